Source: an optimization exercise on an open RTL-to-GDS flow (aim: small area). Production flows keep margins and buffers that such runs may drop.
At most, simulation tests tie the RTL to the original design; equivalence was not proved.
The runs stand in the order in which they began. Some may have run side by side, so a run need not build on the results above it, and the first need not be the original design.
The series may have gaps, and a smaller design here may also do less where the tests do not look.
Only the layout flow was run in runs 7 and 9; the RTL was not checked for function there.

==> flow/design.v <==
module reset_synch(RST_n,rst_n,clk);
input logic RST_n, clk;
output logic rst_n;
logic ff1;
always_ff @(negedge clk, negedge RST_n) begin
	if(!RST_n) begin
		ff1 <= 0;
		rst_n <= 0;
	end
	else begin
		ff1 <= 1'b1;
		rst_n <= ff1;
	end
end
endmodule
module UART_tx(clk , rst_n ,trmt , tx_data, tx_done, TX);
input clk, trmt, rst_n ;
input [7:0] tx_data;
output TX ;
output reg tx_done;
typedef enum logic {IDLE , TRANSMITTING} state_t;
logic init, shift ,transmitting;
logic [3:0] bit_cnt;
logic [3:0] nxt_bit_cnt;
logic [11:0] baud_cnt;
logic [11:0] nxt_baud_cnt;
logic [8:0] shift_reg;
logic [8:0] nxt_shift_reg;
always_comb begin
casez ({init,shift})
2'b1?: nxt_bit_cnt = '0;
2'b01: nxt_bit_cnt = bit_cnt + 1;
2'b00: nxt_bit_cnt = bit_cnt;
endcase
end
always_ff @(posedge clk) begin
bit_cnt <= nxt_bit_cnt;
end
always_comb begin
casez ({(init || shift),transmitting})
2'b1?: nxt_baud_cnt = '0;
2'b01: nxt_baud_cnt = baud_cnt + 1;
2'b00: nxt_baud_cnt = baud_cnt;
endcase
end
always_ff @(posedge clk) begin
baud_cnt <= nxt_baud_cnt;
end
assign shift = (baud_cnt === 12'hA2C)?1'b1:1'b0;
always_comb begin
casez ({init,shift})
2'b1?: nxt_shift_reg = {tx_data,1'b0};
2'b01: nxt_shift_reg = {1'b1,shift_reg[8:1]};
2'b00: nxt_shift_reg = shift_reg;
endcase
end
always_ff @(posedge clk , negedge rst_n) begin
if(!rst_n)
shift_reg <= '1;
else
shift_reg <= nxt_shift_reg;
end
assign TX = shift_reg[0];
state_t state, nxt_state;
logic setdone;
always_comb begin
nxt_state = state;
init = 0;
transmitting = 0;
setdone = 0;
unique case(state)
IDLE: if(trmt) begin
      init = 1;
	  nxt_state = TRANSMITTING;
	  end
TRANSMITTING: begin
               init = 0;
               transmitting = 1;
               if(bit_cnt === 4'b1010) begin
               setdone = 1;
			   nxt_state = IDLE;
			   end
			   end
endcase
end
always_ff @(posedge clk, negedge rst_n) begin
if(!rst_n)
state <= IDLE;
else
state <= nxt_state;
end     
always_ff @(posedge clk, negedge rst_n) begin
if(!rst_n)
tx_done <= 1'b0;
else begin
	if(init)
	tx_done <= 1'b0;
	else if(setdone)
	tx_done <= 1'b1;
end
end
endmodule
module UART_rcv(clk , rst_n ,clr_rdy , rx_data, rdy, RX);
input clk, RX, rst_n , clr_rdy;
output [7:0] rx_data;
output reg rdy;
typedef enum logic {IDLE , RCVNG} state_t;
logic start, shift ,receiving;
logic [3:0] bit_cnt;
logic [3:0] nxt_bit_cnt;
logic [11:0] baud_cnt;
logic [11:0] nxt_baud_cnt;
logic [8:0] shift_reg;
logic [8:0] nxt_shift_reg;
always_comb begin
casez ({start,shift})
2'b1?: nxt_bit_cnt = '0;
2'b01: nxt_bit_cnt = bit_cnt + 1;
2'b00: nxt_bit_cnt = bit_cnt;
endcase
end
always_ff @(posedge clk) begin
bit_cnt <= nxt_bit_cnt;
end
always_comb begin
casez ({(start || shift),receiving})
2'b1?: begin 
       if(start == 1)
	   nxt_baud_cnt = 12'h516;
	   else
	   nxt_baud_cnt = 12'hA2C;
	   end
2'b01: nxt_baud_cnt = baud_cnt - 1;
2'b00: nxt_baud_cnt = baud_cnt;
endcase
end
always_ff @(posedge clk) begin
baud_cnt <= nxt_baud_cnt;
end
assign shift = (baud_cnt === 12'h000)?1'b1:1'b0;
always_comb begin
casez (shift)
1'b1: nxt_shift_reg = {RX,shift_reg[8:1]};
1'b0: nxt_shift_reg = shift_reg;
endcase
end
always_ff @(posedge clk) begin
shift_reg <= nxt_shift_reg;
end
assign rx_data = shift_reg[7:0];
state_t state, nxt_state;
logic set_rdy ;
always_comb begin
nxt_state = state;
receiving= 0;
set_rdy = 0;
unique case(state)
IDLE: if(start) begin
	  nxt_state = RCVNG;
	  end
RCVNG: begin
               receiving = 1;
               if(bit_cnt === 4'b1010) begin
               set_rdy = 1;
			   nxt_state = IDLE;
			   end
			   end
endcase
end
assign start = (state == IDLE && RX == 0)?1'b1:1'b0;
always_ff @(posedge clk, negedge rst_n) begin
if(!rst_n)
state <= IDLE;
else
state <= nxt_state;
end     
always_ff @(posedge clk, negedge rst_n) begin
if(!rst_n)
rdy <= 1'b0;
else begin
	if(start | clr_rdy)
	rdy <= 1'b0;
	else if(set_rdy)
	rdy <= 1'b1;
end
end
endmodule
module UART(clk,rst_n,RX,TX,rx_rdy,clr_rx_rdy,rx_data,trmt,tx_data,tx_done);
input clk,rst_n;		 
input RX,trmt;		 
input clr_rx_rdy;		 
input [7:0] tx_data;		 
output TX,rx_rdy,tx_done;	 
output [7:0] rx_data;		 
UART_tx iTX(.clk(clk), .rst_n(rst_n), .TX(TX), .trmt(trmt),
        .tx_data(tx_data), .tx_done(tx_done));
UART_rcv iRX(.clk(clk), .rst_n(rst_n), .RX(RX), .rdy(rx_rdy),
            .clr_rdy(clr_rx_rdy), .rx_data(rx_data));
endmodule
module UART_wrapper(clk, rst_n, RX, trmt, resp, tx_done, TX, clr_cmd_rdy, cmd, cmd_rdy);
input logic clk, rst_n, RX, trmt, clr_cmd_rdy;
input logic [7:0] resp;
output logic cmd_rdy, tx_done, TX;
output logic [15:0] cmd;
logic rx_rdy, clr_rdy, byte_sel;
logic [7:0] rx_data;
logic [7:0] ff_in;
logic [7:0]upperbyte;
logic set_cmd_rdy;
UART uart(.clk(clk),.rst_n(rst_n),.RX(RX),.TX(TX),.rx_rdy(rx_rdy),.clr_rx_rdy(clr_rdy),.rx_data(rx_data),.trmt(trmt),.tx_data(resp),.tx_done(tx_done));
typedef enum logic {IDLE , RCVNG} state_t; 
state_t state, nxt_state;
always_ff @(posedge clk) begin
	upperbyte <= (byte_sel)?rx_data:upperbyte;
end
always_ff @(posedge clk, negedge rst_n) begin
	if(!rst_n)
		state <= IDLE;
	else
		state <= nxt_state;
end
always_comb begin
	nxt_state = state ;
	set_cmd_rdy = 0;
	clr_rdy = 0;
	byte_sel = 0;
	case (state)
	IDLE:   begin
					  if(rx_rdy) begin
							byte_sel = 1;
							clr_rdy = 1;
							nxt_state = RCVNG;
						end
				  end
	RCVNG:  begin
					 if(rx_rdy) begin
						set_cmd_rdy = 1;
						clr_rdy = 1;
						nxt_state = IDLE;
					 end
					end
	endcase
end
always_ff @(posedge clk, negedge rst_n) begin
	if(!rst_n)
		cmd_rdy <= 0;
	else if(set_cmd_rdy)
		cmd_rdy <= 1;
	else if(rx_rdy)
		cmd_rdy <= 0;
	else if(clr_cmd_rdy)
		cmd_rdy <= 0;
end
assign cmd = {upperbyte,rx_data};
endmodule
module cmd_proc(cmd, cmd_rdy, clk, rst_n, cal_done, sol_cmplt, mv_cmplt, dsrd_hdng, stp_lft, stp_rght,
								strt_mv,strt_hdng,cmd_md, strt_cal, clr_cmd_rdy, send_resp, in_cal);
	input logic [15:0] cmd;
	input logic cmd_rdy, clk, rst_n, cal_done, sol_cmplt, mv_cmplt;
	output logic [11:0] dsrd_hdng;
	output logic stp_lft, stp_rght, strt_mv, strt_hdng, cmd_md, strt_cal, clr_cmd_rdy, send_resp, in_cal;
	logic [11:0] new_hdng;
	logic new_stp_lft, new_stp_rght;
	logic change_dsrd_hdng, change_stp;
	typedef enum logic [1:0] {IDLE, WAIT_CAL, WAIT_MV, WAIT_SLV} state_t;
	state_t state , nxt_state;
	always_ff @(posedge clk, negedge rst_n) begin
		if(!rst_n)
			dsrd_hdng <= '0;
		else
			dsrd_hdng <= (change_dsrd_hdng)?new_hdng:dsrd_hdng;
	end
	always_ff @(posedge clk, negedge rst_n) begin
		if(!rst_n) begin
			stp_lft <= 0;
			stp_rght <= 0;
		end
		else begin
			stp_lft <= (change_stp)?new_stp_lft:stp_lft;
			stp_rght <= (change_stp)?new_stp_rght:stp_rght;
		end
	end
	always_ff @(posedge clk, negedge rst_n) begin
		if(!rst_n)
			state <= IDLE;
		else
			state <= nxt_state;
	end
	always_comb begin
		nxt_state = state;
		change_dsrd_hdng = 0;
		change_stp = 0;
		new_hdng = '0;
		new_stp_lft = 0;
		new_stp_rght = 0;
		strt_mv = 0;
		strt_hdng = 0;
		cmd_md = 1;
		strt_cal = 0;
		clr_cmd_rdy = 0;
		in_cal = 0;
		send_resp = 0;
		case (state)
			IDLE:	begin
							if(cmd_rdy) begin
								clr_cmd_rdy = 1;
								if(cmd[15:13] === 3'b000) begin
									strt_cal = 1;
									nxt_state = WAIT_CAL;
								end
								else if(cmd[15:13] === 3'b001) begin
									new_hdng = cmd[11:0];
									change_dsrd_hdng = 1;
									strt_hdng = 1;
									nxt_state = WAIT_MV;
								end
								else if(cmd[15:13] === 3'b010) begin
									strt_mv = 1;
									change_stp = 1;
									new_stp_lft = cmd[1];
									new_stp_rght = cmd[0];
									nxt_state = WAIT_MV;
								end
								else if(cmd[15:13] === 3'b011) begin
									cmd_md = 0;
									nxt_state = WAIT_SLV;
								end
								else 
									nxt_state = state;
							end
						end
			WAIT_CAL: begin
									in_cal = 1;
									if(cal_done) begin
										send_resp = 1;
										nxt_state = IDLE;
									end
								end
			WAIT_MV:	begin
									if(mv_cmplt) begin
										send_resp = 1;
										nxt_state = IDLE;
									end
								end
			WAIT_SLV: begin
									cmd_md = 0;
									if(sol_cmplt) begin
										send_resp = 1;
										nxt_state = IDLE;
									end
								end
		endcase
	end
endmodule
module maze_solve(cmd_md, cmd0, lft_opn, rght_opn, mv_cmplt,sol_cmplt, clk, rst_n,
									strt_hdng, dsrd_hdng, strt_mv, stp_lft, stp_rght);
	input logic cmd_md, cmd0, lft_opn, rght_opn, mv_cmplt, sol_cmplt, clk, rst_n;
	output logic strt_hdng, strt_mv, stp_lft, stp_rght;
	output logic [11:0] dsrd_hdng;
	logic change_hdng;
	logic [11:0] new_hdng;
	always_ff @(posedge clk, negedge rst_n) begin
		if(!rst_n)
			dsrd_hdng <= '0;
		else if (change_hdng)
			dsrd_hdng <= new_hdng;
	end
	assign stp_lft = (cmd0)?1'b1:1'b0;
	assign stp_rght = ~stp_lft;
	typedef enum logic [2:0] {IDLE, WAIT_FRWRD, STRT_HDNG, NEW_HDNG, WAIT_HDNG} state_t;
	state_t state, nxt_state;
	always_comb begin
	nxt_state = state;
	change_hdng = 0;
	strt_hdng = 0;
	strt_mv = 0;
	new_hdng = '0;
	case (state)
	IDLE: begin
			if(!cmd_md) begin
				strt_mv = 1;
				nxt_state = WAIT_FRWRD;
			end
			end
	WAIT_FRWRD: begin
					if(mv_cmplt) begin
						nxt_state = NEW_HDNG;
					end
				end
	NEW_HDNG: begin
				if(sol_cmplt)
					nxt_state = IDLE;
				else if(cmd0) begin
					if(lft_opn) begin
						change_hdng = 1;
						new_hdng = (dsrd_hdng === 12'h000)?12'h3FF:
											 (dsrd_hdng === 12'h3ff)?12'h7ff:
											 (dsrd_hdng === 12'h7ff)?12'hC00:12'h000;
						nxt_state = STRT_HDNG;
					end
					else if (rght_opn) begin
						change_hdng = 1;
						new_hdng = (dsrd_hdng === 12'h000)?12'hC00:
											 (dsrd_hdng === 12'hC00)?12'h7ff:
											 (dsrd_hdng === 12'h7ff)?12'h3ff:12'h000;
						nxt_state = STRT_HDNG;
					end
					else begin
						change_hdng = 1;
						new_hdng = 12'h7FF;
						nxt_state = STRT_HDNG;
					end
				end
				else begin
					if(rght_opn) begin
						change_hdng = 1;
						new_hdng = (dsrd_hdng === 12'h000)?12'hC00:
											 (dsrd_hdng === 12'hC00)?12'h7ff:
											 (dsrd_hdng === 12'h7ff)?12'h3ff:12'h000;
						nxt_state = STRT_HDNG;
					end
					else if (lft_opn) begin
						change_hdng = 1;
						new_hdng = (dsrd_hdng === 12'h000)?12'h3FF:
											 (dsrd_hdng === 12'h3ff)?12'h7ff:
											 (dsrd_hdng === 12'h7ff)?12'hC00:12'h000;
						nxt_state = STRT_HDNG;
					end
					else begin
						change_hdng = 1;
						new_hdng = 12'h7FF;
						nxt_state = STRT_HDNG;
					end
				end
				end
	STRT_HDNG: begin
							strt_hdng = 1;
							nxt_state = WAIT_HDNG;
						end
	WAIT_HDNG: begin
							if(mv_cmplt) begin
							 strt_mv = 1;
							 nxt_state = WAIT_FRWRD;
							end
						end
	endcase
	end
	always_ff @(posedge clk, negedge rst_n) begin
		if(!rst_n)
			state <= IDLE;
		else
			state <= nxt_state;
	end
endmodule
module navigate(clk,rst_n,strt_hdng,strt_mv,stp_lft,stp_rght,mv_cmplt,hdng_rdy,moving,
                en_fusion,at_hdng,lft_opn,rght_opn,frwrd_opn,frwrd_spd);
  parameter FAST_SIM = 1;		 
  input clk,rst_n;					 
  input strt_hdng;					 
  input strt_mv;					 
  input stp_lft;					 
  input stp_rght;					 
  input hdng_rdy;					 
  output logic mv_cmplt;			 
  output logic moving;				 
  output en_fusion;					 
  input at_hdng;					 
  input lft_opn,rght_opn,frwrd_opn;	 
  output reg [10:0] frwrd_spd;		 
  logic [5:0] frwrd_inc;
  logic lft_opn_rise , rght_opn_rise;
  logic q1,q2;  
  logic dec_frwrd, dec_frwrd_fast, inc_frwrd, init_frwrd;
  typedef enum logic [2:0] {IDLE ,HEADING, ACCELERATE, STOP, FASTSTOP} state_t;
  localparam MAX_FRWRD = 11'h2A0;		 
  localparam MIN_FRWRD = 11'h0D0;		 
  always_ff @(posedge clk, negedge rst_n)
    if (!rst_n)
	  frwrd_spd <= 11'h000;
	else if (init_frwrd)		 
	  frwrd_spd <= MIN_FRWRD;									 
	else if (hdng_rdy && inc_frwrd && (frwrd_spd<MAX_FRWRD))	 
	  frwrd_spd <= frwrd_spd + {5'h00,frwrd_inc};				 
	else if (hdng_rdy && (frwrd_spd>11'h000) && (dec_frwrd | dec_frwrd_fast))
	  frwrd_spd <= ((dec_frwrd_fast) && (frwrd_spd>{2'h0,frwrd_inc,3'b000})) ? frwrd_spd - {2'h0,frwrd_inc,3'b000} :  
                    (dec_frwrd_fast) ? 11'h000 :	   
	                (frwrd_spd>{4'h0,frwrd_inc,1'b0}) ? frwrd_spd - {4'h0,frwrd_inc,1'b0} :  
					11'h000;
 always_ff @(posedge clk) begin
  q1 <= lft_opn;
  q2 <= rght_opn;
  end
  assign lft_opn_rise = (!q1 & lft_opn);
  assign rght_opn_rise = (!q2 & rght_opn);
  assign en_fusion = (frwrd_spd > (MAX_FRWRD/2));
  generate if(FAST_SIM)begin
  assign frwrd_inc = 6'h18;
  end else begin
  assign frwrd_inc = 6'h02;
  end
  endgenerate
  state_t state, nxt_state;
  always_comb begin 
  mv_cmplt = 0;
  moving = 0;
  dec_frwrd = 0;
  dec_frwrd_fast = 0;
  inc_frwrd = 0;
  init_frwrd = 0;
  nxt_state = state;
  case(state) 
  IDLE:  begin
         if(strt_hdng) begin
         nxt_state = HEADING;
		 end
		 if(strt_mv) begin
		 init_frwrd = 1;
		 nxt_state = ACCELERATE;
		 end
		 end
  HEADING:  begin
            if(at_hdng) begin
            mv_cmplt = 1;
			nxt_state = IDLE;
			end 
			else begin
			moving = 1;
			end
			end
  ACCELERATE: begin
             inc_frwrd = 1;
             moving = 1;
             if(!frwrd_opn) begin
			 nxt_state = FASTSTOP;
			 end
			 else if((lft_opn_rise && stp_lft) || (rght_opn_rise && stp_rght)) begin 
			 nxt_state = STOP;
			 end
			 end
   STOP:   begin 
           if(frwrd_spd == 0)begin
			mv_cmplt = 1;
			nxt_state = IDLE;
			end
			else begin
			dec_frwrd = 1;
			moving = 1;
			end
			end
   FASTSTOP: begin 
            if(frwrd_spd == 0)begin
			mv_cmplt = 1;
			nxt_state = IDLE;
			end
			else begin
			dec_frwrd_fast = 1;
			moving = 1;
			end
			end
   default: nxt_state = FASTSTOP;  
   endcase
   end
   always_ff @(posedge clk,negedge rst_n) begin
   if(!rst_n)
   state <= IDLE;
   else
   state <= nxt_state;
   end
    endmodule
module SPI_mnrch(rst_n, clk,wrt, MISO, wt_data, MOSI, SCLK, SS_n, done, rd_data);
input logic wrt, MISO , clk , rst_n;
input [15:0] wt_data;
output logic MOSI, SCLK, SS_n, done;
output logic [15:0] rd_data;
typedef enum logic [1:0] {IDLE, FRONTPORCH ,TRANSACTION, BACKPORCH} state_t;
state_t state, nxt_state;
logic ld_SCLK;
logic [4:0] SCLK_div;
logic smpl, shft_imm, shft, init , set_done;
logic [3:0]bit_cnt;
logic MISO_smpl;
logic [15:0]shft_reg;
logic done15;
always_ff @(posedge clk) begin
	SCLK_div <= (ld_SCLK)?5'b10111:(SCLK_div+1);
end 
assign rd_data = shft_reg;
assign SCLK = SCLK_div[4];
assign smpl = (SCLK_div === 5'b01111)?1'b1:1'b0;
assign shft_imm = (SCLK_div === 5'b11111)?1'b1:1'b0;
assign done15 = (bit_cnt === 4'b1111);
always_ff @(posedge clk) begin
	if(init)
		bit_cnt <= 4'b0000;
	else if(shft) 
		bit_cnt <=bit_cnt+1;
end
always_ff @(posedge clk) begin
	MISO_smpl <= (smpl)?MISO:MISO_smpl;
end
always_ff @(posedge clk) begin
	shft_reg <= (init)?wt_data:
	            (shft)?{shft_reg[14:0],MISO_smpl}:shft_reg;
end
assign MOSI = shft_reg[15];
always_comb begin
init = 0;
ld_SCLK = 0;
set_done = 0;
shft = 0;
nxt_state = state;
case(state)
IDLE:				begin
              ld_SCLK = 1;
              if(wrt) begin
              init = 1;
              nxt_state = FRONTPORCH;
              end
            end
FRONTPORCH:	begin
              if(shft_imm)
              nxt_state = TRANSACTION;
            end
TRANSACTION: begin
              if(done15) begin
              nxt_state = BACKPORCH;
             end
             else if(shft_imm) begin
              shft = 1;
              end
             end
BACKPORCH:   begin
              if(shft_imm) begin
              ld_SCLK = 1;
              shft = 1;
              set_done = 1;
              nxt_state = IDLE;
              end
            end
endcase
end
always_ff @(posedge clk , negedge rst_n) begin
	if(!rst_n)
		state <= IDLE;
	else 
		state <= nxt_state;
end
always_ff @(posedge clk , negedge rst_n) begin
	if(!rst_n)
		SS_n <= 1;
	else if(init)
		SS_n <= 0;
	else if(set_done)
		SS_n <= 1;
end
always_ff @(posedge clk, negedge rst_n) begin
	if(!rst_n)
		done <= 0;
	else if(init)
		done <= 0;
	else if(set_done)
		done <= 1;
end
endmodule
module inertial_integrator(clk,rst_n,strt_cal,cal_done,vld,rdy,yaw_rt,
                           IR_Dtrm,heading,moving,en_fusion);
  parameter FAST_SIM = 1;		 
  input clk, rst_n;
  input strt_cal;						 
  input vld;							 
  input signed [15:0] yaw_rt;			 
  input [8:0] IR_Dtrm;					 
  input moving;							 
  input en_fusion;						 
  output logic cal_done;				 
  output reg rdy;
  output signed [11:0] heading;
  reg signed [18:0] yaw_comp;			 
  reg signed [18:0] yaw_scaled;			 
  reg vld_ff1,vld_ff2;				 
  logic clr_integrator;
  logic clr_smpl_cntr;
  logic en_smpl_cntr;
  logic compensate_offset;
  typedef enum reg[1:0] {IDLE,CALIBRATING,RUNNING} state_t;
  state_t state,nstate;
  reg signed [26:0] yaw_int;						 
  reg signed [18:0] yaw_off;						 
  reg [11:0] smpl_cntr;								 
  wire signed [24:0] prod_rate;		 
  wire enough_smpls;		 
  wire signed [18:0] yaw_fusion;
  always_ff @(posedge clk, negedge rst_n)
    if (!rst_n)
	   state <= IDLE;
	 else
	   state <= nstate;
  always_comb begin
	 cal_done = 0;
	 clr_integrator = 0;
	 clr_smpl_cntr = 0;
	 en_smpl_cntr = 0;
	 compensate_offset = 0;
	 nstate = IDLE;
	 case (state)
	   IDLE : begin
		  if (strt_cal) begin				 
		    clr_integrator = 1;			 
			clr_smpl_cntr = 1;				 
		    nstate = CALIBRATING;			 
		  end else
		    nstate = IDLE;
		end
		CALIBRATING : begin
		  en_smpl_cntr = vld_ff1;			 
		  if (enough_smpls) begin			 
		    cal_done = 1;
			clr_integrator = 1;
			nstate = RUNNING;
		  end else
			nstate = CALIBRATING;
		end
		default : begin		 
		  compensate_offset = 1;
		  if (strt_cal) begin				 
			 clr_smpl_cntr = 1;
			 clr_integrator = 1;
			 nstate = CALIBRATING;
		  end else
		    nstate = RUNNING;
		end
	 endcase
  end
  always_ff @(posedge clk) begin
    yaw_comp <= (compensate_offset) ? {yaw_rt,3'b000}-yaw_off : {{3{yaw_rt[15]}},yaw_rt};
  end
  always_ff @(posedge clk)
    if (vld_ff1)
      yaw_scaled <= yaw_comp;		 
  always @(posedge clk, negedge rst_n)
    if (!rst_n)
	  smpl_cntr <= 0;
	else if (clr_smpl_cntr)
	  smpl_cntr <= 0;
	else if (en_smpl_cntr)
	  smpl_cntr <= smpl_cntr + 1;
  generate if (FAST_SIM)
    assign enough_smpls = (smpl_cntr==12'h008) ? 1'b1 : 1'b0;
  else
    assign enough_smpls = (smpl_cntr==12'h800) ? 1'b1 : 1'b0;
  endgenerate	
  always_ff @(posedge clk, negedge rst_n)
    if (!rst_n) begin
	  vld_ff1 <= 1'b0;
	  vld_ff2 <= 1'b0;
	  rdy <= 1'b0;
	end else begin
      vld_ff1 <= vld;
      vld_ff2 <= vld_ff1;
	  rdy <= vld_ff2;
	end
	assign yaw_fusion = (en_fusion) ? -{{3{IR_Dtrm[8]}},IR_Dtrm,7'h00} + {{7{IR_Dtrm[8]}},IR_Dtrm,3'h0} :  
                                      19'h00000;
  always @(posedge clk, negedge rst_n)
    if (!rst_n) begin
	  yaw_int <= 0;
	end else if (clr_integrator) begin
	  yaw_int <= 0;
	end else if ((vld_ff2) && ((!compensate_offset) || (moving))) begin
	  if (FAST_SIM)	 
	    yaw_int  <= yaw_int + {{6{yaw_scaled[18]}},yaw_scaled,2'b00} +
	                          {{7{yaw_fusion[18]}},yaw_fusion,1'b0};
      else							
	    yaw_int  <= yaw_int + {{8{yaw_scaled[18]}},yaw_scaled} + 
	                          {{8{yaw_fusion[18]}},yaw_fusion};
	end
  always @(posedge clk, negedge rst_n)
    if (!rst_n) begin
	  yaw_off <= 19'h00000;
	end else if (cal_done) begin
	  if (FAST_SIM) begin
		yaw_off <= yaw_int[21:0];
      end else begin
		yaw_off <= yaw_int[26:8];
	  end
	end
	assign heading = yaw_int[26:15];
endmodule
module inert_intf(clk,rst_n,strt_cal,cal_done,heading,rdy,IR_Dtrm,
                  SS_n,SCLK,MOSI,MISO,INT,moving,en_fusion);
  parameter FAST_SIM = 0;	 
  input logic clk, rst_n;
  input logic MISO;							 
  input logic INT;							 
  input logic strt_cal;						 
  input logic moving;							 
  input logic en_fusion;						 
  input logic [8:0] IR_Dtrm;					 
  output logic cal_done;				 
  output logic signed [11:0] heading;	 
  output logic rdy;					 
  output logic SS_n,SCLK,MOSI;		 
  logic done;
  logic [15:0] inert_data;		 
  logic signed [15:0] yaw_rt;
  logic C_Y_H, C_Y_L, wrt, vld;
  logic  [15:0] wt_data;
  logic [15:0] timer;
  logic [7:0] yawL;
  logic [7:0] yawH;
  logic ff1_INT, ff2_INT;
  always_ff @(posedge clk, negedge rst_n) begin
    if(!rst_n)
      timer <= '0;
    else
      timer <= timer + 1;
  end
  always_ff @(posedge clk) begin
    if(C_Y_L)
      yawL <= inert_data[7:0];
  end
  always_ff @(posedge clk) begin
    if(C_Y_H)
      yawH <= inert_data[7:0];
  end
  always_ff @(posedge clk) begin
		ff1_INT <= INT;
		ff2_INT <= ff1_INT;
  end
	assign yaw_rt = {yawH,yawL};
  typedef enum logic [2:0] {INIT1, INIT2,INIT3, WAIT,READH, READL, DONE} state_t; 
  state_t state, nxt_state;
  SPI_mnrch iSPI(.clk(clk),.rst_n(rst_n),.SS_n(SS_n),.SCLK(SCLK),
                 .MISO(MISO),.MOSI(MOSI),.wrt(wrt),.done(done),
				 .rd_data(inert_data),.wt_data(wt_data));
  inertial_integrator #(FAST_SIM) iINT(.clk(clk), .rst_n(rst_n), .strt_cal(strt_cal),
                        .vld(vld),.rdy(rdy),.cal_done(cal_done), .yaw_rt(yaw_rt),.moving(moving),
						.en_fusion(en_fusion),.IR_Dtrm(IR_Dtrm),.heading(heading));
  always_comb begin
  nxt_state = state;
  C_Y_H = 0;
  C_Y_L = 0;
  wrt = 0;
  vld = 0;
  wt_data = 16'h0000;
  case (state)
  INIT1: begin
          wt_data = 16'h0D02;
          if(&timer) begin
            wrt = 1;
            nxt_state = INIT2;
          end
         end
  INIT2: begin
          wt_data = 16'h1160;
          if(done) begin 
						wrt = 1;
						nxt_state = INIT3;
          end
         end
  INIT3: begin
          wt_data = 16'h1440;
          if(done) begin 
						wrt = 1;
						nxt_state = WAIT;
          end
				 end
  WAIT:  begin
          if(ff2_INT) begin
            wt_data = 16'hA700;
            wrt = 1;
            nxt_state = READH;
          end
				 end
  READH: begin
          if(done) begin
						C_Y_H = 1;
						wt_data = 16'hA600;
						wrt = 1;
						nxt_state = READL;
          end
         end
	READL: begin
          if(done) begin
						C_Y_L = 1;
						nxt_state = DONE;
          end
         end
	DONE:  begin
          vld = 1;
          nxt_state = WAIT;
         end 
	default: nxt_state = INIT1;
  endcase
  end
  always_ff @(posedge clk, negedge rst_n) begin
	if(!rst_n)
		state <= INIT1;
	else
		state <= nxt_state;
  end
endmodule
module IR_math(lft_opn, rght_opn,lft_IR,rght_IR, IR_Dtrm,en_fusion,dsrd_hdng,dsrd_hdng_adj);
parameter NOM_IR = 12'h970;
input signed  lft_opn , rght_opn;
input   [11:0]lft_IR;
input   [11:0]rght_IR;
input signed  [8:0]IR_Dtrm;
input signed  en_fusion;
input signed  [11:0]dsrd_hdng;
output signed  [11:0]dsrd_hdng_adj;
logic signed [12:0] diff_lftright;
logic signed [12:0] diff_lftNOM;
logic signed [12:0] diff_NOMright;
logic signed [11:0]mux0;
logic signed [11:0]mux1;
logic signed [11:0]mux2;
assign diff_lftright = lft_IR - rght_IR;
assign diff_lftNOM = lft_IR - NOM_IR;
assign diff_NOMright = NOM_IR - rght_IR;
assign mux0 = (rght_opn)?diff_lftNOM[11:0]:diff_lftright[12:1];
assign mux1 = (lft_opn)?diff_NOMright[11:0]:mux0;
assign mux2 = (lft_opn&&rght_opn)?12'h000:mux1;
logic signed [12:0]extmux2;
assign extmux2 = {{6{mux2[11]}},mux2[11:5]};
logic signed [12:0]extIR_Dtrm;
assign extIR_Dtrm =  {{4{IR_Dtrm[8]}},IR_Dtrm[6:0],2'b00};
logic [12:0]sum_extmux2_extDterm;
assign sum_extmux2_extDterm = extIR_Dtrm + extmux2;
logic signed [12:0]div2sum_extmux2_extDterm;
assign div2sum_extmux2_extDterm = {sum_extmux2_extDterm[12],sum_extmux2_extDterm[12:1]};
logic signed [12:0]fin; 
assign fin = div2sum_extmux2_extDterm + dsrd_hdng;
assign dsrd_hdng_adj = (en_fusion)?fin[11:0]:dsrd_hdng;
endmodule
module I_term(err_sat,moverflowing,hdng_vld,clk,rst_n,I_term);
	input signed [9:0]err_sat;
	input moverflowing,hdng_vld , clk, rst_n;
	output signed [11:0]I_term;
	logic signed [15:0]integrator;
	logic signed [15:0]nxt_integrator;
	logic signed [15:0]err_ext;
	logic signed [15:0]sum;
	logic overflow;
	logic update;
	assign err_ext = {{6{err_sat[9]}},err_sat[9:0]};
	assign sum = err_ext + integrator;
	assign overflow = (integrator[15] === err_ext[15] && err_ext[15] !== sum[15] )?1'b1:1'b0;
	assign update = (~overflow && hdng_vld)?1'b1:1'b0;
	assign nxt_integrator = (~moverflowing)?16'h0000:
													(update)?sum:integrator;
	assign I_term = integrator[15:4];
	always_ff @(posedge clk, negedge rst_n) begin
	 if (!rst_n)
		integrator <= 16'h0000;
	 else
		integrator <= nxt_integrator;
	end
endmodule
module D_term(err_sat, hdng_vld, rst_n, clk ,D_term);
	input signed [9:0] err_sat;
	input hdng_vld, rst_n, clk;
	output signed [12:0] D_term;
	localparam signed [4:0]D_COEFF = 5'h0E;
	logic signed [9:0] d1;
	logic signed [9:0] d2;
	logic signed [9:0] q1;
	logic signed [9:0] q2;
	logic signed [10:0]diff;
	logic signed [7:0]diff_sat;
	assign d1 = (hdng_vld)?err_sat:q1;
	assign d2 = (hdng_vld)?q1:q2;
	always_ff @(posedge clk, negedge rst_n) begin
		if(!rst_n) begin
			q1 <= 0;
			q2 <= 0;
		end
		else begin
			q1 <= d1;
			q2 <= d2;
		end
	end
	assign diff = err_sat - q2;
	assign diff_sat = (diff[10] === 0 && |diff[9:7])?8'b01111111:
									  (diff[10] === 1 && !(&diff[9:7]))?8'b10000000:diff[7:0];
	assign D_term = diff_sat * D_COEFF;
endmodule
module P_term(error, P_term_out);
	input signed [11:0] error;
	output signed [13:0] P_term_out;
	localparam signed [3:0] P_COEFF = 4'h3;
	logic signed [9:0] err_sat;
	assign err_sat = (error[11] === 0 && |error[10:9])?10'b0111111111:
									 (error[11] === 1 && !(&error[10:9]))?10'b1000000000:
										error[9:0];
	assign P_term_out =  P_COEFF * err_sat;
endmodule
module PID(actl_hdng , dsrd_hdng , lft_spd , rght_spd , clk, rst_n ,moverflowing , hdng_vld, frwrd_spd , at_hdng);
	input signed [11:0] actl_hdng;
	input signed [11:0] dsrd_hdng;
	input signed [10:0] frwrd_spd;
	input clk, rst_n, moverflowing, hdng_vld;
	output signed [11:0] lft_spd;
	output signed [11:0] rght_spd;
	output at_hdng;
	localparam signed [9:0]low_err_pos = 10'b0000011110;
	localparam signed [9:0]low_err_neg = 10'b1111100010;
	logic signed [9:0] err_sat;
	logic signed [11:0] error;
	logic signed [13:0] P_term_out;
	logic signed [11:0] I_term_out;
	logic signed [12:0] D_term_out;
	logic signed [11:0] ext_frwrd_spd;
	logic signed [15:0] sum;
	logic signed [14:0] ext_P_term_out;
	logic signed [14:0] ext_D_term_out;
	logic signed [14:0] ext_I_term_out;
	assign error[11:0] = actl_hdng - dsrd_hdng;
	assign ext_frwrd_spd = {1'b0,frwrd_spd} ;
	assign err_sat = (error[11] === 0 && |error[10:9])?10'b0111111111:
									 (error[11] === 1 && !(&error[10:9]))?10'b1000000000:
										error[9:0];
	P_term P(.error(error) , .P_term_out(P_term_out));
	assign ext_P_term_out = {P_term_out[13],P_term_out} ;
	I_term I(.err_sat(err_sat),.moverflowing(moverflowing),.hdng_vld(hdng_vld),.clk(clk),.rst_n(rst_n),.I_term(I_term_out));
	assign ext_I_term_out = {{3{I_term_out[11]}},I_term_out} ;
	D_term D(.err_sat(err_sat), .hdng_vld(hdng_vld), .rst_n(rst_n), .clk(clk) ,.D_term(D_term_out));
	assign ext_D_term_out = {{2{D_term_out[12]}},D_term_out} ;
	assign sum = ext_D_term_out + ext_I_term_out + ext_P_term_out ;
	assign lft_spd =  (moverflowing)? sum[14:3] +  ext_frwrd_spd : 12'h000;
	assign rght_spd =  (moverflowing)?  ext_frwrd_spd - sum[14:3]: 12'h000;
	assign at_hdng = (err_sat < low_err_pos && err_sat > low_err_neg);
endmodule
module DutyScaleROM(clk,batt_level,scale);
  input clk;
  input [5:0] batt_level;
  output [12:0] scale;
  reg [11:0]scaleMem[0:63];
  reg [11:0] entry;
  assign scale = {1'b0,entry};	 
 always_ff @(posedge clk) begin
   case(batt_level)
     8'h00 : entry <= 12'h91B;
     8'h01 : entry <= 12'h90F;
     8'h02 : entry <= 12'h903;
     8'h03 : entry <= 12'h8F8;
     8'h04 : entry <= 12'h8EC;
     8'h05 : entry <= 12'h8E0;
     8'h06 : entry <= 12'h8D5;
     8'h07 : entry <= 12'h8C9;
     8'h08 : entry <= 12'h8BE;
     8'h09 : entry <= 12'h8B3;
     8'h0A : entry <= 12'h8A8;
     8'h0B : entry <= 12'h89D;
     8'h0C : entry <= 12'h892;
     8'h0D : entry <= 12'h888;
     8'h0E : entry <= 12'h87D;
     8'h0F : entry <= 12'h872;
     8'h10 : entry <= 12'h868;
     8'h11 : entry <= 12'h85E;
     8'h12 : entry <= 12'h854;
     8'h13 : entry <= 12'h849;
     8'h14 : entry <= 12'h83F;
     8'h15 : entry <= 12'h836;
     8'h16 : entry <= 12'h82C;
     8'h17 : entry <= 12'h822;
     8'h18 : entry <= 12'h818;
     8'h19 : entry <= 12'h80F;
     8'h1A : entry <= 12'h805;
     8'h1B : entry <= 12'h7FC;
     8'h1C : entry <= 12'h7F3;
     8'h1D : entry <= 12'h7E9;
     8'h1E : entry <= 12'h7E0;
     8'h1F : entry <= 12'h7D7;
     8'h20 : entry <= 12'h7CE;
     8'h21 : entry <= 12'h7C5;
     8'h22 : entry <= 12'h7BD;
     8'h23 : entry <= 12'h7B4;
     8'h24 : entry <= 12'h7AB;
     8'h25 : entry <= 12'h7A3;
     8'h26 : entry <= 12'h79A;
     8'h27 : entry <= 12'h792;
     8'h28 : entry <= 12'h789;
     8'h29 : entry <= 12'h781;
     8'h2A : entry <= 12'h779;
     8'h2B : entry <= 12'h771;
     8'h2C : entry <= 12'h769;
     8'h2D : entry <= 12'h761;
     8'h2E : entry <= 12'h759;
     8'h2F : entry <= 12'h751;
     8'h30 : entry <= 12'h749;
     8'h31 : entry <= 12'h741;
     8'h32 : entry <= 12'h73A;
     8'h33 : entry <= 12'h732;
     8'h34 : entry <= 12'h72B;
     8'h35 : entry <= 12'h723;
     8'h36 : entry <= 12'h71C;
     8'h37 : entry <= 12'h714;
     8'h38 : entry <= 12'h70D;
     8'h39 : entry <= 12'h706;
     8'h3A : entry <= 12'h6FF;
     8'h3B : entry <= 12'h6F7;
     8'h3C : entry <= 12'h6F0;
     8'h3D : entry <= 12'h6E9;
     8'h3E : entry <= 12'h6E2;
     8'h3F : entry <= 12'h6DB;
   endcase
 end
endmodule
module PWM12(clk,rst_n,duty,PWM1,PWM2);
input clk, rst_n;
input [11:0] duty;
output reg PWM1, PWM2;
reg [11:0] cnt;
localparam NONOVERLAP = 12'h02C;
logic S1,S2,R1,R2;
always_comb begin
S1 = 0;
R1 = 0;
S2 = 0;
R2 = 0;
if(cnt >= NONOVERLAP)
S1 = 1;
if(cnt >= (duty+NONOVERLAP))
S2 = 1;
if(cnt >= duty)
R1 = 1;
if(&cnt)
R2 = 1;
end
always_ff @(posedge clk, negedge rst_n) begin
if(!rst_n)
PWM1 <= 1'b0;
else begin
	if(R1)
	PWM1 <= 1'b0;
	else if(S1)
	PWM1 <= 1'b1;
    else
	PWM1 <= PWM1;
end
end
always_ff @(posedge clk, negedge rst_n) begin
if(!rst_n)
PWM2 <= 1'b0;
else begin
	if(R2)
	PWM2 <= 1'b0;
	else if(S2)
	PWM2 <= 1'b1;
    else
	PWM2 <= PWM2;
end
end
always_ff @(posedge clk , negedge rst_n) begin
if(!rst_n)
cnt <= '0;
else
cnt <= cnt + 1;
end
endmodule
module PWM8(clk,rst_n,duty,PWM_sig);
  input clk,rst_n;		 
  input [7:0] duty;	 
  output reg PWM_sig;
  wire set, reset;
  reg [7:0] cnt;
  always_ff @(posedge clk, negedge rst_n) 
    if (!rst_n)
	  cnt <= 8'h0;
	else
	  cnt <= cnt + 1;
  assign set = ~|cnt;		 
  assign reset = (cnt>=duty) ? 1'b1 : 1'b0;
  always_ff @(posedge clk, negedge rst_n)
    if (!rst_n)
	  PWM_sig <= 1'b0;
	else if (reset)
	  PWM_sig <= 1'b0;
	else if (set)
	  PWM_sig <= 1'b1;
endmodule
module MtrDrv(lft_spd, vbatt, rght_spd, clk, rst_n, lftPWM1, lftPWM2, rghtPWM1, rghtPWM2);
input logic [11:0] vbatt;
input logic signed [11:0] lft_spd, rght_spd;
input logic clk, rst_n;
output logic lftPWM1, lftPWM2, rghtPWM1, rghtPWM2;
logic signed [12:0] scale;
DutyScaleROM ROM(.clk(clk),.batt_level(vbatt[9:4]),.scale(scale));
logic signed [23:0] lft_prod , rght_prod;
logic [11:0] lft_duty , rght_duty;
assign lft_prod = scale * lft_spd;
assign rght_prod = scale * rght_spd;
logic signed [11:0] lft_scaled, rght_scaled;
logic signed [12:0]  lft_div, rght_div;
assign lft_div = lft_prod[23:11];
assign rght_div = rght_prod[23:11];
assign lft_scaled =  (lft_div[12] === 0 && lft_div[11])?12'b011111111111:
									 (lft_div[11] === 1 && (!lft_div[11]))?12'b100000000000:
										lft_div[11:0];
assign rght_scaled =  (rght_div[12] === 0 && rght_div[11])?12'b011111111111:
									 (rght_div[11] === 1 && (!rght_div[11]))?12'b100000000000:
										rght_div[11:0];										
assign lft_duty = lft_scaled + 12'h800;
assign rght_duty = 12'h800 - rght_scaled;
PWM12 lftPWM(.clk(clk),.rst_n(rst_n),.duty(lft_duty),.PWM1(lftPWM1),.PWM2(lftPWM2));
PWM12 rghtPWM(.clk(clk),.rst_n(rst_n),.duty(rght_duty),.PWM1(rghtPWM1),.PWM2(rghtPWM2));
endmodule
module A2D_intf(clk,rst_n,strt_cnv,cnv_cmplt,chnnl,res,SS_n,SCLK,MOSI,MISO);
  input clk,rst_n;			 
  input strt_cnv;			 
  input [2:0] chnnl;		 
  input MISO;				 
  output [11:0] res;		 
  output logic cnv_cmplt;	 
  output SS_n;				 
  output SCLK,MOSI;			 
  typedef enum reg[1:0] {IDLE,CMD,WAIT,RSP} state_t;
  state_t state, nxt_state;
  reg [7:0] wait_cnt;
  wire [15:0] rspns;		 
  wire [15:0] cmd;
  wire done;
  logic wrt,clr_cnt;
  assign cmd = {2'b00,chnnl,11'h000};		 
  always_ff @(posedge clk, negedge rst_n)
    if (!rst_n)
	  state <= IDLE;
	else
	  state <= nxt_state;
  always_ff @(posedge clk)
    if (clr_cnt)
	  wait_cnt <= 8'h00;
	else
	  wait_cnt <= wait_cnt + 1;
  always_comb begin
	wrt = 0;
	cnv_cmplt = 1'b0;
	clr_cnt = 0;
	nxt_state = IDLE;
	case (state)
	  IDLE:
	    if (strt_cnv) begin
		  nxt_state = CMD;
		  wrt = 1;
		end
	  CMD: begin
	    if (done) begin
		  clr_cnt = 1;
		  nxt_state = WAIT;
		end else
		  nxt_state = CMD;
	  end
	  WAIT: begin			 
		wrt = 1;
		nxt_state = RSP;
	  end
	  RSP: begin
	    if (done) begin
		  cnv_cmplt = 1;
		  nxt_state = IDLE;
		end else
		  nxt_state = RSP;
	  end
	endcase
  end
  SPI_mnrch iSPI(.clk(clk),.rst_n(rst_n),.SS_n(SS_n),.SCLK(SCLK),.MISO(MISO),.MOSI(MOSI),.wrt(wrt),
                  .done(done),.rd_data(rspns),.wt_data(cmd));
  assign res = rspns[11:0];		 
endmodule
module sensor_intf(clk,rst_n,IR_lft_en,IR_cntr_en,IR_rght_en,lft_IR,
                   rght_IR,IR_Dtrm,vbatt,lft_opn,rght_opn,strt_cal,
				   frwrd_opn,batt_low,A2D_SS_n,
				   A2D_SCLK,A2D_MOSI,A2D_MISO,LED);
  parameter FAST_SIM = 1'b1;
  parameter NOM_IR = 12'h900;		 
  input clk,rst_n;					 
  input A2D_MISO;
  input strt_cal;					 
  output IR_lft_en;					 
  output IR_cntr_en;
  output IR_rght_en;
  output reg [11:0] lft_IR;				 
  output reg [11:0] rght_IR;			 
  output reg [8:0] IR_Dtrm;					 
  output [11:0] vbatt;					 
  output lft_opn,frwrd_opn,rght_opn;	 
  output batt_low;						 
  output A2D_SS_n;						 
  output A2D_MOSI, A2D_SCLK;			 
  output [6:0] LED;
  typedef enum reg [2:0] {LFT_STTL,LFT_CPTR,CNTR_STTL,CNTR_CPTR,RGHT_STTL,
                          RGHT_CPTR,BATT_STTL,BATT_CPTR} state_t;
  typedef enum reg {IDLE,CAL} cal_state_t;
  state_t state,nxt_state;
  cal_state_t cal_state, nxt_cal_state;
  wire [11:0] res;
  wire cnv_cmplt;
  wire IR_duty;
  wire signed [8:0] lft_IR_Dtrm,rght_IR_Dtrm;
  wire signed [12:0] lft_IR_diff,rght_IR_diff;
  wire signed [9:0] IR_Dtrm_sum;
  wire sttl_ovr;				 
  wire [13:0] vbatt_accum;		 
  wire [11:0] IR_err;			 
  logic strt_cnv;
  logic capture_batt,capture_rght,capture_lft,capture_cntr;
  logic [2:0] chnnl;
  logic [1:0] IR_sel;
  logic clr_avg_accums;
  logic accum_lft,accum_rght;
  logic ld_offs;
  reg [11:0] cntr_IR;
  reg [15:0] tmr;			 
  reg [11:0] lft_IR_prev1,rght_IR_prev1;	 
  reg [11:0] lft_IR_prev2,rght_IR_prev2;	 
  reg [11:0] lft_IR_prev3,rght_IR_prev3;	 
  reg [11:0] vbatt1,vbatt2,vbatt3,vbatt4;	 
  reg [11:0] lft_off_reg,rght_off_reg;		 
  reg [14:0] lft_accum,rght_accum;			 
  reg [3:0] smpl_cnt;
  localparam OPEN_THRES = 12'hD30;
  localparam OPEN_THRES_FRNT = 12'hDC0;
  localparam HUG = 12'h0E0;			 
  generate if (FAST_SIM)
	assign sttl_ovr = &tmr[10:0];
  else
	assign sttl_ovr = &tmr;
  endgenerate
  always_ff @(posedge clk, negedge rst_n)
    if (!rst_n)
	  tmr <= 16'h0000;
	else
	  tmr <= tmr + 1;
  always_ff @(posedge clk, negedge rst_n)
    if (!rst_n) begin
      vbatt1 <= 12'hC00;
	  vbatt2 <= 12'hC00;
	  vbatt3 <= 12'hC00;
	  vbatt4 <= 12'hC00;
    end else if (capture_batt) begin
      vbatt1 <= res;
	  vbatt2 <= vbatt1;
	  vbatt3 <= vbatt2;
	  vbatt4 <= vbatt3;
	end
  assign vbatt_accum = vbatt1 + vbatt2 + vbatt3 + vbatt4;
  assign vbatt = vbatt_accum[13:2];				 
  assign LED = vbatt[11:5];
  assign batt_low = (vbatt[11:4]<8'hD9)? 1'b1 : 1'b0;	 
  always_ff @(posedge clk, negedge rst_n)
    if (!rst_n)
      cntr_IR <= 12'h0000;
    else if (capture_cntr)
      cntr_IR <= res;
  always_ff @(posedge clk, negedge rst_n)
    if (!rst_n) begin
      rght_IR <= 12'h000;
	  rght_IR_prev1 <= 12'h000;
	  rght_IR_prev2 <= 12'h000;
	  rght_IR_prev3 <= 12'h000;
    end else if (capture_rght) begin
      rght_IR <= res - rght_off_reg;
	  rght_IR_prev1 <= rght_IR;
	  rght_IR_prev2 <= rght_IR_prev1;
	  rght_IR_prev3 <= rght_IR_prev2;
    end
  always_ff @(posedge clk, negedge rst_n)
    if (!rst_n) begin
      lft_IR <= 12'h000;
	  lft_IR_prev1 <= 12'h000;
	  lft_IR_prev2 <= 12'h000;
	  lft_IR_prev3 <= 12'h000;
    end else if (capture_lft) begin
      lft_IR <= res - lft_off_reg;
	  lft_IR_prev1 <= lft_IR;
	  lft_IR_prev2 <= lft_IR_prev1;
	  lft_IR_prev3 <= lft_IR_prev2;
	end
  assign lft_IR_diff = {1'b0,lft_IR} - {1'b0,lft_IR_prev3};
  assign rght_IR_diff = {1'b0,rght_IR} - {1'b0,rght_IR_prev3};
  assign lft_IR_Dtrm = (lft_IR_diff[12] & ~&lft_IR_diff[11:8]) ? 9'h100 :
                       (~lft_IR_diff[12] & |lft_IR_diff[11:8]) ? 9'h0FF :
					   lft_IR_diff[8:0];
  assign rght_IR_Dtrm = (rght_IR_diff[12] & ~&rght_IR_diff[11:8]) ? 9'h100 :
                        (~rght_IR_diff[12] & |rght_IR_diff[11:8]) ? 9'h0FF :
						rght_IR_diff[8:0]; 
  assign IR_Dtrm_sum = {lft_IR_Dtrm[8],lft_IR_Dtrm} - {rght_IR_Dtrm[8],rght_IR_Dtrm};
  always_ff @(posedge clk)
    IR_Dtrm <= ((lft_opn) && (rght_opn)) ? 9'h000 :		 
              (lft_opn) ? ~{rght_IR_Dtrm[8],rght_IR_Dtrm[8:1]} :				 
	      (rght_opn) ? {lft_IR_Dtrm[8],lft_IR_Dtrm[8:1]} :				 
	      IR_Dtrm_sum[9:1];
  always_ff @(posedge clk, negedge rst_n)
    if (!rst_n)
      state <= LFT_STTL;
    else
      state <= nxt_state;
  always_comb begin
    strt_cnv = 0;
    capture_batt = 0;
    capture_rght = 0;
    capture_lft = 0;
    capture_cntr = 0;
    chnnl = 3'b000;
    IR_sel = 2'b00;		 
    nxt_state = state;
    case (state)
      LFT_STTL : begin
	    IR_sel = 2'b01;				 
	    if (sttl_ovr) begin
	      chnnl = 3'b101;			 
	      strt_cnv = 1;
	      nxt_state = LFT_CPTR;
		end
	  end
	  LFT_CPTR : begin
	    IR_sel = 2'b01;				 
		if (cnv_cmplt) begin
		  capture_lft = 1;
		  nxt_state = CNTR_STTL;
		end
	  end
      CNTR_STTL : begin
	    IR_sel = 2'b10;				 
	    if (sttl_ovr) begin
	      chnnl = 3'b111;			 
	      strt_cnv = 1;
	      nxt_state = CNTR_CPTR;
		end
	  end	    
	  CNTR_CPTR : begin
	    IR_sel = 2'b10;				 
		if (cnv_cmplt) begin
		  capture_cntr = 1;
		  nxt_state = RGHT_STTL;
		end
	  end
      RGHT_STTL : begin
	    IR_sel = 2'b11;				 
	    if (sttl_ovr) begin
	      chnnl = 3'b010;			 
	      strt_cnv = 1;
	      nxt_state = RGHT_CPTR;
		end
	  end
	  RGHT_CPTR : begin
	    IR_sel = 2'b11;				 
		if (cnv_cmplt) begin
		  capture_rght = 1;
		  nxt_state = BATT_STTL;
		end
	  end
	  BATT_STTL : begin
	    if (sttl_ovr) begin
	      chnnl = 3'b000;			 
	      strt_cnv = 1;
	      nxt_state = BATT_CPTR;
		end
	  end
	  BATT_CPTR : begin
	    if (cnv_cmplt) begin
	      capture_batt = 1;
		  nxt_state = LFT_STTL;
	    end
	  end
    endcase
  end
  assign IR_err = res - NOM_IR - HUG;	 
  always_ff @(posedge clk)
    if (clr_avg_accums)
	  lft_accum <= 15'h0000;
	else if (accum_lft)
	  lft_accum <= lft_accum + {{3{IR_err[11]}},IR_err};
  always_ff @(posedge clk)
    if (clr_avg_accums)
	  rght_accum <= 15'h0000;
	else if (accum_rght)
	  rght_accum <= rght_accum + {{3{IR_err[11]}},IR_err};
  always_ff @(posedge clk)
    if (clr_avg_accums)
	  smpl_cnt <= 4'h0;
	else if (accum_rght)	 
	  smpl_cnt <= smpl_cnt + 1;
  always_ff @(posedge clk, negedge rst_n)
    if (!rst_n) begin
	  lft_off_reg <= 12'h000;
	  rght_off_reg <= 12'h000;
	end else if (clr_avg_accums) begin
	  lft_off_reg <= 12'h000;
	  rght_off_reg <= 12'h000;
	end else if (ld_offs) begin
	  lft_off_reg <= lft_accum[14:3];
	  rght_off_reg <= rght_accum[14:3];
	end
  always_ff @(posedge clk, negedge rst_n)
    if (!rst_n)
      cal_state <= IDLE;
    else
      cal_state <= nxt_cal_state;
  always_comb begin
    clr_avg_accums = 0;
    accum_lft = 0;
	accum_rght = 0;
	ld_offs = 0;
    nxt_cal_state = cal_state;
	case (cal_state)
	  IDLE : begin
	    if (strt_cal) begin
		  clr_avg_accums = 1;
		  nxt_cal_state = CAL;
		end
	  end
	  CAL : begin
	    accum_lft = capture_lft;
		accum_rght = capture_rght;
		if (smpl_cnt == 4'h8) begin
		  ld_offs = 1;
		  nxt_cal_state = IDLE;
		end
	  end
	endcase
  end
  assign lft_opn = (lft_IR>OPEN_THRES) ? 1'b1 : 1'b0;
  assign frwrd_opn = (cntr_IR>OPEN_THRES_FRNT) ? 1'b1 : 1'b0;
  assign rght_opn = (rght_IR>OPEN_THRES) ? 1'b1 : 1'b0;
  A2D_intf iA2D(.clk(clk),.rst_n(rst_n),.strt_cnv(strt_cnv),.cnv_cmplt(cnv_cmplt),
                .chnnl(chnnl),.res(res),.SS_n(A2D_SS_n),.SCLK(A2D_SCLK),.MOSI(A2D_MOSI),
  			    .MISO(A2D_MISO));
  PWM8 iDRV(.clk(clk),.rst_n(rst_n),.duty(8'hC0),.PWM_sig(IR_duty));
  assign IR_lft_en = (IR_sel==2'b01) ? IR_duty : 1'b0;
  assign IR_cntr_en = (IR_sel==2'b10) ? IR_duty : 1'b0;
  assign IR_rght_en = (IR_sel==2'b11) ? IR_duty : 1'b0;
endmodule
module piezo_drv(clk, rst_n, batt_low, fanfare, piezo, piezo_n);
parameter FAST_SIM = 1;
input logic clk, rst_n, batt_low, fanfare;
output logic piezo, piezo_n;
logic [23:0] dur_cnt;
logic [14:0] freq_cnt;
logic rst_dur, rst_freq;
typedef enum logic[3:0] {IDLE, G6, G7,C7,E7, E7_LOWBAT, G6_LOWBAT, C7_LOWBAT, G7_2, E7_2} state_t;
always_ff @(posedge clk) begin
	if(rst_dur)
		dur_cnt <= '0;
	else
		dur_cnt <= (FAST_SIM)? dur_cnt + 16: dur_cnt + 1;
end
always_ff @(posedge clk) begin
	if(rst_freq)
		freq_cnt <= '0;
	else
		freq_cnt <= (FAST_SIM)? freq_cnt + 16: freq_cnt + 1;
end
state_t state, nxt_state;
always_comb begin
piezo = 0;
nxt_state = state;
rst_freq = 0;
rst_dur = 0;
case (state)
IDLE: begin
		  if(batt_low) begin
			nxt_state = G6_LOWBAT;
			rst_freq = 1;
			rst_dur = 1;
		end
		else if (fanfare) begin
			nxt_state = G6;
			rst_freq = 1;
			rst_dur = 1;
		end
	  end
G6_LOWBAT: begin
				if (dur_cnt >= 8388608) begin
					 rst_dur = 1;
					 rst_freq = 1;
					 nxt_state = C7_LOWBAT;
				end
				else if(freq_cnt < 16000)
					 piezo = 1;
				else if(freq_cnt > 31888) begin
					 rst_freq = 1;
				end 
			end	
C7_LOWBAT: begin
				if (dur_cnt >= 8388608) begin
					 rst_dur = 1;
					 rst_freq =1;
					 nxt_state = E7_LOWBAT;
				end
				else if(freq_cnt < 12000)
					 piezo = 1;
				else if(freq_cnt > 23890) begin
					 rst_freq = 1;
				end 
			end
E7_LOWBAT: begin
				if (dur_cnt >= 8388608) begin
					 rst_dur = 1;
					 rst_freq =1;
					 nxt_state = IDLE;
				end
				else if(freq_cnt < 9500)
					 piezo = 1;
				else if(freq_cnt > 18960) begin
					 rst_freq = 1;
				end 
			end
G6:	begin
			if(dur_cnt > 8388608) begin
				rst_dur = 1;
				rst_freq = 1;
				nxt_state = C7;
			end
			else if(freq_cnt < 16000)
					 piezo = 1;
			else if(freq_cnt > 31888) begin
					 rst_freq = 1;
		end 
		end
C7:	begin
		if (dur_cnt >= 8388608) begin
					 rst_dur = 1;
					 rst_freq =1;
					 nxt_state = E7;
				end
				else if(freq_cnt < 12000)
					 piezo = 1;
				else if(freq_cnt > 23890) begin
					 rst_freq = 1;
				end 
		end
E7: begin
				if (dur_cnt >= 8388608) begin
					 rst_dur = 1;
					 rst_freq =1;
					 nxt_state = G7;
				end
				else if(freq_cnt < 9500)
					 piezo = 1;
				else if(freq_cnt > 18960) begin
					 rst_freq = 1;
				end 
			end
G7: begin
			if(dur_cnt > 12582912) begin
				rst_dur = 1;
				rst_freq = 1;
				nxt_state = E7_2;
			end
			else if(freq_cnt < 7971)
					 piezo = 1;
			else if(freq_cnt > 15943) begin
					 rst_freq = 1;
			end 
		end
E7_2:	begin
			if (dur_cnt >= 8388608) begin
					 rst_dur = 1;
					 rst_freq =1;
					 nxt_state = G7_2;
				end
				else if(freq_cnt < 9500)
					 piezo = 1;
				else if(freq_cnt > 18960) begin
					 rst_freq = 1;
				end 
		end
G7_2:begin
			if(dur_cnt > 12582912) begin
				rst_dur = 1;
				rst_freq = 1;
				nxt_state = IDLE;
			end
			else if(freq_cnt < 7971)
					 piezo = 1;
			else if(freq_cnt > 15943) begin
					 rst_freq = 1;
			end 
		end
default: nxt_state = IDLE;
endcase
end
always_ff @(posedge clk, negedge rst_n) begin
	if(!rst_n)
		state <= IDLE;
	else
		state <= nxt_state;
end
assign piezo_n = ~piezo;
endmodule
module MazeRunner(
  input clk, RST_n,						 
  output INRT_SS_n,INRT_SCLK,INRT_MOSI,	 
  input INRT_MISO,						 
  input INRT_INT,						 
  output A2D_SS_n,A2D_SCLK,A2D_MOSI,	 
  input A2D_MISO,						 
  output lftPWM1,lftPWM2,				 
  output rghtPWM1,rghtPWM2,				 
  input RX,								 
  input hall_n,							 
  output TX,							 
  output piezo,piezo_n,					 
  output IR_lft_en,						 
  output IR_cntr_en,					 
  output IR_rght_en,					 
  output [7:0] LED
);
  localparam FAST_SIM = 1;
  localparam NOM_IR = 12'h900;			 
  wire rst_n;							 
  wire strt_cal;						 
  wire cal_done;						 
  wire signed [11:0] lft_spd, rght_spd;	 
  wire signed [11:0] actl_hdng;			 
  wire signed [11:0] dsrd_hdng_cmd;		 
  wire signed [11:0] dsrd_hdng_slv;		 
  wire signed [11:0] dsrd_hdng;			 
  wire signed [11:0] dsrd_hdng_adj;		 
  wire strt_hdng_cmd,strt_hdng_slv;		 
  wire strt_mv_cmd,strt_mv_slv;			 
  wire strt_mv,strt_hdng;				 
  wire stp_lft_cmd,stp_rght_cmd;		 
  wire stp_lft_slv,stp_rght_slv;		 
  wire stp_lft,stp_rght;				 
  wire [11:0] lft_IR,rght_IR;			 
  wire [8:0] IR_Dtrm; 					 
  wire [11:0] vbatt;					 
  wire lft_opn,rght_opn,frwrd_opn;		 
  wire hdng_rdy;						 
  wire moving;							 
  wire en_fusion;						 
  wire at_hdng;							 
  wire send_resp;						 
  wire mv_cmplt;						 
  wire sol_cmplt;						 
  wire resp_sent;
  wire [10:0] frwrd_spd;				 
  wire [15:0] cmd;						 
  wire cmd_rdy;							 
  wire clr_cmd_rdy;						 
  wire batt_low;
  wire cmd_md;							 
  assign sol_cmplt = ~hall_n;			 
  reset_synch iRST(.*);
  UART_wrapper iWRAP(.clk(clk), .rst_n(rst_n), .RX(RX), .TX(TX), .resp(8'hA5), 
               .trmt(send_resp), .tx_done(resp_sent),
			   .cmd_rdy(cmd_rdy), .cmd(cmd), .clr_cmd_rdy(clr_cmd_rdy));
  cmd_proc iCMD(.clk(clk),.rst_n(rst_n),.cmd(cmd),.cmd_rdy(cmd_rdy),
           .clr_cmd_rdy(clr_cmd_rdy),.send_resp(send_resp),.strt_cal(strt_cal),
		   .cal_done(cal_done),.cmd_md(cmd_md),.dsrd_hdng(dsrd_hdng_cmd),
		   .strt_hdng(strt_hdng_cmd),.strt_mv(strt_mv_cmd),.stp_lft(stp_lft_cmd),
		   .stp_rght(stp_rght_cmd),.mv_cmplt(mv_cmplt),.sol_cmplt(sol_cmplt),
		   .in_cal(LED[0]));
  maze_solve iSLV(.clk(clk),.rst_n(rst_n),.cmd0(cmd[0]),.cmd_md(cmd_md),
             .lft_opn(lft_opn),.rght_opn(rght_opn),.dsrd_hdng(dsrd_hdng_slv),
			 .strt_hdng(strt_hdng_slv),.strt_mv(strt_mv_slv),
			 .stp_lft(stp_lft_slv),.stp_rght(stp_rght_slv),.mv_cmplt(mv_cmplt)
			 ,.sol_cmplt(sol_cmplt));
  assign dsrd_hdng = (cmd_md) ? dsrd_hdng_cmd : dsrd_hdng_slv;
  assign strt_hdng = (cmd_md) ? strt_hdng_cmd : strt_hdng_slv;
  assign strt_mv = (cmd_md) ? strt_mv_cmd : strt_mv_slv;
  assign stp_lft = (cmd_md) ? stp_lft_cmd : stp_lft_slv;
  assign stp_rght = (cmd_md) ? stp_rght_cmd : stp_rght_slv;
  navigate #(FAST_SIM) iNAV(.clk(clk),.rst_n(rst_n),.strt_hdng(strt_hdng),.strt_mv(strt_mv),
                .stp_lft(stp_lft),.stp_rght(stp_rght),.mv_cmplt(mv_cmplt),.hdng_rdy(hdng_rdy),
				.moving(moving),.en_fusion(en_fusion),.at_hdng(at_hdng),.lft_opn(lft_opn),
				.rght_opn(rght_opn),.frwrd_opn(frwrd_opn),.frwrd_spd(frwrd_spd));
  assign LED[7:1] = 7'h00;	 
  inert_intf #(FAST_SIM) iNEMO(.clk(clk),.rst_n(rst_n),.strt_cal(strt_cal),
             .cal_done(cal_done),.heading(actl_hdng),.rdy(hdng_rdy),.IR_Dtrm(IR_Dtrm),   
			 .SS_n(INRT_SS_n),.SCLK(INRT_SCLK),.MOSI(INRT_MOSI),.MISO(INRT_MISO),
			 .INT(INRT_INT),.moving(moving),.en_fusion(en_fusion));
  IR_math #(NOM_IR) iIR_adj(.lft_opn(lft_opn),.rght_opn(rght_opn),.lft_IR(lft_IR),.rght_IR(rght_IR),
                            .IR_Dtrm(IR_Dtrm),.en_fusion(en_fusion),.dsrd_hdng(dsrd_hdng),
				            .dsrd_hdng_adj(dsrd_hdng_adj));
  PID iCNTRL(.clk(clk),.rst_n(rst_n),.moverflowing(moving),.dsrd_hdng(dsrd_hdng_adj),.actl_hdng(actl_hdng),
             .hdng_vld(hdng_rdy),.at_hdng(at_hdng),.frwrd_spd(frwrd_spd),.lft_spd(lft_spd),
			 .rght_spd(rght_spd));
  MtrDrv iMTR(.clk(clk),.rst_n(rst_n),.lft_spd(lft_spd),.rght_spd(rght_spd),
              .vbatt(vbatt),.lftPWM1(lftPWM1),.lftPWM2(lftPWM2),
				  .rghtPWM1(rghtPWM1),.rghtPWM2(rghtPWM2));
  sensor_intf #(FAST_SIM,NOM_IR) iIR(.clk(clk),.rst_n(rst_n),
                          .IR_lft_en(IR_lft_en),.strt_cal(strt_cal),
                          .IR_cntr_en(IR_cntr_en),.IR_rght_en(IR_rght_en),
						  .lft_IR(lft_IR),.rght_IR(rght_IR),.IR_Dtrm(IR_Dtrm),
						  .vbatt(vbatt),.lft_opn(lft_opn),.rght_opn(rght_opn),
						  .frwrd_opn(frwrd_opn),.batt_low(batt_low),
						  .A2D_SS_n(A2D_SS_n),.A2D_SCLK(A2D_SCLK),
						  .A2D_MOSI(A2D_MOSI),.A2D_MISO(A2D_MISO),.LED());
  piezo_drv #(FAST_SIM) ICHRG(.clk(clk),.rst_n(rst_n),.batt_low(batt_low),.fanfare(sol_cmplt),
                           .piezo(piezo),.piezo_n(piezo_n));
endmodule
==> flow/run.sh <==
#!/bin/bash
# synth_recipe.tcl (not shown) runs the flow's synth.tcl, then flattens the netlist and writes it again
# the make line also repeats each setting of config.mk as NAME=value (left out here)
make -C /OpenROAD-flow-scripts/flow DESIGN_CONFIG=/design/flow/config.mk WORK_HOME=/design/flow/orfs CLKGATE_MAP_FILE= SYNTH_SCRIPT=/design/flow/synth_recipe.tcl finish
==> flow/config.mk <==
export PLATFORM = sky130hd
export DESIGN_NAME = MazeRunner
export DESIGN_NICKNAME = MazeRunner
export VERILOG_FILES = /design/flow/design.v
export SDC_FILE = /design/flow/constraint.sdc
export NUM_CORES = 4
export LEC_CHECK = 0
export CAP_MARGIN = 20
export CORE_MARGIN = 2
export CORE_UTILIZATION = 40
export PLACE_DENSITY = 0.6
export SLEW_MARGIN = 20
==> flow/constraint.sdc <==
create_clock -name core_clock -period 27.0 [get_ports {clk}]
set_input_delay 5.4000 -clock core_clock [delete_from_list [all_inputs] [get_ports {clk}]]
set_output_delay 5.4000 -clock core_clock [all_outputs]
set_load 0.01 [all_outputs]
==> reports/results.tsv, run 1 <==
stage	metric	value	unit
global_routing	pin count of the biggest net entering global routing	159	
final_layout	Largest regs	iNEMO.iINT.yaw_int x25, ICHRG.dur_cnt x20	
final_layout	max FFs per register	25	
worst_setup_path	CP max-delay cell	xnor2_1	
worst_setup_path	R2R depth	104	
floorplan	Die W	362	um
logic_synthesis	async set-reset flop share out of synthesis	62.7	%
worst_setup_path	R2R Path End	iMTR.rghtPWM.PWM2$_DFFE_PN0P_	
logic_synthesis	Post-synth EDFFs	104	
logic_synthesis	Post-Synthesis Cell Area	51300	sq um
global_routing	GRT Overall Usage	17.5	%
outcome	outcome	no timing/DRC/antenna violations	
worst_setup_path	CP Data Required Time	27.55	ns
logic_synthesis	synthesized flop and latch total	651	
final_layout	Most flops, register	iNEMO.iINT.yaw_int	
logic_synthesis	Synth warnings	18	
logic_synthesis	syn avg cell area	9.05	sq um
placement	number of port buffers	23	
hold_path	hold wc startpoint	iRST.ff1$_DFF_NN0_	
worst_setup_path	slowest stage delay, CP	0.71	ns
detailed_routing	Routed WL	113000	um
floorplan	Boundary Pins	31	
clock_network	Worst-Skew Late Latency	0.69	ns
final_layout	Antenna Cells	0	
logic_synthesis	ys flop type	dfrtp_1	
worst_setup_path	CP Launch Point	iIR.rght_IR[1]$_DFFE_PN0P_	
sta	RSZ-0062 raised after global routing	false	
sta	# setup viols final	0	
sta	Fin Clk Skew	0.0528	ns
final_layout	share of cells above drive strength 1	5.95	%
global_routing	vias in the first global route	38039	
placement	GPL Wtd Cong	0.861	
sta	final hold violation count	0	
floorplan	Starting Density	40.3	%
logic_synthesis	Cell variety after synth	108	
detailed_routing	DR vias/cell	5.17	
global_routing	initial antenna violation count	0	
worst_setup_path	Critical Path Sink Type	flip-flop	
sta	f_max	0.0403	GHz
sta	setup total negative slack	0	ns
clock_network	buffers inserted during post-CTS setup optimization	0	
hold_path	WHS Path Cells	0	
sta	Slew headroom	28.9	%
final_layout	number of fillers in the final layout	12415	
worst_setup_path	crit-path max FO	15	
detailed_routing	DRC	0	
hold_path	Hold Path End	iRST.rst_n$_DFF_NN0_	
clock_network	Clock transition at path regs	0.07	ns
floorplan	die area	131000	sq um
final_layout	Post-layout nets	6464	
clock_network	root buf cell	clkbuf_16	
clock_network	CTS H-tree depth	3	
worst_setup_path	WS Path Type	reg2reg	
clock_network	CTS tree	yes	
detailed_routing	Wirelength per Cell	15.3	um
logic_synthesis	Syn Inst Count	5666	
detailed_routing	drt pass-1 iters	6	
final_layout	P&R area growth vs syn	9.37	%
logic_synthesis	post-synthesis sequential area ratio	31.5	%
floorplan	Core ar.	127000	sq um
hold_path	Min-Delay Path Class	reg2reg	
detailed_routing	via count	38097	
floorplan	die height	362	um
detailed_routing	drt initial violations	2362	
floorplan	Site Rows	131	
sta	Final Cycle Share	91.8	%
clock_network	number of clock sinks	651	
sta	max-slew violation count	0	
global_routing	GRT overflow	0	
worst_setup_path	CP most frequent cell	ha_1	
detailed_routing	Detail Route Antenna Nets	0	
worst_setup_path	crit path DAT	25.34	ns
sta	Worst Max-Slew Pin Slew	1.06	ns
worst_setup_path	startpoint types	flip-flop	
worst_setup_path	RR Startpoint	iIR.rght_IR[1]$_DFFE_PN0P_	
run	Max-Cap Viols	0	
clock_network	Inserted Clock Buffers	78	
global_routing	first-pass GRT wire length	191000	um
worst_setup_path	reg2reg setup slack	2.21	ns
placement	dpl hpwl	84200	um
sta	Tmin final	24.79	ns
clock_network	CTS Buffer Depth	3	
## how the worst max path moves through the flow
stage	depth (start not counted)	slack (ns)	end
floorplan	0	1.22	ICHRG.state[0]$_DFFE_PN0P_
global placement	105	2.75	iMTR.rghtPWM.PWM2$_DFFE_PN0P_
detailed placement	105	2.24	iMTR.rghtPWM.PWM2$_DFFE_PN0P_
CTS	105	2.10	iMTR.rghtPWM.PWM2$_DFFE_PN0P_
global route	107	0.06	iMTR.rghtPWM.PWM2$_DFFE_PN0P_
finish	104	2.21	iMTR.rghtPWM.PWM2$_DFFE_PN0P_
## repair_timing
| action | 4_1_cts | 5_1_grt |
|---|---|---|
| gates resized for setup | 0 | 2 |
| setup endpoints to repair | 0 | 2 |
| hold buffers | 0 | 0 |
## cell families (layout without fill, tap and decap cells)
family / after synthesis / after routing / synth area share [%]
AND/OR/NAND/NOR: 1740 / 1740 / 15.8
AO/OA/AOI/OAI: 1132 / 1132 / 13.9
buffers and inverters: 847 / 874 / 6.31
adder cells (fa/ha/maj): 823 / 823 / 24.0
flip-flops: 651 / 651 / 31.5
XOR/XNOR: 372 / 372 / 6.40
multiplexers: 99 / 99 / 2.10
other: 2 / 9 / 0.0146
## cell type report
class                   instances  area (sq um)  share of cell area (%)
well taps                    1662          2080                    3.71
repair buffers                 73           618                    1.10
inverters                     655          2460                    4.38
clock buffers                 103          2180                    3.88
multi-input cells            4175         32000                    57.1
clock inverters                43           606                    1.08
flip-flops and latches        651         16100                    28.8
## critical path, delay by kind of cell, from the launching register on
kind / cells / cell delay [ns]
and+or+nand+nor: 19 / 2.72
DFF: 1 / 0.41
adders and majority gates: 21 / 8.02
xor gates and xnor gates: 9 / 2.64
buffers and inverters: 7 / 0.52
AOI/OAI and AO/OA: 48 / 10.33
## layer usage
layer  global-route usage [%]  wire length [um]  up-vias
li1                         -                 -    19027
met1                     23.3             52800    18320
met2                     29.2             52400      585
met3                     2.59              4350      165
met4                     5.43              3190        0
met5                        0                 0        -
## through the flow
step                hold WS [ns]  util (%)  std cells  setup slack (ns)  area, sq um
floorplan                  0.292         -       5673              1.22        51300
global placement           0.296      41.9       7216              2.75        53300
detailed placement         0.299      41.9       7216              2.24        53300
CTS                        0.299      44.0       7362              2.10        56100
global route               0.300      44.1       7362            0.0603        56100
finish                     0.296      44.1       7362              2.21        56100
## placed cells by master (no fill, tap or decap), types with 24 or more instances in the layout
master	synthesis	layout
or2_2	25	25
nor4_1	25	24
o31ai_1	28	28
a21o_1	103	103
o21bai_1	45	45
a211oi_1	25	25
xor2_1	133	133
nor2b_1	77	77
xnor2_1	237	236
nor2_1	387	385
ha_1	554	554
and2_1	53	52
nor3_1	114	114
o21ai_0	338	338
inv_1	648	648
nand4_1	29	29
a31oi_1	31	30
fa_1	269	269
clkbuf_16	0	80
nand3_1	123	123
edfxtp_1	104	104
dfrtp_1	388	388
a21boi_0	30	30
mux2_2	71	71
a21oi_1	301	300
o21a_1	38	38
and3_1	99	99
buf_4	8	49
mux2i_1	28	28
dfxtp_1	139	139
nand2_1	650	650
nand2b_1	68	68
## Yosys cell counts (12+ instances only)
cell type | instances | share of area (%)
ha_1 | 554 | 14
and3_1 | 99 | 1.2
a21boi_0 | 30 | 0.44
o31ai_1 | 28 | 0.41
a21oi_1 | 301 | 2.9
nand2b_1 | 68 | 0.83
dfstp_2 | 18 | 0.92
nand2_1 | 650 | 4.8
a211oi_1 | 25 | 0.37
dfxtp_1 | 139 | 5.4
clkbuf_1 | 161 | 1.2
o21ai_1 | 12 | 0.12
o21ai_0 | 338 | 3.3
nor4_1 | 25 | 0.30
edfxtp_1 | 104 | 6.1
or3_1 | 23 | 0.28
and2_1 | 53 | 0.65
nor3_1 | 114 | 1.1
o21a_1 | 38 | 0.56
xnor2_1 | 237 | 4.0
a22o_1 | 23 | 0.39
mux2_2 | 71 | 1.6
a31oi_1 | 31 | 0.38
or2_2 | 25 | 0.30
a21o_1 | 103 | 1.5
nor2b_1 | 77 | 0.94
dfrtp_1 | 388 | 19
inv_1 | 648 | 4.7
o211ai_1 | 22 | 0.32
nor2_1 | 387 | 2.8
xor2_1 | 133 | 2.3
nand3b_1 | 16 | 0.23
fa_1 | 269 | 10
mux2i_1 | 28 | 0.55
nand3_1 | 123 | 1.2
o22ai_1 | 12 | 0.15
nand4_1 | 29 | 0.35
o21bai_1 | 45 | 0.66
Power of run 1 is left out: the tool's default activity adds up to more than one toggle a clock period on the data nets, which glitch-free logic cannot reach.
==> run 2, diff against run 1 <==
--- a/flow/design.v
+++ b/flow/design.v
@@ -24,8 +24,6 @@
 logic [3:0] nxt_bit_cnt;
 logic [11:0] baud_cnt;
 logic [11:0] nxt_baud_cnt;
-logic [8:0] shift_reg;
-logic [8:0] nxt_shift_reg;
 always_comb begin
 casez ({init,shift})
 2'b1?: nxt_bit_cnt = '0;
@@ -47,22 +45,11 @@
 baud_cnt <= nxt_baud_cnt;
 end
 assign shift = (baud_cnt === 12'hA2C)?1'b1:1'b0;
-always_comb begin
-casez ({init,shift})
-2'b1?: nxt_shift_reg = {tx_data,1'b0};
-2'b01: nxt_shift_reg = {1'b1,shift_reg[8:1]};
-2'b00: nxt_shift_reg = shift_reg;
-endcase
-end
-always_ff @(posedge clk , negedge rst_n) begin
-if(!rst_n)
-shift_reg <= '1;
-else
-shift_reg <= nxt_shift_reg;
-end
-assign TX = shift_reg[0];
 state_t state, nxt_state;
 logic setdone;
+logic [10:0] frame;
+assign frame = {2'b11,tx_data,1'b0};
+assign TX = (state == TRANSMITTING && bit_cnt <= 4'd10) ? frame[bit_cnt] : 1'b1;
 always_comb begin
 nxt_state = state;
 init = 0;
@@ -357,16 +344,23 @@
 	input logic cmd_md, cmd0, lft_opn, rght_opn, mv_cmplt, sol_cmplt, clk, rst_n;
 	output logic strt_hdng, strt_mv, stp_lft, stp_rght;
 	output logic [11:0] dsrd_hdng;
+	logic [1:0] quad, new_quad;
 	logic change_hdng;
-	logic [11:0] new_hdng;
 	always_ff @(posedge clk, negedge rst_n) begin
 		if(!rst_n)
-			dsrd_hdng <= '0;
+			quad <= 2'b00;
 		else if (change_hdng)
-			dsrd_hdng <= new_hdng;
+			quad <= new_quad;
 	end
-	assign stp_lft = (cmd0)?1'b1:1'b0;
-	assign stp_rght = ~stp_lft;
+	always_comb
+		case (quad)
+			2'b00: dsrd_hdng = 12'h000;
+			2'b01: dsrd_hdng = 12'h3FF;
+			2'b10: dsrd_hdng = 12'h7FF;
+			default: dsrd_hdng = 12'hC00;
+		endcase
+	assign stp_lft = cmd0;
+	assign stp_rght = ~cmd0;
 	typedef enum logic [2:0] {IDLE, WAIT_FRWRD, STRT_HDNG, NEW_HDNG, WAIT_HDNG} state_t;
 	state_t state, nxt_state;
 	always_comb begin
@@ -374,7 +368,7 @@
 	change_hdng = 0;
 	strt_hdng = 0;
 	strt_mv = 0;
-	new_hdng = '0;
+	new_quad = quad;
 	case (state)
 	IDLE: begin
 			if(!cmd_md) begin
@@ -390,47 +384,15 @@
 	NEW_HDNG: begin
 				if(sol_cmplt)
 					nxt_state = IDLE;
-				else if(cmd0) begin
-					if(lft_opn) begin
-						change_hdng = 1;
-						new_hdng = (dsrd_hdng === 12'h000)?12'h3FF:
-											 (dsrd_hdng === 12'h3ff)?12'h7ff:
-											 (dsrd_hdng === 12'h7ff)?12'hC00:12'h000;
-						nxt_state = STRT_HDNG;
-					end
-					else if (rght_opn) begin
-						change_hdng = 1;
-						new_hdng = (dsrd_hdng === 12'h000)?12'hC00:
-											 (dsrd_hdng === 12'hC00)?12'h7ff:
-											 (dsrd_hdng === 12'h7ff)?12'h3ff:12'h000;
-						nxt_state = STRT_HDNG;
-					end
-					else begin
-						change_hdng = 1;
-						new_hdng = 12'h7FF;
-						nxt_state = STRT_HDNG;
-					end
-				end
 				else begin
-					if(rght_opn) begin
-						change_hdng = 1;
-						new_hdng = (dsrd_hdng === 12'h000)?12'hC00:
-											 (dsrd_hdng === 12'hC00)?12'h7ff:
-											 (dsrd_hdng === 12'h7ff)?12'h3ff:12'h000;
-						nxt_state = STRT_HDNG;
-					end
-					else if (lft_opn) begin
-						change_hdng = 1;
-						new_hdng = (dsrd_hdng === 12'h000)?12'h3FF:
-											 (dsrd_hdng === 12'h3ff)?12'h7ff:
-											 (dsrd_hdng === 12'h7ff)?12'hC00:12'h000;
-						nxt_state = STRT_HDNG;
-					end
-					else begin
-						change_hdng = 1;
-						new_hdng = 12'h7FF;
-						nxt_state = STRT_HDNG;
-					end
+					change_hdng = 1;
+					nxt_state = STRT_HDNG;
+					if (cmd0 ? lft_opn : (!rght_opn && lft_opn))
+						new_quad = quad + 2'b01;		 
+					else if (rght_opn)
+						new_quad = quad - 2'b01;		 
+					else
+						new_quad = 2'b10;			 
 				end
 				end
 	STRT_HDNG: begin
@@ -466,39 +428,34 @@
   output en_fusion;					 
   input at_hdng;					 
   input lft_opn,rght_opn,frwrd_opn;	 
-  output reg [10:0] frwrd_spd;		 
-  logic [5:0] frwrd_inc;
+  output [10:0] frwrd_spd;		 
   logic lft_opn_rise , rght_opn_rise;
   logic q1,q2;  
   logic dec_frwrd, dec_frwrd_fast, inc_frwrd, init_frwrd;
   typedef enum logic [2:0] {IDLE ,HEADING, ACCELERATE, STOP, FASTSTOP} state_t;
   localparam MAX_FRWRD = 11'h2A0;		 
   localparam MIN_FRWRD = 11'h0D0;		 
+  logic [6:0] fs;
+  assign frwrd_spd = {1'b0,fs,3'b000};
   always_ff @(posedge clk, negedge rst_n)
     if (!rst_n)
-	  frwrd_spd <= 11'h000;
-	else if (init_frwrd)		 
-	  frwrd_spd <= MIN_FRWRD;									 
-	else if (hdng_rdy && inc_frwrd && (frwrd_spd<MAX_FRWRD))	 
-	  frwrd_spd <= frwrd_spd + {5'h00,frwrd_inc};				 
-	else if (hdng_rdy && (frwrd_spd>11'h000) && (dec_frwrd | dec_frwrd_fast))
-	  frwrd_spd <= ((dec_frwrd_fast) && (frwrd_spd>{2'h0,frwrd_inc,3'b000})) ? frwrd_spd - {2'h0,frwrd_inc,3'b000} :  
-                    (dec_frwrd_fast) ? 11'h000 :	   
-	                (frwrd_spd>{4'h0,frwrd_inc,1'b0}) ? frwrd_spd - {4'h0,frwrd_inc,1'b0} :  
-					11'h000;
+	  fs <= 7'd0;
+	else if (init_frwrd)
+	  fs <= 7'd26;										 
+	else if (hdng_rdy && inc_frwrd && (fs<7'd84))		 
+	  fs <= fs + 7'd3;									 
+	else if (hdng_rdy && (fs>7'd0) && (dec_frwrd | dec_frwrd_fast))
+	  fs <= ((dec_frwrd_fast) && (fs>7'd24)) ? fs - 7'd24 :
+                    (dec_frwrd_fast) ? 7'd0 :
+	                (fs>7'd6) ? fs - 7'd6 :
+					7'd0;
  always_ff @(posedge clk) begin
   q1 <= lft_opn;
   q2 <= rght_opn;
   end
   assign lft_opn_rise = (!q1 & lft_opn);
   assign rght_opn_rise = (!q2 & rght_opn);
-  assign en_fusion = (frwrd_spd > (MAX_FRWRD/2));
-  generate if(FAST_SIM)begin
-  assign frwrd_inc = 6'h18;
-  end else begin
-  assign frwrd_inc = 6'h02;
-  end
-  endgenerate
+  assign en_fusion = (fs > 7'd42);		 
   state_t state, nxt_state;
   always_comb begin 
   mv_cmplt = 0;
@@ -538,7 +495,7 @@
 			 end
 			 end
    STOP:   begin 
-           if(frwrd_spd == 0)begin
+           if(fs == 7'd0)begin
 			mv_cmplt = 1;
 			nxt_state = IDLE;
 			end
@@ -548,7 +505,7 @@
 			end
 			end
    FASTSTOP: begin 
-            if(frwrd_spd == 0)begin
+            if(fs == 7'd0)begin
 			mv_cmplt = 1;
 			nxt_state = IDLE;
 			end
@@ -675,8 +632,7 @@
   output logic cal_done;				 
   output reg rdy;
   output signed [11:0] heading;
-  reg signed [18:0] yaw_comp;			 
-  reg signed [18:0] yaw_scaled;			 
+  reg comp_smpl;						 
   reg vld_ff1,vld_ff2;				 
   logic clr_integrator;
   logic clr_smpl_cntr;
@@ -684,11 +640,11 @@
   logic compensate_offset;
   typedef enum reg[1:0] {IDLE,CALIBRATING,RUNNING} state_t;
   state_t state,nstate;
-  reg signed [26:0] yaw_int;						 
-  reg signed [18:0] yaw_off;						 
-  reg [11:0] smpl_cntr;								 
-  wire signed [24:0] prod_rate;		 
-  wire enough_smpls;		 
+  reg signed [26:1] yaw_int;						 
+  reg signed [18:1] yaw_off;						 
+  reg [3:0] smpl_cntr;								 
+  wire enough_smpls;
+  wire signed [18:0] yaw_comp;
   wire signed [18:0] yaw_fusion;
   always_ff @(posedge clk, negedge rst_n)
     if (!rst_n)
@@ -704,16 +660,16 @@
 	 nstate = IDLE;
 	 case (state)
 	   IDLE : begin
-		  if (strt_cal) begin				 
-		    clr_integrator = 1;			 
-			clr_smpl_cntr = 1;				 
-		    nstate = CALIBRATING;			 
+		  if (strt_cal) begin
+		    clr_integrator = 1;
+			clr_smpl_cntr = 1;
+		    nstate = CALIBRATING;
 		  end else
 		    nstate = IDLE;
 		end
 		CALIBRATING : begin
-		  en_smpl_cntr = vld_ff1;			 
-		  if (enough_smpls) begin			 
+		  en_smpl_cntr = vld_ff1;
+		  if (enough_smpls) begin
 		    cal_done = 1;
 			clr_integrator = 1;
 			nstate = RUNNING;
@@ -722,7 +678,7 @@
 		end
 		default : begin		 
 		  compensate_offset = 1;
-		  if (strt_cal) begin				 
+		  if (strt_cal) begin
 			 clr_smpl_cntr = 1;
 			 clr_integrator = 1;
 			 nstate = CALIBRATING;
@@ -731,12 +687,10 @@
 		end
 	 endcase
   end
-  always_ff @(posedge clk) begin
-    yaw_comp <= (compensate_offset) ? {yaw_rt,3'b000}-yaw_off : {{3{yaw_rt[15]}},yaw_rt};
-  end
   always_ff @(posedge clk)
-    if (vld_ff1)
-      yaw_scaled <= yaw_comp;		 
+    if (vld)
+      comp_smpl <= compensate_offset;
+  assign yaw_comp = (comp_smpl) ? {yaw_rt,3'b000}-{yaw_off,1'b0} : {{3{yaw_rt[15]}},yaw_rt};
   always @(posedge clk, negedge rst_n)
     if (!rst_n)
 	  smpl_cntr <= 0;
@@ -744,11 +698,7 @@
 	  smpl_cntr <= 0;
 	else if (en_smpl_cntr)
 	  smpl_cntr <= smpl_cntr + 1;
-  generate if (FAST_SIM)
-    assign enough_smpls = (smpl_cntr==12'h008) ? 1'b1 : 1'b0;
-  else
-    assign enough_smpls = (smpl_cntr==12'h800) ? 1'b1 : 1'b0;
-  endgenerate	
+  assign enough_smpls = (smpl_cntr==4'h8) ? 1'b1 : 1'b0;
   always_ff @(posedge clk, negedge rst_n)
     if (!rst_n) begin
 	  vld_ff1 <= 1'b0;
@@ -759,7 +709,7 @@
       vld_ff2 <= vld_ff1;
 	  rdy <= vld_ff2;
 	end
-	assign yaw_fusion = (en_fusion) ? -{{3{IR_Dtrm[8]}},IR_Dtrm,7'h00} + {{7{IR_Dtrm[8]}},IR_Dtrm,3'h0} :  
+  assign yaw_fusion = (en_fusion) ? -{{3{IR_Dtrm[8]}},IR_Dtrm,7'h00} + {{7{IR_Dtrm[8]}},IR_Dtrm,3'h0} :
                                       19'h00000;
   always @(posedge clk, negedge rst_n)
     if (!rst_n) begin
@@ -767,27 +717,18 @@
 	end else if (clr_integrator) begin
 	  yaw_int <= 0;
 	end else if ((vld_ff2) && ((!compensate_offset) || (moving))) begin
-	  if (FAST_SIM)	 
-	    yaw_int  <= yaw_int + {{6{yaw_scaled[18]}},yaw_scaled,2'b00} +
-	                          {{7{yaw_fusion[18]}},yaw_fusion,1'b0};
-      else							
-	    yaw_int  <= yaw_int + {{8{yaw_scaled[18]}},yaw_scaled} + 
-	                          {{8{yaw_fusion[18]}},yaw_fusion};
+	  yaw_int  <= yaw_int + {{6{yaw_comp[18]}},yaw_comp,1'b0} + {{7{yaw_fusion[18]}},yaw_fusion};
 	end
   always @(posedge clk, negedge rst_n)
     if (!rst_n) begin
-	  yaw_off <= 19'h00000;
+	  yaw_off <= 18'h00000;
 	end else if (cal_done) begin
-	  if (FAST_SIM) begin
-		yaw_off <= yaw_int[21:0];
-      end else begin
-		yaw_off <= yaw_int[26:8];
-	  end
+	  yaw_off <= yaw_int[18:1];		 
 	end
 	assign heading = yaw_int[26:15];
 endmodule
 module inert_intf(clk,rst_n,strt_cal,cal_done,heading,rdy,IR_Dtrm,
-                  SS_n,SCLK,MOSI,MISO,INT,moving,en_fusion);
+                  SS_n,SCLK,MOSI,MISO,INT,moving,en_fusion,tmr);
   parameter FAST_SIM = 0;	 
   input logic clk, rst_n;
   input logic MISO;							 
@@ -796,6 +737,7 @@
   input logic moving;							 
   input logic en_fusion;						 
   input logic [8:0] IR_Dtrm;					 
+  input logic [15:0] tmr;						 
   output logic cal_done;				 
   output logic signed [11:0] heading;	 
   output logic rdy;					 
@@ -805,16 +747,9 @@
   logic signed [15:0] yaw_rt;
   logic C_Y_H, C_Y_L, wrt, vld;
   logic  [15:0] wt_data;
-  logic [15:0] timer;
   logic [7:0] yawL;
   logic [7:0] yawH;
   logic ff1_INT, ff2_INT;
-  always_ff @(posedge clk, negedge rst_n) begin
-    if(!rst_n)
-      timer <= '0;
-    else
-      timer <= timer + 1;
-  end
   always_ff @(posedge clk) begin
     if(C_Y_L)
       yawL <= inert_data[7:0];
@@ -846,7 +781,7 @@
   case (state)
   INIT1: begin
           wt_data = 16'h0D02;
-          if(&timer) begin
+          if(&tmr) begin
             wrt = 1;
             nxt_state = INIT2;
           end
@@ -1031,180 +966,140 @@
 	assign rght_spd =  (moverflowing)?  ext_frwrd_spd - sum[14:3]: 12'h000;
 	assign at_hdng = (err_sat < low_err_pos && err_sat > low_err_neg);
 endmodule
-module DutyScaleROM(clk,batt_level,scale);
+module DutyScaleROM(clk,batt_level,dscale);
   input clk;
   input [5:0] batt_level;
-  output [12:0] scale;
-  reg [11:0]scaleMem[0:63];
-  reg [11:0] entry;
-  assign scale = {1'b0,entry};	 
- always_ff @(posedge clk) begin
-   case(batt_level)
-     8'h00 : entry <= 12'h91B;
-     8'h01 : entry <= 12'h90F;
-     8'h02 : entry <= 12'h903;
-     8'h03 : entry <= 12'h8F8;
-     8'h04 : entry <= 12'h8EC;
-     8'h05 : entry <= 12'h8E0;
-     8'h06 : entry <= 12'h8D5;
-     8'h07 : entry <= 12'h8C9;
-     8'h08 : entry <= 12'h8BE;
-     8'h09 : entry <= 12'h8B3;
-     8'h0A : entry <= 12'h8A8;
-     8'h0B : entry <= 12'h89D;
-     8'h0C : entry <= 12'h892;
-     8'h0D : entry <= 12'h888;
-     8'h0E : entry <= 12'h87D;
-     8'h0F : entry <= 12'h872;
-     8'h10 : entry <= 12'h868;
-     8'h11 : entry <= 12'h85E;
-     8'h12 : entry <= 12'h854;
-     8'h13 : entry <= 12'h849;
-     8'h14 : entry <= 12'h83F;
-     8'h15 : entry <= 12'h836;
-     8'h16 : entry <= 12'h82C;
-     8'h17 : entry <= 12'h822;
-     8'h18 : entry <= 12'h818;
-     8'h19 : entry <= 12'h80F;
-     8'h1A : entry <= 12'h805;
-     8'h1B : entry <= 12'h7FC;
-     8'h1C : entry <= 12'h7F3;
-     8'h1D : entry <= 12'h7E9;
-     8'h1E : entry <= 12'h7E0;
-     8'h1F : entry <= 12'h7D7;
-     8'h20 : entry <= 12'h7CE;
-     8'h21 : entry <= 12'h7C5;
-     8'h22 : entry <= 12'h7BD;
-     8'h23 : entry <= 12'h7B4;
-     8'h24 : entry <= 12'h7AB;
-     8'h25 : entry <= 12'h7A3;
-     8'h26 : entry <= 12'h79A;
-     8'h27 : entry <= 12'h792;
-     8'h28 : entry <= 12'h789;
-     8'h29 : entry <= 12'h781;
-     8'h2A : entry <= 12'h779;
-     8'h2B : entry <= 12'h771;
-     8'h2C : entry <= 12'h769;
-     8'h2D : entry <= 12'h761;
-     8'h2E : entry <= 12'h759;
-     8'h2F : entry <= 12'h751;
-     8'h30 : entry <= 12'h749;
-     8'h31 : entry <= 12'h741;
-     8'h32 : entry <= 12'h73A;
-     8'h33 : entry <= 12'h732;
-     8'h34 : entry <= 12'h72B;
-     8'h35 : entry <= 12'h723;
-     8'h36 : entry <= 12'h71C;
-     8'h37 : entry <= 12'h714;
-     8'h38 : entry <= 12'h70D;
-     8'h39 : entry <= 12'h706;
-     8'h3A : entry <= 12'h6FF;
-     8'h3B : entry <= 12'h6F7;
-     8'h3C : entry <= 12'h6F0;
-     8'h3D : entry <= 12'h6E9;
-     8'h3E : entry <= 12'h6E2;
-     8'h3F : entry <= 12'h6DB;
-   endcase
- end
+  output logic signed [9:0] dscale;		 
+  reg [5:0] addr;
+  always_ff @(posedge clk)
+    addr <= batt_level;
+  always_comb begin
+    case(addr)
+      6'h00 : dscale = 10'h11B;
+      6'h01 : dscale = 10'h10F;
+      6'h02 : dscale = 10'h103;
+      6'h03 : dscale = 10'h0F8;
+      6'h04 : dscale = 10'h0EC;
+      6'h05 : dscale = 10'h0E0;
+      6'h06 : dscale = 10'h0D5;
+      6'h07 : dscale = 10'h0C9;
+      6'h08 : dscale = 10'h0BE;
+      6'h09 : dscale = 10'h0B3;
+      6'h0A : dscale = 10'h0A8;
+      6'h0B : dscale = 10'h09D;
+      6'h0C : dscale = 10'h092;
+      6'h0D : dscale = 10'h088;
+      6'h0E : dscale = 10'h07D;
+      6'h0F : dscale = 10'h072;
+      6'h10 : dscale = 10'h068;
+      6'h11 : dscale = 10'h05E;
+      6'h12 : dscale = 10'h054;
+      6'h13 : dscale = 10'h049;
+      6'h14 : dscale = 10'h03F;
+      6'h15 : dscale = 10'h036;
+      6'h16 : dscale = 10'h02C;
+      6'h17 : dscale = 10'h022;
+      6'h18 : dscale = 10'h018;
+      6'h19 : dscale = 10'h00F;
+      6'h1A : dscale = 10'h005;
+      6'h1B : dscale = 10'h3FC;
+      6'h1C : dscale = 10'h3F3;
+      6'h1D : dscale = 10'h3E9;
+      6'h1E : dscale = 10'h3E0;
+      6'h1F : dscale = 10'h3D7;
+      6'h20 : dscale = 10'h3CE;
+      6'h21 : dscale = 10'h3C5;
+      6'h22 : dscale = 10'h3BD;
+      6'h23 : dscale = 10'h3B4;
+      6'h24 : dscale = 10'h3AB;
+      6'h25 : dscale = 10'h3A3;
+      6'h26 : dscale = 10'h39A;
+      6'h27 : dscale = 10'h392;
+      6'h28 : dscale = 10'h389;
+      6'h29 : dscale = 10'h381;
+      6'h2A : dscale = 10'h379;
+      6'h2B : dscale = 10'h371;
+      6'h2C : dscale = 10'h369;
+      6'h2D : dscale = 10'h361;
+      6'h2E : dscale = 10'h359;
+      6'h2F : dscale = 10'h351;
+      6'h30 : dscale = 10'h349;
+      6'h31 : dscale = 10'h341;
+      6'h32 : dscale = 10'h33A;
+      6'h33 : dscale = 10'h332;
+      6'h34 : dscale = 10'h32B;
+      6'h35 : dscale = 10'h323;
+      6'h36 : dscale = 10'h31C;
+      6'h37 : dscale = 10'h314;
+      6'h38 : dscale = 10'h30D;
+      6'h39 : dscale = 10'h306;
+      6'h3A : dscale = 10'h2FF;
+      6'h3B : dscale = 10'h2F7;
+      6'h3C : dscale = 10'h2F0;
+      6'h3D : dscale = 10'h2E9;
+      6'h3E : dscale = 10'h2E2;
+      6'h3F : dscale = 10'h2DB;
+    endcase
+  end
 endmodule
-module PWM12(clk,rst_n,duty,PWM1,PWM2);
+module PWM12(clk,rst_n,cnt,duty,PWM1,PWM2);
 input clk, rst_n;
+input [11:0] cnt;			 
 input [11:0] duty;
 output reg PWM1, PWM2;
-reg [11:0] cnt;
 localparam NONOVERLAP = 12'h02C;
 logic S1,S2,R1,R2;
-always_comb begin
-S1 = 0;
-R1 = 0;
-S2 = 0;
-R2 = 0;
-if(cnt >= NONOVERLAP)
-S1 = 1;
-if(cnt >= (duty+NONOVERLAP))
-S2 = 1;
-if(cnt >= duty)
-R1 = 1;
-if(&cnt)
-R2 = 1;
-end
+logic [11:0] duty_no;
+assign duty_no = duty + NONOVERLAP;		 
+assign S1 = (cnt >= NONOVERLAP);
+assign S2 = (cnt >= duty_no);
+assign R1 = (cnt >= duty);
+assign R2 = &cnt;
 always_ff @(posedge clk, negedge rst_n) begin
 if(!rst_n)
 PWM1 <= 1'b0;
-else begin
-	if(R1)
-	PWM1 <= 1'b0;
-	else if(S1)
-	PWM1 <= 1'b1;
-    else
-	PWM1 <= PWM1;
-end
+else if(R1)
+PWM1 <= 1'b0;
+else if(S1)
+PWM1 <= 1'b1;
 end
 always_ff @(posedge clk, negedge rst_n) begin
 if(!rst_n)
 PWM2 <= 1'b0;
-else begin
-	if(R2)
-	PWM2 <= 1'b0;
-	else if(S2)
-	PWM2 <= 1'b1;
-    else
-	PWM2 <= PWM2;
-end
-end
-always_ff @(posedge clk , negedge rst_n) begin
-if(!rst_n)
-cnt <= '0;
-else
-cnt <= cnt + 1;
+else if(R2)
+PWM2 <= 1'b0;
+else if(S2)
+PWM2 <= 1'b1;
 end
 endmodule
-module PWM8(clk,rst_n,duty,PWM_sig);
+module PWM8(clk,rst_n,cnt,PWM_sig);
   input clk,rst_n;		 
-  input [7:0] duty;	 
-  output reg PWM_sig;
-  wire set, reset;
-  reg [7:0] cnt;
-  always_ff @(posedge clk, negedge rst_n) 
-    if (!rst_n)
-	  cnt <= 8'h0;
-	else
-	  cnt <= cnt + 1;
-  assign set = ~|cnt;		 
-  assign reset = (cnt>=duty) ? 1'b1 : 1'b0;
-  always_ff @(posedge clk, negedge rst_n)
-    if (!rst_n)
-	  PWM_sig <= 1'b0;
-	else if (reset)
-	  PWM_sig <= 1'b0;
-	else if (set)
-	  PWM_sig <= 1'b1;
+  input [7:0] cnt;		 
+  output PWM_sig;
+  assign PWM_sig = (|cnt) && (cnt <= 8'hC0);
 endmodule
-module MtrDrv(lft_spd, vbatt, rght_spd, clk, rst_n, lftPWM1, lftPWM2, rghtPWM1, rghtPWM2);
+module MtrDrv(lft_spd, vbatt, rght_spd, clk, rst_n, cnt, lftPWM1, lftPWM2, rghtPWM1, rghtPWM2);
 input logic [11:0] vbatt;
 input logic signed [11:0] lft_spd, rght_spd;
 input logic clk, rst_n;
+input logic [11:0] cnt;				 
 output logic lftPWM1, lftPWM2, rghtPWM1, rghtPWM2;
-logic signed [12:0] scale;
-DutyScaleROM ROM(.clk(clk),.batt_level(vbatt[9:4]),.scale(scale));
-logic signed [23:0] lft_prod , rght_prod;
-logic [11:0] lft_duty , rght_duty;
-assign lft_prod = scale * lft_spd;
-assign rght_prod = scale * rght_spd;
-logic signed [11:0] lft_scaled, rght_scaled;
+logic signed [9:0] dscale;			 
+DutyScaleROM ROM(.clk(clk),.batt_level(vbatt[9:4]),.dscale(dscale));
+logic signed [21:0] lft_pd, rght_pd;
+assign lft_pd = lft_spd * dscale;
+assign rght_pd = rght_spd * dscale;
 logic signed [12:0]  lft_div, rght_div;
-assign lft_div = lft_prod[23:11];
-assign rght_div = rght_prod[23:11];
-assign lft_scaled =  (lft_div[12] === 0 && lft_div[11])?12'b011111111111:
-									 (lft_div[11] === 1 && (!lft_div[11]))?12'b100000000000:
-										lft_div[11:0];
-assign rght_scaled =  (rght_div[12] === 0 && rght_div[11])?12'b011111111111:
-									 (rght_div[11] === 1 && (!rght_div[11]))?12'b100000000000:
-										rght_div[11:0];										
+assign lft_div = {lft_spd[11],lft_spd} + {{2{lft_pd[21]}},lft_pd[21:11]};
+assign rght_div = {rght_spd[11],rght_spd} + {{2{rght_pd[21]}},rght_pd[21:11]};
+logic [11:0] lft_scaled, rght_scaled;
+logic [11:0] lft_duty , rght_duty;
+assign lft_scaled = (!lft_div[12] && lft_div[11]) ? 12'h7FF : lft_div[11:0];
+assign rght_scaled = (!rght_div[12] && rght_div[11]) ? 12'h7FF : rght_div[11:0];
 assign lft_duty = lft_scaled + 12'h800;
 assign rght_duty = 12'h800 - rght_scaled;
-PWM12 lftPWM(.clk(clk),.rst_n(rst_n),.duty(lft_duty),.PWM1(lftPWM1),.PWM2(lftPWM2));
-PWM12 rghtPWM(.clk(clk),.rst_n(rst_n),.duty(rght_duty),.PWM1(rghtPWM1),.PWM2(rghtPWM2));
+PWM12 lftPWM(.clk(clk),.rst_n(rst_n),.cnt(cnt),.duty(lft_duty),.PWM1(lftPWM1),.PWM2(lftPWM2));
+PWM12 rghtPWM(.clk(clk),.rst_n(rst_n),.cnt(cnt),.duty(rght_duty),.PWM1(rghtPWM1),.PWM2(rghtPWM2));
 endmodule
 module A2D_intf(clk,rst_n,strt_cnv,cnv_cmplt,chnnl,res,SS_n,SCLK,MOSI,MISO);
   input clk,rst_n;			 
@@ -1271,7 +1166,7 @@
 module sensor_intf(clk,rst_n,IR_lft_en,IR_cntr_en,IR_rght_en,lft_IR,
                    rght_IR,IR_Dtrm,vbatt,lft_opn,rght_opn,strt_cal,
 				   frwrd_opn,batt_low,A2D_SS_n,
-				   A2D_SCLK,A2D_MOSI,A2D_MISO,LED);
+				   A2D_SCLK,A2D_MOSI,A2D_MISO,tmr);
   parameter FAST_SIM = 1'b1;
   parameter NOM_IR = 12'h900;		 
   input clk,rst_n;					 
@@ -1288,7 +1183,7 @@
   output batt_low;						 
   output A2D_SS_n;						 
   output A2D_MOSI, A2D_SCLK;			 
-  output [6:0] LED;
+  input [10:0] tmr;						 
   typedef enum reg [2:0] {LFT_STTL,LFT_CPTR,CNTR_STTL,CNTR_CPTR,RGHT_STTL,
                           RGHT_CPTR,BATT_STTL,BATT_CPTR} state_t;
   typedef enum reg {IDLE,CAL} cal_state_t;
@@ -1310,28 +1205,18 @@
   logic clr_avg_accums;
   logic accum_lft,accum_rght;
   logic ld_offs;
-  reg [11:0] cntr_IR;
-  reg [15:0] tmr;			 
+  reg frwrd_opn_r;		 
   reg [11:0] lft_IR_prev1,rght_IR_prev1;	 
   reg [11:0] lft_IR_prev2,rght_IR_prev2;	 
   reg [11:0] lft_IR_prev3,rght_IR_prev3;	 
   reg [11:0] vbatt1,vbatt2,vbatt3,vbatt4;	 
-  reg [11:0] lft_off_reg,rght_off_reg;		 
   reg [14:0] lft_accum,rght_accum;			 
+  wire [11:0] lft_off_reg,rght_off_reg;		 
   reg [3:0] smpl_cnt;
   localparam OPEN_THRES = 12'hD30;
   localparam OPEN_THRES_FRNT = 12'hDC0;
   localparam HUG = 12'h0E0;			 
-  generate if (FAST_SIM)
-	assign sttl_ovr = &tmr[10:0];
-  else
-	assign sttl_ovr = &tmr;
-  endgenerate
-  always_ff @(posedge clk, negedge rst_n)
-    if (!rst_n)
-	  tmr <= 16'h0000;
-	else
-	  tmr <= tmr + 1;
+  assign sttl_ovr = &tmr[10:0];
   always_ff @(posedge clk, negedge rst_n)
     if (!rst_n) begin
       vbatt1 <= 12'hC00;
@@ -1346,13 +1231,12 @@
 	end
   assign vbatt_accum = vbatt1 + vbatt2 + vbatt3 + vbatt4;
   assign vbatt = vbatt_accum[13:2];				 
-  assign LED = vbatt[11:5];
   assign batt_low = (vbatt[11:4]<8'hD9)? 1'b1 : 1'b0;	 
   always_ff @(posedge clk, negedge rst_n)
     if (!rst_n)
-      cntr_IR <= 12'h0000;
+      frwrd_opn_r <= 1'b0;
     else if (capture_cntr)
-      cntr_IR <= res;
+      frwrd_opn_r <= (res>OPEN_THRES_FRNT) ? 1'b1 : 1'b0;
   always_ff @(posedge clk, negedge rst_n)
     if (!rst_n) begin
       rght_IR <= 12'h000;
@@ -1467,32 +1351,27 @@
     endcase
   end
   assign IR_err = res - NOM_IR - HUG;	 
-  always_ff @(posedge clk)
-    if (clr_avg_accums)
+  always_ff @(posedge clk, negedge rst_n)
+    if (!rst_n)
+	  lft_accum <= 15'h0000;
+    else if (clr_avg_accums)
 	  lft_accum <= 15'h0000;
-	else if (accum_lft)
+	else if (accum_lft && !ld_offs)
 	  lft_accum <= lft_accum + {{3{IR_err[11]}},IR_err};
-  always_ff @(posedge clk)
-    if (clr_avg_accums)
+  always_ff @(posedge clk, negedge rst_n)
+    if (!rst_n)
+	  rght_accum <= 15'h0000;
+    else if (clr_avg_accums)
 	  rght_accum <= 15'h0000;
-	else if (accum_rght)
+	else if (accum_rght && !ld_offs)
 	  rght_accum <= rght_accum + {{3{IR_err[11]}},IR_err};
   always_ff @(posedge clk)
     if (clr_avg_accums)
 	  smpl_cnt <= 4'h0;
 	else if (accum_rght)	 
 	  smpl_cnt <= smpl_cnt + 1;
-  always_ff @(posedge clk, negedge rst_n)
-    if (!rst_n) begin
-	  lft_off_reg <= 12'h000;
-	  rght_off_reg <= 12'h000;
-	end else if (clr_avg_accums) begin
-	  lft_off_reg <= 12'h000;
-	  rght_off_reg <= 12'h000;
-	end else if (ld_offs) begin
-	  lft_off_reg <= lft_accum[14:3];
-	  rght_off_reg <= rght_accum[14:3];
-	end
+  assign lft_off_reg = (cal_state==CAL) ? 12'h000 : lft_accum[14:3];
+  assign rght_off_reg = (cal_state==CAL) ? 12'h000 : rght_accum[14:3];
   always_ff @(posedge clk, negedge rst_n)
     if (!rst_n)
       cal_state <= IDLE;
@@ -1522,12 +1401,12 @@
 	endcase
   end
   assign lft_opn = (lft_IR>OPEN_THRES) ? 1'b1 : 1'b0;
-  assign frwrd_opn = (cntr_IR>OPEN_THRES_FRNT) ? 1'b1 : 1'b0;
+  assign frwrd_opn = frwrd_opn_r;
   assign rght_opn = (rght_IR>OPEN_THRES) ? 1'b1 : 1'b0;
   A2D_intf iA2D(.clk(clk),.rst_n(rst_n),.strt_cnv(strt_cnv),.cnv_cmplt(cnv_cmplt),
                 .chnnl(chnnl),.res(res),.SS_n(A2D_SS_n),.SCLK(A2D_SCLK),.MOSI(A2D_MOSI),
   			    .MISO(A2D_MISO));
-  PWM8 iDRV(.clk(clk),.rst_n(rst_n),.duty(8'hC0),.PWM_sig(IR_duty));
+  PWM8 iDRV(.clk(clk),.rst_n(rst_n),.cnt(tmr[7:0]),.PWM_sig(IR_duty));
   assign IR_lft_en = (IR_sel==2'b01) ? IR_duty : 1'b0;
   assign IR_cntr_en = (IR_sel==2'b10) ? IR_duty : 1'b0;
   assign IR_rght_en = (IR_sel==2'b11) ? IR_duty : 1'b0;
@@ -1536,21 +1415,25 @@
 parameter FAST_SIM = 1;
 input logic clk, rst_n, batt_low, fanfare;
 output logic piezo, piezo_n;
+logic [19:0] dur_hi;
+logic [10:0] freq_hi;
 logic [23:0] dur_cnt;
 logic [14:0] freq_cnt;
+assign dur_cnt = {dur_hi,4'b0000};
+assign freq_cnt = {freq_hi,4'b0000};
 logic rst_dur, rst_freq;
 typedef enum logic[3:0] {IDLE, G6, G7,C7,E7, E7_LOWBAT, G6_LOWBAT, C7_LOWBAT, G7_2, E7_2} state_t;
 always_ff @(posedge clk) begin
 	if(rst_dur)
-		dur_cnt <= '0;
+		dur_hi <= '0;
 	else
-		dur_cnt <= (FAST_SIM)? dur_cnt + 16: dur_cnt + 1;
+		dur_hi <= dur_hi + 1;
 end
 always_ff @(posedge clk) begin
 	if(rst_freq)
-		freq_cnt <= '0;
+		freq_hi <= '0;
 	else
-		freq_cnt <= (FAST_SIM)? freq_cnt + 16: freq_cnt + 1;
+		freq_hi <= freq_hi + 1;
 end
 state_t state, nxt_state;
 always_comb begin
@@ -1745,6 +1628,12 @@
   wire cmd_md;							 
   assign sol_cmplt = ~hall_n;			 
   reset_synch iRST(.*);
+  logic [15:0] tmr;
+  always_ff @(posedge clk, negedge rst_n)
+    if (!rst_n)
+      tmr <= 16'h0000;
+    else
+      tmr <= tmr + 16'h0001;
   UART_wrapper iWRAP(.clk(clk), .rst_n(rst_n), .RX(RX), .TX(TX), .resp(8'hA5), 
                .trmt(send_resp), .tx_done(resp_sent),
 			   .cmd_rdy(cmd_rdy), .cmd(cmd), .clr_cmd_rdy(clr_cmd_rdy));
@@ -1772,7 +1661,7 @@
   inert_intf #(FAST_SIM) iNEMO(.clk(clk),.rst_n(rst_n),.strt_cal(strt_cal),
              .cal_done(cal_done),.heading(actl_hdng),.rdy(hdng_rdy),.IR_Dtrm(IR_Dtrm),   
 			 .SS_n(INRT_SS_n),.SCLK(INRT_SCLK),.MOSI(INRT_MOSI),.MISO(INRT_MISO),
-			 .INT(INRT_INT),.moving(moving),.en_fusion(en_fusion));
+			 .INT(INRT_INT),.moving(moving),.en_fusion(en_fusion),.tmr(tmr));
   IR_math #(NOM_IR) iIR_adj(.lft_opn(lft_opn),.rght_opn(rght_opn),.lft_IR(lft_IR),.rght_IR(rght_IR),
                             .IR_Dtrm(IR_Dtrm),.en_fusion(en_fusion),.dsrd_hdng(dsrd_hdng),
 				            .dsrd_hdng_adj(dsrd_hdng_adj));
@@ -1780,7 +1669,7 @@
              .hdng_vld(hdng_rdy),.at_hdng(at_hdng),.frwrd_spd(frwrd_spd),.lft_spd(lft_spd),
 			 .rght_spd(rght_spd));
   MtrDrv iMTR(.clk(clk),.rst_n(rst_n),.lft_spd(lft_spd),.rght_spd(rght_spd),
-              .vbatt(vbatt),.lftPWM1(lftPWM1),.lftPWM2(lftPWM2),
+              .vbatt(vbatt),.cnt(tmr[11:0]),.lftPWM1(lftPWM1),.lftPWM2(lftPWM2),
 				  .rghtPWM1(rghtPWM1),.rghtPWM2(rghtPWM2));
   sensor_intf #(FAST_SIM,NOM_IR) iIR(.clk(clk),.rst_n(rst_n),
                           .IR_lft_en(IR_lft_en),.strt_cal(strt_cal),
@@ -1789,7 +1678,7 @@
 						  .vbatt(vbatt),.lft_opn(lft_opn),.rght_opn(rght_opn),
 						  .frwrd_opn(frwrd_opn),.batt_low(batt_low),
 						  .A2D_SS_n(A2D_SS_n),.A2D_SCLK(A2D_SCLK),
-						  .A2D_MOSI(A2D_MOSI),.A2D_MISO(A2D_MISO),.LED());
+						  .A2D_MOSI(A2D_MOSI),.A2D_MISO(A2D_MISO),.tmr(tmr[10:0]));
   piezo_drv #(FAST_SIM) ICHRG(.clk(clk),.rst_n(rst_n),.batt_low(batt_low),.fanfare(sol_cmplt),
                            .piezo(piezo),.piezo_n(piezo_n));
 endmodule
==> run 2 against run 1 <==
Compared with the run above: still clean on timing, DRC and antenna; final cell count is 5.8% lower; core utilization is 0.48 points lower; flip-flop and latch count is 135 lower.
==> reports/results.tsv, run 2 <==
stage	metric	value	unit	change
detailed_routing	DRC	0		unchanged
worst_setup_path	WS Path Type	reg2reg		unchanged
placement	number of port buffers	23		unchanged
worst_setup_path	CP most frequent cell	o21ai_0		was ha_1
floorplan	Core ar.	118000	sq um	was 127000 sq um
final_layout	Antenna Cells	0		unchanged
final_layout	P&R area growth vs syn	8.31	%	was 9.37%
logic_synthesis	count leader, synth	inv_1		was nand2_1
clock_network	Inserted Clock Buffers	58		was 78
global_routing	GRT overflow	0		unchanged
detailed_routing	Routed WL	108000	um	was 113000 um
clock_network	CTS tree	yes		unchanged
placement	worst slack, placed	1.25	ns	was 2.24 ns
worst_setup_path	Critical Path Sink Type	flip-flop		unchanged
outcome	outcome	no timing/DRC/antenna violations		unchanged
sta	f_max	0.0403	GHz	about the same
sta	worst-case hold slack	0.297	ns	was 0.296 ns
sta	# setup viols final	0		unchanged
logic_synthesis	ys flop type	dfrtp_1		unchanged
placement	GPL Wtd Cong	0.856		was 0.861
final_layout	Final Cell Area	51300	sq um	was 56100 sq um
worst_setup_path	critical path buffer and inverter count	10		was 7
placement	dpl cell area	49300	sq um	was 53300 sq um
worst_setup_path	CP max-delay cell	fa_1		was xnor2_1
sta	Tmin final	24.80	ns	was 24.79 ns
logic_synthesis	largest area contributor in the netlist	dfrtp_1		unchanged
detailed_routing	met3 WL	3730	um	was 4350 um
floorplan	die area	121000	sq um	was 131000 sq um
clock_network	Hold Buf Count CTS	0		unchanged
floorplan	Site Rows	126		was 131
logic_synthesis	Post-synth top cells	676 x inv_1, 633 x nand2_1, 539 x ha_1, 355 x nor2_1, 353 x o21ai_0		was 650 x nand2_1, 648 x inv_1, 554 x ha_1, 388 x dfrtp_1, 387 x nor2_1
logic_synthesis	Synth warnings	18		unchanged
worst_setup_path	startpoint types	flip-flop		unchanged
floorplan	die height	348	um	was 362 um
final_layout	Post-layout nets	6182		was 6464
hold_path	Min-Delay Path Class	reg2reg		unchanged
clock_network	CTS Buffer Depth	3		unchanged
placement	dpl hpwl	81600	um	was 84200 um
sta	Final Cycle Share	91.8	%	about the same
clock_network	root buf cell	clkbuf_16		unchanged
logic_synthesis	async set-reset flop share out of synthesis	66.1	%	was 62.7%
detailed_routing	drt pass-1 iters	5		was 6
clock_network	CTS H-tree depth	2		was 3
logic_synthesis	Syn Inst Count	5394		was 5666
sta	Fin Clk Skew	0.0538	ns	was 0.0528 ns
sta	RSZ-0062 raised after global routing	false		unchanged
logic_synthesis	Cell variety after synth	100		was 108
sta	Worst Max-Slew Pin Slew	1.07	ns	was 1.06 ns
run	Max-Cap Viols	0		unchanged
logic_synthesis	top area cells in the synthesized netlist	dfrtp_1 17%, ha_1 14%, fa_1 12%		was dfrtp_1 19%, ha_1 14%, fa_1 10%
detailed_routing	Detail Route Antenna Nets	0		unchanged
global_routing	first-pass GRT wire length	183000	um	was 191000 um
worst_setup_path	slowest stage delay, CP	0.55	ns	was 0.71 ns
detailed_routing	via count	35819		was 38097
detailed_routing	met2 wire len	49700	um	was 52400 um
logic_synthesis	Post-synth EDFFs	86		was 104
floorplan	Boundary Pins	31		unchanged
sta	setup total negative slack	0	ns	unchanged
global_routing	pin count of the biggest net entering global routing	142		was 159
global_routing	GRT Overall Usage	18.0	%	was 17.5%
detailed_routing	wire length on met1	51900	um	was 52800 um
global_routing	initial antenna violation count	1		was 0
logic_synthesis	Post-Synthesis Cell Area	47400	sq um	was 51300 sq um
worst_setup_path	cell family with most CP delay	compound AO/OA/AOI/OAI gates		unchanged
global_routing	vias in the first global route	35877		was 38039
worst_setup_path	crit path DAT	25.32	ns	was 25.34 ns
logic_synthesis	post-synthesis sequential area ratio	27.2	%	was 31.5%
sta	final worst setup slack	2.20	ns	was 2.21 ns
sta	final hold violation count	0		unchanged
final_layout	commonest cells after routing, fill and taps aside	675 x inv_1, 633 x nand2_1, 539 x ha_1		was 650 x nand2_1, 648 x inv_1, 554 x ha_1
sta	Slew headroom	28.3	%	was 28.9%
worst_setup_path	crit-path max FO	12		was 15
final_layout	commonest non-fill, non-tap cell in the layout	inv_1		was nand2_1
detailed_routing	drt initial violations	1975		was 2362
clock_network	number of clock sinks	516		was 651
clock_network	Clock transition at path regs	0.06	ns	was 0.07 ns
final_layout	Most flops, register	iNEMO.iINT.yaw_int		unchanged
worst_setup_path	CP Data Required Time	27.53	ns	was 27.55 ns
logic_synthesis	syn avg cell area	8.78	sq um	was 9.05 sq um
floorplan	Starting Density	40.2	%	was 40.3%
clock_network	Worst-Skew Late Latency	0.66	ns	was 0.69 ns
logic_synthesis	synthesized flop and latch total	516		was 651
sta	max-slew violation count	0		unchanged
final_layout	max FFs per register	25		unchanged
final_layout	share of cells above drive strength 1	5.13	%	was 5.95%
final_layout	Largest regs	iNEMO.iINT.yaw_int x25, ICHRG.dur_hi x20, iNEMO.iINT.yaw_off x17		was iNEMO.iINT.yaw_int x25, ICHRG.dur_cnt x20
detailed_routing	top layer in use	met4		unchanged
floorplan	Die W	348	um	was 362 um
detailed_routing	DR vias/cell	5.16		was 5.17
detailed_routing	Wirelength per Cell	15.6	um	was 15.3 um
logic_synthesis	Yosys top cell area share	17.4	%	was 18.9%
## run 2: logic make-up (layout without fill, tap and decap cells)
family	Yosys count	count (layout)	share of synthesized area, %
AO/OA/AOI/OAI	1145	1145	15.1
XOR/XNOR	362	362	6.72
adder cells (fa/ha/maj)	823	823	26.2
buffers and inverters	851	853	6.83
flip-flops	516	516	27.2
multiplexers	86	86	2.03
other	2	8	0.0159
AND/OR/NAND/NOR	1609	1609	15.8
## run 2: layer usage
layer,track usage (%),up-vias
met2,30.0,493
met1,24.9,17216
met5,0,-
li1,-,17984
met4,4.86,0
met3,1.87,126
## run 2: path summary, 6_finish.rpt
kind | depth (start not counted) | from | to | slack (ns)
max | 113 | iIR.rght_IR[1]$_DFFE_PN0P_ | iMTR.rghtPWM.PWM2$_DFFE_PN0P_ | 2.20
min | 0 | iRST.ff1$_DFF_NN0_ | iRST.rst_n$_DFF_NN0_ | 0.30
max reg2reg | 113 | iIR.rght_IR[1]$_DFFE_PN0P_ | iMTR.rghtPWM.PWM2$_DFFE_PN0P_ | 2.20
min reg2reg | 0 | iRST.ff1$_DFF_NN0_ | iRST.rst_n$_DFF_NN0_ | 0.30
max in group asynchronous | 1 | RST_n | iRST.rst_n$_DFF_NN0_ | 8.51
min in group asynchronous | 1 | iRST.rst_n$_DFF_NN0_ | ICHRG.state[1]$_DFFE_PN0P_ | 13.96
## run 2: cell type report
cell class	count	area (sq um)
clock buffer	75	1600
clock inverter	35	372
fill	11508	66500
inverter	677	2540
multi-input combinational	4033	31400
sequential	516	12900
tap	1536	1920
timing repair buffer	66	586
## run 2: worst register-to-register path, delay by kind of cell (launching register included)
kind,cells,cell delay [ns]
buffers and inverters,10,0.77
AO/OA/AOI/OAI,43,8.50
adder cells (fa/ha/maj),22,8.17
XOR/XNOR,9,1.94
AND/OR/NAND/NOR,29,4.87
flip-flops,1,0.42
## run 2: repair_timing
action / 4_1_cts / 5_1_grt
setup buffers: 0 / 1
resized for setup: 0 / 11
setup endpoints to repair: 0 / 4
## run 2: metrics by stage
stage	util [%]	instances
final	43.6	6938
after global routing	43.6	6938
after CTS	43.5	6936
after detailed placement	41.8	6826
after global placement	41.8	6826
after floorplan	-	5400
Power of run 2 is left out for the same reason.
==> run 3, diff against run 2 <==
--- a/flow/design.v
+++ b/flow/design.v
@@ -24,10 +24,14 @@
 logic [3:0] nxt_bit_cnt;
 logic [11:0] baud_cnt;
 logic [11:0] nxt_baud_cnt;
+logic [3:0] bit_cnt_inc;
+logic [11:0] baud_cnt_inc;
+rc_inc #(4) iBITINC(.a(bit_cnt), .s(bit_cnt_inc));
+rc_inc #(12) iBAUDINC(.a(baud_cnt), .s(baud_cnt_inc));
 always_comb begin
 casez ({init,shift})
 2'b1?: nxt_bit_cnt = '0;
-2'b01: nxt_bit_cnt = bit_cnt + 1;
+2'b01: nxt_bit_cnt = bit_cnt_inc;
 2'b00: nxt_bit_cnt = bit_cnt;
 endcase
 end
@@ -37,7 +41,7 @@
 always_comb begin
 casez ({(init || shift),transmitting})
 2'b1?: nxt_baud_cnt = '0;
-2'b01: nxt_baud_cnt = baud_cnt + 1;
+2'b01: nxt_baud_cnt = baud_cnt_inc;
 2'b00: nxt_baud_cnt = baud_cnt;
 endcase
 end
@@ -93,16 +97,18 @@
 output reg rdy;
 typedef enum logic {IDLE , RCVNG} state_t;
 logic start, shift ,receiving;
-logic [3:0] bit_cnt;
+logic [3:0] bit_cnt, bit_cnt_inc;
 logic [3:0] nxt_bit_cnt;
-logic [11:0] baud_cnt;
+logic [11:0] baud_cnt, baud_cnt_dec;
 logic [11:0] nxt_baud_cnt;
 logic [8:0] shift_reg;
 logic [8:0] nxt_shift_reg;
+rc_inc #(4) iBITINC(.a(bit_cnt), .s(bit_cnt_inc));
+rc_add #(12) iBAUDDEC(.a(baud_cnt), .b(12'hFFF), .ci(1'b0), .s(baud_cnt_dec), .co());
 always_comb begin
 casez ({start,shift})
 2'b1?: nxt_bit_cnt = '0;
-2'b01: nxt_bit_cnt = bit_cnt + 1;
+2'b01: nxt_bit_cnt = bit_cnt_inc;
 2'b00: nxt_bit_cnt = bit_cnt;
 endcase
 end
@@ -111,13 +117,13 @@
 end
 always_comb begin
 casez ({(start || shift),receiving})
-2'b1?: begin 
+2'b1?: begin
        if(start == 1)
 	   nxt_baud_cnt = 12'h516;
 	   else
 	   nxt_baud_cnt = 12'hA2C;
 	   end
-2'b01: nxt_baud_cnt = baud_cnt - 1;
+2'b01: nxt_baud_cnt = baud_cnt_dec;
 2'b00: nxt_baud_cnt = baud_cnt;
 endcase
 end
@@ -160,7 +166,7 @@
 state <= IDLE;
 else
 state <= nxt_state;
-end     
+end
 always_ff @(posedge clk, negedge rst_n) begin
 if(!rst_n)
 rdy <= 1'b0;
@@ -538,8 +544,12 @@
 logic MISO_smpl;
 logic [15:0]shft_reg;
 logic done15;
+logic [4:0] SCLK_div_inc;
+logic [3:0] bit_cnt_inc;
+rc_inc #(5) iDIVINC(.a(SCLK_div), .s(SCLK_div_inc));
+rc_inc #(4) iBITINC(.a(bit_cnt), .s(bit_cnt_inc));
 always_ff @(posedge clk) begin
-	SCLK_div <= (ld_SCLK)?5'b10111:(SCLK_div+1);
+	SCLK_div <= (ld_SCLK)?5'b10111:SCLK_div_inc;
 end 
 assign rd_data = shft_reg;
 assign SCLK = SCLK_div[4];
@@ -550,7 +560,7 @@
 	if(init)
 		bit_cnt <= 4'b0000;
 	else if(shft) 
-		bit_cnt <=bit_cnt+1;
+		bit_cnt <= bit_cnt_inc;
 end
 always_ff @(posedge clk) begin
 	MISO_smpl <= (smpl)?MISO:MISO_smpl;
@@ -644,6 +654,8 @@
   reg signed [18:1] yaw_off;						 
   reg [3:0] smpl_cntr;								 
   wire enough_smpls;
+  wire [3:0] smpl_cntr_inc;
+  rc_inc #(4) iSMPLINC(.a(smpl_cntr), .s(smpl_cntr_inc));
   wire signed [18:0] yaw_comp;
   wire signed [18:0] yaw_fusion;
   always_ff @(posedge clk, negedge rst_n)
@@ -690,14 +702,16 @@
   always_ff @(posedge clk)
     if (vld)
       comp_smpl <= compensate_offset;
-  assign yaw_comp = (comp_smpl) ? {yaw_rt,3'b000}-{yaw_off,1'b0} : {{3{yaw_rt[15]}},yaw_rt};
+  wire [18:1] yaw_diff;
+  rc_add #(18) iCOMP(.a({yaw_rt,2'b00}), .b(~yaw_off), .ci(1'b1), .s(yaw_diff), .co());
+  assign yaw_comp = (comp_smpl) ? {yaw_diff,1'b0} : {{3{yaw_rt[15]}},yaw_rt};
   always @(posedge clk, negedge rst_n)
     if (!rst_n)
 	  smpl_cntr <= 0;
 	else if (clr_smpl_cntr)
 	  smpl_cntr <= 0;
 	else if (en_smpl_cntr)
-	  smpl_cntr <= smpl_cntr + 1;
+	  smpl_cntr <= smpl_cntr_inc;
   assign enough_smpls = (smpl_cntr==4'h8) ? 1'b1 : 1'b0;
   always_ff @(posedge clk, negedge rst_n)
     if (!rst_n) begin
@@ -709,15 +723,21 @@
       vld_ff2 <= vld_ff1;
 	  rdy <= vld_ff2;
 	end
-  assign yaw_fusion = (en_fusion) ? -{{3{IR_Dtrm[8]}},IR_Dtrm,7'h00} + {{7{IR_Dtrm[8]}},IR_Dtrm,3'h0} :
-                                      19'h00000;
+  wire [15:3] fus_raw;
+  rc_add #(13) iFUS(.a({{4{IR_Dtrm[8]}},IR_Dtrm}), .b(~{IR_Dtrm,4'h0}), .ci(1'b1), .s(fus_raw), .co());
+  assign yaw_fusion = (en_fusion) ? {{3{fus_raw[15]}},fus_raw,3'b000} : 19'h00000;
+  wire [20:0] yaw_inc;
+  rc_add #(18) iINC(.a({yaw_comp[18],yaw_comp[18:2]}), .b({{2{yaw_fusion[18]}},yaw_fusion[18:3]}), .ci(1'b0), .s(yaw_inc[20:3]), .co());
+  assign yaw_inc[2:0] = {yaw_comp[1:0],1'b0};
+  wire [26:1] yaw_int_nxt;
+  rc_add #(26) iINT(.a(yaw_int), .b({{5{yaw_inc[20]}},yaw_inc}), .ci(1'b0), .s(yaw_int_nxt), .co());
   always @(posedge clk, negedge rst_n)
     if (!rst_n) begin
 	  yaw_int <= 0;
 	end else if (clr_integrator) begin
 	  yaw_int <= 0;
 	end else if ((vld_ff2) && ((!compensate_offset) || (moving))) begin
-	  yaw_int  <= yaw_int + {{6{yaw_comp[18]}},yaw_comp,1'b0} + {{7{yaw_fusion[18]}},yaw_fusion};
+	  yaw_int  <= yaw_int_nxt;
 	end
   always @(posedge clk, negedge rst_n)
     if (!rst_n) begin
@@ -879,7 +899,7 @@
 	logic overflow;
 	logic update;
 	assign err_ext = {{6{err_sat[9]}},err_sat[9:0]};
-	assign sum = err_ext + integrator;
+	rc_add #(16) iISUM(.a(integrator), .b(err_ext), .ci(1'b0), .s(sum), .co());
 	assign overflow = (integrator[15] === err_ext[15] && err_ext[15] !== sum[15] )?1'b1:1'b0;
 	assign update = (~overflow && hdng_vld)?1'b1:1'b0;
 	assign nxt_integrator = (~moverflowing)?16'h0000:
@@ -1213,6 +1233,8 @@
   reg [14:0] lft_accum,rght_accum;			 
   wire [11:0] lft_off_reg,rght_off_reg;		 
   reg [3:0] smpl_cnt;
+  wire [3:0] smpl_cnt_inc;
+  rc_inc #(4) iSMPLINC(.a(smpl_cnt), .s(smpl_cnt_inc));
   localparam OPEN_THRES = 12'hD30;
   localparam OPEN_THRES_FRNT = 12'hDC0;
   localparam HUG = 12'h0E0;			 
@@ -1229,7 +1251,10 @@
 	  vbatt3 <= vbatt2;
 	  vbatt4 <= vbatt3;
 	end
-  assign vbatt_accum = vbatt1 + vbatt2 + vbatt3 + vbatt4;
+  wire [12:0] vb12, vb34;
+  rc_add #(13) iVB12(.a({1'b0,vbatt1}), .b({1'b0,vbatt2}), .ci(1'b0), .s(vb12), .co());
+  rc_add #(13) iVB34(.a({1'b0,vbatt3}), .b({1'b0,vbatt4}), .ci(1'b0), .s(vb34), .co());
+  rc_add #(14) iVBSUM(.a({1'b0,vb12}), .b({1'b0,vb34}), .ci(1'b0), .s(vbatt_accum), .co());
   assign vbatt = vbatt_accum[13:2];				 
   assign batt_low = (vbatt[11:4]<8'hD9)? 1'b1 : 1'b0;	 
   always_ff @(posedge clk, negedge rst_n)
@@ -1237,6 +1262,10 @@
       frwrd_opn_r <= 1'b0;
     else if (capture_cntr)
       frwrd_opn_r <= (res>OPEN_THRES_FRNT) ? 1'b1 : 1'b0;
+  wire [11:0] IR_new;
+  wire [11:0] off_sel;
+  assign off_sel = (state==LFT_CPTR) ? lft_off_reg : rght_off_reg;
+  rc_add #(12) iIRSUB(.a(res), .b(~off_sel), .ci(1'b1), .s(IR_new), .co());
   always_ff @(posedge clk, negedge rst_n)
     if (!rst_n) begin
       rght_IR <= 12'h000;
@@ -1244,7 +1273,7 @@
 	  rght_IR_prev2 <= 12'h000;
 	  rght_IR_prev3 <= 12'h000;
     end else if (capture_rght) begin
-      rght_IR <= res - rght_off_reg;
+      rght_IR <= IR_new;
 	  rght_IR_prev1 <= rght_IR;
 	  rght_IR_prev2 <= rght_IR_prev1;
 	  rght_IR_prev3 <= rght_IR_prev2;
@@ -1256,20 +1285,20 @@
 	  lft_IR_prev2 <= 12'h000;
 	  lft_IR_prev3 <= 12'h000;
     end else if (capture_lft) begin
-      lft_IR <= res - lft_off_reg;
+      lft_IR <= IR_new;
 	  lft_IR_prev1 <= lft_IR;
 	  lft_IR_prev2 <= lft_IR_prev1;
 	  lft_IR_prev3 <= lft_IR_prev2;
 	end
-  assign lft_IR_diff = {1'b0,lft_IR} - {1'b0,lft_IR_prev3};
-  assign rght_IR_diff = {1'b0,rght_IR} - {1'b0,rght_IR_prev3};
+  rc_add #(13) iLDIFF(.a({1'b0,lft_IR}), .b({1'b1,~lft_IR_prev3}), .ci(1'b1), .s(lft_IR_diff), .co());
+  rc_add #(13) iRDIFF(.a({1'b0,rght_IR}), .b({1'b1,~rght_IR_prev3}), .ci(1'b1), .s(rght_IR_diff), .co());
   assign lft_IR_Dtrm = (lft_IR_diff[12] & ~&lft_IR_diff[11:8]) ? 9'h100 :
                        (~lft_IR_diff[12] & |lft_IR_diff[11:8]) ? 9'h0FF :
 					   lft_IR_diff[8:0];
   assign rght_IR_Dtrm = (rght_IR_diff[12] & ~&rght_IR_diff[11:8]) ? 9'h100 :
                         (~rght_IR_diff[12] & |rght_IR_diff[11:8]) ? 9'h0FF :
 						rght_IR_diff[8:0]; 
-  assign IR_Dtrm_sum = {lft_IR_Dtrm[8],lft_IR_Dtrm} - {rght_IR_Dtrm[8],rght_IR_Dtrm};
+  rc_add #(10) iDSUM(.a({lft_IR_Dtrm[8],lft_IR_Dtrm}), .b(~{rght_IR_Dtrm[8],rght_IR_Dtrm}), .ci(1'b1), .s(IR_Dtrm_sum), .co());
   always_ff @(posedge clk)
     IR_Dtrm <= ((lft_opn) && (rght_opn)) ? 9'h000 :		 
               (lft_opn) ? ~{rght_IR_Dtrm[8],rght_IR_Dtrm[8:1]} :				 
@@ -1350,26 +1379,28 @@
 	  end
     endcase
   end
-  assign IR_err = res - NOM_IR - HUG;	 
+  rc_add #(12) iIRERR(.a(res), .b(12'h000 - NOM_IR - HUG), .ci(1'b0), .s(IR_err), .co());
+  wire [14:0] accum_new;
+  rc_add #(15) iACC(.a((state==LFT_CPTR) ? lft_accum : rght_accum), .b({{3{IR_err[11]}},IR_err}), .ci(1'b0), .s(accum_new), .co());
   always_ff @(posedge clk, negedge rst_n)
     if (!rst_n)
 	  lft_accum <= 15'h0000;
     else if (clr_avg_accums)
 	  lft_accum <= 15'h0000;
 	else if (accum_lft && !ld_offs)
-	  lft_accum <= lft_accum + {{3{IR_err[11]}},IR_err};
+	  lft_accum <= accum_new;
   always_ff @(posedge clk, negedge rst_n)
     if (!rst_n)
 	  rght_accum <= 15'h0000;
     else if (clr_avg_accums)
 	  rght_accum <= 15'h0000;
 	else if (accum_rght && !ld_offs)
-	  rght_accum <= rght_accum + {{3{IR_err[11]}},IR_err};
+	  rght_accum <= accum_new;
   always_ff @(posedge clk)
     if (clr_avg_accums)
 	  smpl_cnt <= 4'h0;
 	else if (accum_rght)	 
-	  smpl_cnt <= smpl_cnt + 1;
+	  smpl_cnt <= smpl_cnt_inc;
   assign lft_off_reg = (cal_state==CAL) ? 12'h000 : lft_accum[14:3];
   assign rght_off_reg = (cal_state==CAL) ? 12'h000 : rght_accum[14:3];
   always_ff @(posedge clk, negedge rst_n)
@@ -1421,19 +1452,23 @@
 logic [14:0] freq_cnt;
 assign dur_cnt = {dur_hi,4'b0000};
 assign freq_cnt = {freq_hi,4'b0000};
+logic [19:0] dur_hi_inc;
+logic [10:0] freq_hi_inc;
+rc_inc #(20) iDURINC(.a(dur_hi), .s(dur_hi_inc));
+rc_inc #(11) iFRQINC(.a(freq_hi), .s(freq_hi_inc));
 logic rst_dur, rst_freq;
 typedef enum logic[3:0] {IDLE, G6, G7,C7,E7, E7_LOWBAT, G6_LOWBAT, C7_LOWBAT, G7_2, E7_2} state_t;
 always_ff @(posedge clk) begin
 	if(rst_dur)
 		dur_hi <= '0;
 	else
-		dur_hi <= dur_hi + 1;
+		dur_hi <= dur_hi_inc;
 end
 always_ff @(posedge clk) begin
 	if(rst_freq)
 		freq_hi <= '0;
 	else
-		freq_hi <= freq_hi + 1;
+		freq_hi <= freq_hi_inc;
 end
 state_t state, nxt_state;
 always_comb begin
@@ -1628,12 +1663,13 @@
   wire cmd_md;							 
   assign sol_cmplt = ~hall_n;			 
   reset_synch iRST(.*);
-  logic [15:0] tmr;
+  logic [15:0] tmr, tmr_inc;
+  rc_inc #(16) iTMRINC(.a(tmr), .s(tmr_inc));
   always_ff @(posedge clk, negedge rst_n)
     if (!rst_n)
       tmr <= 16'h0000;
     else
-      tmr <= tmr + 16'h0001;
+      tmr <= tmr_inc;
   UART_wrapper iWRAP(.clk(clk), .rst_n(rst_n), .RX(RX), .TX(TX), .resp(8'hA5), 
                .trmt(send_resp), .tx_done(resp_sent),
 			   .cmd_rdy(cmd_rdy), .cmd(cmd), .clr_cmd_rdy(clr_cmd_rdy));
@@ -1682,3 +1718,42 @@
   piezo_drv #(FAST_SIM) ICHRG(.clk(clk),.rst_n(rst_n),.batt_low(batt_low),.fanfare(sol_cmplt),
                            .piezo(piezo),.piezo_n(piezo_n));
 endmodule
+module rc_add #(parameter W = 8) (
+  input  [W-1:0] a, b,
+  input          ci,
+  output [W-1:0] s,
+  output         co
+);
+  wire [W:0] c;
+  assign c[0] = ci;
+  genvar i;
+  generate for (i = 0; i < W; i = i + 1) begin : g_bit
+    assign s[i] = a[i] ^ b[i] ^ c[i];
+    assign c[i+1] = (a[i] & b[i]) | (c[i] & (a[i] ^ b[i]));
+  end endgenerate
+  assign co = c[W];
+endmodule
+module rc_inc #(parameter W = 8) (
+  input  [W-1:0] a,
+  output [W-1:0] s
+);
+  wire [W:0] c;
+  assign c[0] = 1'b1;
+  genvar i;
+  generate for (i = 0; i < W; i = i + 1) begin : g_bit
+    assign s[i] = a[i] ^ c[i];
+    assign c[i+1] = a[i] & c[i];
+  end endgenerate
+endmodule
+module rc_ge #(parameter W = 8) (
+  input  [W-1:0] a, b,
+  output         ge
+);
+  wire [W:0] c;
+  assign c[0] = 1'b1;
+  genvar i;
+  generate for (i = 0; i < W; i = i + 1) begin : g_bit
+    assign c[i+1] = (a[i] & ~b[i]) | (c[i] & (a[i] | ~b[i]));
+  end endgenerate
+  assign ge = c[W];
+endmodule
==> run 3 against run 2 <==
Compared with the run above: synthesized cell count shrank 15%; non-clock buffer count grew 2; hold slack lost 0.0012 ns; critical path type unchanged; critical endpoint unchanged; largest cell class unchanged.
==> reports/results.tsv, run 3 <==
stage	metric	value	unit	change
outcome	outcome	no timing/DRC/antenna violations		unchanged
clock_network	Hold Buf Count CTS	0		unchanged
sta	worst-case hold slack	0.295	ns	was 0.297 ns
worst_setup_path	RR Startpoint	iIR.rght_IR[1]$_DFFE_PN0P_		unchanged
clock_network	CTS tree	yes		unchanged
global_routing	GRT Overall Usage	17.5	%	was 18.0%
clock_network	root buf cell	clkbuf_16		unchanged
floorplan	die area	113000	sq um	was 121000 sq um
sta	Final Cycle Share	92.3	%	was 91.8%
logic_synthesis	largest family of logic cells by synthesized area	adder cells		unchanged
logic_synthesis	largest area contributor in the netlist	dfrtp_1		unchanged
run	Max-Cap Viols	0		unchanged
logic_synthesis	Post-synth top cells	594 x inv_1, 497 x nand2_1, 448 x ha_1, 397 x fa_1, 329 x dfrtp_1		was 676 x inv_1, 633 x nand2_1, 539 x ha_1, 355 x nor2_1, 353 x o21ai_0
final_layout	Antenna Cells	0		unchanged
floorplan	Starting Density	40.2	%	about the same
worst_setup_path	WS Path Type	reg2reg		unchanged
worst_setup_path	crit-path max FO	13		was 12
hold_path	WHS Path Cells	0		unchanged
sta	setup total negative slack	0	ns	unchanged
worst_setup_path	Critical Path Sink Type	flip-flop		unchanged
hold_path	Hold Path End	iRST.rst_n$_DFF_NN0_		unchanged
sta	f_max	0.0401	GHz	was 0.0403 GHz
floorplan	die height	337	um	was 348 um
global_routing	GRT overflow	0		unchanged
sta	# setup viols final	0		unchanged
logic_synthesis	post-synthesis mux area share	4.60	%	was 2.03%
logic_synthesis	Post-synth EDFFs	86		unchanged
hold_path	Min-Delay Path Class	reg2reg		unchanged
logic_synthesis	Synth Area in Adders	30.6	%	was 26.2%
logic_synthesis	Yosys top cell area share	18.6	%	was 17.4%
detailed_routing	Wirelength per Cell	15.9	um	was 15.6 um
detailed_routing	drt pass-1 iters	7		was 5
worst_setup_path	R2R Path End	iMTR.rghtPWM.PWM2$_DFFE_PN0P_		unchanged
global_routing	pin count of the biggest net entering global routing	163		was 142
clock_network	CTS H-tree depth	2		unchanged
logic_synthesis	top area cells in the synthesized netlist	dfrtp_1 19%, fa_1 18%, ha_1 13%		was dfrtp_1 17%, ha_1 14%, fa_1 12%
final_layout	share of cells above drive strength 1	7.67	%	was 5.13%
clock_network	Gates resized, CTS repair	0		unchanged
logic_synthesis	Synth Area in Compound Gates	11.7	%	was 15.1%
detailed_routing	Routed WL	97500	um	was 108000 um
logic_synthesis	async set-reset flop share out of synthesis	66.1	%	unchanged
worst_setup_path	slowest stage delay, CP	0.53	ns	was 0.55 ns
clock_network	Inserted Clock Buffers	53		was 58
logic_synthesis	count leader, synth	inv_1		unchanged
floorplan	Core ar.	110000	sq um	was 118000 sq um
sta	Worst Max-Slew Pin Slew	1.07	ns	about the same
worst_setup_path	crit path DAT	25.44	ns	was 25.32 ns
floorplan	Boundary Pins	31		unchanged
logic_synthesis	Post-Synthesis Cell Area	44300	sq um	was 47400 sq um
clock_network	Clock transition at path regs	0.07	ns	was 0.06 ns
logic_synthesis	syn avg cell area	9.60	sq um	was 8.78 sq um
worst_setup_path	CP Data Required Time	27.52	ns	was 27.53 ns
placement	GPL Wtd Cong	0.849		was 0.856
floorplan	Die W	337	um	was 348 um
floorplan	Site Rows	122		was 126
logic_synthesis	Synth warnings	18		unchanged
sta	final hold violation count	0		unchanged
final_layout	commonest cells after routing, fill and taps aside	594 x inv_1, 497 x nand2_1, 448 x ha_1		was 675 x inv_1, 633 x nand2_1, 539 x ha_1
worst_setup_path	CP Launch Point	iIR.rght_IR[1]$_DFFE_PN0P_		unchanged
final_layout	commonest non-fill, non-tap cell in the layout	inv_1		unchanged
logic_synthesis	synthesized flop and latch total	516		unchanged
clock_network	buffers inserted during post-CTS setup optimization	0		unchanged
logic_synthesis	post-synthesis sequential area ratio	29.2	%	was 27.2%
logic_synthesis	Synth Area in Simple Gates	13.8	%	was 15.8%
logic_synthesis	Cell variety after synth	103		was 100
global_routing	vias in the first global route	31075		was 35877
worst_setup_path	CP most frequent cell	ha_1		was o21ai_0
clock_network	number of clock sinks	516		unchanged
worst_setup_path	CP max-delay cell	fa_1		unchanged
logic_synthesis	ys flop type	dfrtp_1		unchanged
detailed_routing	DR vias/cell	5.08		was 5.16
final_layout	P&R area growth vs syn	8.43	%	was 8.31%
detailed_routing	via count	31050		was 35819
worst_setup_path	reg2reg setup slack	2.08	ns	was 2.20 ns
sta	Fin Clk Skew	0.0493	ns	was 0.0538 ns
logic_synthesis	Post-Synth XOR/XNOR Area	3.62	%	was 6.72%
clock_network	Worst-Skew Late Latency	0.64	ns	was 0.66 ns
sta	Slew headroom	28.4	%	was 28.3%
clock_network	CTS Buffer Depth	3		unchanged
sta	RSZ-0062 raised after global routing	false		unchanged
global_routing	first-pass GRT wire length	162000	um	was 183000 um
final_layout	Largest regs	iNEMO.iINT.yaw_int x25, ICHRG.dur_hi x20, iNEMO.iINT.yaw_off x17		unchanged
logic_synthesis	Syn Inst Count	4611		was 5394
detailed_routing	Detail Route Antenna Nets	0		unchanged
placement	dpl hpwl	74500	um	was 81600 um
detailed_routing	DRC	0		unchanged
hold_path	hold wc startpoint	iRST.ff1$_DFF_NN0_		unchanged
detailed_routing	drt initial violations	1798		was 1975
sta	max-slew violation count	0		unchanged
final_layout	Most flops, register	iNEMO.iINT.yaw_int		unchanged
global_routing	initial antenna violation count	0		was 1
worst_setup_path	R2R depth	104		was 113
final_layout	max FFs per register	25		unchanged
final_layout	Post-layout nets	5433		was 6182
worst_setup_path	cell family with most CP delay	compound AO/OA/AOI/OAI gates		unchanged
worst_setup_path	startpoint types	flip-flop		unchanged
placement	number of port buffers	23		unchanged
worst_setup_path	critical path buffer and inverter count	13		was 10
sta	Tmin final	24.92	ns	was 24.80 ns
-- run 3: kinds of logic after synthesis --
group,count (synthesis)
and+or+nand+nor,1296
adders and majority gates,845
AOI/OAI and AO/OA,829
buffers and inverters,755
DFF,516
muxes,186
xor gates and xnor gates,182
other,2
-- run 3: per-stage QoR --
step	worst slack, ns	cells	util (%)	instance area [sq um]
2_1_floorplan	3.16	4617	-	44300
3_3_place_gp	1.53	6014	41.9	46100
3_5_place_dp	0.982	6014	41.9	46100
4_1_cts	0.862	6114	43.5	48000
5_1_grt	0.0626	6114	43.6	48000
6_report	2.08	6114	43.6	48000
-- run 3: per-layer routing --
metal  global-route usage (%)  vias to the layer above  part of all wire (%)
met5                        0                        -                     0
met4                     4.14                        0                   2.1
met2                     29.5                      414                    48
met3                     1.46                      111                   2.8
met1                     24.4                    15242                    48
li1                         -                    15283                     -
-- run 3: area by class of cell --
cell class                 instances  area, sq um
clock buffer                      60         1460
fill                           10761        62200
sequential                       516        12900
tap                             1488         1860
multi-input combinational       3346        28600
timing repair buffer              68          581
clock inverter                    40          383
inverter                         596         2240
-- run 3: how the worst max path moves through the flow --
stage | to | slack [ns] | cells after the start
6_report | iMTR.rghtPWM.PWM2$_DFFE_PN0P_ | 2.08 | 104
5_1_grt | iMTR.rghtPWM.PWM2$_DFFE_PN0P_ | 0.06 | 115
4_1_cts | iMTR.rghtPWM.PWM2$_DFFE_PN0P_ | 0.86 | 104
3_5_place_dp | iMTR.rghtPWM.PWM2$_DFFE_PN0P_ | 0.98 | 104
3_3_place_gp | iMTR.rghtPWM.PWM2$_DFFE_PN0P_ | 1.53 | 108
2_1_floorplan | iMTR.rghtPWM.PWM2$_DFFE_PN0P_ | 3.16 | 110
Power of run 3 is left out for the same reason.
==> run 4, diff against run 3 <==
--- a/flow/design.v
+++ b/flow/design.v
@@ -1062,18 +1062,14 @@
     endcase
   end
 endmodule
-module PWM12(clk,rst_n,cnt,duty,PWM1,PWM2);
+module PWM12(clk,rst_n,cnt,S1,R1,S2,PWM1,PWM2);
 input clk, rst_n;
 input [11:0] cnt;			 
-input [11:0] duty;
+input S1;					 
+input R1;					 
+input S2;					 
 output reg PWM1, PWM2;
-localparam NONOVERLAP = 12'h02C;
-logic S1,S2,R1,R2;
-logic [11:0] duty_no;
-assign duty_no = duty + NONOVERLAP;		 
-assign S1 = (cnt >= NONOVERLAP);
-assign S2 = (cnt >= duty_no);
-assign R1 = (cnt >= duty);
+logic R2;
 assign R2 = &cnt;
 always_ff @(posedge clk, negedge rst_n) begin
 if(!rst_n)
@@ -1106,20 +1102,189 @@
 output logic lftPWM1, lftPWM2, rghtPWM1, rghtPWM2;
 logic signed [9:0] dscale;			 
 DutyScaleROM ROM(.clk(clk),.batt_level(vbatt[9:4]),.dscale(dscale));
-logic signed [21:0] lft_pd, rght_pd;
-assign lft_pd = lft_spd * dscale;
-assign rght_pd = rght_spd * dscale;
-logic signed [12:0]  lft_div, rght_div;
-assign lft_div = {lft_spd[11],lft_spd} + {{2{lft_pd[21]}},lft_pd[21:11]};
-assign rght_div = {rght_spd[11],rght_spd} + {{2{rght_pd[21]}},rght_pd[21:11]};
-logic [11:0] lft_scaled, rght_scaled;
-logic [11:0] lft_duty , rght_duty;
-assign lft_scaled = (!lft_div[12] && lft_div[11]) ? 12'h7FF : lft_div[11:0];
-assign rght_scaled = (!rght_div[12] && rght_div[11]) ? 12'h7FF : rght_div[11:0];
-assign lft_duty = lft_scaled + 12'h800;
-assign rght_duty = 12'h800 - rght_scaled;
-PWM12 lftPWM(.clk(clk),.rst_n(rst_n),.cnt(cnt),.duty(lft_duty),.PWM1(lftPWM1),.PWM2(lftPWM2));
-PWM12 rghtPWM(.clk(clk),.rst_n(rst_n),.cnt(cnt),.duty(rght_duty),.PWM1(rghtPWM1),.PWM2(rghtPWM2));
+logic [12:0]  lft_div, rght_div;
+spd_scale iLMUL(.spd(lft_spd), .d(dscale), .div(lft_div));
+spd_scale iRMUL(.spd(rght_spd), .d(dscale), .div(rght_div));
+logic [11:0] lft_x, rght_x;
+assign lft_x = (!lft_div[12] && lft_div[11]) ? 12'hFFF : {~lft_div[11],lft_div[10:0]};
+assign rght_x = (!rght_div[12] && rght_div[11]) ? 12'hFFF : {~rght_div[11],rght_div[10:0]};
+logic [11:0] cm;
+rc_add #(12) iCM(.a(cnt), .b(12'hFD4), .ci(1'b0), .s(cm), .co());
+logic S1;
+assign S1 = (cnt >= 12'h02C);
+logic lR1, lG, lW, lS2;
+rc_ge #(12) iLR1(.a(cnt), .b(lft_x), .ge(lR1));
+rc_ge #(12) iLG(.a(cm), .b(lft_x), .ge(lG));
+assign lW = (lft_x >= 12'hFD4);
+assign lS2 = lW ? (S1 | lG) : (S1 & lG);
+logic rz, rR1c, rGc, rR1, rG, rW, rS2;
+assign rz = ~|rght_x;
+rc_add #(12) iRR1(.a(cnt), .b(rght_x), .ci(1'b0), .s(), .co(rR1c));
+rc_add #(12) iRG(.a(cm), .b(rght_x), .ci(1'b0), .s(), .co(rGc));
+assign rR1 = rz | rR1c;
+assign rG = rz | rGc;
+assign rW = ~rz & (rght_x <= 12'd44);
+assign rS2 = rW ? (S1 | rG) : (S1 & rG);
+PWM12 lftPWM(.clk(clk),.rst_n(rst_n),.cnt(cnt),.S1(S1),.R1(lR1),.S2(lS2),.PWM1(lftPWM1),.PWM2(lftPWM2));
+PWM12 rghtPWM(.clk(clk),.rst_n(rst_n),.cnt(cnt),.S1(S1),.R1(rR1),.S2(rS2),.PWM1(rghtPWM1),.PWM2(rghtPWM2));
+endmodule
+module spd_scale(input [11:0] spd, input [9:0] d, output [12:0] div);
+  wire [10:0] dd = {d, 1'b0};
+  wire one0 = dd[1] ^ dd[0];
+  wire two0 = (dd[2] & ~dd[1] & ~dd[0]) | (~dd[2] & dd[1] & dd[0]);
+  wire neg0 = dd[2];
+  wire [12:0] m0 = one0 ? {spd[11],spd} : two0 ? {spd,1'b0} : 13'd0;
+  wire [12:0] pp0 = m0 ^ {13{neg0}};
+  wire one1 = dd[3] ^ dd[2];
+  wire two1 = (dd[4] & ~dd[3] & ~dd[2]) | (~dd[4] & dd[3] & dd[2]);
+  wire neg1 = dd[4];
+  wire [12:0] m1 = one1 ? {spd[11],spd} : two1 ? {spd,1'b0} : 13'd0;
+  wire [12:0] pp1 = m1 ^ {13{neg1}};
+  wire one2 = dd[5] ^ dd[4];
+  wire two2 = (dd[6] & ~dd[5] & ~dd[4]) | (~dd[6] & dd[5] & dd[4]);
+  wire neg2 = dd[6];
+  wire [12:0] m2 = one2 ? {spd[11],spd} : two2 ? {spd,1'b0} : 13'd0;
+  wire [12:0] pp2 = m2 ^ {13{neg2}};
+  wire one3 = dd[7] ^ dd[6];
+  wire two3 = (dd[8] & ~dd[7] & ~dd[6]) | (~dd[8] & dd[7] & dd[6]);
+  wire neg3 = dd[8];
+  wire [12:0] m3 = one3 ? {spd[11],spd} : two3 ? {spd,1'b0} : 13'd0;
+  wire [12:0] pp3 = m3 ^ {13{neg3}};
+  wire one4 = dd[9] ^ dd[8];
+  wire two4 = (dd[10] & ~dd[9] & ~dd[8]) | (~dd[10] & dd[9] & dd[8]);
+  wire neg4 = dd[10];
+  wire [12:0] m4 = one4 ? {spd[11],spd} : two4 ? {spd,1'b0} : 13'd0;
+  wire [12:0] pp4 = m4 ^ {13{neg4}};
+  wire hs0 = ~pp0[12] ^ pp1[10];
+  wire hc0 = ~pp0[12] & pp1[10];
+  wire hs1 = pp1[11] ^ pp2[9];
+  wire hc1 = pp1[11] & pp2[9];
+  wire hs2 = pp0[6] ^ pp1[4];
+  wire hc2 = pp0[6] & pp1[4];
+  wire hs3 = pp0[7] ^ pp1[5];
+  wire hc3 = pp0[7] & pp1[5];
+  wire fs4 = pp0[8] ^ pp1[6] ^ pp2[4];
+  wire fc4 = (pp0[8] & pp1[6]) | (pp0[8] & pp2[4]) | (pp1[6] & pp2[4]);
+  wire hs5 = pp3[2] ^ pp4[0];
+  wire hc5 = pp3[2] & pp4[0];
+  wire fs6 = pp0[9] ^ pp1[7] ^ pp2[5];
+  wire fc6 = (pp0[9] & pp1[7]) | (pp0[9] & pp2[5]) | (pp1[7] & pp2[5]);
+  wire hs7 = pp3[3] ^ pp4[1];
+  wire hc7 = pp3[3] & pp4[1];
+  wire fs8 = pp0[10] ^ pp1[8] ^ pp2[6];
+  wire fc8 = (pp0[10] & pp1[8]) | (pp0[10] & pp2[6]) | (pp1[8] & pp2[6]);
+  wire hs9 = pp3[4] ^ pp4[2];
+  wire hc9 = pp3[4] & pp4[2];
+  wire fs10 = pp0[11] ^ pp1[9] ^ pp2[7];
+  wire fc10 = (pp0[11] & pp1[9]) | (pp0[11] & pp2[7]) | (pp1[9] & pp2[7]);
+  wire fs11 = pp3[5] ^ pp4[3] ^ spd[0];
+  wire fc11 = (pp3[5] & pp4[3]) | (pp3[5] & spd[0]) | (pp4[3] & spd[0]);
+  wire fs12 = pp2[8] ^ pp3[6] ^ pp4[4];
+  wire fc12 = (pp2[8] & pp3[6]) | (pp2[8] & pp4[4]) | (pp3[6] & pp4[4]);
+  wire fs13 = spd[1] ^ 1'b1 ^ hs0;
+  wire fc13 = (spd[1] & 1'b1) | (spd[1] & hs0) | (1'b1 & hs0);
+  wire fs14 = pp3[7] ^ pp4[5] ^ spd[2];
+  wire fc14 = (pp3[7] & pp4[5]) | (pp3[7] & spd[2]) | (pp4[5] & spd[2]);
+  wire fs15 = 1'b1 ^ hs1 ^ hc0;
+  wire fc15 = (1'b1 & hs1) | (1'b1 & hc0) | (hs1 & hc0);
+  wire fs16 = ~pp1[12] ^ pp2[10] ^ pp3[8];
+  wire fc16 = (~pp1[12] & pp2[10]) | (~pp1[12] & pp3[8]) | (pp2[10] & pp3[8]);
+  wire fs17 = pp4[6] ^ spd[3] ^ hc1;
+  wire fc17 = (pp4[6] & spd[3]) | (pp4[6] & hc1) | (spd[3] & hc1);
+  wire fs18 = pp2[11] ^ pp3[9] ^ pp4[7];
+  wire fc18 = (pp2[11] & pp3[9]) | (pp2[11] & pp4[7]) | (pp3[9] & pp4[7]);
+  wire hs19 = spd[4] ^ 1'b1;
+  wire hc19 = spd[4] & 1'b1;
+  wire fs20 = ~pp2[12] ^ pp3[10] ^ pp4[8];
+  wire fc20 = (~pp2[12] & pp3[10]) | (~pp2[12] & pp4[8]) | (pp3[10] & pp4[8]);
+  wire hs21 = pp3[11] ^ pp4[9];
+  wire hc21 = pp3[11] & pp4[9];
+  wire hs22 = pp0[4] ^ pp1[2];
+  wire hc22 = pp0[4] & pp1[2];
+  wire hs23 = pp0[5] ^ pp1[3];
+  wire hc23 = pp0[5] & pp1[3];
+  wire fs24 = pp2[2] ^ pp3[0] ^ neg3;
+  wire fc24 = (pp2[2] & pp3[0]) | (pp2[2] & neg3) | (pp3[0] & neg3);
+  wire fs25 = pp2[3] ^ pp3[1] ^ hs3;
+  wire fc25 = (pp2[3] & pp3[1]) | (pp2[3] & hs3) | (pp3[1] & hs3);
+  wire fs26 = neg4 ^ fs4 ^ hs5;
+  wire fc26 = (neg4 & fs4) | (neg4 & hs5) | (fs4 & hs5);
+  wire fs27 = fs6 ^ hs7 ^ fc4;
+  wire fc27 = (fs6 & hs7) | (fs6 & fc4) | (hs7 & fc4);
+  wire fs28 = fs8 ^ hs9 ^ fc6;
+  wire fc28 = (fs8 & hs9) | (fs8 & fc6) | (hs9 & fc6);
+  wire fs29 = fs10 ^ fs11 ^ fc8;
+  wire fc29 = (fs10 & fs11) | (fs10 & fc8) | (fs11 & fc8);
+  wire fs30 = fs12 ^ fs13 ^ fc10;
+  wire fc30 = (fs12 & fs13) | (fs12 & fc10) | (fs13 & fc10);
+  wire fs31 = fs14 ^ fs15 ^ fc12;
+  wire fc31 = (fs14 & fs15) | (fs14 & fc12) | (fs15 & fc12);
+  wire fs32 = fs16 ^ fs17 ^ fc14;
+  wire fc32 = (fs16 & fs17) | (fs16 & fc14) | (fs17 & fc14);
+  wire fs33 = fs18 ^ hs19 ^ fc16;
+  wire fc33 = (fs18 & hs19) | (fs18 & fc16) | (hs19 & fc16);
+  wire fs34 = spd[5] ^ fs20 ^ fc18;
+  wire fc34 = (spd[5] & fs20) | (spd[5] & fc18) | (fs20 & fc18);
+  wire fs35 = spd[6] ^ 1'b1 ^ hs21;
+  wire fc35 = (spd[6] & 1'b1) | (spd[6] & hs21) | (1'b1 & hs21);
+  wire fs36 = ~pp3[12] ^ pp4[10] ^ spd[7];
+  wire fc36 = (~pp3[12] & pp4[10]) | (~pp3[12] & spd[7]) | (pp4[10] & spd[7]);
+  wire hs37 = pp4[11] ^ spd[8];
+  wire hc37 = pp4[11] & spd[8];
+  wire hs38 = pp0[2] ^ pp1[0];
+  wire hc38 = pp0[2] & pp1[0];
+  wire hs39 = pp0[3] ^ pp1[1];
+  wire hc39 = pp0[3] & pp1[1];
+  wire fs40 = pp2[0] ^ neg2 ^ hs22;
+  wire fc40 = (pp2[0] & neg2) | (pp2[0] & hs22) | (neg2 & hs22);
+  wire fs41 = pp2[1] ^ hs23 ^ hc22;
+  wire fc41 = (pp2[1] & hs23) | (pp2[1] & hc22) | (hs23 & hc22);
+  wire fs42 = hs2 ^ fs24 ^ hc23;
+  wire fc42 = (hs2 & fs24) | (hs2 & hc23) | (fs24 & hc23);
+  wire fs43 = hc2 ^ fs25 ^ fc24;
+  wire fc43 = (hc2 & fs25) | (hc2 & fc24) | (fs25 & fc24);
+  wire fs44 = hc3 ^ fs26 ^ fc25;
+  wire fc44 = (hc3 & fs26) | (hc3 & fc25) | (fs26 & fc25);
+  wire fs45 = hc5 ^ fs27 ^ fc26;
+  wire fc45 = (hc5 & fs27) | (hc5 & fc26) | (fs27 & fc26);
+  wire fs46 = hc7 ^ fs28 ^ fc27;
+  wire fc46 = (hc7 & fs28) | (hc7 & fc27) | (fs28 & fc27);
+  wire fs47 = hc9 ^ fs29 ^ fc28;
+  wire fc47 = (hc9 & fs29) | (hc9 & fc28) | (fs29 & fc28);
+  wire fs48 = fc11 ^ fs30 ^ fc29;
+  wire fc48 = (fc11 & fs30) | (fc11 & fc29) | (fs30 & fc29);
+  wire fs49 = fc13 ^ fs31 ^ fc30;
+  wire fc49 = (fc13 & fs31) | (fc13 & fc30) | (fs31 & fc30);
+  wire fs50 = fc15 ^ fs32 ^ fc31;
+  wire fc50 = (fc15 & fs32) | (fc15 & fc31) | (fs32 & fc31);
+  wire fs51 = fc17 ^ fs33 ^ fc32;
+  wire fc51 = (fc17 & fs33) | (fc17 & fc32) | (fs33 & fc32);
+  wire fs52 = hc19 ^ fs34 ^ fc33;
+  wire fc52 = (hc19 & fs34) | (hc19 & fc33) | (fs34 & fc33);
+  wire fs53 = fc20 ^ fs35 ^ fc34;
+  wire fc53 = (fc20 & fs35) | (fc20 & fc34) | (fs35 & fc34);
+  wire fs54 = hc21 ^ fs36 ^ fc35;
+  wire fc54 = (hc21 & fs36) | (hc21 & fc35) | (fs36 & fc35);
+  wire fs55 = 1'b1 ^ hs37 ^ fc36;
+  wire fc55 = (1'b1 & hs37) | (1'b1 & fc36) | (hs37 & fc36);
+  wire fs56 = ~pp4[12] ^ spd[9] ^ hc37;
+  wire fc56 = (~pp4[12] & spd[9]) | (~pp4[12] & hc37) | (spd[9] & hc37);
+  wire hs57 = spd[10] ^ 1'b1;
+  wire hc57 = spd[10] & 1'b1;
+  wire [11:0] lc;
+  assign lc[0] = 1'b0;
+  assign lc[1] = (pp0[0] & neg0) | (lc[0] & (pp0[0] | neg0));
+  assign lc[2] = (pp0[1] & 1'b0) | (lc[1] & (pp0[1] | 1'b0));
+  assign lc[3] = (neg1 & hs38) | (lc[2] & (neg1 | hs38));
+  assign lc[4] = (hs39 & hc38) | (lc[3] & (hs39 | hc38));
+  assign lc[5] = (fs40 & hc39) | (lc[4] & (fs40 | hc39));
+  assign lc[6] = (fs41 & fc40) | (lc[5] & (fs41 | fc40));
+  assign lc[7] = (fs42 & fc41) | (lc[6] & (fs42 | fc41));
+  assign lc[8] = (fs43 & fc42) | (lc[7] & (fs43 | fc42));
+  assign lc[9] = (fs44 & fc43) | (lc[8] & (fs44 | fc43));
+  assign lc[10] = (fs45 & fc44) | (lc[9] & (fs45 | fc44));
+  assign lc[11] = (fs46 & fc45) | (lc[10] & (fs46 | fc45));
+  assign div = {1'b1, ~spd[11], hs57, fs56, fs55, fs54, fs53, fs52, fs51, fs50, fs49, fs48, fs47} + {1'b0, hc57, fc56, fc55, fc54, fc53, fc52, fc51, fc50, fc49, fc48, fc47, fc46} + {12'd0, lc[11]};
 endmodule
 module A2D_intf(clk,rst_n,strt_cnv,cnv_cmplt,chnnl,res,SS_n,SCLK,MOSI,MISO);
   input clk,rst_n;			 
==> run 4 against run 3 <==
Compared with the run above: core utilization grew 0.31 points; via count is 3.7% higher; die area shrank 5.0%; register-to-register slack improved by 0.77 ns; global-route usage increased by 1.8 points; design area fell by 5.0%; critical endpoint is now iMTR.lftPWM.PWM1$_DFFE_PN0P_; highest routed layer unchanged.
==> reports/results.tsv, run 4 <==
stage	metric	value	unit	change
outcome	outcome	no timing/DRC/antenna violations		unchanged
logic_synthesis	async set-reset flop share out of synthesis	66.1	%	unchanged
floorplan	die height	328	um	was 337 um
sta	Worst Max-Slew Pin Slew	1.01	ns	was 1.07 ns
logic_synthesis	post-synthesis sequential area ratio	30.7	%	was 29.2%
floorplan	Site Rows	118		was 122
clock_network	Hold Buf Count CTS	0		unchanged
run	Max-Cap Viols	0		unchanged
logic_synthesis	count leader, synth	inv_1		unchanged
sta	max-slew violation count	0		unchanged
detailed_routing	Detail Route Antenna Nets	0		unchanged
clock_network	buffers inserted during post-CTS setup optimization	0		unchanged
hold_path	Min-Delay Path Class	reg2reg		unchanged
final_layout	share of cells above drive strength 1	8.66	%	was 7.67%
worst_setup_path	slowest stage delay, CP	0.69	ns	was 0.53 ns
clock_network	Clock transition at path regs	0.06	ns	was 0.07 ns
worst_setup_path	crit-path max FO	28		was 13
clock_network	root buf cell	clkbuf_16		unchanged
clock_network	number of clock sinks	516		unchanged
final_layout	Post-Route Utilization	43.9	%	was 43.6%
clock_network	Worst-Skew Late Latency	0.68	ns	was 0.64 ns
global_routing	GRT Overall Usage	19.3	%	was 17.5%
final_layout	commonest cells after routing, fill and taps aside	497 x inv_1, 398 x nand2_1, 359 x ha_1		was 594 x inv_1, 497 x nand2_1, 448 x ha_1
floorplan	Starting Density	40.5	%	was 40.2%
final_layout	Antenna Cells	0		unchanged
detailed_routing	drt pass-1 iters	7		unchanged
logic_synthesis	Post-Synthesis Cell Area	42100	sq um	was 44300 sq um
clock_network	CTS H-tree depth	2		unchanged
sta	f_max	0.0414	GHz	was 0.0401 GHz
detailed_routing	Routed WL	103000	um	was 97500 um
final_layout	number of fillers in the final layout	10193		was 10761
clock_network	CTS tree	yes		unchanged
final_layout	commonest non-fill, non-tap cell in the layout	inv_1		unchanged
logic_synthesis	Post-synth EDFFs	86		unchanged
worst_setup_path	Critical Path Sink Type	flip-flop		unchanged
clock_network	Inserted Clock Buffers	61		was 53
floorplan	Die W	328	um	was 337 um
floorplan	Core ar.	104000	sq um	was 110000 sq um
clock_network	Gates resized, CTS repair	0		unchanged
global_routing	first-pass GRT wire length	170000	um	was 162000 um
logic_synthesis	top area cells in the synthesized netlist	dfrtp_1 20%, fa_1 13%, ha_1 11%		was dfrtp_1 19%, fa_1 18%, ha_1 13%
logic_synthesis	Post-synth top cells	497 x inv_1, 398 x nand2_1, 359 x ha_1, 329 x dfrtp_1, 320 x nor2_1		was 594 x inv_1, 497 x nand2_1, 448 x ha_1, 397 x fa_1, 329 x dfrtp_1
final_layout	Most flops, register	iNEMO.iINT.yaw_int		unchanged
logic_synthesis	Syn Inst Count	4566		was 4611
sta	final hold violation count	0		unchanged
global_routing	pin count of the biggest net entering global routing	154		was 163
worst_setup_path	CP Data Required Time	27.59	ns	was 27.52 ns
worst_setup_path	WS Path Type	reg2reg		unchanged
final_layout	Largest regs	iNEMO.iINT.yaw_int x25, ICHRG.dur_hi x20, iNEMO.iINT.yaw_off x17		unchanged
logic_synthesis	largest area contributor in the netlist	dfrtp_1		unchanged
detailed_routing	drt initial violations	2555		was 1798
sta	Slew headroom	32.7	%	was 28.4%
final_layout	max FFs per register	25		unchanged
sta	# setup viols final	0		unchanged
logic_synthesis	syn avg cell area	9.21	sq um	was 9.60 sq um
final_layout	Post-layout nets	5095		was 5433
sta	RSZ-0062 raised after global routing	false		unchanged
logic_synthesis	Yosys top cell area share	19.6	%	was 18.6%
sta	Tmin final	24.15	ns	was 24.92 ns
clock_network	CTS Buffer Depth	3		unchanged
logic_synthesis	Synth warnings	18		unchanged
detailed_routing	DRC	0		unchanged
logic_synthesis	ys flop type	dfrtp_1		unchanged
floorplan	Boundary Pins	31		unchanged
global_routing	vias in the first global route	31710		was 31075
logic_synthesis	synthesized flop and latch total	516		unchanged
worst_setup_path	crit path DAT	24.74	ns	was 25.44 ns
worst_setup_path	CP max-delay cell	a2111oi_0		was fa_1
sta	Fin Clk Skew	0.0553	ns	was 0.0493 ns
detailed_routing	Wirelength per Cell	17.5	um	was 15.9 um
placement	GPL Wtd Cong	0.904		was 0.849
global_routing	initial antenna violation count	0		unchanged
sta	setup total negative slack	0	ns	unchanged
placement	dpl hpwl	74600	um	was 74500 um
floorplan	die area	108000	sq um	was 113000 sq um
placement	number of port buffers	23		unchanged
detailed_routing	DR vias/cell	5.46		was 5.08
logic_synthesis	Cell variety after synth	106		was 103
global_routing	GRT overflow	0		unchanged
final_layout	P&R area growth vs syn	8.43	%	about the same
detailed_routing	via count	32192		was 31050
sta	Final Cycle Share	89.5	%	was 92.3%
worst_setup_path	startpoint types	flip-flop		unchanged
run 4: per-stage QoR:
step / instance area, sq um / setup WS [ns] / std cells / hold WS, ns
global route: 45600 / 0.565 / 5896 / 0.314
CTS: 45600 / 3.02 / 5895 / 0.307
finish: 45600 / 2.85 / 5896 / 0.305
floorplan: 42100 / 3.22 / 4572 / 0.292
detailed placement: 43500 / 3.11 / 5780 / 0.307
global placement: 43500 / 3.68 / 5780 / 0.294
run 4: final timing paths:
| check | start | endpoint | slack, ns | cells past startpoint |
|---|---|---|---|---|
| worst max-delay path | iIR.lft_IR[9]$_DFFE_PN0P_ | iMTR.lftPWM.PWM1$_DFFE_PN0P_ | 2.85 | 95 |
| worst min-delay path | iRST.ff1$_DFF_NN0_ | iRST.rst_n$_DFF_NN0_ | 0.30 | 0 |
| worst max register to register | iIR.lft_IR[9]$_DFFE_PN0P_ | iMTR.lftPWM.PWM1$_DFFE_PN0P_ | 2.85 | 95 |
| worst min register to register | iRST.ff1$_DFF_NN0_ | iRST.rst_n$_DFF_NN0_ | 0.30 | 0 |
| max in group asynchronous | RST_n | iRST.ff1$_DFF_NN0_ | 8.53 | 1 |
| min in group asynchronous | iRST.rst_n$_DFF_NN0_ | iIR.lft_IR_prev1[1]$_DFFE_PN0P_ | 13.88 | 1 |
run 4: per-layer routing:
metal,up-vias,global-route usage [%],wire [um]
li1,15627,-,-
met1,15511,27.1,47800
met2,836,30.8,46800
met3,218,2.72,5510
met4,0,5.60,2970
met5,-,0,0
run 4: kinds of logic after synthesis:
logic type	Yosys count	share of synthesized area, %
AO/OA/AOI/OAI	1159	17.9
buffers and inverters	758	6.96
adder cells (fa/ha/maj)	643	23.7
other	2	0.0179
XOR/XNOR	118	2.47
multiplexers	191	4.99
AND/OR/NAND/NOR	1179	13.2
flip-flops	516	30.7
run 4: cell type report:
cell class / count / area [sq um] / share of cell area [%]
timing repair buffer: 76 / 661 / 1.45
tap: 1380 / 1730 / 3.79
sequential: 516 / 12900 / 28.3
clock buffer: 88 / 1750 / 3.84
inverter: 511 / 1920 / 4.21
multi-input combinational: 3298 / 26300 / 57.7
clock inverter: 27 / 317 / 0.694
run 4: worst max-delay path: cells and delay by family (launching register included):
| kind | cells | cell delay, ns |
|---|---|---|
| compound gates | 32 | 8.09 |
| buf+inv | 8 | 1.18 |
| xor+xnor | 5 | 1.38 |
| flops | 1 | 0.47 |
| mux | 1 | 0.26 |
| simple gates | 28 | 4.97 |
| fa+ha+maj | 21 | 7.70 |
Power of run 4 is left out for the same reason.
==> run 5, diff against run 4 <==
--- a/flow/design.v
+++ b/flow/design.v
@@ -91,9 +91,10 @@
 end
 end
 endmodule
-module UART_rcv(clk , rst_n ,clr_rdy , rx_data, rdy, RX);
+module UART_rcv(clk , rst_n ,clr_rdy , rx_data, rx_data_n, rdy, RX);
 input clk, RX, rst_n , clr_rdy;
 output [7:0] rx_data;
+output [7:0] rx_data_n;		 
 output reg rdy;
 typedef enum logic {IDLE , RCVNG} state_t;
 logic start, shift ,receiving;
@@ -141,6 +142,7 @@
 shift_reg <= nxt_shift_reg;
 end
 assign rx_data = shift_reg[7:0];
+assign rx_data_n = nxt_shift_reg[7:0];
 state_t state, nxt_state;
 logic set_rdy ;
 always_comb begin
@@ -178,33 +180,38 @@
 end
 end
 endmodule
-module UART(clk,rst_n,RX,TX,rx_rdy,clr_rx_rdy,rx_data,trmt,tx_data,tx_done);
+module UART(clk,rst_n,RX,TX,rx_rdy,clr_rx_rdy,rx_data,rx_data_n,trmt,tx_data,tx_done);
 input clk,rst_n;		 
 input RX,trmt;		 
 input clr_rx_rdy;		 
 input [7:0] tx_data;		 
 output TX,rx_rdy,tx_done;	 
-output [7:0] rx_data;		 
+output [7:0] rx_data;
+output [7:0] rx_data_n;		 
 UART_tx iTX(.clk(clk), .rst_n(rst_n), .TX(TX), .trmt(trmt),
         .tx_data(tx_data), .tx_done(tx_done));
 UART_rcv iRX(.clk(clk), .rst_n(rst_n), .RX(RX), .rdy(rx_rdy),
-            .clr_rdy(clr_rx_rdy), .rx_data(rx_data));
+            .clr_rdy(clr_rx_rdy), .rx_data(rx_data), .rx_data_n(rx_data_n));
 endmodule
-module UART_wrapper(clk, rst_n, RX, trmt, resp, tx_done, TX, clr_cmd_rdy, cmd, cmd_rdy);
+module UART_wrapper(clk, rst_n, RX, trmt, resp, tx_done, TX, clr_cmd_rdy, cmd, cmd_rdy, cmd_n, cmd_rdy_n);
 input logic clk, rst_n, RX, trmt, clr_cmd_rdy;
 input logic [7:0] resp;
 output logic cmd_rdy, tx_done, TX;
 output logic [15:0] cmd;
+output logic [15:0] cmd_n;		 
+output logic cmd_rdy_n;
 logic rx_rdy, clr_rdy, byte_sel;
-logic [7:0] rx_data;
+logic [7:0] rx_data, rx_data_n;
+logic [7:0] upperbyte_n;
 logic [7:0] ff_in;
 logic [7:0]upperbyte;
 logic set_cmd_rdy;
-UART uart(.clk(clk),.rst_n(rst_n),.RX(RX),.TX(TX),.rx_rdy(rx_rdy),.clr_rx_rdy(clr_rdy),.rx_data(rx_data),.trmt(trmt),.tx_data(resp),.tx_done(tx_done));
+UART uart(.clk(clk),.rst_n(rst_n),.RX(RX),.TX(TX),.rx_rdy(rx_rdy),.clr_rx_rdy(clr_rdy),.rx_data(rx_data),.rx_data_n(rx_data_n),.trmt(trmt),.tx_data(resp),.tx_done(tx_done));
 typedef enum logic {IDLE , RCVNG} state_t; 
 state_t state, nxt_state;
+assign upperbyte_n = (byte_sel)?rx_data:upperbyte;
 always_ff @(posedge clk) begin
-	upperbyte <= (byte_sel)?rx_data:upperbyte;
+	upperbyte <= upperbyte_n;
 end
 always_ff @(posedge clk, negedge rst_n) begin
 	if(!rst_n)
@@ -234,21 +241,24 @@
 					end
 	endcase
 end
+assign cmd_rdy_n = set_cmd_rdy | (cmd_rdy & ~rx_rdy & ~clr_cmd_rdy);
 always_ff @(posedge clk, negedge rst_n) begin
 	if(!rst_n)
 		cmd_rdy <= 0;
-	else if(set_cmd_rdy)
-		cmd_rdy <= 1;
-	else if(rx_rdy)
-		cmd_rdy <= 0;
-	else if(clr_cmd_rdy)
-		cmd_rdy <= 0;
+	else
+		cmd_rdy <= cmd_rdy_n;
 end
 assign cmd = {upperbyte,rx_data};
+assign cmd_n = {upperbyte_n,rx_data_n};
 endmodule
 module cmd_proc(cmd, cmd_rdy, clk, rst_n, cal_done, sol_cmplt, mv_cmplt, dsrd_hdng, stp_lft, stp_rght,
-								strt_mv,strt_hdng,cmd_md, strt_cal, clr_cmd_rdy, send_resp, in_cal);
+								strt_mv,strt_hdng,cmd_md, strt_cal, clr_cmd_rdy, send_resp, in_cal,
+								cmd_n, cmd_rdy_n, cmd_md_n, dsrd_hdng_n);
 	input logic [15:0] cmd;
+	input logic [15:0] cmd_n;			 
+	input logic cmd_rdy_n;
+	output logic cmd_md_n;				 
+	output logic [11:0] dsrd_hdng_n;
 	input logic cmd_rdy, clk, rst_n, cal_done, sol_cmplt, mv_cmplt;
 	output logic [11:0] dsrd_hdng;
 	output logic stp_lft, stp_rght, strt_mv, strt_hdng, cmd_md, strt_cal, clr_cmd_rdy, send_resp, in_cal;
@@ -257,12 +267,15 @@
 	logic change_dsrd_hdng, change_stp;
 	typedef enum logic [1:0] {IDLE, WAIT_CAL, WAIT_MV, WAIT_SLV} state_t;
 	state_t state , nxt_state;
+	assign dsrd_hdng_n = (change_dsrd_hdng)?new_hdng:dsrd_hdng;
 	always_ff @(posedge clk, negedge rst_n) begin
 		if(!rst_n)
 			dsrd_hdng <= '0;
 		else
-			dsrd_hdng <= (change_dsrd_hdng)?new_hdng:dsrd_hdng;
+			dsrd_hdng <= dsrd_hdng_n;
 	end
+	assign cmd_md_n = !((nxt_state == WAIT_SLV) ||
+	                    ((nxt_state == IDLE) && cmd_rdy_n && (cmd_n[15:13] == 3'b011)));
 	always_ff @(posedge clk, negedge rst_n) begin
 		if(!rst_n) begin
 			stp_lft <= 0;
@@ -346,25 +359,31 @@
 	end
 endmodule
 module maze_solve(cmd_md, cmd0, lft_opn, rght_opn, mv_cmplt,sol_cmplt, clk, rst_n,
-									strt_hdng, dsrd_hdng, strt_mv, stp_lft, stp_rght);
+									strt_hdng, dsrd_hdng, strt_mv, stp_lft, stp_rght, dsrd_hdng_n);
 	input logic cmd_md, cmd0, lft_opn, rght_opn, mv_cmplt, sol_cmplt, clk, rst_n;
 	output logic strt_hdng, strt_mv, stp_lft, stp_rght;
 	output logic [11:0] dsrd_hdng;
+	output logic [11:0] dsrd_hdng_n;		 
 	logic [1:0] quad, new_quad;
 	logic change_hdng;
+	logic [1:0] quad_n;
+	assign quad_n = (change_hdng) ? new_quad : quad;
 	always_ff @(posedge clk, negedge rst_n) begin
 		if(!rst_n)
 			quad <= 2'b00;
-		else if (change_hdng)
-			quad <= new_quad;
+		else
+			quad <= quad_n;
 	end
-	always_comb
-		case (quad)
-			2'b00: dsrd_hdng = 12'h000;
-			2'b01: dsrd_hdng = 12'h3FF;
-			2'b10: dsrd_hdng = 12'h7FF;
-			default: dsrd_hdng = 12'hC00;
+	function automatic [11:0] quad_hdng(input [1:0] q);
+		case (q)
+			2'b00: quad_hdng = 12'h000;
+			2'b01: quad_hdng = 12'h3FF;
+			2'b10: quad_hdng = 12'h7FF;
+			default: quad_hdng = 12'hC00;
 		endcase
+	endfunction
+	assign dsrd_hdng = quad_hdng(quad);
+	assign dsrd_hdng_n = quad_hdng(quad_n);
 	assign stp_lft = cmd0;
 	assign stp_rght = ~cmd0;
 	typedef enum logic [2:0] {IDLE, WAIT_FRWRD, STRT_HDNG, NEW_HDNG, WAIT_HDNG} state_t;
@@ -421,7 +440,7 @@
 	end
 endmodule
 module navigate(clk,rst_n,strt_hdng,strt_mv,stp_lft,stp_rght,mv_cmplt,hdng_rdy,moving,
-                en_fusion,at_hdng,lft_opn,rght_opn,frwrd_opn,frwrd_spd);
+                en_fusion,at_hdng,lft_opn,rght_opn,frwrd_opn,frwrd_spd,en_fusion_n);
   parameter FAST_SIM = 1;		 
   input clk,rst_n;					 
   input strt_hdng;					 
@@ -431,7 +450,8 @@
   input hdng_rdy;					 
   output logic mv_cmplt;			 
   output logic moving;				 
-  output en_fusion;					 
+  output en_fusion;
+  output en_fusion_n;				 
   input at_hdng;					 
   input lft_opn,rght_opn,frwrd_opn;	 
   output [10:0] frwrd_spd;		 
@@ -443,18 +463,25 @@
   localparam MIN_FRWRD = 11'h0D0;		 
   logic [6:0] fs;
   assign frwrd_spd = {1'b0,fs,3'b000};
-  always_ff @(posedge clk, negedge rst_n)
-    if (!rst_n)
-	  fs <= 7'd0;
-	else if (init_frwrd)
-	  fs <= 7'd26;										 
+  logic [6:0] fs_n;
+  always_comb
+	if (init_frwrd)
+	  fs_n = 7'd26;										 
 	else if (hdng_rdy && inc_frwrd && (fs<7'd84))		 
-	  fs <= fs + 7'd3;									 
+	  fs_n = fs + 7'd3;									 
 	else if (hdng_rdy && (fs>7'd0) && (dec_frwrd | dec_frwrd_fast))
-	  fs <= ((dec_frwrd_fast) && (fs>7'd24)) ? fs - 7'd24 :
+	  fs_n = ((dec_frwrd_fast) && (fs>7'd24)) ? fs - 7'd24 :
                     (dec_frwrd_fast) ? 7'd0 :
 	                (fs>7'd6) ? fs - 7'd6 :
 					7'd0;
+	else
+	  fs_n = fs;
+  always_ff @(posedge clk, negedge rst_n)
+    if (!rst_n)
+	  fs <= 7'd0;
+	else
+	  fs <= fs_n;
+  assign en_fusion_n = (fs_n > 7'd42);
  always_ff @(posedge clk) begin
   q1 <= lft_opn;
   q2 <= rght_opn;
@@ -630,7 +657,7 @@
 end
 endmodule
 module inertial_integrator(clk,rst_n,strt_cal,cal_done,vld,rdy,yaw_rt,
-                           IR_Dtrm,heading,moving,en_fusion);
+                           IR_Dtrm,heading,moving,en_fusion,heading_n);
   parameter FAST_SIM = 1;		 
   input clk, rst_n;
   input strt_cal;						 
@@ -642,6 +669,7 @@
   output logic cal_done;				 
   output reg rdy;
   output signed [11:0] heading;
+  output [11:0] heading_n;				 
   reg comp_smpl;						 
   reg vld_ff1,vld_ff2;				 
   logic clr_integrator;
@@ -734,11 +762,13 @@
   always @(posedge clk, negedge rst_n)
     if (!rst_n) begin
 	  yaw_int <= 0;
-	end else if (clr_integrator) begin
-	  yaw_int <= 0;
-	end else if ((vld_ff2) && ((!compensate_offset) || (moving))) begin
-	  yaw_int  <= yaw_int_nxt;
+	end else begin
+	  yaw_int <= yaw_int_n;
 	end
+  wire [26:1] yaw_int_n;
+  assign yaw_int_n = (clr_integrator) ? 26'h0 :
+                     ((vld_ff2) && ((!compensate_offset) || (moving))) ? yaw_int_nxt : yaw_int;
+  assign heading_n = yaw_int_n[26:15];
   always @(posedge clk, negedge rst_n)
     if (!rst_n) begin
 	  yaw_off <= 18'h00000;
@@ -748,7 +778,7 @@
 	assign heading = yaw_int[26:15];
 endmodule
 module inert_intf(clk,rst_n,strt_cal,cal_done,heading,rdy,IR_Dtrm,
-                  SS_n,SCLK,MOSI,MISO,INT,moving,en_fusion,tmr);
+                  SS_n,SCLK,MOSI,MISO,INT,moving,en_fusion,tmr,heading_n);
   parameter FAST_SIM = 0;	 
   input logic clk, rst_n;
   input logic MISO;							 
@@ -759,6 +789,7 @@
   input logic [8:0] IR_Dtrm;					 
   input logic [15:0] tmr;						 
   output logic cal_done;				 
+  output logic [11:0] heading_n;		 
   output logic signed [11:0] heading;	 
   output logic rdy;					 
   output logic SS_n,SCLK,MOSI;		 
@@ -790,7 +821,7 @@
 				 .rd_data(inert_data),.wt_data(wt_data));
   inertial_integrator #(FAST_SIM) iINT(.clk(clk), .rst_n(rst_n), .strt_cal(strt_cal),
                         .vld(vld),.rdy(rdy),.cal_done(cal_done), .yaw_rt(yaw_rt),.moving(moving),
-						.en_fusion(en_fusion),.IR_Dtrm(IR_Dtrm),.heading(heading));
+						.en_fusion(en_fusion),.IR_Dtrm(IR_Dtrm),.heading(heading),.heading_n(heading_n));
   always_comb begin
   nxt_state = state;
   C_Y_H = 0;
@@ -855,38 +886,36 @@
 		state <= nxt_state;
   end
 endmodule
-module IR_math(lft_opn, rght_opn,lft_IR,rght_IR, IR_Dtrm,en_fusion,dsrd_hdng,dsrd_hdng_adj);
+module IR_math(en_fusion,dsrd_hdng,IR_corr,dsrd_hdng_adj);
+input en_fusion;
+input [11:0] dsrd_hdng;
+input [11:0] IR_corr;			 
+output [11:0] dsrd_hdng_adj;
+wire [11:0] sum;
+rc_add #(12) iADJ(.a(dsrd_hdng), .b(IR_corr), .ci(1'b0), .s(sum), .co());
+assign dsrd_hdng_adj = (en_fusion) ? sum : dsrd_hdng;
+endmodule
+module IR_corr(lft_IR,rght_IR,IR_Dtrm,corr);
 parameter NOM_IR = 12'h970;
-input signed  lft_opn , rght_opn;
 input   [11:0]lft_IR;
 input   [11:0]rght_IR;
-input signed  [8:0]IR_Dtrm;
-input signed  en_fusion;
-input signed  [11:0]dsrd_hdng;
-output signed  [11:0]dsrd_hdng_adj;
-logic signed [12:0] diff_lftright;
-logic signed [12:0] diff_lftNOM;
-logic signed [12:0] diff_NOMright;
-logic signed [11:0]mux0;
-logic signed [11:0]mux1;
-logic signed [11:0]mux2;
-assign diff_lftright = lft_IR - rght_IR;
-assign diff_lftNOM = lft_IR - NOM_IR;
-assign diff_NOMright = NOM_IR - rght_IR;
-assign mux0 = (rght_opn)?diff_lftNOM[11:0]:diff_lftright[12:1];
-assign mux1 = (lft_opn)?diff_NOMright[11:0]:mux0;
-assign mux2 = (lft_opn&&rght_opn)?12'h000:mux1;
-logic signed [12:0]extmux2;
-assign extmux2 = {{6{mux2[11]}},mux2[11:5]};
-logic signed [12:0]extIR_Dtrm;
-assign extIR_Dtrm =  {{4{IR_Dtrm[8]}},IR_Dtrm[6:0],2'b00};
-logic [12:0]sum_extmux2_extDterm;
-assign sum_extmux2_extDterm = extIR_Dtrm + extmux2;
-logic signed [12:0]div2sum_extmux2_extDterm;
-assign div2sum_extmux2_extDterm = {sum_extmux2_extDterm[12],sum_extmux2_extDterm[12:1]};
-logic signed [12:0]fin; 
-assign fin = div2sum_extmux2_extDterm + dsrd_hdng;
-assign dsrd_hdng_adj = (en_fusion)?fin[11:0]:dsrd_hdng;
+input   [8:0]IR_Dtrm;
+output  [11:0]corr;
+localparam OPEN_THRES = 12'hD30;
+wire lft_opn, rght_opn;
+assign lft_opn = (lft_IR>OPEN_THRES);
+assign rght_opn = (rght_IR>OPEN_THRES);
+wire [11:0] x, y;
+wire [12:0] diff;
+assign x = lft_opn ? NOM_IR : lft_IR;
+assign y = (rght_opn && !lft_opn) ? NOM_IR : rght_IR;
+rc_add #(13) iDIFF(.a({1'b0,x}), .b(~{1'b0,y}), .ci(1'b1), .s(diff), .co());
+wire [11:5] mux2;
+assign mux2 = (lft_opn&&rght_opn) ? 7'h00 :
+              (lft_opn||rght_opn) ? diff[11:5] : diff[12:6];
+wire [12:1] sum;
+rc_add #(12) iSUM(.a({{4{IR_Dtrm[8]}},IR_Dtrm[6:0],1'b0}), .b({{6{mux2[11]}},mux2[11:6]}), .ci(1'b0), .s(sum), .co());
+assign corr = sum[12:1];
 endmodule
 module I_term(err_sat,moverflowing,hdng_vld,clk,rst_n,I_term);
 	input signed [9:0]err_sat;
@@ -935,24 +964,24 @@
 			q2 <= d2;
 		end
 	end
-	assign diff = err_sat - q2;
+	rc_add #(11) iDIFF(.a({err_sat[9],err_sat}), .b(~{q2[9],q2}), .ci(1'b1), .s(diff), .co());
 	assign diff_sat = (diff[10] === 0 && |diff[9:7])?8'b01111111:
 									  (diff[10] === 1 && !(&diff[9:7]))?8'b10000000:diff[7:0];
-	assign D_term = diff_sat * D_COEFF;
+	wire [11:0] d14;
+	rc_add #(12) iD14(.a({diff_sat,4'h0}), .b(~{{3{diff_sat[7]}},diff_sat,1'b0}), .ci(1'b1), .s(d14), .co());
+	assign D_term = {d14[11],d14};
 endmodule
-module P_term(error, P_term_out);
-	input signed [11:0] error;
+module P_term(err_sat, P_term_out);
+	input signed [9:0] err_sat;
 	output signed [13:0] P_term_out;
 	localparam signed [3:0] P_COEFF = 4'h3;
-	logic signed [9:0] err_sat;
-	assign err_sat = (error[11] === 0 && |error[10:9])?10'b0111111111:
-									 (error[11] === 1 && !(&error[10:9]))?10'b1000000000:
-										error[9:0];
-	assign P_term_out =  P_COEFF * err_sat;
-endmodule
-module PID(actl_hdng , dsrd_hdng , lft_spd , rght_spd , clk, rst_n ,moverflowing , hdng_vld, frwrd_spd , at_hdng);
-	input signed [11:0] actl_hdng;
-	input signed [11:0] dsrd_hdng;
+	wire [11:0] p3;
+	rc_add #(12) iP3(.a({{2{err_sat[9]}},err_sat}), .b({err_sat[9],err_sat,1'b0}), .ci(1'b0), .s(p3), .co());
+	assign P_term_out = {{2{p3[11]}},p3};
+endmodule
+module PID(actl_hdng_n , dsrd_hdng_n , lft_spd , rght_spd , clk, rst_n ,moverflowing , hdng_vld, frwrd_spd , at_hdng);
+	input signed [11:0] actl_hdng_n;
+	input signed [11:0] dsrd_hdng_n;
 	input signed [10:0] frwrd_spd;
 	input clk, rst_n, moverflowing, hdng_vld;
 	output signed [11:0] lft_spd;
@@ -960,8 +989,8 @@
 	output at_hdng;
 	localparam signed [9:0]low_err_pos = 10'b0000011110;
 	localparam signed [9:0]low_err_neg = 10'b1111100010;
-	logic signed [9:0] err_sat;
-	logic signed [11:0] error;
+	logic signed [9:0] err_sat, err_sat_n;
+	logic signed [11:0] error_n;
 	logic signed [13:0] P_term_out;
 	logic signed [11:0] I_term_out;
 	logic signed [12:0] D_term_out;
@@ -970,20 +999,31 @@
 	logic signed [14:0] ext_P_term_out;
 	logic signed [14:0] ext_D_term_out;
 	logic signed [14:0] ext_I_term_out;
-	assign error[11:0] = actl_hdng - dsrd_hdng;
+	rc_add #(12) iERR(.a(actl_hdng_n), .b(~dsrd_hdng_n), .ci(1'b1), .s(error_n), .co());
+	assign err_sat_n = (error_n[11] === 0 && |error_n[10:9])?10'b0111111111:
+									 (error_n[11] === 1 && !(&error_n[10:9]))?10'b1000000000:
+										error_n[9:0];
+	always_ff @(posedge clk, negedge rst_n)
+		if (!rst_n)
+			err_sat <= 10'h000;
+		else
+			err_sat <= err_sat_n;
 	assign ext_frwrd_spd = {1'b0,frwrd_spd} ;
-	assign err_sat = (error[11] === 0 && |error[10:9])?10'b0111111111:
-									 (error[11] === 1 && !(&error[10:9]))?10'b1000000000:
-										error[9:0];
-	P_term P(.error(error) , .P_term_out(P_term_out));
+	P_term P(.err_sat(err_sat) , .P_term_out(P_term_out));
 	assign ext_P_term_out = {P_term_out[13],P_term_out} ;
 	I_term I(.err_sat(err_sat),.moverflowing(moverflowing),.hdng_vld(hdng_vld),.clk(clk),.rst_n(rst_n),.I_term(I_term_out));
 	assign ext_I_term_out = {{3{I_term_out[11]}},I_term_out} ;
 	D_term D(.err_sat(err_sat), .hdng_vld(hdng_vld), .rst_n(rst_n), .clk(clk) ,.D_term(D_term_out));
 	assign ext_D_term_out = {{2{D_term_out[12]}},D_term_out} ;
-	assign sum = ext_D_term_out + ext_I_term_out + ext_P_term_out ;
-	assign lft_spd =  (moverflowing)? sum[14:3] +  ext_frwrd_spd : 12'h000;
-	assign rght_spd =  (moverflowing)?  ext_frwrd_spd - sum[14:3]: 12'h000;
+	wire [13:0] sum_di, sum_dip;
+	rc_add #(14) iS1(.a({{2{D_term_out[11]}},D_term_out[11:0]}), .b({{2{I_term_out[11]}},I_term_out}), .ci(1'b0), .s(sum_di), .co());
+	rc_add #(14) iS2(.a(sum_di), .b({{2{P_term_out[11]}},P_term_out[11:0]}), .ci(1'b0), .s(sum_dip), .co());
+	assign sum = {{2{sum_dip[13]}},sum_dip};
+	wire [11:0] lft_sum, rght_dif;
+	rc_add #(12) iLFT(.a(sum[14:3]), .b(ext_frwrd_spd), .ci(1'b0), .s(lft_sum), .co());
+	rc_add #(12) iRGHT(.a(ext_frwrd_spd), .b(~sum[14:3]), .ci(1'b1), .s(rght_dif), .co());
+	assign lft_spd =  (moverflowing)? lft_sum : 12'h000;
+	assign rght_spd =  (moverflowing)? rght_dif : 12'h000;
 	assign at_hdng = (err_sat < low_err_pos && err_sat > low_err_neg);
 endmodule
 module DutyScaleROM(clk,batt_level,dscale);
@@ -1284,7 +1324,7 @@
   assign lc[9] = (fs44 & fc43) | (lc[8] & (fs44 | fc43));
   assign lc[10] = (fs45 & fc44) | (lc[9] & (fs45 | fc44));
   assign lc[11] = (fs46 & fc45) | (lc[10] & (fs46 | fc45));
-  assign div = {1'b1, ~spd[11], hs57, fs56, fs55, fs54, fs53, fs52, fs51, fs50, fs49, fs48, fs47} + {1'b0, hc57, fc56, fc55, fc54, fc53, fc52, fc51, fc50, fc49, fc48, fc47, fc46} + {12'd0, lc[11]};
+  rc_add #(13) iHI(.a({1'b1, ~spd[11], hs57, fs56, fs55, fs54, fs53, fs52, fs51, fs50, fs49, fs48, fs47}), .b({1'b0, hc57, fc56, fc55, fc54, fc53, fc52, fc51, fc50, fc49, fc48, fc47, fc46}), .ci(lc[11]), .s(div), .co());
 endmodule
 module A2D_intf(clk,rst_n,strt_cnv,cnv_cmplt,chnnl,res,SS_n,SCLK,MOSI,MISO);
   input clk,rst_n;			 
@@ -1351,7 +1391,7 @@
 module sensor_intf(clk,rst_n,IR_lft_en,IR_cntr_en,IR_rght_en,lft_IR,
                    rght_IR,IR_Dtrm,vbatt,lft_opn,rght_opn,strt_cal,
 				   frwrd_opn,batt_low,A2D_SS_n,
-				   A2D_SCLK,A2D_MOSI,A2D_MISO,tmr);
+				   A2D_SCLK,A2D_MOSI,A2D_MISO,tmr,IR_corr_n);
   parameter FAST_SIM = 1'b1;
   parameter NOM_IR = 12'h900;		 
   input clk,rst_n;					 
@@ -1369,6 +1409,7 @@
   output A2D_SS_n;						 
   output A2D_MOSI, A2D_SCLK;			 
   input [10:0] tmr;						 
+  output [11:0] IR_corr_n;				 
   typedef enum reg [2:0] {LFT_STTL,LFT_CPTR,CNTR_STTL,CNTR_CPTR,RGHT_STTL,
                           RGHT_CPTR,BATT_STTL,BATT_CPTR} state_t;
   typedef enum reg {IDLE,CAL} cal_state_t;
@@ -1464,11 +1505,17 @@
                         (~rght_IR_diff[12] & |rght_IR_diff[11:8]) ? 9'h0FF :
 						rght_IR_diff[8:0]; 
   rc_add #(10) iDSUM(.a({lft_IR_Dtrm[8],lft_IR_Dtrm}), .b(~{rght_IR_Dtrm[8],rght_IR_Dtrm}), .ci(1'b1), .s(IR_Dtrm_sum), .co());
-  always_ff @(posedge clk)
-    IR_Dtrm <= ((lft_opn) && (rght_opn)) ? 9'h000 :		 
+  wire [8:0] IR_Dtrm_n;
+  assign IR_Dtrm_n = ((lft_opn) && (rght_opn)) ? 9'h000 :		 
               (lft_opn) ? ~{rght_IR_Dtrm[8],rght_IR_Dtrm[8:1]} :				 
 	      (rght_opn) ? {lft_IR_Dtrm[8],lft_IR_Dtrm[8:1]} :				 
 	      IR_Dtrm_sum[9:1];
+  always_ff @(posedge clk)
+    IR_Dtrm <= IR_Dtrm_n;
+  wire [11:0] lft_IR_n, rght_IR_n;
+  assign lft_IR_n = capture_lft ? IR_new : lft_IR;
+  assign rght_IR_n = capture_rght ? IR_new : rght_IR;
+  IR_corr #(NOM_IR) iCORR(.lft_IR(lft_IR_n), .rght_IR(rght_IR_n), .IR_Dtrm(IR_Dtrm_n), .corr(IR_corr_n));
   always_ff @(posedge clk, negedge rst_n)
     if (!rst_n)
       state <= LFT_STTL;
@@ -1809,6 +1856,10 @@
   wire stp_lft_slv,stp_rght_slv;		 
   wire stp_lft,stp_rght;				 
   wire [11:0] lft_IR,rght_IR;			 
+  wire [11:0] IR_corr_n;				 
+  wire [15:0] cmd_n;					 
+  wire cmd_rdy_n, cmd_md_n, en_fusion_n;
+  wire [11:0] dsrd_hdng_cmd_n, dsrd_hdng_slv_n, dsrd_hdng_n, dsrd_hdng_adj_n, actl_hdng_n;
   wire [8:0] IR_Dtrm; 					 
   wire [11:0] vbatt;					 
   wire lft_opn,rght_opn,frwrd_opn;		 
@@ -1837,19 +1888,21 @@
       tmr <= tmr_inc;
   UART_wrapper iWRAP(.clk(clk), .rst_n(rst_n), .RX(RX), .TX(TX), .resp(8'hA5), 
                .trmt(send_resp), .tx_done(resp_sent),
-			   .cmd_rdy(cmd_rdy), .cmd(cmd), .clr_cmd_rdy(clr_cmd_rdy));
+			   .cmd_rdy(cmd_rdy), .cmd(cmd), .clr_cmd_rdy(clr_cmd_rdy),
+			   .cmd_n(cmd_n), .cmd_rdy_n(cmd_rdy_n));
   cmd_proc iCMD(.clk(clk),.rst_n(rst_n),.cmd(cmd),.cmd_rdy(cmd_rdy),
            .clr_cmd_rdy(clr_cmd_rdy),.send_resp(send_resp),.strt_cal(strt_cal),
 		   .cal_done(cal_done),.cmd_md(cmd_md),.dsrd_hdng(dsrd_hdng_cmd),
 		   .strt_hdng(strt_hdng_cmd),.strt_mv(strt_mv_cmd),.stp_lft(stp_lft_cmd),
 		   .stp_rght(stp_rght_cmd),.mv_cmplt(mv_cmplt),.sol_cmplt(sol_cmplt),
-		   .in_cal(LED[0]));
+		   .in_cal(LED[0]),.cmd_n(cmd_n),.cmd_rdy_n(cmd_rdy_n),.cmd_md_n(cmd_md_n),.dsrd_hdng_n(dsrd_hdng_cmd_n));
   maze_solve iSLV(.clk(clk),.rst_n(rst_n),.cmd0(cmd[0]),.cmd_md(cmd_md),
              .lft_opn(lft_opn),.rght_opn(rght_opn),.dsrd_hdng(dsrd_hdng_slv),
 			 .strt_hdng(strt_hdng_slv),.strt_mv(strt_mv_slv),
 			 .stp_lft(stp_lft_slv),.stp_rght(stp_rght_slv),.mv_cmplt(mv_cmplt)
-			 ,.sol_cmplt(sol_cmplt));
+			 ,.sol_cmplt(sol_cmplt),.dsrd_hdng_n(dsrd_hdng_slv_n));
   assign dsrd_hdng = (cmd_md) ? dsrd_hdng_cmd : dsrd_hdng_slv;
+  assign dsrd_hdng_n = (cmd_md_n) ? dsrd_hdng_cmd_n : dsrd_hdng_slv_n;
   assign strt_hdng = (cmd_md) ? strt_hdng_cmd : strt_hdng_slv;
   assign strt_mv = (cmd_md) ? strt_mv_cmd : strt_mv_slv;
   assign stp_lft = (cmd_md) ? stp_lft_cmd : stp_lft_slv;
@@ -1857,16 +1910,15 @@
   navigate #(FAST_SIM) iNAV(.clk(clk),.rst_n(rst_n),.strt_hdng(strt_hdng),.strt_mv(strt_mv),
                 .stp_lft(stp_lft),.stp_rght(stp_rght),.mv_cmplt(mv_cmplt),.hdng_rdy(hdng_rdy),
 				.moving(moving),.en_fusion(en_fusion),.at_hdng(at_hdng),.lft_opn(lft_opn),
-				.rght_opn(rght_opn),.frwrd_opn(frwrd_opn),.frwrd_spd(frwrd_spd));
+				.rght_opn(rght_opn),.frwrd_opn(frwrd_opn),.frwrd_spd(frwrd_spd),.en_fusion_n(en_fusion_n));
   assign LED[7:1] = 7'h00;	 
   inert_intf #(FAST_SIM) iNEMO(.clk(clk),.rst_n(rst_n),.strt_cal(strt_cal),
              .cal_done(cal_done),.heading(actl_hdng),.rdy(hdng_rdy),.IR_Dtrm(IR_Dtrm),   
 			 .SS_n(INRT_SS_n),.SCLK(INRT_SCLK),.MOSI(INRT_MOSI),.MISO(INRT_MISO),
-			 .INT(INRT_INT),.moving(moving),.en_fusion(en_fusion),.tmr(tmr));
-  IR_math #(NOM_IR) iIR_adj(.lft_opn(lft_opn),.rght_opn(rght_opn),.lft_IR(lft_IR),.rght_IR(rght_IR),
-                            .IR_Dtrm(IR_Dtrm),.en_fusion(en_fusion),.dsrd_hdng(dsrd_hdng),
-				            .dsrd_hdng_adj(dsrd_hdng_adj));
-  PID iCNTRL(.clk(clk),.rst_n(rst_n),.moverflowing(moving),.dsrd_hdng(dsrd_hdng_adj),.actl_hdng(actl_hdng),
+			 .INT(INRT_INT),.moving(moving),.en_fusion(en_fusion),.tmr(tmr),.heading_n(actl_hdng_n));
+  IR_math iIR_adj(.en_fusion(en_fusion_n),.dsrd_hdng(dsrd_hdng_n),.IR_corr(IR_corr_n),
+				            .dsrd_hdng_adj(dsrd_hdng_adj_n));
+  PID iCNTRL(.clk(clk),.rst_n(rst_n),.moverflowing(moving),.dsrd_hdng_n(dsrd_hdng_adj_n),.actl_hdng_n(actl_hdng_n),
              .hdng_vld(hdng_rdy),.at_hdng(at_hdng),.frwrd_spd(frwrd_spd),.lft_spd(lft_spd),
 			 .rght_spd(rght_spd));
   MtrDrv iMTR(.clk(clk),.rst_n(rst_n),.lft_spd(lft_spd),.rght_spd(rght_spd),
@@ -1879,7 +1931,7 @@
 						  .vbatt(vbatt),.lft_opn(lft_opn),.rght_opn(rght_opn),
 						  .frwrd_opn(frwrd_opn),.batt_low(batt_low),
 						  .A2D_SS_n(A2D_SS_n),.A2D_SCLK(A2D_SCLK),
-						  .A2D_MOSI(A2D_MOSI),.A2D_MISO(A2D_MISO),.tmr(tmr[10:0]));
+						  .A2D_MOSI(A2D_MOSI),.A2D_MISO(A2D_MISO),.tmr(tmr[10:0]),.IR_corr_n(IR_corr_n));
   piezo_drv #(FAST_SIM) ICHRG(.clk(clk),.rst_n(rst_n),.batt_low(batt_low),.fanfare(sol_cmplt),
                            .piezo(piezo),.piezo_n(piezo_n));
 endmodule
==> run 5 against run 4 <==
Compared with the run above: register-to-register slack better by 3.5 ns; global-route usage down 1.0 points; area after synthesis down 3.8%; highest routed layer is now met5; first-iteration DRC count down 7.4%; synthesized cell count down 4.4%; hold slack worse by 0.0068 ns; sequential share of layout area up 1.6 points.
==> reports/results.tsv, run 5 <==
stage	metric	value	unit	change
worst_setup_path	crit-path max FO	22		was 28
logic_synthesis	Synth warnings	19		was 18
hold_path	WHS Path Cells	0		unchanged
final_layout	Most flops, register	iNEMO.iINT.yaw_int		unchanged
sta	Fin Clk Skew	0.0436	ns	was 0.0553 ns
worst_setup_path	WS Path Type	reg2reg		unchanged
floorplan	die area	104000	sq um	was 108000 sq um
clock_network	Gates resized, CTS repair	0		unchanged
worst_setup_path	critical path buffer and inverter count	17		was 8
hold_path	hold wc startpoint	iRST.ff1$_DFF_NN0_		unchanged
worst_setup_path	crit path DAT	21.15	ns	was 24.74 ns
logic_synthesis	syn avg cell area	9.27	sq um	was 9.21 sq um
clock_network	Inserted Clock Buffers	58		was 61
worst_setup_path	Critical Path Sink Type	flip-flop		unchanged
logic_synthesis	synthesized flop and latch total	526		was 516
logic_synthesis	post-synthesis sequential area ratio	32.4	%	was 30.7%
floorplan	Die W	322	um	was 328 um
sta	max-slew violation count	0		unchanged
final_layout	commonest cells after routing, fill and taps aside	512 x inv_1, 497 x nand2_1, 394 x nor2_1		was 497 x inv_1, 398 x nand2_1, 359 x ha_1
logic_synthesis	Cell variety after synth	98		was 106
sta	f_max	0.0485	GHz	was 0.0414 GHz
worst_setup_path	cell family with most CP delay	adder cells		was compound AO/OA/AOI/OAI gates
logic_synthesis	Syn Inst Count	4366		was 4566
logic_synthesis	Post-Synthesis Cell Area	40500	sq um	was 42100 sq um
global_routing	GRT overflow	0		unchanged
logic_synthesis	largest area contributor in the netlist	dfrtp_1		unchanged
hold_path	Hold Path End	iRST.rst_n$_DFF_NN0_		unchanged
detailed_routing	Routed WL	92500	um	was 103000 um
global_routing	initial antenna violation count	1		was 0
detailed_routing	Wirelength per Cell	16.5	um	was 17.5 um
floorplan	Core ar.	100000	sq um	was 104000 sq um
detailed_routing	DRC	0		unchanged
final_layout	Post-layout nets	4870		was 5095
clock_network	Clock transition at path regs	0.06	ns	about the same
worst_setup_path	R2R Path End	iMTR.lftPWM.PWM2$_DFFE_PN0P_		was iMTR.lftPWM.PWM1$_DFFE_PN0P_
clock_network	Hold Buf Count CTS	0		unchanged
sta	# setup viols final	0		unchanged
global_routing	GRT Overall Usage	18.2	%	was 19.3%
final_layout	share of cells above drive strength 1	7.86	%	was 8.66%
final_layout	number of fillers in the final layout	9714		was 10193
worst_setup_path	R2R depth	77		was 95
worst_setup_path	slowest stage delay, CP	0.55	ns	was 0.69 ns
placement	dpl hpwl	67300	um	was 74600 um
logic_synthesis	Post-synth EDFFs	83		was 86
detailed_routing	drt initial violations	2367		was 2555
worst_setup_path	CP max-delay cell	fa_1		was a2111oi_0
logic_synthesis	Post-synth top cells	512 x inv_1, 497 x nand2_1, 395 x nor2_1, 351 x fa_1, 339 x dfrtp_1		was 497 x inv_1, 398 x nand2_1, 359 x ha_1, 329 x dfrtp_1, 320 x nor2_1
logic_synthesis	Yosys top cell area share	21.0	%	was 19.6%
worst_setup_path	CP most frequent cell	fa_1		
global_routing	pin count of the biggest net entering global routing	143		was 154
final_layout	P&R area growth vs syn	8.33	%	was 8.43%
worst_setup_path	reg2reg setup slack	6.37	ns	was 2.85 ns
sta	final hold violation count	0		unchanged
clock_network	number of clock sinks	526		was 516
logic_synthesis	async set-reset flop share out of synthesis	66.7	%	was 66.1%
worst_setup_path	RR Startpoint	iCNTRL.err_sat[0]$_DFF_PN0_		was iIR.lft_IR[9]$_DFFE_PN0P_
detailed_routing	via count	29894		was 32192
run	Max-Cap Viols	0		unchanged
sta	Tmin final	20.63	ns	was 24.15 ns
clock_network	CTS H-tree depth	2		unchanged
detailed_routing	DR vias/cell	5.33		was 5.46
final_layout	commonest non-fill, non-tap cell in the layout	inv_1		unchanged
floorplan	Starting Density	40.4	%	was 40.5%
outcome	outcome	no timing/DRC/antenna violations		unchanged
worst_setup_path	startpoint types	flip-flop		unchanged
sta	setup total negative slack	0	ns	unchanged
logic_synthesis	ys flop type	dfrtp_1		unchanged
clock_network	Worst-Skew Late Latency	0.64	ns	was 0.68 ns
placement	GPL Wtd Cong	0.880		was 0.904
clock_network	buffers inserted during post-CTS setup optimization	0		unchanged
final_layout	Antenna Cells	0		unchanged
detailed_routing	drt pass-1 iters	6		was 7
worst_setup_path	CP Data Required Time	27.51	ns	was 27.59 ns
floorplan	die height	322	um	was 328 um
logic_synthesis	top area cells in the synthesized netlist	dfrtp_1 21%, fa_1 17%, ha_1 7.7%		was dfrtp_1 20%, fa_1 13%, ha_1 11%
sta	Worst Max-Slew Pin Slew	1.03	ns	was 1.01 ns
final_layout	Largest regs	iNEMO.iINT.yaw_int x25, ICHRG.dur_hi x20, iNEMO.iINT.yaw_off x17		unchanged
logic_synthesis	count leader, synth	inv_1		unchanged
floorplan	Boundary Pins	31		unchanged
placement	number of port buffers	23		unchanged
global_routing	vias in the first global route	29302		was 31710
global_routing	first-pass GRT wire length	156000	um	was 170000 um
clock_network	CTS Buffer Depth	3		unchanged
sta	Slew headroom	30.6	%	was 32.7%
clock_network	CTS tree	yes		unchanged
final_layout	max FFs per register	25		unchanged
floorplan	Site Rows	116		was 118
sta	Final Cycle Share	76.4	%	was 89.5%
detailed_routing	Detail Route Antenna Nets	0		unchanged
sta	RSZ-0062 raised after global routing	false		unchanged
clock_network	root buf cell	clkbuf_16		unchanged
hold_path	Min-Delay Path Class	reg2reg		unchanged
## run 5: changes by cell type in the layout (fill, tap and decap cells not counted), moves of 31 or more
cell     change
a21oi_1     -42
fa_1        +86
ha_1       -109
o22ai_1     +31
xnor2_1     -66
nand2_1     +99
nor2_1      +78
## run 5: layout make-up
class                           instances  area (sq um)  share of cell area [%]
Clock buffer                           82          1640                    3.75
Clock inverter                         27           315                   0.719
Inverter                              516          1940                    4.42
Multi-Input combinational cell       3071         24400                    55.8
Sequential cell                       526         13100                    30.0
Tap cell                             1298          1620                    3.70
Timing Repair Buffer                   89           738                    1.68
## run 5: layer usage
layer / wire length [um] / global-route usage, % / share of wire (%)
met1: 44300 / 26.7 / 48
met5: 13 / 0 / 0.014
met3: 4350 / 1.97 / 4.7
met2: 42200 / 29.1 / 46
met4: 1610 / 3.97 / 1.7
## run 5: cells by family (layout without fill, tap and decap cells)
logic type,after synthesis,count (layout),share of synthesized area (%)
compound gates,981,981,15.2
xor+xnor,39,39,0.937
fa+ha+maj,625,625,25.7
buf+inv,775,714,7.29
flops,526,526,32.4
mux,168,168,4.57
other cells,2,8,0.0186
simple gates,1250,1250,13.8
## run 5: stage by stage
stage	instances	area [sq um]	worst slack, ns	utilization [%]	hold slack [ns]
after floorplan	4372	40500	2.92	-	0.292
after global placement	5500	41900	6.71	41.8	0.297
after detailed placement	5500	41900	6.39	41.8	0.300
after CTS	5609	43800	6.39	43.8	0.300
after global routing	5609	43800	5.08	43.8	0.310
final	5609	43800	6.37	43.8	0.298
## run 5: worst max-delay path by stage
stage / cells after the start / startpoint / slack, ns / end
final: 77 / iCNTRL.err_sat[0]$_DFF_PN0_ / 6.37 / iMTR.lftPWM.PWM2$_DFFE_PN0P_
after global routing: 77 / iCNTRL.err_sat[0]$_DFF_PN0_ / 5.08 / iMTR.lftPWM.PWM2$_DFFE_PN0P_
after CTS: 77 / iCNTRL.err_sat[0]$_DFF_PN0_ / 6.39 / iMTR.lftPWM.PWM2$_DFFE_PN0P_
after detailed placement: 79 / iCNTRL.err_sat[0]$_DFF_PN0_ / 6.39 / iMTR.rghtPWM.PWM2$_DFFE_PN0P_
after global placement: 79 / iCNTRL.err_sat[0]$_DFF_PN0_ / 6.71 / iMTR.rghtPWM.PWM2$_DFFE_PN0P_
after floorplan: 0 / iRST.rst_n$_DFF_NN0_ / 2.92 / ICHRG.state[0]$_DFFE_PN0P_
## run 5: worst reg2reg max path: cells and delay by family, from the launching register on
family	cells	cell delay, ns
adders and majority gates	41	15.20
buffers and inverters	17	1.35
AOI/OAI and AO/OA	10	1.98
and+or+nand+nor	9	1.57
DFF	1	0.43
Power of run 5 is left out for the same reason.
==> run 6, diff against run 5 <==
--- a/flow/config.mk
+++ b/flow/config.mk
@@ -8,5 +8,6 @@
 export CAP_MARGIN = 20
 export CORE_MARGIN = 2
 export CORE_UTILIZATION = 40
+export CTS_BUF_LIST = sky130_fd_sc_hd__clkbuf_4 sky130_fd_sc_hd__clkbuf_8
 export PLACE_DENSITY = 0.6
 export SLEW_MARGIN = 20
==> run 6 against run 5 <==
Compared with the run above: still clean; worst setup slack better by 0.055 ns; area after synthesis unchanged; core utilization hardly changed; die area stayed put; via count rose by 0.83%; critical path depth did not move; first-iteration DRC count decreased by 0.63%.
==> reports/results.tsv, run 6 <==
stage	metric	value	unit	change
outcome	outcome	no timing/DRC/antenna violations		unchanged
placement	number of port buffers	23		unchanged
worst_setup_path	CP Launch Point	iCNTRL.err_sat[0]$_DFF_PN0_		unchanged
floorplan	die area	104000	sq um	unchanged
worst_setup_path	slowest stage delay, CP	0.55	ns	about the same
logic_synthesis	Synth Area in Compound Gates	15.2	%	unchanged
worst_setup_path	CP Data Required Time	27.57	ns	was 27.51 ns
logic_synthesis	count leader, synth	inv_1		unchanged
global_routing	GRT overflow	0		unchanged
final_layout	number of fillers in the final layout	9745		was 9714
floorplan	Core ar.	100000	sq um	unchanged
clock_network	CTS tree	yes		unchanged
placement	dpl cell area	41900	sq um	unchanged
detailed_routing	Wirelength per Cell	16.4	um	was 16.5 um
logic_synthesis	Synth Area in Adders	25.7	%	unchanged
sta	final worst setup slack	6.42	ns	was 6.37 ns
final_layout	Final Cell Area	43900	sq um	was 43800 sq um
global_routing	first-pass GRT wire length	157000	um	was 156000 um
sta	Final Cycle Share	76.2	%	was 76.4%
logic_synthesis	syn avg cell area	9.27	sq um	unchanged
logic_synthesis	Post-synth top cells	512 x inv_1, 497 x nand2_1, 395 x nor2_1, 351 x fa_1, 339 x dfrtp_1		unchanged
detailed_routing	Detail Route Antenna Nets	0		unchanged
hold_path	hold wc startpoint	iRST.ff1$_DFF_NN0_		unchanged
final_layout	Largest regs	iNEMO.iINT.yaw_int x25, ICHRG.dur_hi x20, iNEMO.iINT.yaw_off x17		unchanged
sta	Fin Clk Skew	0.104	ns	was 0.0436 ns
floorplan	Boundary Pins	31		unchanged
clock_network	Inserted Clock Buffers	91		was 58
logic_synthesis	largest area contributor in the netlist	dfrtp_1		unchanged
logic_synthesis	top area cells in the synthesized netlist	dfrtp_1 21%, fa_1 17%, ha_1 7.7%		unchanged
clock_network	Worst-Skew Late Latency	0.72	ns	was 0.64 ns
sta	Worst Max-Slew Pin Slew	1.06	ns	was 1.03 ns
sta	# setup viols final	0		unchanged
logic_synthesis	post-synthesis mux area share	4.57	%	unchanged
final_layout	P&R area growth vs syn	8.37	%	was 8.33%
worst_setup_path	RR Startpoint	iCNTRL.err_sat[0]$_DFF_PN0_		unchanged
floorplan	Starting Density	40.4	%	unchanged
detailed_routing	Routed WL	92900	um	was 92500 um
detailed_routing	DRC	0		unchanged
worst_setup_path	startpoint types	flip-flop		unchanged
detailed_routing	drt pass-1 iters	6		unchanged
hold_path	Min-Delay Path Class	reg2reg		unchanged
logic_synthesis	Syn Inst Count	4366		unchanged
sta	f_max	0.0486	GHz	was 0.0485 GHz
clock_network	Gates resized, CTS repair	0		unchanged
final_layout	Storage cell area	13100	sq um	unchanged
worst_setup_path	WS Path Type	reg2reg		unchanged
logic_synthesis	synthesized flop and latch total	526		unchanged
clock_network	CTS H-tree depth	3		was 2
clock_network	Clock transition at path regs	0.06	ns	about the same
logic_synthesis	ys flop type	dfrtp_1		unchanged
logic_synthesis	Cell variety after synth	98		unchanged
run	Max-Cap Viols	0		unchanged
sta	final hold violation count	0		unchanged
final_layout	commonest cells after routing, fill and taps aside	512 x inv_1, 497 x nand2_1, 394 x nor2_1		unchanged
detailed_routing	drt initial violations	2352		was 2367
final_layout	share of cells above drive strength 1	9.58	%	was 7.86%
placement	worst slack, placed	6.39	ns	unchanged
logic_synthesis	Post-Synth XOR/XNOR Area	0.937	%	unchanged
final_layout	max FFs per register	25		unchanged
logic_synthesis	largest family of logic cells by synthesized area	adder cells		unchanged
global_routing	initial antenna violation count	2		was 1
sta	Tmin final	20.58	ns	was 20.63 ns
worst_setup_path	crit-path max FO	22		unchanged
worst_setup_path	reg2reg setup slack	6.42	ns	was 6.37 ns
placement	dpl hpwl	67300	um	unchanged
worst_setup_path	CP most frequent cell	fa_1		unchanged
global_routing	GRT Overall Usage	18.4	%	was 18.2%
logic_synthesis	Synth warnings	19		unchanged
floorplan	Die W	322	um	unchanged
logic_synthesis	Post-Synthesis Cell Area	40500	sq um	unchanged
global_routing	pin count of the biggest net entering global routing	143		unchanged
global_routing	vias in the first global route	29637		was 29302
sta	RSZ-0062 raised after global routing	false		unchanged
logic_synthesis	Synth Area in Simple Gates	13.8	%	unchanged
logic_synthesis	async set-reset flop share out of synthesis	66.7	%	unchanged
logic_synthesis	post-synthesis sequential area ratio	32.4	%	unchanged
sta	setup total negative slack	0	ns	unchanged
clock_network	CTS Buffer Depth	3		unchanged
logic_synthesis	Post-synth EDFFs	83		unchanged
clock_network	buffers inserted during post-CTS setup optimization	0		unchanged
sta	Slew headroom	29.1	%	was 30.6%
logic_synthesis	Yosys top cell area share	21.0	%	unchanged
final_layout	fin cells	5673		was 5609
worst_setup_path	crit path DAT	21.15	ns	about the same
clock_network	number of clock sinks	526		unchanged
placement	placed cell count	5500		unchanged
clock_network	root buf cell	clkbuf_8		was clkbuf_16
placement	GPL Wtd Cong	0.880		unchanged
floorplan	die height	322	um	unchanged
detailed_routing	via count	30143		was 29894
final_layout	multi-input logic area	24400	sq um	unchanged
worst_setup_path	Critical Path Sink Type	flip-flop		unchanged
floorplan	Site Rows	116		unchanged
sta	max-slew violation count	0		unchanged
clock_network	Hold Buf Count CTS	0		unchanged
detailed_routing	DR vias/cell	5.31		was 5.33
final_layout	commonest non-fill, non-tap cell in the layout	inv_1		unchanged
final_layout	Most flops, register	iNEMO.iINT.yaw_int		unchanged
final_layout	Post-layout nets	4903		was 4870
worst_setup_path	CP max-delay cell	fa_1		unchanged
-- run 6: through the flow --
stage,hold WS [ns],util [%]
3_3_place_gp,0.297,41.8
6_report,0.298,43.8
5_1_grt,0.310,43.8
3_5_place_dp,0.300,41.8
4_1_cts,0.300,43.8
2_1_floorplan,0.292,-
-- run 6: worst paths after layout --
path	cells past startpoint	to
max	77	iMTR.lftPWM.PWM2$_DFFE_PN0P_
min	0	iRST.rst_n$_DFF_NN0_
min in group asynchronous	0	iIR.vbatt1[3]$_DFFE_PN0P_
max reg2reg	77	iMTR.lftPWM.PWM2$_DFFE_PN0P_
min reg2reg	0	iRST.rst_n$_DFF_NN0_
max in group asynchronous	1	iRST.rst_n$_DFF_NN0_
-- run 6: cell families after synthesis --
logic type | after synthesis
AOI/OAI and AO/OA | 981
xor gates and xnor gates | 39
adders and majority gates | 625
buffers and inverters | 775
DFF | 526
muxes | 168
other | 2
and+or+nand+nor | 1250
-- run 6: routing by layer --
metal | vias to the layer above | track usage (%) | wire (um)
met3 | 120 | 2.50 | 4550
li1 | 14625 | - | -
met1 | 14732 | 26.7 | 44400
met2 | 664 | 29.1 | 42300
met4 | 2 | 4.40 | 1640
met5 | - | 0 | 13
-- run 6: layout make-up --
type	instances	area share [%]
Clock buffer	144	4.03
Clock inverter	28	0.468
Antenna cell	1	0.00571
Timing Repair Buffer	89	1.68
Tap cell	1298	3.70
Inverter	516	4.42
Sequential cell	526	29.9
Multi-Input combinational cell	3071	55.7
-- run 6: critical path, delay by kind of cell (launching register included) --
kind	cells	cell delay, ns
flops	1	0.43
fa+ha+maj	41	15.20
buf+inv	17	1.33
compound gates	10	1.95
simple gates	9	1.52
Power of run 6 is left out for the same reason.
==> run 7, diff against run 6 <==
--- a/flow/design.v
+++ b/flow/design.v
@@ -1169,162 +1169,218 @@
 PWM12 rghtPWM(.clk(clk),.rst_n(rst_n),.cnt(cnt),.S1(S1),.R1(rR1),.S2(rS2),.PWM1(rghtPWM1),.PWM2(rghtPWM2));
 endmodule
 module spd_scale(input [11:0] spd, input [9:0] d, output [12:0] div);
-  wire [10:0] dd = {d, 1'b0};
-  wire one0 = dd[1] ^ dd[0];
-  wire two0 = (dd[2] & ~dd[1] & ~dd[0]) | (~dd[2] & dd[1] & dd[0]);
-  wire neg0 = dd[2];
-  wire [12:0] m0 = one0 ? {spd[11],spd} : two0 ? {spd,1'b0} : 13'd0;
-  wire [12:0] pp0 = m0 ^ {13{neg0}};
-  wire one1 = dd[3] ^ dd[2];
-  wire two1 = (dd[4] & ~dd[3] & ~dd[2]) | (~dd[4] & dd[3] & dd[2]);
-  wire neg1 = dd[4];
-  wire [12:0] m1 = one1 ? {spd[11],spd} : two1 ? {spd,1'b0} : 13'd0;
-  wire [12:0] pp1 = m1 ^ {13{neg1}};
-  wire one2 = dd[5] ^ dd[4];
-  wire two2 = (dd[6] & ~dd[5] & ~dd[4]) | (~dd[6] & dd[5] & dd[4]);
-  wire neg2 = dd[6];
-  wire [12:0] m2 = one2 ? {spd[11],spd} : two2 ? {spd,1'b0} : 13'd0;
-  wire [12:0] pp2 = m2 ^ {13{neg2}};
-  wire one3 = dd[7] ^ dd[6];
-  wire two3 = (dd[8] & ~dd[7] & ~dd[6]) | (~dd[8] & dd[7] & dd[6]);
-  wire neg3 = dd[8];
-  wire [12:0] m3 = one3 ? {spd[11],spd} : two3 ? {spd,1'b0} : 13'd0;
-  wire [12:0] pp3 = m3 ^ {13{neg3}};
-  wire one4 = dd[9] ^ dd[8];
-  wire two4 = (dd[10] & ~dd[9] & ~dd[8]) | (~dd[10] & dd[9] & dd[8]);
-  wire neg4 = dd[10];
-  wire [12:0] m4 = one4 ? {spd[11],spd} : two4 ? {spd,1'b0} : 13'd0;
-  wire [12:0] pp4 = m4 ^ {13{neg4}};
-  wire hs0 = ~pp0[12] ^ pp1[10];
-  wire hc0 = ~pp0[12] & pp1[10];
-  wire hs1 = pp1[11] ^ pp2[9];
-  wire hc1 = pp1[11] & pp2[9];
-  wire hs2 = pp0[6] ^ pp1[4];
-  wire hc2 = pp0[6] & pp1[4];
-  wire hs3 = pp0[7] ^ pp1[5];
-  wire hc3 = pp0[7] & pp1[5];
-  wire fs4 = pp0[8] ^ pp1[6] ^ pp2[4];
-  wire fc4 = (pp0[8] & pp1[6]) | (pp0[8] & pp2[4]) | (pp1[6] & pp2[4]);
-  wire hs5 = pp3[2] ^ pp4[0];
-  wire hc5 = pp3[2] & pp4[0];
-  wire fs6 = pp0[9] ^ pp1[7] ^ pp2[5];
-  wire fc6 = (pp0[9] & pp1[7]) | (pp0[9] & pp2[5]) | (pp1[7] & pp2[5]);
-  wire hs7 = pp3[3] ^ pp4[1];
-  wire hc7 = pp3[3] & pp4[1];
-  wire fs8 = pp0[10] ^ pp1[8] ^ pp2[6];
-  wire fc8 = (pp0[10] & pp1[8]) | (pp0[10] & pp2[6]) | (pp1[8] & pp2[6]);
-  wire hs9 = pp3[4] ^ pp4[2];
-  wire hc9 = pp3[4] & pp4[2];
-  wire fs10 = pp0[11] ^ pp1[9] ^ pp2[7];
-  wire fc10 = (pp0[11] & pp1[9]) | (pp0[11] & pp2[7]) | (pp1[9] & pp2[7]);
-  wire fs11 = pp3[5] ^ pp4[3] ^ spd[0];
-  wire fc11 = (pp3[5] & pp4[3]) | (pp3[5] & spd[0]) | (pp4[3] & spd[0]);
-  wire fs12 = pp2[8] ^ pp3[6] ^ pp4[4];
-  wire fc12 = (pp2[8] & pp3[6]) | (pp2[8] & pp4[4]) | (pp3[6] & pp4[4]);
-  wire fs13 = spd[1] ^ 1'b1 ^ hs0;
-  wire fc13 = (spd[1] & 1'b1) | (spd[1] & hs0) | (1'b1 & hs0);
-  wire fs14 = pp3[7] ^ pp4[5] ^ spd[2];
-  wire fc14 = (pp3[7] & pp4[5]) | (pp3[7] & spd[2]) | (pp4[5] & spd[2]);
-  wire fs15 = 1'b1 ^ hs1 ^ hc0;
-  wire fc15 = (1'b1 & hs1) | (1'b1 & hc0) | (hs1 & hc0);
-  wire fs16 = ~pp1[12] ^ pp2[10] ^ pp3[8];
-  wire fc16 = (~pp1[12] & pp2[10]) | (~pp1[12] & pp3[8]) | (pp2[10] & pp3[8]);
-  wire fs17 = pp4[6] ^ spd[3] ^ hc1;
-  wire fc17 = (pp4[6] & spd[3]) | (pp4[6] & hc1) | (spd[3] & hc1);
-  wire fs18 = pp2[11] ^ pp3[9] ^ pp4[7];
-  wire fc18 = (pp2[11] & pp3[9]) | (pp2[11] & pp4[7]) | (pp3[9] & pp4[7]);
-  wire hs19 = spd[4] ^ 1'b1;
-  wire hc19 = spd[4] & 1'b1;
-  wire fs20 = ~pp2[12] ^ pp3[10] ^ pp4[8];
-  wire fc20 = (~pp2[12] & pp3[10]) | (~pp2[12] & pp4[8]) | (pp3[10] & pp4[8]);
-  wire hs21 = pp3[11] ^ pp4[9];
-  wire hc21 = pp3[11] & pp4[9];
-  wire hs22 = pp0[4] ^ pp1[2];
-  wire hc22 = pp0[4] & pp1[2];
-  wire hs23 = pp0[5] ^ pp1[3];
-  wire hc23 = pp0[5] & pp1[3];
-  wire fs24 = pp2[2] ^ pp3[0] ^ neg3;
-  wire fc24 = (pp2[2] & pp3[0]) | (pp2[2] & neg3) | (pp3[0] & neg3);
-  wire fs25 = pp2[3] ^ pp3[1] ^ hs3;
-  wire fc25 = (pp2[3] & pp3[1]) | (pp2[3] & hs3) | (pp3[1] & hs3);
-  wire fs26 = neg4 ^ fs4 ^ hs5;
-  wire fc26 = (neg4 & fs4) | (neg4 & hs5) | (fs4 & hs5);
-  wire fs27 = fs6 ^ hs7 ^ fc4;
-  wire fc27 = (fs6 & hs7) | (fs6 & fc4) | (hs7 & fc4);
-  wire fs28 = fs8 ^ hs9 ^ fc6;
-  wire fc28 = (fs8 & hs9) | (fs8 & fc6) | (hs9 & fc6);
-  wire fs29 = fs10 ^ fs11 ^ fc8;
-  wire fc29 = (fs10 & fs11) | (fs10 & fc8) | (fs11 & fc8);
-  wire fs30 = fs12 ^ fs13 ^ fc10;
-  wire fc30 = (fs12 & fs13) | (fs12 & fc10) | (fs13 & fc10);
-  wire fs31 = fs14 ^ fs15 ^ fc12;
-  wire fc31 = (fs14 & fs15) | (fs14 & fc12) | (fs15 & fc12);
-  wire fs32 = fs16 ^ fs17 ^ fc14;
-  wire fc32 = (fs16 & fs17) | (fs16 & fc14) | (fs17 & fc14);
-  wire fs33 = fs18 ^ hs19 ^ fc16;
-  wire fc33 = (fs18 & hs19) | (fs18 & fc16) | (hs19 & fc16);
-  wire fs34 = spd[5] ^ fs20 ^ fc18;
-  wire fc34 = (spd[5] & fs20) | (spd[5] & fc18) | (fs20 & fc18);
-  wire fs35 = spd[6] ^ 1'b1 ^ hs21;
-  wire fc35 = (spd[6] & 1'b1) | (spd[6] & hs21) | (1'b1 & hs21);
-  wire fs36 = ~pp3[12] ^ pp4[10] ^ spd[7];
-  wire fc36 = (~pp3[12] & pp4[10]) | (~pp3[12] & spd[7]) | (pp4[10] & spd[7]);
-  wire hs37 = pp4[11] ^ spd[8];
-  wire hc37 = pp4[11] & spd[8];
-  wire hs38 = pp0[2] ^ pp1[0];
-  wire hc38 = pp0[2] & pp1[0];
-  wire hs39 = pp0[3] ^ pp1[1];
-  wire hc39 = pp0[3] & pp1[1];
-  wire fs40 = pp2[0] ^ neg2 ^ hs22;
-  wire fc40 = (pp2[0] & neg2) | (pp2[0] & hs22) | (neg2 & hs22);
-  wire fs41 = pp2[1] ^ hs23 ^ hc22;
-  wire fc41 = (pp2[1] & hs23) | (pp2[1] & hc22) | (hs23 & hc22);
-  wire fs42 = hs2 ^ fs24 ^ hc23;
-  wire fc42 = (hs2 & fs24) | (hs2 & hc23) | (fs24 & hc23);
-  wire fs43 = hc2 ^ fs25 ^ fc24;
-  wire fc43 = (hc2 & fs25) | (hc2 & fc24) | (fs25 & fc24);
-  wire fs44 = hc3 ^ fs26 ^ fc25;
-  wire fc44 = (hc3 & fs26) | (hc3 & fc25) | (fs26 & fc25);
-  wire fs45 = hc5 ^ fs27 ^ fc26;
-  wire fc45 = (hc5 & fs27) | (hc5 & fc26) | (fs27 & fc26);
-  wire fs46 = hc7 ^ fs28 ^ fc27;
-  wire fc46 = (hc7 & fs28) | (hc7 & fc27) | (fs28 & fc27);
-  wire fs47 = hc9 ^ fs29 ^ fc28;
-  wire fc47 = (hc9 & fs29) | (hc9 & fc28) | (fs29 & fc28);
-  wire fs48 = fc11 ^ fs30 ^ fc29;
-  wire fc48 = (fc11 & fs30) | (fc11 & fc29) | (fs30 & fc29);
-  wire fs49 = fc13 ^ fs31 ^ fc30;
-  wire fc49 = (fc13 & fs31) | (fc13 & fc30) | (fs31 & fc30);
-  wire fs50 = fc15 ^ fs32 ^ fc31;
-  wire fc50 = (fc15 & fs32) | (fc15 & fc31) | (fs32 & fc31);
-  wire fs51 = fc17 ^ fs33 ^ fc32;
-  wire fc51 = (fc17 & fs33) | (fc17 & fc32) | (fs33 & fc32);
-  wire fs52 = hc19 ^ fs34 ^ fc33;
-  wire fc52 = (hc19 & fs34) | (hc19 & fc33) | (fs34 & fc33);
-  wire fs53 = fc20 ^ fs35 ^ fc34;
-  wire fc53 = (fc20 & fs35) | (fc20 & fc34) | (fs35 & fc34);
-  wire fs54 = hc21 ^ fs36 ^ fc35;
-  wire fc54 = (hc21 & fs36) | (hc21 & fc35) | (fs36 & fc35);
-  wire fs55 = 1'b1 ^ hs37 ^ fc36;
-  wire fc55 = (1'b1 & hs37) | (1'b1 & fc36) | (hs37 & fc36);
-  wire fs56 = ~pp4[12] ^ spd[9] ^ hc37;
-  wire fc56 = (~pp4[12] & spd[9]) | (~pp4[12] & hc37) | (spd[9] & hc37);
-  wire hs57 = spd[10] ^ 1'b1;
-  wire hc57 = spd[10] & 1'b1;
+  wire fs0 = ~(spd[0] & d[9]) ^ (spd[1] & d[8]) ^ (spd[2] & d[7]);
+  wire fc0 = (~(spd[0] & d[9]) & (spd[1] & d[8])) | (~(spd[0] & d[9]) & (spd[2] & d[7])) | ((spd[1] & d[8]) & (spd[2] & d[7]));
+  wire fs1 = ~(spd[1] & d[9]) ^ (spd[2] & d[8]) ^ (spd[3] & d[7]);
+  wire fc1 = (~(spd[1] & d[9]) & (spd[2] & d[8])) | (~(spd[1] & d[9]) & (spd[3] & d[7])) | ((spd[2] & d[8]) & (spd[3] & d[7]));
+  wire fs2 = ~(spd[2] & d[9]) ^ (spd[3] & d[8]) ^ (spd[4] & d[7]);
+  wire fc2 = (~(spd[2] & d[9]) & (spd[3] & d[8])) | (~(spd[2] & d[9]) & (spd[4] & d[7])) | ((spd[3] & d[8]) & (spd[4] & d[7]));
+  wire fs3 = (spd[5] & d[6]) ^ (spd[6] & d[5]) ^ (spd[7] & d[4]);
+  wire fc3 = ((spd[5] & d[6]) & (spd[6] & d[5])) | ((spd[5] & d[6]) & (spd[7] & d[4])) | ((spd[6] & d[5]) & (spd[7] & d[4]));
+  wire fs4 = ~(spd[3] & d[9]) ^ (spd[4] & d[8]) ^ (spd[5] & d[7]);
+  wire fc4 = (~(spd[3] & d[9]) & (spd[4] & d[8])) | (~(spd[3] & d[9]) & (spd[5] & d[7])) | ((spd[4] & d[8]) & (spd[5] & d[7]));
+  wire hs5 = (spd[6] & d[6]) ^ (spd[7] & d[5]);
+  wire hc5 = (spd[6] & d[6]) & (spd[7] & d[5]);
+  wire fs6 = ~(spd[4] & d[9]) ^ (spd[5] & d[8]) ^ (spd[6] & d[7]);
+  wire fc6 = (~(spd[4] & d[9]) & (spd[5] & d[8])) | (~(spd[4] & d[9]) & (spd[6] & d[7])) | ((spd[5] & d[8]) & (spd[6] & d[7]));
+  wire hs7 = (spd[0] & d[6]) ^ (spd[1] & d[5]);
+  wire hc7 = (spd[0] & d[6]) & (spd[1] & d[5]);
+  wire fs8 = (spd[0] & d[7]) ^ (spd[1] & d[6]) ^ (spd[2] & d[5]);
+  wire fc8 = ((spd[0] & d[7]) & (spd[1] & d[6])) | ((spd[0] & d[7]) & (spd[2] & d[5])) | ((spd[1] & d[6]) & (spd[2] & d[5]));
+  wire hs9 = (spd[3] & d[4]) ^ (spd[4] & d[3]);
+  wire hc9 = (spd[3] & d[4]) & (spd[4] & d[3]);
+  wire fs10 = (spd[0] & d[8]) ^ (spd[1] & d[7]) ^ (spd[2] & d[6]);
+  wire fc10 = ((spd[0] & d[8]) & (spd[1] & d[7])) | ((spd[0] & d[8]) & (spd[2] & d[6])) | ((spd[1] & d[7]) & (spd[2] & d[6]));
+  wire fs11 = (spd[3] & d[5]) ^ (spd[4] & d[4]) ^ (spd[5] & d[3]);
+  wire fc11 = ((spd[3] & d[5]) & (spd[4] & d[4])) | ((spd[3] & d[5]) & (spd[5] & d[3])) | ((spd[4] & d[4]) & (spd[5] & d[3]));
+  wire hs12 = (spd[6] & d[2]) ^ (spd[7] & d[1]);
+  wire hc12 = (spd[6] & d[2]) & (spd[7] & d[1]);
+  wire fs13 = (spd[3] & d[6]) ^ (spd[4] & d[5]) ^ (spd[5] & d[4]);
+  wire fc13 = ((spd[3] & d[6]) & (spd[4] & d[5])) | ((spd[3] & d[6]) & (spd[5] & d[4])) | ((spd[4] & d[5]) & (spd[5] & d[4]));
+  wire fs14 = (spd[6] & d[3]) ^ (spd[7] & d[2]) ^ (spd[8] & d[1]);
+  wire fc14 = ((spd[6] & d[3]) & (spd[7] & d[2])) | ((spd[6] & d[3]) & (spd[8] & d[1])) | ((spd[7] & d[2]) & (spd[8] & d[1]));
+  wire fs15 = (spd[9] & d[0]) ^ 1'b1 ^ fs0;
+  wire fc15 = ((spd[9] & d[0]) & 1'b1) | ((spd[9] & d[0]) & fs0) | (1'b1 & fs0);
+  wire fs16 = (spd[4] & d[6]) ^ (spd[5] & d[5]) ^ (spd[6] & d[4]);
+  wire fc16 = ((spd[4] & d[6]) & (spd[5] & d[5])) | ((spd[4] & d[6]) & (spd[6] & d[4])) | ((spd[5] & d[5]) & (spd[6] & d[4]));
+  wire fs17 = (spd[7] & d[3]) ^ (spd[8] & d[2]) ^ (spd[9] & d[1]);
+  wire fc17 = ((spd[7] & d[3]) & (spd[8] & d[2])) | ((spd[7] & d[3]) & (spd[9] & d[1])) | ((spd[8] & d[2]) & (spd[9] & d[1]));
+  wire fs18 = (spd[10] & d[0]) ^ fs1 ^ fc0;
+  wire fc18 = ((spd[10] & d[0]) & fs1) | ((spd[10] & d[0]) & fc0) | (fs1 & fc0);
+  wire fs19 = (spd[8] & d[3]) ^ (spd[9] & d[2]) ^ (spd[10] & d[1]);
+  wire fc19 = ((spd[8] & d[3]) & (spd[9] & d[2])) | ((spd[8] & d[3]) & (spd[10] & d[1])) | ((spd[9] & d[2]) & (spd[10] & d[1]));
+  wire fs20 = ~(spd[11] & d[0]) ^ spd[0] ^ 1'b1;
+  wire fc20 = (~(spd[11] & d[0]) & spd[0]) | (~(spd[11] & d[0]) & 1'b1) | (spd[0] & 1'b1);
+  wire fs21 = fs2 ^ fs3 ^ fc1;
+  wire fc21 = (fs2 & fs3) | (fs2 & fc1) | (fs3 & fc1);
+  wire fs22 = (spd[8] & d[4]) ^ (spd[9] & d[3]) ^ (spd[10] & d[2]);
+  wire fc22 = ((spd[8] & d[4]) & (spd[9] & d[3])) | ((spd[8] & d[4]) & (spd[10] & d[2])) | ((spd[9] & d[3]) & (spd[10] & d[2]));
+  wire fs23 = ~(spd[11] & d[1]) ^ spd[1] ^ fs4;
+  wire fc23 = (~(spd[11] & d[1]) & spd[1]) | (~(spd[11] & d[1]) & fs4) | (spd[1] & fs4);
+  wire fs24 = hs5 ^ fc2 ^ fc3;
+  wire fc24 = (hs5 & fc2) | (hs5 & fc3) | (fc2 & fc3);
+  wire fs25 = (spd[7] & d[6]) ^ (spd[8] & d[5]) ^ (spd[9] & d[4]);
+  wire fc25 = ((spd[7] & d[6]) & (spd[8] & d[5])) | ((spd[7] & d[6]) & (spd[9] & d[4])) | ((spd[8] & d[5]) & (spd[9] & d[4]));
+  wire fs26 = (spd[10] & d[3]) ^ ~(spd[11] & d[2]) ^ spd[2];
+  wire fc26 = ((spd[10] & d[3]) & ~(spd[11] & d[2])) | ((spd[10] & d[3]) & spd[2]) | (~(spd[11] & d[2]) & spd[2]);
+  wire fs27 = fs6 ^ fc4 ^ hc5;
+  wire fc27 = (fs6 & fc4) | (fs6 & hc5) | (fc4 & hc5);
+  wire fs28 = ~(spd[5] & d[9]) ^ (spd[6] & d[8]) ^ (spd[7] & d[7]);
+  wire fc28 = (~(spd[5] & d[9]) & (spd[6] & d[8])) | (~(spd[5] & d[9]) & (spd[7] & d[7])) | ((spd[6] & d[8]) & (spd[7] & d[7]));
+  wire fs29 = (spd[8] & d[6]) ^ (spd[9] & d[5]) ^ (spd[10] & d[4]);
+  wire fc29 = ((spd[8] & d[6]) & (spd[9] & d[5])) | ((spd[8] & d[6]) & (spd[10] & d[4])) | ((spd[9] & d[5]) & (spd[10] & d[4]));
+  wire fs30 = ~(spd[11] & d[3]) ^ spd[3] ^ fc6;
+  wire fc30 = (~(spd[11] & d[3]) & spd[3]) | (~(spd[11] & d[3]) & fc6) | (spd[3] & fc6);
+  wire fs31 = ~(spd[6] & d[9]) ^ (spd[7] & d[8]) ^ (spd[8] & d[7]);
+  wire fc31 = (~(spd[6] & d[9]) & (spd[7] & d[8])) | (~(spd[6] & d[9]) & (spd[8] & d[7])) | ((spd[7] & d[8]) & (spd[8] & d[7]));
+  wire fs32 = (spd[9] & d[6]) ^ (spd[10] & d[5]) ^ ~(spd[11] & d[4]);
+  wire fc32 = ((spd[9] & d[6]) & (spd[10] & d[5])) | ((spd[9] & d[6]) & ~(spd[11] & d[4])) | ((spd[10] & d[5]) & ~(spd[11] & d[4]));
+  wire fs33 = ~(spd[7] & d[9]) ^ (spd[8] & d[8]) ^ (spd[9] & d[7]);
+  wire fc33 = (~(spd[7] & d[9]) & (spd[8] & d[8])) | (~(spd[7] & d[9]) & (spd[9] & d[7])) | ((spd[8] & d[8]) & (spd[9] & d[7]));
+  wire hs34 = (spd[0] & d[4]) ^ (spd[1] & d[3]);
+  wire hc34 = (spd[0] & d[4]) & (spd[1] & d[3]);
+  wire fs35 = (spd[0] & d[5]) ^ (spd[1] & d[4]) ^ (spd[2] & d[3]);
+  wire fc35 = ((spd[0] & d[5]) & (spd[1] & d[4])) | ((spd[0] & d[5]) & (spd[2] & d[3])) | ((spd[1] & d[4]) & (spd[2] & d[3]));
+  wire hs36 = (spd[3] & d[2]) ^ (spd[4] & d[1]);
+  wire hc36 = (spd[3] & d[2]) & (spd[4] & d[1]);
+  wire fs37 = (spd[2] & d[4]) ^ (spd[3] & d[3]) ^ (spd[4] & d[2]);
+  wire fc37 = ((spd[2] & d[4]) & (spd[3] & d[3])) | ((spd[2] & d[4]) & (spd[4] & d[2])) | ((spd[3] & d[3]) & (spd[4] & d[2]));
+  wire fs38 = (spd[5] & d[1]) ^ (spd[6] & d[0]) ^ hs7;
+  wire fc38 = ((spd[5] & d[1]) & (spd[6] & d[0])) | ((spd[5] & d[1]) & hs7) | ((spd[6] & d[0]) & hs7);
+  wire fs39 = (spd[5] & d[2]) ^ (spd[6] & d[1]) ^ (spd[7] & d[0]);
+  wire fc39 = ((spd[5] & d[2]) & (spd[6] & d[1])) | ((spd[5] & d[2]) & (spd[7] & d[0])) | ((spd[6] & d[1]) & (spd[7] & d[0]));
+  wire fs40 = fs8 ^ hs9 ^ hc7;
+  wire fc40 = (fs8 & hs9) | (fs8 & hc7) | (hs9 & hc7);
+  wire fs41 = (spd[8] & d[0]) ^ fs10 ^ fs11;
+  wire fc41 = ((spd[8] & d[0]) & fs10) | ((spd[8] & d[0]) & fs11) | (fs10 & fs11);
+  wire fs42 = hs12 ^ fc8 ^ hc9;
+  wire fc42 = (hs12 & fc8) | (hs12 & hc9) | (fc8 & hc9);
+  wire fs43 = fs13 ^ fs14 ^ fs15;
+  wire fc43 = (fs13 & fs14) | (fs13 & fs15) | (fs14 & fs15);
+  wire fs44 = fc10 ^ fc11 ^ hc12;
+  wire fc44 = (fc10 & fc11) | (fc10 & hc12) | (fc11 & hc12);
+  wire fs45 = fs16 ^ fs17 ^ fs18;
+  wire fc45 = (fs16 & fs17) | (fs16 & fs18) | (fs17 & fs18);
+  wire fs46 = fc13 ^ fc14 ^ fc15;
+  wire fc46 = (fc13 & fc14) | (fc13 & fc15) | (fc14 & fc15);
+  wire fs47 = fs19 ^ fs20 ^ fs21;
+  wire fc47 = (fs19 & fs20) | (fs19 & fs21) | (fs20 & fs21);
+  wire fs48 = fc16 ^ fc17 ^ fc18;
+  wire fc48 = (fc16 & fc17) | (fc16 & fc18) | (fc17 & fc18);
+  wire fs49 = fs22 ^ fs23 ^ fs24;
+  wire fc49 = (fs22 & fs23) | (fs22 & fs24) | (fs23 & fs24);
+  wire fs50 = fc19 ^ fc20 ^ fc21;
+  wire fc50 = (fc19 & fc20) | (fc19 & fc21) | (fc20 & fc21);
+  wire fs51 = fs25 ^ fs26 ^ fs27;
+  wire fc51 = (fs25 & fs26) | (fs25 & fs27) | (fs26 & fs27);
+  wire fs52 = fc22 ^ fc23 ^ fc24;
+  wire fc52 = (fc22 & fc23) | (fc22 & fc24) | (fc23 & fc24);
+  wire fs53 = fs28 ^ fs29 ^ fs30;
+  wire fc53 = (fs28 & fs29) | (fs28 & fs30) | (fs29 & fs30);
+  wire fs54 = fc25 ^ fc26 ^ fc27;
+  wire fc54 = (fc25 & fc26) | (fc25 & fc27) | (fc26 & fc27);
+  wire fs55 = spd[4] ^ fs31 ^ fs32;
+  wire fc55 = (spd[4] & fs31) | (spd[4] & fs32) | (fs31 & fs32);
+  wire fs56 = fc28 ^ fc29 ^ fc30;
+  wire fc56 = (fc28 & fc29) | (fc28 & fc30) | (fc29 & fc30);
+  wire fs57 = (spd[10] & d[6]) ^ ~(spd[11] & d[5]) ^ spd[5];
+  wire fc57 = ((spd[10] & d[6]) & ~(spd[11] & d[5])) | ((spd[10] & d[6]) & spd[5]) | (~(spd[11] & d[5]) & spd[5]);
+  wire fs58 = fs33 ^ fc31 ^ fc32;
+  wire fc58 = (fs33 & fc31) | (fs33 & fc32) | (fc31 & fc32);
+  wire fs59 = ~(spd[8] & d[9]) ^ (spd[9] & d[8]) ^ (spd[10] & d[7]);
+  wire fc59 = (~(spd[8] & d[9]) & (spd[9] & d[8])) | (~(spd[8] & d[9]) & (spd[10] & d[7])) | ((spd[9] & d[8]) & (spd[10] & d[7]));
+  wire fs60 = ~(spd[11] & d[6]) ^ spd[6] ^ fc33;
+  wire fc60 = (~(spd[11] & d[6]) & spd[6]) | (~(spd[11] & d[6]) & fc33) | (spd[6] & fc33);
+  wire fs61 = ~(spd[9] & d[9]) ^ (spd[10] & d[8]) ^ ~(spd[11] & d[7]);
+  wire fc61 = (~(spd[9] & d[9]) & (spd[10] & d[8])) | (~(spd[9] & d[9]) & ~(spd[11] & d[7])) | ((spd[10] & d[8]) & ~(spd[11] & d[7]));
+  wire hs62 = (spd[0] & d[3]) ^ (spd[1] & d[2]);
+  wire hc62 = (spd[0] & d[3]) & (spd[1] & d[2]);
+  wire fs63 = (spd[2] & d[2]) ^ (spd[3] & d[1]) ^ (spd[4] & d[0]);
+  wire fc63 = ((spd[2] & d[2]) & (spd[3] & d[1])) | ((spd[2] & d[2]) & (spd[4] & d[0])) | ((spd[3] & d[1]) & (spd[4] & d[0]));
+  wire fs64 = (spd[5] & d[0]) ^ fs35 ^ hs36;
+  wire fc64 = ((spd[5] & d[0]) & fs35) | ((spd[5] & d[0]) & hs36) | (fs35 & hs36);
+  wire fs65 = fs37 ^ fs38 ^ fc35;
+  wire fc65 = (fs37 & fs38) | (fs37 & fc35) | (fs38 & fc35);
+  wire fs66 = fs39 ^ fs40 ^ fc37;
+  wire fc66 = (fs39 & fs40) | (fs39 & fc37) | (fs40 & fc37);
+  wire fs67 = fs41 ^ fs42 ^ fc39;
+  wire fc67 = (fs41 & fs42) | (fs41 & fc39) | (fs42 & fc39);
+  wire fs68 = fs43 ^ fs44 ^ fc41;
+  wire fc68 = (fs43 & fs44) | (fs43 & fc41) | (fs44 & fc41);
+  wire fs69 = fs45 ^ fs46 ^ fc43;
+  wire fc69 = (fs45 & fs46) | (fs45 & fc43) | (fs46 & fc43);
+  wire fs70 = fs47 ^ fs48 ^ fc45;
+  wire fc70 = (fs47 & fs48) | (fs47 & fc45) | (fs48 & fc45);
+  wire fs71 = fs49 ^ fs50 ^ fc47;
+  wire fc71 = (fs49 & fs50) | (fs49 & fc47) | (fs50 & fc47);
+  wire fs72 = fs51 ^ fs52 ^ fc49;
+  wire fc72 = (fs51 & fs52) | (fs51 & fc49) | (fs52 & fc49);
+  wire fs73 = fs53 ^ fs54 ^ fc51;
+  wire fc73 = (fs53 & fs54) | (fs53 & fc51) | (fs54 & fc51);
+  wire fs74 = fs55 ^ fs56 ^ fc53;
+  wire fc74 = (fs55 & fs56) | (fs55 & fc53) | (fs56 & fc53);
+  wire fs75 = fs57 ^ fs58 ^ fc55;
+  wire fc75 = (fs57 & fs58) | (fs57 & fc55) | (fs58 & fc55);
+  wire fs76 = fs59 ^ fs60 ^ fc57;
+  wire fc76 = (fs59 & fs60) | (fs59 & fc57) | (fs60 & fc57);
+  wire fs77 = spd[7] ^ fs61 ^ fc59;
+  wire fc77 = (spd[7] & fs61) | (spd[7] & fc59) | (fs61 & fc59);
+  wire fs78 = ~(spd[10] & d[9]) ^ ~(spd[11] & d[8]) ^ spd[8];
+  wire fc78 = (~(spd[10] & d[9]) & ~(spd[11] & d[8])) | (~(spd[10] & d[9]) & spd[8]) | (~(spd[11] & d[8]) & spd[8]);
+  wire hs79 = (spd[0] & d[2]) ^ (spd[1] & d[1]);
+  wire hc79 = (spd[0] & d[2]) & (spd[1] & d[1]);
+  wire fs80 = (spd[2] & d[1]) ^ (spd[3] & d[0]) ^ hs62;
+  wire fc80 = ((spd[2] & d[1]) & (spd[3] & d[0])) | ((spd[2] & d[1]) & hs62) | ((spd[3] & d[0]) & hs62);
+  wire fs81 = hs34 ^ fs63 ^ hc62;
+  wire fc81 = (hs34 & fs63) | (hs34 & hc62) | (fs63 & hc62);
+  wire fs82 = hc34 ^ fs64 ^ fc63;
+  wire fc82 = (hc34 & fs64) | (hc34 & fc63) | (fs64 & fc63);
+  wire fs83 = hc36 ^ fs65 ^ fc64;
+  wire fc83 = (hc36 & fs65) | (hc36 & fc64) | (fs65 & fc64);
+  wire fs84 = fc38 ^ fs66 ^ fc65;
+  wire fc84 = (fc38 & fs66) | (fc38 & fc65) | (fs66 & fc65);
+  wire fs85 = fc40 ^ fs67 ^ fc66;
+  wire fc85 = (fc40 & fs67) | (fc40 & fc66) | (fs67 & fc66);
+  wire fs86 = fc42 ^ fs68 ^ fc67;
+  wire fc86 = (fc42 & fs68) | (fc42 & fc67) | (fs68 & fc67);
+  wire fs87 = fc44 ^ fs69 ^ fc68;
+  wire fc87 = (fc44 & fs69) | (fc44 & fc68) | (fs69 & fc68);
+  wire fs88 = fc46 ^ fs70 ^ fc69;
+  wire fc88 = (fc46 & fs70) | (fc46 & fc69) | (fs70 & fc69);
+  wire fs89 = fc48 ^ fs71 ^ fc70;
+  wire fc89 = (fc48 & fs71) | (fc48 & fc70) | (fs71 & fc70);
+  wire fs90 = fc50 ^ fs72 ^ fc71;
+  wire fc90 = (fc50 & fs72) | (fc50 & fc71) | (fs72 & fc71);
+  wire fs91 = fc52 ^ fs73 ^ fc72;
+  wire fc91 = (fc52 & fs73) | (fc52 & fc72) | (fs73 & fc72);
+  wire fs92 = fc54 ^ fs74 ^ fc73;
+  wire fc92 = (fc54 & fs74) | (fc54 & fc73) | (fs74 & fc73);
+  wire fs93 = fc56 ^ fs75 ^ fc74;
+  wire fc93 = (fc56 & fs75) | (fc56 & fc74) | (fs75 & fc74);
+  wire fs94 = fc58 ^ fs76 ^ fc75;
+  wire fc94 = (fc58 & fs76) | (fc58 & fc75) | (fs76 & fc75);
+  wire fs95 = fc60 ^ fs77 ^ fc76;
+  wire fc95 = (fc60 & fs77) | (fc60 & fc76) | (fs77 & fc76);
+  wire fs96 = fc61 ^ fs78 ^ fc77;
+  wire fc96 = (fc61 & fs78) | (fc61 & fc77) | (fs78 & fc77);
+  wire fs97 = (spd[11] & d[9]) ^ spd[9] ^ fc78;
+  wire fc97 = ((spd[11] & d[9]) & spd[9]) | ((spd[11] & d[9]) & fc78) | (spd[9] & fc78);
+  wire hs98 = spd[10] ^ 1'b1;
+  wire hc98 = spd[10] & 1'b1;
   wire [11:0] lc;
   assign lc[0] = 1'b0;
-  assign lc[1] = (pp0[0] & neg0) | (lc[0] & (pp0[0] | neg0));
-  assign lc[2] = (pp0[1] & 1'b0) | (lc[1] & (pp0[1] | 1'b0));
-  assign lc[3] = (neg1 & hs38) | (lc[2] & (neg1 | hs38));
-  assign lc[4] = (hs39 & hc38) | (lc[3] & (hs39 | hc38));
-  assign lc[5] = (fs40 & hc39) | (lc[4] & (fs40 | hc39));
-  assign lc[6] = (fs41 & fc40) | (lc[5] & (fs41 | fc40));
-  assign lc[7] = (fs42 & fc41) | (lc[6] & (fs42 | fc41));
-  assign lc[8] = (fs43 & fc42) | (lc[7] & (fs43 | fc42));
-  assign lc[9] = (fs44 & fc43) | (lc[8] & (fs44 | fc43));
-  assign lc[10] = (fs45 & fc44) | (lc[9] & (fs45 | fc44));
-  assign lc[11] = (fs46 & fc45) | (lc[10] & (fs46 | fc45));
-  rc_add #(13) iHI(.a({1'b1, ~spd[11], hs57, fs56, fs55, fs54, fs53, fs52, fs51, fs50, fs49, fs48, fs47}), .b({1'b0, hc57, fc56, fc55, fc54, fc53, fc52, fc51, fc50, fc49, fc48, fc47, fc46}), .ci(lc[11]), .s(div), .co());
+  assign lc[1] = ((spd[0] & d[0]) & 1'b0) | (lc[0] & ((spd[0] & d[0]) | 1'b0));
+  assign lc[2] = ((spd[0] & d[1]) & (spd[1] & d[0])) | (lc[1] & ((spd[0] & d[1]) | (spd[1] & d[0])));
+  assign lc[3] = ((spd[2] & d[0]) & hs79) | (lc[2] & ((spd[2] & d[0]) | hs79));
+  assign lc[4] = (fs80 & hc79) | (lc[3] & (fs80 | hc79));
+  assign lc[5] = (fs81 & fc80) | (lc[4] & (fs81 | fc80));
+  assign lc[6] = (fs82 & fc81) | (lc[5] & (fs82 | fc81));
+  assign lc[7] = (fs83 & fc82) | (lc[6] & (fs83 | fc82));
+  assign lc[8] = (fs84 & fc83) | (lc[7] & (fs84 | fc83));
+  assign lc[9] = (fs85 & fc84) | (lc[8] & (fs85 | fc84));
+  assign lc[10] = (fs86 & fc85) | (lc[9] & (fs86 | fc85));
+  assign lc[11] = (fs87 & fc86) | (lc[10] & (fs87 | fc86));
+  rc_add #(13) iHI(.a({1'b1, ~spd[11], hs98, fs97, fs96, fs95, fs94, fs93, fs92, fs91, fs90, fs89, fs88}), .b({1'b0, hc98, fc97, fc96, fc95, fc94, fc93, fc92, fc91, fc90, fc89, fc88, fc87}), .ci(lc[11]), .s(div), .co());
 endmodule
 module A2D_intf(clk,rst_n,strt_cnv,cnv_cmplt,chnnl,res,SS_n,SCLK,MOSI,MISO);
   input clk,rst_n;			 
@@ -1472,25 +1528,15 @@
   wire [11:0] off_sel;
   assign off_sel = (state==LFT_CPTR) ? lft_off_reg : rght_off_reg;
   rc_add #(12) iIRSUB(.a(res), .b(~off_sel), .ci(1'b1), .s(IR_new), .co());
-  always_ff @(posedge clk, negedge rst_n)
-    if (!rst_n) begin
-      rght_IR <= 12'h000;
-	  rght_IR_prev1 <= 12'h000;
-	  rght_IR_prev2 <= 12'h000;
-	  rght_IR_prev3 <= 12'h000;
-    end else if (capture_rght) begin
+  always_ff @(posedge clk)
+    if (capture_rght) begin
       rght_IR <= IR_new;
 	  rght_IR_prev1 <= rght_IR;
 	  rght_IR_prev2 <= rght_IR_prev1;
 	  rght_IR_prev3 <= rght_IR_prev2;
     end
-  always_ff @(posedge clk, negedge rst_n)
-    if (!rst_n) begin
-      lft_IR <= 12'h000;
-	  lft_IR_prev1 <= 12'h000;
-	  lft_IR_prev2 <= 12'h000;
-	  lft_IR_prev3 <= 12'h000;
-    end else if (capture_lft) begin
+  always_ff @(posedge clk)
+    if (capture_lft) begin
       lft_IR <= IR_new;
 	  lft_IR_prev1 <= lft_IR;
 	  lft_IR_prev2 <= lft_IR_prev1;
==> flow/config.mk (replaced) <==
export PLATFORM = sky130hd
export DESIGN_NAME = MazeRunner
export DESIGN_NICKNAME = MazeRunner
export VERILOG_FILES = /design/flow/design.v
export SDC_FILE = /design/flow/constraint.sdc
export NUM_CORES = 4
export LEC_CHECK = 0
export ABC_AREA = 1
export CAP_MARGIN = 20
export CORE_MARGIN = 2
export CORE_UTILIZATION = 40
export PLACE_DENSITY = 0.6
export SLEW_MARGIN = 20
==> run 7 against run 6 <==
Compared with the run above: still clean; register-to-register slack worse by 0.98 ns; clock-buffer cell count fell by 68; clock skew decreased by 0.063 ns; die area fell by 4.6%; global-route usage fell by 1.3 points; design area is 3.9% lower; maximum frequency is 4.6% lower; critical endpoint is now iMTR.rghtPWM.PWM1$_DFFE_PN0P_.
==> reports/results.tsv, run 7 <==
stage	metric	value	unit	change
logic_synthesis	Yosys top cell area share	23.5	%	was 21.0%
logic_synthesis	Post-Synthesis Cell Area	38600	sq um	was 40500 sq um
clock_network	Inserted Clock Buffers	59		was 91
logic_synthesis	top area cells in the synthesized netlist	fa_1 24%, dfrtp_1 16%, edfxtp_1 12%		was dfrtp_1 21%, fa_1 17%, ha_1 7.7%
placement	worst slack, placed	5.23	ns	was 6.39 ns
global_routing	first-pass GRT wire length	138000	um	was 157000 um
placement	dpl hpwl	63100	um	was 67300 um
floorplan	die height	315	um	was 322 um
detailed_routing	Routed WL	81700	um	was 92900 um
clock_network	CTS tree	yes		unchanged
final_layout	Post-layout nets	4926		was 4903
detailed_routing	Detail Route Antenna Nets	0		unchanged
sta	Tmin final	21.56	ns	was 20.58 ns
placement	number of port buffers	23		unchanged
sta	# setup viols final	0		unchanged
logic_synthesis	async set-reset flop share out of synthesis	48.5	%	was 66.7%
placement	GPL Wtd Cong	0.880		about the same
clock_network	buffers inserted during post-CTS setup optimization	0		unchanged
floorplan	Core ar.	95300	sq um	was 100000 sq um
worst_setup_path	CP most frequent cell	fa_1		unchanged
logic_synthesis	syn avg cell area	9.13	sq um	was 9.27 sq um
final_layout	fin cells	5548		was 5673
sta	final worst setup slack	5.44	ns	was 6.42 ns
worst_setup_path	CP Launch Point	iCNTRL.err_sat[0]$_DFF_PN0_		unchanged
worst_setup_path	RR Startpoint	iCNTRL.err_sat[0]$_DFF_PN0_		unchanged
sta	Worst Max-Slew Pin Slew	1.06	ns	about the same
sta	max-slew violation count	0		unchanged
worst_setup_path	slowest stage delay, CP	0.54	ns	was 0.55 ns
final_layout	Most flops, register	iNEMO.iINT.yaw_int		unchanged
final_layout	Antenna Cells	0		was 1
logic_synthesis	Synth warnings	19		unchanged
logic_synthesis	Post-synth EDFFs	155		was 83
global_routing	initial antenna violation count	0		was 2
clock_network	CTS H-tree depth	2		was 3
sta	final hold violation count	0		unchanged
sta	Fin Clk Skew	0.0415	ns	was 0.104 ns
sta	Slew headroom	28.9	%	was 29.1%
logic_synthesis	post-synthesis sequential area ratio	34.7	%	was 32.4%
final_layout	Largest regs	iNEMO.iINT.yaw_int x25, ICHRG.dur_hi x20, iNEMO.iINT.yaw_off x17		unchanged
clock_network	root buf cell	clkbuf_16		was clkbuf_8
logic_synthesis	Post-synth top cells	875 x inv_1, 757 x nand2_1, 455 x nor2_1, 453 x fa_1, 281 x o21ai_0		was 512 x inv_1, 497 x nand2_1, 395 x nor2_1, 351 x fa_1, 339 x dfrtp_1
floorplan	Die W	315	um	was 322 um
detailed_routing	drt pass-1 iters	5		was 6
global_routing	GRT Overall Usage	17.1	%	was 18.4%
worst_setup_path	CP Data Required Time	27.58	ns	was 27.57 ns
floorplan	Starting Density	40.5	%	was 40.4%
final_layout	share of cells above drive strength 1	5.21	%	was 9.58%
worst_setup_path	critical path buffer and inverter count	17		unchanged
detailed_routing	DR vias/cell	4.80		was 5.31
final_layout	commonest non-fill, non-tap cell in the layout	inv_1		unchanged
clock_network	Hold Buf Count CTS	0		unchanged
detailed_routing	DRC	0		unchanged
sta	Final Cycle Share	79.9	%	was 76.2%
logic_synthesis	Cell variety after synth	75		was 98
clock_network	CTS Buffer Depth	3		unchanged
final_layout	Final Cell Area	42100	sq um	was 43900 sq um
sta	f_max	0.0464	GHz	was 0.0486 GHz
floorplan	Boundary Pins	31		unchanged
global_routing	met3 Usage GRT	2.44	%	was 2.50%
final_layout	P&R area growth vs syn	9.23	%	was 8.37%
detailed_routing	via count	26608		was 30143
outcome	outcome	no timing/DRC/antenna violations		unchanged
run	Max-Cap Viols	0		unchanged
detailed_routing	Wirelength per Cell	14.7	um	was 16.4 um
worst_setup_path	Critical Path Sink Type	flip-flop		unchanged
final_layout	commonest cells after routing, fill and taps aside	875 x inv_1, 756 x nand2_1, 455 x nor2_1		was 512 x inv_1, 497 x nand2_1, 394 x nor2_1
clock_network	Clock transition at path regs	0.06	ns	about the same
worst_setup_path	crit path DAT	22.14	ns	was 21.15 ns
logic_synthesis	largest area contributor in the netlist	fa_1		was dfrtp_1
global_routing	GR Layer Usage met1	23.6	%	was 26.7%
global_routing	GRT overflow	0		unchanged
sta	RSZ-0062 raised after global routing	false		unchanged
floorplan	die area	98900	sq um	was 104000 sq um
worst_setup_path	CP max-delay cell	fa_1		unchanged
worst_setup_path	cell family with most CP delay	adder cells		unchanged
placement	placed cell count	5436		was 5500
logic_synthesis	Syn Inst Count	4227		was 4366
global_routing	pin count of the biggest net entering global routing	150		was 143
logic_synthesis	ys flop type	dfrtp_1		unchanged
clock_network	Gates resized, CTS repair	0		unchanged
placement	dpl cell area	40100	sq um	was 41900 sq um
worst_setup_path	crit-path max FO	11		was 22
final_layout	max FFs per register	25		unchanged
clock_network	Worst-Skew Late Latency	0.66	ns	was 0.72 ns
hold_path	hold wc startpoint	iRST.ff1$_DFF_NN0_		unchanged
worst_setup_path	WS Path Type	reg2reg		unchanged
global_routing	vias in the first global route	26964		was 29637
clock_network	number of clock sinks	526		unchanged
global_routing	Top Usage Layer GRT	met2		unchanged
hold_path	Min-Delay Path Class	reg2reg		unchanged
logic_synthesis	synthesized flop and latch total	526		unchanged
floorplan	Site Rows	113		was 116
logic_synthesis	count leader, synth	inv_1		unchanged
detailed_routing	drt initial violations	1519		was 2352
sta	setup total negative slack	0	ns	unchanged
global_routing	met2 Usage GRT	29.0	%	was 29.1%
worst_setup_path	startpoint types	flip-flop		unchanged
==> run 7: cell count changes after synthesis, moves of 72 or more <==
cell	previous run	this run
a21oi_1	254	115
clkbuf_1	220	75
dfrtp_1	339	243
edfxtp_1	83	155
fa_1	351	453
inv_1	512	875
mux2_2	115	24
nand2_1	497	757
o22ai_1	95	15
==> run 7: stage by stage <==
step / util [%] / hold WS [ns]
finish: 44.2 / 0.306
global placement: 42.1 / 0.302
CTS: 44.2 / 0.307
detailed placement: 42.1 / 0.307
floorplan: - / 0.292
global route: 44.2 / 0.313
==> run 7: layout make-up <==
| type | count | area, sq um |
|---|---|---|
| Clock inverter | 36 | 432 |
| Tap cell | 1265 | 1580 |
| Inverter | 903 | 3390 |
| Fill cell | 9249 | 53200 |
| Multi-Input combinational cell | 2704 | 21400 |
| Sequential cell | 526 | 13400 |
| Clock buffer | 76 | 1610 |
| Timing Repair Buffer | 38 | 355 |
==> run 7: cells by family (layout without fill, tap and decap cells) <==
logic type,Yosys count,count (layout),synth area share (%)
simple gates,1420,1420,15.0
buf+inv,1003,1053,9.97
fa+ha+maj,687,687,31.1
compound gates,532,532,7.77
flops,526,526,34.7
xor+xnor,33,33,0.769
mux,24,24,0.701
other cells,2,8,0.0195
==> run 7: final timing paths <==
check                                                     end  slack (ns)  depth (start not counted)
min in group asynchronous       iIR.lft_accum[14]$_DFFE_PN0P_       13.86                          1
max in group asynchronous                  iRST.ff1$_DFF_NN0_        8.53                          1
worst min-delay path                     iRST.rst_n$_DFF_NN0_        0.31                          0
worst min register to register           iRST.rst_n$_DFF_NN0_        0.31                          0
worst max register to register  iMTR.rghtPWM.PWM1$_DFFE_PN0P_        5.44                         86
worst max-delay path            iMTR.rghtPWM.PWM1$_DFFE_PN0P_        5.44                         86
==> run 7: per-layer routing <==
metal / part of all wire (%) / routed length [um]
met3: 4.2 / 3420
met2: 47 / 38800
met5: 0 / 0
met1: 47 / 38200
met4: 1.7 / 1400
Power of run 7 is not shown: the default activity estimate is doubtful for this run.
==> run 8, diff against run 7 <==
--- a/flow/design.v
+++ b/flow/design.v
@@ -1475,7 +1475,6 @@
   wire cnv_cmplt;
   wire IR_duty;
   wire signed [8:0] lft_IR_Dtrm,rght_IR_Dtrm;
-  wire signed [12:0] lft_IR_diff,rght_IR_diff;
   wire signed [9:0] IR_Dtrm_sum;
   wire sttl_ovr;				 
   wire [13:0] vbatt_accum;		 
@@ -1490,8 +1489,7 @@
   reg frwrd_opn_r;		 
   reg [11:0] lft_IR_prev1,rght_IR_prev1;	 
   reg [11:0] lft_IR_prev2,rght_IR_prev2;	 
-  reg [11:0] lft_IR_prev3,rght_IR_prev3;	 
-  reg [11:0] vbatt1,vbatt2,vbatt3,vbatt4;	 
+  reg [11:0] vbatt1,vbatt2,vbatt3;	 
   reg [14:0] lft_accum,rght_accum;			 
   wire [11:0] lft_off_reg,rght_off_reg;		 
   reg [3:0] smpl_cnt;
@@ -1506,18 +1504,19 @@
       vbatt1 <= 12'hC00;
 	  vbatt2 <= 12'hC00;
 	  vbatt3 <= 12'hC00;
-	  vbatt4 <= 12'hC00;
+	  vbatt_hi <= 8'hC0;		 
     end else if (capture_batt) begin
       vbatt1 <= res;
 	  vbatt2 <= vbatt1;
 	  vbatt3 <= vbatt2;
-	  vbatt4 <= vbatt3;
+	  vbatt_hi <= vbatt_accum[13:6];
 	end
   wire [12:0] vb12, vb34;
+  reg [7:0] vbatt_hi;
   rc_add #(13) iVB12(.a({1'b0,vbatt1}), .b({1'b0,vbatt2}), .ci(1'b0), .s(vb12), .co());
-  rc_add #(13) iVB34(.a({1'b0,vbatt3}), .b({1'b0,vbatt4}), .ci(1'b0), .s(vb34), .co());
+  rc_add #(13) iVB34(.a({1'b0,vbatt3}), .b({1'b0,res}), .ci(1'b0), .s(vb34), .co());
   rc_add #(14) iVBSUM(.a({1'b0,vb12}), .b({1'b0,vb34}), .ci(1'b0), .s(vbatt_accum), .co());
-  assign vbatt = vbatt_accum[13:2];				 
+  assign vbatt = {vbatt_hi,4'h0};				 
   assign batt_low = (vbatt[11:4]<8'hD9)? 1'b1 : 1'b0;	 
   always_ff @(posedge clk, negedge rst_n)
     if (!rst_n)
@@ -1533,23 +1532,24 @@
       rght_IR <= IR_new;
 	  rght_IR_prev1 <= rght_IR;
 	  rght_IR_prev2 <= rght_IR_prev1;
-	  rght_IR_prev3 <= rght_IR_prev2;
+	  rght_IR_D <= cap_IR_Dtrm;
     end
   always_ff @(posedge clk)
     if (capture_lft) begin
       lft_IR <= IR_new;
 	  lft_IR_prev1 <= lft_IR;
 	  lft_IR_prev2 <= lft_IR_prev1;
-	  lft_IR_prev3 <= lft_IR_prev2;
+	  lft_IR_D <= cap_IR_Dtrm;
 	end
-  rc_add #(13) iLDIFF(.a({1'b0,lft_IR}), .b({1'b1,~lft_IR_prev3}), .ci(1'b1), .s(lft_IR_diff), .co());
-  rc_add #(13) iRDIFF(.a({1'b0,rght_IR}), .b({1'b1,~rght_IR_prev3}), .ci(1'b1), .s(rght_IR_diff), .co());
-  assign lft_IR_Dtrm = (lft_IR_diff[12] & ~&lft_IR_diff[11:8]) ? 9'h100 :
-                       (~lft_IR_diff[12] & |lft_IR_diff[11:8]) ? 9'h0FF :
-					   lft_IR_diff[8:0];
-  assign rght_IR_Dtrm = (rght_IR_diff[12] & ~&rght_IR_diff[11:8]) ? 9'h100 :
-                        (~rght_IR_diff[12] & |rght_IR_diff[11:8]) ? 9'h0FF :
-						rght_IR_diff[8:0]; 
+  wire [12:0] cap_IR_diff;
+  wire [8:0] cap_IR_Dtrm;
+  reg [8:0] lft_IR_D, rght_IR_D;
+  rc_add #(13) iCDIFF(.a({1'b0,IR_new}), .b({1'b1,~((state==LFT_CPTR) ? lft_IR_prev2 : rght_IR_prev2)}), .ci(1'b1), .s(cap_IR_diff), .co());
+  assign cap_IR_Dtrm = (cap_IR_diff[12] & ~&cap_IR_diff[11:8]) ? 9'h100 :
+                       (~cap_IR_diff[12] & |cap_IR_diff[11:8]) ? 9'h0FF :
+					   cap_IR_diff[8:0];
+  assign lft_IR_Dtrm = lft_IR_D;
+  assign rght_IR_Dtrm = rght_IR_D;
   rc_add #(10) iDSUM(.a({lft_IR_Dtrm[8],lft_IR_Dtrm}), .b(~{rght_IR_Dtrm[8],rght_IR_Dtrm}), .ci(1'b1), .s(IR_Dtrm_sum), .co());
   wire [8:0] IR_Dtrm_n;
   assign IR_Dtrm_n = ((lft_opn) && (rght_opn)) ? 9'h000 :		 
==> run 8 against run 7 <==
Compared with the run above: worst setup slack got worse by 0.30 ns; largest cell class unchanged; critical path depth decreased by 1; clock skew up 0.0046 ns; highest routed layer unchanged; core utilization fell by 0.28 points.
==> reports/results.tsv, run 8 <==
stage	metric	value	unit	change
floorplan	die height	312	um	was 315 um
sta	setup total negative slack	0	ns	unchanged
global_routing	initial antenna violation count	0		unchanged
logic_synthesis	largest area contributor in the netlist	fa_1		unchanged
floorplan	Starting Density	40.2	%	was 40.5%
detailed_routing	Wirelength per Cell	15.2	um	was 14.7 um
worst_setup_path	CP max-delay cell	nor2_1		was fa_1
logic_synthesis	Syn Inst Count	4189		was 4227
final_layout	P&R area growth vs syn	9.40	%	was 9.23%
logic_synthesis	Post-synth top cells	854 x inv_1, 790 x nand2_1, 442 x fa_1, 430 x nor2_1, 283 x o21ai_0		was 875 x inv_1, 757 x nand2_1, 455 x nor2_1, 453 x fa_1, 281 x o21ai_0
sta	Tmin final	21.86	ns	was 21.56 ns
detailed_routing	drt pass-1 iters	6		was 5
worst_setup_path	cell family with most CP delay	adder cells		unchanged
sta	Slew headroom	29.6	%	was 28.9%
detailed_routing	DR vias/cell	4.78		was 4.80
logic_synthesis	ys flop type	dfrtp_1		unchanged
final_layout	Most flops, register	iNEMO.iINT.yaw_int		unchanged
clock_network	root buf cell	clkbuf_16		unchanged
worst_setup_path	CP Data Required Time	27.58	ns	about the same
sta	RSZ-0062 raised after global routing	false		unchanged
sta	# setup viols final	0		unchanged
sta	Worst Max-Slew Pin Slew	1.05	ns	was 1.06 ns
clock_network	CTS Buffer Depth	3		unchanged
floorplan	die area	97500	sq um	was 98900 sq um
logic_synthesis	post-synthesis sequential area ratio	34.5	%	was 34.7%
sta	max-slew violation count	0		unchanged
worst_setup_path	slowest stage delay, CP	0.57	ns	was 0.54 ns
final_layout	Post-layout nets	4873		was 4926
placement	GPL Wtd Cong	0.880		about the same
worst_setup_path	WS Path Type	reg2reg		unchanged
floorplan	Core ar.	94600	sq um	was 95300 sq um
detailed_routing	via count	26327		was 26608
final_layout	commonest non-fill, non-tap cell in the layout	inv_1		unchanged
final_layout	Largest regs	iNEMO.iINT.yaw_int x25, ICHRG.dur_hi x20, iNEMO.iINT.yaw_off x17		unchanged
global_routing	GRT Overall Usage	17.8	%	was 17.1%
sta	Final Cycle Share	81.0	%	was 79.9%
clock_network	buffers inserted during post-CTS setup optimization	0		unchanged
worst_setup_path	critical path buffer and inverter count	16		was 17
worst_setup_path	crit path DAT	22.45	ns	was 22.14 ns
hold_path	Min-Delay Path Class	reg2reg		unchanged
clock_network	Hold Buf Count CTS	0		unchanged
final_layout	number of fillers in the final layout	9194		was 9249
logic_synthesis	Cell variety after synth	77		was 75
clock_network	Inserted Clock Buffers	60		was 59
worst_setup_path	crit-path max FO	10		was 11
logic_synthesis	count leader, synth	inv_1		unchanged
sta	f_max	0.0457	GHz	was 0.0464 GHz
logic_synthesis	syn avg cell area	9.07	sq um	was 9.13 sq um
global_routing	GRT overflow	0		unchanged
final_layout	share of cells above drive strength 1	5.11	%	was 5.21%
worst_setup_path	startpoint types	flip-flop		unchanged
floorplan	Site Rows	113		unchanged
clock_network	CTS tree	yes		unchanged
final_layout	max FFs per register	25		unchanged
clock_network	CTS H-tree depth	2		unchanged
logic_synthesis	Post-synth EDFFs	149		was 155
global_routing	pin count of the biggest net entering global routing	146		was 150
detailed_routing	DRC	0		unchanged
logic_synthesis	async set-reset flop share out of synthesis	48.6	%	was 48.5%
placement	number of port buffers	23		unchanged
detailed_routing	Routed WL	83700	um	was 81700 um
sta	Fin Clk Skew	0.0461	ns	was 0.0415 ns
global_routing	first-pass GRT wire length	141000	um	was 138000 um
worst_setup_path	reg2reg setup slack	5.14	ns	was 5.44 ns
detailed_routing	Detail Route Antenna Nets	0		unchanged
floorplan	Boundary Pins	31		unchanged
placement	dpl hpwl	63600	um	was 63100 um
worst_setup_path	Critical Path Sink Type	flip-flop		unchanged
logic_synthesis	synthesized flop and latch total	516		was 526
logic_synthesis	Post-Synthesis Cell Area	38000	sq um	was 38600 sq um
detailed_routing	drt initial violations	1447		was 1519
final_layout	commonest cells after routing, fill and taps aside	854 x inv_1, 789 x nand2_1, 442 x fa_1		was 875 x inv_1, 756 x nand2_1, 455 x nor2_1
sta	final hold violation count	0		unchanged
clock_network	number of clock sinks	516		was 526
final_layout	Post-Route Utilization	43.9	%	was 44.2%
global_routing	vias in the first global route	27092		was 26964
floorplan	Die W	312	um	was 315 um
logic_synthesis	Synth warnings	19		unchanged
worst_setup_path	CP most frequent cell	fa_1		unchanged
logic_synthesis	top area cells in the synthesized netlist	fa_1 23%, dfrtp_1 16%, edfxtp_1 12%		was fa_1 24%, dfrtp_1 16%, edfxtp_1 12%
clock_network	Gates resized, CTS repair	0		unchanged
run	Max-Cap Viols	0		unchanged
final_layout	Antenna Cells	0		unchanged
outcome	outcome	no timing/DRC/antenna violations		unchanged
clock_network	Worst-Skew Late Latency	0.66	ns	about the same
clock_network	Clock transition at path regs	0.06	ns	about the same
logic_synthesis	Yosys top cell area share	23.3	%	was 23.5%
==> run 8: per-layer routing <==
layer | vias to the layer above | share of wire, % | GRT usage [%]
li1 | 12939 | - | -
met1 | 12804 | 46 | 24.3
met5 | - | 0 | 0
met3 | 113 | 3.7 | 2.12
met4 | 0 | 2.1 | 4.52
met2 | 471 | 48 | 30.1
==> run 8: metrics by stage <==
stage                     setup WS, ns  hold WS [ns]  area (sq um)  std cells
after floorplan                   5.92         0.292         38000       4195
after global placement            5.47         0.296         39500       5395
after detailed placement          5.06         0.301         39500       5395
after CTS                         5.00         0.301         41600       5509
after global routing              3.48         0.302         41600       5509
final                             5.14         0.299         41600       5509
==> run 8: worst paths after layout <==
kind                                              from  cells after the start                       endpoint
setup / recovery           iCNTRL.err_sat[0]$_DFF_PN0_                     85  iMTR.rghtPWM.PWM1$_DFFE_PN0P_
hold / removal                      iRST.ff1$_DFF_NN0_                      0           iRST.rst_n$_DFF_NN0_
setup reg to reg           iCNTRL.err_sat[0]$_DFF_PN0_                     85  iMTR.rghtPWM.PWM1$_DFFE_PN0P_
hold reg to reg                     iRST.ff1$_DFF_NN0_                      0           iRST.rst_n$_DFF_NN0_
max in group asynchronous                        RST_n                      1             iRST.ff1$_DFF_NN0_
min in group asynchronous         iRST.rst_n$_DFF_NN0_                      1     iNEMO.state[0]$_DFFE_PN0P_
==> run 8: area by class of cell <==
class                      instances  area (sq um)  share of cell area, %
clock buffer                      81          1630                   3.93
clock inverter                    33           419                   1.01
inverter                         888          3330                   8.02
multi-input combinational       2688         21100                   50.9
sequential                       516         13100                   31.5
tap                             1265          1580                   3.81
timing repair buffer              38           355                  0.855
==> run 8: cells by family after synthesis <==
logic type | after synthesis | share of synthesized area (%)
and+or+nand+nor | 1432 | 15.5
buffers and inverters | 991 | 9.99
adders and majority gates | 674 | 30.9
AOI/OAI and AO/OA | 527 | 7.89
DFF | 516 | 34.5
xor gates and xnor gates | 30 | 0.692
muxes | 17 | 0.487
other | 2 | 0.0198
Power of run 8 is not shown: the default activity estimate is doubtful for this run.
==> run 9, diff against run 8 <==
--- a/flow/design.v
+++ b/flow/design.v
@@ -464,16 +464,16 @@
   logic [6:0] fs;
   assign frwrd_spd = {1'b0,fs,3'b000};
   logic [6:0] fs_n;
+  logic [7:0] fs_k, fs_sum;
+  assign fs_k = inc_frwrd ? 8'd3 : dec_frwrd_fast ? 8'hE8 : 8'hFA;
+  rc_add #(8) iFS(.a({1'b0,fs}), .b(fs_k), .ci(1'b0), .s(fs_sum), .co());
   always_comb
 	if (init_frwrd)
 	  fs_n = 7'd26;										 
 	else if (hdng_rdy && inc_frwrd && (fs<7'd84))		 
-	  fs_n = fs + 7'd3;									 
+	  fs_n = fs_sum[6:0];								 
 	else if (hdng_rdy && (fs>7'd0) && (dec_frwrd | dec_frwrd_fast))
-	  fs_n = ((dec_frwrd_fast) && (fs>7'd24)) ? fs - 7'd24 :
-                    (dec_frwrd_fast) ? 7'd0 :
-	                (fs>7'd6) ? fs - 7'd6 :
-					7'd0;
+	  fs_n = (!fs_sum[7] && |fs_sum[6:0]) ? fs_sum[6:0] : 7'd0;
 	else
 	  fs_n = fs;
   always_ff @(posedge clk, negedge rst_n)
@@ -656,6 +656,225 @@
 		done <= 1;
 end
 endmodule
+module SPI_a2d(rst_n, clk,wrt, MISO, wt_data, MOSI, SCLK, SS_n, done, rd_data);
+input logic wrt, MISO , clk , rst_n;
+input [15:0] wt_data;
+output logic MOSI, SCLK, SS_n, done;
+output logic [15:0] rd_data;
+typedef enum logic [1:0] {IDLE, FRONTPORCH ,TRANSACTION, BACKPORCH} state_t;
+state_t state, nxt_state;
+logic ld_SCLK;
+logic [4:0] SCLK_div;
+logic smpl, shft_imm, shft, init , set_done;
+logic [3:0]bit_cnt;
+logic MISO_smpl;
+logic [11:0]shft_reg;
+logic [2:0]chnl;
+logic done15;
+logic [4:0] SCLK_div_inc;
+logic [3:0] bit_cnt_inc;
+rc_inc #(5) iDIVINC(.a(SCLK_div), .s(SCLK_div_inc));
+rc_inc #(4) iBITINC(.a(bit_cnt), .s(bit_cnt_inc));
+always_ff @(posedge clk) begin
+	SCLK_div <= (ld_SCLK)?5'b10111:SCLK_div_inc;
+end 
+assign rd_data = {4'h0,shft_reg};
+assign SCLK = SCLK_div[4];
+assign smpl = (SCLK_div === 5'b01111)?1'b1:1'b0;
+assign shft_imm = (SCLK_div === 5'b11111)?1'b1:1'b0;
+assign done15 = (bit_cnt === 4'b1111);
+always_ff @(posedge clk) begin
+	if(init)
+		bit_cnt <= 4'b0000;
+	else if(shft) 
+		bit_cnt <= bit_cnt_inc;
+end
+always_ff @(posedge clk) begin
+	MISO_smpl <= (smpl)?MISO:MISO_smpl;
+end
+always_ff @(posedge clk) begin
+	if (shft)
+		shft_reg <= {shft_reg[10:0],MISO_smpl};
+end
+always_ff @(posedge clk) begin
+	if (init)
+		chnl <= wt_data[13:11];
+end
+assign MOSI = (bit_cnt == 4'd2) ? chnl[2] :
+              (bit_cnt == 4'd3) ? chnl[1] :
+              (bit_cnt == 4'd4) ? chnl[0] : 1'b0;
+always_comb begin
+init = 0;
+ld_SCLK = 0;
+set_done = 0;
+shft = 0;
+nxt_state = state;
+case(state)
+IDLE:				begin
+              ld_SCLK = 1;
+              if(wrt) begin
+              init = 1;
+              nxt_state = FRONTPORCH;
+              end
+            end
+FRONTPORCH:	begin
+              if(shft_imm)
+              nxt_state = TRANSACTION;
+            end
+TRANSACTION: begin
+              if(done15) begin
+              nxt_state = BACKPORCH;
+             end
+             else if(shft_imm) begin
+              shft = 1;
+              end
+             end
+BACKPORCH:   begin
+              if(shft_imm) begin
+              ld_SCLK = 1;
+              shft = 1;
+              set_done = 1;
+              nxt_state = IDLE;
+              end
+            end
+endcase
+end
+always_ff @(posedge clk , negedge rst_n) begin
+	if(!rst_n)
+		state <= IDLE;
+	else 
+		state <= nxt_state;
+end
+always_ff @(posedge clk , negedge rst_n) begin
+	if(!rst_n)
+		SS_n <= 1;
+	else if(init)
+		SS_n <= 0;
+	else if(set_done)
+		SS_n <= 1;
+end
+always_ff @(posedge clk, negedge rst_n) begin
+	if(!rst_n)
+		done <= 0;
+	else if(init)
+		done <= 0;
+	else if(set_done)
+		done <= 1;
+end
+endmodule
+module SPI_inrt(rst_n, clk,wrt, MISO, wt_data, MOSI, SCLK, SS_n, done, rd_data);
+input logic wrt, MISO , clk , rst_n;
+input [15:0] wt_data;
+output logic MOSI, SCLK, SS_n, done;
+output logic [15:0] rd_data;
+typedef enum logic [1:0] {IDLE, FRONTPORCH ,TRANSACTION, BACKPORCH} state_t;
+state_t state, nxt_state;
+logic ld_SCLK;
+logic [4:0] SCLK_div;
+logic smpl, shft_imm, shft, init , set_done;
+logic [3:0]bit_cnt;
+logic MISO_smpl;
+logic [7:0]shft_reg;
+logic [2:0]cid;
+logic [15:0]wt_cmd;
+logic done15;
+logic [4:0] SCLK_div_inc;
+logic [3:0] bit_cnt_inc;
+rc_inc #(5) iDIVINC(.a(SCLK_div), .s(SCLK_div_inc));
+rc_inc #(4) iBITINC(.a(bit_cnt), .s(bit_cnt_inc));
+always_ff @(posedge clk) begin
+	SCLK_div <= (ld_SCLK)?5'b10111:SCLK_div_inc;
+end 
+assign rd_data = {8'h00,shft_reg};
+assign SCLK = SCLK_div[4];
+assign smpl = (SCLK_div === 5'b01111)?1'b1:1'b0;
+assign shft_imm = (SCLK_div === 5'b11111)?1'b1:1'b0;
+assign done15 = (bit_cnt === 4'b1111);
+always_ff @(posedge clk) begin
+	if(init)
+		bit_cnt <= 4'b0000;
+	else if(shft) 
+		bit_cnt <= bit_cnt_inc;
+end
+always_ff @(posedge clk) begin
+	MISO_smpl <= (smpl)?MISO:MISO_smpl;
+end
+always_ff @(posedge clk) begin
+	if (shft)
+		shft_reg <= {shft_reg[6:0],MISO_smpl};
+end
+always_ff @(posedge clk) begin
+	if (init)
+		cid <= {wt_data[15],wt_data[10],wt_data[8]};
+end
+always_comb
+	case (cid)
+		3'b011: wt_cmd = 16'h0D02;
+		3'b001: wt_cmd = 16'h1160;
+		3'b010: wt_cmd = 16'h1440;
+		3'b111: wt_cmd = 16'hA700;
+		default: wt_cmd = 16'hA600;
+	endcase
+assign MOSI = wt_cmd[~bit_cnt];
+always_comb begin
+init = 0;
+ld_SCLK = 0;
+set_done = 0;
+shft = 0;
+nxt_state = state;
+case(state)
+IDLE:				begin
+              ld_SCLK = 1;
+              if(wrt) begin
+              init = 1;
+              nxt_state = FRONTPORCH;
+              end
+            end
+FRONTPORCH:	begin
+              if(shft_imm)
+              nxt_state = TRANSACTION;
+            end
+TRANSACTION: begin
+              if(done15) begin
+              nxt_state = BACKPORCH;
+             end
+             else if(shft_imm) begin
+              shft = 1;
+              end
+             end
+BACKPORCH:   begin
+              if(shft_imm) begin
+              ld_SCLK = 1;
+              shft = 1;
+              set_done = 1;
+              nxt_state = IDLE;
+              end
+            end
+endcase
+end
+always_ff @(posedge clk , negedge rst_n) begin
+	if(!rst_n)
+		state <= IDLE;
+	else 
+		state <= nxt_state;
+end
+always_ff @(posedge clk , negedge rst_n) begin
+	if(!rst_n)
+		SS_n <= 1;
+	else if(init)
+		SS_n <= 0;
+	else if(set_done)
+		SS_n <= 1;
+end
+always_ff @(posedge clk, negedge rst_n) begin
+	if(!rst_n)
+		done <= 0;
+	else if(init)
+		done <= 0;
+	else if(set_done)
+		done <= 1;
+end
+endmodule
 module inertial_integrator(clk,rst_n,strt_cal,cal_done,vld,rdy,yaw_rt,
                            IR_Dtrm,heading,moving,en_fusion,heading_n);
   parameter FAST_SIM = 1;		 
@@ -816,7 +1035,7 @@
 	assign yaw_rt = {yawH,yawL};
   typedef enum logic [2:0] {INIT1, INIT2,INIT3, WAIT,READH, READL, DONE} state_t; 
   state_t state, nxt_state;
-  SPI_mnrch iSPI(.clk(clk),.rst_n(rst_n),.SS_n(SS_n),.SCLK(SCLK),
+  SPI_inrt iSPI(.clk(clk),.rst_n(rst_n),.SS_n(SS_n),.SCLK(SCLK),
                  .MISO(MISO),.MOSI(MOSI),.wrt(wrt),.done(done),
 				 .rd_data(inert_data),.wt_data(wt_data));
   inertial_integrator #(FAST_SIM) iINT(.clk(clk), .rst_n(rst_n), .strt_cal(strt_cal),
@@ -1440,7 +1659,7 @@
 	  end
 	endcase
   end
-  SPI_mnrch iSPI(.clk(clk),.rst_n(rst_n),.SS_n(SS_n),.SCLK(SCLK),.MISO(MISO),.MOSI(MOSI),.wrt(wrt),
+  SPI_a2d iSPI(.clk(clk),.rst_n(rst_n),.SS_n(SS_n),.SCLK(SCLK),.MISO(MISO),.MOSI(MOSI),.wrt(wrt),
                   .done(done),.rd_data(rspns),.wt_data(cmd));
   assign res = rspns[11:0];		 
 endmodule
--- a/flow/config.mk
+++ b/flow/config.mk
@@ -8,6 +8,8 @@
 export ABC_AREA = 1
 export CAP_MARGIN = 20
 export CORE_MARGIN = 2
-export CORE_UTILIZATION = 40
-export PLACE_DENSITY = 0.6
+export CORE_UTILIZATION = 55
+export CTS_CLUSTER_DIAMETER = 120
+export CTS_CLUSTER_SIZE = 25
+export PLACE_DENSITY = 0.7
 export SLEW_MARGIN = 20
==> run 9 against run 8 <==
Compared with the run above: still clean on timing, DRC and antenna; critical path depth down 1; clock-buffer cell count decreased by 38; first-iteration DRC count increased by 36%; sequential share of layout area rose by 1.7 points; hold slack got worse by 0.0034 ns; wire length decreased by 8.7%; flip-flop and latch count decreased by 7.
==> reports/results.tsv, run 9 <==
stage	metric	value	unit	change
worst_setup_path	WS Path Type	reg2reg		unchanged
clock_network	CTS tree	yes		unchanged
floorplan	Starting Density	55.6	%	was 40.2%
global_routing	vias in the first global route	25902		was 27092
placement	GPL Wtd Cong	0.935		was 0.880
floorplan	Site Rows	95		was 113
final_layout	number of fillers in the final layout	5859		was 9194
floorplan	Boundary Pins	31		unchanged
sta	Final Cycle Share	81.3	%	was 81.0%
logic_synthesis	ys flop type	dfrtp_1		unchanged
detailed_routing	Detail Route Antenna Nets	0		unchanged
sta	RSZ-0062 raised after global routing	false		unchanged
logic_synthesis	async set-reset flop share out of synthesis	49.3	%	was 48.6%
final_layout	Storage cell area	13000	sq um	was 13100 sq um
sta	Tmin final	21.96	ns	was 21.86 ns
worst_setup_path	cell family with most CP delay	adder cells		unchanged
final_layout	commonest cells after routing, fill and taps aside	854 x inv_1, 718 x nand2_1, 447 x fa_1		was 854 x inv_1, 789 x nand2_1, 442 x fa_1
outcome	outcome	no timing/DRC/antenna violations		unchanged
detailed_routing	DRC	0		unchanged
worst_setup_path	CP max-delay cell	fa_1		was nor2_1
detailed_routing	Wirelength per Cell	15.5	um	was 15.2 um
worst_setup_path	startpoint types	flip-flop		unchanged
logic_synthesis	post-synthesis sequential area ratio	34.8	%	was 34.5%
detailed_routing	DR vias/cell	5.17		was 4.78
final_layout	Most flops, register	iNEMO.iINT.yaw_int		unchanged
global_routing	pin count of the biggest net entering global routing	140		was 146
detailed_routing	via count	25547		was 26327
final_layout	share of cells above drive strength 1	3.27	%	was 5.11%
logic_synthesis	Syn Inst Count	4065		was 4189
worst_setup_path	slowest stage delay, CP	0.55	ns	was 0.57 ns
sta	f_max	0.0455	GHz	was 0.0457 GHz
sta	max-slew violation count	0		unchanged
final_layout	P&R area growth vs syn	4.84	%	was 9.40%
clock_network	root buf cell	clkbuf_16		unchanged
sta	final hold violation count	0		unchanged
logic_synthesis	synthesized flop and latch total	509		was 516
clock_network	Clock transition at path regs	0.10	ns	was 0.06 ns
global_routing	first-pass GRT wire length	130000	um	was 141000 um
worst_setup_path	crit path DAT	22.47	ns	was 22.45 ns
worst_setup_path	Critical Path Sink Type	flip-flop		unchanged
clock_network	Hold Buf Count CTS	0		unchanged
worst_setup_path	crit-path max FO	9		was 10
logic_synthesis	Post-synth EDFFs	155		was 149
logic_synthesis	syn avg cell area	9.21	sq um	was 9.07 sq um
run	Max-Cap Viols	0		unchanged
logic_synthesis	count leader, synth	inv_1		unchanged
final_layout	commonest non-fill, non-tap cell in the layout	inv_1		unchanged
logic_synthesis	Post-Synthesis Cell Area	37400	sq um	was 38000 sq um
floorplan	die height	265	um	was 312 um
global_routing	initial antenna violation count	1		was 0
worst_setup_path	CP Data Required Time	27.51	ns	was 27.58 ns
clock_network	Worst-Skew Late Latency	0.58	ns	was 0.66 ns
sta	Worst Max-Slew Pin Slew	1.06	ns	was 1.05 ns
logic_synthesis	top area cells in the synthesized netlist	fa_1 24%, dfrtp_1 16%, edfxtp_1 12%		was fa_1 23%, dfrtp_1 16%, edfxtp_1 12%
final_layout	multi-input logic area	20800	sq um	was 21100 sq um
detailed_routing	Routed WL	76400	um	was 83700 um
clock_network	CTS H-tree depth	1		was 2
placement	number of port buffers	23		unchanged
final_layout	Post-layout nets	4726		was 4873
sta	setup total negative slack	0	ns	unchanged
logic_synthesis	Synth warnings	20		was 19
placement	dpl hpwl	59400	um	was 63600 um
detailed_routing	drt pass-1 iters	6		unchanged
global_routing	GRT overflow	0		unchanged
hold_path	Min-Delay Path Class	reg2reg		unchanged
clock_network	CTS Buffer Depth	3		unchanged
floorplan	Die W	265	um	was 312 um
clock_network	buffers inserted during post-CTS setup optimization	0		unchanged
floorplan	die area	70200	sq um	was 97500 sq um
sta	Slew headroom	29.2	%	was 29.6%
final_layout	max FFs per register	25		unchanged
final_layout	Largest regs	iNEMO.iINT.yaw_int x25, ICHRG.dur_hi x20, iNEMO.iINT.yaw_off x17		unchanged
worst_setup_path	CP most frequent cell	fa_1		unchanged
clock_network	number of clock sinks	509		was 516
floorplan	Core ar.	67300	sq um	was 94600 sq um
global_routing	GRT Overall Usage	22.6	%	was 17.8%
final_layout	Antenna Cells	0		unchanged
logic_synthesis	largest area contributor in the netlist	fa_1		unchanged
clock_network	Gates resized, CTS repair	0		unchanged
logic_synthesis	Post-synth top cells	854 x inv_1, 719 x nand2_1, 447 x fa_1, 436 x nor2_1, 264 x o21ai_0		was 854 x inv_1, 790 x nand2_1, 442 x fa_1, 430 x nor2_1, 283 x o21ai_0
logic_synthesis	Yosys top cell area share	23.9	%	was 23.3%
worst_setup_path	critical path buffer and inverter count	16		unchanged
logic_synthesis	Cell variety after synth	75		was 77
sta	Fin Clk Skew	0.0288	ns	was 0.0461 ns
sta	# setup viols final	0		unchanged
detailed_routing	drt initial violations	1964		was 1447
clock_network	Inserted Clock Buffers	24		was 60
[run 9: cell type report]
cell class                      instances  share of cell area, %
Inverter                              880                   8.42
Sequential cell                       509                   33.2
Multi-Input combinational cell       2592                   52.9
Timing Repair Buffer                   40                  0.944
Clock inverter                          1                 0.0415
Clock buffer                           43                   1.77
Tap cell                              873                   2.78
[run 9: layer usage]
layer	global-route usage [%]	share of wire, %	vias up	routed length [um]
met3	2.21	4.3	94	3290
met1	31.8	46	12478	34900
met5	0	0	-	0
met2	38.4	48	490	36600
li1	-	-	12485	-
met4	5.16	2.2	0	1700
[run 9: through the flow]
step	cell area [sq um]	hold WS (ns)	setup WS, ns	cells	utilization [%]
global placement	38500	0.294	5.42	4894	57.3
detailed placement	38500	0.295	5.07	4894	57.3
global route	39200	0.318	3.59	4938	58.3
floorplan	37500	0.292	5.92	4071	-
CTS	39200	0.292	5.04	4938	58.3
finish	39200	0.296	5.04	4938	58.3
[run 9: cells by family (layout without fill, tap and decap cells)]
kind of cell / after synthesis / count (layout) / synth area share [%]
xor gates and xnor gates: 22 / 22 / 0.515
and+or+nand+nor: 1349 / 1349 / 14.8
DFF: 509 / 509 / 34.8
buffers and inverters: 970 / 964 / 9.89
adders and majority gates: 672 / 672 / 31.4
other: 2 / 8 / 0.0201
muxes: 19 / 19 / 0.562
AOI/OAI and AO/OA: 522 / 522 / 8.06
[run 9: path summary, 6_finish.rpt]
kind / from / endpoint / slack, ns / depth (start not counted)
setup / recovery: iCNTRL.err_sat[0]$_DFF_PN0_ / iMTR.rghtPWM.PWM1$_DFFE_PN0P_ / 5.04 / 84
hold reg to reg: iRST.ff1$_DFF_NN0_ / iRST.rst_n$_DFF_NN0_ / 0.30 / 0
max in group asynchronous: RST_n / iRST.rst_n$_DFF_NN0_ / 8.48 / 1
hold / removal: iRST.ff1$_DFF_NN0_ / iRST.rst_n$_DFF_NN0_ / 0.30 / 0
setup reg to reg: iCNTRL.err_sat[0]$_DFF_PN0_ / iMTR.rghtPWM.PWM1$_DFFE_PN0P_ / 5.04 / 84
min in group asynchronous: iRST.rst_n$_DFF_NN0_ / iIR.vbatt2[1]$_DFFE_PN0P_ / 13.84 / 1
Power of run 9 is not shown: the default activity estimate is doubtful for this run.
==> run 10, diff against run 9 <==
--- a/flow/design.v
+++ b/flow/design.v
@@ -952,10 +952,8 @@
   wire [18:1] yaw_diff;
   rc_add #(18) iCOMP(.a({yaw_rt,2'b00}), .b(~yaw_off), .ci(1'b1), .s(yaw_diff), .co());
   assign yaw_comp = (comp_smpl) ? {yaw_diff,1'b0} : {{3{yaw_rt[15]}},yaw_rt};
-  always @(posedge clk, negedge rst_n)
-    if (!rst_n)
-	  smpl_cntr <= 0;
-	else if (clr_smpl_cntr)
+  always @(posedge clk)
+    if (clr_smpl_cntr)
 	  smpl_cntr <= 0;
 	else if (en_smpl_cntr)
 	  smpl_cntr <= smpl_cntr_inc;
@@ -988,10 +986,8 @@
   assign yaw_int_n = (clr_integrator) ? 26'h0 :
                      ((vld_ff2) && ((!compensate_offset) || (moving))) ? yaw_int_nxt : yaw_int;
   assign heading_n = yaw_int_n[26:15];
-  always @(posedge clk, negedge rst_n)
-    if (!rst_n) begin
-	  yaw_off <= 18'h00000;
-	end else if (cal_done) begin
+  always @(posedge clk)
+    if (cal_done) begin
 	  yaw_off <= yaw_int[18:1];		 
 	end
 	assign heading = yaw_int[26:15];
@@ -1153,10 +1149,7 @@
 	assign nxt_integrator = (~moverflowing)?16'h0000:
 													(update)?sum:integrator;
 	assign I_term = integrator[15:4];
-	always_ff @(posedge clk, negedge rst_n) begin
-	 if (!rst_n)
-		integrator <= 16'h0000;
-	 else
+	always_ff @(posedge clk) begin
 		integrator <= nxt_integrator;
 	end
 endmodule
==> run 10 against run 9 <==
Compared with the run above: worst setup slack improved by 0.26 ns; die area shrank 1.0%; synthesized cell count is 1.8% lower; global-route usage is 0.33 points higher; register-to-register slack improved by 0.26 ns; final cell count shrank 1.4%; non-clock buffer count up 2; wire length up 1.3%; area after synthesis decreased by 1.1%.
==> reports/results.tsv, run 10 <==
stage	metric	value	unit	change
outcome	outcome	no timing/DRC/antenna violations		unchanged
final_layout	commonest non-fill, non-tap cell in the layout	inv_1		unchanged
global_routing	GRT overflow	0		unchanged
logic_synthesis	Synth warnings	20		unchanged
sta	Fin Clk Skew	0.0418	ns	was 0.0288 ns
logic_synthesis	largest area contributor in the netlist	fa_1		unchanged
logic_synthesis	Cell variety after synth	73		was 75
sta	Final Cycle Share	80.4	%	was 81.3%
final_layout	fin cells	4870		was 4938
placement	dpl hpwl	60000	um	was 59400 um
worst_setup_path	CP max-delay cell	fa_1		unchanged
sta	max-slew violation count	0		unchanged
logic_synthesis	Post-synth EDFFs	172		was 155
detailed_routing	Routed WL	77400	um	was 76400 um
clock_network	CTS Buffer Depth	3		unchanged
final_layout	Post-layout nets	4653		was 4726
logic_synthesis	async set-reset flop share out of synthesis	42.0	%	was 49.3%
sta	# setup viols final	0		unchanged
final_layout	multi-input logic area	20500	sq um	was 20800 sq um
logic_synthesis	Syn Inst Count	3993		was 4065
detailed_routing	via count	25437		was 25547
floorplan	die area	69400	sq um	was 70200 sq um
global_routing	GRT Overall Usage	23.0	%	was 22.6%
worst_setup_path	WS Path Type	reg2reg		unchanged
final_layout	P&R area growth vs syn	5.04	%	was 4.84%
sta	RSZ-0062 raised after global routing	false		unchanged
placement	GPL Wtd Cong	0.965		was 0.935
run	Max-Cap Viols	0		unchanged
global_routing	vias in the first global route	25405		was 25902
placement	placed cell count	4822		was 4894
floorplan	Starting Density	55.3	%	was 55.6%
floorplan	Die W	264	um	was 265 um
global_routing	met2 Usage GRT	37.2	%	was 38.4%
clock_network	Inserted Clock Buffers	25		was 24
global_routing	Top Usage Layer GRT	met2		unchanged
global_routing	pin count of the biggest net entering global routing	144		was 140
detailed_routing	DR vias/cell	5.22		was 5.17
placement	number of port buffers	23		unchanged
sta	Worst Max-Slew Pin Slew	0.945	ns	was 1.06 ns
worst_setup_path	CP Data Required Time	27.53	ns	was 27.51 ns
worst_setup_path	reg2reg setup slack	5.30	ns	was 5.04 ns
worst_setup_path	Critical Path Sink Type	flip-flop		unchanged
detailed_routing	drt pass-1 iters	7		was 6
sta	final hold violation count	0		unchanged
detailed_routing	Detail Route Antenna Nets	0		unchanged
final_layout	Antenna Cells	0		unchanged
clock_network	root buf cell	clkbuf_16		unchanged
clock_network	Clock transition at path regs	0.10	ns	about the same
final_layout	Final Cell Area	38900	sq um	was 39200 sq um
logic_synthesis	Yosys top cell area share	24.2	%	was 23.9%
logic_synthesis	Post-Synthesis Cell Area	37000	sq um	was 37400 sq um
final_layout	share of cells above drive strength 1	3.20	%	was 3.27%
detailed_routing	drt initial violations	1847		was 1964
logic_synthesis	post-synthesis sequential area ratio	35.1	%	was 34.8%
logic_synthesis	syn avg cell area	9.28	sq um	was 9.21 sq um
global_routing	met3 Usage GRT	3.83	%	was 2.21%
clock_network	buffers inserted during post-CTS setup optimization	0		unchanged
floorplan	die height	264	um	was 265 um
final_layout	Largest regs	iNEMO.iINT.yaw_int x25, ICHRG.dur_hi x20, iNEMO.iINT.yaw_off x17		unchanged
clock_network	Hold Buf Count CTS	0		unchanged
final_layout	Storage cell area	13000	sq um	about the same
worst_setup_path	crit path DAT	22.24	ns	was 22.47 ns
floorplan	Core ar.	66900	sq um	was 67300 sq um
logic_synthesis	top area cells in the synthesized netlist	fa_1 24%, edfxtp_1 14%, dfrtp_1 14%		was fa_1 24%, dfrtp_1 16%, edfxtp_1 12%
detailed_routing	Wirelength per Cell	15.9	um	was 15.5 um
sta	f_max	0.0461	GHz	was 0.0455 GHz
logic_synthesis	synthesized flop and latch total	509		unchanged
worst_setup_path	CP most frequent cell	fa_1		unchanged
sta	final worst setup slack	5.30	ns	was 5.04 ns
final_layout	number of fillers in the final layout	5987		was 5859
worst_setup_path	startpoint types	flip-flop		unchanged
final_layout	Most flops, register	iNEMO.iINT.yaw_int		unchanged
logic_synthesis	count leader, synth	inv_1		unchanged
hold_path	Min-Delay Path Class	reg2reg		unchanged
clock_network	number of clock sinks	509		unchanged
placement	dpl cell area	38100	sq um	was 38500 sq um
logic_synthesis	Post-synth top cells	833 x inv_1, 730 x nand2_1, 447 x fa_1, 411 x nor2_1, 221 x ha_1		was 854 x inv_1, 719 x nand2_1, 447 x fa_1, 436 x nor2_1, 264 x o21ai_0
global_routing	initial antenna violation count	0		was 1
clock_network	Worst-Skew Late Latency	0.62	ns	was 0.58 ns
worst_setup_path	critical path buffer and inverter count	16		unchanged
worst_setup_path	crit-path max FO	10		was 9
global_routing	GR Layer Usage met1	32.5	%	was 31.8%
final_layout	commonest cells after routing, fill and taps aside	833 x inv_1, 729 x nand2_1, 447 x fa_1		was 854 x inv_1, 718 x nand2_1, 447 x fa_1
sta	Slew headroom	36.8	%	was 29.2%
logic_synthesis	ys flop type	dfrtp_1		unchanged
floorplan	Site Rows	95		unchanged
final_layout	max FFs per register	25		unchanged
sta	setup total negative slack	0	ns	unchanged
floorplan	Boundary Pins	31		unchanged
worst_setup_path	slowest stage delay, CP	0.55	ns	about the same
detailed_routing	DRC	0		unchanged
placement	worst slack, placed	5.34	ns	was 5.07 ns
clock_network	CTS tree	yes		unchanged
global_routing	first-pass GRT wire length	129000	um	was 130000 um
worst_setup_path	cell family with most CP delay	adder cells		unchanged
clock_network	CTS H-tree depth	1		unchanged
sta	Tmin final	21.70	ns	was 21.96 ns
clock_network	Gates resized, CTS repair	0		unchanged
==> run 10: cell count changes after synthesis, sizes merged, moves of 5 or more <==
cell / change
nand3b: -5
or2: +10
nand2: +6
dfxtp: +20
o22ai: +14
o21ai: -50
dfrtp: -37
a22o: +12
edfxtp: +17
mux2: -7
nor2: -27
inv: -21
==> run 10: worst paths after layout <==
path,depth (start not counted),startpoint,endpoint
hold reg to reg,0,iRST.ff1$_DFF_NN0_,iRST.rst_n$_DFF_NN0_
setup reg to reg,84,iCNTRL.err_sat[0]$_DFF_PN0_,iMTR.rghtPWM.PWM1$_DFFE_PN0P_
max in group asynchronous,1,RST_n,iRST.rst_n$_DFF_NN0_
hold / removal,0,iRST.ff1$_DFF_NN0_,iRST.rst_n$_DFF_NN0_
setup / recovery,84,iCNTRL.err_sat[0]$_DFF_PN0_,iMTR.rghtPWM.PWM1$_DFFE_PN0P_
min in group asynchronous,1,iRST.rst_n$_DFF_NN0_,iIR.iA2D.iSPI.state[1]$_DFFE_PN0P_
==> run 10: final cells by class <==
type	instances	area share (%)
well taps	873	2.81
inverters	855	8.26
repair buffers	42	0.984
clock buffers	42	1.77
flip-flops and latches	509	33.4
multi-input cells	2545	52.6
clock inverters	4	0.174
==> run 10: cells by family (layout without fill, tap and decap cells) <==
| family | after synthesis | count (layout) | synth area share [%] |
|---|---|---|---|
| buffers and inverters | 945 | 943 | 9.77 |
| adders and majority gates | 668 | 668 | 31.6 |
| other | 2 | 8 | 0.0203 |
| muxes | 15 | 15 | 0.436 |
| xor gates and xnor gates | 25 | 25 | 0.591 |
| and+or+nand+nor | 1328 | 1328 | 14.6 |
| AOI/OAI and AO/OA | 501 | 501 | 7.89 |
| DFF | 509 | 509 | 35.1 |
==> run 10: metal layers <==
| metal | wire length [um] | vias up | share of wire [%] |
|---|---|---|---|
| li1 | - | 12319 | - |
| met1 | 35000 | 12412 | 45 |
| met2 | 35700 | 610 | 46 |
| met3 | 4930 | 96 | 6.4 |
| met4 | 1790 | 0 | 2.3 |
| met5 | 0 | - | 0 |
==> run 10: per-stage QoR <==
step | hold WS (ns) | util [%]
2_1_floorplan | 0.292 | -
3_3_place_gp | 0.300 | 57.0
3_5_place_dp | 0.303 | 57.0
4_1_cts | 0.304 | 58.1
5_1_grt | 0.305 | 58.1
6_report | 0.302 | 58.1
==> run 10: worst reg2reg max path, delay by kind of cell (launching register included) <==
family	cells	cell delay, ns
AO/OA/AOI/OAI	9	1.89
AND/OR/NAND/NOR	17	1.66
buffers and inverters	16	1.44
flip-flops	1	0.44
adder cells (fa/ha/maj)	42	16.19
Power of run 10 is not shown: the default activity estimate is doubtful for this run.
==> run 11, diff against run 10 <==
--- a/flow/config.mk
+++ b/flow/config.mk
@@ -8,8 +8,8 @@
 export ABC_AREA = 1
 export CAP_MARGIN = 20
 export CORE_MARGIN = 2
-export CORE_UTILIZATION = 55
+export CORE_UTILIZATION = 65
 export CTS_CLUSTER_DIAMETER = 120
 export CTS_CLUSTER_SIZE = 25
-export PLACE_DENSITY = 0.7
+export PLACE_DENSITY = 0.8
 export SLEW_MARGIN = 20
==> run 11 against run 10 <==
Compared with the run above: wire length up 0.43%; die area down 15%; area after synthesis unchanged; sequential share of layout area increased by 0.13 points; largest cell class unchanged; critical endpoint unchanged; core utilization grew 11 points; first-iteration DRC count up 21%; still clean on timing, DRC and antenna; synthesized cell count unchanged.
==> reports/results.tsv, run 11 <==
stage	metric	value	unit	change
outcome	outcome	no timing/DRC/antenna violations		unchanged
floorplan	Die W	243	um	was 264 um
sta	setup total negative slack	0	ns	unchanged
worst_setup_path	R2R Path End	iMTR.rghtPWM.PWM1$_DFFE_PN0P_		unchanged
worst_setup_path	slowest stage delay, CP	0.56	ns	was 0.55 ns
floorplan	Boundary Pins	31		unchanged
hold_path	Min-Delay Path Class	reg2reg		unchanged
detailed_routing	DR vias/cell	5.45		was 5.22
logic_synthesis	syn avg cell area	9.28	sq um	unchanged
sta	Tmin final	22.07	ns	was 21.70 ns
sta	Slew headroom	38.0	%	was 36.8%
floorplan	die area	58900	sq um	was 69400 sq um
logic_synthesis	async set-reset flop share out of synthesis	42.0	%	unchanged
sta	Final Cycle Share	81.7	%	was 80.4%
worst_setup_path	WS Path Type	reg2reg		unchanged
global_routing	vias in the first global route	26184		was 25405
floorplan	Core ar.	56400	sq um	was 66900 sq um
detailed_routing	drt pass-1 iters	6		was 7
clock_network	CTS H-tree depth	1		unchanged
sta	RSZ-0062 raised after global routing	false		unchanged
global_routing	GRT overflow	0		unchanged
logic_synthesis	count leader, synth	inv_1		unchanged
worst_setup_path	CP most frequent cell	fa_1		unchanged
floorplan	die height	243	um	was 264 um
sta	max-slew violation count	0		unchanged
global_routing	first-pass GRT wire length	131000	um	was 129000 um
clock_network	Inserted Clock Buffers	25		unchanged
logic_synthesis	Yosys top cell area share	24.2	%	unchanged
worst_setup_path	Critical Path Sink Type	flip-flop		unchanged
run	Max-Cap Viols	0		unchanged
clock_network	Gates resized, CTS repair	0		unchanged
placement	GPL Wtd Cong	0.986		was 0.965
worst_setup_path	CP max-delay cell	fa_1		unchanged
final_layout	Post-layout nets	4651		was 4653
hold_path	hold wc startpoint	iRST.ff1$_DFF_NN0_		unchanged
worst_setup_path	startpoint types	flip-flop		unchanged
logic_synthesis	Cell variety after synth	73		unchanged
sta	# setup viols final	0		unchanged
worst_setup_path	critical path buffer and inverter count	16		unchanged
worst_setup_path	RR Startpoint	iCNTRL.err_sat[0]$_DFF_PN0_		unchanged
clock_network	Worst-Skew Late Latency	0.61	ns	was 0.62 ns
clock_network	Clock transition at path regs	0.10	ns	about the same
detailed_routing	DRC	0		unchanged
final_layout	P&R area growth vs syn	4.63	%	was 5.04%
logic_synthesis	largest area contributor in the netlist	fa_1		unchanged
logic_synthesis	Post-synth EDFFs	172		unchanged
sta	final hold violation count	0		unchanged
clock_network	root buf cell	clkbuf_16		unchanged
worst_setup_path	crit-path max FO	10		unchanged
final_layout	share of cells above drive strength 1	3.18	%	was 3.20%
logic_synthesis	Post-Synthesis Cell Area	37000	sq um	unchanged
placement	dpl hpwl	60300	um	was 60000 um
hold_path	WHS Path Cells	0		unchanged
sta	Fin Clk Skew	0.0266	ns	was 0.0418 ns
logic_synthesis	Syn Inst Count	3993		unchanged
final_layout	Most flops, register	iNEMO.iINT.yaw_int		unchanged
worst_setup_path	R2R depth	84		unchanged
final_layout	Largest regs	iNEMO.iINT.yaw_int x25, ICHRG.dur_hi x20, iNEMO.iINT.yaw_off x17		unchanged
clock_network	number of clock sinks	509		unchanged
final_layout	commonest non-fill, non-tap cell in the layout	inv_1		unchanged
logic_synthesis	Post-synth top cells	833 x inv_1, 730 x nand2_1, 447 x fa_1, 411 x nor2_1, 221 x ha_1		unchanged
clock_network	Hold Buf Count CTS	0		unchanged
floorplan	Site Rows	87		was 95
detailed_routing	via count	25888		was 25437
logic_synthesis	top area cells in the synthesized netlist	fa_1 24%, edfxtp_1 14%, dfrtp_1 14%		unchanged
worst_setup_path	reg2reg setup slack	4.93	ns	was 5.30 ns
logic_synthesis	ys flop type	dfrtp_1		unchanged
worst_setup_path	CP Data Required Time	27.54	ns	was 27.53 ns
sta	Worst Max-Slew Pin Slew	0.930	ns	was 0.945 ns
global_routing	GRT Overall Usage	27.4	%	was 23.0%
clock_network	buffers inserted during post-CTS setup optimization	0		unchanged
detailed_routing	Detail Route Antenna Nets	0		unchanged
worst_setup_path	crit path DAT	22.61	ns	was 22.24 ns
placement	number of port buffers	23		unchanged
worst_setup_path	cell family with most CP delay	adder cells		unchanged
logic_synthesis	synthesized flop and latch total	509		unchanged
final_layout	max FFs per register	25		unchanged
final_layout	Antenna Cells	0		unchanged
detailed_routing	drt initial violations	2244		was 1847
detailed_routing	Wirelength per Cell	16.4	um	was 15.9 um
floorplan	Starting Density	65.7	%	was 55.3%
clock_network	CTS Buffer Depth	3		unchanged
logic_synthesis	post-synthesis sequential area ratio	35.1	%	unchanged
global_routing	pin count of the biggest net entering global routing	83		was 144
detailed_routing	Routed WL	77700	um	was 77400 um
hold_path	Hold Path End	iRST.rst_n$_DFF_NN0_		unchanged
sta	f_max	0.0453	GHz	was 0.0461 GHz
logic_synthesis	Synth warnings	20		unchanged
global_routing	initial antenna violation count	0		unchanged
final_layout	commonest cells after routing, fill and taps aside	833 x inv_1, 729 x nand2_1, 447 x fa_1		unchanged
clock_network	CTS tree	yes		unchanged
[run 11: cell types whose count changed in the layout (fill, tap and decap cells not counted), sizes merged]
| cell | previous run | this run |
|---|---|---|
| clkbuf | 43 | 42 |
| clkinv | 12 | 13 |
| inv | 847 | 846 |
| buf | 18 | 17 |
[run 11: routing by layer]
metal | global-route usage (%) | up-vias | wire length, um
met4 | 8.14 | 0 | 2580
met2 | 45.0 | 767 | 36800
met1 | 38.3 | 12666 | 33300
met3 | 4.10 | 145 | 5000
li1 | - | 12310 | -
met5 | 0 | - | 0
[run 11: worst max-delay path by stage]
stage,start,endpoint,slack [ns],cells after the start
2_1_floorplan,iCNTRL.err_sat[0]$_DFF_PN0_,iMTR.rghtPWM.PWM1$_DFFE_PN0P_,6.57,84
3_3_place_gp,iCNTRL.err_sat[0]$_DFF_PN0_,iMTR.rghtPWM.PWM2$_DFFE_PN0P_,5.60,91
3_5_place_dp,iCNTRL.err_sat[0]$_DFF_PN0_,iMTR.rghtPWM.PWM2$_DFFE_PN0P_,5.15,91
4_1_cts,iCNTRL.err_sat[0]$_DFF_PN0_,iMTR.rghtPWM.PWM1$_DFFE_PN0P_,4.98,84
5_1_grt,iCNTRL.err_sat[0]$_DFF_PN0_,iMTR.rghtPWM.PWM2$_DFFE_PN0P_,3.53,91
6_report,iCNTRL.err_sat[0]$_DFF_PN0_,iMTR.rghtPWM.PWM1$_DFFE_PN0P_,4.93,84
[run 11: through the flow]
step	setup WS (ns)	cells	hold WS [ns]	instance area (sq um)	utilization, %
finish	4.93	4751	0.306	38800	68.7
global placement	5.60	4703	0.302	38000	67.3
detailed placement	5.15	4703	0.306	38000	67.3
CTS	4.98	4749	0.307	38700	68.7
global route	3.53	4751	0.313	38800	68.7
floorplan	6.57	3999	0.292	37100	-
[run 11: kinds of logic (layout without fill, tap and decap cells)]
kind of cell	Yosys count	count (layout)	synth area share [%]
muxes	15	15	0.436
and+or+nand+nor	1328	1328	14.6
adders and majority gates	668	668	31.6
other	2	8	0.0203
DFF	509	509	35.1
buffers and inverters	945	941	9.77
AOI/OAI and AO/OA	501	501	7.89
xor gates and xnor gates	25	25	0.591
[run 11: layout make-up]
type                       instances  area [sq um]
clock buffer                      42           689
clock inverter                     4          72.6
fill                            4392         17600
inverter                         855          3210
multi-input combinational       2545         20500
sequential                       509         13000
tap                              756           946
timing repair buffer              40           368
Power of run 11 is not shown: the default activity estimate is doubtful for this run.
==> run 12, diff against run 11 <==
--- a/flow/design.v
+++ b/flow/design.v
@@ -1852,27 +1852,31 @@
   rc_add #(12) iIRERR(.a(res), .b(12'h000 - NOM_IR - HUG), .ci(1'b0), .s(IR_err), .co());
   wire [14:0] accum_new;
   rc_add #(15) iACC(.a((state==LFT_CPTR) ? lft_accum : rght_accum), .b({{3{IR_err[11]}},IR_err}), .ci(1'b0), .s(accum_new), .co());
-  always_ff @(posedge clk, negedge rst_n)
-    if (!rst_n)
-	  lft_accum <= 15'h0000;
-    else if (clr_avg_accums)
+  always_ff @(posedge clk)
+    if (clr_avg_accums)
 	  lft_accum <= 15'h0000;
 	else if (accum_lft && !ld_offs)
 	  lft_accum <= accum_new;
-  always_ff @(posedge clk, negedge rst_n)
-    if (!rst_n)
-	  rght_accum <= 15'h0000;
-    else if (clr_avg_accums)
+  always_ff @(posedge clk)
+    if (clr_avg_accums)
 	  rght_accum <= 15'h0000;
 	else if (accum_rght && !ld_offs)
 	  rght_accum <= accum_new;
+  reg offs_vld;
+  always_ff @(posedge clk, negedge rst_n)
+    if (!rst_n)
+	  offs_vld <= 1'b0;
+	else if (clr_avg_accums)
+	  offs_vld <= 1'b0;
+	else if (ld_offs)
+	  offs_vld <= 1'b1;
   always_ff @(posedge clk)
     if (clr_avg_accums)
 	  smpl_cnt <= 4'h0;
 	else if (accum_rght)	 
 	  smpl_cnt <= smpl_cnt_inc;
-  assign lft_off_reg = (cal_state==CAL) ? 12'h000 : lft_accum[14:3];
-  assign rght_off_reg = (cal_state==CAL) ? 12'h000 : rght_accum[14:3];
+  assign lft_off_reg = (offs_vld) ? lft_accum[14:3] : 12'h000;
+  assign rght_off_reg = (offs_vld) ? rght_accum[14:3] : 12'h000;
   always_ff @(posedge clk, negedge rst_n)
     if (!rst_n)
       cal_state <= IDLE;
--- a/flow/config.mk
+++ b/flow/config.mk
@@ -8,8 +8,8 @@
 export ABC_AREA = 1
 export CAP_MARGIN = 20
 export CORE_MARGIN = 2
-export CORE_UTILIZATION = 65
+export CORE_UTILIZATION = 72
 export CTS_CLUSTER_DIAMETER = 120
 export CTS_CLUSTER_SIZE = 25
-export PLACE_DENSITY = 0.8
+export PLACE_DENSITY = 0.88
 export SLEW_MARGIN = 20
==> run 12 against run 11 <==
Compared with the run above: still clean on timing, DRC and antenna; die area shrank 9.7%; critical path depth up 7; via count increased by 1.8%; wire length increased by 1.3%; area after synthesis shrank 0.18%; synthesized cell count fell by 1.3%; core utilization grew 6.7 points; clock-buffer cell count unchanged; flip-flop and latch count grew 1; maximum frequency fell by 0.29%; global-route usage is 3.4 points higher; critical path type unchanged.
==> reports/results.tsv, run 12 <==
stage	metric	value	unit	change
outcome	outcome	no timing/DRC/antenna violations		unchanged
logic_synthesis	ys flop type	dfrtp_1		unchanged
sta	RSZ-0062 raised after global routing	false		unchanged
logic_synthesis	Post-synth EDFFs	172		unchanged
worst_setup_path	WS Path Type	reg2reg		unchanged
global_routing	pin count of the biggest net entering global routing	83		unchanged
clock_network	Clock transition at path regs	0.11	ns	was 0.10 ns
floorplan	die height	231	um	was 243 um
final_layout	max FFs per register	25		unchanged
logic_synthesis	synthesized flop and latch total	510		was 509
global_routing	GRT Overall Usage	30.8	%	was 27.4%
final_layout	commonest non-fill, non-tap cell in the layout	inv_1		unchanged
detailed_routing	DR vias/cell	5.71		was 5.45
final_layout	share of cells above drive strength 1	3.43	%	was 3.18%
final_layout	number of fillers in the final layout	3337		was 4392
sta	Fin Clk Skew	0.0285	ns	was 0.0266 ns
worst_setup_path	crit-path max FO	11		was 10
logic_synthesis	Synth Area in Simple Gates	13.8	%	was 14.6%
worst_setup_path	reg2reg setup slack	4.86	ns	was 4.93 ns
global_routing	first-pass GRT wire length	132000	um	was 131000 um
detailed_routing	Routed WL	78700	um	was 77700 um
logic_synthesis	Post-synth top cells	845 x inv_1, 626 x nand2_1, 447 x fa_1, 409 x nor2_1, 224 x ha_1		was 833 x inv_1, 730 x nand2_1, 447 x fa_1, 411 x nor2_1, 221 x ha_1
logic_synthesis	async set-reset flop share out of synthesis	36.3	%	was 42.0%
detailed_routing	Wirelength per Cell	17.1	um	was 16.4 um
hold_path	WHS Path Cells	0		unchanged
worst_setup_path	CP Data Required Time	27.51	ns	was 27.54 ns
detailed_routing	drt initial violations	2423		was 2244
logic_synthesis	post-synthesis sequential area ratio	34.8	%	was 35.1%
logic_synthesis	largest area contributor in the netlist	fa_1		unchanged
clock_network	CTS Buffer Depth	3		unchanged
logic_synthesis	Synth warnings	20		unchanged
logic_synthesis	Cell variety after synth	76		was 73
placement	GPL Wtd Cong	0.997		was 0.986
sta	Slew headroom	34.7	%	was 38.0%
clock_network	Hold Buf Count CTS	0		unchanged
worst_setup_path	crit path DAT	22.64	ns	was 22.61 ns
detailed_routing	drt pass-1 iters	5		was 6
sta	Tmin final	22.14	ns	was 22.07 ns
sta	final hold violation count	0		unchanged
global_routing	initial antenna violation count	0		unchanged
final_layout	commonest cells after routing, fill and taps aside	845 x inv_1, 625 x nand2_1, 447 x fa_1		was 833 x inv_1, 729 x nand2_1, 447 x fa_1
floorplan	Core ar.	51000	sq um	was 56400 sq um
floorplan	Site Rows	83		was 87
detailed_routing	via count	26345		was 25888
sta	# setup viols final	0		unchanged
hold_path	hold wc startpoint	iRST.ff1$_DFF_NN0_		unchanged
clock_network	CTS H-tree depth	1		unchanged
final_layout	P&R area growth vs syn	4.07	%	was 4.63%
worst_setup_path	CP most frequent cell	fa_1		unchanged
floorplan	die area	53200	sq um	was 58900 sq um
final_layout	Antenna Cells	0		unchanged
floorplan	Starting Density	72.5	%	was 65.7%
worst_setup_path	CP max-delay cell	fa_1		unchanged
sta	max-slew violation count	0		unchanged
logic_synthesis	post-synthesis mux area share	0.927	%	was 0.436%
sta	Final Cycle Share	82.0	%	was 81.7%
logic_synthesis	Synth Area in Compound Gates	8.14	%	was 7.89%
floorplan	Die W	231	um	was 243 um
sta	setup total negative slack	0	ns	unchanged
logic_synthesis	Synth Area in Adders	31.8	%	was 31.6%
logic_synthesis	count leader, synth	inv_1		unchanged
final_layout	Final Cell Area	38500	sq um	was 38800 sq um
logic_synthesis	top area cells in the synthesized netlist	fa_1 24%, edfxtp_1 14%, dfrtp_1 12%		was fa_1 24%, edfxtp_1 14%, dfrtp_1 14%
clock_network	root buf cell	clkbuf_16		unchanged
worst_setup_path	startpoint types	flip-flop		unchanged
placement	dpl hpwl	61100	um	was 60300 um
logic_synthesis	Yosys top cell area share	24.2	%	about the same
run	Max-Cap Viols	0		unchanged
sta	f_max	0.0452	GHz	was 0.0453 GHz
worst_setup_path	Critical Path Sink Type	flip-flop		unchanged
clock_network	buffers inserted during post-CTS setup optimization	0		unchanged
clock_network	CTS tree	yes		unchanged
worst_setup_path	slowest stage delay, CP	0.56	ns	about the same
hold_path	Min-Delay Path Class	reg2reg		unchanged
final_layout	Post-layout nets	4594		was 4651
clock_network	number of clock sinks	510		was 509
logic_synthesis	Post-Synth XOR/XNOR Area	0.592	%	was 0.591%
clock_network	Worst-Skew Late Latency	0.60	ns	was 0.61 ns
global_routing	GRT overflow	0		unchanged
final_layout	Largest regs	iNEMO.iINT.yaw_int x25, ICHRG.dur_hi x20, iNEMO.iINT.yaw_off x17		unchanged
worst_setup_path	R2R depth	91		was 84
detailed_routing	Detail Route Antenna Nets	0		unchanged
final_layout	Most flops, register	iNEMO.iINT.yaw_int		unchanged
placement	number of port buffers	23		unchanged
hold_path	Hold Path End	iRST.rst_n$_DFF_NN0_		unchanged
clock_network	Inserted Clock Buffers	24		was 25
logic_synthesis	Syn Inst Count	3940		was 3993
clock_network	Gates resized, CTS repair	0		unchanged
logic_synthesis	largest family of logic cells by synthesized area	adder cells		unchanged
detailed_routing	DRC	0		unchanged
worst_setup_path	RR Startpoint	iCNTRL.err_sat[0]$_DFF_PN0_		unchanged
global_routing	vias in the first global route	26918		was 26184
final_layout	Post-Route Utilization	75.5	%	was 68.7%
sta	Worst Max-Slew Pin Slew	0.980	ns	was 0.930 ns
logic_synthesis	Post-Synthesis Cell Area	37000	sq um	about the same
placement	dpl cell area	37800	sq um	was 38000 sq um
logic_synthesis	syn avg cell area	9.38	sq um	was 9.28 sq um
worst_setup_path	R2R Path End	iMTR.rghtPWM.PWM2$_DFFE_PN0P_		was iMTR.rghtPWM.PWM1$_DFFE_PN0P_
floorplan	Boundary Pins	31		unchanged
run 12: changes by cell type after synthesis, sizes merged, moves of 5 or more:
cell	delta
nand3b	+5
dfxtp	+30
nand2	-99
mux2i	+8
inv	+8
mux2	+9
o22ai	+6
a21oi	+9
or2	-5
nor3	+5
dfrtp	-29
o221ai	+6
o21ai	-7
run 12: cell type report:
| type | instances | area (sq um) | area share, % |
|---|---|---|---|
| Multi-Input combinational cell | 2482 | 20500 | 53.2 |
| Sequential cell | 510 | 12900 | 33.5 |
| Clock buffer | 42 | 678 | 1.76 |
| Clock inverter | 2 | 32.5 | 0.0846 |
| Timing Repair Buffer | 36 | 328 | 0.852 |
| Inverter | 862 | 3240 | 8.42 |
| Tap cell | 680 | 851 | 2.21 |
run 12: cells by family after synthesis:
logic type / after synthesis
flip-flops: 510
AO/OA/AOI/OAI: 507
other: 2
buffers and inverters: 954
XOR/XNOR: 25
multiplexers: 32
adder cells (fa/ha/maj): 671
AND/OR/NAND/NOR: 1239
run 12: worst max path at each step:
| stage | slack (ns) | end | cells past startpoint | start |
|---|---|---|---|---|
| global route | 3.65 | iMTR.rghtPWM.PWM1$_DFFE_PN0P_ | 84 | iCNTRL.err_sat[0]$_DFF_PN0_ |
| detailed placement | 4.98 | iMTR.rghtPWM.PWM2$_DFFE_PN0P_ | 91 | iCNTRL.err_sat[0]$_DFF_PN0_ |
| finish | 4.86 | iMTR.rghtPWM.PWM2$_DFFE_PN0P_ | 91 | iCNTRL.err_sat[0]$_DFF_PN0_ |
| global placement | 5.81 | iMTR.rghtPWM.PWM1$_DFFE_PN0P_ | 84 | iCNTRL.err_sat[0]$_DFF_PN0_ |
| floorplan | 6.43 | iMTR.rghtPWM.PWM1$_DFFE_PN0P_ | 85 | iCNTRL.err_sat[0]$_DFF_PN0_ |
| CTS | 4.90 | iMTR.rghtPWM.PWM2$_DFFE_PN0P_ | 91 | iCNTRL.err_sat[0]$_DFF_PN0_ |
run 12: worst max-delay path: cells and delay by family (launching register included):
family / cells / cell delay (ns)
buffers and inverters: 16 / 1.62
and+or+nand+nor: 28 / 2.04
DFF: 1 / 0.44
AOI/OAI and AO/OA: 5 / 1.42
adders and majority gates: 42 / 16.50
run 12: per-stage QoR:
step,setup slack (ns),std cells,hold slack [ns]
2_1_floorplan,6.43,3946,0.292
3_3_place_gp,5.81,4570,0.297
3_5_place_dp,4.98,4570,0.299
4_1_cts,4.90,4614,0.300
5_1_grt,3.65,4614,0.302
6_report,4.86,4614,0.297
run 12: per-layer routing:
layer  track usage (%)  wire length, um  vias up
li1                  -                -    12196
met3              4.94             6240      208
met1              41.5            31400    12847
met5                 0                0        -
met4              10.1             2820        0
met2              51.7            38300     1094
Power of run 12 is not shown: the default activity estimate is doubtful for this run.
==> run 13, diff against run 12 <==
--- a/flow/config.mk
+++ b/flow/config.mk
@@ -6,10 +6,10 @@
 export NUM_CORES = 4
 export LEC_CHECK = 0
 export ABC_AREA = 1
-export CAP_MARGIN = 20
+export CAP_MARGIN = 5
 export CORE_MARGIN = 2
 export CORE_UTILIZATION = 72
 export CTS_CLUSTER_DIAMETER = 120
 export CTS_CLUSTER_SIZE = 25
 export PLACE_DENSITY = 0.88
-export SLEW_MARGIN = 20
+export SLEW_MARGIN = 5
==> run 13 against run 12 <==
Compared with the run above: final cell count unchanged; sequential share of layout area about the same; wire length down 0.10%; critical path type unchanged; non-clock buffer count unchanged; clock skew down 0.00059 ns; maximum frequency about the same; hold slack about the same.
==> reports/results.tsv, run 13 <==
stage	metric	value	unit	change
outcome	outcome	no timing/DRC/antenna violations		unchanged
sta	# setup viols final	0		unchanged
detailed_routing	via count	26396		was 26345
placement	placed cell count	4570		unchanged
logic_synthesis	count leader, synth	inv_1		unchanged
placement	GPL Wtd Cong	0.997		unchanged
worst_setup_path	RR Startpoint	iCNTRL.err_sat[0]$_DFF_PN0_		unchanged
worst_setup_path	critical path capture point	iMTR.rghtPWM.PWM2$_DFFE_PN0P_		unchanged
clock_network	Clock transition at path regs	0.11	ns	about the same
floorplan	Die W	231	um	unchanged
sta	Tmin final	22.13	ns	was 22.14 ns
worst_setup_path	slowest stage delay, CP	0.56	ns	about the same
logic_synthesis	ys flop type	dfrtp_1		unchanged
logic_synthesis	syn avg cell area	9.38	sq um	unchanged
final_layout	share of cells above drive strength 1	3.43	%	unchanged
logic_synthesis	Post-synth EDFFs	172		unchanged
final_layout	Most flops, register	iNEMO.iINT.yaw_int		unchanged
logic_synthesis	Syn Inst Count	3940		unchanged
global_routing	pin count of the biggest net entering global routing	83		unchanged
logic_synthesis	post-synthesis sequential area ratio	34.8	%	unchanged
worst_setup_path	WS Path Type	reg2reg		unchanged
detailed_routing	DR vias/cell	5.72		was 5.71
detailed_routing	DRC	0		unchanged
logic_synthesis	top area cells in the synthesized netlist	fa_1 24%, edfxtp_1 14%, dfrtp_1 12%		unchanged
worst_setup_path	startpoint types	flip-flop		unchanged
sta	f_max	0.0452	GHz	about the same
worst_setup_path	R2R depth	91		unchanged
worst_setup_path	R2R Path End	iMTR.rghtPWM.PWM2$_DFFE_PN0P_		unchanged
sta	Worst Max-Slew Pin Slew	1.09	ns	was 0.980 ns
sta	final hold violation count	0		unchanged
placement	number of port buffers	23		unchanged
logic_synthesis	Post-synth top cells	845 x inv_1, 626 x nand2_1, 447 x fa_1, 409 x nor2_1, 224 x ha_1		unchanged
worst_setup_path	Critical Path Sink Type	flip-flop		unchanged
floorplan	Core ar.	51000	sq um	unchanged
floorplan	die area	53200	sq um	unchanged
sta	RSZ-0062 raised after global routing	false		unchanged
sta	setup total negative slack	0	ns	unchanged
clock_network	Inserted Clock Buffers	24		unchanged
sta	Final Cycle Share	82.0	%	about the same
final_layout	commonest non-fill, non-tap cell in the layout	inv_1		unchanged
final_layout	P&R area growth vs syn	4.04	%	was 4.07%
clock_network	Worst-Skew Late Latency	0.60	ns	about the same
sta	Slew headroom	27.0	%	was 34.7%
final_layout	number of fillers in the final layout	3340		was 3337
clock_network	Hold Buf Count CTS	0		unchanged
clock_network	CTS tree	yes		unchanged
clock_network	CTS H-tree depth	1		unchanged
global_routing	first-pass GRT wire length	132000	um	unchanged
logic_synthesis	Cell variety after synth	76		unchanged
detailed_routing	drt pass-1 iters	6		was 5
worst_setup_path	CP most frequent cell	fa_1		unchanged
worst_setup_path	reg2reg setup slack	4.87	ns	was 4.86 ns
global_routing	GRT overflow	0		unchanged
worst_setup_path	CP max-delay cell	fa_1		unchanged
logic_synthesis	synthesized flop and latch total	510		unchanged
floorplan	die height	231	um	unchanged
worst_setup_path	CP Data Required Time	27.50	ns	was 27.51 ns
logic_synthesis	largest area contributor in the netlist	fa_1		unchanged
floorplan	Starting Density	72.5	%	unchanged
final_layout	max FFs per register	25		unchanged
final_layout	Largest regs	iNEMO.iINT.yaw_int x25, ICHRG.dur_hi x20, iNEMO.iINT.yaw_off x17		unchanged
logic_synthesis	Post-Synthesis Cell Area	37000	sq um	unchanged
final_layout	Antenna Cells	0		unchanged
placement	dpl hpwl	61100	um	unchanged
hold_path	Min-Delay Path Class	reg2reg		unchanged
global_routing	initial antenna violation count	0		unchanged
detailed_routing	Wirelength per Cell	17.0	um	was 17.1 um
logic_synthesis	Synth warnings	20		unchanged
sta	Fin Clk Skew	0.0279	ns	was 0.0285 ns
final_layout	commonest cells after routing, fill and taps aside	845 x inv_1, 625 x nand2_1, 447 x fa_1		unchanged
floorplan	Site Rows	83		unchanged
clock_network	CTS Buffer Depth	3		unchanged
detailed_routing	Routed WL	78700	um	about the same
clock_network	buffers inserted during post-CTS setup optimization	0		unchanged
detailed_routing	Detail Route Antenna Nets	0		unchanged
worst_setup_path	crit-path max FO	11		unchanged
final_layout	fin cells	4614		unchanged
detailed_routing	drt initial violations	2355		was 2423
clock_network	number of clock sinks	510		unchanged
run	Max-Cap Viols	0		unchanged
sta	max-slew violation count	0		unchanged
worst_setup_path	crit path DAT	22.64	ns	about the same
worst_setup_path	CP Launch Point	iCNTRL.err_sat[0]$_DFF_PN0_		unchanged
final_layout	Post-layout nets	4594		unchanged
global_routing	GRT Overall Usage	30.8	%	unchanged
clock_network	root buf cell	clkbuf_16		unchanged
clock_network	Gates resized, CTS repair	0		unchanged
logic_synthesis	async set-reset flop share out of synthesis	36.3	%	unchanged
logic_synthesis	Yosys top cell area share	24.2	%	unchanged
global_routing	vias in the first global route	26918		unchanged
floorplan	Boundary Pins	31		unchanged
[run 13: kinds of logic after synthesis]
family | count (synthesis) | synth area share, %
simple gates | 1239 | 13.8
buf+inv | 954 | 9.91
fa+ha+maj | 671 | 31.8
flops | 510 | 34.8
compound gates | 507 | 8.14
mux | 32 | 0.927
xor+xnor | 25 | 0.592
other cells | 2 | 0.0203
[run 13: worst max-delay path, delay by kind of cell, from the launching register on]
family                   cells  cell delay, ns
AO/OA/AOI/OAI                5            1.43
adder cells (fa/ha/maj)     42           16.49
buffers and inverters       16            1.61
flip-flops                   1            0.44
AND/OR/NAND/NOR             28            2.05
[run 13: layout make-up]
type	count	area (sq um)	area share (%)
multi-input cells	2482	20500	53.2
inverters	862	3240	8.42
flip-flops and latches	510	12900	33.5
repair buffers	36	328	0.852
well taps	680	851	2.21
clock inverters	2	32.5	0.0846
clock buffers	42	678	1.76
[run 13: stage by stage]
stage / area (sq um) / setup slack [ns] / hold WS [ns] / util, %
finish: 38500 / 4.87 / 0.297 / 75.4
global route: 38500 / 3.65 / 0.302 / 75.4
CTS: 38500 / 4.90 / 0.300 / 75.4
detailed placement: 37800 / 4.98 / 0.299 / 74.0
global placement: 37800 / 5.81 / 0.297 / 74.0
floorplan: 37000 / 6.43 / 0.292 / -
[run 13: layer usage]
metal	wire length, um	global-route usage (%)	part of all wire, %	vias to the layer above
met3	6230	4.94	7.9	231
met2	38100	51.7	48	1110
met4	2940	10.1	3.7	0
li1	-	-	-	12208
met5	0	0	0	-
met1	31300	41.5	40	12847
[run 13: worst min-delay path by stage]
stage                        from              endpoint  slack, ns  depth (start not counted)
2_1_floorplan  iRST.ff1$_DFF_NN0_  iRST.rst_n$_DFF_NN0_       0.29                          0
3_3_place_gp   iRST.ff1$_DFF_NN0_  iRST.rst_n$_DFF_NN0_       0.30                          0
3_5_place_dp   iRST.ff1$_DFF_NN0_  iRST.rst_n$_DFF_NN0_       0.30                          0
4_1_cts        iRST.ff1$_DFF_NN0_  iRST.rst_n$_DFF_NN0_       0.30                          0
5_1_grt        iRST.ff1$_DFF_NN0_  iRST.rst_n$_DFF_NN0_       0.30                          0
6_report       iRST.ff1$_DFF_NN0_  iRST.rst_n$_DFF_NN0_       0.30                          0
Power of run 13 is not shown: the default activity estimate is doubtful for this run.
==> run 14, diff against run 13 <==
--- a/flow/config.mk
+++ b/flow/config.mk
@@ -6,10 +6,10 @@
 export NUM_CORES = 4
 export LEC_CHECK = 0
 export ABC_AREA = 1
-export CAP_MARGIN = 5
+export CAP_MARGIN = 20
 export CORE_MARGIN = 2
-export CORE_UTILIZATION = 72
+export CORE_UTILIZATION = 80
 export CTS_CLUSTER_DIAMETER = 120
 export CTS_CLUSTER_SIZE = 25
-export PLACE_DENSITY = 0.88
-export SLEW_MARGIN = 5
+export PLACE_DENSITY = 0.93
+export SLEW_MARGIN = 20
==> run 14 against run 13 <==
Compared with the run above: still clean; clock skew rose by 0.023 ns; hold slack improved by 0.010 ns; area after synthesis did not move; die area fell by 9.8%; critical path depth fell by 7; clock-buffer cell count did not move; via count rose by 4.2%; synthesized cell count did not move; critical endpoint is now iMTR.rghtPWM.PWM1$_DFFE_PN0P_.
==> reports/results.tsv, run 14 <==
stage	metric	value	unit	change
outcome	outcome	no timing/DRC/antenna violations		unchanged
worst_setup_path	reg2reg setup slack	4.06	ns	was 4.87 ns
clock_network	Gates resized, CTS repair	0		unchanged
logic_synthesis	ys flop type	dfrtp_1		unchanged
final_layout	number of fillers in the final layout	2421		was 3340
sta	Tmin final	22.94	ns	was 22.13 ns
worst_setup_path	critical path buffer and inverter count	16		unchanged
global_routing	pin count of the biggest net entering global routing	83		unchanged
detailed_routing	top layer in use	met5		was met4
worst_setup_path	R2R Path End	iMTR.rghtPWM.PWM1$_DFFE_PN0P_		was iMTR.rghtPWM.PWM2$_DFFE_PN0P_
logic_synthesis	Yosys top cell area share	24.2	%	unchanged
logic_synthesis	largest area contributor in the netlist	fa_1		unchanged
logic_synthesis	Synth warnings	20		unchanged
sta	RSZ-0062 raised after global routing	false		unchanged
floorplan	Site Rows	78		was 83
placement	dpl hpwl	65600	um	was 61100 um
sta	# setup viols final	0		unchanged
final_layout	max FFs per register	25		unchanged
logic_synthesis	Cell variety after synth	76		unchanged
detailed_routing	drt pass-1 iters	10		was 6
detailed_routing	Detail Route Antenna Nets	0		unchanged
detailed_routing	met3 WL	8380	um	was 6230 um
logic_synthesis	async set-reset flop share out of synthesis	36.3	%	unchanged
worst_setup_path	CP Data Required Time	27.53	ns	was 27.50 ns
detailed_routing	wire length on met1	31600	um	was 31300 um
worst_setup_path	cell family with most CP delay	adder cells		unchanged
floorplan	Die W	219	um	was 231 um
final_layout	share of cells above drive strength 1	3.43	%	unchanged
clock_network	buffers inserted during post-CTS setup optimization	0		unchanged
logic_synthesis	top area cells in the synthesized netlist	fa_1 24%, edfxtp_1 14%, dfrtp_1 12%		unchanged
sta	Fin Clk Skew	0.0506	ns	was 0.0279 ns
clock_network	root buf cell	clkbuf_16		unchanged
worst_setup_path	startpoint types	flip-flop		unchanged
global_routing	vias in the first global route	28622		was 26918
worst_setup_path	WS Path Type	reg2reg		unchanged
worst_setup_path	slowest stage delay, CP	0.67	ns	was 0.56 ns
final_layout	P&R area growth vs syn	3.89	%	was 4.04%
global_routing	first-pass GRT wire length	142000	um	was 132000 um
hold_path	Hold Path End	iRST.rst_n$_DFF_NN0_		unchanged
floorplan	Core ar.	45500	sq um	was 51000 sq um
global_routing	GRT Overall Usage	37.7	%	was 30.8%
detailed_routing	DRC	0		unchanged
logic_synthesis	Syn Inst Count	3940		unchanged
worst_setup_path	crit path DAT	23.48	ns	was 22.64 ns
clock_network	number of clock sinks	510		unchanged
final_layout	commonest non-fill, non-tap cell in the layout	inv_1		unchanged
logic_synthesis	post-synthesis sequential area ratio	34.8	%	unchanged
global_routing	initial antenna violation count	3		was 0
clock_network	Clock transition at path regs	0.11	ns	about the same
worst_setup_path	R2R depth	84		was 91
global_routing	GRT overflow	0		unchanged
logic_synthesis	syn avg cell area	9.38	sq um	unchanged
logic_synthesis	Post-Synthesis Cell Area	37000	sq um	unchanged
floorplan	die height	219	um	was 231 um
clock_network	CTS tree	yes		unchanged
sta	f_max	0.0436	GHz	was 0.0452 GHz
placement	placed cell count	4488		was 4570
hold_path	Min-Delay Path Class	reg2reg		unchanged
detailed_routing	DR vias/cell	6.06		was 5.72
detailed_routing	Routed WL	86900	um	was 78700 um
hold_path	hold wc startpoint	iRST.ff1$_DFF_NN0_		unchanged
worst_setup_path	CP max-delay cell	o31ai_1		was fa_1
detailed_routing	drt initial violations	3354		was 2355
placement	GPL Wtd Cong	0.952		was 0.997
worst_setup_path	CP most frequent cell	fa_1		unchanged
worst_setup_path	RR Startpoint	iCNTRL.err_sat[0]$_DFF_PN0_		unchanged
final_layout	fin cells	4535		was 4614
final_layout	Post-layout nets	4593		was 4594
floorplan	Boundary Pins	31		unchanged
floorplan	Starting Density	81.3	%	was 72.5%
logic_synthesis	Post-synth top cells	845 x inv_1, 626 x nand2_1, 447 x fa_1, 409 x nor2_1, 224 x ha_1		unchanged
clock_network	CTS Buffer Depth	3		unchanged
sta	final hold violation count	0		unchanged
logic_synthesis	Post-synth EDFFs	172		unchanged
sta	Worst Max-Slew Pin Slew	0.971	ns	was 1.09 ns
sta	max-slew violation count	0		unchanged
logic_synthesis	count leader, synth	inv_1		unchanged
clock_network	CTS H-tree depth	1		unchanged
detailed_routing	Wirelength per Cell	19.2	um	was 17.0 um
final_layout	Most flops, register	iNEMO.iINT.yaw_int		unchanged
clock_network	Worst-Skew Late Latency	0.62	ns	was 0.60 ns
sta	setup total negative slack	0	ns	unchanged
placement	number of port buffers	23		unchanged
worst_setup_path	crit-path max FO	11		unchanged
floorplan	die area	47900	sq um	was 53200 sq um
worst_setup_path	Critical Path Sink Type	flip-flop		unchanged
final_layout	Post-Route Utilization	84.5	%	was 75.4%
final_layout	commonest cells after routing, fill and taps aside	845 x inv_1, 625 x nand2_1, 447 x fa_1		unchanged
logic_synthesis	synthesized flop and latch total	510		unchanged
clock_network	Hold Buf Count CTS	0		unchanged
worst_setup_path	CP Launch Point	iCNTRL.err_sat[0]$_DFF_PN0_		unchanged
detailed_routing	met2 wire len	42300	um	was 38100 um
sta	Final Cycle Share	85.0	%	was 82.0%
hold_path	WHS Path Cells	0		unchanged
run	Max-Cap Viols	0		unchanged
sta	Slew headroom	35.0	%	was 27.0%
final_layout	Largest regs	iNEMO.iINT.yaw_int x25, ICHRG.dur_hi x20, iNEMO.iINT.yaw_off x17		unchanged
detailed_routing	via count	27503		was 26396
clock_network	Inserted Clock Buffers	25		was 24
run 14: area by class of cell:
class | instances | area (sq um) | share of cell area, %
tap | 600 | 751 | 1.95
inverter | 862 | 3240 | 8.43
clock inverter | 4 | 67.6 | 0.176
sequential | 510 | 12900 | 33.5
clock buffer | 42 | 689 | 1.79
multi-input combinational | 2482 | 20500 | 53.3
antenna | 1 | 2.50 | 0.00652
timing repair buffer | 34 | 313 | 0.814
run 14: how the worst max path moves through the flow:
stage	end	slack, ns	depth (start not counted)
2_1_floorplan	iMTR.rghtPWM.PWM1$_DFFE_PN0P_	6.43	85
3_3_place_gp	iMTR.rghtPWM.PWM1$_DFFE_PN0P_	5.70	84
3_5_place_dp	iMTR.rghtPWM.PWM1$_DFFE_PN0P_	4.43	84
4_1_cts	iMTR.rghtPWM.PWM1$_DFFE_PN0P_	4.33	84
5_1_grt	iMTR.rghtPWM.PWM2$_DFFE_PN0P_	3.11	91
6_report	iMTR.rghtPWM.PWM1$_DFFE_PN0P_	4.06	84
run 14: cell families (layout without fill, tap and decap cells):
logic type	after synthesis	in the layout	synth area share, %
compound gates	507	507	8.14
simple gates	1239	1239	13.8
buf+inv	954	942	9.91
mux	32	32	0.927
other cells	2	9	0.0203
xor+xnor	25	25	0.592
fa+ha+maj	671	671	31.8
flops	510	510	34.8
run 14: metal layers:
layer  up-vias  GRT usage, %
li1      12198             -
met1     13307          47.8
met2      1603          63.3
met3       391          7.65
met4         4          17.1
met5         -             0
run 14: per-stage QoR:
step	cell area, sq um	hold WS (ns)	worst slack, ns
3_5_place_dp	37600	0.312	4.43
2_1_floorplan	37000	0.292	6.43
6_report	38400	0.308	4.06
3_3_place_gp	37600	0.295	5.70
5_1_grt	38400	0.320	3.11
4_1_cts	38400	0.313	4.33
Power of run 14 is not shown: the default activity estimate is doubtful for this run.
